Source: an optimization exercise on an open RTL-to-GDS flow (aim: small area, a short achievable clock period and few clock cycles per item). Production flows keep margins and buffers that such runs may drop. At most, simulation tests tie the RTL to the original design; equivalence was not proved. Order is by start time. A run may have started before the one above it ended, and the first run may already hold edits. Not every run is shown, and edits may drop behaviour that the tests do not exercise. The RTL of runs 2 to 6, 14, 15, 19, 23, 24, 32 to 36 and 47 to 49 was laid out without a check of its function. Power figures rest on the tool's default switching activity, not on a simulated workload.

$ cat design/flow/design.v
module non_restoring_div #(parameter N = 16) (
    input  logic clk, rst_n, start,
    input  logic [N-1:0] dividend, divisor,
    output logic [N-1:0] quotient, remainder,
    output logic ready
);
    logic [N-1:0] m, q;
    logic [N:0]   a; 
    logic [$clog2(N):0] count;
    typedef enum logic [1:0] {IDLE, CALC, FIX, DONE} state_t;
    state_t state;
    logic [N:0] next_a;
    logic [N-1:0] next_q;
    logic [N:0] add_sub_a;
    always @(*) begin
        next_a = {a[N-1:0], q[N-1]};
        next_q = {q[N-2:0], 1'b0};
        if (a[N]) add_sub_a = next_a + m;
        else      add_sub_a = next_a - m;
    end
    always_ff @(posedge clk or negedge rst_n) begin
        if (!rst_n) begin
            state <= IDLE; ready <= 0;
            quotient <= '0; remainder <= '0;
            a <= '0; m <= '0; q <= '0; count <= '0;
        end else begin
            case (state)
                IDLE: begin
                    ready <= 0;
                    if (start && divisor != 0) begin
                        m <= divisor; q <= dividend; 
                        a <= '0; count <= N; state <= CALC;
                    end
                end
                CALC: begin
                    if (count > 0) begin
                        a <= add_sub_a;
                        q <= {next_q[N-1:1], ~add_sub_a[N]};
                        count <= count - 1;
                    end else begin
                        state <= FIX;
                    end
                end
                FIX: begin
                    if (a[N]) a <= a + m;
                    state <= DONE;
                end
                DONE: begin
                    quotient <= q; remainder <= a[N-1:0];
                    ready <= 1; state <= IDLE;
                end
            endcase
        end
    end
endmodule
$ cat design/flow/run.sh
#!/bin/bash
# synth_recipe.tcl (not shown) runs the flow's synth.tcl, then flattens the netlist and writes it again
# the make line also repeats each setting of config.mk as NAME=value (left out here)
make -C /OpenROAD-flow-scripts/flow DESIGN_CONFIG=/design/flow/config.mk WORK_HOME=/design/flow/orfs CLKGATE_MAP_FILE= SYNTH_SCRIPT=/design/flow/synth_recipe.tcl finish
$ cat design/flow/config.mk
export PLATFORM = sky130hd
export DESIGN_NAME = non_restoring_div
export DESIGN_NICKNAME = non_restoring_div
export VERILOG_FILES = /design/flow/design.v
export SDC_FILE = /design/flow/constraint.sdc
export NUM_CORES = 4
export LEC_CHECK = 0
export CAP_MARGIN = 20
export CORE_MARGIN = 2
export CORE_UTILIZATION = 40
export SLEW_MARGIN = 20
$ cat design/flow/constraint.sdc
create_clock -name core_clock -period 5.0 [get_ports {clk}]
set_input_delay 1.0000 -clock core_clock [delete_from_list [all_inputs] [get_ports {clk}]]
set_output_delay 1.0000 -clock core_clock [all_outputs]
set_load 0.01 [all_outputs]
==> flow_summary_export.csv, run 1 <==
group,metric,value,unit
finish,sequential_cell_area_in_the_final_layout,2230,sq um
sta,tightestPinTransition,0.930,ns
synthesis,synth_top_area_share,40.2,%
critical_path,crit_chain,"nor2_1 > nor4b_1 > nand2_1 > nor2_1 > a21oi_1 > xor2_1 > ha_1 > a21o_1 > a21o_1 > a21oi_1 > a21boi_1 > o31a_1 > or4_1 > o311ai_1 > o311ai_1",
sta,min_period_over_period,78.4,%
global_route,grt_antenna_before_repair,0,
placement,gp_congestion,0.916,
clock_tree,tritoncts_num_sinks,89,
finish,final_nets,687,
synthesis,synth_cells,550,
status,status,"no timing/DRC/antenna violations",
critical_path,timing_worst_setup_path_type,"reg2reg",
route,post_drt_via_cell_ratio,5.54,
critical_path,path_delay_family,"simple AND/OR/NAND/NOR gates",
finish,areaGrowthSynthToFinish,21.2,%
floorplanning,start_util,41.3,%
finish,antennaDiodeCount,0,
global_route,grt_pass1_vias,4515,
finish,multi_input_comb_area,3180,sq um
sta,setup_viol,0,
synthesis,synth.lib_cells_used.distinct,56,
global_route,grt_start_max_net_pins,59,
critical_path,critical-path-slowest-cell,"nor4b_1",
critical_path,critical_path.max_fanout,7,
sta,layout_min_cycle_time,3.92,ns
route,drc_violation_count_after_routing,0,
critical_path,critical_path_buf_inv_count,0,
floorplanning,dieArea,14800,sq um
placement,hpwl,10200,um
route,postRouteAntennaNets,0,
synthesis,post_synthesis_instance_area,5540,sq um
critical_path,max_stage_delay,0.50,ns
sta,finalHoldViolCount,0,
clock_tree,cts_hold_repair.buffers,0,
route,postRouteWirelength,13800,um
critical_path,cp.required,5.21,ns
clock_tree,cts_tree,"yes",
synthesis,number_of_enable_flip_flop_cells_after_synthesis,0,
synthesis,postSynth.asyncResetShare,100,%
floorplanning,chip_height,122,um
sta,slew_headroom,38.0,%
sta,rsz_0062_raised_after_global_routing,"false",
finish,fill_cells,1235,
floorplanning,fp.coreArea,13400,sq um
synthesis,synth_nets,626,
synthesis,yosysTopAreaCell,"dfrtp_1",
synthesis,synth_flop_cell,"dfrtp_1",
clock_tree,ctsHtreeMaxLevel,3,
floorplanning,rows,42,
route,drt-pass1-iter-count,4,
synthesis,syn_area_per_cell,10.1,sq um
global_route,grt_remaining_overflow,0,
route,number_of_drc_violations_after_detailed_routing_iteration_0,239,
critical_path,worst_setup_path_start_kind,"flop",
global_route,gr-usage-all-layers,20.0,%
clock_tree,cts.repair_timing.setup_buffer_count,0,
clock_tree,clk_latency,0.35,ns
min_path,hold_class,"reg2reg",
clock_tree,worst_setup_hold_path_clk_slew,0.07,ns
clock_tree,cts_made_buffers,9,
run,max_cap_violations,0,
synthesis,synthesis.yosys.warnings,1,
floorplanning,die_x,122,um
sta,fmax,255,MHz
floorplanning,io_pins,68,
synthesis,synth-seq-area-share,40.2,%
global_route,grt_first_pass_wirelength,23000,um
synthesis,yosys-top-cells-area,"dfrtp_1 (40%), mux2_2 (10%), ha_1 (8.8%)",
clock_tree,cts.repair.resized,0,
route,detailroute.via_count,4387,
sta,totalNegativeSetupSlack,0,ns
clock_tree,cts.path.max_buffers,2,
finish,layout-drive-gt1-share,12.8,%
synthesis,postSynthRegisterBits,89,
critical_path,worst-endpoint-arrival,4.14,ns
critical_path,setup.worst_path.end_class,"flop",
route,routedWlPerCell,17.4,um
sta,skew_final,0.00530,ns
placement,buffer_ports.inserted,67,
sta,slew_viol_final,0,
clock_tree,cts.root.buffer_cell,"clkbuf_16",
==> logic make-up after synthesis <==
kind of cell / share of synthesized area (%)
fa+ha+maj: 9.53
compound gates: 17.4
buf+inv: 2.44
xor+xnor: 5.54
simple gates: 11.4
flops: 40.2
mux: 13.4
==> metal layers <==
layer	GRT usage (%)	share of wire, %	vias to the layer above
met3	4.63	6.0	19
li1	-	-	2143
met5	0	0	-
met1	26.2	45	2109
met2	32.2	47	116
met4	8.05	2.0	0
==> layout by cell type, fill, tap and decap left out, types with 3 or more instances in the layout <==
cell type        count
a22oi_1              6
mux2_2              51
nand4_1              3
dfrtp_1             89
a22o_1               3
and3_1               4
inv_1               15
a221o_1              5
o21ai_0             27
xnor2_1             18
o21ai_1             23
a21o_1               9
and2_1               3
clkdlybuf4s50_1     66
a211oi_1             7
or4_1                3
buf_4                5
or3_1                5
nor4_1               8
nor2_1              29
nand3_1              4
mux2i_1             17
nand2_1             51
nor3_1               8
xor2_1              17
ha_1                38
o21a_1               5
nor2b_1              4
a21oi_1             34
a31oi_1              5
clkbuf_16            9
o21bai_1             5
==> path summary, 6_finish.rpt <==
kind,from,to,slack (ns),cells past startpoint
worst max-delay path,m[3],a[16],1.08,15
worst min-delay path,q[11],q[11],0.50,2
worst max register to register,m[3],a[16],1.08,15
worst min register to register,q[11],q[11],0.50,2
max in group asynchronous,rst_n,q[0],3.37,2
min in group asynchronous,rst_n,remainder[4],0.71,1
==> layout make-up <==
type / count / share of cell area, %
Multi-Input combinational cell: 425 / 47.4
Timing Repair Buffer: 71 / 10.4
Clock inverter: 6 / 1.45
Inverter: 15 / 0.839
Sequential cell: 89 / 33.2
Clock buffer: 10 / 3.41
Tap cell: 176 / 3.28
==> state kept, by name, indices dropped and copies added (netlist names) <==
register / flops
remainder: 16
ready: 1
count: 5
a: 17
m: 16
quotient: 16
state: 2
q: 16
==> worst register-to-register path, stage by stage (launching register included) <==
cell and delay, ns:
dfrtp_1 0.44, nor2_1 0.15, nor4b_1 0.50, nand2_1 0.11, nor2_1 0.25, a21oi_1 0.13
xor2_1 0.17, ha_1 0.36, a21o_1 0.21, a21o_1 0.17, a21oi_1 0.17, a21boi_1 0.10
o31a_1 0.29, or4_1 0.47, o311ai_1 0.14, o311ai_1 0.14
==> cell usage after synthesis (all sizes together), types with 4 or more instances <==
| library cell | count |
|---|---|
| a211oi | 8 |
| a21o | 9 |
| a21oi | 34 |
| a221o | 5 |
| a22oi | 6 |
| a31oi | 5 |
| and3 | 4 |
| clkbuf | 18 |
| dfrtp | 89 |
| ha | 39 |
| inv | 15 |
| mux2 | 51 |
| mux2i | 17 |
| nand2 | 51 |
| nand3 | 4 |
| nor2 | 29 |
| nor2b | 4 |
| nor3 | 9 |
| nor4 | 9 |
| o21a | 5 |
| o21ai | 51 |
| o21bai | 5 |
| or3 | 5 |
| xnor2 | 18 |
| xor2 | 17 |
==> metrics by stage <==
step / worst slack, ns / cells / hold WS [ns] / utilization [%] / cell area [sq um]
floorplan: 1.59 / 550 / 0.466 / - / 5540
global placement: 1.25 / 776 / 0.488 / 47.6 / 6380
detailed placement: 1.16 / 776 / 0.491 / 47.6 / 6380
CTS: 1.14 / 792 / 0.507 / 50.1 / 6710
global route: 0.735 / 792 / 0.524 / 50.1 / 6710
finish: 1.08 / 792 / 0.503 / 50.1 / 6710
Testbench counts, summed over its fixed seeds: cycles 64,000, items 3,200.
Power of run 1 is not shown: the default activity estimate is doubtful for this run.
==> run 2, diff against run 1 <==
==> design/flow/design.v (replaced) <==
module non_restoring_div #(parameter N = 16) (
    input  logic clk, rst_n, start,
    input  logic [N-1:0] dividend, divisor,
    output logic [N-1:0] quotient, remainder,
    output logic ready
);
    localparam W = $clog2(N);
    function automatic logic [W:0] blen(input logic [N-1:0] x);
        blen = '0;
        for (int i = 0; i < N; i++)
            if (x[i]) blen = i + 1;
    endfunction
    logic [N-1:0] r, d, q;
    logic [W-1:0] cnt;
    logic         busy;
    logic [W:0]   la, ld;
    logic [W+1:0] s;
    logic         accept;
    logic [N-1:0] dsh;
    logic [N:0]   diff;
    assign la     = blen(dividend);
    assign ld     = blen(divisor);
    assign s      = {1'b0, la} - {1'b0, ld};
    assign accept = start && !busy && divisor != '0;
    assign dsh    = d << cnt;
    assign diff   = {1'b0, r} - {1'b0, dsh};
    always_ff @(posedge clk or negedge rst_n) begin
        if (!rst_n) begin
            busy  <= 1'b0;
            ready <= 1'b0;
        end else if (accept) begin
            busy  <= !s[W+1];
            ready <= s[W+1];
        end else begin
            busy  <= busy && cnt != '0;
            ready <= busy && cnt == '0;
        end
    end
    always_ff @(posedge clk) begin
        if (accept) begin
            r   <= dividend;
            d   <= divisor;
            q   <= '0;
            cnt <= s[W-1:0];
        end else if (busy) begin
            if (!diff[N]) r <= diff[N-1:0];
            q   <= {q[N-2:0], !diff[N]};
            cnt <= cnt - 1'b1;
        end
    end
    assign quotient  = q;
    assign remainder = r;
endmodule
==> run 2 against run 1 <==
Die area decreased by 31%. Non-clock buffer count unchanged. Via count down 26%. Clock skew about the same. Synthesized area shrank 32%. Wire length fell by 30%. Critical path type unchanged. Cell area shrank 31%. Sequential cell count fell by 35. Hold slack better by 0.0042 ns.
==> flow_summary_export.csv, run 2 <==
group,metric,value,unit
critical_path,worst-endpoint-arrival,3.85,ns
route,routedWlPerCell,16.3,um
floorplanning,start_util,41.0,%
clock_tree,cts_tree,"yes",
synthesis,syn_area_per_cell,9.01,sq um
synthesis,yosysTopAreaCell,"edfxtp_1",
critical_path,critical-path-slowest-cell,"edfxtp_1",
sta,slew_headroom,39.3,%
min_path,hold_class,"reg2reg",
global_route,gr-usage-all-layers,19.3,%
synthesis,postSynthRegisterBits,54,
clock_tree,cts_hold_repair.buffers,0,
sta,min_period_over_period,79.2,%
sta,fmax,252,MHz
synthesis,postSynth.asyncResetShare,3.70,%
floorplanning,die_x,101,um
critical_path,worst_setup_path_start_kind,"flop",
finish,fill_cells,913,
sta,slew_viol_final,0,
global_route,grtUsageMet2,31.7,%
global_route,busiest_layer,"met2",
critical_path,cp.required,4.89,ns
critical_path,critical_path.max_fanout,19,
route,drt-pass1-iter-count,4,
run,max_cap_violations,0,
placement,hpwl,7400,um
synthesis,synth_top_area_share,28.7,%
critical_path,path_delay_family,"compound AO/OA/AOI/OAI gates",
synthesis,synthesis.yosys.warnings,1,
clock_tree,cts.repair_timing.setup_buffer_count,0,
global_route,grt_pass1_vias,3215,
global_route,met1_usage,25.7,%
synthesis,number_of_enable_flip_flop_cells_after_synthesis,36,
finish,layout-drive-gt1-share,4.80,%
floorplanning,rows,35,
sta,totalNegativeSetupSlack,0,ns
critical_path,crit_chain,"mux2_2 > nor2_1 > nor2_1 > mux2i_1 > or2_2 > ha_1 > o211ai_1 > a21oi_1 > o311a_1 > o21bai_1 > a21o_1 > nand2_1",
synthesis,synthMostInstantiatedCell,"nor2_1",
sta,layout_min_cycle_time,3.96,ns
floorplanning,fp.coreArea,9200,sq um
synthesis,synth_flop_cell,"edfxtp_1",
route,post_drt_via_cell_ratio,5.51,
sta,setup_viol,0,
synthesis,synth-seq-area-share,38.5,%
synthesis,yosys-top-cells-count,"nor2_1 (49), nand2_1 (44), a21oi_1 (39)",
route,detailroute.via_count,3250,
route,number_of_drc_violations_after_detailed_routing_iteration_0,186,
clock_tree,tritoncts_num_sinks,54,
clock_tree,cts.repair.resized,0,
route,drc_violation_count_after_routing,0,
critical_path,critical_path.most_common_cell,"nor2_1",
floorplanning,dieArea,10200,sq um
synthesis,post_synthesis_instance_area,3770,sq um
critical_path,critical_path_buf_inv_count,0,
status,status,"no timing/DRC/antenna violations",
synthesis,synth.lib_cells_used.distinct,47,
synthesis,synth_cells,418,
clock_tree,ctsHtreeMaxLevel,2,
clock_tree,clk_latency,0.31,ns
critical_path,timing_worst_setup_path_type,"reg2reg",
sta,tightestPinTransition,0.911,ns
critical_path,setup.worst_path.end_class,"flop",
sta,skew_final,0.00576,ns
synthesis,yosys-top-cells-area,"edfxtp_1 (29%), dfxtp_1 (8.5%), mux2i_1 (8.2%)",
finish,largest_regs,"d (16), q (16), r (16)",
critical_path,max_stage_delay,0.89,ns
global_route,global_route.usage.met3,4.16,%
finish,most_frequent_cells_in_the_layout,"clkdlybuf4s50_1 (67), nor2_1 (49), nand2_1 (44), a21oi_1 (39), edfxtp_1 (36)",
clock_tree,cts.root.buffer_cell,"clkbuf_8",
floorplanning,io_pins,68,
route,postRouteWirelength,9630,um
global_route,grt_antenna_before_repair,0,
placement,gp_congestion,0.903,
sta,finalHoldViolCount,0,
sta,rsz_0062_raised_after_global_routing,"false",
global_route,grt_remaining_overflow,0,
finish,commonest_non_fill_non_tap_cell_in_the_layout,"clkdlybuf4s50_1",
synthesis,synth_nets,477,
finish,final_nets,537,
global_route,grt_first_pass_wirelength,15400,um
clock_tree,worst_setup_hold_path_clk_slew,0.10,ns
placement,buffer_ports.inserted,67,
clock_tree,cts_made_buffers,5,
finish,areaGrowthSynthToFinish,22.9,%
route,postRouteAntennaNets,0,
finish,antennaDiodeCount,0,
clock_tree,cts.path.max_buffers,2,
floorplanning,chip_height,101,um
global_route,grt_start_max_net_pins,38,
## run 2: changes by cell type in the layout (fill, tap and decap cells not counted), moves of 14 or more
cell      change
dfrtp_1      -87
mux2_2       -45
edfxtp_1     +36
o21ai_1      -23
nor2_1       +20
dfxtp_1      +16
ha_1         -16
mux2i_1      +14
## run 2: cell families after synthesis
group                    share of synthesized area [%]
AO/OA/AOI/OAI                                     17.3
XOR/XNOR                                          3.02
adder cells (fa/ha/maj)                           8.37
buffers and inverters                             4.05
AND/OR/NAND/NOR                                   16.8
multiplexers                                      11.8
flip-flops                                        38.5
## run 2: worst paths after layout
| path | startpoint | end | slack [ns] | depth (start not counted) |
|---|---|---|---|---|
| worst max-delay path | cnt[1] | r[3] | 1.04 | 12 |
| worst min-delay path | q[15] | q[15] | 0.51 | 2 |
| worst max register to register | cnt[1] | r[3] | 1.04 | 12 |
| worst min register to register | q[15] | q[15] | 0.51 | 2 |
| max in group asynchronous | rst_n | ready | 4.02 | 1 |
| min in group asynchronous | rst_n | busy | 0.85 | 1 |
## run 2: layout make-up
class | count | area, sq um | share of cell area [%]
multi-input cells | 326 | 2160 | 46.7
flip-flops and latches | 54 | 1450 | 31.4
repair buffers | 71 | 701 | 15.1
well taps | 111 | 139 | 3.00
clock buffers | 8 | 101 | 2.19
inverters | 20 | 75.1 | 1.62
## run 2: per-layer routing
| metal | wire (um) | part of all wire, % |
|---|---|---|
| met5 | 0 | 0 |
| met3 | 483 | 5.0 |
| met1 | 4480 | 47 |
| met4 | 173 | 1.8 |
| met2 | 4490 | 47 |
## run 2: stage by stage
step	std cells	setup WS, ns	area, sq um	utilization (%)	hold WS (ns)
after CTS	590	1.04	4630	50.3	0.519
after detailed placement	582	1.06	4530	49.2	0.488
final	590	1.04	4630	50.3	0.508
after floorplan	418	1.86	3770	-	0.531
after global placement	582	1.19	4530	49.2	0.483
after global routing	590	0.804	4630	50.3	0.551
## run 2: worst min-delay path: stages (launching register included)
cell     delay (ns)
dfxtp_1        0.34
mux2i_1        0.06
nor2_1         0.07
Power of run 2 is not shown: the default activity estimate is doubtful for this run.
==> run 3, diff against run 2 <==
--- a/design/flow/config.mk
+++ b/design/flow/config.mk
@@ -7,2 +7,3 @@
 export LEC_CHECK = 0
+export ABC_CLOCK_PERIOD_IN_PS = 2800
 export CAP_MARGIN = 20
@@ -10,2 +11,3 @@
 export CORE_UTILIZATION = 40
+export SETUP_SLACK_MARGIN = 2.2
 export SLEW_MARGIN = 20
==> run 3 against run 2 <==
Still clean on timing, DRC and antenna. Synthesized cell count did not move. Non-clock buffer count rose by 43. Synthesized area unchanged. Sequential cell count did not move. Setup slack improved by 0.98 ns. Sequential share of layout area fell by 5.0 points. First-iteration DRC count decreased by 16%. Critical endpoint is now r[4].
==> flow_summary_export.csv, run 3 <==
group,metric,value,unit
route,drc_violation_count_after_routing,0,
min_path,worst_hold_path.num_cells,2,
floorplanning,fp.coreArea,9200,sq um
synthesis,yosysTopAreaCell,"edfxtp_1",
route,detailroute.via_count,3526,
finish,stdcell_count,635,
min_path,worst_hold_path.endpoint,"q[15]",
sta,skew_final,0.00867,ns
sta,finalHoldViolCount,0,
sta,setup_viol,0,
finish,final_nets,582,
sta,min_period_over_period,59.6,%
global_route,grt_pass1_vias,3500,
global_route,grt_start_max_net_pins,33,
synthesis,number_of_enable_flip_flop_cells_after_synthesis,36,
synthesis,synth-seq-area-share,38.5,%
clock_tree,ctsHtreeMaxLevel,2,
min_path,hp-start,"q[15]",
floorplanning,start_util,41.0,%
clock_tree,cts_tree,"yes",
synthesis,postSynthRegisterBits,54,
sta,fmax,336,MHz
floorplanning,die_x,101,um
synthesis,yosys-top-cells-area,"edfxtp_1 (29%), dfxtp_1 (8.5%), mux2i_1 (8.2%)",
finish,commonest_non_fill_non_tap_cell_in_the_layout,"nor2_1",
finish,largest_regs,"d (16), q (16), r (16)",
global_route,grtUsageMet2,37.1,%
global_route,busiest_layer,"met2",
clock_tree,worst_setup_hold_path_clk_slew,0.11,ns
critical_path,worst_setup_path_start_kind,"flop",
synthesis,post_synthesis_instance_area,3770,sq um
sta,setup_slack_of_the_critical_path_after_layout,2.02,ns
sta,totalNegativeSetupSlack,0,ns
global_route,global_route.usage.met3,4.16,%
critical_path,flop_to_flop_setup_slack,2.02,ns
global_route,grt_remaining_overflow,0,
min_path,hold_class,"reg2reg",
synthesis,synth.lib_cells_used.distinct,47,
finish,layout-drive-gt1-share,29.4,%
synthesis,synthesis.yosys.warnings,1,
global_route,grt_first_pass_wirelength,17100,um
synthesis,postSynth.asyncResetShare,3.70,%
global_route,met1_usage,27.1,%
clock_tree,cts.path.max_buffers,2,
route,postRouteWirelength,10900,um
floorplanning,dieArea,10200,sq um
placement,gp_congestion,0.934,
clock_tree,cts_hold_repair.buffers,0,
clock_tree,cts.root.buffer_cell,"clkbuf_8",
critical_path,ff2ff_path_depth,13,
synthesis,synth_flop_cell,"edfxtp_1",
critical_path,setup.worst_path.end_class,"flop",
synthesis,synth_top_area_share,28.7,%
synthesis,synthMostInstantiatedCell,"nor2_1",
sta,layout_min_cycle_time,2.98,ns
placement,hpwl,7210,um
route,post_drt_via_cell_ratio,5.55,
clock_tree,tritoncts_num_sinks,54,
sta,rsz_0062_raised_after_global_routing,"true",
synthesis,synth_nets,477,
critical_path,critical_path.max_fanout,8,
finish,antennaDiodeCount,0,
finish,most_frequent_cells_in_the_layout,"nor2_1 (43), nand2_1 (40), clkdlybuf4s50_1 (40), buf_4 (39), edfxtp_1 (36)",
sta,slew_viol_final,0,
floorplanning,rows,35,
status,status,"no timing/DRC/antenna violations",
placement,buffer_ports.inserted,67,
clock_tree,cts_made_buffers,5,
floorplanning,io_pins,68,
route,drt-pass1-iter-count,4,
synthesis,yosys-top-cells-count,"nor2_1 (49), nand2_1 (44), a21oi_1 (39)",
clock_tree,clk_latency,0.32,ns
floorplanning,chip_height,101,um
route,routedWlPerCell,17.1,um
placement,dp_worst_setup_slack,1.30,ns
sta,tightestPinTransition,0.864,ns
critical_path,worst-endpoint-arrival,3.01,ns
critical_path,timing.rr.start,"cnt[1]",
placement,place.detailed.instances,579,
synthesis,syn_area_per_cell,9.01,sq um
critical_path,cp.required,5.03,ns
critical_path,timing_worst_setup_path_type,"reg2reg",
sta,slew_headroom,42.4,%
global_route,grt_antenna_before_repair,0,
finish,areaGrowthSynthToFinish,46.3,%
route,number_of_drc_violations_after_detailed_routing_iteration_0,156,
global_route,gr-usage-all-layers,21.2,%
critical_path,regToRegEndpoint,"r[4]",
synthesis,synth_cells,418,
run,max_cap_violations,0,
route,postRouteAntennaNets,0,
==> run 3: worst max path at each step <==
stage | startpoint | endpoint | slack [ns] | depth (start not counted)
after floorplan | divisor[0] | busy | 2.12 | 13
after global placement | cnt[0] | r[5] | 1.32 | 11
final | cnt[1] | r[4] | 2.02 | 13
after CTS | cnt[1] | r[14] | 1.94 | 13
after global routing | cnt[1] | r[4] | 1.88 | 15
after detailed placement | cnt[0] | r[5] | 1.30 | 11
==> run 3: cell families after synthesis <==
family          after synthesis  share of synthesized area (%)
compound gates              109                           17.3
fa+ha+maj                    24                           8.37
mux                          40                           11.8
flops                        54                           38.5
xor+xnor                     13                           3.02
buf+inv                      38                           4.05
simple gates                140                           16.8
==> run 3: through the flow <==
stage | hold slack, ns | cell area, sq um | util [%]
2_1_floorplan | 0.531 | 3830 | -
3_3_place_gp | 0.485 | 4560 | 49.6
3_5_place_dp | 0.493 | 4560 | 49.6
4_1_cts | 0.533 | 5290 | 57.5
5_1_grt | 0.560 | 5510 | 59.9
6_report | 0.520 | 5510 | 59.9
==> run 3: what timing repair did <==
item	in CTS	in global routing
hold endpoints to repair	0	0
pin swaps	52	32
gates resized for setup	145	49
setup buffers	40	6
endpoints found under the setup margin	36	32
cloned	2	0
==> run 3: cell type report <==
cell class | instances | area, sq um
sequential | 54 | 1450
clock buffer | 6 | 93.8
timing repair buffer | 114 | 1040
fill | 808 | 3690
multi-input combinational | 327 | 2660
timing repair inverter | 1 | 8.76
inverter | 20 | 104
clock inverter | 2 | 12.5
tap | 111 | 139
==> run 3: layer usage <==
metal	vias to the layer above	part of all wire, %
li1	1732	-
met1	1688	44
met2	94	50
met3	12	4.2
met4	0	1.6
met5	-	0
==> run 3: critical path, stage by stage (launching register included) <==
cell,delay (ns)
edfxtp_1,0.42
buf_6,0.16
buf_6,0.13
mux2i_4,0.19
nand2_1,0.08
o21ai_2,0.08
o21ai_0,0.23
o21ai_2,0.10
ha_1,0.36
and3_1,0.22
o311a_4,0.25
o21bai_4,0.08
a21o_4,0.25
nand2_4,0.15
Power of run 3 is not shown: the default activity estimate is doubtful for this run.
==> run 4, diff against run 3 <==
--- a/design/flow/design.v
+++ b/design/flow/design.v
@@ -18,3 +18,2 @@
     logic         accept;
-    logic [N-1:0] dsh;
     logic [N:0]   diff;
@@ -24,4 +23,3 @@
     assign accept = start && !busy && divisor != '0;
-    assign dsh    = d << cnt;
-    assign diff   = {1'b0, r} - {1'b0, dsh};
+    assign diff   = {1'b0, r} - {1'b0, d};
     always_ff @(posedge clk or negedge rst_n) begin
@@ -41,3 +39,3 @@
             r   <= dividend;
-            d   <= divisor;
+            d   <= divisor << s[W-1:0];
             q   <= '0;
@@ -46,2 +44,3 @@
             if (!diff[N]) r <= diff[N-1:0];
+            d   <= d >> 1;
             q   <= {q[N-2:0], !diff[N]};
==> run 4 against run 3 <==
Still clean. Sequential cell count unchanged. Clock skew up 0.0021 ns. Sequential share of layout area down 0.77 points. Utilization down 1.2 points. Setup slack worse by 0.85 ns. First-iteration DRC count down 7.7%. Register-to-register slack better by 0.22 ns. Largest cell class unchanged. Highest routed layer unchanged.
==> flow_summary_export.csv, run 4 <==
group,metric,value,unit
placement,hpwl,7720,um
floorplanning,start_util,40.7,%
pwr,pwr_dens,632,nW/um^2
clock_tree,cts_tree,"yes",
critical_path,path_delay_family,"compound AO/OA/AOI/OAI gates",
global_route,grt_first_pass_wirelength,16900,um
min_path,worst_hold_path.num_cells,2,
placement,buffer_ports.inserted,67,
finish,antennaDiodeCount,0,
pwr,irDropWorstVdd,0.000251,V
finish,areaGrowthSynthToFinish,43.9,%
finish,largest_regs,"d (16), q (16), r (16)",
route,detailroute.via_count,3781,
floorplanning,chip_height,103,um
synthesis,yosys-top-cells-count,"nand2_1 (71), o21ai_0 (38), edfxtp_1 (36)",
synthesis,synth_adder_area_share,7.99,%
synthesis,synth_cells,452,
pwr,leakage_power_total,2.33,nW
min_path,hold_class,"reg2reg",
critical_path,cp.required,5.08,ns
route,number_of_drc_violations_after_detailed_routing_iteration_0,144,
synthesis,yosysTopAreaCell,"edfxtp_1",
route,postRouteWirelength,11400,um
synthesis,postSynth.asyncResetShare,3.70,%
synthesis,synth_flop_cell,"edfxtp_1",
synthesis,synth_top_area_share,27.4,%
synthesis,muxShareOfSynthArea,8.88,%
global_route,grt_remaining_overflow,0,
synthesis,synthMostInstantiatedCell,"nand2_1",
global_route,grt_pass1_vias,3402,
synthesis,dominant_combinational_cell_family_by_area_after_synthesis,"compound AO/OA/AOI/OAI gates",
sta,totalNegativeSetupSlack,0,ns
synthesis,postSynthRegisterBits,54,
sta,tightestPinTransition,0.640,ns
placement,place.detailed.instances,637,
floorplanning,io_pins,68,
finish,multi_input_comb_area,2770,sq um
clock_tree,cts.path.max_buffers,2,
placement,gp_congestion,0.858,
route,postRouteAntennaNets,0,
floorplanning,die_x,103,um
finish,layout-drive-gt1-share,29.5,%
sta,fmax,261,MHz
route,post_drt_via_cell_ratio,5.49,
synthesis,synth_compound_area_share,20.4,%
run,max_cap_violations,0,
synthesis,yosys-top-cells-area,"edfxtp_1 (27%), dfxtp_1 (8.1%), ha_1 (7.0%)",
sta,skew_final,0.0108,ns
floorplanning,rows,36,
finish,fill_cells,854,
finish,sequential_cell_area_in_the_final_layout,1450,sq um
synthesis,synthesis.yosys.warnings,1,
route,drt-pass1-iter-count,5,
sta,rsz_0062_raised_after_global_routing,"true",
critical_path,ff2ff_path_depth,10,
critical_path,max_stage_delay,0.67,ns
clock_tree,clk_latency,0.32,ns
clock_tree,ctsHtreeMaxLevel,2,
critical_path,timing_worst_setup_path_type,"in2reg",
clock_tree,worst_setup_hold_path_clk_slew,0.11,ns
finish,final_nets,614,
clock_tree,cts_made_buffers,5,
global_route,gr-usage-all-layers,20.4,%
critical_path,critical-path-slowest-cell,"fa_2",
route,drc_violation_count_after_routing,0,
clock_tree,cts.root.buffer_cell,"clkbuf_8",
sta,slew_headroom,57.1,%
critical_path,flop_to_flop_setup_slack,2.24,ns
critical_path,critical_path_buf_inv_count,4,
sta,finalHoldViolCount,0,
status,status,"no timing/DRC/antenna violations",
finish,commonest_non_fill_non_tap_cell_in_the_layout,"nand2_1",
floorplanning,fp.coreArea,9680,sq um
sta,min_period_over_period,76.7,%
synthesis,synth_nets,511,
global_route,grt_start_max_net_pins,39,
finish,stdcell_count,689,
critical_path,critical_path.most_common_cell,"buf_6",
synthesis,post_synthesis_instance_area,3950,sq um
critical_path,critical_path.max_fanout,5,
sta,setup_viol,0,
critical_path,setup.worst_path.end_class,"flop",
synthesis,synthSimpleGateAreaFrac,18.0,%
synthesis,number_of_enable_flip_flop_cells_after_synthesis,36,
synthesis,synth.lib_cells_used.distinct,58,
synthesis,synth_xor_xnor_area_share,2.89,%
sta,slew_viol_final,0,
critical_path,worst-endpoint-arrival,3.91,ns
critical_path,crit_chain,"buf_8 > nor3_4 > nor3_2 > o31a_1 > o31ai_1 > nor2b_4 > inv_2 > fa_2 > buf_6 > buf_6 > mux2i_4 > nand2_2 > o21ai_4 > and4b_1 > a31oi_1 > a22oi_1",
clock_tree,tritoncts_num_sinks,54,
floorplanning,dieArea,10700,sq um
route,routedWlPerCell,16.6,um
synthesis,syn_area_per_cell,8.73,sq um
critical_path,worst_setup_path_start_kind,"input pin",
global_route,grt_antenna_before_repair,0,
clock_tree,cts_hold_repair.buffers,0,
synthesis,synth-seq-area-share,36.8,%
critical_path,path_depth,16,
sta,layout_min_cycle_time,3.83,ns
finish,most_frequent_cells_in_the_layout,"nand2_1 (67), clkdlybuf4s50_1 (37), edfxtp_1 (36), buf_4 (30), nor2_1 (28)",
-- run 4: final timing paths --
kind                        startpoint     to
hold reg to reg                   q[7]   q[7]
min in group asynchronous        rst_n   busy
setup / recovery           dividend[4]  d[11]
setup reg to reg                  r[0]   r[2]
hold / removal                    q[7]   q[7]
max in group asynchronous        rst_n   busy
-- run 4: cells by family after synthesis --
logic type / Yosys count
flip-flops: 54
adder cells (fa/ha/maj): 24
AO/OA/AOI/OAI: 126
AND/OR/NAND/NOR: 154
buffers and inverters: 49
multiplexers: 32
XOR/XNOR: 13
-- run 4: layout make-up --
class / instances / area share, %
clock inverter: 3 / 0.352
clock buffer: 5 / 1.21
sequential: 54 / 25.6
tap: 133 / 2.93
inverter: 29 / 2.00
timing repair buffer: 114 / 19.3
multi-input combinational: 351 / 48.7
-- run 4: repair_timing --
action                     CTS  global route
setup endpoints to repair   79            78
resized for setup          138            78
setup buffers               22            20
cloned                       1             1
pin swaps                   31            32
-- run 4: layer usage --
metal	share of wire [%]	track usage [%]
met5	0	0
met4	3.3	7.29
met3	4.6	2.62
met2	47	32.8
met1	45	28.2
-- run 4: power by group --
group          internal (W)  total, W  switching, W  leakage (nW)
combinational       0.00114   0.00235       0.00120          1.76
clock             0.0000994  0.000254      0.000155        0.0484
sequential         0.000819  0.000989      0.000171         0.521
-- run 4: stage by stage --
step / utilization [%] / total power (W) / setup WS, ns / instance area [sq um] / hold WS, ns
2_1_floorplan: - / 0.00242 / 1.28 / 4130 / 0.480
5_1_grt: 58.7 / 0.00388 / 1.07 / 5680 / 0.499
3_5_place_dp: 50.1 / 0.00297 / 0.316 / 4850 / 0.456
4_1_cts: 54.1 / 0.00340 / 1.30 / 5240 / 0.484
6_report: 58.7 / 0.00359 / 1.17 / 5680 / 0.478
3_3_place_gp: 50.1 / 0.00293 / 0.325 / 4850 / 0.450
-- run 4: tightest hold or removal path: cells and delay by family, from the launching register on --
family / cells / cell delay, ns
compound gates: 1 / 0.06
simple gates: 1 / 0.05
flops: 1 / 0.33
==> run 5, diff against run 4 <==
==> design/flow/design.v (replaced) <==
module non_restoring_div #(parameter N = 16) (
    input  logic clk, rst_n, start,
    input  logic [N-1:0] dividend, divisor,
    output logic [N-1:0] quotient, remainder,
    output logic ready
);
    localparam W = $clog2(N);
    function automatic logic [W:0] blen(input logic [N-1:0] x);
        blen = '0;
        for (int i = 0; i < N; i++)
            if (x[i]) blen = i + 1;
    endfunction
    logic [N-1:0] r, d;
    logic [N-2:0] q;
    logic [W-1:0] cnt;
    logic         busy, align;
    logic [W:0]   la, ld;
    logic [W+1:0] s;
    logic         last, accept;
    logic [N:0]   diff;
    assign la     = blen(dividend);
    assign ld     = blen(divisor);
    assign s      = {1'b0, la} - {1'b0, ld};
    assign last   = !align && cnt == '0;
    assign accept = start && (!busy || last) && divisor != '0;
    assign diff   = {1'b0, r} - {1'b0, d};
    always_ff @(posedge clk or negedge rst_n) begin
        if (!rst_n)
            busy <= 1'b0;
        else
            busy <= accept || (busy && !last);
    end
    always_ff @(posedge clk) begin
        if (accept) begin
            r     <= dividend;
            d     <= divisor;
            q     <= '0;
            cnt   <= s[W+1] ? '0 : s[W-1:0];
            align <= !s[W+1];
        end else if (align) begin
            d     <= d << cnt;
            align <= 1'b0;
        end else begin
            if (!diff[N]) r <= diff[N-1:0];
            d   <= d >> 1;
            q   <= {q[N-3:0], !diff[N]};
            cnt <= cnt - 1'b1;
        end
    end
    assign ready     = busy && last;
    assign quotient  = {q, !diff[N]};
    assign remainder = diff[N] ? r : diff[N-1:0];
endmodule
--- a/design/flow/config.mk
+++ b/design/flow/config.mk
@@ -7,3 +7,3 @@
 export LEC_CHECK = 0
-export ABC_CLOCK_PERIOD_IN_PS = 2800
+export ABC_CLOCK_PERIOD_IN_PS = 2000
 export CAP_MARGIN = 20
@@ -11,3 +11,3 @@
 export CORE_UTILIZATION = 40
-export SETUP_SLACK_MARGIN = 2.2
+export SETUP_SLACK_MARGIN = 3.0
 export SLEW_MARGIN = 20
==> run 5 against run 4 <==
Still clean. Critical path depth fell by 7. Maximum frequency rose by 3.2%. Die area rose by 14%. Synthesized cell count rose by 16%. Clock skew rose by 0.00053 ns. Critical path type is now reg2out. Highest routed layer unchanged.
==> flow_summary_export.csv, run 5 <==
group,metric,value,unit
status,status,"no timing/DRC/antenna violations",
global_route,grt_first_pass_wirelength,25700,um
floorplanning,die_x,110,um
synthesis,number_of_enable_flip_flop_cells_after_synthesis,22,
clock_tree,worst_setup_hold_path_clk_slew,0.07,ns
placement,gp_congestion,0.888,
clock_tree,ctsHtreeMaxLevel,2,
finish,fin_area,7040,sq um
sta,rsz_0062_raised_after_global_routing,"true",
finish,largest_regs,"d (16), r (16), q (15)",
route,met3WireLength,1210,um
placement,buffer_ports.inserted,67,
global_route,gr-usage-all-layers,27.8,%
sta,skew_final,0.0113,ns
critical_path,cp.required,4.00,ns
route,wirelength_met1,7190,um
run,max_cap_violations,0,
floorplanning,dieArea,12100,sq um
sta,setup_viol,0,
synthesis,synthesis.yosys.warnings,1,
finish,sequential_cell_area_in_the_final_layout,1300,sq um
clock_tree,cts_made_buffers,5,
route,number_of_drc_violations_after_detailed_routing_iteration_0,442,
floorplanning,start_util,41.2,%
finish,final_nets,729,
synthesis,postSynth.asyncResetShare,1.89,%
global_route,grt_start_max_net_pins,40,
route,routedWlPerCell,21.7,um
floorplanning,chip_height,110,um
finish,antennaDiodeCount,0,
global_route,grt_remaining_overflow,0,
placement,dp_worst_setup_slack,0.962,ns
finish,commonest_non_fill_non_tap_cell_in_the_layout,"buf_4",
finish,fill_cells,901,
route,detailroute.via_count,5009,
global_route,grt_pass1_vias,4709,
synthesis,synth_flop_cell,"dfxtp_1",
sta,fin_worst_hold_slack,0.517,ns
synthesis,synth_nets,585,
route,postRouteWirelength,17500,um
sta,tightestPinTransition,0.682,ns
synthesis,synth_top_area_share,14.7,%
placement,hpwl,9780,um
critical_path,critical-path-slowest-cell,"edfxtp_1",
critical_path,worst-endpoint-arrival,2.71,ns
sta,setup_slack_of_the_critical_path_after_layout,1.29,ns
synthesis,yosys-top-cells-area,"edfxtp_1 (15%), dfxtp_1 (13%), mux2i_1 (7.8%)",
synthesis,yosysTopAreaCell,"edfxtp_1",
global_route,grt_antenna_before_repair,0,
clock_tree,cts_tree,"yes",
floorplanning,io_pins,68,
critical_path,crit_chain,"ha_4 > o21a_1 > o31a_1 > o211ai_2 > o211a_4 > inv_12 > buf_12 > mux2_2 > buf_6",
critical_path,worst_setup_path_start_kind,"flop",
placement,dpl-instance-area,5390,sq um
sta,fmax,269,MHz
route,drt-pass1-iter-count,5,
route,wl_met2,8460,um
critical_path,timing_worst_setup_path_type,"reg2out",
clock_tree,clk_latency,0.30,ns
route,drc_violation_count_after_routing,0,
critical_path,critical_path.max_fanout,8,
route,post_drt_via_cell_ratio,6.18,
synthesis,synth_cells,525,
sta,layout_min_cycle_time,3.71,ns
sta,min_period_over_period,74.3,%
finish,most_frequent_cells_in_the_layout,"buf_4 (49), nand2_1 (47), nor2_1 (47), buf_6 (36)",
synthesis,syn_area_per_cell,8.58,sq um
clock_tree,cts.root.buffer_cell,"clkbuf_16",
synthesis,postSynthRegisterBits,53,
floorplanning,rows,38,
sta,totalNegativeSetupSlack,0,ns
sta,slew_viol_final,0,
sta,slew_headroom,54.6,%
synthesis,synth-seq-area-share,28.5,%
clock_tree,tritoncts_num_sinks,53,
synthesis,post_synthesis_instance_area,4510,sq um
floorplanning,fp.coreArea,10900,sq um
synthesis,synth.lib_cells_used.distinct,72,
route,postRouteAntennaNets,0,
critical_path,setup.worst_path.end_class,"primary output",
critical_path,path_delay_family,"compound AO/OA/AOI/OAI gates",
synthesis,yosys-top-cells-count,"nor2_1 (53), nand2_1 (52), o21ai_0 (43)",
finish,layout-drive-gt1-share,40.4,%
clock_tree,cts.path.max_buffers,2,
min_path,hold_class,"reg2reg",
critical_path,max_stage_delay,0.46,ns
critical_path,critical_path_buf_inv_count,3,
finish,areaGrowthSynthToFinish,56.2,%
route,top_layer,"met4",
finish,multi_input_comb_area,3730,sq um
synthesis,synthMostInstantiatedCell,"nor2_1",
sta,finalHoldViolCount,0,
clock_tree,cts_hold_repair.buffers,0,
-- run 5: cells by family after synthesis --
| logic type | share of synthesized area (%) |
|---|---|
| fa+ha+maj | 7.28 |
| mux | 17.1 |
| flops | 28.5 |
| buf+inv | 5.83 |
| simple gates | 17.5 |
| compound gates | 21.6 |
| xor+xnor | 2.14 |
-- run 5: worst paths after layout --
path	from	endpoint	slack (ns)	cells after the start
setup / recovery	r[4]	remainder[6]	1.29	9
hold / removal	q[14]	q[14]	0.52	2
setup reg to reg	r[3]	r[3]	2.21	9
hold reg to reg	q[14]	q[14]	0.52	2
max in group asynchronous	rst_n	busy	4.08	1
min in group asynchronous	rst_n	busy	0.83	1
-- run 5: area by class of cell --
type	instances	share of cell area, %
multi-input cells	418	53.0
clock inverters	2	0.196
flip-flops and latches	53	18.5
clock buffers	6	1.83
repair inverters	1	0.160
inverters	37	2.19
well taps	140	2.49
repair buffers	153	21.6
-- run 5: layer usage --
| metal | GRT usage, % | vias to the layer above |
|---|---|---|
| met5 | 0 | - |
| met4 | 9.02 | 0 |
| met3 | 3.76 | 50 |
| met2 | 45.9 | 272 |
| met1 | 37.6 | 2429 |
| li1 | - | 2258 |
-- run 5: worst register-to-register path: cells and delay by family (launching register included) --
kind / cells / cell delay, ns
compound gates: 4 / 1.03
fa+ha+maj: 1 / 0.29
buf+inv: 2 / 0.19
flops: 1 / 0.45
mux: 2 / 0.58
-- run 5: repair_timing --
item,4_1_cts,5_1_grt
cloned,11,1
hold endpoints to repair,0,0
pin swaps,50,39
endpoints found under the setup margin,108,92
resized for setup,283,85
buffers inserted,55,26
-- run 5: metrics by stage --
step / cells / util (%)
finish: 810 / 64.3
global placement: 709 / 49.3
floorplan: 525 / -
detailed placement: 709 / 49.3
global route: 810 / 64.3
CTS: 783 / 59.6
Power of run 5 is not shown: the default activity estimate is doubtful for this run.
==> run 6, diff against run 5 <==
--- a/design/flow/design.v
+++ b/design/flow/design.v
@@ -12,4 +12,3 @@
     endfunction
-    logic [N-1:0] r, d;
-    logic [N-2:0] q;
+    logic [N-1:0] r, d, q;
     logic [W-1:0] cnt;
@@ -18,3 +17,3 @@
     logic [W+1:0] s;
-    logic         last, accept;
+    logic         accept;
     logic [N:0]   diff;
@@ -23,10 +22,15 @@
     assign s      = {1'b0, la} - {1'b0, ld};
-    assign last   = !align && cnt == '0;
-    assign accept = start && (!busy || last) && divisor != '0;
+    assign accept = start && !busy && divisor != '0;
     assign diff   = {1'b0, r} - {1'b0, d};
     always_ff @(posedge clk or negedge rst_n) begin
-        if (!rst_n)
-            busy <= 1'b0;
-        else
-            busy <= accept || (busy && !last);
+        if (!rst_n) begin
+            busy  <= 1'b0;
+            ready <= 1'b0;
+        end else if (accept) begin
+            busy  <= !s[W+1];
+            ready <= s[W+1];
+        end else begin
+            busy  <= busy && (align || cnt != '0);
+            ready <= busy && !align && cnt == '0;
+        end
     end
@@ -37,4 +41,4 @@
             q     <= '0;
-            cnt   <= s[W+1] ? '0 : s[W-1:0];
-            align <= !s[W+1];
+            cnt   <= s[W-1:0];
+            align <= 1'b1;
         end else if (align) begin
@@ -45,3 +49,3 @@
             d   <= d >> 1;
-            q   <= {q[N-3:0], !diff[N]};
+            q   <= {q[N-2:0], !diff[N]};
             cnt <= cnt - 1'b1;
@@ -49,5 +53,4 @@
     end
-    assign ready     = busy && last;
-    assign quotient  = {q, !diff[N]};
-    assign remainder = diff[N] ? r : diff[N-1:0];
+    assign quotient  = q;
+    assign remainder = r;
 endmodule
==> run 6 against run 5 <==
Hold slack about the same. Cell count fell by 12%. Critical path type is now in2reg. Still clean on timing, DRC and antenna. Synthesized cell count decreased by 14%. Via count down 19%. Sequential cell count increased by 2. Utilization rose by 0.093 points. Critical endpoint is now busy.
==> flow_summary_export.csv, run 6 <==
group,metric,value,unit
critical_path,timing_worst_setup_path_type,"in2reg",
critical_path,path_delay_family,"compound AO/OA/AOI/OAI gates",
synthesis,number_of_enable_flip_flop_cells_after_synthesis,22,
critical_path,critical_path_buf_inv_count,1,
finish,layout-drive-gt1-share,42.1,%
finish,antennaDiodeCount,0,
critical_path,critical-path-slowest-cell,"o31a_1",
clock_tree,cts_hold_repair.buffers,0,
synthesis,synth_cells,451,
synthesis,syn_area_per_cell,8.82,sq um
clock_tree,worst_setup_hold_path_clk_slew,0.11,ns
run,max_cap_violations,0,
route,number_of_drc_violations_after_detailed_routing_iteration_0,215,
global_route,grt_first_pass_wirelength,20700,um
synthesis,synth_xor_xnor_area_share,2.86,%
placement,gp_congestion,0.863,
synthesis,synth_compound_area_share,20.4,%
global_route,gr-usage-all-layers,24.0,%
critical_path,crit_chain,"buf_8 > nor3_4 > nor3_2 > o31a_1 > o31ai_2 > nor2b_2 > ha_1 > a21o_1 > a21oi_2 > o21bai_1 > a21o_1 > a22o_1",
critical_path,critical_path.max_fanout,3,
route,postRouteAntennaNets,0,
global_route,grt_remaining_overflow,0,
synthesis,synth-seq-area-share,33.5,%
placement,hpwl,8740,um
clock_tree,clk_latency,0.32,ns
synthesis,synth.lib_cells_used.distinct,62,
clock_tree,cts.path.max_buffers,2,
finish,commonest_non_fill_non_tap_cell_in_the_layout,"buf_6",
critical_path,worst_setup_path_start_kind,"input pin",
synthesis,synth_flop_cell,"dfxtp_1",
finish,most_frequent_cells_in_the_layout,"buf_6 (40), nor2_1 (31), mux2i_1 (31), inv_1 (28), buf_4 (25)",
sta,finalHoldViolCount,0,
synthesis,synth_adder_area_share,7.93,%
sta,skew_final,0.0121,ns
floorplanning,dieArea,10800,sq um
floorplanning,start_util,40.9,%
finish,areaGrowthSynthToFinish,57.6,%
synthesis,synthesis.yosys.warnings,1,
synthesis,synthMostInstantiatedCell,"nor2_1",
synthesis,synth_nets,510,
synthesis,postSynth.asyncResetShare,3.64,%
sta,rsz_0062_raised_after_global_routing,"true",
route,routedWlPerCell,19.1,um
route,post_drt_via_cell_ratio,5.72,
synthesis,post_synthesis_instance_area,3980,sq um
finish,sequential_cell_area_in_the_final_layout,1350,sq um
synthesis,yosysTopAreaCell,"edfxtp_1",
route,drc_violation_count_after_routing,0,
floorplanning,chip_height,104,um
critical_path,max_stage_delay,0.26,ns
clock_tree,tritoncts_num_sinks,55,
sta,tightestPinTransition,0.851,ns
critical_path,worst-endpoint-arrival,2.98,ns
sta,fmax,362,MHz
route,drt-pass1-iter-count,5,
global_route,grt_antenna_before_repair,0,
global_route,grt_start_max_net_pins,27,
min_path,hold_class,"reg2reg",
sta,setup_viol,0,
clock_tree,cts_tree,"yes",
synthesis,dominant_combinational_cell_family_by_area_after_synthesis,"compound AO/OA/AOI/OAI gates",
synthesis,synth_top_area_share,16.6,%
finish,finalCoreUtilization,64.4,%
clock_tree,cts_made_buffers,5,
placement,buffer_ports.inserted,67,
sta,slew_viol_final,0,
sta,min_period_over_period,55.3,%
finish,largest_regs,"d (16), q (16), r (16)",
floorplanning,die_x,104,um
finish,multi_input_comb_area,2960,sq um
synthesis,muxShareOfSynthArea,13.2,%
critical_path,cp.required,5.21,ns
clock_tree,cts.root.buffer_cell,"clkbuf_8",
floorplanning,io_pins,68,
sta,layout_min_cycle_time,2.77,ns
status,status,"no timing/DRC/antenna violations",
floorplanning,rows,36,
synthesis,synthSimpleGateAreaFrac,16.1,%
finish,fill_cells,768,
finish,final_nets,635,
critical_path,setup.worst_path.end_class,"flop",
sta,totalNegativeSetupSlack,0,ns
critical_path,critical_path.most_common_cell,"a21o_1",
synthesis,postSynthRegisterBits,55,
route,detailroute.via_count,4062,
synthesis,yosys-top-cells-area,"edfxtp_1 (17%), dfxtp_1 (16%), mux2i_1 (7.8%)",
floorplanning,fp.coreArea,9730,sq um
route,postRouteWirelength,13500,um
synthesis,yosys-top-cells-count,"nor2_1 (45), o21ai_0 (42), a21oi_1 (37)",
sta,slew_headroom,43.3,%
clock_tree,ctsHtreeMaxLevel,2,
global_route,grt_pass1_vias,3900,
sta,fin_worst_hold_slack,0.517,ns
-- run 6: changes by cell type in the layout (fill, tap and decap cells not counted), sizes merged, moves of 5 or more --
cell    delta
a21oi      +7
mux2      -15
buf       -19
o211ai    -11
and3       -5
a221oi     +5
nor3       +6
nor2       -8
nand2     -24
-- run 6: layout make-up --
cell class                 instances  share of cell area [%]
clock inverter                     3                   0.739
timing repair inverter             5                    1.34
tap                              133                    2.65
multi-input combinational        341                    47.1
timing repair buffer             135                    23.2
clock buffer                       5                    1.10
sequential                        55                    21.5
inverter                          33                    2.36
-- run 6: final timing paths --
path | startpoint | to | slack [ns] | cells past startpoint
max | dividend[3] | busy | 2.23 | 12
max in group asynchronous | rst_n | ready | 4.05 | 1
max reg2reg | r[0] | r[0] | 2.32 | 11
min | q[15] | q[15] | 0.52 | 2
min in group asynchronous | rst_n | busy | 0.83 | 1
min reg2reg | q[15] | q[15] | 0.52 | 2
-- run 6: cell families after synthesis --
| kind of cell | after synthesis |
|---|---|
| flip-flops | 55 |
| AO/OA/AOI/OAI | 129 |
| multiplexers | 42 |
| adder cells (fa/ha/maj) | 24 |
| buffers and inverters | 55 |
| AND/OR/NAND/NOR | 133 |
| XOR/XNOR | 13 |
-- run 6: worst min-delay path, stage by stage (launching register included) --
cell and delay [ns]:
dfxtp_1 0.34, mux2i_1 0.07, nor2_1 0.09
-- run 6: layer usage --
| layer | track usage (%) | vias up | wire, um |
|---|---|---|---|
| met5 | 0 | - | 0 |
| met4 | 5.41 | 0 | 223 |
| met3 | 2.83 | 20 | 674 |
| met2 | 41.8 | 164 | 6840 |
| met1 | 32.1 | 1975 | 5790 |
| li1 | - | 1903 | - |
-- run 6: timing repair --
item,CTS,global route
pin swaps,38,44
buffers inserted,41,20
setup endpoints to repair,110,97
cloned,8,0
resized for setup,270,114
-- run 6: through the flow --
| step | instances | instance area, sq um | worst slack, ns |
|---|---|---|---|
| 5_1_grt | 710 | 6270 | 2.12 |
| 3_5_place_dp | 633 | 4860 | 1.14 |
| 4_1_cts | 690 | 5770 | 2.05 |
| 3_3_place_gp | 633 | 4860 | 1.21 |
| 6_report | 710 | 6270 | 2.23 |
| 2_1_floorplan | 451 | 4170 | 2.19 |
Power of run 6 is not shown: the default activity estimate is doubtful for this run.
==> run 7, diff against run 6 <==
--- a/design/flow/design.v
+++ b/design/flow/design.v
@@ -7,17 +7,22 @@
     localparam W = $clog2(N);
-    function automatic logic [W:0] blen(input logic [N-1:0] x);
-        blen = '0;
-        for (int i = 0; i < N; i++)
-            if (x[i]) blen = i + 1;
+    function automatic logic [W-1:0] lead(input logic [N-1:0] x);
+        logic [N-1:0] sm;
+        lead = '0;
+        sm[N-1] = x[N-1];
+        for (int i = N - 2; i >= 0; i--) sm[i] = sm[i+1] | x[i];
+        for (int k = 0; k < W; k++)
+            for (int i = 0; i < N; i++)
+                if (i[k] && x[i] && (i == N - 1 || !sm[i+1])) lead[k] = 1'b1;
     endfunction
     logic [N-1:0] r, d, q;
-    logic [W-1:0] cnt;
+    logic [W-1:0] cnt, pd;
     logic         busy, align;
-    logic [W:0]   la, ld;
-    logic [W+1:0] s;
-    logic         accept;
+    logic [N-1:0] sma;
+    logic         below, accept;
     logic [N:0]   diff;
-    assign la     = blen(dividend);
-    assign ld     = blen(divisor);
-    assign s      = {1'b0, la} - {1'b0, ld};
+    always_comb begin
+        sma[N-1] = dividend[N-1];
+        for (int i = N - 2; i >= 0; i--) sma[i] = sma[i+1] | dividend[i];
+    end
+    assign below  = |(divisor & ~sma);
     assign accept = start && !busy && divisor != '0;
@@ -29,4 +34,4 @@
         end else if (accept) begin
-            busy  <= !s[W+1];
-            ready <= s[W+1];
+            busy  <= !below;
+            ready <= below;
         end else begin
@@ -37,3 +42,3 @@
     always_ff @(posedge clk) begin
-        if (accept) begin
+        if (!busy) begin
             r     <= dividend;
@@ -41,6 +46,8 @@
             q     <= '0;
-            cnt   <= s[W-1:0];
+            cnt   <= lead(dividend);
+            pd    <= lead(divisor);
             align <= 1'b1;
         end else if (align) begin
-            d     <= d << cnt;
+            d     <= d << (cnt - pd);
+            cnt   <= cnt - pd;
             align <= 1'b0;
--- a/design/flow/config.mk
+++ b/design/flow/config.mk
@@ -7,3 +7,3 @@
 export LEC_CHECK = 0
-export ABC_CLOCK_PERIOD_IN_PS = 2000
+export ABC_CLOCK_PERIOD_IN_PS = 2500
 export CAP_MARGIN = 20
@@ -11,3 +11,3 @@
 export CORE_UTILIZATION = 40
-export SETUP_SLACK_MARGIN = 3.0
+export SETUP_SLACK_MARGIN = 2.5
 export SLEW_MARGIN = 20
==> run 7 against run 6 <==
Largest cell class unchanged. Maximum frequency is 8.4% higher. Non-clock buffer count down 43. Count of clock-buffer cells in the layout up 4. Hold slack got worse by 0.016 ns. First-iteration DRC count up 23%. Critical path depth decreased by 6. Synthesized cell count increased by 5.3%. Synthesized area rose by 3.9%. Die area is 3.7% higher. Cell count decreased by 1.8%. Global-route usage is 0.90 points lower. Register-to-register slack gained 0.17 ns.
==> flow_summary_export.csv, run 7 <==
group,metric,value,unit
status,status,"no timing/DRC/antenna violations",
synthesis,synthMostInstantiatedCell,"nor2_1",
synthesis,postSynth.asyncResetShare,3.39,%
route,postRouteWirelength,12800,um
sta,fin_worst_hold_slack,0.502,ns
floorplanning,rows,37,
global_route,grt_antenna_before_repair,0,
finish,final_nets,614,
synthesis,yosys-top-cells-count,"nor2_1 (42), inv_1 (39), mux2i_1 (37)",
finish,antennaDiodeCount,0,
finish,layout-drive-gt1-share,20.0,%
route,drt-pass1-iter-count,6,
critical_path,critical_path.max_fanout,5,
route,postRouteAntennaNets,0,
global_route,gr-usage-all-layers,23.2,%
sta,slew_viol_final,0,
global_route,grt_first_pass_wirelength,19900,um
sta,min_period_over_period,51.0,%
clock_tree,cts_made_buffers,9,
synthesis,synth-seq-area-share,34.2,%
synthesis,synth_cells,475,
sta,totalNegativeSetupSlack,0,ns
placement,buffer_ports.inserted,67,
clock_tree,cts.path.max_buffers,2,
placement,gp_congestion,0.879,
clock_tree,cts_tree,"yes",
synthesis,synth.lib_cells_used.distinct,64,
global_route,grt_start_max_net_pins,48,
synthesis,synth_flop_cell,"dfxtp_1",
sta,tightestPinTransition,1.04,ns
global_route,grt_pass1_vias,3779,
clock_tree,tritoncts_num_sinks,59,
critical_path,setup.worst_path.end_class,"flop",
min_path,hold_class,"reg2reg",
critical_path,worst-endpoint-arrival,2.82,ns
synthesis,synth_top_area_share,17.0,%
floorplanning,chip_height,106,um
sta,slew_headroom,30.6,%
clock_tree,cts.root.buffer_cell,"clkbuf_8",
finish,largest_regs,"d (16), q (16), r (16)",
synthesis,yosysTopAreaCell,"dfxtp_1",
critical_path,worst_setup_path_start_kind,"input pin",
sta,setup_viol,0,
sta,rsz_0062_raised_after_global_routing,"true",
clock_tree,cts_hold_repair.buffers,0,
route,drc_violation_count_after_routing,0,
synthesis,postSynthRegisterBits,59,
clock_tree,ctsHtreeMaxLevel,3,
critical_path,flop_to_flop_setup_slack,2.49,ns
global_route,grt_remaining_overflow,0,
floorplanning,dieArea,11200,sq um
synthesis,synth_nets,533,
floorplanning,io_pins,68,
synthesis,yosys-top-cells-area,"dfxtp_1 (17%), edfxtp_1 (16%), mux2i_1 (9.0%)",
clock_tree,clk_latency,0.35,ns
route,routedWlPerCell,18.4,um
synthesis,synthesis.yosys.warnings,9,
floorplanning,fp.coreArea,10200,sq um
sta,layout_min_cycle_time,2.55,ns
synthesis,number_of_enable_flip_flop_cells_after_synthesis,22,
route,detailroute.via_count,3975,
route,number_of_drc_violations_after_detailed_routing_iteration_0,264,
critical_path,timing_worst_setup_path_type,"in2reg",
finish,areaGrowthSynthToFinish,34.2,%
finish,most_frequent_cells_in_the_layout,"clkdlybuf4s50_1 (66), nor2_1 (40), inv_1 (36), nand2_1 (33), o21ai_0 (31)",
synthesis,syn_area_per_cell,8.70,sq um
critical_path,cp.required,5.27,ns
clock_tree,worst_setup_hold_path_clk_slew,0.08,ns
floorplanning,die_x,106,um
run,max_cap_violations,0,
finish,commonest_non_fill_non_tap_cell_in_the_layout,"clkdlybuf4s50_1",
synthesis,post_synthesis_instance_area,4130,sq um
sta,skew_final,0.0111,ns
floorplanning,start_util,40.6,%
sta,fmax,392,MHz
route,post_drt_via_cell_ratio,5.70,
placement,hpwl,9010,um
sta,finalHoldViolCount,0,
## run 7: cell types whose count changed in the layout (fill, tap and decap cells not counted), sizes merged, moves of 6 or more
| cell | delta |
|---|---|
| o21ai | -9 |
| mux2i | +6 |
| a221oi | -6 |
| buf | -76 |
| clkdlybuf4s50 | +64 |
| mux4 | -6 |
| mux2 | +9 |
| o211ai | +9 |
| dlygate4sd2 | -16 |
## run 7: stage by stage
| step | instance area (sq um) | util [%] | cells | worst slack, ns |
|---|---|---|---|---|
| finish | 5540 | 54.4 | 697 | 2.45 |
| global route | 5540 | 54.4 | 697 | 2.39 |
| CTS | 5360 | 52.6 | 689 | 2.50 |
| detailed placement | 4910 | 48.2 | 658 | 1.97 |
| global placement | 4910 | 48.2 | 658 | 2.05 |
| floorplan | 4150 | - | 475 | 2.53 |
## run 7: cell type report
type | count | area [sq um]
flip-flops and latches | 59 | 1430
multi-input cells | 354 | 2730
well taps | 136 | 170
inverters | 40 | 150
repair buffers | 92 | 872
clock inverters | 7 | 75.1
fillers | 945 | 4640
clock buffers | 9 | 124
## run 7: cell families (layout without fill, tap and decap cells)
family	count (synthesis)	after routing	synth area share [%]
AOI/OAI and AO/OA	132	133	20.7
xor gates and xnor gates	15	15	3.18
and+or+nand+nor	132	132	15.4
adders and majority gates	23	23	7.33
DFF	59	59	34.2
muxes	51	51	13.4
buffers and inverters	63	148	5.84
## run 7: metal layers
metal	vias up	share of wire (%)	track usage [%]
met1	1871	44	32.8
met5	-	0	0
met4	0	2.5	6.58
met3	29	6.7	3.53
met2	172	47	36.7
li1	1903	-	-
## run 7: timing repair
item,in CTS,in global routing
cloned,1,0
hold endpoints to repair,0,0
setup buffers,14,8
pin swaps,5,11
setup endpoints to repair,39,36
gates resized for setup,33,33
## run 7: path summary, 6_finish.rpt
kind | startpoint | end | depth (start not counted)
max | dividend[11] | cnt[1] | 6
min | q[15] | q[15] | 2
max reg2reg | cnt[0] | d[14] | 11
min reg2reg | q[15] | q[15] | 2
max in group asynchronous | rst_n | busy | 1
min in group asynchronous | rst_n | ready | 1
## run 7: critical path: stages
cell	delay [ns]
clkdlybuf4s50_1	0.53
or2_2	0.38
or3_1	0.41
o221ai_1	0.20
nor2_1	0.11
a21oi_1	0.19
Testbench counts for the RTL of run 7, summed over its fixed seeds: cycles 14,538, items 3,200.
Power of run 7 is not shown: the default activity estimate is doubtful for this run.
==> run 8, diff against run 7 <==
--- a/design/flow/config.mk
+++ b/design/flow/config.mk
@@ -7,3 +7,3 @@
 export LEC_CHECK = 0
-export ABC_CLOCK_PERIOD_IN_PS = 2500
+export ABC_CLOCK_PERIOD_IN_PS = 2000
 export CAP_MARGIN = 20
@@ -11,3 +11,3 @@
 export CORE_UTILIZATION = 40
-export SETUP_SLACK_MARGIN = 2.5
+export SETUP_SLACK_MARGIN = 3.0
 export SLEW_MARGIN = 20
==> run 8 against run 7 <==
First-iteration DRC count increased by 29%. Wire length increased by 12%. Global-route usage increased by 1.8 points. Maximum frequency increased by 0.72%. Sequential cell count unchanged. Cell area increased by 15%. Register-to-register slack got worse by 0.02 ns. Setup slack improved by 0.018 ns. Clock skew increased by 0.0026 ns. Utilization increased by 8.0 points.
==> flow_summary_export.csv, run 8 <==
group,metric,value,unit
floorplanning,chip_height,106,um
placement,dp_worst_setup_slack,2.00,ns
global_route,grt_remaining_overflow,0,
synthesis,synth_cells,475,
route,drc_violation_count_after_routing,0,
synthesis,postSynth.asyncResetShare,3.39,%
clock_tree,clk_latency,0.35,ns
finish,multi_input_comb_area,3120,sq um
critical_path,path_delay_family,"adder cells",
status,status,"no timing/DRC/antenna violations",
finish,most_frequent_cells_in_the_layout,"buf_4 (45), buf_6 (38), nor2_1 (36), nand2_1 (32), mux2i_1 (30)",
synthesis,synthesis.yosys.warnings,9,
critical_path,critical-path-slowest-cell,"fa_2",
run,max_cap_violations,0,
sta,finalHoldViolCount,0,
clock_tree,tritoncts_num_sinks,59,
route,wl_met2,7050,um
route,post_drt_via_cell_ratio,5.73,
clock_tree,cts_tree,"yes",
sta,slew_viol_final,0,
route,detailroute.via_count,4262,
finish,stdcell_count,744,
floorplanning,io_pins,68,
finish,final_nets,661,
finish,antennaDiodeCount,0,
floorplanning,dieArea,11200,sq um
floorplanning,die_x,106,um
clock_tree,cts.path.max_buffers,2,
synthesis,synth-seq-area-share,34.2,%
synthesis,synth.lib_cells_used.distinct,64,
critical_path,timing_worst_setup_path_type,"reg2reg",
sta,rsz_0062_raised_after_global_routing,"true",
synthesis,yosys-top-cells-area,"dfxtp_1 (17%), edfxtp_1 (16%), mux2i_1 (9.0%)",
finish,layout-drive-gt1-share,42.1,%
critical_path,max_stage_delay,0.56,ns
critical_path,crit_chain,"inv_2 > ha_4 > inv_2 > fa_2 > buf_12 > mux2i_2 > mux2i_1 > mux2i_1 > nor2_1 > a31oi_1 > o221ai_1",
synthesis,syn_area_per_cell,8.70,sq um
synthesis,postSynthRegisterBits,59,
synthesis,synth_flop_cell,"dfxtp_1",
clock_tree,cts_made_buffers,9,
finish,areaGrowthSynthToFinish,53.8,%
sta,setup_viol,0,
floorplanning,fp.coreArea,10200,sq um
critical_path,critical_path_buf_inv_count,3,
finish,sequential_cell_area_in_the_final_layout,1430,sq um
placement,place.detailed.instances,658,
route,wirelength_met1,6000,um
sta,slew_headroom,32.1,%
finish,commonest_non_fill_non_tap_cell_in_the_layout,"buf_4",
floorplanning,start_util,40.6,%
global_route,grt_antenna_before_repair,0,
sta,totalNegativeSetupSlack,0,ns
sta,fmax,395,MHz
synthesis,synthMostInstantiatedCell,"nor2_1",
global_route,grt_start_max_net_pins,47,
clock_tree,cts.root.buffer_cell,"clkbuf_8",
critical_path,critical_path.max_fanout,10,
global_route,gr-usage-all-layers,24.9,%
route,postRouteWirelength,14300,um
critical_path,setup.worst_path.end_class,"flop",
route,top_layer,"met4",
sta,skew_final,0.0137,ns
route,routedWlPerCell,19.2,um
floorplanning,rows,37,
sta,tightestPinTransition,1.02,ns
placement,buffer_ports.inserted,67,
synthesis,number_of_enable_flip_flop_cells_after_synthesis,22,
critical_path,worst_setup_path_start_kind,"flop",
critical_path,flop_to_flop_setup_slack,2.47,ns
synthesis,post_synthesis_instance_area,4130,sq um
synthesis,synth_nets,533,
placement,hpwl,9250,um
global_route,grt_pass1_vias,4047,
clock_tree,worst_setup_hold_path_clk_slew,0.08,ns
sta,layout_min_cycle_time,2.53,ns
placement,gp_congestion,0.898,
synthesis,synth_top_area_share,17.0,%
clock_tree,ctsHtreeMaxLevel,3,
global_route,grt_first_pass_wirelength,21600,um
route,met3WireLength,1010,um
sta,min_period_over_period,50.7,%
sta,setup_slack_of_the_critical_path_after_layout,2.47,ns
finish,fill_cells,865,
critical_path,cp.required,5.08,ns
min_path,hold_class,"reg2reg",
synthesis,yosysTopAreaCell,"dfxtp_1",
route,number_of_drc_violations_after_detailed_routing_iteration_0,341,
finish,largest_regs,"d (16), q (16), r (16)",
synthesis,yosys-top-cells-count,"nor2_1 (42), inv_1 (39), mux2i_1 (37)",
route,drt-pass1-iter-count,5,
clock_tree,cts_hold_repair.buffers,0,
route,postRouteAntennaNets,0,
critical_path,worst-endpoint-arrival,2.61,ns
run 8: cell counts after synthesis:
Identical to the previous run, type by type.
run 8: worst paths after layout:
kind,end,from,depth (start not counted)
min in group asynchronous,busy,rst_n,1
max in group asynchronous,ready,rst_n,1
setup reg to reg,d[14],cnt[0],11
hold / removal,q[2],q[1],2
hold reg to reg,q[2],q[1],2
setup / recovery,d[14],cnt[0],11
run 8: cells by family (layout without fill, tap and decap cells):
logic type / Yosys count / count (layout) / share of synthesized area (%)
AO/OA/AOI/OAI: 132 / 133 / 20.7
multiplexers: 51 / 51 / 13.4
flip-flops: 59 / 59 / 34.2
XOR/XNOR: 15 / 15 / 3.18
adder cells (fa/ha/maj): 23 / 23 / 7.33
AND/OR/NAND/NOR: 132 / 132 / 15.4
buffers and inverters: 63 / 195 / 5.84
run 8: area by class of cell:
type,instances,share of cell area [%]
Clock buffer,9,1.95
Sequential cell,59,22.6
Inverter,40,2.36
Timing Repair Buffer,139,20.2
Clock inverter,7,1.16
Multi-Input combinational cell,354,49.1
Tap cell,136,2.68
run 8: through the flow:
step                hold slack, ns  util, %  instance area, sq um
global route                 0.549     62.4                  6360
CTS                          0.513     58.2                  5930
detailed placement           0.507     49.4                  5030
global placement             0.482     49.4                  5030
floorplan                    0.483        -                  4270
finish                       0.512     62.4                  6360
run 8: per-layer routing:
layer | global-route usage, % | up-vias
li1 | - | 2000
met3 | 4.21 | 25
met2 | 42.3 | 178
met5 | 0 | -
met1 | 33.7 | 2059
met4 | 4.61 | 0
run 8: what timing repair did:
| item | CTS | global route |
|---|---|---|
| setup buffers | 42 | 25 |
| setup endpoints to repair | 88 | 86 |
| cloned | 3 | 0 |
| gates resized for setup | 245 | 102 |
| pin swaps | 36 | 39 |
run 8: worst min-delay path, cell delays in order, from the launching register on:
cell	delay, ns
dfxtp_1	0.34
mux2i_1	0.07
nor2_1	0.07
Power of run 8 is not shown: the default activity estimate is doubtful for this run.
==> run 9, diff against run 8 <==
==> design/flow/flow/run.sh (new file) <==
#!/bin/bash
set -euo pipefail
export BUFFER_PORTS_ARGS="-buffer_cell sky130_fd_sc_hd__buf_2"
bash standard.sh > flow.log 2>&1
==> design/flow/standard.sh (new file) <==
#!/bin/bash
# synth_recipe.tcl (not shown) runs the flow's synth.tcl, then flattens the netlist and writes it again
# the make line also repeats each setting of config.mk as NAME=value (left out here)
make -C /OpenROAD-flow-scripts/flow DESIGN_CONFIG=/design/flow/config.mk WORK_HOME=/design/flow/orfs CLKGATE_MAP_FILE= SYNTH_SCRIPT=/design/flow/synth_recipe.tcl "${@:-finish}"
--- a/design/flow/config.mk
+++ b/design/flow/config.mk
@@ -7,3 +7,3 @@
 export LEC_CHECK = 0
-export ABC_CLOCK_PERIOD_IN_PS = 2000
+export ABC_CLOCK_PERIOD_IN_PS = 2500
 export CAP_MARGIN = 20
@@ -11,3 +11,3 @@
 export CORE_UTILIZATION = 40
-export SETUP_SLACK_MARGIN = 3.0
+export SETUP_SLACK_MARGIN = 2.5
 export SLEW_MARGIN = 20
removed: design/flow/run.sh
==> run 9 against run 8 <==
Sequential cell count did not move. Die area did not move. Utilization fell by 12 points. Hold slack got worse by 0.076 ns. Wire length fell by 12%. Count of clock-buffer cells in the layout did not move. Still clean. Largest cell class unchanged.
==> flow_summary_export.csv, run 9 <==
group,metric,value,unit
synthesis,synth-seq-area-share,34.2,%
critical_path,path_delay_family,"adder cells",
global_route,global_route.usage.met3,2.84,%
route,postRouteWirelength,12600,um
critical_path,ff2ff_path_depth,11,
route,routedWlPerCell,18.2,um
synthesis,synthMostInstantiatedCell,"nor2_1",
sta,rsz_0062_raised_after_global_routing,"true",
critical_path,critical_path.most_common_cell,"mux2i_1",
finish,antennaDiodeCount,0,
synthesis,yosys-top-cells-count,"nor2_1 (42), inv_1 (39), mux2i_1 (37)",
global_route,grt_antenna_before_repair,0,
global_route,grt_remaining_overflow,0,
critical_path,worst_setup_path_start_kind,"flop",
global_route,grt_pass1_vias,3680,
placement,buffer_ports.inserted,67,
finish,commonest_non_fill_non_tap_cell_in_the_layout,"buf_2",
floorplanning,start_util,40.6,%
sta,finalHoldViolCount,0,
floorplanning,die_x,106,um
synthesis,synth_top_area_share,17.0,%
critical_path,setup.worst_path.end_class,"flop",
sta,skew_final,0.00864,ns
synthesis,yosysTopAreaCell,"dfxtp_1",
synthesis,post_synthesis_instance_area,4130,sq um
route,detailroute.via_count,3938,
clock_tree,ctsHtreeMaxLevel,3,
finish,areaGrowthSynthToFinish,24.0,%
floorplanning,io_pins,68,
global_route,grtUsageMet2,36.8,%
critical_path,timing_worst_setup_path_type,"reg2reg",
synthesis,synth_cells,475,
critical_path,path_depth,11,
route,post_drt_via_cell_ratio,5.70,
placement,gp_congestion,0.946,
route,drc_violation_count_after_routing,0,
placement,hpwl,9130,um
global_route,grt_start_max_net_pins,48,
finish,finalCoreUtilization,50.3,%
sta,fmax,399,MHz
status,status,"no timing/DRC/antenna violations",
finish,most_frequent_cells_in_the_layout,"buf_2 (67), nor2_1 (42), inv_1 (35), nand2_1 (34), mux2i_1 (33)",
critical_path,crit_chain,"inv_4 > ha_4 > inv_2 > fa_2 > buf_12 > mux2i_4 > mux2i_1 > mux2i_1 > nor2_1 > a31oi_1 > o221ai_1",
clock_tree,cts_hold_repair.buffers,0,
clock_tree,cts.path.max_buffers,2,
clock_tree,tritoncts_num_sinks,59,
finish,layout-drive-gt1-share,28.5,%
synthesis,number_of_enable_flip_flop_cells_after_synthesis,22,
floorplanning,dieArea,11200,sq um
sta,slew_headroom,60.1,%
clock_tree,clk_latency,0.34,ns
global_route,met1_usage,30.5,%
finish,final_nets,608,
min_path,hold_class,"in2async",
run,max_cap_violations,0,
global_route,grt_first_pass_wirelength,19500,um
critical_path,critical_path_buf_inv_count,3,
sta,tightestPinTransition,0.590,ns
critical_path,critical-path-slowest-cell,"fa_2",
synthesis,postSynthRegisterBits,59,
critical_path,cp.required,5.07,ns
sta,min_period_over_period,50.1,%
sta,layout_min_cycle_time,2.50,ns
synthesis,yosys-top-cells-area,"dfxtp_1 (17%), edfxtp_1 (16%), mux2i_1 (9.0%)",
global_route,busiest_layer,"met2",
route,drt-pass1-iter-count,5,
synthesis,synth.lib_cells_used.distinct,64,
global_route,gr-usage-all-layers,22.3,%
clock_tree,cts.root.buffer_cell,"clkbuf_8",
synthesis,synth_nets,533,
clock_tree,cts_tree,"yes",
clock_tree,cts_made_buffers,9,
synthesis,postSynth.asyncResetShare,3.39,%
sta,totalNegativeSetupSlack,0,ns
floorplanning,chip_height,106,um
sta,slew_viol_final,0,
synthesis,synth_flop_cell,"dfxtp_1",
synthesis,synthesis.yosys.warnings,9,
floorplanning,rows,37,
sta,setup_viol,0,
route,number_of_drc_violations_after_detailed_routing_iteration_0,311,
critical_path,worst-endpoint-arrival,2.58,ns
critical_path,critical_path.max_fanout,6,
synthesis,syn_area_per_cell,8.70,sq um
clock_tree,worst_setup_hold_path_clk_slew,0.08,ns
route,postRouteAntennaNets,0,
finish,largest_regs,"d (16), q (16), r (16)",
floorplanning,fp.coreArea,10200,sq um
critical_path,max_stage_delay,0.60,ns
-- run 9: cell counts after synthesis --
Identical to the previous run, type by type.
-- run 9: stage by stage --
stage	hold slack (ns)	instances	area (sq um)	worst slack, ns
finish	0.435	691	5120	2.50
CTS	0.430	683	4950	2.47
global placement	0.475	660	4590	2.09
detailed placement	0.507	660	4590	2.00
floorplan	0.480	475	4150	2.53
global route	0.430	691	5120	2.37
-- run 9: what timing repair did --
action / CTS / global route
pin swaps: 7 / 9
endpoints found under the setup margin: 35 / 32
cloned: 1 / 2
setup buffers: 6 / 6
gates resized for setup: 19 / 27
-- run 9: area by class of cell --
cell class                      count  area [sq um]
Sequential cell                    59          1420
Clock inverter                      7          75.1
Inverter                           40           156
Tap cell                          136           170
Fill cell                         971          5060
Timing Repair inverter              1          5.00
Multi-Input combinational cell    354          2670
Timing Repair Buffer               85           504
Clock buffer                        9           124
-- run 9: cell families after synthesis --
| group | Yosys count | synth area share (%) |
|---|---|---|
| AO/OA/AOI/OAI | 132 | 20.7 |
| AND/OR/NAND/NOR | 132 | 15.4 |
| buffers and inverters | 63 | 5.84 |
| flip-flops | 59 | 34.2 |
| multiplexers | 51 | 13.4 |
| adder cells (fa/ha/maj) | 23 | 7.33 |
| XOR/XNOR | 15 | 3.18 |
-- run 9: path summary, 6_finish.rpt --
| check | end | from | slack (ns) |
|---|---|---|---|
| setup / recovery | d[14] | cnt[0] | 2.50 |
| setup reg to reg | d[14] | cnt[0] | 2.50 |
| min in group core_clock | q[10] | q[10] | 0.52 |
| max in group asynchronous | ready | rst_n | 4.47 |
| hold reg to reg | q[10] | q[10] | 0.52 |
| hold / removal | busy | rst_n | 0.44 |
-- run 9: metal layers --
layer | share of wire [%] | vias to the layer above | wire length [um]
met4 | 2.2 | 0 | 280
met3 | 6.0 | 28 | 753
met1 | 44 | 1886 | 5500
met2 | 48 | 136 | 6030
li1 | - | 1888 | -
met5 | 0 | - | 0
Power of run 9 is not shown: the default activity estimate is doubtful for this run.
==> run 10, diff against run 9 <==
==> design/flow/design.v (replaced) <==
module non_restoring_div #(parameter N = 16) (
    input  logic clk, rst_n, start,
    input  logic [N-1:0] dividend, divisor,
    output logic [N-1:0] quotient, remainder,
    output logic ready
);
    localparam W = $clog2(N);
    function automatic logic [3:0] lead16(input logic [15:0] x);
        logic [3:0] v;
        logic [1:0] e [4];
        for (int k = 0; k < 4; k++) begin
            v[k] = |x[4*k +: 4];
            e[k] = x[4*k+3] ? 2'd3 : x[4*k+2] ? 2'd2 : x[4*k+1] ? 2'd1 : 2'd0;
        end
        lead16[3] = v[3] | v[2];
        lead16[2] = v[3] | (!v[2] & v[1]);
        lead16[1:0] = v[3] ? e[3] : v[2] ? e[2] : v[1] ? e[1] : e[0];
    endfunction
    logic [N-1:0] r, d, q;
    logic [W-1:0] cnt;
    logic         busy, align;
    logic [N-1:0] sma;
    logic         below, accept, last;
    logic [W-1:0] amt;
    logic [N-1:0] rot;
    logic [N:0]   diff;
    always_comb begin
        sma[N-1] = dividend[N-1];
        for (int i = N - 2; i >= 0; i--) sma[i] = sma[i+1] | dividend[i];
    end
    assign below  = |(divisor & ~sma);
    assign accept = start && !busy && divisor != '0;
    assign last   = !align && cnt == '1;
    assign amt    = align ? cnt : '1;
    logic [N-1:0] rot1, rot2, rot4;
    assign rot1 = amt[0] ? {d[N-2:0],    d[N-1]}      : d;
    assign rot2 = amt[1] ? {rot1[N-3:0], rot1[N-1-:2]} : rot1;
    assign rot4 = amt[2] ? {rot2[N-5:0], rot2[N-1-:4]} : rot2;
    assign rot  = amt[3] ? {rot4[N-9:0], rot4[N-1-:8]} : rot4;
    assign diff   = {1'b0, r} - {1'b0, d};
    always_ff @(posedge clk or negedge rst_n) begin
        if (!rst_n) begin
            busy  <= 1'b0;
            ready <= 1'b0;
        end else if (accept) begin
            busy  <= !below;
            ready <= below;
        end else begin
            busy  <= busy && !last;
            ready <= busy && last;
        end
    end
    always_ff @(posedge clk) begin
        align <= !busy;
        if (!busy) begin
            r   <= dividend;
            d   <= divisor;
            q   <= '0;
            cnt <= lead16(dividend) - lead16(divisor);
        end else begin
            if (!align && !diff[N]) r <= diff[N-1:0];
            d   <= rot;
            q   <= {q[N-2:0], !align && !diff[N]};
            cnt <= cnt - 1'b1;
        end
    end
    assign quotient  = q;
    assign remainder = r;
endmodule
--- a/design/flow/config.mk
+++ b/design/flow/config.mk
@@ -10,3 +10,3 @@
 export CORE_MARGIN = 2
-export CORE_UTILIZATION = 40
+export CORE_UTILIZATION = 65
 export SETUP_SLACK_MARGIN = 2.5
==> run 10 against run 9 <==
Critical path depth up 1. Register-to-register slack improved by 0.08 ns. Utilization increased by 26 points. Die area is 36% lower. Wire length down 2.0%. Maximum frequency is 0.83% lower. Setup slack got worse by 0.021 ns. Global-route usage grew 11 points. Sequential share of layout area decreased by 1.5 points. Synthesized area rose by 2.8%. Cell count decreased by 6.5%. Critical endpoint is now cnt[3].
==> flow_summary_export.csv, run 10 <==
group,metric,value,unit
floorplanning,start_util,66.9,%
global_route,grt_start_max_net_pins,77,
floorplanning,fp.coreArea,6350,sq um
synthesis,synthesis.yosys.warnings,3,
synthesis,synth.lib_cells_used.distinct,64,
synthesis,synth_xor_xnor_area_share,2.06,%
critical_path,flop_to_flop_setup_slack,2.58,ns
synthesis,yosysTopAreaCell,"dfxtp_1",
synthesis,postSynthRegisterBits,55,
global_route,global_route.usage.met3,4.09,%
placement,buffer_ports.inserted,67,
finish,commonest_non_fill_non_tap_cell_in_the_layout,"buf_2",
clock_tree,worst_setup_hold_path_clk_slew,0.12,ns
route,number_of_drc_violations_after_detailed_routing_iteration_0,427,
route,drc_violation_count_after_routing,0,
clock_tree,cts_made_buffers,5,
route,detailroute.via_count,4333,
synthesis,muxShareOfSynthArea,9.07,%
finish,most_frequent_cells_in_the_layout,"buf_2 (62), nor2_1 (54), a21oi_1 (51), dfxtp_1 (36), inv_1 (34)",
finish,layout-drive-gt1-share,23.0,%
route,routedWlPerCell,19.1,um
placement,gp_congestion,0.990,
floorplanning,rows,29,
synthesis,dominant_combinational_cell_family_by_area_after_synthesis,"simple AND/OR/NAND/NOR gates",
critical_path,worst_setup_path_start_kind,"input pin",
clock_tree,cts.path.max_buffers,2,
global_route,grt_pass1_vias,3890,
synthesis,synthSimpleGateAreaFrac,23.3,%
critical_path,worst-endpoint-arrival,2.72,ns
critical_path,timing_worst_setup_path_type,"in2reg",
global_route,grt_first_pass_wirelength,19500,um
route,postRouteWirelength,12300,um
finish,areaGrowthSynthToFinish,14.0,%
synthesis,number_of_enable_flip_flop_cells_after_synthesis,16,
synthesis,synthMostInstantiatedCell,"nor2_1",
clock_tree,cts_tree,"yes",
synthesis,synth_nets,572,
floorplanning,io_pins,68,
synthesis,postSynth.asyncResetShare,3.64,%
sta,skew_final,0.0103,ns
global_route,grt_remaining_overflow,0,
critical_path,cp.required,5.19,ns
global_route,met1_usage,49.3,%
global_route,grtUsageMet2,52.4,%
sta,fmax,396,MHz
global_route,gr-usage-all-layers,33.8,%
sta,slew_viol_final,0,
synthesis,post_synthesis_instance_area,4250,sq um
status,status,"no timing/DRC/antenna violations",
finish,fill_cells,489,
finish,antennaDiodeCount,0,
finish,fin_area,4840,sq um
clock_tree,cts_hold_repair.buffers,0,
global_route,grt_antenna_before_repair,0,
synthesis,yosys-top-cells-area,"dfxtp_1 (17%), edfxtp_1 (11%), a21oi_1 (6.4%)",
run,max_cap_violations,0,
synthesis,yosys-top-cells-count,"nor2_1 (55), a21oi_1 (54), dfxtp_1 (37)",
min_path,hold_class,"in2async",
sta,min_period_over_period,50.5,%
floorplanning,dieArea,7200,sq um
sta,tightestPinTransition,1.08,ns
critical_path,setup.worst_path.end_class,"flop",
route,postRouteAntennaNets,0,
finish,final_nets,626,
clock_tree,cts.root.buffer_cell,"clkbuf_8",
global_route,busiest_layer,"met2",
clock_tree,tritoncts_num_sinks,55,
synthesis,synth_flop_cell,"dfxtp_1",
sta,totalNegativeSetupSlack,0,ns
sta,slew_headroom,27.7,%
finish,largest_regs,"d (16), q (16), r (16)",
floorplanning,die_x,84.8,um
route,post_drt_via_cell_ratio,6.71,
synthesis,synth_cells,514,
sta,layout_min_cycle_time,2.53,ns
synthesis,syn_area_per_cell,8.26,sq um
placement,dpl-instance-area,4570,sq um
clock_tree,ctsHtreeMaxLevel,2,
sta,rsz_0062_raised_after_global_routing,"true",
route,drt-pass1-iter-count,6,
critical_path,regToRegEndpoint,"r[4]",
sta,setup_viol,0,
critical_path,ff2ff_path_depth,7,
synthesis,synth_compound_area_share,21.8,%
sta,finalHoldViolCount,0,
placement,hpwl,8960,um
synthesis,synth_top_area_share,17.4,%
synthesis,synth-seq-area-share,29.9,%
critical_path,critical_path.max_fanout,2,
clock_tree,clk_latency,0.33,ns
critical_path,timing.rr.start,"d[10]",
synthesis,synth_adder_area_share,7.13,%
floorplanning,chip_height,84.8,um
## run 10: changes by cell type after synthesis, moves of 6 or more
cell / delta
a21oi_1: +21
and2_1: +17
edfxtp_1: -6
mux2_1: +11
mux2i_1: -21
nand2b_1: +7
nand3_1: +8
nor2_1: +13
nor4_2: +8
o21ai_0: -19
o22ai_1: +15
or3_1: -6
## run 10: repair_timing
action / 4_1_cts / 5_1_grt
hold endpoints to repair: 0 / 0
pin swaps: 8 / 15
buffers inserted: 1 / 4
cloned: 1 / 0
endpoints found under the setup margin: 19 / 19
gates resized for setup: 11 / 26
## run 10: final cells by class
cell class                      count  area [sq um]  share of cell area [%]
Clock buffer                        5          68.8                    1.42
Inverter                           36           135                    2.79
Timing Repair Buffer               74           423                    8.73
Clock inverter                      3          31.3                   0.646
Tap cell                           77          96.3                    1.99
Sequential cell                    55          1270                    26.3
Multi-Input combinational cell    396          2810                    58.1
## run 10: through the flow
stage,hold slack (ns),worst slack (ns),instances,util [%]
after floorplan,0.504,2.37,514,-
after global placement,0.432,2.11,632,72.0
after detailed placement,0.441,2.02,632,72.0
after CTS,0.436,2.48,642,74.5
after global routing,0.428,2.41,646,76.3
final,0.427,2.47,646,76.3
## run 10: logic make-up (layout without fill, tap and decap cells)
family                   after synthesis  count (layout)
AO/OA/AOI/OAI                        142             142
XOR/XNOR                              10              10
adder cells (fa/ha/maj)               23              23
buffers and inverters                 64             118
flip-flops                            55              55
multiplexers                          36              36
AND/OR/NAND/NOR                      184             185
## run 10: worst max path at each step
stage / start / endpoint / slack [ns] / cells after the start
2_1_floorplan: divisor[5] / cnt[3] / 2.37 / 11
3_3_place_gp: divisor[5] / cnt[3] / 2.11 / 12
3_5_place_dp: divisor[5] / cnt[3] / 2.02 / 12
4_1_cts: divisor[5] / cnt[3] / 2.48 / 12
5_1_grt: divisor[4] / cnt[3] / 2.41 / 12
6_report: divisor[4] / cnt[3] / 2.47 / 12
## run 10: metal layers
metal  part of all wire (%)  wire (um)  vias to the layer above
met5                      0          0                        -
met4                    2.8        345                        0
met3                     11       1330                       48
met2                     44       5400                      290
met1                     43       5240                     1994
li1                       -          -                     2001
## run 10: critical path: stages
cell,delay (ns)
buf_8,0.10
nor2_4,0.11
o21ai_2,0.07
a211oi_2,0.24
nor3_2,0.06
o31ai_2,0.24
inv_1,0.07
ha_1,0.29
a21o_1,0.19
a21oi_2,0.13
xnor2_1,0.14
o21ai_1,0.07
Testbench counts for the RTL of run 10, summed over its fixed seeds: cycles 14,538, items 3,200.
Power of run 10 is not shown: the default activity estimate is doubtful for this run.
==> run 11, diff against run 10 <==
==> design/flow/flow/run.sh (replaced) <==
#!/bin/bash
set -euo pipefail
export BUFFER_PORTS_ARGS="-buffer_cell sky130_fd_sc_hd__buf_1"
bash standard.sh > flow.log 2>&1
==> run 11 against run 10 <==
Count of clock-buffer cells in the layout unchanged. Synthesized cell count unchanged. Cell area down 0.23%. Non-clock buffer count up 3. Utilization down 0.18 points. Synthesized area unchanged. Setup slack worse by 0.0048 ns. Clock skew up 0.0054 ns. Largest cell class unchanged. Wire length up 1.3%. Hold slack better by 0.0089 ns. Die area unchanged.
==> flow_summary_export.csv, run 11 <==
group,metric,value,unit
synthesis,synth_nets,572,
sta,rsz_0062_raised_after_global_routing,"true",
floorplanning,start_util,66.9,%
finish,sequential_cell_area_in_the_final_layout,1270,sq um
finish,fill_cells,503,
sta,min_period_over_period,50.6,%
placement,gp_congestion,0.946,
synthesis,synth.lib_cells_used.distinct,64,
synthesis,postSynth.asyncResetShare,3.64,%
finish,antennaDiodeCount,0,
route,number_of_drc_violations_after_detailed_routing_iteration_0,332,
sta,layout_min_cycle_time,2.53,ns
min_path,hold_class,"in2async",
synthesis,synthesis.yosys.warnings,3,
sta,totalNegativeSetupSlack,0,ns
route,postRouteAntennaNets,0,
critical_path,cp.required,5.18,ns
critical_path,setup.worst_path.end_class,"flop",
placement,hpwl,9080,um
global_route,grt_first_pass_wirelength,19800,um
synthesis,synth_cells,514,
synthesis,postSynthRegisterBits,55,
floorplanning,fp.coreArea,6350,sq um
clock_tree,cts.root.buffer_cell,"clkbuf_8",
synthesis,yosys-top-cells-area,"dfxtp_1 (17%), edfxtp_1 (11%), a21oi_1 (6.4%)",
finish,final_nets,629,
finish,largest_regs,"d (16), q (16), r (16)",
sta,setup_viol,0,
status,status,"no timing/DRC/antenna violations",
critical_path,regToRegEndpoint,"r[5]",
finish,layout-drive-gt1-share,15.9,%
synthesis,post_synthesis_instance_area,4250,sq um
sta,fmax,395,MHz
sta,finalHoldViolCount,0,
synthesis,number_of_enable_flip_flop_cells_after_synthesis,16,
floorplanning,die_x,84.8,um
route,drc_violation_count_after_routing,0,
synthesis,syn_area_per_cell,8.26,sq um
placement,buffer_ports.inserted,67,
synthesis,synth-seq-area-share,29.9,%
clock_tree,tritoncts_num_sinks,55,
route,postRouteWirelength,12500,um
clock_tree,ctsHtreeMaxLevel,2,
critical_path,critical_path.max_fanout,6,
clock_tree,cts.path.max_buffers,2,
route,detailroute.via_count,4328,
sta,skew_final,0.0157,ns
finish,areaGrowthSynthToFinish,13.8,%
finish,most_frequent_cells_in_the_layout,"nor2_1 (51), buf_1 (51), a21oi_1 (50), dfxtp_1 (35), inv_1 (34)",
global_route,grt_pass1_vias,4009,
route,post_drt_via_cell_ratio,6.67,
route,routedWlPerCell,19.2,um
sta,tightestPinTransition,0.834,ns
global_route,grt_start_max_net_pins,77,
global_route,grt_antenna_before_repair,0,
critical_path,flop_to_flop_setup_slack,2.59,ns
synthesis,synth_flop_cell,"dfxtp_1",
sta,slew_viol_final,0,
clock_tree,clk_latency,0.32,ns
global_route,grt_remaining_overflow,0,
global_route,gr-usage-all-layers,34.3,%
floorplanning,rows,29,
floorplanning,chip_height,84.8,um
critical_path,ff2ff_path_depth,8,
clock_tree,cts_tree,"yes",
critical_path,timing.rr.start,"r[0]",
critical_path,timing_worst_setup_path_type,"in2reg",
synthesis,yosys-top-cells-count,"nor2_1 (55), a21oi_1 (54), dfxtp_1 (37)",
synthesis,synth_top_area_share,17.4,%
clock_tree,cts_made_buffers,5,
clock_tree,worst_setup_hold_path_clk_slew,0.12,ns
synthesis,yosysTopAreaCell,"dfxtp_1",
route,drt-pass1-iter-count,5,
critical_path,worst_setup_path_start_kind,"input pin",
floorplanning,io_pins,68,
floorplanning,dieArea,7200,sq um
finish,multi_input_comb_area,2840,sq um
run,max_cap_violations,0,
synthesis,synthMostInstantiatedCell,"nor2_1",
sta,slew_headroom,44.3,%
critical_path,worst-endpoint-arrival,2.71,ns
==> run 11: cell counts after synthesis <==
No cell type changed its count.
==> run 11: stage by stage <==
| stage | cell area [sq um] | hold slack, ns | util, % | worst slack (ns) | std cells |
|---|---|---|---|---|---|
| global placement | 4500 | 0.436 | 70.8 | 2.04 | 633 |
| detailed placement | 4500 | 0.447 | 70.8 | 2.02 | 633 |
| finish | 4830 | 0.436 | 76.1 | 2.47 | 649 |
| global route | 4830 | 0.439 | 76.1 | 2.36 | 649 |
| CTS | 4760 | 0.438 | 74.9 | 2.50 | 647 |
| floorplan | 4270 | 0.504 | - | 2.37 | 514 |
==> run 11: repair_timing <==
action	4_1_cts	5_1_grt
setup buffers	5	2
resized for setup	34	26
hold buffers	0	0
gates cloned	1	0
setup endpoints to repair	19	32
pin swaps	17	9
==> run 11: logic make-up (layout without fill, tap and decap cells) <==
kind of cell	Yosys count	in the layout	share of synthesized area, %
AND/OR/NAND/NOR	184	185	23.3
XOR/XNOR	10	10	2.06
multiplexers	36	36	9.07
flip-flops	55	55	29.9
adder cells (fa/ha/maj)	23	23	7.13
buffers and inverters	64	121	6.66
AO/OA/AOI/OAI	142	142	21.8
==> run 11: routing by layer <==
| layer | up-vias | GRT usage (%) | wire length, um |
|---|---|---|---|
| met5 | - | 0 | 0 |
| met4 | 0 | 11.0 | 341 |
| met3 | 45 | 6.81 | 1260 |
| met2 | 273 | 52.0 | 5520 |
| met1 | 1999 | 49.5 | 5370 |
| li1 | 2011 | - | - |
==> run 11: worst max-delay path: stages <==
cell and delay (ns):
buf_1 0.19, nor3_2 0.24, a221oi_2 0.10, a221o_1 0.33
ha_2 0.20, fa_1 0.40, xor2_1 0.16, a21oi_1 0.08
==> run 11: final cells by class <==
cell class,count,share of cell area (%)
Clock buffer,5,1.42
Clock inverter,3,0.699
Inverter,36,2.80
Multi-Input combinational cell,396,58.7
Sequential cell,55,26.4
Tap cell,77,1.99
Timing Repair Buffer,77,8.00
==> run 11: how the worst max path moves through the flow <==
stage	endpoint	cells after the start	from
floorplan	cnt[3]	11	divisor[5]
global placement	cnt[3]	12	divisor[5]
finish	cnt[2]	8	divisor[9]
CTS	cnt[3]	12	divisor[5]
detailed placement	cnt[3]	9	dividend[14]
global route	cnt[2]	8	divisor[9]
Power of run 11 is not shown: the default activity estimate is doubtful for this run.
==> run 12, diff against run 11 <==
--- a/design/flow/design.v
+++ b/design/flow/design.v
@@ -18,2 +18,22 @@
     endfunction
+    function automatic logic [N:0] sub(input logic [N-1:0] x, y, input int M);
+        logic [N-1:0] g, p;
+        g = ~x & y;
+        p = ~(x ^ y);
+        for (int l = 0; (2 << l) <= M; l++)
+            for (int i = 0; i < M; i++)
+                if ((i + 1) % (2 << l) == 0) begin
+                    g[i] = g[i] | (p[i] & g[i - (1 << l)]);
+                    p[i] = p[i] & p[i - (1 << l)];
+                end
+        for (int l = $clog2(M) - 2; l >= 0; l--)
+            for (int i = 0; i < M; i++)
+                if ((i + 1) % (2 << l) == (1 << l) && i >= (2 << l)) begin
+                    g[i] = g[i] | (p[i] & g[i - (1 << l)]);
+                    p[i] = p[i] & p[i - (1 << l)];
+                end
+        sub = '0;
+        sub[M] = g[M-1];
+        sub[N-1:0] = x ^ y ^ {g[N-2:0], 1'b0};
+    endfunction
     logic [N-1:0] r, d, q;
@@ -21,3 +41,3 @@
     logic         busy, align;
-    logic [N-1:0] sma;
+    logic [N:0]   s;
     logic         below, accept, last;
@@ -26,7 +46,5 @@
     logic [N:0]   diff;
-    always_comb begin
-        sma[N-1] = dividend[N-1];
-        for (int i = N - 2; i >= 0; i--) sma[i] = sma[i+1] | dividend[i];
-    end
-    assign below  = |(divisor & ~sma);
+    assign s      = sub({{(N-W){1'b0}}, lead16(dividend)},
+                        {{(N-W){1'b0}}, lead16(divisor)}, W);
+    assign below  = s[W];
     assign accept = start && !busy && divisor != '0;
@@ -39,3 +57,3 @@
     assign rot  = amt[3] ? {rot4[N-9:0], rot4[N-1-:8]} : rot4;
-    assign diff   = {1'b0, r} - {1'b0, d};
+    assign diff   = sub(r, d, N);
     always_ff @(posedge clk or negedge rst_n) begin
@@ -58,3 +76,3 @@
             q   <= '0;
-            cnt <= lead16(dividend) - lead16(divisor);
+            cnt <= s[W-1:0];
         end else begin
==> design/flow/flow/run.sh (replaced) <==
#!/bin/bash
set -euo pipefail
export BUFFER_PORTS_ARGS="-buffer_cell sky130_fd_sc_hd__buf_2"
bash standard.sh > flow.log 2>&1
--- a/design/flow/config.mk
+++ b/design/flow/config.mk
@@ -10,4 +10,4 @@
 export CORE_MARGIN = 2
-export CORE_UTILIZATION = 65
-export SETUP_SLACK_MARGIN = 2.5
+export CORE_UTILIZATION = 40
+export SETUP_SLACK_MARGIN = 2.0
 export SLEW_MARGIN = 20
==> run 12 against run 11 <==
Maximum frequency is 14% lower. Via count is 19% lower. Count of clock-buffer cells in the layout is 1 higher. Synthesized cell count is 12% lower. First-iteration DRC count is 39% lower. Critical path depth is 3 higher. Cell count is 1.8% lower.
==> flow_summary_export.csv, run 12 <==
group,metric,value,unit
status,status,"no timing/DRC/antenna violations",
sta,min_period_over_period,58.8,%
sta,setup_viol,0,
min_path,hold_class,"in2async",
route,detailroute.via_count,3520,
floorplanning,rows,36,
synthesis,postSynthRegisterBits,55,
critical_path,cp.required,5.25,ns
sta,slew_headroom,33.5,%
synthesis,synth_adder_area_share,11.1,%
clock_tree,cts_hold_repair.buffers,0,
synthesis,synthesis.yosys.warnings,3,
run,max_cap_violations,0,
critical_path,critical-path-slowest-cell,"fa_2",
sta,tightestPinTransition,0.993,ns
route,number_of_drc_violations_after_detailed_routing_iteration_0,201,
critical_path,setup.worst_path.end_class,"flop",
sta,skew_final,0.0183,ns
critical_path,max_stage_delay,0.42,ns
floorplanning,start_util,41.2,%
critical_path,worst_setup_path_start_kind,"input pin",
critical_path,ff2ff_path_depth,10,
finish,layout-drive-gt1-share,26.2,%
placement,dp_worst_setup_slack,1.63,ns
synthesis,yosysTopAreaCell,"dfxtp_1",
critical_path,regToRegEndpoint,"r[9]",
synthesis,synth_cells,450,
global_route,grt_first_pass_wirelength,17000,um
synthesis,synth_top_area_share,18.3,%
synthesis,yosys-top-cells-area,"dfxtp_1 (18%), edfxtp_1 (12%), ha_1 (6.2%)",
route,postRouteAntennaNets,0,
sta,layout_min_cycle_time,2.94,ns
route,drc_violation_count_after_routing,0,
synthesis,number_of_enable_flip_flop_cells_after_synthesis,16,
synthesis,synth_xor_xnor_area_share,2.16,%
floorplanning,die_x,105,um
clock_tree,ctsHtreeMaxLevel,2,
synthesis,yosys-top-cells-count,"dfxtp_1 (37), nor2_1 (34), inv_1 (30), nand2_1 (30), o21ai_0 (30)",
finish,largest_regs,"d (16), q (16), r (16)",
global_route,gr-usage-all-layers,19.4,%
route,post_drt_via_cell_ratio,5.53,
clock_tree,cts_made_buffers,5,
floorplanning,chip_height,105,um
floorplanning,dieArea,10900,sq um
synthesis,dominant_combinational_cell_family_by_area_after_synthesis,"compound AO/OA/AOI/OAI gates",
route,drt-pass1-iter-count,5,
placement,gp_congestion,0.903,
synthesis,synth_flop_cell,"dfxtp_1",
global_route,grt_antenna_before_repair,0,
synthesis,post_synthesis_instance_area,4050,sq um
finish,areaGrowthSynthToFinish,14.3,%
sta,setup_slack_of_the_critical_path_after_layout,2.06,ns
finish,final_nets,568,
route,postRouteWirelength,10800,um
clock_tree,clk_latency,0.32,ns
sta,rsz_0062_raised_after_global_routing,"true",
critical_path,crit_chain,"buf_8 > nor4_4 > and3_4 > or3b_4 > o21ai_2 > ha_2 > inv_2 > fa_2 > inv_2 > fa_2 > a21oi_2",
synthesis,synth.lib_cells_used.distinct,46,
critical_path,timing.rr.start,"d[0]",
floorplanning,io_pins,68,
critical_path,critical_path.max_fanout,2,
synthesis,synthSimpleGateAreaFrac,18.0,%
sta,totalNegativeSetupSlack,0,ns
finish,commonest_non_fill_non_tap_cell_in_the_layout,"buf_2",
finish,antennaDiodeCount,0,
clock_tree,cts_tree,"yes",
clock_tree,tritoncts_num_sinks,55,
finish,most_frequent_cells_in_the_layout,"buf_2 (65), dfxtp_1 (37), nor2_1 (34), nand2_1 (30), o21ai_0 (29)",
global_route,grt_start_max_net_pins,52,
route,routedWlPerCell,16.9,um
finish,fill_cells,979,
critical_path,path_delay_family,"adder cells",
sta,slew_viol_final,0,
sta,finalHoldViolCount,0,
critical_path,timing_worst_setup_path_type,"in2reg",
clock_tree,worst_setup_hold_path_clk_slew,0.10,ns
placement,hpwl,8150,um
synthesis,synthMostInstantiatedCell,"dfxtp_1",
placement,buffer_ports.inserted,67,
global_route,grt_remaining_overflow,0,
clock_tree,cts.path.max_buffers,2,
synthesis,syn_area_per_cell,9.00,sq um
synthesis,synth-seq-area-share,31.4,%
clock_tree,cts.root.buffer_cell,"clkbuf_8",
synthesis,muxShareOfSynthArea,11.1,%
floorplanning,fp.coreArea,9820,sq um
critical_path,flop_to_flop_setup_slack,2.12,ns
synthesis,synth_nets,515,
global_route,grt_pass1_vias,3248,
synthesis,synth_compound_area_share,19.4,%
critical_path,worst-endpoint-arrival,3.18,ns
critical_path,critical_path_buf_inv_count,3,
synthesis,postSynth.asyncResetShare,3.64,%
sta,fmax,340,MHz
-- run 12: cell types whose count changed in the layout (fill, tap and decap cells not counted), moves of 10 or more --
cell / delta
nor2_1: -17
o2111ai_1: +13
nor2b_1: +14
a21oi_2: +10
buf_2: +61
a21oi_1: -29
nor3b_1: +14
a22oi_1: +15
buf_1: -51
mux2_1: -11
o21ai_0: +19
mux2_2: +13
o22ai_1: -20
-- run 12: area by class of cell --
type	count	area [sq um]	share of cell area, %
clock buffer	6	72.6	1.57
clock inverter	2	38.8	0.838
inverter	31	116	2.51
multi-input combinational	337	2570	55.4
sequential	55	1270	27.5
tap	133	166	3.59
timing repair buffer	73	397	8.57
-- run 12: worst register-to-register path, delay by kind of cell (launching register included) --
family | cells | cell delay (ns)
mux | 1 | 0.27
simple gates | 2 | 0.25
flops | 1 | 0.40
xor+xnor | 1 | 0.15
compound gates | 3 | 0.58
fa+ha+maj | 3 | 1.02
-- run 12: what timing repair did --
| action | CTS | global route |
|---|---|---|
| pin swaps | 2 | 5 |
| setup buffers | 1 | 2 |
| endpoints found under the setup margin | 18 | 7 |
| gates resized for setup | 2 | 15 |
-- run 12: cell families after synthesis --
logic type	Yosys count
compound gates	117
xor+xnor	10
fa+ha+maj	30
buf+inv	58
flops	55
mux	42
simple gates	138
-- run 12: metal layers --
layer  vias to the layer above  share of wire (%)  GRT usage [%]
met2                       105                 50           32.7
li1                       1708                  -              -
met1                      1703                 45           26.9
met5                         -                  0              0
met3                         4                4.6           2.06
met4                         0               0.37           4.00
-- run 12: how the worst max path moves through the flow --
stage,startpoint,to,cells past startpoint
after global placement,dividend[11],cnt[2],11
after CTS,d[0],r[11],10
after global routing,dividend[8],cnt[2],11
after floorplan,dividend[11],cnt[2],10
final,dividend[8],cnt[2],11
after detailed placement,divisor[14],cnt[3],12
-- run 12: metrics by stage --
step	instance area (sq um)	util, %	hold slack, ns	instances
after global placement	4440	45.2	0.434	626
after global routing	4630	47.1	0.440	637
after detailed placement	4440	45.2	0.442	626
final	4630	47.1	0.450	637
after CTS	4560	46.4	0.448	635
after floorplan	4070	-	0.504	450
Testbench counts for the RTL of run 12, summed over its fixed seeds: cycles 14,556, items 3,200.
Power of run 12 is not shown: the default activity estimate is doubtful for this run.
==> run 13, diff against run 12 <==
--- a/design/flow/config.mk
+++ b/design/flow/config.mk
@@ -11,3 +11,3 @@
 export CORE_UTILIZATION = 40
-export SETUP_SLACK_MARGIN = 2.0
+export SETUP_SLACK_MARGIN = 2.5
 export SLEW_MARGIN = 20
==> run 13 against run 12 <==
Clock skew down 0.011 ns. Synthesized area unchanged. Sequential cell count stayed put. Still clean on timing, DRC and antenna. Hold slack got worse by 0.0061 ns. Largest cell class unchanged. Cell area rose by 1.1%. Wire length rose by 1.0%. Global-route usage up 0.59 points. Critical path type unchanged. Die area did not move.
==> flow_summary_export.csv, run 13 <==
group,metric,value,unit
global_route,grt_first_pass_wirelength,17500,um
floorplanning,dieArea,10900,sq um
synthesis,syn_area_per_cell,9.00,sq um
synthesis,post_synthesis_instance_area,4050,sq um
sta,slew_viol_final,0,
synthesis,postSynth.asyncResetShare,3.64,%
sta,skew_final,0.00755,ns
sta,layout_min_cycle_time,2.95,ns
synthesis,synthesis.yosys.warnings,3,
floorplanning,rows,36,
sta,setup_viol,0,
run,max_cap_violations,0,
synthesis,yosys-top-cells-count,"dfxtp_1 (37), nor2_1 (34), inv_1 (30), nand2_1 (30), o21ai_0 (30)",
floorplanning,start_util,41.2,%
sta,fmax,339,MHz
global_route,grt_pass1_vias,3324,
finish,final_nets,572,
synthesis,yosys-top-cells-area,"dfxtp_1 (18%), edfxtp_1 (12%), ha_1 (6.2%)",
finish,antennaDiodeCount,0,
status,status,"no timing/DRC/antenna violations",
floorplanning,die_x,105,um
route,drc_violation_count_after_routing,0,
finish,commonest_non_fill_non_tap_cell_in_the_layout,"buf_2",
critical_path,timing_worst_setup_path_type,"in2reg",
sta,setup_slack_of_the_critical_path_after_layout,2.05,ns
clock_tree,cts_tree,"yes",
clock_tree,ctsHtreeMaxLevel,2,
clock_tree,cts_hold_repair.buffers,0,
synthesis,synth_top_area_share,18.3,%
route,routedWlPerCell,17.0,um
critical_path,max_stage_delay,0.43,ns
floorplanning,chip_height,105,um
finish,fill_cells,1001,
route,detailroute.via_count,3535,
critical_path,setup.worst_path.end_class,"flop",
clock_tree,cts.path.max_buffers,2,
sta,rsz_0062_raised_after_global_routing,"true",
critical_path,crit_chain,"buf_8 > nor4_4 > and3_1 > or3b_4 > o21ai_2 > ha_2 > inv_2 > fa_2 > inv_2 > fa_2 > a21oi_2",
clock_tree,cts_made_buffers,5,
finish,layout-drive-gt1-share,28.9,%
route,drt-pass1-iter-count,5,
floorplanning,io_pins,68,
synthesis,synth_cells,450,
synthesis,number_of_enable_flip_flop_cells_after_synthesis,16,
synthesis,synth.lib_cells_used.distinct,46,
global_route,grt_antenna_before_repair,0,
critical_path,cp.required,5.25,ns
synthesis,synth-seq-area-share,31.4,%
placement,dp_worst_setup_slack,1.68,ns
sta,min_period_over_period,59.0,%
synthesis,synth_flop_cell,"dfxtp_1",
sta,totalNegativeSetupSlack,0,ns
global_route,grt_start_max_net_pins,44,
finish,most_frequent_cells_in_the_layout,"buf_2 (65), dfxtp_1 (34), nor2_1 (33), nand2_1 (30)",
synthesis,yosysTopAreaCell,"dfxtp_1",
critical_path,critical-path-slowest-cell,"fa_2",
finish,largest_regs,"d (16), q (16), r (16)",
global_route,gr-usage-all-layers,20.0,%
sta,slew_headroom,31.4,%
synthesis,postSynthRegisterBits,55,
finish,areaGrowthSynthToFinish,15.5,%
sta,finalHoldViolCount,0,
floorplanning,fp.coreArea,9820,sq um
sta,tightestPinTransition,1.02,ns
clock_tree,cts.root.buffer_cell,"clkbuf_8",
clock_tree,tritoncts_num_sinks,55,
min_path,hold_class,"in2async",
placement,hpwl,8130,um
clock_tree,clk_latency,0.32,ns
clock_tree,worst_setup_hold_path_clk_slew,0.10,ns
placement,gp_congestion,0.882,
synthesis,synth_nets,515,
route,postRouteWirelength,10900,um
global_route,grt_remaining_overflow,0,
placement,buffer_ports.inserted,67,
synthesis,synthMostInstantiatedCell,"dfxtp_1",
critical_path,worst-endpoint-arrival,3.20,ns
route,post_drt_via_cell_ratio,5.51,
critical_path,critical_path.max_fanout,3,
route,postRouteAntennaNets,0,
route,number_of_drc_violations_after_detailed_routing_iteration_0,249,
critical_path,worst_setup_path_start_kind,"input pin",
-- run 13: cell counts after synthesis --
Identical to the previous run, type by type.
-- run 13: worst paths after layout --
kind / depth (start not counted) / slack (ns) / endpoint / from
max: 11 / 2.05 / cnt[2] / dividend[10]
min: 1 / 0.44 / busy / rst_n
max reg2reg: 6 / 2.24 / r[6] / d[10]
min reg2reg: 1 / 0.47 / q[7] / q[6]
max in group asynchronous: 1 / 4.45 / busy / rst_n
min in group core_clock: 1 / 0.47 / q[7] / q[6]
-- run 13: critical path: cells and delay by family --
kind                       cells  cell delay [ns]
buffers and inverters          3             0.20
and+or+nand+nor                3             0.85
AOI/OAI and AO/OA              2             0.19
adders and majority gates      3             0.94
-- run 13: metrics by stage --
| stage | utilization [%] | std cells | hold WS (ns) | instance area (sq um) |
|---|---|---|---|---|
| detailed placement | 45.4 | 626 | 0.444 | 4460 |
| floorplan | - | 450 | 0.504 | 4090 |
| finish | 47.6 | 641 | 0.443 | 4680 |
| global route | 47.6 | 641 | 0.432 | 4680 |
| global placement | 45.4 | 626 | 0.435 | 4460 |
| CTS | 47.3 | 641 | 0.440 | 4650 |
-- run 13: timing repair --
action / CTS / global route
gates resized for setup: 18 / 7
setup endpoints to repair: 31 / 30
pin swaps: 9 / 7
buffers inserted: 7 / 0
-- run 13: kinds of logic after synthesis --
| family | count (synthesis) | synth area share [%] |
|---|---|---|
| multiplexers | 42 | 11.1 |
| buffers and inverters | 58 | 6.83 |
| AND/OR/NAND/NOR | 138 | 18.0 |
| XOR/XNOR | 10 | 2.16 |
| flip-flops | 55 | 31.4 |
| adder cells (fa/ha/maj) | 30 | 11.1 |
| AO/OA/AOI/OAI | 117 | 19.4 |
-- run 13: per-layer routing --
layer	wire, um	vias up	global-route usage (%)
met5	0	-	0
met2	5120	109	33.2
li1	-	1718	-
met3	566	20	3.31
met1	4930	1688	26.8
met4	251	0	5.62
-- run 13: area by class of cell --
type	instances	area [sq um]	area share [%]
multi-input combinational	337	2600	55.7
sequential	55	1280	27.3
timing repair buffer	77	430	9.20
tap	133	166	3.56
inverter	31	116	2.49
clock buffer	7	76.3	1.63
clock inverter	1	8.76	0.187
Power of run 13 is not shown: the default activity estimate is doubtful for this run.
==> run 14, diff against run 13 <==
--- a/design/flow/design.v
+++ b/design/flow/design.v
@@ -39,5 +39,6 @@
     logic [N-1:0] r, d, q;
-    logic [W-1:0] cnt;
+    logic [W-1:0] cnt, pd;
     logic         busy, align;
     logic [N:0]   s;
+    logic [N-1:0] sma;
     logic         below, accept, last;
@@ -46,8 +47,11 @@
     logic [N:0]   diff;
-    assign s      = sub({{(N-W){1'b0}}, lead16(dividend)},
-                        {{(N-W){1'b0}}, lead16(divisor)}, W);
-    assign below  = s[W];
+    always_comb begin
+        sma[N-1] = dividend[N-1];
+        for (int i = N - 2; i >= 0; i--) sma[i] = sma[i+1] | dividend[i];
+    end
+    assign below  = |(divisor & ~sma);
     assign accept = start && !busy && divisor != '0;
-    assign last   = !align && cnt == '1;
-    assign amt    = align ? cnt : '1;
+    assign s      = sub({{(N-W){1'b0}}, cnt}, {{(N-W){1'b0}}, pd}, W);
+    assign last   = !align && cnt == '0;
+    assign amt    = align ? s[W-1:0] : '1;
     logic [N-1:0] rot1, rot2, rot4;
@@ -76,3 +80,4 @@
             q   <= '0;
-            cnt <= s[W-1:0];
+            cnt <= lead16(dividend);
+            pd  <= lead16(divisor);
         end else begin
@@ -81,3 +86,3 @@
             q   <= {q[N-2:0], !align && !diff[N]};
-            cnt <= cnt - 1'b1;
+            cnt <= align ? s[W-1:0] : cnt - 1'b1;
         end
==> run 14 against run 13 <==
Die area rose by 5.2%. Critical path depth shrank 1. Via count is 17% higher. Clock skew increased by 0.0027 ns. Maximum frequency is 6.8% higher. Synthesized area rose by 5.4%. Cell count grew 7.5%. Critical endpoint is now r[15].
==> flow_summary_export.csv, run 14 <==
group,metric,value,unit
synthesis,synthSimpleGateAreaFrac,13.7,%
synthesis,muxShareOfSynthArea,7.35,%
clock_tree,tritoncts_num_sinks,59,
finish,sequential_cell_area_in_the_final_layout,1410,sq um
sta,setup_viol,0,
floorplanning,die_x,107,um
critical_path,timing_worst_setup_path_type,"reg2reg",
sta,fmax,362,MHz
critical_path,cp.required,5.11,ns
finish,layout-drive-gt1-share,36.3,%
synthesis,syn_area_per_cell,9.26,sq um
route,postRouteAntennaNets,0,
sta,rsz_0062_raised_after_global_routing,"true",
synthesis,postSynthRegisterBits,59,
floorplanning,io_pins,68,
sta,tightestPinTransition,0.958,ns
floorplanning,chip_height,107,um
global_route,grtUsageMet2,43.4,%
synthesis,synth_top_area_share,17.3,%
global_route,grt_first_pass_wirelength,22800,um
placement,gp_congestion,0.941,
route,postRouteWirelength,14500,um
clock_tree,cts_hold_repair.buffers,0,
finish,most_frequent_cells_in_the_layout,"buf_2 (68), inv_1 (32), dfxtp_1 (29), a21oi_1 (26), nand2_1 (25)",
critical_path,setup.worst_path.end_class,"flop",
synthesis,synthesis.yosys.warnings,3,
route,detailroute.via_count,4136,
critical_path,worst-endpoint-arrival,2.88,ns
global_route,global_route.usage.met3,6.17,%
clock_tree,ctsHtreeMaxLevel,3,
clock_tree,cts_made_buffers,9,
critical_path,critical_path.most_common_cell,"a21o_1",
finish,areaGrowthSynthToFinish,29.5,%
synthesis,synth_flop_cell,"dfxtp_1",
synthesis,synth-seq-area-share,32.6,%
global_route,grt_start_max_net_pins,44,
clock_tree,cts.path.max_buffers,2,
sta,totalNegativeSetupSlack,0,ns
finish,final_nets,611,
synthesis,synth_nets,524,
critical_path,critical_path_buf_inv_count,1,
sta,slew_viol_final,0,
sta,fin_worst_hold_slack,0.401,ns
clock_tree,worst_setup_hold_path_clk_slew,0.07,ns
floorplanning,dieArea,11500,sq um
critical_path,critical-path-slowest-cell,"edfxtp_1",
sta,finalHoldViolCount,0,
synthesis,synth_adder_area_share,9.96,%
synthesis,yosys-top-cells-count,"inv_1 (38), dfxtp_1 (37), a21oi_1 (30)",
synthesis,number_of_enable_flip_flop_cells_after_synthesis,20,
finish,commonest_non_fill_non_tap_cell_in_the_layout,"buf_2",
route,drt-pass1-iter-count,4,
global_route,met1_usage,32.7,%
global_route,grt_pass1_vias,4167,
critical_path,critical_path.max_fanout,3,
synthesis,dominant_combinational_cell_family_by_area_after_synthesis,"compound AO/OA/AOI/OAI gates",
sta,skew_final,0.0102,ns
placement,buffer_ports.inserted,67,
global_route,grt_antenna_before_repair,0,
sta,slew_headroom,36.1,%
global_route,busiest_layer,"met2",
synthesis,synth_compound_area_share,27.2,%
synthesis,post_synthesis_instance_area,4270,sq um
floorplanning,rows,37,
clock_tree,cts.root.buffer_cell,"clkbuf_8",
synthesis,synthMostInstantiatedCell,"inv_1",
global_route,grt_remaining_overflow,0,
synthesis,postSynth.asyncResetShare,3.39,%
synthesis,synth_xor_xnor_area_share,2.23,%
floorplanning,start_util,41.4,%
run,max_cap_violations,0,
critical_path,max_stage_delay,0.40,ns
status,status,"no timing/DRC/antenna violations",
route,number_of_drc_violations_after_detailed_routing_iteration_0,252,
critical_path,path_delay_family,"compound AO/OA/AOI/OAI gates",
synthesis,synth_cells,461,
min_path,hold_class,"in2async",
clock_tree,cts_tree,"yes",
critical_path,worst_setup_path_start_kind,"flop",
sta,min_period_over_period,55.3,%
finish,fill_cells,969,
finish,multi_input_comb_area,2990,sq um
synthesis,yosys-top-cells-area,"dfxtp_1 (17%), edfxtp_1 (14%), ha_1 (5.3%)",
global_route,gr-usage-all-layers,26.3,%
route,post_drt_via_cell_ratio,6.00,
finish,largest_regs,"d (16), q (16), r (16)",
placement,hpwl,10000,um
floorplanning,fp.coreArea,10300,sq um
synthesis,synth.lib_cells_used.distinct,67,
synthesis,yosysTopAreaCell,"dfxtp_1",
route,routedWlPerCell,21.0,um
route,drc_violation_count_after_routing,0,
finish,antennaDiodeCount,0,
critical_path,crit_chain,"inv_2 > ha_4 > a21o_1 > a21o_1 > a221o_1 > a31o_4 > a31o_1 > fa_2 > xnor2_1 > mux2_4",
sta,layout_min_cycle_time,2.76,ns
clock_tree,clk_latency,0.37,ns
## run 14: layout make-up
type | count | area share, %
inverter | 38 | 2.58
clock inverter | 4 | 0.905
sequential | 59 | 25.4
clock buffer | 12 | 2.81
multi-input combinational | 343 | 54.0
timing repair buffer | 97 | 11.2
tap | 136 | 3.08
## run 14: metal layers
layer	share of wire, %	wire [um]
met1	43	6170
met2	48	6980
met3	6.2	894
met4	3.0	440
met5	0	0
## run 14: path summary, 6_finish.rpt
| path | slack [ns] | startpoint | to | cells after the start |
|---|---|---|---|---|
| min | 0.40 | rst_n | ready | 1 |
| max in group asynchronous | 4.49 | rst_n | busy | 1 |
| min in group core_clock | 0.46 | q[6] | q[7] | 1 |
| min reg2reg | 0.46 | q[6] | q[7] | 1 |
| max reg2reg | 2.24 | r[9] | r[15] | 10 |
| max | 2.24 | r[9] | r[15] | 10 |
## run 14: repair_timing
item                       in CTS  in global routing
gates cloned                    4                  1
setup buffers                  23                  3
gates resized for setup        63                 16
setup endpoints to repair      42                 29
pin swaps                      39                 16
## run 14: kinds of logic (layout without fill, tap and decap cells)
logic type / count (synthesis) / after routing
AO/OA/AOI/OAI: 161 / 161
XOR/XNOR: 10 / 10
adder cells (fa/ha/maj): 28 / 28
buffers and inverters: 63 / 151
flip-flops: 59 / 59
multiplexers: 29 / 30
AND/OR/NAND/NOR: 111 / 114
## run 14: per-stage QoR
stage               setup slack (ns)  area (sq um)  std cells  util (%)
floorplan                       2.21          4340        461         -
global placement                1.82          4700        642      45.6
detailed placement              1.70          4700        642      45.6
CTS                             2.22          5430        685      52.6
global route                    2.17          5530        689      53.6
finish                          2.24          5530        689      53.6
## run 14: worst reg2reg max path, cell delays in order (launching register included)
cell and delay (ns):
edfxtp_1 0.40, inv_2 0.09, ha_4 0.20, a21o_1 0.16
a21o_1 0.18, a221o_1 0.32, a31o_4 0.23, a31o_1 0.20
fa_2 0.34, xnor2_1 0.13, mux2_4 0.25
Power of run 14 is not shown: the default activity estimate is doubtful for this run.
==> run 15, diff against run 14 <==
--- a/design/flow/config.mk
+++ b/design/flow/config.mk
@@ -7,3 +7,3 @@
 export LEC_CHECK = 0
-export ABC_CLOCK_PERIOD_IN_PS = 2500
+export ABC_CLOCK_PERIOD_IN_PS = 2200
 export CAP_MARGIN = 20
@@ -11,3 +11,3 @@
 export CORE_UTILIZATION = 40
-export SETUP_SLACK_MARGIN = 2.5
+export SETUP_SLACK_MARGIN = 2.8
 export SLEW_MARGIN = 20
==> run 15 against run 14 <==
Critical path depth increased by 2. Register-to-register slack got worse by 0.02 ns. Cell area decreased by 0.18%. Via count decreased by 1.1%. Die area unchanged. Synthesized area unchanged. Setup slack got worse by 0.020 ns. Maximum frequency decreased by 0.74%. First-iteration DRC count decreased by 2.4%. Utilization decreased by 0.097 points. Highest routed layer unchanged. Still clean on timing, DRC and antenna. Critical endpoint unchanged.
==> flow_summary_export.csv, run 15 <==
group,metric,value,unit
status,status,"no timing/DRC/antenna violations",
synthesis,number_of_enable_flip_flop_cells_after_synthesis,20,
floorplanning,fp.coreArea,10300,sq um
synthesis,yosys-top-cells-count,"inv_1 (38), dfxtp_1 (37), a21oi_1 (30)",
route,postRouteAntennaNets,0,
route,detailroute.via_count,4089,
placement,dp_worst_setup_slack,2.00,ns
finish,final_nets,605,
critical_path,worst_setup_path_start_kind,"flop",
route,wl_met2,6370,um
synthesis,postSynth.asyncResetShare,3.39,%
synthesis,synth_top_area_share,17.3,%
sta,fmax,359,MHz
global_route,grt_antenna_before_repair,0,
synthesis,synth_cells,461,
route,drt-pass1-iter-count,4,
sta,finalHoldViolCount,0,
global_route,grt_pass1_vias,4032,
global_route,grt_first_pass_wirelength,21800,um
synthesis,synthMostInstantiatedCell,"inv_1",
route,top_layer,"met4",
floorplanning,dieArea,11500,sq um
min_path,hold_class,"in2async",
route,drc_violation_count_after_routing,0,
critical_path,worst-endpoint-arrival,2.89,ns
clock_tree,worst_setup_hold_path_clk_slew,0.08,ns
synthesis,synth_flop_cell,"dfxtp_1",
sta,rsz_0062_raised_after_global_routing,"true",
finish,layout-drive-gt1-share,37.1,%
clock_tree,clk_latency,0.35,ns
sta,tightestPinTransition,0.894,ns
synthesis,yosys-top-cells-area,"dfxtp_1 (17%), edfxtp_1 (14%), ha_1 (5.3%)",
critical_path,setup.worst_path.end_class,"flop",
placement,hpwl,9730,um
sta,skew_final,0.00939,ns
synthesis,syn_area_per_cell,9.26,sq um
synthesis,synthesis.yosys.warnings,3,
critical_path,ff2ff_path_depth,12,
route,post_drt_via_cell_ratio,5.99,
sta,slew_headroom,40.4,%
floorplanning,die_x,107,um
sta,totalNegativeSetupSlack,0,ns
sta,setup_slack_of_the_critical_path_after_layout,2.22,ns
route,postRouteWirelength,13700,um
sta,setup_viol,0,
synthesis,postSynthRegisterBits,59,
clock_tree,cts_hold_repair.buffers,0,
route,routedWlPerCell,20.0,um
critical_path,timing_worst_setup_path_type,"reg2reg",
clock_tree,cts.path.max_buffers,2,
global_route,gr-usage-all-layers,24.8,%
floorplanning,io_pins,68,
clock_tree,cts_made_buffers,9,
clock_tree,ctsHtreeMaxLevel,3,
critical_path,regToRegEndpoint,"r[15]",
synthesis,synth.lib_cells_used.distinct,67,
sta,layout_min_cycle_time,2.78,ns
finish,areaGrowthSynthToFinish,29.3,%
route,met3WireLength,868,um
sta,slew_viol_final,0,
clock_tree,tritoncts_num_sinks,59,
floorplanning,rows,37,
floorplanning,chip_height,107,um
global_route,grt_start_max_net_pins,53,
finish,largest_regs,"d (16), q (16), r (16)",
critical_path,flop_to_flop_setup_slack,2.22,ns
placement,dpl-instance-area,4850,sq um
clock_tree,cts.root.buffer_cell,"clkbuf_8",
run,max_cap_violations,0,
clock_tree,cts_tree,"yes",
finish,antennaDiodeCount,0,
route,number_of_drc_violations_after_detailed_routing_iteration_0,246,
placement,gp_congestion,0.890,
synthesis,synth-seq-area-share,32.6,%
placement,buffer_ports.inserted,67,
sta,min_period_over_period,55.7,%
finish,most_frequent_cells_in_the_layout,"buf_2 (67), inv_1 (32), dfxtp_1 (31), nand2_1 (25), a21oi_1 (25)",
critical_path,critical_path.max_fanout,2,
synthesis,yosysTopAreaCell,"dfxtp_1",
floorplanning,start_util,41.4,%
global_route,grt_remaining_overflow,0,
route,wirelength_met1,5990,um
synthesis,post_synthesis_instance_area,4270,sq um
finish,fin_area,5520,sq um
synthesis,synth_nets,524,
finish,commonest_non_fill_non_tap_cell_in_the_layout,"buf_2",
critical_path,cp.required,5.11,ns
critical_path,timing.rr.start,"r[0]",
[run 15: through the flow]
stage / utilization, % / instances / hold slack (ns)
floorplan: - / 461 / 0.504
global placement: 47.0 / 641 / 0.432
detailed placement: 47.0 / 641 / 0.443
CTS: 52.7 / 680 / 0.399
global route: 53.5 / 683 / 0.408
finish: 53.5 / 683 / 0.421
[run 15: how the worst max path moves through the flow]
stage                     startpoint    end  slack, ns  cells past startpoint
after global routing            r[0]  r[15]       2.11                     12
final                           r[0]  r[15]       2.22                     12
after CTS                       r[9]  r[15]       2.25                     10
after detailed placement      cnt[0]   d[2]       2.00                     11
after floorplan                 r[9]  r[15]       2.21                     10
after global placement          d[9]  r[15]       2.05                      9
[run 15: cells by family (layout without fill, tap and decap cells)]
kind of cell	Yosys count	in the layout	share of synthesized area (%)
fa+ha+maj	28	28	9.96
compound gates	161	161	27.2
simple gates	111	114	13.7
mux	29	29	7.35
buf+inv	63	146	6.91
xor+xnor	10	10	2.23
flops	59	59	32.6
[run 15: metal layers]
layer	vias up	global-route usage, %
met5	-	0
met4	0	11.4
met3	33	5.21
met2	186	38.3
met1	1978	33.3
li1	1892	-
[run 15: critical path, cell delays in order (launching register included)]
cell and delay (ns):
edfxtp_1 0.35, inv_1 0.05, ha_2 0.18, inv_2 0.05, fa_2 0.20, nor2b_2 0.05
o211ai_1 0.28, nand3_1 0.17, a31o_4 0.27, a31o_1 0.22, fa_2 0.33, xnor2_1 0.13
mux2_2 0.25
[run 15: area by class of cell]
cell class              count  area, sq um
clock buffers              11          174
clock inverters             5         40.0
fillers                   965         4800
inverters                  38          143
multi-input cells         342         3000
flip-flops and latches     59         1400
well taps                 136          170
repair buffers             92          588
[run 15: timing repair]
action / in CTS / in global routing
pin swaps: 25 / 10
setup endpoints to repair: 45 / 46
cloned: 3 / 0
gates resized for setup: 40 / 11
buffers inserted: 20 / 3
Power of run 15 is not shown: the default activity estimate is doubtful for this run.
==> run 16, diff against run 15 <==
--- a/design/flow/design.v
+++ b/design/flow/design.v
@@ -18,26 +18,5 @@
     endfunction
-    function automatic logic [N:0] sub(input logic [N-1:0] x, y, input int M);
-        logic [N-1:0] g, p;
-        g = ~x & y;
-        p = ~(x ^ y);
-        for (int l = 0; (2 << l) <= M; l++)
-            for (int i = 0; i < M; i++)
-                if ((i + 1) % (2 << l) == 0) begin
-                    g[i] = g[i] | (p[i] & g[i - (1 << l)]);
-                    p[i] = p[i] & p[i - (1 << l)];
-                end
-        for (int l = $clog2(M) - 2; l >= 0; l--)
-            for (int i = 0; i < M; i++)
-                if ((i + 1) % (2 << l) == (1 << l) && i >= (2 << l)) begin
-                    g[i] = g[i] | (p[i] & g[i - (1 << l)]);
-                    p[i] = p[i] & p[i - (1 << l)];
-                end
-        sub = '0;
-        sub[M] = g[M-1];
-        sub[N-1:0] = x ^ y ^ {g[N-2:0], 1'b0};
-    endfunction
     logic [N-1:0] r, d, q;
-    logic [W-1:0] cnt, pd;
+    logic [W-1:0] cnt;
     logic         busy, align;
-    logic [N:0]   s;
     logic [N-1:0] sma;
@@ -53,5 +32,4 @@
     assign accept = start && !busy && divisor != '0;
-    assign s      = sub({{(N-W){1'b0}}, cnt}, {{(N-W){1'b0}}, pd}, W);
-    assign last   = !align && cnt == '0;
-    assign amt    = align ? s[W-1:0] : '1;
+    assign last   = !align && cnt == '1;
+    assign amt    = align ? cnt : '1;
     logic [N-1:0] rot1, rot2, rot4;
@@ -61,3 +39,3 @@
     assign rot  = amt[3] ? {rot4[N-9:0], rot4[N-1-:8]} : rot4;
-    assign diff   = sub(r, d, N);
+    assign diff   = {1'b0, r} - {1'b0, d};
     always_ff @(posedge clk or negedge rst_n) begin
@@ -80,4 +58,3 @@
             q   <= '0;
-            cnt <= lead16(dividend);
-            pd  <= lead16(divisor);
+            cnt <= lead16(dividend) - lead16(divisor);
         end else begin
@@ -86,3 +63,3 @@
             q   <= {q[N-2:0], !align && !diff[N]};
-            cnt <= align ? s[W-1:0] : cnt - 1'b1;
+            cnt <= cnt - 1'b1;
         end
--- a/design/flow/config.mk
+++ b/design/flow/config.mk
@@ -7,3 +7,3 @@
 export LEC_CHECK = 0
-export ABC_CLOCK_PERIOD_IN_PS = 2200
+export ABC_CLOCK_PERIOD_IN_PS = 2500
 export CAP_MARGIN = 20
@@ -11,3 +11,3 @@
 export CORE_UTILIZATION = 40
-export SETUP_SLACK_MARGIN = 2.8
+export SETUP_SLACK_MARGIN = 2.5
 export SLEW_MARGIN = 20
==> run 16 against run 15 <==
Synthesized area down 0.56%. Highest routed layer unchanged. Wire length decreased by 3.8%. Cell count grew 3.5%. Setup slack better by 0.25 ns. Die area decreased by 0.54%. Clock skew grew 0.0034 ns. Critical path depth down 2. Still clean on timing, DRC and antenna. Hold slack gained 0.015 ns. Largest cell class unchanged. Utilization decreased by 6.1 points.
==> flow_summary_export.csv, run 16 <==
group,metric,value,unit
status,status,"no timing/DRC/antenna violations",
route,routedWlPerCell,18.6,um
synthesis,yosys-top-cells-count,"nor2_1 (55), a21oi_1 (54), dfxtp_1 (37)",
route,number_of_drc_violations_after_detailed_routing_iteration_0,294,
global_route,grt_remaining_overflow,0,
floorplanning,chip_height,107,um
placement,hpwl,10000,um
synthesis,yosysTopAreaCell,"dfxtp_1",
critical_path,timing.critical_path.from,"divisor[3]",
synthesis,postSynthRegisterBits,55,
finish,antennaDiodeCount,0,
synthesis,post_synthesis_instance_area,4250,sq um
synthesis,syn_area_per_cell,8.26,sq um
critical_path,flop_to_flop_setup_slack,2.57,ns
clock_tree,cts_tree,"yes",
placement,gp_congestion,0.900,
clock_tree,clk_latency,0.32,ns
min_path,hold_class,"in2async",
sta,finalHoldViolCount,0,
run,max_cap_violations,0,
synthesis,synth_flop_cell,"dfxtp_1",
synthesis,synth_nets,572,
route,postRouteWirelength,13100,um
placement,buffer_ports.inserted,67,
route,postRouteAntennaNets,0,
route,post_drt_via_cell_ratio,5.89,
critical_path,worst-endpoint-arrival,2.79,ns
sta,totalNegativeSetupSlack,0,ns
placement,place.detailed.instances,693,
synthesis,yosys-top-cells-area,"dfxtp_1 (17%), edfxtp_1 (11%), a21oi_1 (6.4%)",
critical_path,worst_setup_path_start_kind,"input pin",
synthesis,synthesis.yosys.warnings,3,
critical_path,critical_path.most_common_cell,"a21oi_1",
synthesis,synth-seq-area-share,29.9,%
clock_tree,cts.path.max_buffers,2,
clock_tree,worst_setup_hold_path_clk_slew,0.11,ns
critical_path,regToRegEndpoint,"r[14]",
finish,commonest_non_fill_non_tap_cell_in_the_layout,"buf_2",
floorplanning,fp.coreArea,10300,sq um
critical_path,timing.rr.start,"d[7]",
floorplanning,start_util,41.1,%
clock_tree,ctsHtreeMaxLevel,2,
sta,layout_min_cycle_time,2.53,ns
sta,min_period_over_period,50.6,%
sta,tightestPinTransition,1.09,ns
critical_path,ff2ff_path_depth,8,
synthesis,synth_top_area_share,17.4,%
finish,final_nets,628,
finish,fill_cells,1030,
sta,slew_viol_final,0,
global_route,gr-usage-all-layers,23.4,%
global_route,grt_pass1_vias,3896,
synthesis,synth_cells,514,
synthesis,postSynth.asyncResetShare,3.64,%
floorplanning,die_x,107,um
global_route,grt_start_max_net_pins,53,
finish,stdcell_count,707,
critical_path,timing_worst_setup_path_type,"in2reg",
critical_path,critical_path.max_fanout,4,
critical_path,cp.required,5.26,ns
synthesis,number_of_enable_flip_flop_cells_after_synthesis,16,
sta,fmax,395,MHz
finish,most_frequent_cells_in_the_layout,"buf_2 (65), nor2_1 (54), a21oi_1 (52), dfxtp_1 (37), inv_1 (36)",
sta,skew_final,0.0128,ns
clock_tree,tritoncts_num_sinks,55,
floorplanning,dieArea,11500,sq um
floorplanning,rows,37,
finish,largest_regs,"d (16), q (16), r (16)",
floorplanning,io_pins,68,
route,drc_violation_count_after_routing,0,
synthesis,synthMostInstantiatedCell,"nor2_1",
route,drt-pass1-iter-count,5,
critical_path,crit_chain,"buf_2 > inv_1 > a21oi_1 > o21bai_1 > a221oi_1 > a221o_1 > ha_2 > fa_1 > xor2_1 > a21oi_1",
clock_tree,cts_made_buffers,5,
clock_tree,cts.root.buffer_cell,"clkbuf_8",
finish,areaGrowthSynthToFinish,15.1,%
critical_path,crit_path_end,"cnt[2]",
route,detailroute.via_count,4161,
sta,rsz_0062_raised_after_global_routing,"true",
sta,setup_viol,0,
finish,layout-drive-gt1-share,21.9,%
synthesis,synth.lib_cells_used.distinct,64,
critical_path,setup.worst_path.end_class,"flop",
critical_path,critical-path-slowest-cell,"fa_1",
critical_path,max_stage_delay,0.38,ns
sta,slew_headroom,27.1,%
global_route,grt_first_pass_wirelength,21000,um
global_route,grt_antenna_before_repair,0,
==> run 16: stage by stage <==
stage | cell area, sq um | util, % | hold slack (ns) | setup slack (ns)
2_1_floorplan | 4270 | - | 0.504 | 2.37
3_3_place_gp | 4660 | 45.2 | 0.441 | 2.11
3_5_place_dp | 4660 | 45.2 | 0.449 | 2.02
4_1_cts | 4830 | 46.8 | 0.427 | 2.51
5_1_grt | 4890 | 47.4 | 0.423 | 2.32
6_report | 4890 | 47.4 | 0.437 | 2.47
==> run 16: worst max-delay path, delay by kind of cell <==
family | cells | cell delay [ns]
buf+inv | 2 | 0.25
fa+ha+maj | 2 | 0.56
xor+xnor | 1 | 0.16
compound gates | 5 | 0.82
==> run 16: how the worst min path moves through the flow <==
| stage | startpoint | to | slack [ns] | cells after the start |
|---|---|---|---|---|
| CTS | rst_n | busy | 0.43 | 1 |
| finish | rst_n | busy | 0.44 | 1 |
| floorplan | q[9] | q[10] | 0.50 | 1 |
| detailed placement | q[7] | q[8] | 0.45 | 1 |
| global placement | q[2] | q[3] | 0.44 | 1 |
| global route | rst_n | busy | 0.42 | 1 |
==> run 16: cell type report <==
type | instances | area, sq um | share of cell area (%)
clock buffer | 5 | 68.8 | 1.41
clock inverter | 3 | 23.8 | 0.486
inverter | 36 | 135 | 2.76
multi-input combinational | 395 | 2780 | 56.8
sequential | 55 | 1270 | 26.0
tap | 136 | 170 | 3.48
timing repair buffer | 77 | 440 | 9.01
==> run 16: timing repair <==
action,CTS,global route
resized for setup,8,7
pin swaps,3,9
setup endpoints to repair,18,19
hold buffers,0,0
setup buffers,3,3
hold endpoints to repair,0,0
==> run 16: cell families after synthesis <==
| kind of cell | after synthesis | synth area share, % |
|---|---|---|
| AO/OA/AOI/OAI | 142 | 21.8 |
| AND/OR/NAND/NOR | 184 | 23.3 |
| multiplexers | 36 | 9.07 |
| XOR/XNOR | 10 | 2.06 |
| flip-flops | 55 | 29.9 |
| adder cells (fa/ha/maj) | 23 | 7.13 |
| buffers and inverters | 64 | 6.66 |
==> run 16: layer usage <==
layer	wire length, um	vias up	global-route usage [%]	part of all wire, %
met5	0	-	0	0
met4	220	0	5.84	1.7
met3	800	16	3.47	6.1
met2	5910	171	37.1	45
met1	6210	1966	33.3	47
li1	-	2008	-	-
Testbench counts for the RTL of run 16, summed over its fixed seeds: cycles 14,538, items 3,200.
Power of run 16 is not shown: the default activity estimate is doubtful for this run.
==> run 17, diff against run 16 <==
==> design/flow/flow/run.sh (replaced) <==
#!/bin/bash
set -euo pipefail
export BUFFER_PORTS_ARGS="-buffer_cell sky130_fd_sc_hd__buf_2"
bash standard.sh ADDER_MAP_FILE= finish > flow.log 2>&1
==> run 17 against run 16 <==
Hold slack improved by 0.0015 ns. Highest routed layer unchanged. Register-to-register slack improved by 0.07 ns. Utilization is 2.1 points higher. Synthesized area fell by 8.7%. Critical endpoint is now cnt[3]. Non-clock buffer count is the same. Maximum frequency fell by 11%. Count of clock-buffer cells in the layout unchanged. Still clean. First-iteration DRC count fell by 19%.
==> flow_summary_export.csv, run 17 <==
group,metric,value,unit
sta,slew_viol_final,0,
clock_tree,worst_setup_hold_path_clk_slew,0.11,ns
synthesis,number_of_enable_flip_flop_cells_after_synthesis,16,
floorplanning,rows,35,
floorplanning,chip_height,102,um
synthesis,yosysTopAreaCell,"dfxtp_1",
route,post_drt_via_cell_ratio,5.30,
route,drt-pass1-iter-count,5,
sta,layout_min_cycle_time,2.83,ns
synthesis,synthMostInstantiatedCell,"nand2_1",
route,detailroute.via_count,3530,
global_route,gr-usage-all-layers,20.8,%
sta,rsz_0062_raised_after_global_routing,"true",
sta,finalHoldViolCount,0,
critical_path,worst-endpoint-arrival,3.09,ns
critical_path,critical_path.max_fanout,3,
status,status,"no timing/DRC/antenna violations",
global_route,grt_remaining_overflow,0,
synthesis,synth-seq-area-share,32.8,%
critical_path,cp.required,5.26,ns
synthesis,synth_flop_cell,"dfxtp_1",
floorplanning,fp.coreArea,9330,sq um
sta,skew_final,0.00537,ns
route,postRouteAntennaNets,0,
sta,min_period_over_period,56.6,%
global_route,grt_first_pass_wirelength,16700,um
synthesis,post_synthesis_instance_area,3880,sq um
clock_tree,cts.root.buffer_cell,"clkbuf_8",
critical_path,timing_worst_setup_path_type,"in2reg",
finish,final_nets,571,
clock_tree,cts_hold_repair.buffers,0,
clock_tree,clk_latency,0.32,ns
clock_tree,cts.path.max_buffers,2,
global_route,grt_pass1_vias,3275,
clock_tree,cts_made_buffers,5,
floorplanning,io_pins,68,
sta,slew_headroom,29.6,%
synthesis,synth_cells,471,
finish,most_frequent_cells_in_the_layout,"buf_2 (62), nand2_1 (49), mux2i_1 (47), nor2_1 (41), dfxtp_1 (37)",
synthesis,synth_top_area_share,19.1,%
finish,commonest_non_fill_non_tap_cell_in_the_layout,"buf_2",
synthesis,yosys-top-cells-count,"nand2_1 (49), mux2i_1 (47), nor2_1 (41)",
global_route,grt_start_max_net_pins,42,
sta,fmax,353,MHz
run,max_cap_violations,0,
global_route,grt_antenna_before_repair,0,
clock_tree,tritoncts_num_sinks,55,
route,routedWlPerCell,16.1,um
placement,hpwl,8240,um
route,drc_violation_count_after_routing,0,
synthesis,postSynth.asyncResetShare,3.64,%
route,postRouteWirelength,10700,um
finish,largest_regs,"d (16), q (16), r (16)",
sta,setup_viol,0,
finish,layout-drive-gt1-share,22.3,%
route,number_of_drc_violations_after_detailed_routing_iteration_0,239,
synthesis,yosys-top-cells-area,"dfxtp_1 (19%), edfxtp_1 (12%), mux2i_1 (12%)",
synthesis,postSynthRegisterBits,55,
sta,totalNegativeSetupSlack,0,ns
floorplanning,start_util,41.6,%
finish,areaGrowthSynthToFinish,18.9,%
min_path,hold_class,"in2async",
floorplanning,die_x,102,um
synthesis,synth_nets,506,
clock_tree,cts_tree,"yes",
critical_path,setup.worst_path.end_class,"flop",
placement,buffer_ports.inserted,67,
synthesis,syn_area_per_cell,8.24,sq um
synthesis,synthesis.yosys.warnings,3,
floorplanning,dieArea,10500,sq um
clock_tree,ctsHtreeMaxLevel,2,
synthesis,synth.lib_cells_used.distinct,48,
finish,antennaDiodeCount,0,
placement,gp_congestion,0.883,
critical_path,worst_setup_path_start_kind,"input pin",
sta,tightestPinTransition,1.05,ns
==> run 17: cell type report <==
type	count	area [sq um]
Fill cell	919	4710
Timing Repair Buffer	77	462
Tap cell	129	161
Inverter	33	124
Clock inverter	3	23.8
Clock buffer	5	68.8
Sequential cell	55	1270
Multi-Input combinational cell	364	2500
==> run 17: per-layer routing <==
metal,vias up,track usage [%],share of wire (%)
li1,1749,-,-
met1,1654,29.5,47
met2,108,32.4,45
met3,19,3.56,5.6
met4,0,6.15,1.9
met5,-,0,0
==> run 17: metrics by stage <==
stage	cell area, sq um	instances	hold WS [ns]	setup WS (ns)	utilization, %
after floorplan	3890	471	0.504	2.01	-
after global placement	4320	649	0.435	1.78	46.3
after detailed placement	4320	649	0.441	1.73	46.3
after CTS	4540	665	0.434	2.15	48.7
after global routing	4610	666	0.416	2.09	49.5
final	4610	666	0.438	2.17	49.5
==> run 17: worst paths after layout <==
| check | startpoint | end | slack [ns] | depth (start not counted) |
|---|---|---|---|---|
| max | dividend[12] | cnt[3] | 2.17 | 9 |
| min | rst_n | busy | 0.44 | 1 |
| max reg2reg | r[12] | r[4] | 2.64 | 8 |
| min reg2reg | q[2] | q[3] | 0.46 | 1 |
| max in group asynchronous | rst_n | busy | 4.46 | 1 |
| min in group core_clock | q[2] | q[3] | 0.46 | 1 |
==> run 17: timing repair <==
action                                 4_1_cts  5_1_grt
endpoints found under the hold margin        0        0
pin swaps                                    8        5
gates resized for setup                      9       16
buffers inserted                             8        1
setup endpoints to repair                   18       37
==> run 17: cell families (layout without fill, tap and decap cells) <==
| family | count (synthesis) | count (layout) | synth area share, % |
|---|---|---|---|
| muxes | 58 | 58 | 15.3 |
| DFF | 55 | 55 | 32.8 |
| buffers and inverters | 52 | 118 | 5.10 |
| adders and majority gates | 13 | 13 | 3.42 |
| xor gates and xnor gates | 37 | 37 | 8.35 |
| and+or+nand+nor | 174 | 174 | 22.0 |
| AOI/OAI and AO/OA | 82 | 82 | 13.0 |
==> run 17: worst max-delay path, stage by stage <==
cell      delay [ns]
buf_8           0.10
or4_4           0.55
nor3_4          0.20
o21a_4          0.18
o221ai_4        0.10
maj3_2          0.35
maj3_2          0.34
xnor2_2         0.13
mux2i_1         0.13
Power of run 17 is not shown: the default activity estimate is doubtful for this run.
==> run 18, diff against run 17 <==
--- a/design/flow/design.v
+++ b/design/flow/design.v
@@ -18,2 +18,22 @@
     endfunction
+    function automatic logic [N:0] sub(input logic [N-1:0] x, y, input int M);
+        logic [N-1:0] g, p;
+        g = ~x & y;
+        p = ~(x ^ y);
+        for (int l = 0; (2 << l) <= M; l++)
+            for (int i = 0; i < M; i++)
+                if ((i + 1) % (2 << l) == 0) begin
+                    g[i] = g[i] | (p[i] & g[i - (1 << l)]);
+                    p[i] = p[i] & p[i - (1 << l)];
+                end
+        for (int l = $clog2(M) - 2; l >= 0; l--)
+            for (int i = 0; i < M; i++)
+                if ((i + 1) % (2 << l) == (1 << l) && i >= (2 << l)) begin
+                    g[i] = g[i] | (p[i] & g[i - (1 << l)]);
+                    p[i] = p[i] & p[i - (1 << l)];
+                end
+        sub = '0;
+        sub[M] = g[M-1];
+        sub[N-1:0] = x ^ y ^ {g[N-2:0], 1'b0};
+    endfunction
     logic [N-1:0] r, d, q;
@@ -21,3 +41,3 @@
     logic         busy, align;
-    logic [N-1:0] sma;
+    logic [N:0]   s;
     logic         below, accept, last;
@@ -26,7 +46,5 @@
     logic [N:0]   diff;
-    always_comb begin
-        sma[N-1] = dividend[N-1];
-        for (int i = N - 2; i >= 0; i--) sma[i] = sma[i+1] | dividend[i];
-    end
-    assign below  = |(divisor & ~sma);
+    assign s      = sub({{(N-W){1'b0}}, lead16(dividend)},
+                        {{(N-W){1'b0}}, lead16(divisor)}, W);
+    assign below  = s[W];
     assign accept = start && !busy && divisor != '0;
@@ -39,3 +57,3 @@
     assign rot  = amt[3] ? {rot4[N-9:0], rot4[N-1-:8]} : rot4;
-    assign diff   = {1'b0, r} - {1'b0, d};
+    assign diff   = sub(r, d, N);
     always_ff @(posedge clk or negedge rst_n) begin
@@ -58,3 +76,3 @@
             q   <= '0;
-            cnt <= lead16(dividend) - lead16(divisor);
+            cnt <= s[W-1:0];
         end else begin
==> run 18 against run 17 <==
Register-to-register slack got worse by 0.11 ns. Still clean on timing, DRC and antenna. First-iteration DRC count decreased by 36%. Sequential cell count unchanged. Cell count decreased by 4.4%. Maximum frequency increased by 1.5%. Synthesized area decreased by 3.9%. Count of clock-buffer cells in the layout unchanged. Cell area decreased by 1.5%. Non-clock buffer count increased by 3. Sequential share of layout area increased by 0.45 points. Synthesized cell count decreased by 3.0%.
==> flow_summary_export.csv, run 18 <==
group,metric,value,unit
clock_tree,cts_made_buffers,5,
run,max_cap_violations,0,
sta,tightestPinTransition,1.01,ns
critical_path,setup.worst_path.end_class,"flop",
synthesis,synth-seq-area-share,34.1,%
route,detailroute.via_count,3436,
synthesis,synth_xor_xnor_area_share,6.34,%
synthesis,synthMostInstantiatedCell,"nand2_1",
route,drc_violation_count_after_routing,0,
route,drt-pass1-iter-count,4,
finish,areaGrowthSynthToFinish,21.9,%
synthesis,dominant_combinational_cell_family_by_area_after_synthesis,"simple AND/OR/NAND/NOR gates",
placement,gp_congestion,0.936,
clock_tree,tritoncts_num_sinks,55,
clock_tree,worst_setup_hold_path_clk_slew,0.11,ns
sta,rsz_0062_raised_after_global_routing,"true",
sta,slew_headroom,32.7,%
synthesis,yosysTopAreaCell,"dfxtp_1",
status,status,"no timing/DRC/antenna violations",
critical_path,regToRegEndpoint,"r[0]",
placement,buffer_ports.inserted,67,
clock_tree,cts_hold_repair.buffers,0,
clock_tree,cts.path.max_buffers,2,
floorplanning,die_x,101,um
floorplanning,io_pins,68,
route,postRouteAntennaNets,0,
synthesis,number_of_enable_flip_flop_cells_after_synthesis,16,
sta,min_period_over_period,55.7,%
synthesis,synth_cells,457,
floorplanning,fp.coreArea,9150,sq um
synthesis,muxShareOfSynthArea,12.4,%
sta,setup_viol,0,
clock_tree,cts.root.buffer_cell,"clkbuf_8",
synthesis,synth_compound_area_share,16.9,%
critical_path,timing.critical_path.from,"dividend[11]",
critical_path,flop_to_flop_setup_slack,2.53,ns
critical_path,cp.required,5.22,ns
synthesis,postSynth.asyncResetShare,3.64,%
synthesis,synth.lib_cells_used.distinct,57,
floorplanning,dieArea,10100,sq um
sta,layout_min_cycle_time,2.79,ns
sta,slew_viol_final,0,
finish,layout-drive-gt1-share,25.9,%
route,postRouteWirelength,10100,um
global_route,grt_pass1_vias,3261,
sta,fmax,359,MHz
critical_path,worst_setup_path_start_kind,"input pin",
global_route,gr-usage-all-layers,20.1,%
synthesis,synth_nets,492,
synthesis,synth_flop_cell,"dfxtp_1",
global_route,grt_first_pass_wirelength,16000,um
floorplanning,chip_height,101,um
placement,hpwl,7580,um
sta,skew_final,0.0129,ns
clock_tree,clk_latency,0.33,ns
synthesis,synth_top_area_share,19.9,%
critical_path,worst-endpoint-arrival,3.01,ns
critical_path,crit_path_end,"busy",
synthesis,yosys-top-cells-area,"dfxtp_1 (20%), edfxtp_1 (13%), mux2i_1 (12%)",
finish,antennaDiodeCount,0,
global_route,grt_start_max_net_pins,80,
critical_path,timing_worst_setup_path_type,"in2reg",
synthesis,synthesis.yosys.warnings,3,
sta,totalNegativeSetupSlack,0,ns
global_route,grt_antenna_before_repair,0,
route,routedWlPerCell,15.9,um
synthesis,postSynthRegisterBits,55,
route,post_drt_via_cell_ratio,5.39,
floorplanning,rows,35,
sta,finalHoldViolCount,0,
finish,largest_regs,"d (16), q (16), r (16)",
route,number_of_drc_violations_after_detailed_routing_iteration_0,154,
critical_path,critical_path.max_fanout,4,
synthesis,yosys-top-cells-count,"nand2_1 (48), mux2i_1 (44), dfxtp_1 (37)",
min_path,hold_class,"in2async",
synthesis,post_synthesis_instance_area,3730,sq um
synthesis,syn_area_per_cell,8.16,sq um
finish,commonest_non_fill_non_tap_cell_in_the_layout,"buf_2",
critical_path,timing.rr.start,"r[6]",
critical_path,ff2ff_path_depth,8,
global_route,grt_remaining_overflow,0,
synthesis,synth_adder_area_share,1.07,%
finish,final_nets,560,
synthesis,synthSimpleGateAreaFrac,23.3,%
clock_tree,ctsHtreeMaxLevel,2,
floorplanning,start_util,40.7,%
clock_tree,cts_tree,"yes",
finish,most_frequent_cells_in_the_layout,"buf_2 (65), nand2_1 (47), mux2i_1 (44), inv_1 (36), dfxtp_1 (36)",
==> run 18: area by class of cell <==
type                            count  area [sq um]
Inverter                           36           135
Fill cell                         871          4610
Timing Repair Buffer               80           449
Tap cell                          111           139
Sequential cell                    55          1270
Clock buffer                        5          68.8
Multi-Input combinational cell    347          2450
Clock inverter                      3          26.3
==> run 18: repair_timing <==
item / CTS / global route
buffers inserted: 5 / 7
pin swaps: 4 / 5
gates resized for setup: 33 / 18
cloned: 1 / 0
endpoints found under the setup margin: 26 / 42
endpoints found under the hold margin: 0 / 0
==> run 18: cells by family after synthesis <==
| group | count (synthesis) |
|---|---|
| mux | 46 |
| xor+xnor | 27 |
| buf+inv | 56 |
| fa+ha+maj | 4 |
| compound gates | 97 |
| flops | 55 |
| simple gates | 172 |
==> run 18: metrics by stage <==
stage	utilization, %	setup WS [ns]	hold WS, ns	std cells	cell area [sq um]
6_report	49.7	2.21	0.436	637	4540
5_1_grt	49.7	2.18	0.410	637	4540
4_1_cts	48.3	2.21	0.427	630	4420
3_5_place_dp	45.2	1.66	0.442	616	4130
3_3_place_gp	45.2	1.76	0.445	616	4130
2_1_floorplan	-	2.09	0.453	457	3730
==> run 18: how the worst min path moves through the flow <==
stage,start,end
final,rst_n,busy
after global routing,rst_n,busy
after CTS,rst_n,busy
after detailed placement,q[8],q[9]
after global placement,q[13],q[14]
after floorplan,cnt[0],cnt[0]
==> run 18: metal layers <==
metal / vias up / wire [um] / track usage [%]
met4: 0 / 271 / 7.27
met1: 1611 / 4820 / 26.9
met3: 17 / 410 / 3.54
met2: 82 / 4610 / 32.7
met5: - / 0 / 0
li1: 1726 / - / -
==> run 18: worst max-delay path, stage by stage <==
cell and delay, ns:
buf_2 0.12, nor4_2 0.34, nand2_1 0.16, a211o_1 0.35, a211oi_4 0.34, a21oi_2 0.11
maj3_2 0.32, a32o_1 0.25
Testbench counts for the RTL of run 18, summed over its fixed seeds: cycles 14,556, items 3,200.
Power of run 18 is not shown: the default activity estimate is doubtful for this run.
==> run 19, diff against run 18 <==
--- a/design/flow/design.v
+++ b/design/flow/design.v
@@ -39,5 +39,6 @@
     logic [N-1:0] r, d, q;
-    logic [W-1:0] cnt;
+    logic [W-1:0] cnt, pd;
     logic         busy, align;
     logic [N:0]   s;
+    logic [N-1:0] sma;
     logic         below, accept, last;
@@ -46,8 +47,11 @@
     logic [N:0]   diff;
-    assign s      = sub({{(N-W){1'b0}}, lead16(dividend)},
-                        {{(N-W){1'b0}}, lead16(divisor)}, W);
-    assign below  = s[W];
+    always_comb begin
+        sma[N-1] = dividend[N-1];
+        for (int i = N - 2; i >= 0; i--) sma[i] = sma[i+1] | dividend[i];
+    end
+    assign below  = |(divisor & ~sma);
     assign accept = start && !busy && divisor != '0;
-    assign last   = !align && cnt == '1;
-    assign amt    = align ? cnt : '1;
+    assign s      = sub({{(N-W){1'b0}}, cnt}, {{(N-W){1'b0}}, pd}, W);
+    assign last   = !align && cnt == '0;
+    assign amt    = align ? s[W-1:0] : '1;
     logic [N-1:0] rot1, rot2, rot4;
@@ -76,3 +80,4 @@
             q   <= '0;
-            cnt <= s[W-1:0];
+            cnt <= lead16(dividend);
+            pd  <= lead16(divisor);
         end else begin
@@ -81,3 +86,3 @@
             q   <= {q[N-2:0], !align && !diff[N]};
-            cnt <= cnt - 1'b1;
+            cnt <= align ? s[W-1:0] : cnt - 1'b1;
         end
==> run 19 against run 18 <==
Hold slack got worse by 0.019 ns. First-iteration DRC count rose by 120%. Maximum frequency grew 12%. Sequential share of layout area is 1.4 points lower. Sequential cell count up 4. Utilization increased by 4.0 points. Synthesized area rose by 9.1%. Die area increased by 8.7%. Critical path type is now reg2reg. Largest cell class unchanged. Highest routed layer unchanged.
==> flow_summary_export.csv, run 19 <==
group,metric,value,unit
route,number_of_drc_violations_after_detailed_routing_iteration_0,338,
clock_tree,tritoncts_num_sinks,59,
critical_path,flop_to_flop_setup_slack,2.51,ns
finish,fill_cells,917,
critical_path,cp.required,5.25,ns
global_route,grt_first_pass_wirelength,18400,um
global_route,grt_start_max_net_pins,67,
synthesis,post_synthesis_instance_area,4070,sq um
route,postRouteWirelength,11700,um
critical_path,setup.worst_path.end_class,"flop",
finish,areaGrowthSynthToFinish,29.5,%
placement,buffer_ports.inserted,67,
min_path,hold_class,"in2async",
route,drt-pass1-iter-count,4,
sta,setup_viol,0,
floorplanning,start_util,41.4,%
synthesis,synth.lib_cells_used.distinct,58,
sta,skew_final,0.0109,ns
clock_tree,cts_made_buffers,9,
route,routedWlPerCell,18.4,um
sta,layout_min_cycle_time,2.49,ns
floorplanning,chip_height,105,um
placement,hpwl,8330,um
global_route,gr-usage-all-layers,21.6,%
finish,antennaDiodeCount,0,
critical_path,timing_worst_setup_path_type,"reg2reg",
sta,tightestPinTransition,0.743,ns
synthesis,synthMostInstantiatedCell,"dfxtp_1",
global_route,grt_antenna_before_repair,0,
synthesis,syn_area_per_cell,9.80,sq um
clock_tree,cts.path.max_buffers,2,
sta,totalNegativeSetupSlack,0,ns
synthesis,postSynth.asyncResetShare,3.39,%
route,drc_violation_count_after_routing,0,
placement,gp_congestion,0.878,
critical_path,worst-endpoint-arrival,2.74,ns
route,post_drt_via_cell_ratio,5.61,
floorplanning,fp.coreArea,9820,sq um
floorplanning,rows,36,
synthesis,synth_flop_cell,"dfxtp_1",
synthesis,synth_top_area_share,18.2,%
clock_tree,clk_latency,0.36,ns
global_route,grt_pass1_vias,3428,
synthesis,synth-seq-area-share,34.2,%
finish,final_nets,535,
synthesis,yosysTopAreaCell,"dfxtp_1",
synthesis,synth_cells,415,
sta,fmax,401,MHz
status,status,"no timing/DRC/antenna violations",
synthesis,synthesis.yosys.warnings,3,
synthesis,number_of_enable_flip_flop_cells_after_synthesis,20,
finish,multi_input_comb_area,2870,sq um
finish,sequential_cell_area_in_the_final_layout,1400,sq um
critical_path,critical_path.max_fanout,8,
run,max_cap_violations,0,
sta,min_period_over_period,49.8,%
synthesis,yosys-top-cells-count,"dfxtp_1 (37), mux2i_1 (34), a21oi_1 (27)",
floorplanning,io_pins,68,
finish,layout-drive-gt1-share,36.6,%
route,postRouteAntennaNets,0,
clock_tree,cts.root.buffer_cell,"clkbuf_8",
finish,largest_regs,"d (16), q (16), r (16)",
synthesis,yosys-top-cells-area,"dfxtp_1 (18%), edfxtp_1 (15%), mux2i_1 (8.4%)",
floorplanning,die_x,105,um
sta,slew_headroom,50.5,%
sta,slew_viol_final,0,
finish,commonest_non_fill_non_tap_cell_in_the_layout,"buf_2",
critical_path,worst_setup_path_start_kind,"flop",
finish,most_frequent_cells_in_the_layout,"buf_2 (67), dfxtp_1 (30), nor2_1 (26), a21oi_1 (26), xnor2_1 (23)",
clock_tree,cts_tree,"yes",
synthesis,postSynthRegisterBits,59,
sta,rsz_0062_raised_after_global_routing,"true",
sta,finalHoldViolCount,0,
clock_tree,cts_hold_repair.buffers,0,
clock_tree,worst_setup_hold_path_clk_slew,0.07,ns
route,detailroute.via_count,3576,
global_route,grt_remaining_overflow,0,
floorplanning,dieArea,11000,sq um
synthesis,synth_nets,450,
clock_tree,ctsHtreeMaxLevel,3,
-- run 19: path summary, 6_finish.rpt --
path | start | endpoint | depth (start not counted)
setup / recovery | pd[1] | d[0] | 8
hold / removal | rst_n | busy | 1
setup reg to reg | pd[1] | d[0] | 8
hold reg to reg | q[0] | q[1] | 1
max in group asynchronous | rst_n | busy | 1
min in group core_clock | q[0] | q[1] | 1
-- run 19: stage by stage --
| stage | cells | util [%] | cell area (sq um) | hold WS [ns] | worst slack [ns] |
|---|---|---|---|---|---|
| final | 638 | 53.6 | 5270 | 0.416 | 2.51 |
| after global routing | 638 | 53.6 | 5270 | 0.406 | 2.42 |
| after CTS | 628 | 51.0 | 5010 | 0.405 | 2.50 |
| after detailed placement | 599 | 45.9 | 4510 | 0.442 | 2.05 |
| after global placement | 599 | 45.9 | 4510 | 0.434 | 2.08 |
| after floorplan | 415 | - | 4080 | 0.504 | 2.59 |
-- run 19: what timing repair did --
item / in CTS / in global routing
gates cloned: 2 / 1
buffers inserted: 11 / 9
endpoints found under the hold margin: 0 / 0
pin swaps: 5 / 8
endpoints found under the setup margin: 35 / 35
gates resized for setup: 34 / 34
-- run 19: final cells by class --
class | instances | share of cell area [%]
multi-input cells | 323 | 54.5
flip-flops and latches | 59 | 26.7
repair buffers | 89 | 10.6
well taps | 133 | 3.16
clock buffers | 10 | 2.83
inverters | 18 | 1.35
clock inverters | 6 | 0.903
-- run 19: kinds of logic after synthesis --
| logic type | after synthesis | share of synthesized area, % |
|---|---|---|
| AOI/OAI and AO/OA | 82 | 12.9 |
| xor gates and xnor gates | 33 | 7.29 |
| adders and majority gates | 5 | 1.26 |
| buffers and inverters | 35 | 3.66 |
| DFF | 59 | 34.2 |
| muxes | 70 | 23.1 |
| and+or+nand+nor | 131 | 17.5 |
-- run 19: layer usage --
metal | share of wire (%) | track usage, % | up-vias
li1 | - | - | 1698
met1 | 44 | 29.1 | 1749
met2 | 47 | 34.0 | 107
met3 | 6.5 | 3.43 | 22
met4 | 2.9 | 10.2 | 0
met5 | 0 | 0 | -
-- run 19: critical path, stage by stage (launching register included) --
cell      delay (ns)
edfxtp_1        0.46
xnor2_2         0.18
xnor2_2         0.17
buf_6           0.19
nand2_8         0.13
mux2i_2         0.29
mux2i_1         0.17
mux4_1          0.51
mux2_2          0.27
Power of run 19 is not shown: the default activity estimate is doubtful for this run.
==> run 20, diff against run 19 <==
--- a/design/flow/design.v
+++ b/design/flow/design.v
@@ -18,26 +18,5 @@
     endfunction
-    function automatic logic [N:0] sub(input logic [N-1:0] x, y, input int M);
-        logic [N-1:0] g, p;
-        g = ~x & y;
-        p = ~(x ^ y);
-        for (int l = 0; (2 << l) <= M; l++)
-            for (int i = 0; i < M; i++)
-                if ((i + 1) % (2 << l) == 0) begin
-                    g[i] = g[i] | (p[i] & g[i - (1 << l)]);
-                    p[i] = p[i] & p[i - (1 << l)];
-                end
-        for (int l = $clog2(M) - 2; l >= 0; l--)
-            for (int i = 0; i < M; i++)
-                if ((i + 1) % (2 << l) == (1 << l) && i >= (2 << l)) begin
-                    g[i] = g[i] | (p[i] & g[i - (1 << l)]);
-                    p[i] = p[i] & p[i - (1 << l)];
-                end
-        sub = '0;
-        sub[M] = g[M-1];
-        sub[N-1:0] = x ^ y ^ {g[N-2:0], 1'b0};
-    endfunction
     logic [N-1:0] r, d, q;
-    logic [W-1:0] cnt, pd;
+    logic [W-1:0] cnt;
     logic         busy, align;
-    logic [N:0]   s;
     logic [N-1:0] sma;
@@ -53,5 +32,4 @@
     assign accept = start && !busy && divisor != '0;
-    assign s      = sub({{(N-W){1'b0}}, cnt}, {{(N-W){1'b0}}, pd}, W);
-    assign last   = !align && cnt == '0;
-    assign amt    = align ? s[W-1:0] : '1;
+    assign last   = !align && cnt == '1;
+    assign amt    = align ? cnt : '1;
     logic [N-1:0] rot1, rot2, rot4;
@@ -61,3 +39,3 @@
     assign rot  = amt[3] ? {rot4[N-9:0], rot4[N-1-:8]} : rot4;
-    assign diff   = sub(r, d, N);
+    assign diff   = {1'b0, r} - {1'b0, d};
     always_ff @(posedge clk or negedge rst_n) begin
@@ -80,4 +58,3 @@
             q   <= '0;
-            cnt <= lead16(dividend);
-            pd  <= lead16(divisor);
+            cnt <= lead16(dividend) - lead16(divisor);
         end else begin
@@ -86,3 +63,3 @@
             q   <= {q[N-2:0], !align && !diff[N]};
-            cnt <= align ? s[W-1:0] : cnt - 1'b1;
+            cnt <= cnt - 1'b1;
         end
--- a/design/flow/config.mk
+++ b/design/flow/config.mk
@@ -7,3 +7,3 @@
 export LEC_CHECK = 0
-export ABC_CLOCK_PERIOD_IN_PS = 2500
+export ABC_AREA = 1
 export CAP_MARGIN = 20
@@ -11,3 +11,3 @@
 export CORE_UTILIZATION = 40
-export SETUP_SLACK_MARGIN = 2.5
+export SETUP_SLACK_MARGIN = 2.6
 export SLEW_MARGIN = 20
==> run 20 against run 19 <==
Global-route usage grew 2.4 points. Maximum frequency grew 11%. Utilization shrank 7.6 points. Via count grew 26%.
==> flow_summary_export.csv, run 20 <==
group,metric,value,unit
status,status,"no timing/DRC/antenna violations",
sta,fmax,447,MHz
finish,multi_input_comb_area,2330,sq um
finish,largest_regs,"d (16), q (16), r (16)",
synthesis,dominant_combinational_cell_family_by_area_after_synthesis,"simple AND/OR/NAND/NOR gates",
finish,final_nets,776,
synthesis,postSynthRegisterBits,55,
critical_path,cp.required,5.22,ns
clock_tree,cts.root.buffer_cell,"clkbuf_8",
clock_tree,worst_setup_hold_path_clk_slew,0.11,ns
sta,slew_viol_final,0,
critical_path,regToRegEndpoint,"d[8]",
route,routedWlPerCell,15.3,um
synthesis,synth_xor_xnor_area_share,1.27,%
synthesis,synth_top_area_share,17.9,%
synthesis,muxShareOfSynthArea,2.90,%
global_route,gr-usage-all-layers,24.0,%
synthesis,synth_cells,685,
floorplanning,rows,37,
finish,fill_cells,1125,
finish,antennaDiodeCount,0,
global_route,grt_first_pass_wirelength,21000,um
critical_path,timing.rr.start,"align",
synthesis,yosys-top-cells-count,"nand2_1 (194), inv_1 (122), nand3_1 (64), nor2_1 (64), dfxtp_1 (37)",
synthesis,postSynth.asyncResetShare,3.64,%
synthesis,synth_compound_area_share,17.2,%
placement,hpwl,11000,um
route,post_drt_via_cell_ratio,5.12,
sta,min_period_over_period,44.7,%
synthesis,post_synthesis_instance_area,4150,sq um
synthesis,synth.lib_cells_used.distinct,34,
global_route,grt_start_max_net_pins,55,
global_route,grt_pass1_vias,4183,
critical_path,flop_to_flop_setup_slack,2.79,ns
floorplanning,start_util,40.7,%
synthesis,yosys-top-cells-area,"dfxtp_1 (18%), nand2_1 (18%), edfxtp_1 (12%)",
finish,areaGrowthSynthToFinish,13.0,%
critical_path,worst_setup_path_start_kind,"input pin",
synthesis,yosysTopAreaCell,"dfxtp_1",
floorplanning,chip_height,106,um
synthesis,synth_adder_area_share,0,%
synthesis,synthesis.yosys.warnings,3,
sta,skew_final,0.0132,ns
finish,commonest_non_fill_non_tap_cell_in_the_layout,"nand2_1",
synthesis,number_of_enable_flip_flop_cells_after_synthesis,16,
synthesis,synthSimpleGateAreaFrac,34.4,%
min_path,hold_class,"in2async",
floorplanning,dieArea,11200,sq um
sta,totalNegativeSetupSlack,0,ns
placement,gp_congestion,0.891,
critical_path,critical_path.max_fanout,4,
route,postRouteWirelength,13400,um
sta,setup_viol,0,
clock_tree,tritoncts_num_sinks,55,
floorplanning,die_x,106,um
sta,finalHoldViolCount,0,
floorplanning,io_pins,68,
critical_path,timing_worst_setup_path_type,"in2reg",
synthesis,synth_nets,720,
route,drc_violation_count_after_routing,0,
sta,slew_headroom,53.0,%
finish,sequential_cell_area_in_the_final_layout,1270,sq um
sta,layout_min_cycle_time,2.24,ns
clock_tree,cts_tree,"yes",
clock_tree,ctsHtreeMaxLevel,2,
clock_tree,clk_latency,0.31,ns
critical_path,setup.worst_path.end_class,"flop",
route,number_of_drc_violations_after_detailed_routing_iteration_0,259,
synthesis,synth_flop_cell,"dfxtp_1",
critical_path,worst-endpoint-arrival,2.45,ns
run,max_cap_violations,0,
synthesis,syn_area_per_cell,6.06,sq um
synthesis,synthMostInstantiatedCell,"nand2_1",
global_route,grt_antenna_before_repair,0,
route,postRouteAntennaNets,0,
critical_path,ff2ff_path_depth,9,
synthesis,synth-seq-area-share,30.6,%
clock_tree,cts.repair_timing.setup_buffer_count,0,
sta,tightestPinTransition,0.704,ns
finish,layout-drive-gt1-share,12.5,%
clock_tree,cts.path.max_buffers,2,
sta,rsz_0062_raised_after_global_routing,"false",
route,drt-pass1-iter-count,5,
placement,buffer_ports.inserted,67,
floorplanning,fp.coreArea,10200,sq um
global_route,grt_remaining_overflow,0,
clock_tree,cts_made_buffers,5,
route,detailroute.via_count,4495,
finish,most_frequent_cells_in_the_layout,"nand2_1 (193), inv_1 (122), buf_2 (67), nand3_1 (64), nor2_1 (60)",
run 20: cell types whose count changed in the layout (fill, tap and decap cells not counted), sizes merged, moves of 20 or more:
| cell | change |
|---|---|
| xnor2 | -23 |
| nor2 | +38 |
| mux2i | -22 |
| nand3 | +57 |
| o211ai | +22 |
| mux2 | -20 |
| inv | +107 |
| o21ai | +41 |
| nand2 | +174 |
run 20: worst max-delay path by stage:
stage                       from      to  cells past startpoint
finish                divisor[8]  cnt[3]                     15
global route                r[1]    r[6]                     11
CTS                   divisor[8]  cnt[3]                     15
detailed placement    divisor[8]   ready                      8
global placement      divisor[8]    busy                      7
floorplan           dividend[11]  cnt[2]                     12
run 20: what timing repair did:
item	CTS	global route
endpoints found under the setup margin	18	32
hold buffers	0	0
endpoints found under the hold margin	0	0
gates resized for setup	2	5
run 20: routing by layer:
layer	track usage, %	routed length [um]	vias to the layer above
met3	1.98	669	14
met1	33.2	6350	2035
met4	5.73	169	0
met5	0	0	-
li1	-	-	2300
met2	40.6	6220	146
run 20: kinds of logic after synthesis:
family	Yosys count
DFF	55
buffers and inverters	145
and+or+nand+nor	345
AOI/OAI and AO/OA	122
muxes	12
xor gates and xnor gates	6
run 20: cell type report:
| class | count | area share, % |
|---|---|---|
| multi-input combinational | 485 | 49.7 |
| sequential | 55 | 27.1 |
| inverter | 124 | 9.93 |
| timing repair buffer | 70 | 7.63 |
| tap | 136 | 3.63 |
| clock buffer | 5 | 1.47 |
| clock inverter | 3 | 0.480 |
run 20: metrics by stage:
stage,util (%),hold WS (ns),std cells,setup slack [ns],cell area (sq um)
after floorplan,-,0.446,685,2.88,4150
after detailed placement,45.0,0.421,870,2.23,4580
after CTS,45.9,0.432,878,2.68,4670
after global routing,46.0,0.426,878,2.61,4690
after global placement,45.0,0.413,870,2.18,4580
final,46.0,0.436,878,2.76,4690
run 20: critical path: stages:
cell and delay (ns):
buf_2 0.11, inv_1 0.11, nand2_1 0.10, nor2_2 0.19, nand2_1 0.16, inv_1 0.08
nand2_1 0.06, nand2_1 0.07, inv_1 0.06, nand2_1 0.10, nand4_1 0.12, nand2_1 0.09
nand2_1 0.05, nand3_1 0.09, nand2_1 0.07
Testbench counts for the RTL of run 20, summed over its fixed seeds: cycles 14,538, items 3,200.
Power of run 20 is not shown: the default activity estimate is doubtful for this run.
==> run 21, diff against run 20 <==
--- a/design/flow/design.v
+++ b/design/flow/design.v
@@ -18,2 +18,22 @@
     endfunction
+    function automatic logic [N:0] sub(input logic [N-1:0] x, y, input int M);
+        logic [N-1:0] g, p;
+        g = ~x & y;
+        p = ~(x ^ y);
+        for (int l = 0; (2 << l) <= M; l++)
+            for (int i = 0; i < M; i++)
+                if ((i + 1) % (2 << l) == 0) begin
+                    g[i] = g[i] | (p[i] & g[i - (1 << l)]);
+                    p[i] = p[i] & p[i - (1 << l)];
+                end
+        for (int l = $clog2(M) - 2; l >= 0; l--)
+            for (int i = 0; i < M; i++)
+                if ((i + 1) % (2 << l) == (1 << l) && i >= (2 << l)) begin
+                    g[i] = g[i] | (p[i] & g[i - (1 << l)]);
+                    p[i] = p[i] & p[i - (1 << l)];
+                end
+        sub = '0;
+        sub[M] = g[M-1];
+        sub[N-1:0] = x ^ y ^ {g[N-2:0], 1'b0};
+    endfunction
     logic [N-1:0] r, d, q;
@@ -21,3 +41,3 @@
     logic         busy, align;
-    logic [N-1:0] sma;
+    logic [N:0]   s;
     logic         below, accept, last;
@@ -26,7 +46,5 @@
     logic [N:0]   diff;
-    always_comb begin
-        sma[N-1] = dividend[N-1];
-        for (int i = N - 2; i >= 0; i--) sma[i] = sma[i+1] | dividend[i];
-    end
-    assign below  = |(divisor & ~sma);
+    assign s      = sub({{(N-W){1'b0}}, lead16(dividend)},
+                        {{(N-W){1'b0}}, lead16(divisor)}, W);
+    assign below  = s[W];
     assign accept = start && !busy && divisor != '0;
@@ -39,3 +57,3 @@
     assign rot  = amt[3] ? {rot4[N-9:0], rot4[N-1-:8]} : rot4;
-    assign diff   = {1'b0, r} - {1'b0, d};
+    assign diff   = sub(r, d, N);
     always_ff @(posedge clk or negedge rst_n) begin
@@ -58,3 +76,3 @@
             q   <= '0;
-            cnt <= lead16(dividend) - lead16(divisor);
+            cnt <= s[W-1:0];
         end else begin
==> run 21 against run 20 <==
Critical path depth unchanged. Sequential cell count unchanged. Synthesized cell count decreased by 13%. Sequential share of layout area increased by 1.6 points. First-iteration DRC count decreased by 28%. Via count decreased by 18%. Maximum frequency decreased by 0.58%. Highest routed layer unchanged. Cell area decreased by 5.7%. Largest cell class unchanged. Non-clock buffer count increased by 3.
==> flow_summary_export.csv, run 21 <==
group,metric,value,unit
synthesis,postSynthRegisterBits,55,
placement,buffer_ports.inserted,67,
finish,largest_regs,"d (16), q (16), r (16)",
status,status,"no timing/DRC/antenna violations",
synthesis,synth_cells,598,
sta,slew_headroom,39.5,%
critical_path,crit_chain,"buf_2 > nor2_1 > nand3_1 > inv_1 > nand2_1 > nand3_1 > nand2_1 > nor2_1 > o21ai_2 > nand2_1 > nand2_1 > nand2_1 > nand2_1 > nand2_1 > nand2_1",
sta,fmax,444,MHz
finish,areaGrowthSynthToFinish,15.3,%
synthesis,yosysTopAreaCell,"dfxtp_1",
global_route,gr-usage-all-layers,18.5,%
global_route,grt_antenna_before_repair,0,
synthesis,syn_area_per_cell,6.41,sq um
route,number_of_drc_violations_after_detailed_routing_iteration_0,186,
route,postRouteAntennaNets,0,
critical_path,ff2ff_path_depth,14,
clock_tree,worst_setup_hold_path_clk_slew,0.11,ns
critical_path,path_delay_family,"simple AND/OR/NAND/NOR gates",
clock_tree,cts_made_buffers,5,
critical_path,critical_path_buf_inv_count,2,
finish,layout-drive-gt1-share,23.9,%
global_route,grt_first_pass_wirelength,15300,um
finish,antennaDiodeCount,0,
synthesis,yosys-top-cells-area,"dfxtp_1 (19%), nand2_1 (17%), edfxtp_1 (13%)",
finish,finalCoreUtilization,47.6,%
synthesis,synth.lib_cells_used.distinct,31,
sta,fin_worst_hold_slack,0.437,ns
critical_path,critical_path.most_common_cell,"nand2_1",
route,drc_violation_count_after_routing,0,
synthesis,number_of_enable_flip_flop_cells_after_synthesis,16,
placement,gp_congestion,0.878,
sta,slew_viol_final,0,
route,detailroute.via_count,3694,
floorplanning,chip_height,102,um
critical_path,cp.required,5.21,ns
sta,totalNegativeSetupSlack,0,ns
sta,rsz_0062_raised_after_global_routing,"false",
min_path,worst_hold_path.num_cells,2,
finish,most_frequent_cells_in_the_layout,"nand2_1 (173), inv_1 (82), nor2_1 (70), buf_2 (67), dfxtp_1 (37)",
global_route,grt_remaining_overflow,0,
floorplanning,start_util,41.3,%
global_route,met1_usage,26.7,%
global_route,grt_start_max_net_pins,43,
sta,layout_min_cycle_time,2.25,ns
critical_path,worst-endpoint-arrival,2.46,ns
clock_tree,tritoncts_num_sinks,55,
clock_tree,cts.path.max_buffers,2,
sta,tightestPinTransition,0.907,ns
synthesis,post_synthesis_instance_area,3830,sq um
run,max_cap_violations,0,
global_route,busiest_layer,"met2",
clock_tree,cts_tree,"yes",
route,routedWlPerCell,12.5,um
sta,finalHoldViolCount,0,
global_route,grtUsageMet2,30.4,%
route,drt-pass1-iter-count,4,
clock_tree,ctsHtreeMaxLevel,2,
synthesis,synth_top_area_share,19.3,%
floorplanning,io_pins,68,
critical_path,timing_worst_setup_path_type,"in2reg",
route,postRouteWirelength,9840,um
floorplanning,die_x,102,um
floorplanning,rows,35,
global_route,grt_pass1_vias,3302,
finish,commonest_non_fill_non_tap_cell_in_the_layout,"nand2_1",
critical_path,path_depth,15,
critical_path,worst_setup_path_start_kind,"input pin",
critical_path,setup.worst_path.end_class,"flop",
floorplanning,dieArea,10400,sq um
synthesis,synth-seq-area-share,33.2,%
critical_path,critical-path-slowest-cell,"nand3_1",
synthesis,synth_flop_cell,"dfxtp_1",
sta,skew_final,0.0100,ns
critical_path,critical_path.max_fanout,5,
synthesis,synth_nets,633,
global_route,global_route.usage.met3,2.33,%
sta,setup_viol,0,
placement,place.detailed.instances,774,
clock_tree,cts.root.buffer_cell,"clkbuf_8",
synthesis,postSynth.asyncResetShare,3.64,%
finish,stdcell_count,786,
finish,final_nets,691,
floorplanning,fp.coreArea,9280,sq um
clock_tree,clk_latency,0.31,ns
synthesis,yosys-top-cells-count,"nand2_1 (177), inv_1 (82), nor2_1 (72)",
synthesis,synthMostInstantiatedCell,"nand2_1",
min_path,hold_class,"reg2reg",
synthesis,synthesis.yosys.warnings,3,
sta,min_period_over_period,45.0,%
route,post_drt_via_cell_ratio,4.70,
critical_path,max_stage_delay,0.17,ns
placement,hpwl,7600,um
==> run 21: final cells by class <==
cell class	instances	area, sq um
clock buffer	6	82.6
sequential	55	1270
multi-input combinational	430	2170
tap	129	161
clock inverter	2	16.3
fill	1007	4860
inverter	91	342
timing repair buffer	73	380
==> run 21: worst register-to-register path, stage by stage, from the launching register on <==
cell and delay [ns]:
edfxtp_1 0.41, inv_1 0.09, nor2_1 0.08, o21ai_4 0.19
nand2_1 0.09, nand2_2 0.11, nand2_2 0.08, nand2_4 0.08
nand2_2 0.06, nand2_2 0.06, nand2_1 0.08, nand2_2 0.11
nand2_4 0.08, o21ai_4 0.27, nand2_4 0.16
==> run 21: repair_timing <==
item	4_1_cts	5_1_grt
cloned	0	1
hold buffers	0	0
setup endpoints to repair	16	19
pin swaps	0	4
gates resized for setup	1	16
buffers inserted	0	3
==> run 21: per-stage QoR <==
step           area [sq um]  setup slack (ns)
2_1_floorplan          3830              2.80
3_3_place_gp           4220              2.46
3_5_place_dp           4220              2.40
4_1_cts                4320              2.70
5_1_grt                4420              2.60
6_report               4420              2.75
==> run 21: path summary, 6_finish.rpt <==
| path | startpoint | endpoint | slack, ns |
|---|---|---|---|
| setup reg to reg | r[1] | r[6] | 2.79 |
| hold reg to reg | q[9] | q[10] | 0.44 |
| min in group asynchronous | rst_n | busy | 0.45 |
| hold / removal | q[9] | q[10] | 0.44 |
| max in group asynchronous | rst_n | busy | 4.45 |
| setup / recovery | divisor[11] | cnt[3] | 2.75 |
==> run 21: metal layers <==
| metal | vias up | share of wire (%) |
|---|---|---|
| met1 | 1646 | 50 |
| li1 | 1969 | - |
| met3 | 4 | 4.4 |
| met2 | 75 | 46 |
| met5 | - | 0 |
| met4 | 0 | 0.32 |
==> run 21: kinds of logic after synthesis <==
group | after synthesis | synth area share [%]
DFF | 55 | 33.2
xor gates and xnor gates | 19 | 4.34
buffers and inverters | 114 | 12.6
and+or+nand+nor | 304 | 32.5
AOI/OAI and AO/OA | 106 | 17.4
Testbench counts for the RTL of run 21, summed over its fixed seeds: cycles 14,556, items 3,200.
Power of run 21 is not shown: the default activity estimate is doubtful for this run.
==> run 22, diff against run 21 <==
--- a/design/flow/config.mk
+++ b/design/flow/config.mk
@@ -11,3 +11,3 @@
 export CORE_UTILIZATION = 40
-export SETUP_SLACK_MARGIN = 2.6
+export SETUP_SLACK_MARGIN = 2.8
 export SLEW_MARGIN = 20
==> run 22 against run 21 <==
First-iteration DRC count decreased by 5.9%. Largest cell class unchanged. Wire length increased by 2.7%. Sequential cell count is the same. Hold slack worse by 0.00058 ns. Cell area rose by 4.8%. Still clean. Sequential share of layout area decreased by 1.3 points. Synthesized cell count stayed put. Die area unchanged. Setup slack improved by 0.069 ns.
==> flow_summary_export.csv, run 22 <==
group,metric,value,unit
status,status,"no timing/DRC/antenna violations",
floorplanning,fp.coreArea,9280,sq um
placement,gp_congestion,0.878,
placement,hpwl,7600,um
finish,sequential_cell_area_in_the_final_layout,1270,sq um
synthesis,synth_nets,633,
synthesis,syn_area_per_cell,6.41,sq um
route,post_drt_via_cell_ratio,4.71,
synthesis,yosys-top-cells-count,"nand2_1 (177), inv_1 (82), nor2_1 (72)",
global_route,gr-usage-all-layers,18.6,%
global_route,grt_antenna_before_repair,0,
synthesis,postSynthRegisterBits,55,
floorplanning,die_x,102,um
critical_path,worst-endpoint-arrival,2.21,ns
sta,layout_min_cycle_time,2.18,ns
synthesis,synthesis.yosys.warnings,3,
sta,setup_viol,0,
critical_path,worst_setup_path_start_kind,"flop",
clock_tree,cts.path.max_buffers,2,
synthesis,synth.lib_cells_used.distinct,31,
synthesis,post_synthesis_instance_area,3830,sq um
finish,final_nets,700,
clock_tree,clk_latency,0.31,ns
clock_tree,cts_hold_repair.buffers,0,
finish,antennaDiodeCount,0,
critical_path,timing_worst_setup_path_type,"reg2reg",
sta,totalNegativeSetupSlack,0,ns
route,drc_violation_count_after_routing,0,
finish,commonest_non_fill_non_tap_cell_in_the_layout,"nand2_1",
synthesis,yosys-top-cells-area,"dfxtp_1 (19%), nand2_1 (17%), edfxtp_1 (13%)",
sta,slew_viol_final,0,
run,max_cap_violations,0,
finish,layout-drive-gt1-share,29.6,%
placement,buffer_ports.inserted,67,
clock_tree,worst_setup_hold_path_clk_slew,0.10,ns
sta,skew_final,0.00938,ns
synthesis,postSynth.asyncResetShare,3.64,%
global_route,grt_first_pass_wirelength,15400,um
sta,tightestPinTransition,0.894,ns
clock_tree,cts_made_buffers,5,
route,postRouteWirelength,10100,um
route,routedWlPerCell,12.7,um
floorplanning,dieArea,10400,sq um
route,postRouteAntennaNets,0,
synthesis,synth_flop_cell,"dfxtp_1",
floorplanning,io_pins,68,
sta,rsz_0062_raised_after_global_routing,"true",
floorplanning,chip_height,102,um
finish,largest_regs,"d (16), q (16), r (16)",
critical_path,critical_path.max_fanout,8,
synthesis,yosysTopAreaCell,"dfxtp_1",
synthesis,synth_cells,598,
global_route,grt_remaining_overflow,0,
clock_tree,ctsHtreeMaxLevel,2,
route,drt-pass1-iter-count,5,
floorplanning,rows,35,
sta,slew_headroom,40.4,%
global_route,grt_pass1_vias,3336,
critical_path,setup.worst_path.end_class,"flop",
min_path,hold_class,"reg2reg",
critical_path,cp.required,5.03,ns
global_route,grt_start_max_net_pins,43,
clock_tree,tritoncts_num_sinks,55,
route,detailroute.via_count,3746,
finish,areaGrowthSynthToFinish,20.8,%
synthesis,number_of_enable_flip_flop_cells_after_synthesis,16,
finish,fill_cells,992,
clock_tree,cts.root.buffer_cell,"clkbuf_8",
finish,most_frequent_cells_in_the_layout,"nand2_1 (162), inv_1 (80), buf_2 (67), nor2_1 (60), dfxtp_1 (36)",
finish,multi_input_comb_area,2310,sq um
synthesis,synth_top_area_share,19.3,%
synthesis,synthMostInstantiatedCell,"nand2_1",
synthesis,synth-seq-area-share,33.2,%
route,number_of_drc_violations_after_detailed_routing_iteration_0,175,
floorplanning,start_util,41.3,%
sta,min_period_over_period,43.6,%
sta,fmax,458,MHz
sta,finalHoldViolCount,0,
clock_tree,cts_tree,"yes",
[run 22: metrics by stage]
step                hold WS [ns]  instance area, sq um  cells  setup slack (ns)  util [%]
CTS                        0.438                  4350    783              2.82      46.8
global route               0.425                  4630    795              2.69      49.9
finish                     0.436                  4630    795              2.82      49.9
detailed placement         0.417                  4220    774              2.40      45.4
floorplan                  0.446                  3830    598              2.80         -
global placement           0.411                  4220    774              2.46      45.4
[run 22: path summary, 6_finish.rpt]
kind / start / endpoint / slack (ns) / cells past startpoint
setup / recovery: r[6] / r[6] / 2.82 / 12
hold / removal: q[12] / q[13] / 0.44 / 2
setup reg to reg: r[6] / r[6] / 2.82 / 12
hold reg to reg: q[12] / q[13] / 0.44 / 2
max in group asynchronous: rst_n / busy / 4.45 / 1
min in group asynchronous: rst_n / busy / 0.45 / 1
[run 22: area by class of cell]
class,count,area share (%)
Clock buffer,6,1.78
Clock inverter,2,0.351
Inverter,91,7.37
Multi-Input combinational cell,430,49.8
Sequential cell,55,27.5
Tap cell,129,3.48
Timing Repair Buffer,82,9.67
[run 22: layer usage]
metal / up-vias / track usage (%) / share of wire (%)
li1: 1989 / - / -
met1: 1663 / 26.7 / 48
met2: 89 / 30.8 / 47
met3: 5 / 2.33 / 4.8
met4: 0 / 2.46 / 0.39
met5: - / 0 / 0
[run 22: what timing repair did]
item,in CTS,in global routing
setup endpoints to repair,31,22
gates resized for setup,8,54
setup buffers,1,11
gates cloned,0,1
pin swaps,1,16
[run 22: cell families after synthesis]
family                    Yosys count  share of synthesized area (%)
xor gates and xnor gates           19                           4.34
DFF                                55                           33.2
buffers and inverters             114                           12.6
and+or+nand+nor                   304                           32.5
AOI/OAI and AO/OA                 106                           17.4
[run 22: critical path, stage by stage (launching register included)]
cell      delay, ns
edfxtp_1       0.48
xnor2_2        0.22
nand2_1        0.12
nor2_2         0.17
nand2_4        0.07
nand2_4        0.08
nand2_4        0.06
nand2_4        0.07
nand2_4        0.05
nand2_4        0.08
nand2_4        0.06
o21ai_4        0.28
nand2_4        0.17
Power of run 22 is not shown: the default activity estimate is doubtful for this run.
==> run 23, diff against run 22 <==
--- a/design/flow/design.v
+++ b/design/flow/design.v
@@ -39,5 +39,6 @@
     logic [N-1:0] r, d, q;
-    logic [W-1:0] cnt;
+    logic [W-1:0] cnt, pd;
     logic         busy, align;
     logic [N:0]   s;
+    logic [N-1:0] sma;
     logic         below, accept, last;
@@ -46,8 +47,7 @@
     logic [N:0]   diff;
-    assign s      = sub({{(N-W){1'b0}}, lead16(dividend)},
-                        {{(N-W){1'b0}}, lead16(divisor)}, W);
-    assign below  = s[W];
+    assign below  = lead16(dividend) < lead16(divisor);
     assign accept = start && !busy && divisor != '0;
-    assign last   = !align && cnt == '1;
-    assign amt    = align ? cnt : '1;
+    assign s      = sub({{(N-W){1'b0}}, cnt}, {{(N-W){1'b0}}, pd}, W);
+    assign last   = !align && cnt == '0;
+    assign amt    = align ? s[W-1:0] : '1;
     logic [N-1:0] rot1, rot2, rot4;
@@ -76,3 +76,4 @@
             q   <= '0;
-            cnt <= s[W-1:0];
+            cnt <= lead16(dividend);
+            pd  <= lead16(divisor);
         end else begin
@@ -81,3 +82,3 @@
             q   <= {q[N-2:0], !align && !diff[N]};
-            cnt <= cnt - 1'b1;
+            cnt <= align ? s[W-1:0] : cnt - 1'b1;
         end
--- a/design/flow/config.mk
+++ b/design/flow/config.mk
@@ -11,3 +11,3 @@
 export CORE_UTILIZATION = 40
-export SETUP_SLACK_MARGIN = 2.8
+export SETUP_SLACK_MARGIN = 2.7
 export SLEW_MARGIN = 20
==> run 23 against run 22 <==
Clock skew increased by 0.0010 ns. Utilization decreased by 1.1 points. Hold slack lost 0.011 ns. Cell count increased by 0.88%. Count of clock-buffer cells in the layout rose by 3. Synthesized cell count down 1.0%. Largest cell class unchanged.
==> flow_summary_export.csv, run 23 <==
group,metric,value,unit
critical_path,crit_path_end,"busy",
critical_path,timing_worst_setup_path_type,"in2reg",
critical_path,cp.required,5.24,ns
synthesis,number_of_enable_flip_flop_cells_after_synthesis,20,
floorplanning,die_x,103,um
global_route,grt_pass1_vias,3419,
global_route,grt_start_max_net_pins,61,
global_route,gr-usage-all-layers,20.1,%
synthesis,yosysTopAreaCell,"dfxtp_1",
route,post_drt_via_cell_ratio,4.83,
critical_path,worst_setup_path_start_kind,"input pin",
finish,antennaDiodeCount,0,
critical_path,timing.critical_path.from,"dividend[11]",
critical_path,path_delay_family,"simple AND/OR/NAND/NOR gates",
finish,layout-drive-gt1-share,22.6,%
finish,most_frequent_cells_in_the_layout,"nand2_1 (187), inv_1 (76), buf_2 (67), nor2_1 (57), dfxtp_1 (35)",
global_route,grtUsageMet2,34.8,%
clock_tree,cts_tree,"yes",
route,drt-pass1-iter-count,4,
floorplanning,rows,36,
synthesis,synthMostInstantiatedCell,"nand2_1",
critical_path,critical_path.most_common_cell,"nand2_1",
floorplanning,dieArea,10600,sq um
finish,fill_cells,1059,
sta,tightestPinTransition,0.537,ns
clock_tree,ctsHtreeMaxLevel,3,
synthesis,syn_area_per_cell,6.61,sq um
route,postRouteAntennaNets,0,
synthesis,synth_adder_area_share,0,%
critical_path,critical_path.max_fanout,3,
clock_tree,cts.root.buffer_cell,"clkbuf_8",
critical_path,regToRegEndpoint,"r[6]",
placement,dp_worst_setup_slack,2.33,ns
synthesis,postSynthRegisterBits,59,
global_route,grt_first_pass_wirelength,16200,um
clock_tree,worst_setup_hold_path_clk_slew,0.07,ns
critical_path,crit_chain,"buf_2 > nor2_1 > nand3_2 > inv_1 > a21oi_2 > or2_2 > nand2_1 > nor3_1 > nand3_1 > nand2_1 > nand2_1 > nand2_1",
finish,sequential_cell_area_in_the_final_layout,1400,sq um
sta,slew_viol_final,0,
synthesis,synthesis.yosys.warnings,5,
critical_path,flop_to_flop_setup_slack,2.81,ns
synthesis,yosys-top-cells-area,"dfxtp_1 (19%), nand2_1 (19%), edfxtp_1 (15%)",
finish,largest_regs,"d (16), q (16), r (16)",
global_route,grt_remaining_overflow,0,
synthesis,postSynth.asyncResetShare,3.39,%
synthesis,yosys-top-cells-count,"nand2_1 (195), inv_1 (78), nor2_1 (59)",
placement,gp_congestion,0.918,
sta,totalNegativeSetupSlack,0,ns
synthesis,synthSimpleGateAreaFrac,31.7,%
placement,buffer_ports.inserted,67,
route,routedWlPerCell,13.4,um
sta,rsz_0062_raised_after_global_routing,"false",
synthesis,synth.lib_cells_used.distinct,35,
sta,finalHoldViolCount,0,
synthesis,synth_xor_xnor_area_share,3.13,%
route,number_of_drc_violations_after_detailed_routing_iteration_0,170,
finish,multi_input_comb_area,2160,sq um
min_path,hold_class,"in2async",
synthesis,synth_flop_cell,"dfxtp_1",
clock_tree,tritoncts_num_sinks,59,
status,status,"no timing/DRC/antenna violations",
critical_path,ff2ff_path_depth,12,
route,postRouteWirelength,10700,um
global_route,met1_usage,25.5,%
clock_tree,cts_made_buffers,9,
critical_path,worst-endpoint-arrival,2.47,ns
critical_path,timing.rr.start,"r[4]",
route,detailroute.via_count,3873,
placement,hpwl,7810,um
synthesis,muxShareOfSynthArea,4.09,%
floorplanning,fp.coreArea,9640,sq um
sta,layout_min_cycle_time,2.23,ns
finish,commonest_non_fill_non_tap_cell_in_the_layout,"nand2_1",
synthesis,synth_cells,592,
clock_tree,clk_latency,0.35,ns
critical_path,critical_path_buf_inv_count,2,
global_route,grt_antenna_before_repair,0,
sta,fmax,448,MHz
sta,fin_worst_hold_slack,0.425,ns
global_route,global_route.usage.met3,3.25,%
finish,areaGrowthSynthToFinish,20.3,%
synthesis,synth-seq-area-share,35.6,%
sta,setup_slack_of_the_critical_path_after_layout,2.77,ns
sta,skew_final,0.0104,ns
critical_path,critical-path-slowest-cell,"or2_2",
clock_tree,cts.path.max_buffers,2,
synthesis,synth_top_area_share,18.9,%
finish,final_nets,699,
sta,slew_headroom,64.2,%
clock_tree,cts_hold_repair.buffers,0,
floorplanning,io_pins,68,
floorplanning,chip_height,103,um
run,max_cap_violations,0,
critical_path,path_depth,12,
floorplanning,start_util,40.6,%
global_route,busiest_layer,"met2",
sta,setup_viol,0,
synthesis,post_synthesis_instance_area,3910,sq um
synthesis,synth_nets,627,
synthesis,synth_compound_area_share,13.6,%
route,drc_violation_count_after_routing,0,
sta,min_period_over_period,44.6,%
critical_path,max_stage_delay,0.32,ns
critical_path,setup.worst_path.end_class,"flop",
synthesis,dominant_combinational_cell_family_by_area_after_synthesis,"simple AND/OR/NAND/NOR gates",
run 23: cell types whose count changed in the layout (fill, tap and decap cells not counted), sizes merged, moves of 6 or more:
cell	change
nor2	-19
mux2i	+16
o21ai	-16
nand3	+9
a21oi	-7
nand2	+6
run 23: how the worst min path moves through the flow:
stage,startpoint,to,cells past startpoint
CTS,rst_n,busy,1
detailed placement,q[14],q[15],2
finish,rst_n,busy,1
global route,rst_n,busy,1
global placement,q[13],q[14],2
floorplan,q[0],q[1],2
run 23: timing repair:
item,4_1_cts,5_1_grt
setup endpoints to repair,34,35
pin swaps,0,6
endpoints found under the hold margin,0,0
cloned,1,1
buffers inserted,0,11
gates resized for setup,4,25
run 23: per-layer routing:
layer / vias up / wire [um] / share of wire [%]
met2: 83 / 5270 / 49
li1: 2015 / - / -
met4: 0 / 122 / 1.1
met1: 1765 / 4920 / 46
met3: 10 / 436 / 4.1
met5: - / 0 / 0
run 23: stage by stage:
stage	instance area (sq um)	util (%)	std cells
floorplan	3910	-	592
global placement	4290	44.5	773
detailed placement	4290	44.5	773
CTS	4520	46.9	790
global route	4710	48.8	802
finish	4710	48.8	802
run 23: logic make-up after synthesis:
logic type,after synthesis
buffers and inverters,108
AOI/OAI and AO/OA,90
xor gates and xnor gates,14
and+or+nand+nor,305
DFF,59
muxes,16
run 23: cell type report:
class                   instances  area share [%]
clock buffers                   9            2.63
clock inverters                 7            1.75
inverters                      87            7.07
multi-input cells             427            45.8
flip-flops and latches         59            29.7
well taps                     133            3.54
repair buffers                 80            9.47
Power of run 23 is not shown: the default activity estimate is doubtful for this run.
==> run 24, diff against run 23 <==
--- a/design/flow/design.v
+++ b/design/flow/design.v
@@ -39,6 +39,5 @@
     logic [N-1:0] r, d, q;
-    logic [W-1:0] cnt, pd;
+    logic [W-1:0] cnt;
     logic         busy, align;
     logic [N:0]   s;
-    logic [N-1:0] sma;
     logic         below, accept, last;
@@ -47,7 +46,7 @@
     logic [N:0]   diff;
-    assign below  = lead16(dividend) < lead16(divisor);
+    assign s      = {{(N-W){1'b0}}, 1'b0, lead16(dividend)} - {{(N-W){1'b0}}, 1'b0, lead16(divisor)};
+    assign below  = s[W];
     assign accept = start && !busy && divisor != '0;
-    assign s      = sub({{(N-W){1'b0}}, cnt}, {{(N-W){1'b0}}, pd}, W);
-    assign last   = !align && cnt == '0;
-    assign amt    = align ? s[W-1:0] : '1;
+    assign last   = !align && cnt == '1;
+    assign amt    = align ? cnt : '1;
     logic [N-1:0] rot1, rot2, rot4;
@@ -57,3 +56,3 @@
     assign rot  = amt[3] ? {rot4[N-9:0], rot4[N-1-:8]} : rot4;
-    assign diff   = sub(r, d, N);
+    assign diff   = {1'b0, r} - {1'b0, d};
     always_ff @(posedge clk or negedge rst_n) begin
@@ -76,4 +75,3 @@
             q   <= '0;
-            cnt <= lead16(dividend);
-            pd  <= lead16(divisor);
+            cnt <= s[W-1:0];
         end else begin
@@ -82,3 +80,3 @@
             q   <= {q[N-2:0], !align && !diff[N]};
-            cnt <= align ? s[W-1:0] : cnt - 1'b1;
+            cnt <= cnt - 1'b1;
         end
--- a/design/flow/config.mk
+++ b/design/flow/config.mk
@@ -11,3 +11,3 @@
 export CORE_UTILIZATION = 40
-export SETUP_SLACK_MARGIN = 2.7
+export SETUP_SLACK_MARGIN = 2.8
 export SLEW_MARGIN = 20
==> run 24 against run 23 <==
Critical path type unchanged. Highest routed layer unchanged. Synthesized cell count grew 14%. Setup slack gained 0.15 ns. Wire length grew 12%. Synthesized area grew 4.6%. Critical path depth grew 1. Cell count grew 8.0%. Register-to-register slack gained 0.15 ns. Global-route usage grew 1.2 points. Cell area grew 1.1%. Sequential cell count shrank 4. Clock skew grew 0.0025 ns. Hold slack gained 0.0029 ns.
==> flow_summary_export.csv, run 24 <==
group,metric,value,unit
status,status,"no timing/DRC/antenna violations",
clock_tree,ctsHtreeMaxLevel,2,
critical_path,crit_chain,"buf_2 > inv_1 > nand2_1 > nor2_4 > nor2_1 > nor2_2 > nand2_1 > nand2_2 > nand4_1 > nand2_1 > nand2_1 > nand3_1 > nand2_1",
synthesis,post_synthesis_instance_area,4090,sq um
synthesis,synth_nets,708,
sta,setup_viol,0,
critical_path,worst-endpoint-arrival,2.31,ns
critical_path,critical_path.max_fanout,4,
synthesis,number_of_enable_flip_flop_cells_after_synthesis,16,
sta,min_period_over_period,41.7,%
critical_path,setup.worst_path.end_class,"flop",
synthesis,synth.lib_cells_used.distinct,35,
clock_tree,cts.path.max_buffers,2,
global_route,grt_first_pass_wirelength,18800,um
global_route,grt_pass1_vias,3927,
critical_path,worst_setup_path_start_kind,"input pin",
placement,buffer_ports.inserted,67,
critical_path,max_stage_delay,0.16,ns
floorplanning,dieArea,11100,sq um
route,postRouteAntennaNets,0,
placement,dp_worst_setup_slack,2.36,ns
floorplanning,io_pins,68,
clock_tree,clk_latency,0.33,ns
global_route,grt_start_max_net_pins,67,
critical_path,ff2ff_path_depth,11,
finish,areaGrowthSynthToFinish,16.3,%
floorplanning,start_util,41.5,%
floorplanning,fp.coreArea,9860,sq um
min_path,hold_class,"in2async",
sta,slew_headroom,45.5,%
route,routedWlPerCell,13.9,um
finish,layout-drive-gt1-share,20.6,%
synthesis,synthesis.yosys.warnings,3,
route,met3WireLength,755,um
critical_path,path_delay_family,"simple AND/OR/NAND/NOR gates",
synthesis,postSynth.asyncResetShare,3.64,%
finish,most_frequent_cells_in_the_layout,"nand2_1 (202), inv_1 (92), nand3_1 (75), buf_2 (67), nor2_1 (56)",
clock_tree,cts_tree,"yes",
route,drc_violation_count_after_routing,0,
run,max_cap_violations,0,
route,detailroute.via_count,4392,
clock_tree,worst_setup_hold_path_clk_slew,0.12,ns
floorplanning,rows,36,
placement,hpwl,9520,um
sta,fmax,480,MHz
critical_path,timing_worst_setup_path_type,"in2reg",
sta,totalNegativeSetupSlack,0,ns
synthesis,yosys-top-cells-area,"nand2_1 (19%), dfxtp_1 (18%), edfxtp_1 (12%)",
synthesis,synthMostInstantiatedCell,"nand2_1",
route,wl_met2,5640,um
floorplanning,die_x,105,um
global_route,grt_remaining_overflow,0,
clock_tree,tritoncts_num_sinks,55,
synthesis,yosys-top-cells-count,"nand2_1 (208), inv_1 (93), nand3_1 (75)",
critical_path,path_depth,13,
sta,layout_min_cycle_time,2.09,ns
synthesis,yosysTopAreaCell,"nand2_1",
synthesis,synth_top_area_share,19.1,%
finish,largest_regs,"d (16), q (16), r (16)",
route,drt-pass1-iter-count,5,
global_route,grt_antenna_before_repair,0,
sta,slew_viol_final,0,
route,top_layer,"met4",
critical_path,critical_path_buf_inv_count,2,
sta,setup_slack_of_the_critical_path_after_layout,2.91,ns
finish,commonest_non_fill_non_tap_cell_in_the_layout,"nand2_1",
synthesis,syn_area_per_cell,6.08,sq um
sta,skew_final,0.0129,ns
global_route,gr-usage-all-layers,21.2,%
floorplanning,chip_height,105,um
finish,final_nets,767,
placement,gp_congestion,0.887,
critical_path,critical-path-slowest-cell,"nor2_4",
clock_tree,cts_hold_repair.buffers,0,
route,post_drt_via_cell_ratio,5.07,
synthesis,synth_cells,673,
critical_path,critical_path.most_common_cell,"nand2_1",
clock_tree,cts.root.buffer_cell,"clkbuf_8",
sta,rsz_0062_raised_after_global_routing,"false",
sta,tightestPinTransition,0.812,ns
sta,finalHoldViolCount,0,
route,postRouteWirelength,12000,um
synthesis,synth_flop_cell,"dfxtp_1",
route,wirelength_met1,5490,um
synthesis,postSynthRegisterBits,55,
route,number_of_drc_violations_after_detailed_routing_iteration_0,281,
critical_path,cp.required,5.22,ns
clock_tree,cts_made_buffers,5,
finish,antennaDiodeCount,0,
synthesis,synth-seq-area-share,31.1,%
-- run 24: cell count changes after synthesis, moves of 6 or more --
cell / before / now
a21oi_2: 1 / 8
inv_1: 78 / 93
mux2i_1: 16 / 0
nand2_1: 195 / 208
nand3_1: 31 / 75
nor2_1: 59 / 68
o21ai_1: 17 / 23
o21ai_2: 11 / 18
-- run 24: worst paths after layout --
kind	from	to	slack (ns)
max in group asynchronous	rst_n	busy	4.47
max reg2reg	r[0]	r[0]	2.96
min	rst_n	ready	0.43
min in group core_clock	q[7]	q[8]	0.44
min reg2reg	q[7]	q[8]	0.44
max	divisor[5]	cnt[3]	2.91
-- run 24: kinds of logic (layout without fill, tap and decap cells) --
| group | Yosys count | after routing | share of synthesized area (%) |
|---|---|---|---|
| xor+xnor | 10 | 10 | 2.14 |
| simple gates | 369 | 370 | 37.3 |
| buf+inv | 123 | 182 | 12.1 |
| flops | 55 | 55 | 31.1 |
| compound gates | 116 | 116 | 17.3 |
-- run 24: what timing repair did --
action                                 CTS  global route
endpoints found under the hold margin    0             0
gates resized for setup                  4            33
setup endpoints to repair               20            34
setup buffers                            0             2
pin swaps                                0             4
gates cloned                             0             1
-- run 24: through the flow --
step	hold WS, ns	cells	instance area (sq um)	utilization [%]
5_1_grt	0.420	866	4760	48.2
6_report	0.428	866	4760	48.2
3_5_place_dp	0.420	855	4500	45.6
4_1_cts	0.421	863	4620	46.8
2_1_floorplan	0.446	673	4090	-
3_3_place_gp	0.412	855	4500	45.6
-- run 24: metal layers --
| layer | track usage, % | vias to the layer above |
|---|---|---|
| li1 | - | 2264 |
| met1 | 28.4 | 1961 |
| met2 | 36.2 | 157 |
| met3 | 3.06 | 10 |
| met4 | 4.67 | 0 |
| met5 | 0 | - |
-- run 24: final cells by class --
cell class | count | area [sq um]
tap | 133 | 166
fill | 1040 | 5110
sequential | 55 | 1270
multi-input combinational | 496 | 2460
clock buffer | 5 | 68.8
clock inverter | 3 | 33.8
timing repair buffer | 72 | 373
inverter | 102 | 383
Power of run 24 is not shown: the default activity estimate is doubtful for this run.
==> run 25, diff against run 24 <==
--- a/design/flow/design.v
+++ b/design/flow/design.v
@@ -46,3 +46,4 @@
     logic [N:0]   diff;
-    assign s      = {{(N-W){1'b0}}, 1'b0, lead16(dividend)} - {{(N-W){1'b0}}, 1'b0, lead16(divisor)};
+    assign s      = sub({{(N-W){1'b0}}, lead16(dividend)},
+                        {{(N-W){1'b0}}, lead16(divisor)}, W);
     assign below  = s[W];
@@ -56,3 +57,3 @@
     assign rot  = amt[3] ? {rot4[N-9:0], rot4[N-1-:8]} : rot4;
-    assign diff   = {1'b0, r} - {1'b0, d};
+    assign diff   = sub(r, d, N);
     always_ff @(posedge clk or negedge rst_n) begin
==> design/flow/flow/run.sh (replaced) <==
#!/bin/bash
set -euo pipefail
export BUFFER_PORTS_ARGS="-buffer_cell sky130_fd_sc_hd__buf_1"
bash standard.sh ADDER_MAP_FILE= finish > flow.log 2>&1
--- a/design/flow/config.mk
+++ b/design/flow/config.mk
@@ -11,3 +11,3 @@
 export CORE_UTILIZATION = 40
-export SETUP_SLACK_MARGIN = 2.8
+export SETUP_SLACK_MARGIN = 2.6
 export SLEW_MARGIN = 20
==> run 25 against run 24 <==
Utilization is 1.8 points lower. Maximum frequency is 6.9% lower. Synthesized area is 6.3% lower. Clock skew is 0.0049 ns higher. Cell count is 8.9% lower. First-iteration DRC count is 38% lower. Register-to-register slack worse by 0.20 ns. Critical path depth is 1 higher. Largest cell class unchanged. Highest routed layer unchanged.
==> flow_summary_export.csv, run 25 <==
group,metric,value,unit
status,status,"no timing/DRC/antenna violations",
route,routedWlPerCell,12.3,um
route,postRouteAntennaNets,0,
clock_tree,ctsHtreeMaxLevel,2,
finish,most_frequent_cells_in_the_layout,"nand2_1 (176), inv_1 (82), nor2_1 (70), buf_1 (67), dfxtp_1 (37)",
clock_tree,worst_setup_hold_path_clk_slew,0.11,ns
finish,final_nets,694,
critical_path,timing.rr.start,"r[0]",
finish,fill_cells,1021,
placement,dp_worst_setup_slack,2.37,ns
sta,slew_viol_final,0,
critical_path,crit_chain,"inv_1 > nand2_1 > o21ai_2 > nand2_1 > nand2_2 > nand2_1 > nand2_2 > nand2_2 > nand2_2 > nand2_1 > nand2_2 > nand2_4 > o21ai_4 > nand2_4",
sta,tightestPinTransition,0.891,ns
placement,hpwl,7550,um
global_route,grt_antenna_before_repair,0,
sta,totalNegativeSetupSlack,0,ns
critical_path,timing.critical_path.from,"r[0]",
route,number_of_drc_violations_after_detailed_routing_iteration_0,173,
synthesis,synth_flop_cell,"dfxtp_1",
critical_path,critical_path.most_common_cell,"nand2_2",
placement,dpl-instance-area,4130,sq um
global_route,gr-usage-all-layers,18.5,%
critical_path,worst_setup_path_start_kind,"flop",
sta,setup_slack_of_the_critical_path_after_layout,2.76,ns
clock_tree,cts_made_buffers,5,
critical_path,setup.worst_path.end_class,"flop",
finish,fin_area,4310,sq um
critical_path,max_stage_delay,0.44,ns
critical_path,critical-path-slowest-cell,"edfxtp_1",
sta,rsz_0062_raised_after_global_routing,"false",
critical_path,cp.required,5.04,ns
synthesis,synthesis.yosys.warnings,3,
clock_tree,cts_tree,"yes",
critical_path,path_depth,14,
critical_path,critical_path.max_fanout,8,
clock_tree,cts_hold_repair.buffers,0,
global_route,grt_pass1_vias,3181,
synthesis,yosys-top-cells-area,"dfxtp_1 (19%), nand2_1 (17%), edfxtp_1 (13%)",
critical_path,path_delay_family,"simple AND/OR/NAND/NOR gates",
run,max_cap_violations,0,
clock_tree,clk_latency,0.32,ns
route,post_drt_via_cell_ratio,4.67,
min_path,hold_class,"reg2reg",
placement,gp_congestion,0.906,
synthesis,synthMostInstantiatedCell,"nand2_1",
global_route,grt_start_max_net_pins,43,
synthesis,syn_area_per_cell,6.41,sq um
clock_tree,tritoncts_num_sinks,55,
min_path,worst_hold_path.endpoint,"q[15]",
critical_path,regToRegEndpoint,"r[15]",
clock_tree,cts.path.max_buffers,2,
synthesis,post_synthesis_instance_area,3830,sq um
critical_path,timing_worst_setup_path_type,"reg2reg",
sta,finalHoldViolCount,0,
min_path,worst_hold_path.num_cells,2,
critical_path,flop_to_flop_setup_slack,2.76,ns
floorplanning,rows,35,
sta,fmax,446,MHz
synthesis,number_of_enable_flip_flop_cells_after_synthesis,16,
synthesis,yosysTopAreaCell,"dfxtp_1",
floorplanning,dieArea,10400,sq um
route,drc_violation_count_after_routing,0,
global_route,grt_remaining_overflow,0,
min_path,hp-start,"q[14]",
finish,layout-drive-gt1-share,13.0,%
floorplanning,io_pins,68,
sta,skew_final,0.0178,ns
sta,min_period_over_period,44.8,%
sta,layout_min_cycle_time,2.24,ns
floorplanning,start_util,41.3,%
finish,antennaDiodeCount,0,
critical_path,ff2ff_path_depth,14,
synthesis,yosys-top-cells-count,"nand2_1 (177), inv_1 (82), nor2_1 (72)",
floorplanning,chip_height,102,um
clock_tree,cts.root.buffer_cell,"clkbuf_8",
finish,commonest_non_fill_non_tap_cell_in_the_layout,"nand2_1",
synthesis,synth_nets,633,
finish,areaGrowthSynthToFinish,12.4,%
floorplanning,die_x,102,um
global_route,grt_first_pass_wirelength,15200,um
route,detailroute.via_count,3686,
route,drt-pass1-iter-count,4,
synthesis,postSynthRegisterBits,55,
finish,largest_regs,"d (16), q (16), r (16)",
synthesis,synth_top_area_share,19.3,%
synthesis,synth-seq-area-share,33.2,%
synthesis,synth_cells,598,
synthesis,synth.lib_cells_used.distinct,31,
sta,slew_headroom,40.5,%
route,postRouteWirelength,9720,um
synthesis,postSynth.asyncResetShare,3.64,%
sta,setup_viol,0,
critical_path,critical_path_buf_inv_count,1,
placement,buffer_ports.inserted,67,
floorplanning,fp.coreArea,9280,sq um
critical_path,worst-endpoint-arrival,2.28,ns
run 25: changes by cell type after synthesis, moves of 7 or more:
cell     delta
a21oi_1     -9
nand2_2    +13
inv_1      -11
nand2_1    -31
xor2_1      +7
nand3_1    -50
run 25: metal layers:
layer  track usage (%)  part of all wire [%]  up-vias
met2              29.6                    45       92
met4              2.77                  0.46        0
met3              2.33                   4.7        4
li1                  -                     -     1979
met1              27.4                    50     1611
met5                 0                     0        -
run 25: worst max-delay path by stage:
stage,slack [ns],end
3_3_place_gp,2.46,cnt[3]
3_5_place_dp,2.37,cnt[3]
6_report,2.76,r[15]
5_1_grt,2.59,ready
2_1_floorplan,2.80,ready
4_1_cts,2.63,r[4]
run 25: repair_timing:
item	4_1_cts	5_1_grt
buffers inserted	0	6
gates cloned	0	1
gates resized for setup	1	7
pin swaps	0	3
endpoints found under the setup margin	16	19
run 25: cells by family (layout without fill, tap and decap cells):
group                     count (synthesis)  after routing  synth area share [%]
and+or+nand+nor                         304            305                  32.5
AOI/OAI and AO/OA                       106            106                  17.4
DFF                                      55             55                  33.2
xor gates and xnor gates                 19             19                  4.34
buffers and inverters                   114            175                  12.6
run 25: tightest hold or removal path, stage by stage (launching register included):
cell,delay [ns]
dfxtp_1,0.32
nand2_1,0.06
inv_1,0.03
run 25: through the flow:
| step | cells | hold slack [ns] | util [%] |
|---|---|---|---|
| final | 789 | 0.437 | 46.4 |
| after floorplan | 598 | 0.446 | - |
| after global placement | 774 | 0.415 | 44.5 |
| after detailed placement | 774 | 0.422 | 44.5 |
| after global routing | 789 | 0.440 | 46.4 |
| after CTS | 782 | 0.441 | 45.5 |
run 25: area by class of cell:
| cell class | instances | area (sq um) | share of cell area, % |
|---|---|---|---|
| well taps | 129 | 161 | 3.75 |
| repair buffers | 76 | 319 | 7.41 |
| multi-input cells | 430 | 2120 | 49.3 |
| clock inverters | 2 | 16.3 | 0.378 |
| clock buffers | 6 | 72.6 | 1.68 |
| flip-flops and latches | 55 | 1270 | 29.5 |
| inverters | 91 | 342 | 7.93 |
Testbench counts for the RTL of run 25, summed over its fixed seeds: cycles 14,556, items 3,200.
Power of run 25 is not shown: the default activity estimate is doubtful for this run.
==> run 26, diff against run 25 <==
--- a/design/flow/config.mk
+++ b/design/flow/config.mk
@@ -11,3 +11,3 @@
 export CORE_UTILIZATION = 40
-export SETUP_SLACK_MARGIN = 2.6
+export SETUP_SLACK_MARGIN = 2.7
 export SLEW_MARGIN = 20
==> run 26 against run 25 <==
Still clean on timing, DRC and antenna. Utilization is 1.3 points higher. Clock skew about the same. Cell area up 2.7%. Register-to-register slack better by 0.05 ns. Hold slack barely moved. Cell count rose by 0.76%. Synthesized cell count did not move. Sequential share of layout area shrank 0.78 points. Sequential cell count unchanged. Highest routed layer unchanged.
==> flow_summary_export.csv, run 26 <==
group,metric,value,unit
critical_path,regToRegEndpoint,"r[15]",
global_route,grt_pass1_vias,3179,
floorplanning,chip_height,102,um
sta,skew_final,0.0182,ns
critical_path,worst_setup_path_start_kind,"flop",
clock_tree,cts.path.max_buffers,2,
route,postRouteAntennaNets,0,
sta,tightestPinTransition,0.879,ns
finish,final_nets,700,
sta,layout_min_cycle_time,2.19,ns
floorplanning,dieArea,10400,sq um
synthesis,post_synthesis_instance_area,3830,sq um
finish,most_frequent_cells_in_the_layout,"nand2_1 (169), inv_1 (81), buf_1 (67), nor2_1 (66), dfxtp_1 (37)",
min_path,worst_hold_path.endpoint,"q[15]",
synthesis,yosys-top-cells-area,"dfxtp_1 (19%), nand2_1 (17%), edfxtp_1 (13%)",
synthesis,number_of_enable_flip_flop_cells_after_synthesis,16,
synthesis,yosysTopAreaCell,"dfxtp_1",
route,post_drt_via_cell_ratio,4.63,
clock_tree,cts.root.buffer_cell,"clkbuf_8",
clock_tree,cts_hold_repair.buffers,0,
finish,largest_regs,"d (16), q (16), r (16)",
clock_tree,clk_latency,0.32,ns
clock_tree,worst_setup_hold_path_clk_slew,0.11,ns
critical_path,crit_chain,"inv_2 > nor2_2 > o21ai_2 > nand2_1 > nand2_2 > nand2_2 > nand2_4 > nand2_2 > nand2_2 > nand2_2 > nand2_2 > nand2_4 > o21ai_4 > nand2_4",
route,detailroute.via_count,3682,
route,number_of_drc_violations_after_detailed_routing_iteration_0,189,
global_route,grt_antenna_before_repair,0,
status,status,"no timing/DRC/antenna violations",
route,postRouteWirelength,9860,um
clock_tree,ctsHtreeMaxLevel,2,
global_route,grt_remaining_overflow,0,
sta,min_period_over_period,43.7,%
critical_path,critical_path.most_common_cell,"nand2_2",
global_route,gr-usage-all-layers,18.6,%
sta,fin_worst_hold_slack,0.437,ns
synthesis,synth_nets,633,
synthesis,synth-seq-area-share,33.2,%
placement,gp_congestion,0.906,
finish,areaGrowthSynthToFinish,15.4,%
critical_path,max_stage_delay,0.45,ns
critical_path,flop_to_flop_setup_slack,2.81,ns
sta,rsz_0062_raised_after_global_routing,"false",
route,drt-pass1-iter-count,4,
sta,slew_headroom,41.3,%
floorplanning,io_pins,68,
run,max_cap_violations,0,
global_route,grt_first_pass_wirelength,15200,um
critical_path,timing_worst_setup_path_type,"reg2reg",
finish,antennaDiodeCount,0,
route,drc_violation_count_after_routing,0,
sta,totalNegativeSetupSlack,0,ns
critical_path,worst-endpoint-arrival,2.22,ns
synthesis,synth.lib_cells_used.distinct,31,
critical_path,setup.worst_path.end_class,"flop",
clock_tree,cts_made_buffers,5,
critical_path,ff2ff_path_depth,14,
route,routedWlPerCell,12.4,um
sta,fmax,457,MHz
min_path,hp-start,"q[14]",
floorplanning,start_util,41.3,%
sta,slew_viol_final,0,
floorplanning,die_x,102,um
synthesis,synthesis.yosys.warnings,3,
clock_tree,tritoncts_num_sinks,55,
placement,hpwl,7550,um
min_path,worst_hold_path.num_cells,2,
floorplanning,rows,35,
min_path,hold_class,"reg2reg",
placement,buffer_ports.inserted,67,
synthesis,synthMostInstantiatedCell,"nand2_1",
synthesis,synth_cells,598,
finish,commonest_non_fill_non_tap_cell_in_the_layout,"nand2_1",
synthesis,synth_top_area_share,19.3,%
floorplanning,fp.coreArea,9280,sq um
sta,finalHoldViolCount,0,
synthesis,synth_flop_cell,"dfxtp_1",
synthesis,postSynth.asyncResetShare,3.64,%
synthesis,postSynthRegisterBits,55,
critical_path,critical-path-slowest-cell,"edfxtp_1",
clock_tree,cts_tree,"yes",
critical_path,timing.rr.start,"r[1]",
synthesis,syn_area_per_cell,6.41,sq um
finish,layout-drive-gt1-share,16.5,%
synthesis,yosys-top-cells-count,"nand2_1 (177), inv_1 (82), nor2_1 (72)",
critical_path,critical_path.max_fanout,8,
global_route,grt_start_max_net_pins,43,
critical_path,cp.required,5.04,ns
sta,setup_viol,0,
==> run 26: kinds of logic (layout without fill, tap and decap cells) <==
group                     after synthesis  after routing  synth area share, %
buffers and inverters                 114            181                 12.6
DFF                                    55             55                 33.2
AOI/OAI and AO/OA                     106            106                 17.4
xor gates and xnor gates               19             19                 4.34
and+or+nand+nor                       304            305                 32.5
==> run 26: what timing repair did <==
action	4_1_cts	5_1_grt
resized for setup	4	26
cloned	0	1
pin swaps	0	8
setup endpoints to repair	20	19
buffers inserted	0	12
==> run 26: worst max-delay path: cells and delay by family, from the launching register on <==
family	cells	cell delay [ns]
AND/OR/NAND/NOR	11	0.92
flip-flops	1	0.45
AO/OA/AOI/OAI	2	0.44
buffers and inverters	1	0.09
==> run 26: worst max-delay path by stage <==
stage,from,cells past startpoint,slack [ns],endpoint
after floorplan,divisor[11],14,2.80,ready
after global placement,dividend[15],14,2.46,cnt[3]
after detailed placement,dividend[15],14,2.37,cnt[3]
after CTS,dividend[15],14,2.72,cnt[3]
after global routing,dividend[11],14,2.67,cnt[3]
final,r[1],14,2.81,r[15]
==> run 26: area by class of cell <==
type | instances | area, sq um
multi-input combinational | 430 | 2200
tap | 129 | 161
clock inverter | 2 | 16.3
inverter | 91 | 342
timing repair buffer | 82 | 364
fill | 1016 | 4860
sequential | 55 | 1270
clock buffer | 6 | 72.6
==> run 26: layer usage <==
| layer | part of all wire, % | global-route usage, % | vias up |
|---|---|---|---|
| li1 | - | - | 1989 |
| met1 | 50 | 27.4 | 1600 |
| met2 | 44 | 29.7 | 89 |
| met3 | 5.1 | 2.33 | 4 |
| met4 | 0.49 | 2.77 | 0 |
| met5 | 0 | 0 | - |
==> run 26: through the flow <==
stage          util, %  setup WS, ns  area, sq um  instances
2_1_floorplan        -          2.80         3830        598
3_3_place_gp      44.5          2.46         4130        774
3_5_place_dp      44.5          2.37         4130        774
4_1_cts           45.6          2.72         4230        782
5_1_grt           47.7          2.67         4430        795
6_report          47.7          2.81         4430        795
Power of run 26 is not shown: the default activity estimate is doubtful for this run.
==> run 27, diff against run 26 <==
--- a/design/flow/config.mk
+++ b/design/flow/config.mk
@@ -11,3 +11,4 @@
 export CORE_UTILIZATION = 40
-export SETUP_SLACK_MARGIN = 2.7
+export PLACE_DENSITY = 0.75
+export SETUP_SLACK_MARGIN = 2.4
 export SLEW_MARGIN = 20
==> run 27 against run 26 <==
Cell area fell by 4.5%. Synthesized area did not move. Critical path depth down 2. Maximum frequency fell by 7.1%. Synthesized cell count stayed put. Sequential cell count stayed put. Via count is 2.1% higher. Global-route usage increased by 0.46 points. Count of clock-buffer cells in the layout down 1. Die area unchanged. Setup slack worse by 0.17 ns. Cell count fell by 1.6%. Highest routed layer unchanged.
==> flow_summary_export.csv, run 27 <==
group,metric,value,unit
global_route,grt_pass1_vias,3443,
global_route,grt_first_pass_wirelength,15700,um
global_route,grt_antenna_before_repair,0,
sta,setup_viol,0,
route,routedWlPerCell,12.3,um
sta,min_period_over_period,47.1,%
sta,totalNegativeSetupSlack,0,ns
synthesis,synthMostInstantiatedCell,"nand2_1",
finish,largest_regs,"d (16), q (16), r (16)",
floorplanning,rows,35,
critical_path,crit_chain,"xnor2_1 > nand2_1 > nor2_1 > nand2_1 > nand2_2 > nand2_2 > nand2_2 > nand2_1 > nand2_2 > nand2_2 > o21ai_2 > nand2_2",
synthesis,postSynthRegisterBits,55,
route,postRouteWirelength,9630,um
finish,commonest_non_fill_non_tap_cell_in_the_layout,"nand2_1",
synthesis,postSynth.asyncResetShare,3.64,%
critical_path,max_stage_delay,0.46,ns
critical_path,worst-endpoint-arrival,2.34,ns
clock_tree,cts_made_buffers,5,
route,detailroute.via_count,3760,
synthesis,synth.lib_cells_used.distinct,31,
critical_path,timing.critical_path.from,"r[5]",
sta,slew_headroom,42.6,%
sta,finalHoldViolCount,0,
finish,most_frequent_cells_in_the_layout,"nand2_1 (176), inv_1 (82), nor2_1 (71), buf_1 (67), dfxtp_1 (37)",
finish,antennaDiodeCount,0,
sta,skew_final,0.00891,ns
critical_path,critical_path.most_common_cell,"nand2_2",
clock_tree,cts_hold_repair.buffers,0,
clock_tree,tritoncts_num_sinks,55,
critical_path,timing_worst_setup_path_type,"reg2reg",
clock_tree,cts_tree,"yes",
route,postRouteAntennaNets,0,
finish,areaGrowthSynthToFinish,10.2,%
global_route,grt_start_max_net_pins,53,
run,max_cap_violations,0,
sta,slew_viol_final,0,
placement,hpwl,7620,um
finish,layout-drive-gt1-share,11.9,%
global_route,gr-usage-all-layers,19.0,%
critical_path,ff2ff_path_depth,12,
synthesis,post_synthesis_instance_area,3830,sq um
critical_path,critical-path-slowest-cell,"edfxtp_1",
critical_path,critical_path_buf_inv_count,0,
clock_tree,clk_latency,0.32,ns
synthesis,synth_cells,598,
route,number_of_drc_violations_after_detailed_routing_iteration_0,214,
route,drc_violation_count_after_routing,0,
critical_path,crit_path_end,"r[1]",
synthesis,synth-seq-area-share,33.2,%
clock_tree,worst_setup_hold_path_clk_slew,0.11,ns
critical_path,cp.required,4.99,ns
synthesis,syn_area_per_cell,6.41,sq um
placement,gp_congestion,0.850,
finish,final_nets,687,
critical_path,regToRegEndpoint,"r[1]",
floorplanning,fp.coreArea,9280,sq um
synthesis,synth_flop_cell,"dfxtp_1",
floorplanning,chip_height,102,um
critical_path,path_delay_family,"simple AND/OR/NAND/NOR gates",
floorplanning,die_x,102,um
clock_tree,cts.repair.resized,0,
floorplanning,io_pins,68,
synthesis,number_of_enable_flip_flop_cells_after_synthesis,16,
critical_path,worst_setup_path_start_kind,"flop",
clock_tree,cts.repair_timing.setup_buffer_count,0,
floorplanning,start_util,41.3,%
critical_path,setup.worst_path.end_class,"flop",
sta,rsz_0062_raised_after_global_routing,"false",
min_path,hold_class,"reg2reg",
placement,buffer_ports.inserted,67,
status,status,"no timing/DRC/antenna violations",
synthesis,yosys-top-cells-count,"nand2_1 (177), inv_1 (82), nor2_1 (72)",
sta,tightestPinTransition,0.860,ns
sta,fmax,425,MHz
floorplanning,dieArea,10400,sq um
critical_path,critical_path.max_fanout,16,
sta,layout_min_cycle_time,2.35,ns
clock_tree,ctsHtreeMaxLevel,2,
synthesis,synthesis.yosys.warnings,3,
clock_tree,cts.path.max_buffers,2,
synthesis,yosysTopAreaCell,"dfxtp_1",
synthesis,yosys-top-cells-area,"dfxtp_1 (19%), nand2_1 (17%), edfxtp_1 (13%)",
critical_path,path_depth,12,
synthesis,synth_nets,633,
critical_path,timing.rr.start,"r[5]",
clock_tree,cts.root.buffer_cell,"clkbuf_8",
synthesis,synth_top_area_share,19.3,%
route,drt-pass1-iter-count,5,
route,post_drt_via_cell_ratio,4.81,
global_route,grt_remaining_overflow,0,
critical_path,flop_to_flop_setup_slack,2.65,ns
==> run 27: how the worst min path moves through the flow <==
stage,from,end,slack (ns),depth (start not counted)
2_1_floorplan,cnt[0],cnt[0],0.45,1
3_3_place_gp,q[12],q[13],0.42,2
3_5_place_dp,q[9],q[10],0.43,2
4_1_cts,q[0],q[1],0.43,2
5_1_grt,rst_n,busy,0.45,1
6_report,q[0],q[1],0.44,2
==> run 27: kinds of logic after synthesis <==
group	count (synthesis)	synth area share, %
simple gates	304	32.5
buf+inv	114	12.6
compound gates	106	17.4
flops	55	33.2
xor+xnor	19	4.34
==> run 27: area by class of cell <==
cell class,count,area [sq um]
tap,129,161
clock buffer,5,68.8
timing repair buffer,70,274
clock inverter,3,22.5
fill,1031,5060
multi-input combinational,429,2080
sequential,55,1270
inverter,91,342
==> run 27: per-layer routing <==
layer  up-vias  global-route usage, %  share of wire, %
met2       114                   31.6                45
met4         0                   4.10               1.6
met5         -                      0                 0
met3        13                   2.94               5.7
li1       1960                      -                 -
met1      1673                   26.3                48
==> run 27: per-stage QoR <==
step	area, sq um	setup slack, ns	hold slack, ns	util, %	cells
detailed placement	4130	2.40	0.426	44.5	774
global route	4230	2.42	0.446	45.5	782
global placement	4130	2.47	0.415	44.5	774
CTS	4220	2.41	0.430	45.5	782
floorplan	3830	2.80	0.446	-	598
finish	4230	2.65	0.436	45.5	782
==> run 27: tightest hold or removal path, delay by kind of cell, from the launching register on <==
kind          cells  cell delay [ns]
simple gates      1             0.06
buf+inv           1             0.03
flops             1             0.33
Power of run 27 is not shown: the default activity estimate is doubtful for this run.
==> run 28, diff against run 27 <==
--- a/design/flow/config.mk
+++ b/design/flow/config.mk
@@ -12,3 +12,3 @@
 export PLACE_DENSITY = 0.75
-export SETUP_SLACK_MARGIN = 2.4
+export SETUP_SLACK_MARGIN = 2.2
 export SLEW_MARGIN = 20
==> run 28 against run 27 <==
Global-route usage unchanged. Still clean. Maximum frequency unchanged. Clock skew unchanged. Largest cell class unchanged. Cell count unchanged. Synthesized area unchanged. Hold slack unchanged. Non-clock buffer count unchanged. Sequential cell count unchanged.
==> flow_summary_export.csv, run 28 <==
group,metric,value,unit
status,status,"no timing/DRC/antenna violations",
finish,fill_cells,1031,
clock_tree,ctsHtreeMaxLevel,2,
route,drt-pass1-iter-count,5,
synthesis,yosysTopAreaCell,"dfxtp_1",
floorplanning,chip_height,102,um
route,number_of_drc_violations_after_detailed_routing_iteration_0,214,
synthesis,synth_adder_area_share,0,%
clock_tree,cts_made_buffers,5,
critical_path,timing.rr.start,"r[5]",
floorplanning,dieArea,10400,sq um
global_route,gr-usage-all-layers,19.0,%
clock_tree,cts_hold_repair.buffers,0,
synthesis,synth.lib_cells_used.distinct,31,
clock_tree,cts_tree,"yes",
synthesis,synth_top_area_share,19.3,%
clock_tree,tritoncts_num_sinks,55,
synthesis,synth_compound_area_share,17.4,%
global_route,grt_remaining_overflow,0,
sta,slew_viol_final,0,
floorplanning,fp.coreArea,9280,sq um
sta,skew_final,0.00891,ns
synthesis,synth-seq-area-share,33.2,%
synthesis,synth_flop_cell,"dfxtp_1",
sta,layout_min_cycle_time,2.35,ns
clock_tree,cts.path.max_buffers,2,
critical_path,timing_worst_setup_path_type,"reg2reg",
global_route,grt_pass1_vias,3443,
synthesis,synth_nets,633,
sta,fmax,425,MHz
critical_path,critical_path.max_fanout,16,
placement,buffer_ports.inserted,67,
run,max_cap_violations,0,
min_path,hold_class,"reg2reg",
critical_path,crit_chain,"xnor2_1 > nand2_1 > nor2_1 > nand2_1 > nand2_2 > nand2_2 > nand2_2 > nand2_1 > nand2_2 > nand2_2 > o21ai_2 > nand2_2",
sta,slew_headroom,42.6,%
synthesis,postSynthRegisterBits,55,
global_route,grt_start_max_net_pins,53,
clock_tree,worst_setup_hold_path_clk_slew,0.11,ns
critical_path,path_delay_family,"simple AND/OR/NAND/NOR gates",
floorplanning,die_x,102,um
critical_path,worst-endpoint-arrival,2.34,ns
synthesis,synthSimpleGateAreaFrac,32.5,%
synthesis,postSynth.asyncResetShare,3.64,%
route,routedWlPerCell,12.3,um
clock_tree,cts.repair_timing.setup_buffer_count,0,
placement,hpwl,7620,um
route,post_drt_via_cell_ratio,4.81,
critical_path,worst_setup_path_start_kind,"flop",
critical_path,critical_path_buf_inv_count,0,
synthesis,muxShareOfSynthArea,0,%
synthesis,synthesis.yosys.warnings,3,
sta,rsz_0062_raised_after_global_routing,"false",
critical_path,timing.critical_path.from,"r[5]",
route,detailroute.via_count,3760,
finish,commonest_non_fill_non_tap_cell_in_the_layout,"nand2_1",
floorplanning,io_pins,68,
clock_tree,clk_latency,0.32,ns
sta,totalNegativeSetupSlack,0,ns
synthesis,number_of_enable_flip_flop_cells_after_synthesis,16,
synthesis,synth_xor_xnor_area_share,4.34,%
finish,areaGrowthSynthToFinish,10.2,%
critical_path,cp.required,4.99,ns
floorplanning,start_util,41.3,%
synthesis,syn_area_per_cell,6.41,sq um
global_route,grt_first_pass_wirelength,15700,um
floorplanning,rows,35,
finish,final_nets,687,
route,postRouteAntennaNets,0,
synthesis,synth_cells,598,
critical_path,setup.worst_path.end_class,"flop",
critical_path,critical-path-slowest-cell,"edfxtp_1",
sta,setup_viol,0,
sta,tightestPinTransition,0.860,ns
critical_path,critical_path.most_common_cell,"nand2_2",
critical_path,max_stage_delay,0.46,ns
clock_tree,cts.root.buffer_cell,"clkbuf_8",
route,postRouteWirelength,9630,um
synthesis,yosys-top-cells-count,"nand2_1 (177), inv_1 (82), nor2_1 (72)",
min_path,hp-start,"q[0]",
global_route,grt_antenna_before_repair,0,
finish,largest_regs,"d (16), q (16), r (16)",
route,drc_violation_count_after_routing,0,
finish,layout-drive-gt1-share,11.9,%
placement,gp_congestion,0.850,
sta,finalHoldViolCount,0,
synthesis,post_synthesis_instance_area,3830,sq um
synthesis,synthMostInstantiatedCell,"nand2_1",
clock_tree,cts.repair.resized,0,
synthesis,yosys-top-cells-area,"dfxtp_1 (19%), nand2_1 (17%), edfxtp_1 (13%)",
finish,most_frequent_cells_in_the_layout,"nand2_1 (176), inv_1 (82), nor2_1 (71), buf_1 (67), dfxtp_1 (37)",
synthesis,dominant_combinational_cell_family_by_area_after_synthesis,"simple AND/OR/NAND/NOR gates",
finish,antennaDiodeCount,0,
sta,min_period_over_period,47.1,%
==> run 28: cell counts after synthesis <==
No cell type changed its count.
==> run 28: cells by family after synthesis <==
family	Yosys count
DFF	55
buffers and inverters	114
and+or+nand+nor	304
AOI/OAI and AO/OA	106
xor gates and xnor gates	19
==> run 28: stage by stage <==
| stage | hold slack [ns] | instance area [sq um] | std cells | utilization, % | worst slack, ns |
|---|---|---|---|---|---|
| final | 0.436 | 4230 | 782 | 45.5 | 2.65 |
| after CTS | 0.430 | 4220 | 782 | 45.5 | 2.41 |
| after floorplan | 0.446 | 3830 | 598 | - | 2.80 |
| after global placement | 0.415 | 4130 | 774 | 44.5 | 2.47 |
| after global routing | 0.446 | 4230 | 782 | 45.5 | 2.42 |
| after detailed placement | 0.426 | 4130 | 774 | 44.5 | 2.40 |
==> run 28: worst paths after layout <==
path                       slack, ns  depth (start not counted)    to
setup reg to reg                2.65                         12  r[1]
hold / removal                  0.44                          2  q[1]
max in group asynchronous       4.36                          1  busy
min in group asynchronous       0.47                          1  busy
hold reg to reg                 0.44                          2  q[1]
setup / recovery                2.65                         12  r[1]
==> run 28: layout make-up <==
| cell class | count | area, sq um | share of cell area [%] |
|---|---|---|---|
| clock inverters | 3 | 22.5 | 0.533 |
| repair buffers | 70 | 274 | 6.49 |
| well taps | 129 | 161 | 3.82 |
| multi-input cells | 429 | 2080 | 49.3 |
| inverters | 91 | 342 | 8.08 |
| flip-flops and latches | 55 | 1270 | 30.1 |
| clock buffers | 5 | 68.8 | 1.63 |
==> run 28: routing by layer <==
layer  global-route usage (%)  up-vias  part of all wire [%]
met5                        0        -                     0
met4                     4.10        0                   1.6
met3                     2.94       13                   5.7
met2                     31.6      114                    45
met1                     26.3     1673                    48
li1                         -     1960                     -
==> run 28: tightest hold or removal path: cells and delay by family, from the launching register on <==
family                 cells  cell delay (ns)
and+or+nand+nor            1             0.06
buffers and inverters      1             0.03
DFF                        1             0.33
Power of run 28 is not shown: the default activity estimate is doubtful for this run.
==> run 29, diff against run 28 <==
--- a/design/flow/config.mk
+++ b/design/flow/config.mk
@@ -10,5 +10,5 @@
 export CORE_MARGIN = 2
-export CORE_UTILIZATION = 40
+export CORE_UTILIZATION = 55
 export PLACE_DENSITY = 0.75
-export SETUP_SLACK_MARGIN = 2.2
+export SETUP_SLACK_MARGIN = 2.65
 export SLEW_MARGIN = 20
==> run 29 against run 28 <==
Setup slack better by 0.12 ns. Non-clock buffer count rose by 6. Via count is 0.29% lower. Hold slack better by 0.0020 ns. Utilization increased by 18 points. Critical endpoint is now cnt[3]. Largest cell class unchanged. Highest routed layer unchanged.
==> flow_summary_export.csv, run 29 <==
group,metric,value,unit
global_route,gr-usage-all-layers,24.1,%
sta,slew_viol_final,0,
synthesis,synth_top_area_share,19.3,%
placement,hpwl,7090,um
global_route,grt_first_pass_wirelength,14400,um
status,status,"no timing/DRC/antenna violations",
run,max_cap_violations,0,
synthesis,yosysTopAreaCell,"dfxtp_1",
finish,fill_cells,625,
route,detailroute.via_count,3749,
min_path,hold_class,"reg2reg",
finish,commonest_non_fill_non_tap_cell_in_the_layout,"nand2_1",
route,postRouteAntennaNets,0,
global_route,grt_remaining_overflow,0,
clock_tree,cts_hold_repair.buffers,0,
placement,gp_congestion,0.919,
route,drt-pass1-iter-count,5,
clock_tree,cts.path.max_buffers,2,
critical_path,cp.required,5.26,ns
finish,sequential_cell_area_in_the_final_layout,1270,sq um
clock_tree,ctsHtreeMaxLevel,2,
sta,totalNegativeSetupSlack,0,ns
route,postRouteWirelength,9150,um
finish,final_nets,694,
synthesis,yosys-top-cells-count,"nand2_1 (177), inv_1 (82), nor2_1 (72)",
synthesis,synth_flop_cell,"dfxtp_1",
sta,finalHoldViolCount,0,
synthesis,synth-seq-area-share,33.2,%
floorplanning,start_util,56.7,%
synthesis,synth_nets,633,
synthesis,post_synthesis_instance_area,3830,sq um
finish,areaGrowthSynthToFinish,12.1,%
sta,layout_min_cycle_time,2.23,ns
floorplanning,io_pins,68,
finish,multi_input_comb_area,2150,sq um
synthesis,postSynthRegisterBits,55,
sta,fmax,448,MHz
clock_tree,tritoncts_num_sinks,55,
placement,dp_worst_setup_slack,2.44,ns
sta,setup_slack_of_the_critical_path_after_layout,2.77,ns
floorplanning,rows,30,
finish,largest_regs,"d (16), q (16), r (16)",
synthesis,synth.lib_cells_used.distinct,31,
synthesis,postSynth.asyncResetShare,3.64,%
route,number_of_drc_violations_after_detailed_routing_iteration_0,314,
floorplanning,dieArea,7650,sq um
finish,most_frequent_cells_in_the_layout,"nand2_1 (174), inv_1 (81), nor2_1 (68), buf_1 (67), dfxtp_1 (37)",
placement,buffer_ports.inserted,67,
finish,layout-drive-gt1-share,14.4,%
finish,antennaDiodeCount,0,
critical_path,worst_setup_path_start_kind,"input pin",
sta,skew_final,0.0121,ns
floorplanning,fp.coreArea,6760,sq um
floorplanning,die_x,87.5,um
route,routedWlPerCell,12.4,um
synthesis,synthesis.yosys.warnings,3,
route,post_drt_via_cell_ratio,5.07,
global_route,grt_antenna_before_repair,0,
critical_path,timing_worst_setup_path_type,"in2reg",
synthesis,number_of_enable_flip_flop_cells_after_synthesis,16,
critical_path,worst-endpoint-arrival,2.49,ns
clock_tree,cts_made_buffers,5,
floorplanning,chip_height,87.5,um
critical_path,setup.worst_path.end_class,"flop",
clock_tree,cts.root.buffer_cell,"clkbuf_8",
clock_tree,clk_latency,0.32,ns
synthesis,syn_area_per_cell,6.41,sq um
sta,slew_headroom,43.5,%
clock_tree,worst_setup_hold_path_clk_slew,0.10,ns
global_route,grt_pass1_vias,3097,
synthesis,synthMostInstantiatedCell,"nand2_1",
sta,rsz_0062_raised_after_global_routing,"false",
global_route,grt_start_max_net_pins,34,
route,drc_violation_count_after_routing,0,
sta,tightestPinTransition,0.847,ns
synthesis,yosys-top-cells-area,"dfxtp_1 (19%), nand2_1 (17%), edfxtp_1 (13%)",
sta,min_period_over_period,44.6,%
synthesis,synth_cells,598,
sta,setup_viol,0,
critical_path,critical_path.max_fanout,4,
clock_tree,cts_tree,"yes",
## run 29: cell counts after synthesis
No cell type changed its count.
## run 29: layout make-up
cell class,instances,share of cell area (%)
repair buffers,76,7.89
clock buffers,5,1.60
clock inverters,3,0.524
flip-flops and latches,55,29.6
multi-input cells,430,50.1
inverters,91,7.95
well taps,80,2.33
## run 29: cells by family (layout without fill, tap and decap cells)
| kind of cell | Yosys count | after routing | share of synthesized area, % |
|---|---|---|---|
| AO/OA/AOI/OAI | 106 | 106 | 17.4 |
| AND/OR/NAND/NOR | 304 | 305 | 32.5 |
| flip-flops | 55 | 55 | 33.2 |
| XOR/XNOR | 19 | 19 | 4.34 |
| buffers and inverters | 114 | 175 | 12.6 |
## run 29: metrics by stage
stage                     hold slack, ns  instances  util (%)  cell area [sq um]
after global placement             0.414        724      60.1               4060
after floorplan                    0.446        598         -               3830
after detailed placement           0.422        725      60.5               4090
final                              0.437        740      63.6               4300
after global routing               0.450        740      63.6               4300
after CTS                          0.440        733      61.9               4180
## run 29: worst max-delay path, stage by stage
cell	delay, ns
buf_1	0.11
nor2_1	0.16
nand2_1	0.18
nor2_4	0.18
nand2_1	0.07
nand2_1	0.10
nand2_2	0.07
o21ai_1	0.16
nand2_1	0.11
nand2_1	0.07
nand2_1	0.08
nand2_1	0.07
nand2_1	0.04
nand2_1	0.08
## run 29: timing repair
| item | CTS | global route |
|---|---|---|
| cloned | 0 | 1 |
| resized for setup | 1 | 16 |
| pin swaps | 0 | 4 |
| buffers inserted | 0 | 6 |
| setup endpoints to repair | 16 | 19 |
## run 29: routing by layer
| layer | vias to the layer above | track usage (%) | share of wire [%] | wire length (um) |
|---|---|---|---|---|
| li1 | 1982 | - | - | - |
| met2 | 108 | 40.5 | 48 | 4370 |
| met5 | - | 0 | 0 | 0 |
| met3 | 7 | 2.84 | 5.8 | 527 |
| met4 | 0 | 5.03 | 0.85 | 78 |
| met1 | 1652 | 33.3 | 46 | 4180 |
## run 29: final timing paths
kind                              startpoint      to  slack [ns]  cells after the start
worst max-delay path            dividend[11]  cnt[3]        2.77                     14
worst min-delay path                    q[9]   q[10]        0.44                      2
worst max register to register         r[10]    r[3]        2.84                     10
worst min register to register          q[9]   q[10]        0.44                      2
max in group asynchronous              rst_n    busy        4.38                      1
min in group asynchronous              rst_n   ready        0.47                      1
Power of run 29 is not shown: the default activity estimate is doubtful for this run.
==> run 30, diff against run 29 <==
--- a/design/flow/config.mk
+++ b/design/flow/config.mk
@@ -10,5 +10,5 @@
 export CORE_MARGIN = 2
-export CORE_UTILIZATION = 55
-export PLACE_DENSITY = 0.75
-export SETUP_SLACK_MARGIN = 2.65
+export CORE_UTILIZATION = 40
+export PLACE_DENSITY = 0.85
+export SETUP_SLACK_MARGIN = 2.6
 export SLEW_MARGIN = 20
==> run 30 against run 29 <==
Register-to-register slack lost 0.06 ns. Clock skew grew 0.0043 ns. Hold slack gained 0.0056 ns. Via count grew 0.27%. Still clean. Critical path depth is the same. Die area grew 36%. Wire length grew 3.2%. Maximum frequency grew 0.40%. Cell area shrank 0.96%. Sequential cell count is the same. Synthesized cell count is the same.
==> flow_summary_export.csv, run 30 <==
group,metric,value,unit
route,number_of_drc_violations_after_detailed_routing_iteration_0,223,
finish,antennaDiodeCount,0,
synthesis,yosys-top-cells-count,"nand2_1 (177), inv_1 (82), nor2_1 (72)",
critical_path,timing_worst_setup_path_type,"reg2reg",
synthesis,postSynth.asyncResetShare,3.64,%
synthesis,synth_cells,598,
route,postRouteAntennaNets,0,
sta,slew_viol_final,0,
synthesis,synth.lib_cells_used.distinct,31,
synthesis,yosysTopAreaCell,"dfxtp_1",
clock_tree,worst_setup_hold_path_clk_slew,0.11,ns
clock_tree,cts.root.buffer_cell,"clkbuf_8",
route,post_drt_via_cell_ratio,4.81,
finish,finalCoreUtilization,45.9,%
sta,fmax,450,MHz
floorplanning,io_pins,68,
synthesis,synthMostInstantiatedCell,"nand2_1",
synthesis,synthesis.yosys.warnings,3,
finish,areaGrowthSynthToFinish,11.1,%
synthesis,synth_top_area_share,19.3,%
route,postRouteWirelength,9440,um
finish,layout-drive-gt1-share,12.6,%
synthesis,postSynthRegisterBits,55,
critical_path,critical-path-slowest-cell,"edfxtp_1",
placement,buffer_ports.inserted,67,
route,drc_violation_count_after_routing,0,
min_path,hold_class,"reg2reg",
finish,final_nets,687,
route,routedWlPerCell,12.1,um
floorplanning,chip_height,102,um
clock_tree,cts_made_buffers,5,
sta,skew_final,0.0163,ns
critical_path,crit_chain,"inv_1 > nand2_1 > o21ai_2 > nand2_1 > nand2_2 > nand2_1 > nand2_2 > nand2_2 > nand2_2 > nand2_1 > nand2_2 > nand2_2 > o21ai_2 > nand2_4",
run,max_cap_violations,0,
finish,commonest_non_fill_non_tap_cell_in_the_layout,"nand2_1",
critical_path,worst-endpoint-arrival,2.25,ns
global_route,grt_start_max_net_pins,40,
route,wl_met2,4690,um
floorplanning,dieArea,10400,sq um
critical_path,worst_setup_path_start_kind,"flop",
sta,setup_viol,0,
status,status,"no timing/DRC/antenna violations",
global_route,gr-usage-all-layers,18.4,%
clock_tree,cts_tree,"yes",
synthesis,synth_flop_cell,"dfxtp_1",
route,drt-pass1-iter-count,5,
synthesis,synth_nets,633,
global_route,grt_remaining_overflow,0,
sta,min_period_over_period,44.4,%
clock_tree,clk_latency,0.33,ns
synthesis,syn_area_per_cell,6.41,sq um
finish,largest_regs,"d (16), q (16), r (16)",
synthesis,number_of_enable_flip_flop_cells_after_synthesis,16,
critical_path,max_stage_delay,0.42,ns
placement,hpwl,7360,um
floorplanning,start_util,41.3,%
floorplanning,fp.coreArea,9280,sq um
clock_tree,cts.path.max_buffers,2,
clock_tree,ctsHtreeMaxLevel,2,
sta,layout_min_cycle_time,2.22,ns
synthesis,synth-seq-area-share,33.2,%
global_route,grt_first_pass_wirelength,15200,um
sta,finalHoldViolCount,0,
synthesis,yosys-top-cells-area,"dfxtp_1 (19%), nand2_1 (17%), edfxtp_1 (13%)",
sta,rsz_0062_raised_after_global_routing,"true",
critical_path,critical_path.most_common_cell,"nand2_2",
sta,slew_headroom,38.3,%
critical_path,critical_path.max_fanout,16,
placement,gp_congestion,0.949,
clock_tree,tritoncts_num_sinks,55,
sta,tightestPinTransition,0.924,ns
critical_path,setup.worst_path.end_class,"flop",
floorplanning,rows,35,
finish,most_frequent_cells_in_the_layout,"nand2_1 (175), inv_1 (82), nor2_1 (70), buf_1 (67), dfxtp_1 (37)",
route,met3WireLength,518,um
route,detailroute.via_count,3759,
synthesis,post_synthesis_instance_area,3830,sq um
sta,totalNegativeSetupSlack,0,ns
clock_tree,cts.repair_timing.setup_buffer_count,0,
global_route,grt_antenna_before_repair,0,
global_route,grt_pass1_vias,3365,
critical_path,cp.required,5.03,ns
floorplanning,die_x,102,um
route,wirelength_met1,4140,um
route,top_layer,"met4",
run 30: path summary, 6_finish.rpt:
| path | slack [ns] | from | depth (start not counted) | end |
|---|---|---|---|---|
| worst max-delay path | 2.78 | r[0] | 14 | r[1] |
| worst min-delay path | 0.44 | q[8] | 2 | q[9] |
| worst max register to register | 2.78 | r[0] | 14 | r[1] |
| worst min register to register | 0.44 | q[8] | 2 | q[9] |
| max in group asynchronous | 4.38 | rst_n | 1 | busy |
| min in group asynchronous | 0.45 | rst_n | 1 | ready |
run 30: kinds of logic after synthesis:
kind of cell           share of synthesized area [%]
AO/OA/AOI/OAI                                   17.4
XOR/XNOR                                        4.34
buffers and inverters                           12.6
flip-flops                                      33.2
AND/OR/NAND/NOR                                 32.5
run 30: critical path: cells and delay by family (launching register included):
kind / cells / cell delay (ns)
AO/OA/AOI/OAI: 2 / 0.41
AND/OR/NAND/NOR: 11 / 1.02
flip-flops: 1 / 0.42
buffers and inverters: 1 / 0.07
run 30: layout make-up:
cell class | instances | area, sq um
fill | 979 | 5030
multi-input combinational | 429 | 2110
sequential | 55 | 1270
inverter | 91 | 342
timing repair buffer | 70 | 274
tap | 129 | 161
clock buffer | 5 | 68.8
clock inverter | 3 | 31.3
run 30: per-stage QoR:
stage | hold slack, ns | cells | setup WS [ns] | cell area, sq um
after floorplan | 0.446 | 598 | 2.80 | 3830
after global placement | 0.416 | 774 | 2.45 | 4130
after detailed placement | 0.426 | 774 | 2.42 | 4130
after CTS | 0.444 | 782 | 2.68 | 4230
after global routing | 0.448 | 782 | 2.58 | 4260
final | 0.443 | 782 | 2.78 | 4260
run 30: repair_timing:
action | 4_1_cts | 5_1_grt
endpoints found under the setup margin | 16 | 19
pin swaps | 0 | 1
hold buffers | 0 | 0
resized for setup | 1 | 7
run 30: metal layers:
layer / vias to the layer above / global-route usage (%)
li1: 1961 / -
met1: 1671 / 22.8
met2: 116 / 33.2
met3: 11 / 3.21
met4: 0 / 4.10
met5: - / 0
Power of run 30 is not shown: the default activity estimate is doubtful for this run.
==> run 31, diff against run 30 <==
--- a/design/flow/config.mk
+++ b/design/flow/config.mk
@@ -11,3 +11,3 @@
 export CORE_UTILIZATION = 40
-export PLACE_DENSITY = 0.85
+export PLACE_DENSITY = 0.75
 export SETUP_SLACK_MARGIN = 2.6
==> run 31 against run 30 <==
Largest cell class unchanged. Cell count rose by 0.13%. Synthesized cell count stayed put. Non-clock buffer count stayed put. Sequential share of layout area fell by 0.18 points. Still clean on timing, DRC and antenna. Critical path type is now in2reg. Global-route usage increased by 0.70 points.
==> flow_summary_export.csv, run 31 <==
group,metric,value,unit
placement,buffer_ports.inserted,67,
route,number_of_drc_violations_after_detailed_routing_iteration_0,185,
synthesis,synthMostInstantiatedCell,"nand2_1",
synthesis,synthesis.yosys.warnings,3,
synthesis,number_of_enable_flip_flop_cells_after_synthesis,16,
clock_tree,cts_tree,"yes",
global_route,grt_antenna_before_repair,0,
floorplanning,rows,35,
route,detailroute.via_count,3734,
synthesis,yosysTopAreaCell,"dfxtp_1",
min_path,hold_class,"reg2reg",
global_route,met1_usage,26.3,%
critical_path,timing.rr.start,"r[6]",
placement,hpwl,7620,um
floorplanning,chip_height,102,um
route,routedWlPerCell,12.4,um
clock_tree,cts.repair_timing.setup_buffer_count,0,
critical_path,timing_worst_setup_path_type,"in2reg",
sta,fmax,452,MHz
sta,tightestPinTransition,0.863,ns
min_path,hp-start,"q[0]",
critical_path,cp.required,5.26,ns
synthesis,synth_flop_cell,"dfxtp_1",
route,drc_violation_count_after_routing,0,
clock_tree,cts.path.max_buffers,2,
critical_path,timing.critical_path.from,"dividend[7]",
sta,slew_viol_final,0,
finish,most_frequent_cells_in_the_layout,"nand2_1 (175), inv_1 (82), nor2_1 (68), buf_1 (67), dfxtp_1 (37)",
sta,setup_viol,0,
synthesis,synthSimpleGateAreaFrac,32.5,%
floorplanning,die_x,102,um
floorplanning,fp.coreArea,9280,sq um
sta,skew_final,0.0133,ns
critical_path,setup.worst_path.end_class,"flop",
finish,final_nets,688,
global_route,grtUsageMet2,31.7,%
synthesis,yosys-top-cells-count,"nand2_1 (177), inv_1 (82), nor2_1 (72)",
global_route,global_route.usage.met3,2.94,%
global_route,grt_first_pass_wirelength,15700,um
run,max_cap_violations,0,
global_route,grt_start_max_net_pins,53,
finish,commonest_non_fill_non_tap_cell_in_the_layout,"nand2_1",
floorplanning,io_pins,68,
sta,rsz_0062_raised_after_global_routing,"false",
synthesis,synth_adder_area_share,0,%
synthesis,synth_top_area_share,19.3,%
clock_tree,cts_made_buffers,5,
placement,gp_congestion,0.850,
synthesis,postSynth.asyncResetShare,3.64,%
critical_path,worst-endpoint-arrival,2.48,ns
clock_tree,clk_latency,0.32,ns
global_route,gr-usage-all-layers,19.1,%
critical_path,critical_path.max_fanout,3,
clock_tree,ctsHtreeMaxLevel,2,
global_route,grt_pass1_vias,3447,
synthesis,yosys-top-cells-area,"dfxtp_1 (19%), nand2_1 (17%), edfxtp_1 (13%)",
finish,fill_cells,1025,
synthesis,syn_area_per_cell,6.41,sq um
critical_path,critical_path.most_common_cell,"nand2_1",
sta,slew_headroom,42.4,%
synthesis,synth_nets,633,
synthesis,synth_xor_xnor_area_share,4.34,%
critical_path,crit_chain,"buf_1 > inv_1 > nand2_1 > o21bai_1 > a21oi_1 > nor2_1 > o21ai_2 > nand2_1 > nand2_1 > nand2_1 > nand2_1 > nand2_1 > nand2_1",
critical_path,critical-path-slowest-cell,"a21oi_1",
sta,layout_min_cycle_time,2.21,ns
synthesis,dominant_combinational_cell_family_by_area_after_synthesis,"simple AND/OR/NAND/NOR gates",
global_route,grt_remaining_overflow,0,
route,drt-pass1-iter-count,4,
clock_tree,cts.root.buffer_cell,"clkbuf_8",
synthesis,post_synthesis_instance_area,3830,sq um
synthesis,synth.lib_cells_used.distinct,31,
synthesis,synth_compound_area_share,17.4,%
finish,antennaDiodeCount,0,
synthesis,muxShareOfSynthArea,0,%
global_route,busiest_layer,"met2",
clock_tree,worst_setup_hold_path_clk_slew,0.12,ns
route,postRouteWirelength,9720,um
clock_tree,tritoncts_num_sinks,55,
finish,layout-drive-gt1-share,13.3,%
synthesis,synth_cells,598,
route,postRouteAntennaNets,0,
finish,largest_regs,"d (16), q (16), r (16)",
synthesis,postSynthRegisterBits,55,
sta,min_period_over_period,44.3,%
floorplanning,start_util,41.3,%
critical_path,worst_setup_path_start_kind,"input pin",
sta,totalNegativeSetupSlack,0,ns
sta,finalHoldViolCount,0,
finish,areaGrowthSynthToFinish,11.7,%
critical_path,max_stage_delay,0.30,ns
route,post_drt_via_cell_ratio,4.77,
status,status,"no timing/DRC/antenna violations",
synthesis,synth-seq-area-share,33.2,%
floorplanning,dieArea,10400,sq um
run 31: changes by cell type in the layout (fill, tap and decap cells not counted), sizes merged:
cell / change
clkinv: -1
nand2: +1
clkinvlp: +1
run 31: through the flow:
step                hold WS (ns)  area (sq um)  std cells  setup WS [ns]  utilization (%)
finish                     0.429          4280        783           2.79             46.1
CTS                        0.430          4230        782           2.66             45.5
floorplan                  0.446          3830        598           2.80                -
global route               0.446          4280        783           2.59             46.1
global placement           0.415          4130        774           2.47             44.5
detailed placement         0.426          4130        774           2.40             44.5
run 31: timing repair:
action                                 CTS  global route
hold buffers                             0             0
setup endpoints to repair               16            19
resized for setup                        1            13
gates cloned                             0             1
endpoints found under the hold margin    0             0
run 31: area by class of cell:
type	count	area (sq um)	share of cell area [%]
Clock buffer	5	68.8	1.61
Multi-Input combinational cell	430	2140	50.0
Tap cell	129	161	3.77
Sequential cell	55	1270	29.7
Timing Repair Buffer	70	274	6.40
Clock inverter	3	22.5	0.526
Inverter	91	342	7.97
run 31: critical path: cells and delay by family:
kind	cells	cell delay, ns
simple gates	8	0.63
buf+inv	2	0.19
compound gates	3	0.65
run 31: cells by family (layout without fill, tap and decap cells):
| group | after synthesis | after routing |
|---|---|---|
| AND/OR/NAND/NOR | 304 | 305 |
| buffers and inverters | 114 | 169 |
| AO/OA/AOI/OAI | 106 | 106 |
| flip-flops | 55 | 55 |
| XOR/XNOR | 19 | 19 |
run 31: final timing paths:
path | slack (ns) | to | cells past startpoint
hold reg to reg | 0.43 | q[1] | 2
hold / removal | 0.43 | q[1] | 2
max in group asynchronous | 4.36 | ready | 1
min in group asynchronous | 0.46 | busy | 1
setup / recovery | 2.79 | cnt[3] | 13
setup reg to reg | 2.81 | r[1] | 12
run 31: metal layers:
layer / share of wire, % / wire length [um] / vias up
li1: - / - / 1963
met1: 48 / 4710 / 1680
met2: 46 / 4460 / 84
met3: 4.6 / 444 / 7
met4: 1.1 / 104 / 0
met5: 0 / 0 / -
Power of run 31 is not shown: the default activity estimate is doubtful for this run.
==> run 32, diff against run 31 <==
--- a/design/flow/design.v
+++ b/design/flow/design.v
@@ -50,3 +50,5 @@
     assign accept = start && !busy && divisor != '0;
-    assign last   = !align && cnt == '1;
+    logic step;
+    assign step   = !align || cnt == '0;
+    assign last   = align ? cnt == '0 : cnt == '1;
     assign amt    = align ? cnt : '1;
@@ -78,5 +80,5 @@
         end else begin
-            if (!align && !diff[N]) r <= diff[N-1:0];
+            if (step && !diff[N]) r <= diff[N-1:0];
             d   <= rot;
-            q   <= {q[N-2:0], !align && !diff[N]};
+            q   <= {q[N-2:0], step && !diff[N]};
             cnt <= cnt - 1'b1;
==> run 32 against run 31 <==
Critical path type is now reg2reg. Count of clock-buffer cells in the layout unchanged. Via count grew 2.6%. Sequential share of layout area fell by 0.21 points. Die area up 1.0%. Non-clock buffer count stayed put. Critical endpoint is now r[3]. Still clean on timing, DRC and antenna. Largest cell class unchanged. Critical path depth up 3. Cell count increased by 0.51%.
==> flow_summary_export.csv, run 32 <==
group,metric,value,unit
status,status,"no timing/DRC/antenna violations",
synthesis,synth.lib_cells_used.distinct,32,
synthesis,syn_area_per_cell,6.43,sq um
synthesis,postSynthRegisterBits,55,
clock_tree,cts.path.max_buffers,2,
critical_path,worst_setup_path_start_kind,"flop",
route,number_of_drc_violations_after_detailed_routing_iteration_0,268,
sta,slew_viol_final,0,
floorplanning,chip_height,102,um
sta,layout_min_cycle_time,2.25,ns
synthesis,synth_top_area_share,19.1,%
critical_path,path_delay_family,"simple AND/OR/NAND/NOR gates",
critical_path,timing_worst_setup_path_type,"reg2reg",
floorplanning,io_pins,68,
clock_tree,ctsHtreeMaxLevel,2,
critical_path,regToRegEndpoint,"r[3]",
synthesis,post_synthesis_instance_area,3870,sq um
clock_tree,cts.repair_timing.setup_buffer_count,0,
synthesis,synth-seq-area-share,32.8,%
min_path,hold_class,"in2async",
global_route,gr-usage-all-layers,19.2,%
synthesis,synthesis.yosys.warnings,3,
clock_tree,clk_latency,0.33,ns
floorplanning,dieArea,10500,sq um
synthesis,synth_flop_cell,"dfxtp_1",
sta,min_period_over_period,44.9,%
synthesis,muxShareOfSynthArea,0,%
floorplanning,rows,35,
sta,fin_worst_hold_slack,0.435,ns
route,routedWlPerCell,12.5,um
critical_path,timing.critical_path.from,"r[0]",
sta,setup_viol,0,
synthesis,synth_compound_area_share,17.9,%
clock_tree,cts_tree,"yes",
synthesis,synthMostInstantiatedCell,"nand2_1",
clock_tree,tritoncts_num_sinks,55,
critical_path,critical_path_buf_inv_count,1,
finish,largest_regs,"d (16), q (16), r (16)",
critical_path,timing.rr.start,"r[0]",
route,drc_violation_count_after_routing,0,
route,drt-pass1-iter-count,5,
sta,finalHoldViolCount,0,
sta,skew_final,0.0154,ns
placement,buffer_ports.inserted,67,
sta,totalNegativeSetupSlack,0,ns
clock_tree,cts_made_buffers,5,
route,detailroute.via_count,3831,
global_route,grt_pass1_vias,3613,
global_route,grt_remaining_overflow,0,
critical_path,max_stage_delay,0.45,ns
clock_tree,cts_hold_repair.buffers,0,
route,post_drt_via_cell_ratio,4.87,
route,postRouteAntennaNets,0,
sta,rsz_0062_raised_after_global_routing,"true",
synthesis,synth_nets,638,
synthesis,synthSimpleGateAreaFrac,32.8,%
sta,fmax,445,MHz
clock_tree,worst_setup_hold_path_clk_slew,0.11,ns
finish,layout-drive-gt1-share,14.4,%
synthesis,yosys-top-cells-count,"nand2_1 (176), inv_1 (78), nor2_1 (75)",
synthesis,synth_cells,603,
synthesis,yosys-top-cells-area,"dfxtp_1 (19%), nand2_1 (17%), edfxtp_1 (12%)",
route,postRouteWirelength,9820,um
floorplanning,start_util,41.5,%
global_route,grt_first_pass_wirelength,15900,um
synthesis,synth_xor_xnor_area_share,4.07,%
finish,commonest_non_fill_non_tap_cell_in_the_layout,"nand2_1",
clock_tree,cts.root.buffer_cell,"clkbuf_8",
critical_path,cp.required,5.04,ns
critical_path,critical_path.most_common_cell,"nand2_2",
finish,most_frequent_cells_in_the_layout,"nand2_1 (175), inv_1 (78), nor2_1 (73), buf_1 (67), dfxtp_1 (37)",
global_route,grt_start_max_net_pins,53,
sta,slew_headroom,37.8,%
synthesis,dominant_combinational_cell_family_by_area_after_synthesis,"simple AND/OR/NAND/NOR gates",
global_route,grt_antenna_before_repair,0,
sta,tightestPinTransition,0.932,ns
finish,antennaDiodeCount,0,
synthesis,number_of_enable_flip_flop_cells_after_synthesis,16,
finish,areaGrowthSynthToFinish,11.3,%
finish,final_nets,692,
floorplanning,fp.coreArea,9330,sq um
floorplanning,die_x,102,um
placement,gp_congestion,0.925,
synthesis,yosysTopAreaCell,"dfxtp_1",
critical_path,flop_to_flop_setup_slack,2.75,ns
critical_path,ff2ff_path_depth,16,
critical_path,worst-endpoint-arrival,2.29,ns
critical_path,critical-path-slowest-cell,"edfxtp_1",
synthesis,synth_adder_area_share,0,%
run,max_cap_violations,0,
placement,hpwl,7740,um
synthesis,postSynth.asyncResetShare,3.64,%
critical_path,critical_path.max_fanout,16,
critical_path,setup.worst_path.end_class,"flop",
critical_path,crit_chain,"inv_1 > nand2_2 > o21ai_2 > nand2_1 > nand2_2 > nand2_1 > nand2_2 > nand2_2 > nand2_2 > nand2_1 > nand2_2 > nand2_2 > nand2_1 > nand2_1 > nand2_1 > nand2_4",
run 32: cell types whose count changed in the layout (fill, tap and decap cells not counted), moves of 2 or more:
cell	before	now
inv_1	82	78
o21ai_1	28	23
nor2_2	9	6
inv_2	9	15
or2_1	1	3
nor2_1	68	73
o21ai_2	18	23
run 32: logic make-up after synthesis:
| logic type | count (synthesis) |
|---|---|
| flip-flops | 55 |
| buffers and inverters | 116 |
| XOR/XNOR | 18 |
| AO/OA/AOI/OAI | 106 |
| AND/OR/NAND/NOR | 308 |
run 32: worst max-delay path by stage:
| stage | endpoint | slack [ns] | cells after the start |
|---|---|---|---|
| final | r[3] | 2.75 | 16 |
| after global routing | r[6] | 2.59 | 16 |
| after CTS | r[3] | 2.64 | 16 |
| after detailed placement | r[3] | 2.40 | 16 |
| after global placement | cnt[3] | 2.45 | 14 |
| after floorplan | ready | 2.81 | 14 |
run 32: per-stage QoR:
step                      cell area (sq um)  setup slack, ns  utilization, %  std cells
final                                  4310             2.75            46.3        787
after floorplan                        3870             2.81               -        603
after global routing                   4310             2.59            46.3        787
after detailed placement               4180             2.40            44.8        779
after CTS                              4280             2.64            45.9        787
after global placement                 4180             2.45            44.8        779
run 32: area by class of cell:
| type | instances | area (sq um) |
|---|---|---|
| Inverter | 93 | 349 |
| Tap cell | 129 | 161 |
| Clock buffer | 5 | 68.8 |
| Sequential cell | 55 | 1270 |
| Multi-Input combinational cell | 432 | 2150 |
| Clock inverter | 3 | 33.8 |
| Timing Repair Buffer | 70 | 274 |
| Fill cell | 973 | 5010 |
run 32: routing by layer:
| layer | vias to the layer above | track usage [%] | part of all wire, % |
|---|---|---|---|
| met4 | 0 | 6.05 | 2.0 |
| li1 | 1973 | - | - |
| met3 | 20 | 2.87 | 4.2 |
| met1 | 1730 | 25.1 | 46 |
| met2 | 108 | 32.6 | 48 |
| met5 | - | 0 | 0 |
run 32: what timing repair did:
action                     4_1_cts  5_1_grt
cloned                           0        0
setup endpoints to repair       16       19
gates resized for setup          1        6
Power of run 32 is not shown: the default activity estimate is doubtful for this run.
==> run 33, diff against run 32 <==
--- a/design/flow/config.mk
+++ b/design/flow/config.mk
@@ -12,3 +12,3 @@
 export PLACE_DENSITY = 0.75
-export SETUP_SLACK_MARGIN = 2.6
+export SETUP_SLACK_MARGIN = 2.7
 export SLEW_MARGIN = 20
==> run 33 against run 32 <==
Sequential cell count stayed put. Setup slack better by 0.032 ns. Synthesized area did not move. First-iteration DRC count up 9.3%. Maximum frequency is 1.4% higher. Clock skew about the same. Sequential share of layout area decreased by 0.60 points. Wire length rose by 3.9%. Largest cell class unchanged. Register-to-register slack improved by 0.03 ns. Critical path depth is the same.
==> flow_summary_export.csv, run 33 <==
group,metric,value,unit
clock_tree,cts.path.max_buffers,2,
floorplanning,chip_height,102,um
synthesis,synth_flop_cell,"dfxtp_1",
finish,largest_regs,"d (16), q (16), r (16)",
sta,skew_final,0.0152,ns
synthesis,synth_top_area_share,19.1,%
route,drc_violation_count_after_routing,0,
global_route,grt_first_pass_wirelength,16000,um
critical_path,cp.required,5.06,ns
synthesis,yosys-top-cells-area,"dfxtp_1 (19%), nand2_1 (17%), edfxtp_1 (12%)",
floorplanning,dieArea,10500,sq um
sta,setup_viol,0,
run,max_cap_violations,0,
global_route,grt_antenna_before_repair,0,
synthesis,syn_area_per_cell,6.43,sq um
finish,fin_area,4400,sq um
synthesis,synth_cells,603,
sta,layout_min_cycle_time,2.21,ns
route,routedWlPerCell,12.9,um
critical_path,setup.worst_path.end_class,"flop",
critical_path,crit_chain,"inv_1 > nand2_2 > o21ai_4 > nand2_1 > nand2_2 > nand2_1 > nand2_2 > nand2_2 > nand2_2 > nand2_1 > nand2_2 > nand2_2 > nand2_1 > nand2_1 > nand2_4 > nand2_4",
sta,rsz_0062_raised_after_global_routing,"true",
synthesis,postSynthRegisterBits,55,
synthesis,yosys-top-cells-count,"nand2_1 (176), inv_1 (78), nor2_1 (75)",
critical_path,critical_path_buf_inv_count,1,
critical_path,critical_path.max_fanout,8,
placement,hpwl,7740,um
finish,areaGrowthSynthToFinish,13.6,%
finish,commonest_non_fill_non_tap_cell_in_the_layout,"nand2_1",
route,post_drt_via_cell_ratio,4.86,
critical_path,critical_path.most_common_cell,"nand2_2",
finish,layout-drive-gt1-share,16.8,%
min_path,hold_class,"reg2reg",
synthesis,synth.lib_cells_used.distinct,32,
status,status,"no timing/DRC/antenna violations",
finish,final_nets,695,
sta,finalHoldViolCount,0,
sta,tightestPinTransition,0.965,ns
synthesis,yosysTopAreaCell,"dfxtp_1",
critical_path,worst-endpoint-arrival,2.27,ns
finish,most_frequent_cells_in_the_layout,"nand2_1 (171), inv_1 (78), nor2_1 (68), buf_1 (67), dfxtp_1 (37)",
sta,fmax,452,MHz
clock_tree,cts_tree,"yes",
synthesis,synthesis.yosys.warnings,3,
critical_path,worst_setup_path_start_kind,"flop",
critical_path,max_stage_delay,0.44,ns
synthesis,post_synthesis_instance_area,3870,sq um
floorplanning,rows,35,
floorplanning,io_pins,68,
placement,dpl-instance-area,4180,sq um
synthesis,synth_nets,638,
critical_path,path_delay_family,"simple AND/OR/NAND/NOR gates",
global_route,grt_pass1_vias,3621,
clock_tree,cts_hold_repair.buffers,0,
synthesis,postSynth.asyncResetShare,3.64,%
clock_tree,ctsHtreeMaxLevel,2,
floorplanning,start_util,41.5,%
route,number_of_drc_violations_after_detailed_routing_iteration_0,293,
sta,slew_headroom,35.6,%
placement,gp_congestion,0.925,
synthesis,number_of_enable_flip_flop_cells_after_synthesis,16,
sta,totalNegativeSetupSlack,0,ns
critical_path,timing_worst_setup_path_type,"reg2reg",
clock_tree,cts.root.buffer_cell,"clkbuf_8",
critical_path,critical-path-slowest-cell,"edfxtp_1",
route,postRouteAntennaNets,0,
clock_tree,worst_setup_hold_path_clk_slew,0.12,ns
global_route,grt_start_max_net_pins,53,
global_route,gr-usage-all-layers,19.2,%
clock_tree,cts_made_buffers,5,
placement,buffer_ports.inserted,67,
sta,slew_viol_final,0,
floorplanning,die_x,102,um
floorplanning,fp.coreArea,9330,sq um
route,drt-pass1-iter-count,4,
synthesis,synth-seq-area-share,32.8,%
route,detailroute.via_count,3839,
synthesis,synthMostInstantiatedCell,"nand2_1",
clock_tree,tritoncts_num_sinks,55,
route,postRouteWirelength,10200,um
sta,min_period_over_period,44.3,%
finish,fill_cells,966,
global_route,grt_remaining_overflow,0,
clock_tree,clk_latency,0.33,ns
finish,antennaDiodeCount,0,
==> run 33: path summary, 6_finish.rpt <==
path / cells after the start / start / slack, ns / endpoint
worst max register to register: 16 / r[0] / 2.79 / r[14]
max in group asynchronous: 1 / rst_n / 4.42 / busy
min in group asynchronous: 1 / rst_n / 0.45 / ready
worst min-delay path: 2 / q[2] / 0.44 / q[3]
worst max-delay path: 16 / r[0] / 2.79 / r[14]
worst min register to register: 2 / q[2] / 0.44 / q[3]
==> run 33: routing by layer <==
layer	share of wire (%)	wire (um)	global-route usage (%)
met2	48	4850	32.8
met3	4.4	452	2.87
met4	1.8	185	6.05
met1	46	4710	24.9
met5	0	0	0
==> run 33: metrics by stage <==
step / worst slack, ns / hold WS (ns) / utilization [%] / std cells
global route: 2.67 / 0.434 / 47.2 / 790
detailed placement: 2.40 / 0.428 / 44.8 / 779
global placement: 2.45 / 0.414 / 44.8 / 779
floorplan: 2.81 / 0.446 / - / 603
CTS: 2.73 / 0.440 / 46.0 / 787
finish: 2.79 / 0.436 / 47.2 / 790
==> run 33: final cells by class <==
cell class                      count  area [sq um]  area share (%)
Multi-Input combinational cell    433          2230            50.6
Sequential cell                    55          1270            28.9
Inverter                           93           349            7.93
Timing Repair Buffer               72           289            6.56
Tap cell                          129           161            3.67
Clock buffer                        5          68.8            1.56
Clock inverter                      3          33.8           0.767
==> run 33: logic make-up (layout without fill, tap and decap cells) <==
| group | count (synthesis) | count (layout) | share of synthesized area, % |
|---|---|---|---|
| AOI/OAI and AO/OA | 106 | 106 | 17.9 |
| buffers and inverters | 116 | 173 | 12.5 |
| DFF | 55 | 55 | 32.8 |
| and+or+nand+nor | 308 | 309 | 32.8 |
| xor gates and xnor gates | 18 | 18 | 4.07 |
==> run 33: worst register-to-register path, cell delays in order (launching register included) <==
cell and delay (ns):
edfxtp_1 0.44, inv_1 0.09, nand2_2 0.08, o21ai_4 0.18, nand2_1 0.08, nand2_2 0.10, nand2_1 0.07, nand2_2 0.10
nand2_2 0.07, nand2_2 0.06, nand2_1 0.08, nand2_2 0.08, nand2_2 0.06, nand2_1 0.10, nand2_1 0.09, nand2_4 0.11
nand2_4 0.13
==> run 33: timing repair <==
action                                  in CTS  in global routing
cloned                                       0                  1
setup buffers                                0                  2
hold endpoints to repair                     0                  0
resized for setup                            2                 24
pin swaps                                    0                  2
endpoints found under the setup margin      16                 19
Power of run 33 is not shown: the default activity estimate is doubtful for this run.
==> run 34, diff against run 33 <==
--- a/design/flow/config.mk
+++ b/design/flow/config.mk
@@ -11,4 +11,4 @@
 export CORE_UTILIZATION = 40
-export PLACE_DENSITY = 0.75
-export SETUP_SLACK_MARGIN = 2.7
+export PLACE_DENSITY = 0.85
+export SETUP_SLACK_MARGIN = 2.6
 export SLEW_MARGIN = 20
==> run 34 against run 33 <==
Synthesized cell count unchanged. Setup slack improved by 0.013 ns. Critical path type is now in2reg. Register-to-register slack about the same. Utilization decreased by 0.86 points. Synthesized area unchanged. Sequential share of layout area increased by 0.54 points. Via count decreased by 0.13%. Still clean on timing, DRC and antenna. Count of clock-buffer cells in the layout unchanged. Critical path depth decreased by 1. Wire length decreased by 6.7%. Clock skew decreased by 0.0066 ns.
==> flow_summary_export.csv, run 34 <==
group,metric,value,unit
floorplanning,chip_height,102,um
clock_tree,cts.path.max_buffers,2,
route,postRouteWirelength,9510,um
clock_tree,tritoncts_num_sinks,55,
floorplanning,dieArea,10500,sq um
floorplanning,io_pins,68,
route,drt-pass1-iter-count,5,
critical_path,ff2ff_path_depth,16,
synthesis,synthesis.yosys.warnings,3,
global_route,grt_pass1_vias,3543,
status,status,"no timing/DRC/antenna violations",
synthesis,yosys-top-cells-area,"dfxtp_1 (19%), nand2_1 (17%), edfxtp_1 (12%)",
synthesis,synthMostInstantiatedCell,"nand2_1",
finish,most_frequent_cells_in_the_layout,"nand2_1 (173), inv_1 (78), nor2_1 (72), buf_1 (67), dfxtp_1 (37)",
sta,slew_headroom,37.5,%
min_path,hold_class,"in2async",
critical_path,cp.required,5.28,ns
global_route,grt_antenna_before_repair,0,
clock_tree,ctsHtreeMaxLevel,2,
finish,areaGrowthSynthToFinish,11.6,%
critical_path,critical_path.max_fanout,3,
route,routedWlPerCell,12.1,um
synthesis,synth_flop_cell,"dfxtp_1",
synthesis,yosysTopAreaCell,"dfxtp_1",
clock_tree,worst_setup_hold_path_clk_slew,0.11,ns
placement,gp_congestion,0.913,
placement,place.detailed.instances,779,
synthesis,postSynth.asyncResetShare,3.64,%
sta,layout_min_cycle_time,2.20,ns
synthesis,synth.lib_cells_used.distinct,32,
route,number_of_drc_violations_after_detailed_routing_iteration_0,213,
finish,layout-drive-gt1-share,14.8,%
synthesis,post_synthesis_instance_area,3870,sq um
global_route,grt_first_pass_wirelength,15700,um
critical_path,setup.worst_path.end_class,"flop",
synthesis,synth_top_area_share,19.1,%
finish,stdcell_count,789,
route,drc_violation_count_after_routing,0,
sta,slew_viol_final,0,
sta,fin_worst_hold_slack,0.439,ns
sta,setup_viol,0,
placement,dpl-instance-area,4180,sq um
clock_tree,cts.root.buffer_cell,"clkbuf_8",
clock_tree,cts_made_buffers,5,
critical_path,timing.rr.start,"r[0]",
route,detailroute.via_count,3834,
sta,rsz_0062_raised_after_global_routing,"false",
route,postRouteAntennaNets,0,
clock_tree,clk_latency,0.33,ns
sta,skew_final,0.00860,ns
critical_path,flop_to_flop_setup_slack,2.80,ns
floorplanning,rows,35,
placement,hpwl,7360,um
finish,fin_area,4320,sq um
global_route,gr-usage-all-layers,18.8,%
floorplanning,die_x,102,um
finish,commonest_non_fill_non_tap_cell_in_the_layout,"nand2_1",
critical_path,regToRegEndpoint,"r[1]",
run,max_cap_violations,0,
finish,antennaDiodeCount,0,
sta,totalNegativeSetupSlack,0,ns
synthesis,postSynthRegisterBits,55,
synthesis,synth-seq-area-share,32.8,%
sta,tightestPinTransition,0.937,ns
synthesis,synth_cells,603,
critical_path,worst-endpoint-arrival,2.48,ns
critical_path,worst_setup_path_start_kind,"input pin",
placement,buffer_ports.inserted,67,
finish,largest_regs,"d (16), q (16), r (16)",
global_route,grt_start_max_net_pins,34,
finish,final_nets,694,
sta,min_period_over_period,44.0,%
floorplanning,fp.coreArea,9330,sq um
synthesis,number_of_enable_flip_flop_cells_after_synthesis,16,
sta,finalHoldViolCount,0,
global_route,grt_remaining_overflow,0,
synthesis,yosys-top-cells-count,"nand2_1 (176), inv_1 (78), nor2_1 (75)",
route,post_drt_via_cell_ratio,4.86,
critical_path,timing.critical_path.from,"dividend[2]",
synthesis,syn_area_per_cell,6.43,sq um
sta,fmax,454,MHz
floorplanning,start_util,41.5,%
synthesis,synth_nets,638,
clock_tree,cts_tree,"yes",
critical_path,crit_path_end,"cnt[3]",
critical_path,timing_worst_setup_path_type,"in2reg",
[run 34: cell count changes in the layout (fill, tap and decap cells not counted), moves of 2 or more]
cell	change
nor2_1	+4
nor2_2	-3
nand2_1	+2
o21ai_0	+2
xnor2_1	+2
xnor2_2	-2
[run 34: layout make-up]
cell class / instances / area [sq um]
Fill cell: 955 / 5000
Multi-Input combinational cell: 433 / 2160
Sequential cell: 55 / 1270
Inverter: 93 / 349
Timing Repair Buffer: 71 / 282
Tap cell: 129 / 161
Clock buffer: 5 / 68.8
Clock inverter: 3 / 33.8
[run 34: worst min-delay path by stage]
stage	depth (start not counted)	endpoint	startpoint	slack, ns
final	1	ready	rst_n	0.44
after global routing	1	ready	rst_n	0.44
after CTS	1	ready	rst_n	0.44
after detailed placement	2	q[2]	q[1]	0.43
after global placement	2	q[13]	q[12]	0.42
after floorplan	1	cnt[0]	cnt[0]	0.45
[run 34: cell families after synthesis]
kind of cell,synth area share (%)
flip-flops,32.8
AO/OA/AOI/OAI,17.9
AND/OR/NAND/NOR,32.8
buffers and inverters,12.5
XOR/XNOR,4.07
[run 34: what timing repair did]
action | in CTS | in global routing
cloned | 0 | 1
gates resized for setup | 1 | 7
setup endpoints to repair | 16 | 19
hold buffers | 0 | 0
setup buffers | 0 | 1
pin swaps | 0 | 2
[run 34: metal layers]
layer	up-vias	wire [um]	track usage, %
met3	14	606	3.83
met2	113	4510	32.7
li1	1980	-	-
met1	1727	4250	23.7
met4	0	140	4.72
met5	-	0	0
[run 34: per-stage QoR]
stage	util, %	worst slack (ns)
after floorplan	-	2.81
after global placement	44.8	2.39
after detailed placement	44.8	2.38
after CTS	45.9	2.69
after global routing	46.3	2.60
final	46.3	2.80
[run 34: critical path: stages]
cell and delay (ns):
buf_1 0.10, inv_1 0.07, a21oi_1 0.21, nand2_1 0.08, o21ai_0 0.12, nand2_1 0.09
nand2_1 0.13, nand2_2 0.09, o21ai_2 0.16, nand2_1 0.10, nand2_1 0.07, nand2_1 0.08
nand2_1 0.06, nand2_1 0.04, nand2_1 0.08
Power of run 34 is not shown: the default activity estimate is doubtful for this run.
==> run 35, diff against run 34 <==
--- a/design/flow/design.v
+++ b/design/flow/design.v
@@ -39,5 +39,6 @@
     logic [N-1:0] r, d, q;
-    logic [W-1:0] cnt;
+    logic [W-1:0] cnt, pd;
     logic         busy, align;
     logic [N:0]   s;
+    logic [N-1:0] sma;
     logic         below, accept, last;
@@ -46,10 +47,14 @@
     logic [N:0]   diff;
-    assign s      = sub({{(N-W){1'b0}}, lead16(dividend)},
-                        {{(N-W){1'b0}}, lead16(divisor)}, W);
-    assign below  = s[W];
+    always_comb begin
+        sma[N-1] = dividend[N-1];
+        for (int i = N - 2; i >= 0; i--) sma[i] = sma[i+1] | dividend[i];
+    end
+    assign below  = |(divisor & ~sma);
     assign accept = start && !busy && divisor != '0;
-    logic step;
-    assign step   = !align || cnt == '0;
-    assign last   = align ? cnt == '0 : cnt == '1;
-    assign amt    = align ? cnt : '1;
+    assign s      = sub({{(N-W){1'b0}}, cnt}, {{(N-W){1'b0}}, pd}, W);
+    logic step, s0;
+    assign s0     = cnt == pd;
+    assign step   = !align || s0;
+    assign last   = align ? s0 : cnt == '0;
+    assign amt    = align ? s[W-1:0] : '1;
     logic [N-1:0] rot1, rot2, rot4;
@@ -78,3 +83,4 @@
             q   <= '0;
-            cnt <= s[W-1:0];
+            cnt <= lead16(dividend);
+            pd  <= lead16(divisor);
         end else begin
@@ -83,3 +89,3 @@
             q   <= {q[N-2:0], step && !diff[N]};
-            cnt <= cnt - 1'b1;
+            cnt <= align ? s[W-1:0] : cnt - 1'b1;
         end
--- a/design/flow/config.mk
+++ b/design/flow/config.mk
@@ -11,4 +11,4 @@
 export CORE_UTILIZATION = 40
-export PLACE_DENSITY = 0.85
-export SETUP_SLACK_MARGIN = 2.6
+export PLACE_DENSITY = 0.75
+export SETUP_SLACK_MARGIN = 2.8
 export SLEW_MARGIN = 20
==> run 35 against run 34 <==
Critical path depth decreased by 3. First-iteration DRC count rose by 92%. Synthesized cell count stayed put. Utilization rose by 3.3 points. Register-to-register slack better by 0.096 ns. Sequential cell count grew 4. Critical path type is now reg2reg.
==> flow_summary_export.csv, run 35 <==
group,metric,value,unit
synthesis,synth_cells,603,
sta,tightestPinTransition,0.846,ns
global_route,gr-usage-all-layers,21.5,%
placement,dp_worst_setup_slack,2.39,ns
clock_tree,cts.root.buffer_cell,"clkbuf_8",
synthesis,postSynthRegisterBits,59,
synthesis,post_synthesis_instance_area,4020,sq um
clock_tree,tritoncts_num_sinks,59,
critical_path,setup.worst_path.end_class,"flop",
finish,areaGrowthSynthToFinish,20.8,%
finish,commonest_non_fill_non_tap_cell_in_the_layout,"nand2_1",
critical_path,critical_path_buf_inv_count,1,
clock_tree,cts.path.max_buffers,2,
critical_path,worst-endpoint-arrival,2.15,ns
sta,setup_slack_of_the_critical_path_after_layout,2.90,ns
synthesis,yosys-top-cells-area,"dfxtp_1 (18%), nand2_1 (16%), edfxtp_1 (15%)",
floorplanning,chip_height,104,um
synthesis,synth_top_area_share,18.4,%
route,number_of_drc_violations_after_detailed_routing_iteration_0,410,
synthesis,synth_flop_cell,"dfxtp_1",
critical_path,timing.critical_path.from,"r[10]",
critical_path,crit_chain,"or2_4 > nand2_1 > inv_1 > nand3_1 > nor2_1 > nor2_1 > nand2_2 > nand2_2 > nand2_2 > nand2_4 > o21ai_4 > nand2_4",
sta,setup_viol,0,
synthesis,postSynth.asyncResetShare,3.39,%
sta,rsz_0062_raised_after_global_routing,"false",
synthesis,synth_nets,638,
clock_tree,clk_latency,0.36,ns
synthesis,synthesis.yosys.warnings,3,
global_route,grt_first_pass_wirelength,18700,um
finish,fill_cells,964,
critical_path,cp.required,5.05,ns
sta,finalHoldViolCount,0,
route,drc_violation_count_after_routing,0,
synthesis,yosys-top-cells-count,"nand2_1 (175), inv_1 (86), nor2_1 (48)",
route,detailroute.via_count,4183,
floorplanning,start_util,41.1,%
clock_tree,cts_made_buffers,9,
finish,layout-drive-gt1-share,17.2,%
route,drt-pass1-iter-count,5,
synthesis,synth-seq-area-share,34.7,%
floorplanning,io_pins,68,
finish,final_nets,717,
global_route,grt_start_max_net_pins,74,
floorplanning,rows,36,
finish,most_frequent_cells_in_the_layout,"nand2_1 (159), inv_1 (85), buf_1 (67), nor2_1 (44), o21ai_1 (39)",
clock_tree,ctsHtreeMaxLevel,3,
global_route,grt_antenna_before_repair,0,
finish,antennaDiodeCount,0,
run,max_cap_violations,0,
min_path,hold_class,"in2async",
finish,finalCoreUtilization,49.6,%
critical_path,worst_setup_path_start_kind,"flop",
floorplanning,fp.coreArea,9770,sq um
placement,hpwl,8270,um
critical_path,timing_worst_setup_path_type,"reg2reg",
sta,fmax,475,MHz
global_route,grt_remaining_overflow,0,
sta,min_period_over_period,42.1,%
status,status,"no timing/DRC/antenna violations",
critical_path,timing.rr.start,"r[10]",
critical_path,critical_path.most_common_cell,"nand2_2",
sta,slew_headroom,43.5,%
sta,totalNegativeSetupSlack,0,ns
sta,slew_viol_final,0,
sta,skew_final,0.00895,ns
route,postRouteWirelength,11900,um
route,routedWlPerCell,14.5,um
route,postRouteAntennaNets,0,
critical_path,path_delay_family,"simple AND/OR/NAND/NOR gates",
synthesis,number_of_enable_flip_flop_cells_after_synthesis,20,
synthesis,synth.lib_cells_used.distinct,39,
sta,layout_min_cycle_time,2.10,ns
synthesis,synthMostInstantiatedCell,"nand2_1",
critical_path,critical-path-slowest-cell,"edfxtp_1",
floorplanning,die_x,104,um
clock_tree,worst_setup_hold_path_clk_slew,0.07,ns
critical_path,critical_path.max_fanout,8,
synthesis,syn_area_per_cell,6.66,sq um
route,post_drt_via_cell_ratio,5.10,
critical_path,max_stage_delay,0.42,ns
global_route,grt_pass1_vias,4003,
placement,gp_congestion,0.904,
floorplanning,dieArea,10900,sq um
placement,buffer_ports.inserted,67,
clock_tree,cts_tree,"yes",
synthesis,yosysTopAreaCell,"dfxtp_1",
finish,largest_regs,"d (16), q (16), r (16)",
==> run 35: cell type report <==
class | count | area (sq um) | area share, %
flip-flops and latches | 59 | 1400 | 28.9
clock inverters | 2 | 38.8 | 0.799
inverters | 92 | 358 | 7.37
well taps | 133 | 166 | 3.43
repair buffers | 85 | 399 | 8.23
clock buffers | 14 | 194 | 4.00
multi-input cells | 435 | 2290 | 47.3
==> run 35: cells by family after synthesis <==
logic type	count (synthesis)	share of synthesized area, %
AOI/OAI and AO/OA	126	19.0
xor gates and xnor gates	8	1.74
buffers and inverters	111	11.7
DFF	59	34.7
and+or+nand+nor	299	32.9
==> run 35: path summary, 6_finish.rpt <==
kind | to | slack (ns) | depth (start not counted)
max in group asynchronous | busy | 4.41 | 1
max | r[15] | 2.90 | 12
min in group core_clock | q[9] | 0.43 | 2
min | ready | 0.43 | 1
max reg2reg | r[15] | 2.90 | 12
min reg2reg | q[9] | 0.43 | 2
==> run 35: per-layer routing <==
metal / routed length, um / vias up / part of all wire [%] / GRT usage (%)
li1: - / 2100 / - / -
met1: 5090 / 1913 / 43 / 26.4
met2: 5710 / 134 / 48 / 36.5
met3: 601 / 36 / 5.1 / 3.51
met4: 466 / 0 / 3.9 / 10.7
met5: 0 / - / 0 / 0
==> run 35: what timing repair did <==
action / CTS / global route
gates cloned: 1 / 1
gates resized for setup: 12 / 35
pin swaps: 3 / 9
hold buffers: 0 / 0
buffers inserted: 4 / 13
setup endpoints to repair: 17 / 36
==> run 35: worst reg2reg max path, delay by kind of cell (launching register included) <==
| family | cells | cell delay (ns) |
|---|---|---|
| AND/OR/NAND/NOR | 10 | 1.23 |
| AO/OA/AOI/OAI | 1 | 0.08 |
| flip-flops | 1 | 0.42 |
| buffers and inverters | 1 | 0.07 |
==> run 35: per-stage QoR <==
stage          hold WS (ns)  cell area (sq um)  cells
5_1_grt               0.430               4850    820
4_1_cts               0.421               4630    806
6_report              0.431               4850    820
3_3_place_gp          0.414               4320    785
2_1_floorplan         0.461               4020    603
3_5_place_dp          0.422               4320    785
Power of run 35 is not shown: the default activity estimate is doubtful for this run.
==> run 36, diff against run 35 <==
--- a/design/flow/config.mk
+++ b/design/flow/config.mk
@@ -11,4 +11,4 @@
 export CORE_UTILIZATION = 40
-export PLACE_DENSITY = 0.75
-export SETUP_SLACK_MARGIN = 2.8
+export PLACE_DENSITY = 0.85
+export SETUP_SLACK_MARGIN = 2.7
 export SLEW_MARGIN = 20
==> run 36 against run 35 <==
Still clean. Clock skew rose by 0.0012 ns. Non-clock buffer count fell by 12. Cell count down 1.5%. Cell area is 3.4% lower. Via count about the same. Setup slack got worse by 0.11 ns. Die area is the same. Wire length down 8.2%. Global-route usage fell by 2.3 points. Critical path depth fell by 3. Synthesized cell count unchanged. Synthesized area did not move. Critical endpoint is now busy.
==> flow_summary_export.csv, run 36 <==
group,metric,value,unit
synthesis,synth_top_area_share,18.4,%
floorplanning,fp.coreArea,9770,sq um
critical_path,critical-path-slowest-cell,"a2111oi_4",
synthesis,synth_cells,603,
finish,most_frequent_cells_in_the_layout,"nand2_1 (170), inv_1 (84), buf_1 (67), nor2_1 (44), o21ai_1 (39)",
synthesis,syn_area_per_cell,6.66,sq um
critical_path,ff2ff_path_depth,11,
run,max_cap_violations,0,
min_path,hold_class,"in2async",
synthesis,synth.lib_cells_used.distinct,39,
clock_tree,cts.path.max_buffers,2,
finish,commonest_non_fill_non_tap_cell_in_the_layout,"nand2_1",
synthesis,synthesis.yosys.warnings,3,
finish,fin_area,4690,sq um
sta,slew_viol_final,0,
clock_tree,cts_made_buffers,9,
synthesis,post_synthesis_instance_area,4020,sq um
floorplanning,die_x,104,um
critical_path,critical_path_buf_inv_count,1,
status,status,"no timing/DRC/antenna violations",
clock_tree,cts.root.buffer_cell,"clkbuf_8",
finish,final_nets,705,
placement,dpl-instance-area,4320,sq um
critical_path,regToRegEndpoint,"r[3]",
clock_tree,cts_hold_repair.buffers,0,
synthesis,synth-seq-area-share,34.7,%
clock_tree,cts_tree,"yes",
route,drt-pass1-iter-count,5,
route,routedWlPerCell,13.5,um
clock_tree,clk_latency,0.34,ns
critical_path,cp.required,5.18,ns
global_route,grt_first_pass_wirelength,16800,um
finish,largest_regs,"d (16), q (16), r (16)",
route,postRouteWirelength,10900,um
critical_path,setup.worst_path.end_class,"flop",
synthesis,synth_nets,638,
route,post_drt_via_cell_ratio,5.18,
sta,min_period_over_period,44.2,%
clock_tree,ctsHtreeMaxLevel,3,
critical_path,worst-endpoint-arrival,2.39,ns
synthesis,synthMostInstantiatedCell,"nand2_1",
critical_path,max_stage_delay,0.29,ns
route,drc_violation_count_after_routing,0,
synthesis,yosys-top-cells-area,"dfxtp_1 (18%), nand2_1 (16%), edfxtp_1 (15%)",
sta,fmax,452,MHz
floorplanning,dieArea,10900,sq um
finish,fill_cells,961,
placement,buffer_ports.inserted,67,
critical_path,flop_to_flop_setup_slack,2.82,ns
finish,layout-drive-gt1-share,13.2,%
global_route,grt_antenna_before_repair,0,
route,number_of_drc_violations_after_detailed_routing_iteration_0,325,
sta,skew_final,0.0102,ns
synthesis,synth_flop_cell,"dfxtp_1",
critical_path,timing_worst_setup_path_type,"in2reg",
critical_path,path_delay_family,"simple AND/OR/NAND/NOR gates",
global_route,gr-usage-all-layers,19.2,%
synthesis,postSynthRegisterBits,59,
placement,gp_congestion,0.937,
synthesis,yosys-top-cells-count,"nand2_1 (175), inv_1 (86), nor2_1 (48)",
sta,slew_headroom,44.3,%
route,detailroute.via_count,4185,
global_route,grt_start_max_net_pins,52,
critical_path,crit_chain,"buf_1 > nor2_1 > nand2_1 > nor2_2 > nand2_1 > a2111oi_4 > a21oi_1 > nand3_1 > o21ai_0",
clock_tree,tritoncts_num_sinks,59,
floorplanning,rows,36,
clock_tree,worst_setup_hold_path_clk_slew,0.07,ns
synthesis,number_of_enable_flip_flop_cells_after_synthesis,20,
synthesis,postSynth.asyncResetShare,3.39,%
sta,layout_min_cycle_time,2.21,ns
sta,tightestPinTransition,0.835,ns
sta,rsz_0062_raised_after_global_routing,"true",
critical_path,path_depth,9,
floorplanning,io_pins,68,
global_route,grt_remaining_overflow,0,
critical_path,critical_path.most_common_cell,"nand2_1",
critical_path,timing.rr.start,"r[8]",
sta,setup_viol,0,
sta,totalNegativeSetupSlack,0,ns
finish,areaGrowthSynthToFinish,16.7,%
critical_path,critical_path.max_fanout,4,
finish,finalCoreUtilization,47.9,%
critical_path,worst_setup_path_start_kind,"input pin",
route,postRouteAntennaNets,0,
synthesis,yosysTopAreaCell,"dfxtp_1",
floorplanning,start_util,41.1,%
finish,antennaDiodeCount,0,
global_route,grt_pass1_vias,3670,
floorplanning,chip_height,104,um
sta,finalHoldViolCount,0,
placement,hpwl,7790,um
[run 36: worst max-delay path by stage]
stage | from | endpoint | slack (ns)
4_1_cts | dividend[14] | busy | 2.71
6_report | dividend[14] | busy | 2.79
3_3_place_gp | dividend[10] | busy | 1.98
3_5_place_dp | dividend[10] | busy | 2.00
5_1_grt | r[1] | r[3] | 2.67
2_1_floorplan | r[0] | r[0] | 2.76
[run 36: per-stage QoR]
stage	hold slack [ns]	setup WS, ns	std cells
floorplan	0.461	2.76	603
global placement	0.415	1.98	785
detailed placement	0.428	2.00	785
CTS	0.420	2.71	801
global route	0.426	2.67	808
finish	0.427	2.79	808
[run 36: what timing repair did]
| action | 4_1_cts | 5_1_grt |
|---|---|---|
| pin swaps | 0 | 5 |
| setup endpoints to repair | 18 | 25 |
| resized for setup | 7 | 19 |
| setup buffers | 0 | 5 |
| cloned | 0 | 2 |
[run 36: kinds of logic (layout without fill, tap and decap cells)]
group	Yosys count	in the layout	share of synthesized area, %
flops	59	59	34.7
xor+xnor	8	8	1.74
simple gates	299	301	32.9
buf+inv	111	181	11.7
compound gates	126	126	19.0
[run 36: layout make-up]
type                    instances  area (sq um)  area share, %
multi-input cells             435          2250           48.1
flip-flops and latches         59          1390           29.7
inverters                      92           353           7.53
repair buffers                 73           297           6.33
clock buffers                  13           180           3.85
well taps                     133           166           3.55
clock inverters                 3          43.8          0.935
[run 36: per-layer routing]
metal / share of wire [%] / wire length (um) / global-route usage [%]
met1: 42 / 4590 / 24.8
met2: 46 / 5040 / 30.3
met3: 7.5 / 818 / 4.01
met4: 4.1 / 451 / 9.75
met5: 0 / 0 / 0
Power of run 36 is not shown: the default activity estimate is doubtful for this run.
==> run 37, diff against run 36 <==
--- a/design/flow/design.v
+++ b/design/flow/design.v
@@ -39,6 +39,5 @@
     logic [N-1:0] r, d, q;
-    logic [W-1:0] cnt, pd;
+    logic [W-1:0] cnt;
     logic         busy, align;
     logic [N:0]   s;
-    logic [N-1:0] sma;
     logic         below, accept, last;
@@ -47,19 +46,15 @@
     logic [N:0]   diff;
-    always_comb begin
-        sma[N-1] = dividend[N-1];
-        for (int i = N - 2; i >= 0; i--) sma[i] = sma[i+1] | dividend[i];
-    end
-    assign below  = |(divisor & ~sma);
+    assign s      = sub({{(N-W){1'b0}}, lead16(dividend)},
+                        {{(N-W){1'b0}}, lead16(divisor)}, W);
+    assign below  = s[W];
     assign accept = start && !busy && divisor != '0;
-    assign s      = sub({{(N-W){1'b0}}, cnt}, {{(N-W){1'b0}}, pd}, W);
-    logic step, s0;
-    assign s0     = cnt == pd;
-    assign step   = !align || s0;
-    assign last   = align ? s0 : cnt == '0;
-    assign amt    = align ? s[W-1:0] : '1;
+    logic step;
+    assign step   = !align || cnt == '0;
+    assign last   = align ? cnt == '0 : cnt == '1;
+    assign amt    = cnt;
     logic [N-1:0] rot1, rot2, rot4;
-    assign rot1 = amt[0] ? {d[N-2:0],    d[N-1]}      : d;
-    assign rot2 = amt[1] ? {rot1[N-3:0], rot1[N-1-:2]} : rot1;
-    assign rot4 = amt[2] ? {rot2[N-5:0], rot2[N-1-:4]} : rot2;
-    assign rot  = amt[3] ? {rot4[N-9:0], rot4[N-1-:8]} : rot4;
+    assign rot1 = amt[0] ? {d[N-2:0],    1'b0}  : d;
+    assign rot2 = amt[1] ? {rot1[N-3:0], 2'b0}  : rot1;
+    assign rot4 = amt[2] ? {rot2[N-5:0], 4'b0}  : rot2;
+    assign rot  = amt[3] ? {rot4[N-9:0], 8'b0}  : rot4;
     assign diff   = sub(r, d, N);
@@ -83,9 +78,8 @@
             q   <= '0;
-            cnt <= lead16(dividend);
-            pd  <= lead16(divisor);
+            cnt <= s[W-1:0];
         end else begin
             if (step && !diff[N]) r <= diff[N-1:0];
-            d   <= rot;
+            d   <= align ? rot : d >> 1;
             q   <= {q[N-2:0], step && !diff[N]};
-            cnt <= align ? s[W-1:0] : cnt - 1'b1;
+            cnt <= cnt - 1'b1;
         end
--- a/design/flow/config.mk
+++ b/design/flow/config.mk
@@ -12,3 +12,3 @@
 export PLACE_DENSITY = 0.85
-export SETUP_SLACK_MARGIN = 2.7
+export SETUP_SLACK_MARGIN = 2.6
 export SLEW_MARGIN = 20
==> run 37 against run 36 <==
Critical path depth is 6 higher. First-iteration DRC count decreased by 7.7%. Cell count decreased by 8.9%. Cell area shrank 12%. Global-route usage increased by 1.3 points. Hold slack better by 0.0041 ns. Clock skew increased by 0.0051 ns. Non-clock buffer count is the same. Critical path type unchanged. Largest cell class unchanged.
==> flow_summary_export.csv, run 37 <==
group,metric,value,unit
status,status,"no timing/DRC/antenna violations",
synthesis,yosys-top-cells-area,"dfxtp_1 (19%), nand2_1 (16%), edfxtp_1 (15%)",
floorplanning,rows,34,
finish,areaGrowthSynthToFinish,13.4,%
route,postRouteAntennaNets,0,
critical_path,timing_worst_setup_path_type,"in2reg",
floorplanning,dieArea,9890,sq um
placement,buffer_ports.inserted,67,
critical_path,worst_setup_path_start_kind,"input pin",
synthesis,synth_adder_area_share,0,%
synthesis,postSynthRegisterBits,55,
sta,slew_headroom,56.1,%
finish,layout-drive-gt1-share,8.76,%
pwr,total_switching_power,0.00156,W
pwr,total_internal_power,0.00144,W
clock_tree,tritoncts_num_sinks,55,
clock_tree,worst_setup_hold_path_clk_slew,0.11,ns
global_route,gr-usage-all-layers,20.5,%
sta,fmax,444,MHz
critical_path,cp.required,5.22,ns
critical_path,critical_path.max_fanout,5,
floorplanning,chip_height,99.5,um
pwr,overall_power,0.00299,W
synthesis,synthSimpleGateAreaFrac,32.7,%
synthesis,synthesis.yosys.warnings,3,
critical_path,worst-endpoint-arrival,2.48,ns
route,routedWlPerCell,13.5,um
sta,skew_final,0.0153,ns
clock_tree,cts.path.max_buffers,2,
pwr,pwr-share-seq,30.8,%
synthesis,synth_flop_cell,"dfxtp_1",
synthesis,syn_area_per_cell,6.42,sq um
floorplanning,fp.coreArea,8760,sq um
floorplanning,die_x,99.5,um
finish,final_nets,662,
min_path,hold_class,"reg2reg",
synthesis,synth_top_area_share,19.2,%
synthesis,synth-seq-area-share,35.4,%
clock_tree,cts_made_buffers,5,
global_route,grt_first_pass_wirelength,16500,um
floorplanning,io_pins,68,
finish,sequential_cell_area_in_the_final_layout,1290,sq um
placement,gp_congestion,0.947,
pwr,share_clk_of_total_power,9.4,%
pwr,leakage_power_total,1.99,nW
sta,rsz_0062_raised_after_global_routing,"false",
pwr,pwr_dens,724,nW/um^2
placement,place.detailed.instances,725,
sta,tightestPinTransition,0.658,ns
synthesis,synth_cells,568,
route,drt-pass1-iter-count,5,
route,postRouteWirelength,9910,um
synthesis,synth.lib_cells_used.distinct,38,
finish,commonest_non_fill_non_tap_cell_in_the_layout,"nand2_1",
synthesis,muxShareOfSynthArea,0.549,%
finish,multi_input_comb_area,2000,sq um
synthesis,synth_compound_area_share,17.5,%
global_route,grt_antenna_before_repair,0,
clock_tree,clk_latency,0.33,ns
sta,finalHoldViolCount,0,
global_route,grt_start_max_net_pins,40,
finish,largest_regs,"d (16), q (16), r (16)",
sta,slew_viol_final,0,
synthesis,synthMostInstantiatedCell,"nand2_1",
route,number_of_drc_violations_after_detailed_routing_iteration_0,300,
synthesis,number_of_enable_flip_flop_cells_after_synthesis,18,
sta,layout_min_cycle_time,2.25,ns
pwr,comb_power_share,59.8,%
sta,setup_viol,0,
floorplanning,start_util,41.6,%
global_route,grt_remaining_overflow,0,
clock_tree,cts_tree,"yes",
sta,min_period_over_period,45.1,%
synthesis,yosysTopAreaCell,"dfxtp_1",
synthesis,synth_xor_xnor_area_share,3.12,%
pwr,power_switching_share,52.0,%
placement,hpwl,7350,um
pwr,irDropWorstVdd,0.000230,V
route,post_drt_via_cell_ratio,5.18,
run,max_cap_violations,0,
synthesis,post_synthesis_instance_area,3640,sq um
finish,antennaDiodeCount,0,
synthesis,synth_nets,603,
critical_path,setup.worst_path.end_class,"flop",
synthesis,dominant_combinational_cell_family_by_area_after_synthesis,"simple AND/OR/NAND/NOR gates",
sta,totalNegativeSetupSlack,0,ns
global_route,grt_pass1_vias,3616,
synthesis,postSynth.asyncResetShare,3.64,%
finish,stdcell_count,736,
route,detailroute.via_count,3810,
clock_tree,ctsHtreeMaxLevel,2,
synthesis,yosys-top-cells-count,"nand2_1 (155), inv_1 (76), nor2_1 (73)",
route,drc_violation_count_after_routing,0,
finish,fill_cells,895,
sta,fin_worst_hold_slack,0.431,ns
finish,most_frequent_cells_in_the_layout,"nand2_1 (154), inv_1 (76), nor2_1 (70), buf_1 (67), o21ai_0 (51)",
clock_tree,cts.root.buffer_cell,"clkbuf_8",
clock_tree,cts_hold_repair.buffers,0,
==> run 37: stage by stage <==
stage,setup slack (ns),instance area [sq um],util [%]
finish,2.75,4130,47.1
floorplan,2.82,3640,-
global route,2.60,4130,47.1
detailed placement,2.38,3970,45.3
CTS,2.66,4080,46.5
global placement,2.42,3970,45.3
==> run 37: timing repair <==
| action | 4_1_cts | 5_1_grt |
|---|---|---|
| hold endpoints to repair | 0 | 0 |
| setup buffers | 0 | 3 |
| endpoints found under the setup margin | 16 | 24 |
| gates resized for setup | 1 | 8 |
==> run 37: metal layers <==
layer,global-route usage [%],part of all wire (%),vias to the layer above
met5,0,0,-
met3,3.58,6.3,24
met4,8.32,3.3,0
met1,26.2,44,1714
li1,-,-,1933
met2,34.3,47,139
==> run 37: power groups by stage <==
stage,Combinational (W),Clock [W],Sequential (W)
2_1_floorplan,0.00138,0,0.000866
3_3_place_gp,0.00172,0,0.000925
3_5_place_dp,0.00173,0,0.000927
4_1_cts,0.00175,0.000288,0.000915
5_1_grt,0.00204,0.000306,0.000952
6_report,0.00179,0.000281,0.000922
==> run 37: final timing paths <==
check | slack [ns] | cells past startpoint | from | endpoint
max | 2.75 | 15 | divisor[11] | ready
min | 0.43 | 2 | q[8] | q[9]
max reg2reg | 2.82 | 16 | r[0] | r[1]
min reg2reg | 0.43 | 2 | q[8] | q[9]
max in group asynchronous | 4.40 | 1 | rst_n | busy
min in group asynchronous | 0.46 | 1 | rst_n | ready
==> run 37: worst max-delay path, stage by stage <==
cell and delay (ns):
buf_1 0.11, nor2_1 0.17, nand3_1 0.24, nor2_4 0.20, nand2_1 0.07, nand2_1 0.06, inv_1 0.05, nand2_1 0.11
o21ai_2 0.08, nand2_2 0.07, nand2_1 0.05, nand2_1 0.10, nand2_1 0.06, nand2_1 0.07, nand2_1 0.04
==> run 37: cell families (layout without fill, tap and decap cells) <==
logic type,count (synthesis),after routing
XOR/XNOR,13,13
flip-flops,55,55
multiplexers,2,2
AO/OA/AOI/OAI,111,111
AND/OR/NAND/NOR,285,285
buffers and inverters,102,162
==> run 37: cell type report <==
class / count / area share, %
Clock buffer: 5 / 1.67
Clock inverter: 3 / 0.818
Inverter: 81 / 7.45
Multi-Input combinational cell: 411 / 48.4
Sequential cell: 55 / 31.3
Tap cell: 108 / 3.27
Timing Repair Buffer: 73 / 7.18
Testbench counts for the RTL of run 37, summed over its fixed seeds: cycles 14,351, items 3,200.
==> run 38, diff against run 37 <==
--- a/design/flow/config.mk
+++ b/design/flow/config.mk
@@ -11,4 +11,4 @@
 export CORE_UTILIZATION = 40
-export PLACE_DENSITY = 0.85
-export SETUP_SLACK_MARGIN = 2.6
+export PLACE_DENSITY = 0.8
+export SETUP_SLACK_MARGIN = 2.65
 export SLEW_MARGIN = 20
==> run 38 against run 37 <==
Sequential share of layout area down 0.27 points. Still clean. Register-to-register slack hardly changed. Die area is the same.
==> flow_summary_export.csv, run 38 <==
group,metric,value,unit
synthesis,synth_cells,568,
global_route,grt_start_max_net_pins,57,
clock_tree,cts_made_buffers,5,
critical_path,path_delay_family,"simple AND/OR/NAND/NOR gates",
finish,fin_area,4170,sq um
critical_path,crit_chain,"buf_1 > nor2_2 > nand3_4 > nand2_1 > nand3_1 > nand2_1 > nor2_1 > o21ai_2 > nand2_2 > nand2_1 > nand2_1 > nand3_1 > nand2_1",
synthesis,synth_nets,603,
floorplanning,io_pins,68,
critical_path,worst-endpoint-arrival,2.45,ns
min_path,hold_class,"reg2reg",
critical_path,critical_path_buf_inv_count,1,
clock_tree,worst_setup_hold_path_clk_slew,0.11,ns
sta,skew_final,0.0164,ns
synthesis,yosys-top-cells-count,"nand2_1 (155), inv_1 (76), nor2_1 (73)",
critical_path,critical-path-slowest-cell,"nor2_2",
sta,totalNegativeSetupSlack,0,ns
route,drt-pass1-iter-count,7,
route,postRouteAntennaNets,0,
critical_path,worst_setup_path_start_kind,"input pin",
critical_path,timing_worst_setup_path_type,"in2reg",
finish,commonest_non_fill_non_tap_cell_in_the_layout,"nand2_1",
sta,finalHoldViolCount,0,
clock_tree,clk_latency,0.32,ns
floorplanning,dieArea,9890,sq um
synthesis,synth-seq-area-share,35.4,%
critical_path,critical_path.max_fanout,5,
route,number_of_drc_violations_after_detailed_routing_iteration_0,274,
route,routedWlPerCell,14.2,um
finish,largest_regs,"d (16), q (16), r (16)",
status,status,"no timing/DRC/antenna violations",
synthesis,synthesis.yosys.warnings,3,
floorplanning,die_x,99.5,um
floorplanning,chip_height,99.5,um
global_route,grt_first_pass_wirelength,17000,um
synthesis,postSynth.asyncResetShare,3.64,%
sta,slew_headroom,51.9,%
finish,stdcell_count,737,
placement,hpwl,7920,um
synthesis,number_of_enable_flip_flop_cells_after_synthesis,18,
synthesis,yosysTopAreaCell,"dfxtp_1",
floorplanning,rows,34,
finish,antennaDiodeCount,0,
finish,most_frequent_cells_in_the_layout,"nand2_1 (152), inv_1 (76), buf_1 (67), nor2_1 (66), o21ai_0 (50)",
clock_tree,cts_tree,"yes",
sta,setup_viol,0,
clock_tree,cts.path.max_buffers,2,
synthesis,syn_area_per_cell,6.42,sq um
sta,rsz_0062_raised_after_global_routing,"false",
critical_path,critical_path.most_common_cell,"nand2_1",
route,detailroute.via_count,3816,
placement,gp_congestion,0.935,
clock_tree,cts.root.buffer_cell,"clkbuf_8",
placement,buffer_ports.inserted,67,
critical_path,setup.worst_path.end_class,"flop",
global_route,grt_antenna_before_repair,0,
floorplanning,fp.coreArea,8760,sq um
synthesis,post_synthesis_instance_area,3640,sq um
placement,place.detailed.instances,725,
sta,min_period_over_period,44.8,%
route,postRouteWirelength,10500,um
finish,final_nets,663,
clock_tree,tritoncts_num_sinks,55,
finish,areaGrowthSynthToFinish,14.3,%
placement,dpl-instance-area,3970,sq um
sta,slew_viol_final,0,
route,post_drt_via_cell_ratio,5.18,
finish,layout-drive-gt1-share,10.2,%
clock_tree,cts_hold_repair.buffers,0,
synthesis,synth.lib_cells_used.distinct,38,
sta,fmax,446,MHz
synthesis,synth_flop_cell,"dfxtp_1",
clock_tree,ctsHtreeMaxLevel,2,
synthesis,synth_top_area_share,19.2,%
route,drc_violation_count_after_routing,0,
run,max_cap_violations,0,
global_route,grt_remaining_overflow,0,
finish,fill_cells,936,
synthesis,synthMostInstantiatedCell,"nand2_1",
synthesis,yosys-top-cells-area,"dfxtp_1 (19%), nand2_1 (16%), edfxtp_1 (15%)",
global_route,gr-usage-all-layers,20.9,%
global_route,grt_pass1_vias,3592,
synthesis,postSynthRegisterBits,55,
sta,layout_min_cycle_time,2.24,ns
critical_path,max_stage_delay,0.19,ns
critical_path,cp.required,5.21,ns
sta,tightestPinTransition,0.712,ns
floorplanning,start_util,41.6,%
## run 38: routing by layer
layer	global-route usage (%)	part of all wire, %	up-vias
met5	0	0	-
met4	3.58	1.5	0
met3	2.95	5.5	12
met2	36.2	48	119
met1	28.2	45	1756
li1	-	-	1929
## run 38: layout make-up
class	count	area (sq um)	share of cell area (%)
sequential	55	1290	31.0
inverter	81	308	7.39
tap	108	135	3.24
clock inverter	3	28.8	0.690
clock buffer	5	68.8	1.65
multi-input combinational	411	2030	48.8
timing repair buffer	74	304	7.30
## run 38: kinds of logic after synthesis
family / share of synthesized area [%]
muxes: 0.549
and+or+nand+nor: 32.7
xor gates and xnor gates: 3.12
buffers and inverters: 10.6
DFF: 35.4
AOI/OAI and AO/OA: 17.5
## run 38: metrics by stage
| stage | utilization [%] | setup slack [ns] | hold slack (ns) |
|---|---|---|---|
| global route | 47.6 | 2.65 | 0.441 |
| global placement | 45.3 | 2.41 | 0.424 |
| floorplan | - | 2.82 | 0.461 |
| finish | 47.6 | 2.76 | 0.438 |
| detailed placement | 45.3 | 2.35 | 0.428 |
| CTS | 46.5 | 2.69 | 0.444 |
## run 38: tightest hold or removal path, cell delays in order (launching register included)
cell and delay [ns]:
dfxtp_1 0.33, nand2_1 0.06, inv_1 0.03
## run 38: path summary, 6_finish.rpt
path,from,endpoint,slack (ns),cells after the start
worst max-delay path,divisor[11],busy,2.76,13
worst min-delay path,q[9],q[10],0.44,2
worst max register to register,r[0],r[0],2.83,16
worst min register to register,q[9],q[10],0.44,2
max in group asynchronous,rst_n,busy,4.42,1
min in group asynchronous,rst_n,ready,0.45,1
## run 38: repair_timing
item | in CTS | in global routing
resized for setup | 2 | 18
endpoints found under the setup margin | 16 | 28
buffers inserted | 0 | 4
pin swaps | 0 | 1
Power of run 38 is not shown: the default activity estimate is doubtful for this run.
==> run 39, diff against run 38 <==
==> design/flow/flow/run.sh (replaced) <==
#!/bin/bash
set -euo pipefail
W=$PWD
S=$FLOW_HOME/scripts
mkdir -p "$W/mysyn"
sed "s#set abc_script \$::env(SCRIPTS_DIR)/abc_area.script#set abc_script $W/flow/abc.script#" \
  "$S/synth_preamble.tcl" > "$W/mysyn/synth_preamble.tcl"
sed "s#source \$::env(SCRIPTS_DIR)/synth_preamble.tcl#source $W/mysyn/synth_preamble.tcl#" \
  "$S/synth.tcl" > "$W/mysyn/synth.tcl"
sed "s#source \$::env(SCRIPTS_DIR)/synth.tcl#source $W/mysyn/synth.tcl#" \
  "$W/synth_recipe.tcl" > "$W/mysyn/synth_recipe.tcl"
grep -q "$W/flow/abc.script" "$W/mysyn/synth_preamble.tcl"
grep -q "$W/mysyn/synth_preamble.tcl" "$W/mysyn/synth.tcl"
grep -q "$W/mysyn/synth.tcl" "$W/mysyn/synth_recipe.tcl"
export BUFFER_PORTS_ARGS="-buffer_cell sky130_fd_sc_hd__buf_1"
bash standard.sh ADDER_MAP_FILE= SYNTH_SCRIPT="$W/mysyn/synth_recipe.tcl" finish > flow.log 2>&1
==> design/flow/flow/abc.script (new file) <==
strash
dch
map -B 0.9
topo
stime -c
--- a/design/flow/config.mk
+++ b/design/flow/config.mk
@@ -11,4 +11,4 @@
 export CORE_UTILIZATION = 40
-export PLACE_DENSITY = 0.8
-export SETUP_SLACK_MARGIN = 2.65
+export PLACE_DENSITY = 0.85
+export SETUP_SLACK_MARGIN = 2.6
 export SLEW_MARGIN = 20
==> run 39 against run 38 <==
Still clean on timing, DRC and antenna. Global-route usage rose by 0.50 points. Synthesized cell count fell by 3.7%. Via count rose by 0.71%. First-iteration DRC count fell by 6.2%. Hold slack improved by 0.0086 ns. Clock skew fell by 0.0032 ns. Wire length fell by 4.9%. Utilization rose by 1.8 points. Cell area fell by 1.6%. Sequential cell count did not move.
==> flow_summary_export.csv, run 39 <==
group,metric,value,unit
finish,commonest_non_fill_non_tap_cell_in_the_layout,"nand2_1",
floorplanning,rows,33,
finish,most_frequent_cells_in_the_layout,"nand2_1 (164), clkinv_1 (79), nor2_1 (70), buf_1 (67), o21ai_0 (52)",
critical_path,timing_worst_setup_path_type,"reg2reg",
route,postRouteWirelength,9980,um
placement,place.detailed.instances,721,
critical_path,cp.required,5.03,ns
global_route,busiest_layer,"met2",
critical_path,critical_path.most_common_cell,"nand2_1",
route,post_drt_via_cell_ratio,5.25,
route,detailroute.via_count,3843,
critical_path,path_delay_family,"simple AND/OR/NAND/NOR gates",
floorplanning,die_x,97.2,um
floorplanning,chip_height,97.2,um
placement,buffer_ports.inserted,67,
sta,setup_viol,0,
critical_path,critical_path_buf_inv_count,1,
floorplanning,dieArea,9440,sq um
synthesis,synthesis.yosys.warnings,3,
sta,slew_headroom,51.6,%
floorplanning,fp.coreArea,8300,sq um
critical_path,setup.worst_path.end_class,"flop",
critical_path,critical_path.max_fanout,8,
synthesis,postSynth.asyncResetShare,3.64,%
route,routedWlPerCell,13.6,um
synthesis,postSynthRegisterBits,55,
global_route,grt_first_pass_wirelength,16800,um
floorplanning,io_pins,68,
synthesis,syn_area_per_cell,6.35,sq um
finish,stdcell_count,732,
synthesis,yosysTopAreaCell,"dfxtp_1",
global_route,grt_start_max_net_pins,57,
clock_tree,cts.root.buffer_cell,"clkbuf_8",
synthesis,synth_cells,547,
clock_tree,cts_made_buffers,5,
route,drt-pass1-iter-count,5,
status,status,"no timing/DRC/antenna violations",
critical_path,worst-endpoint-arrival,2.29,ns
global_route,grtUsageMet2,35.9,%
clock_tree,cts.path.max_buffers,2,
finish,final_nets,661,
finish,layout-drive-gt1-share,6.86,%
sta,slew_viol_final,0,
critical_path,worst_setup_path_start_kind,"flop",
finish,largest_regs,"d (16), q (16), r (16)",
global_route,met1_usage,28.4,%
sta,layout_min_cycle_time,2.27,ns
clock_tree,clk_latency,0.31,ns
sta,rsz_0062_raised_after_global_routing,"true",
route,drc_violation_count_after_routing,0,
critical_path,critical-path-slowest-cell,"dfxtp_1",
route,number_of_drc_violations_after_detailed_routing_iteration_0,257,
global_route,global_route.usage.met3,2.73,%
placement,hpwl,7460,um
global_route,grt_remaining_overflow,0,
placement,gp_congestion,0.998,
finish,antennaDiodeCount,0,
synthesis,yosys-top-cells-area,"dfxtp_1 (20%), nand2_1 (18%), edfxtp_1 (16%)",
placement,dpl-instance-area,3870,sq um
critical_path,max_stage_delay,0.37,ns
finish,fin_area,4100,sq um
sta,tightestPinTransition,0.718,ns
critical_path,crit_chain,"clkinv_1 > or2_2 > and2_2 > nand3_1 > nor2_1 > nand2_1 > nand2_1 > nand2_1 > nand2_1 > nand2_1 > nand2_1 > nand2_1 > nand2_4 > nand2_4",
synthesis,post_synthesis_instance_area,3470,sq um
synthesis,synth.lib_cells_used.distinct,23,
synthesis,number_of_enable_flip_flop_cells_after_synthesis,18,
sta,skew_final,0.0132,ns
clock_tree,ctsHtreeMaxLevel,2,
min_path,hold_class,"in2async",
sta,min_period_over_period,45.3,%
sta,finalHoldViolCount,0,
synthesis,synth_nets,582,
finish,areaGrowthSynthToFinish,18.0,%
synthesis,synth_top_area_share,20.2,%
synthesis,synth_flop_cell,"dfxtp_1",
global_route,grt_antenna_before_repair,0,
synthesis,synth-seq-area-share,37.2,%
synthesis,synthMostInstantiatedCell,"nand2_1",
route,postRouteAntennaNets,0,
synthesis,yosys-top-cells-count,"nand2_1 (171), clkinv_1 (81), nor2_1 (78)",
global_route,grt_pass1_vias,3574,
run,max_cap_violations,0,
global_route,gr-usage-all-layers,21.4,%
sta,fmax,441,MHz
floorplanning,start_util,41.9,%
clock_tree,cts_tree,"yes",
clock_tree,tritoncts_num_sinks,55,
sta,totalNegativeSetupSlack,0,ns
clock_tree,worst_setup_hold_path_clk_slew,0.10,ns
## run 39: final timing paths
| kind | cells past startpoint | to | from | slack [ns] |
|---|---|---|---|---|
| worst min-delay path | 1 | ready | rst_n | 0.45 |
| worst min register to register | 2 | q[1] | q[0] | 0.45 |
| min in group core_clock | 2 | q[1] | q[0] | 0.45 |
| worst max register to register | 14 | r[15] | d[8] | 2.73 |
| worst max-delay path | 14 | r[15] | d[8] | 2.73 |
| max in group asynchronous | 1 | busy | rst_n | 4.43 |
## run 39: routing by layer
| metal | part of all wire [%] | vias up |
|---|---|---|
| met5 | 0 | - |
| met4 | 2.5 | 0 |
| met3 | 5.2 | 21 |
| met2 | 49 | 130 |
| met1 | 43 | 1758 |
| li1 | - | 1934 |
## run 39: through the flow
step                      worst slack, ns  hold WS [ns]  utilization, %
after floorplan                      2.61         0.470               -
after global placement               2.25         0.416            46.7
after detailed placement             2.01         0.424            46.7
after CTS                            2.62         0.444            48.4
after global routing                 2.59         0.429            49.4
final                                2.73         0.447            49.4
## run 39: worst register-to-register path: cells and delay by family, from the launching register on
kind / cells / cell delay [ns]
DFF: 1 / 0.37
and+or+nand+nor: 13 / 1.49
buffers and inverters: 1 / 0.12
## run 39: layout make-up
cell class | count | area (sq um)
Clock buffer | 5 | 68.8
Clock inverter | 3 | 42.5
Fill cell | 829 | 4200
Inverter | 81 | 313
Multi-Input combinational cell | 412 | 1970
Sequential cell | 55 | 1290
Tap cell | 105 | 131
Timing Repair Buffer | 71 | 282
## run 39: cells by family (layout without fill, tap and decap cells)
logic type	Yosys count	count (layout)	share of synthesized area, %
AOI/OAI and AO/OA	111	111	17.8
xor gates and xnor gates	13	13	3.28
buffers and inverters	81	160	8.75
muxes	2	2	0.576
DFF	55	55	37.2
and+or+nand+nor	285	286	32.4
## run 39: what timing repair did
item                                    CTS  global route
buffers inserted                          1             1
cloned                                    1             0
resized for setup                         6            28
pin swaps                                 0             3
endpoints found under the setup margin   17            25
hold buffers                              0             0
Power of run 39 is not shown: the default activity estimate is doubtful for this run.
==> run 40, diff against run 39 <==
==> design/flow/flow/abc.script (replaced) <==
strash
dch -f
map -B 0.9
topo
stime -c
buffer -c
upsize -c
dnsize -c
==> run 40 against run 39 <==
Still clean on timing, DRC and antenna. Global-route usage decreased by 1.7 points. Die area up 7.2%. Hold slack worse by 0.010 ns. Wire length is 3.8% lower. Count of clock-buffer cells in the layout is the same. Sequential share of layout area decreased by 0.65 points. Maximum frequency decreased by 1.1%. Sequential cell count unchanged. Cell area is 1.9% higher. Non-clock buffer count down 1. Largest cell class unchanged. Highest routed layer unchanged.
==> flow_summary_export.csv, run 40 <==
group,metric,value,unit
status,status,"no timing/DRC/antenna violations",
clock_tree,cts_made_buffers,5,
critical_path,flop_to_flop_setup_slack,2.83,ns
sta,skew_final,0.0127,ns
finish,commonest_non_fill_non_tap_cell_in_the_layout,"nand2_1",
critical_path,timing.critical_path.from,"dividend[11]",
finish,stdcell_count,734,
route,postRouteWirelength,9600,um
route,routedWlPerCell,13.1,um
clock_tree,clk_latency,0.32,ns
sta,fin_worst_hold_slack,0.437,ns
synthesis,synth_nets,601,
sta,tightestPinTransition,0.634,ns
run,max_cap_violations,0,
global_route,gr-usage-all-layers,19.7,%
finish,most_frequent_cells_in_the_layout,"nand2_1 (144), inv_1 (82), buf_1 (67), o21ai_0 (51), nor2_1 (47)",
critical_path,critical_path.most_common_cell,"nand2_1",
floorplanning,dieArea,10100,sq um
sta,setup_viol,0,
placement,dpl-instance-area,4050,sq um
critical_path,worst-endpoint-arrival,2.51,ns
route,drt-pass1-iter-count,6,
critical_path,ff2ff_path_depth,7,
synthesis,synth_flop_cell,"dfxtp_1",
sta,slew_viol_final,0,
floorplanning,die_x,101,um
finish,largest_regs,"d (16), q (16), r (16)",
floorplanning,rows,35,
finish,antennaDiodeCount,0,
critical_path,path_depth,17,
sta,min_period_over_period,45.9,%
route,drc_violation_count_after_routing,0,
sta,totalNegativeSetupSlack,0,ns
global_route,grt_antenna_before_repair,0,
finish,final_nets,657,
placement,buffer_ports.inserted,67,
global_route,busiest_layer,"met2",
clock_tree,ctsHtreeMaxLevel,2,
synthesis,number_of_enable_flip_flop_cells_after_synthesis,18,
critical_path,path_delay_family,"simple AND/OR/NAND/NOR gates",
sta,slew_headroom,57.7,%
route,post_drt_via_cell_ratio,5.11,
critical_path,crit_chain,"buf_1 > nor2_2 > nand3_2 > nor2_4 > nand2_1 > nand2_1 > inv_1 > nand3_1 > nand2_1 > nand2_1 > nand2_1 > nand2_1 > nand2_1 > nand2_2 > nand2_1 > nand2_1 > nand2_1",
sta,layout_min_cycle_time,2.29,ns
synthesis,yosys-top-cells-count,"nand2_1 (145), inv_1 (82), o21ai_0 (52)",
synthesis,postSynth.asyncResetShare,3.64,%
critical_path,worst_setup_path_start_kind,"input pin",
synthesis,yosys-top-cells-area,"dfxtp_1 (19%), nand2_1 (15%), edfxtp_1 (14%)",
route,detailroute.via_count,3753,
critical_path,cp.required,5.22,ns
critical_path,critical-path-slowest-cell,"nor2_2",
global_route,grt_remaining_overflow,0,
floorplanning,chip_height,101,um
global_route,global_route.usage.met3,4.16,%
global_route,grt_start_max_net_pins,50,
synthesis,synthesis.yosys.warnings,3,
critical_path,timing.rr.start,"cnt[1]",
global_route,grt_pass1_vias,3499,
critical_path,setup.worst_path.end_class,"flop",
clock_tree,cts.path.max_buffers,2,
critical_path,critical_path.max_fanout,3,
synthesis,synth-seq-area-share,34.6,%
placement,hpwl,7240,um
route,postRouteAntennaNets,0,
critical_path,max_stage_delay,0.18,ns
floorplanning,fp.coreArea,9150,sq um
synthesis,post_synthesis_instance_area,3730,sq um
clock_tree,cts_tree,"yes",
critical_path,regToRegEndpoint,"d[14]",
synthesis,synth_cells,566,
placement,gp_congestion,0.975,
synthesis,synth_top_area_share,18.8,%
sta,rsz_0062_raised_after_global_routing,"false",
clock_tree,worst_setup_hold_path_clk_slew,0.11,ns
critical_path,timing_worst_setup_path_type,"in2reg",
finish,areaGrowthSynthToFinish,11.9,%
sta,fmax,436,MHz
finish,layout-drive-gt1-share,9.47,%
floorplanning,start_util,40.8,%
clock_tree,cts.root.buffer_cell,"clkbuf_8",
synthesis,yosysTopAreaCell,"dfxtp_1",
placement,place.detailed.instances,725,
sta,finalHoldViolCount,0,
finish,fin_area,4180,sq um
synthesis,postSynthRegisterBits,55,
global_route,grtUsageMet2,32.5,%
synthesis,syn_area_per_cell,6.60,sq um
min_path,hold_class,"in2async",
global_route,grt_first_pass_wirelength,16100,um
floorplanning,io_pins,68,
clock_tree,tritoncts_num_sinks,55,
critical_path,critical_path_buf_inv_count,2,
synthesis,synthMostInstantiatedCell,"nand2_1",
route,number_of_drc_violations_after_detailed_routing_iteration_0,332,
synthesis,synth.lib_cells_used.distinct,43,
global_route,met1_usage,26.5,%
## run 40: cell types whose count changed in the layout (fill, tap and decap cells not counted), sizes merged, moves of 4 or more
cell    before  now
clkinv      80    3
o311ai       4    0
o21ai       56   62
nor2        78   57
nand2      172  163
a21oi       26   31
inv          1   91
## run 40: how the worst max path moves through the flow
stage                     endpoint
after floorplan              ready
after global placement        busy
after detailed placement     ready
after CTS                    ready
after global routing         ready
final                       cnt[3]
## run 40: logic make-up (layout without fill, tap and decap cells)
| family | count (synthesis) | after routing | synth area share (%) |
|---|---|---|---|
| buffers and inverters | 112 | 169 | 11.7 |
| AOI/OAI and AO/OA | 125 | 125 | 19.2 |
| and+or+nand+nor | 258 | 258 | 30.8 |
| muxes | 2 | 2 | 0.536 |
| DFF | 55 | 55 | 34.6 |
| xor gates and xnor gates | 14 | 14 | 3.28 |
## run 40: cell type report
cell class	instances	area, sq um
timing repair buffer	70	274
clock inverter	3	26.3
inverter	91	342
multi-input combinational	399	2040
clock buffer	5	68.8
tap	111	139
fill	926	4970
sequential	55	1290
## run 40: metal layers
metal,routed length [um],share of wire (%),vias to the layer above
met5,0,0,-
li1,-,-,1928
met1,4350,45,1652
met4,142,1.5,0
met3,849,8.8,18
met2,4250,44,155
## run 40: per-stage QoR
step | util (%) | setup slack [ns]
6_report | 45.6 | 2.71
5_1_grt | 45.6 | 2.53
3_3_place_gp | 44.2 | 2.39
4_1_cts | 45.3 | 2.70
2_1_floorplan | - | 2.81
3_5_place_dp | 44.2 | 2.35
## run 40: repair_timing
| item | in CTS | in global routing |
|---|---|---|
| gates resized for setup | 2 | 7 |
| setup endpoints to repair | 17 | 23 |
| pin swaps | 0 | 2 |
| setup buffers | 0 | 1 |
| hold buffers | 0 | 0 |
## run 40: worst register-to-register path: stages (launching register included)
cell	delay [ns]
dfxtp_1	0.74
inv_1	0.37
o21ai_0	0.30
nand2_1	0.10
nand3_1	0.10
o21ai_0	0.08
nand2_1	0.08
o221ai_1	0.12
Power of run 40 is not shown: the default activity estimate is doubtful for this run.
==> run 41, diff against run 40 <==
==> design/flow/flow/run.sh (replaced) <==
#!/bin/bash
set -euo pipefail
export BUFFER_PORTS_ARGS="-buffer_cell sky130_fd_sc_hd__buf_1"
bash standard.sh ADDER_MAP_FILE= finish > flow.log 2>&1
--- a/design/flow/config.mk
+++ b/design/flow/config.mk
@@ -10,4 +10,4 @@
 export CORE_MARGIN = 2
-export CORE_UTILIZATION = 40
-export PLACE_DENSITY = 0.85
+export CORE_UTILIZATION = 60
+export PLACE_DENSITY = 0.9
 export SETUP_SLACK_MARGIN = 2.6
removed: design/flow/flow/abc.script
==> run 41 against run 40 <==
Critical path depth fell by 3. Clock skew decreased by 0.0021 ns. Wire length up 2.7%. Critical endpoint is now ready. First-iteration DRC count is 19% higher. Still clean. Sequential share of layout area up 0.78 points.
==> flow_summary_export.csv, run 41 <==
group,metric,value,unit
route,routedWlPerCell,14.1,um
clock_tree,cts.path.max_buffers,2,
clock_tree,cts_made_buffers,5,
finish,largest_regs,"d (16), q (16), r (16)",
floorplanning,fp.coreArea,5890,sq um
placement,hpwl,7290,um
finish,final_nets,659,
status,status,"no timing/DRC/antenna violations",
clock_tree,clk_latency,0.32,ns
sta,tightestPinTransition,0.731,ns
min_path,hp-start,"q[12]",
synthesis,number_of_enable_flip_flop_cells_after_synthesis,18,
synthesis,syn_area_per_cell,6.42,sq um
critical_path,worst-endpoint-arrival,2.52,ns
sta,fmax,442,MHz
route,detailroute.via_count,3859,
clock_tree,cts_tree,"yes",
route,post_drt_via_cell_ratio,5.51,
synthesis,synth_nets,603,
synthesis,yosysTopAreaCell,"dfxtp_1",
route,number_of_drc_violations_after_detailed_routing_iteration_0,394,
finish,fill_cells,535,
sta,slew_headroom,50.6,%
global_route,grt_pass1_vias,3433,
synthesis,postSynthRegisterBits,55,
synthesis,synthMostInstantiatedCell,"nand2_1",
sta,fin_worst_hold_slack,0.433,ns
synthesis,synth.lib_cells_used.distinct,38,
route,postRouteAntennaNets,0,
run,max_cap_violations,0,
synthesis,postSynth.asyncResetShare,3.64,%
floorplanning,die_x,81.9,um
critical_path,setup.worst_path.end_class,"flop",
critical_path,cp.required,5.26,ns
global_route,grt_first_pass_wirelength,15400,um
critical_path,worst_setup_path_start_kind,"input pin",
clock_tree,cts_hold_repair.buffers,0,
synthesis,synth_flop_cell,"dfxtp_1",
floorplanning,chip_height,81.9,um
floorplanning,io_pins,68,
global_route,grt_start_max_net_pins,56,
sta,rsz_0062_raised_after_global_routing,"true",
floorplanning,rows,28,
route,drc_violation_count_after_routing,0,
clock_tree,ctsHtreeMaxLevel,2,
clock_tree,tritoncts_num_sinks,55,
clock_tree,cts.repair.resized,1,
finish,most_frequent_cells_in_the_layout,"nand2_1 (154), inv_1 (76), nor2_1 (69), buf_1 (67), o21ai_0 (50)",
sta,layout_min_cycle_time,2.26,ns
critical_path,ff2ff_path_depth,6,
synthesis,synth_top_area_share,19.2,%
sta,totalNegativeSetupSlack,0,ns
clock_tree,worst_setup_hold_path_clk_slew,0.11,ns
finish,commonest_non_fill_non_tap_cell_in_the_layout,"nand2_1",
sta,min_period_over_period,45.2,%
route,postRouteWirelength,9850,um
synthesis,synth-seq-area-share,35.4,%
finish,antennaDiodeCount,0,
min_path,hold_class,"reg2reg",
finish,layout-drive-gt1-share,8.64,%
critical_path,flop_to_flop_setup_slack,2.76,ns
sta,finalHoldViolCount,0,
critical_path,critical_path.max_fanout,5,
global_route,grt_antenna_before_repair,0,
min_path,worst_hold_path.num_cells,2,
synthesis,yosys-top-cells-area,"dfxtp_1 (19%), nand2_1 (16%), edfxtp_1 (15%)",
placement,buffer_ports.inserted,67,
synthesis,synthesis.yosys.warnings,3,
critical_path,timing_worst_setup_path_type,"in2reg",
min_path,worst_hold_path.endpoint,"q[13]",
synthesis,post_synthesis_instance_area,3640,sq um
clock_tree,cts.root.buffer_cell,"clkbuf_8",
critical_path,timing.rr.start,"cnt[1]",
sta,setup_viol,0,
sta,skew_final,0.0106,ns
finish,areaGrowthSynthToFinish,11.7,%
route,drt-pass1-iter-count,5,
floorplanning,start_util,61.9,%
synthesis,yosys-top-cells-count,"nand2_1 (155), inv_1 (76), nor2_1 (73)",
finish,fin_area,4070,sq um
floorplanning,dieArea,6710,sq um
placement,dpl-instance-area,3930,sq um
sta,slew_viol_final,0,
critical_path,regToRegEndpoint,"d[15]",
synthesis,synth_cells,568,
global_route,gr-usage-all-layers,30.0,%
clock_tree,cts.repair_timing.setup_buffer_count,0,
global_route,grt_remaining_overflow,0,
placement,gp_congestion,0.993,
==> run 41: cell count changes after synthesis, moves of 3 or more <==
cell / delta
a21oi_1: -3
clkbuf_1: +5
inv_1: -6
inv_2: -3
nand2_1: +10
nand2_2: +4
nand2_4: -6
nand3_1: -3
nor2_1: +24
o21ai_1: -6
o311ai_0: +4
==> run 41: cell families (layout without fill, tap and decap cells) <==
| family | Yosys count | count (layout) | synth area share, % |
|---|---|---|---|
| AO/OA/AOI/OAI | 111 | 111 | 17.5 |
| multiplexers | 2 | 2 | 0.549 |
| AND/OR/NAND/NOR | 285 | 285 | 32.7 |
| XOR/XNOR | 13 | 13 | 3.12 |
| buffers and inverters | 102 | 159 | 10.6 |
| flip-flops | 55 | 55 | 35.4 |
==> run 41: how the worst max path moves through the flow <==
| stage | from | to | slack [ns] | depth (start not counted) |
|---|---|---|---|---|
| 2_1_floorplan | divisor[10] | ready | 2.82 | 14 |
| 3_3_place_gp | divisor[5] | ready | 2.47 | 17 |
| 3_5_place_dp | divisor[11] | ready | 2.33 | 15 |
| 4_1_cts | divisor[11] | ready | 2.67 | 15 |
| 5_1_grt | cnt[1] | d[15] | 2.54 | 6 |
| 6_report | divisor[11] | ready | 2.74 | 14 |
==> run 41: layer usage <==
| layer | track usage, % | up-vias | share of wire [%] |
|---|---|---|---|
| met1 | 39.3 | 1762 | 44 |
| met2 | 51.0 | 160 | 47 |
| met3 | 4.40 | 13 | 7.4 |
| met5 | 0 | - | 0 |
| met4 | 8.83 | 0 | 1.7 |
| li1 | - | 1924 | - |
==> run 41: cell type report <==
class	instances	area, sq um	area share [%]
sequential	55	1290	31.7
clock buffer	6	93.8	2.30
tap	75	93.8	2.30
clock inverter	2	17.5	0.430
multi-input combinational	411	1990	49.0
inverter	81	308	7.56
timing repair buffer	70	274	6.73
==> run 41: worst max-delay path: stages <==
cell	delay [ns]
buf_1	0.13
nor2_2	0.17
nand3_2	0.18
nand2_1	0.15
nand3_1	0.08
nand2_1	0.12
nor2_1	0.07
o21ai_2	0.17
nand2_2	0.08
nand2_1	0.07
nand2_1	0.09
nand2_1	0.08
nand2_1	0.06
nand2_1	0.07
==> run 41: metrics by stage <==
stage	worst slack (ns)	std cells	util, %
CTS	2.67	700	68.7
global placement	2.47	692	66.8
detailed placement	2.33	692	66.8
finish	2.74	700	69.2
global route	2.54	700	69.2
floorplan	2.82	568	-
Power of run 41 is not shown: the default activity estimate is doubtful for this run.
==> run 42, diff against run 41 <==
--- a/design/flow/config.mk
+++ b/design/flow/config.mk
@@ -10,5 +10,5 @@
 export CORE_MARGIN = 2
-export CORE_UTILIZATION = 60
-export PLACE_DENSITY = 0.9
-export SETUP_SLACK_MARGIN = 2.6
+export CORE_UTILIZATION = 50
+export PLACE_DENSITY = 0.85
+export SETUP_SLACK_MARGIN = 2.7
 export SLEW_MARGIN = 20
==> run 42 against run 41 <==
Count of clock-buffer cells in the layout decreased by 1. Sequential cell count unchanged. Die area increased by 19%. Cell area increased by 2.3%. Global-route usage decreased by 4.4 points. Cell count increased by 4.1%. Via count increased by 0.36%. Clock skew decreased by 0.00068 ns. Critical path depth increased by 2. Sequential share of layout area decreased by 0.68 points. Maximum frequency increased by 3.6%. Utilization decreased by 11 points.
==> flow_summary_export.csv, run 42 <==
group,metric,value,unit
status,status,"no timing/DRC/antenna violations",
critical_path,worst-endpoint-arrival,2.23,ns
global_route,global_route.usage.met3,3.79,%
placement,hpwl,7400,um
synthesis,synth_cells,568,
synthesis,synthMostInstantiatedCell,"nand2_1",
clock_tree,worst_setup_hold_path_clk_slew,0.11,ns
route,drc_violation_count_after_routing,0,
sta,layout_min_cycle_time,2.18,ns
finish,largest_regs,"d (16), q (16), r (16)",
global_route,met1_usage,34.8,%
sta,setup_viol,0,
sta,rsz_0062_raised_after_global_routing,"true",
synthesis,postSynthRegisterBits,55,
synthesis,yosysTopAreaCell,"dfxtp_1",
critical_path,setup.worst_path.end_class,"flop",
synthesis,synth-seq-area-share,35.4,%
sta,totalNegativeSetupSlack,0,ns
run,max_cap_violations,0,
critical_path,cp.required,5.05,ns
synthesis,synth_flop_cell,"dfxtp_1",
floorplanning,dieArea,7990,sq um
sta,fmax,458,MHz
synthesis,postSynth.asyncResetShare,3.64,%
route,drt-pass1-iter-count,5,
clock_tree,clk_latency,0.32,ns
sta,skew_final,0.00989,ns
synthesis,yosys-top-cells-area,"dfxtp_1 (19%), nand2_1 (16%), edfxtp_1 (15%)",
route,routedWlPerCell,13.7,um
synthesis,synth_top_area_share,19.2,%
sta,finalHoldViolCount,0,
global_route,gr-usage-all-layers,25.5,%
global_route,grt_remaining_overflow,0,
synthesis,syn_area_per_cell,6.42,sq um
finish,commonest_non_fill_non_tap_cell_in_the_layout,"nand2_1",
critical_path,flop_to_flop_setup_slack,2.82,ns
finish,final_nets,664,
synthesis,synth.lib_cells_used.distinct,38,
global_route,grt_pass1_vias,3493,
critical_path,critical_path.max_fanout,8,
clock_tree,cts.root.buffer_cell,"clkbuf_8",
clock_tree,cts_tree,"yes",
floorplanning,rows,31,
finish,antennaDiodeCount,0,
synthesis,number_of_enable_flip_flop_cells_after_synthesis,18,
clock_tree,cts_made_buffers,5,
critical_path,timing_worst_setup_path_type,"reg2reg",
floorplanning,io_pins,68,
route,post_drt_via_cell_ratio,5.31,
clock_tree,ctsHtreeMaxLevel,2,
global_route,grt_antenna_before_repair,0,
sta,tightestPinTransition,0.563,ns
floorplanning,start_util,51.1,%
sta,slew_viol_final,0,
synthesis,post_synthesis_instance_area,3640,sq um
route,detailroute.via_count,3873,
route,number_of_drc_violations_after_detailed_routing_iteration_0,416,
critical_path,worst_setup_path_start_kind,"flop",
finish,most_frequent_cells_in_the_layout,"nand2_1 (151), inv_1 (76), buf_1 (67), nor2_1 (66), o21ai_0 (50)",
floorplanning,chip_height,89.4,um
global_route,grtUsageMet2,42.2,%
synthesis,synthesis.yosys.warnings,3,
clock_tree,tritoncts_num_sinks,55,
placement,buffer_ports.inserted,67,
synthesis,yosys-top-cells-count,"nand2_1 (155), inv_1 (76), nor2_1 (73)",
clock_tree,cts.path.max_buffers,2,
global_route,grt_first_pass_wirelength,16000,um
floorplanning,die_x,89.4,um
placement,gp_congestion,0.964,
global_route,busiest_layer,"met2",
clock_tree,cts_hold_repair.buffers,0,
global_route,grt_start_max_net_pins,40,
sta,min_period_over_period,43.7,%
floorplanning,fp.coreArea,7140,sq um
min_path,hold_class,"in2async",
finish,layout-drive-gt1-share,10.3,%
finish,areaGrowthSynthToFinish,14.2,%
synthesis,synth_nets,603,
route,postRouteAntennaNets,0,
route,postRouteWirelength,9980,um
sta,slew_headroom,62.0,%
run 42: changes by cell type in the layout (fill, tap and decap cells not counted), sizes merged:
cell	change
buf	+4
inv	+2
nand2	+1
clkbuf	-1
clkinv	-1
run 42: what timing repair did:
item                       CTS  global route
pin swaps                    0             1
setup endpoints to repair   16            27
buffers inserted             0             4
cloned                       0             1
resized for setup            2            18
run 42: final timing paths:
check,from,endpoint,depth (start not counted)
setup / recovery,r[0],r[15],16
hold / removal,rst_n,ready,1
setup reg to reg,r[0],r[15],16
hold reg to reg,q[1],q[2],2
max in group asynchronous,rst_n,busy,1
min in group core_clock,q[1],q[2],2
run 42: per-layer routing:
metal | share of wire, % | vias to the layer above
met3 | 6.9 | 11
met5 | 0 | -
met4 | 1.2 | 0
met1 | 43 | 1759
met2 | 49 | 173
li1 | - | 1930
run 42: cell families after synthesis:
logic type,count (synthesis),synth area share (%)
simple gates,285,32.7
xor+xnor,13,3.12
flops,55,35.4
mux,2,0.549
buf+inv,102,10.6
compound gates,111,17.5
run 42: critical path: stages (launching register included):
cell and delay (ns):
edfxtp_1 0.43, inv_1 0.08, nand2_2 0.09, o21ai_4 0.20
nand2_2 0.09, nand2_4 0.09, nand2_2 0.05, nand2_2 0.10
nand2_2 0.07, nand2_2 0.07, nand2_2 0.06, nand2_2 0.06
nand2_2 0.06, nand2_2 0.07, nand2_1 0.06, nand2_2 0.17
nand2_4 0.14
run 42: area by class of cell:
type                    count  area [sq um]
inverters                  81           308
repair buffers             74           304
flip-flops and latches     55          1290
multi-input cells         412          2040
clock buffers               5          68.8
fillers                   712          2970
well taps                  99           124
clock inverters             3          28.8
run 42: metrics by stage:
step	area [sq um]	setup slack (ns)	utilization, %	hold slack, ns	instances
after CTS	4060	2.76	56.9	0.436	724
final	4160	2.82	58.3	0.441	729
after floorplan	3640	2.82	-	0.461	568
after global placement	3960	2.44	55.5	0.423	716
after detailed placement	3960	2.37	55.5	0.428	716
after global routing	4160	2.70	58.3	0.432	729
Power of run 42 is not shown: the default activity estimate is doubtful for this run.
==> run 43, diff against run 42 <==
--- a/design/flow/config.mk
+++ b/design/flow/config.mk
@@ -12,3 +12,3 @@
 export PLACE_DENSITY = 0.85
-export SETUP_SLACK_MARGIN = 2.7
+export SETUP_SLACK_MARGIN = 2.6
 export SLEW_MARGIN = 20
==> run 43 against run 42 <==
Global-route usage unchanged. Register-to-register slack got worse by 0.02 ns. Utilization fell by 1.0 points.
==> flow_summary_export.csv, run 43 <==
group,metric,value,unit
floorplanning,start_util,51.1,%
sta,slew_headroom,60.1,%
sta,skew_final,0.00795,ns
clock_tree,cts.root.buffer_cell,"clkbuf_8",
finish,fin_area,4090,sq um
critical_path,timing.critical_path.from,"dividend[8]",
global_route,gr-usage-all-layers,25.5,%
sta,slew_viol_final,0,
clock_tree,tritoncts_num_sinks,55,
route,postRouteAntennaNets,0,
placement,gp_congestion,0.964,
route,detailroute.via_count,3830,
global_route,grt_remaining_overflow,0,
clock_tree,cts.path.max_buffers,2,
floorplanning,die_x,89.4,um
synthesis,synth_top_area_share,19.2,%
finish,layout-drive-gt1-share,8.48,%
finish,commonest_non_fill_non_tap_cell_in_the_layout,"nand2_1",
global_route,grt_pass1_vias,3493,
route,number_of_drc_violations_after_detailed_routing_iteration_0,395,
synthesis,synth_cells,568,
synthesis,postSynth.asyncResetShare,3.64,%
status,status,"no timing/DRC/antenna violations",
critical_path,cp.required,5.22,ns
synthesis,post_synthesis_instance_area,3640,sq um
critical_path,flop_to_flop_setup_slack,2.80,ns
sta,min_period_over_period,44.0,%
finish,areaGrowthSynthToFinish,12.3,%
floorplanning,chip_height,89.4,um
synthesis,synth_flop_cell,"dfxtp_1",
critical_path,regToRegEndpoint,"r[3]",
min_path,hold_class,"in2async",
finish,multi_input_comb_area,2000,sq um
synthesis,yosys-top-cells-area,"dfxtp_1 (19%), nand2_1 (16%), edfxtp_1 (15%)",
sta,finalHoldViolCount,0,
synthesis,syn_area_per_cell,6.42,sq um
floorplanning,rows,31,
synthesis,number_of_enable_flip_flop_cells_after_synthesis,18,
sta,totalNegativeSetupSlack,0,ns
critical_path,timing_worst_setup_path_type,"in2reg",
clock_tree,cts_tree,"yes",
finish,fill_cells,728,
critical_path,critical_path.max_fanout,3,
synthesis,synthMostInstantiatedCell,"nand2_1",
floorplanning,fp.coreArea,7140,sq um
sta,fmax,454,MHz
finish,largest_regs,"d (16), q (16), r (16)",
route,postRouteWirelength,9870,um
floorplanning,io_pins,68,
placement,dpl-instance-area,3960,sq um
route,drc_violation_count_after_routing,0,
finish,antennaDiodeCount,0,
global_route,grt_first_pass_wirelength,16000,um
synthesis,yosys-top-cells-count,"nand2_1 (155), inv_1 (76), nor2_1 (73)",
sta,tightestPinTransition,0.597,ns
sta,layout_min_cycle_time,2.20,ns
synthesis,synth_nets,603,
synthesis,synth.lib_cells_used.distinct,38,
finish,most_frequent_cells_in_the_layout,"nand2_1 (154), inv_1 (76), nor2_1 (69), buf_1 (67), o21ai_0 (51)",
clock_tree,clk_latency,0.32,ns
synthesis,synth-seq-area-share,35.4,%
critical_path,setup.worst_path.end_class,"flop",
finish,sequential_cell_area_in_the_final_layout,1290,sq um
placement,buffer_ports.inserted,67,
placement,hpwl,7400,um
sta,setup_viol,0,
route,routedWlPerCell,13.6,um
run,max_cap_violations,0,
critical_path,worst_setup_path_start_kind,"input pin",
clock_tree,worst_setup_hold_path_clk_slew,0.11,ns
floorplanning,dieArea,7990,sq um
synthesis,synthesis.yosys.warnings,3,
route,drt-pass1-iter-count,5,
sta,rsz_0062_raised_after_global_routing,"false",
critical_path,ff2ff_path_depth,16,
route,post_drt_via_cell_ratio,5.29,
clock_tree,cts_made_buffers,5,
finish,final_nets,659,
synthesis,yosysTopAreaCell,"dfxtp_1",
global_route,grt_antenna_before_repair,0,
synthesis,postSynthRegisterBits,55,
clock_tree,ctsHtreeMaxLevel,2,
critical_path,timing.rr.start,"r[0]",
critical_path,worst-endpoint-arrival,2.42,ns
global_route,grt_start_max_net_pins,40,
run 43: cell counts after synthesis:
Identical to the previous run, type by type.
run 43: routing by layer:
layer  routed length, um  GRT usage, %  vias up
met4                 170          7.33        0
met5                   0             0        -
li1                    -             -     1920
met2                4750          42.2      153
met1                4340          34.8     1743
met3                 610          3.79       14
run 43: how the worst max path moves through the flow:
| stage | endpoint | slack, ns | cells past startpoint |
|---|---|---|---|
| after global routing | busy | 2.63 | 13 |
| after CTS | r[3] | 2.63 | 10 |
| final | busy | 2.80 | 13 |
| after detailed placement | r[7] | 2.37 | 16 |
| after floorplan | ready | 2.82 | 14 |
| after global placement | ready | 2.44 | 15 |
run 43: layout make-up:
cell class | instances | share of cell area [%]
multi-input combinational | 411 | 48.8
sequential | 55 | 31.6
tap | 99 | 3.03
clock buffer | 5 | 1.68
inverter | 81 | 7.52
timing repair buffer | 70 | 6.70
clock inverter | 3 | 0.703
run 43: cells by family (layout without fill, tap and decap cells):
logic type | Yosys count | after routing | synth area share (%)
multiplexers | 2 | 2 | 0.549
AND/OR/NAND/NOR | 285 | 285 | 32.7
AO/OA/AOI/OAI | 111 | 111 | 17.5
flip-flops | 55 | 55 | 35.4
XOR/XNOR | 13 | 13 | 3.12
buffers and inverters | 102 | 159 | 10.6
run 43: repair_timing:
| action | 4_1_cts | 5_1_grt |
|---|---|---|
| pin swaps | 0 | 0 |
| hold buffers | 0 | 0 |
| endpoints found under the setup margin | 16 | 20 |
| gates resized for setup | 1 | 8 |
| setup buffers | 0 | 0 |
run 43: critical path, stage by stage:
cell and delay, ns:
buf_1 0.11, nor2_1 0.16, nand2_1 0.17, nor2_2 0.20
nand2_1 0.08, nand2_1 0.10, nand2_1 0.11, o21ai_2 0.16
nand2_2 0.08, nand2_1 0.06, nand2_1 0.08, nand3_1 0.07
nand2_1 0.05
run 43: metrics by stage:
step	setup WS [ns]	hold slack [ns]	util [%]	instances
floorplan	2.82	0.461	-	568
global route	2.63	0.432	57.3	724
global placement	2.44	0.423	55.5	716
finish	2.80	0.439	57.3	724
detailed placement	2.37	0.428	55.5	716
CTS	2.63	0.436	56.9	724
Power of run 43 is not shown: the default activity estimate is doubtful for this run.
==> run 44, diff against run 43 <==
--- a/design/flow/config.mk
+++ b/design/flow/config.mk
@@ -11,4 +11,5 @@
 export CORE_UTILIZATION = 50
+export GPL_TIMING_DRIVEN = 0
 export PLACE_DENSITY = 0.85
-export SETUP_SLACK_MARGIN = 2.6
+export SETUP_SLACK_MARGIN = 2.65
 export SLEW_MARGIN = 20
==> run 44 against run 43 <==
Critical path type unchanged. Non-clock buffer count rose by 18. Sequential share of layout area is 0.62 points lower. Count of clock-buffer cells in the layout unchanged. First-iteration DRC count grew 1.5%. Synthesized area stayed put. Sequential cell count is the same. Global-route usage rose by 2.0 points. Via count up 3.2%. Cell area is 2.0% higher. Die area stayed put. Largest cell class unchanged.
==> flow_summary_export.csv, run 44 <==
group,metric,value,unit
sta,setup_viol,0,
synthesis,synth_adder_area_share,0,%
sta,fmax,455,MHz
placement,buffer_ports.inserted,67,
route,post_drt_via_cell_ratio,5.33,
global_route,grt_antenna_before_repair,0,
critical_path,worst_setup_path_start_kind,"input pin",
finish,areaGrowthSynthToFinish,14.5,%
finish,most_frequent_cells_in_the_layout,"nand2_1 (150), inv_1 (75), buf_1 (68), nor2_1 (67), o21ai_0 (50)",
finish,final_nets,677,
synthesis,synthSimpleGateAreaFrac,32.7,%
synthesis,post_synthesis_instance_area,3640,sq um
status,status,"no timing/DRC/antenna violations",
critical_path,setup.worst_path.end_class,"flop",
synthesis,yosysTopAreaCell,"dfxtp_1",
clock_tree,clk_latency,0.33,ns
sta,min_period_over_period,43.9,%
route,postRouteAntennaNets,0,
synthesis,synthesis.yosys.warnings,3,
sta,rsz_0062_raised_after_global_routing,"true",
finish,sequential_cell_area_in_the_final_layout,1290,sq um
clock_tree,cts_hold_repair.buffers,0,
synthesis,synth_nets,603,
floorplanning,fp.coreArea,7140,sq um
sta,tightestPinTransition,0.660,ns
finish,fill_cells,735,
synthesis,synth_xor_xnor_area_share,3.12,%
route,drc_violation_count_after_routing,0,
placement,dp_worst_setup_slack,2.34,ns
critical_path,critical_path.max_fanout,6,
critical_path,cp.required,5.22,ns
clock_tree,cts_tree,"yes",
finish,largest_regs,"d (16), q (16), r (16)",
sta,setup_slack_of_the_critical_path_after_layout,2.80,ns
synthesis,synth-seq-area-share,35.4,%
sta,totalNegativeSetupSlack,0,ns
sta,slew_headroom,56.0,%
synthesis,synthMostInstantiatedCell,"nand2_1",
route,routedWlPerCell,14.7,um
sta,finalHoldViolCount,0,
clock_tree,worst_setup_hold_path_clk_slew,0.11,ns
route,drt-pass1-iter-count,5,
synthesis,synth_flop_cell,"dfxtp_1",
synthesis,synth_cells,568,
critical_path,timing.critical_path.from,"dividend[14]",
clock_tree,cts_made_buffers,5,
synthesis,syn_area_per_cell,6.42,sq um
route,postRouteWirelength,10900,um
floorplanning,chip_height,89.4,um
global_route,grt_start_max_net_pins,20,
sta,layout_min_cycle_time,2.20,ns
finish,antennaDiodeCount,0,
run,max_cap_violations,0,
clock_tree,cts.path.max_buffers,2,
route,detailroute.via_count,3953,
clock_tree,tritoncts_num_sinks,55,
critical_path,timing_worst_setup_path_type,"in2reg",
clock_tree,ctsHtreeMaxLevel,2,
finish,commonest_non_fill_non_tap_cell_in_the_layout,"nand2_1",
critical_path,worst-endpoint-arrival,2.42,ns
global_route,grt_remaining_overflow,0,
critical_path,timing.rr.start,"r[0]",
floorplanning,rows,31,
floorplanning,die_x,89.4,um
synthesis,synth.lib_cells_used.distinct,38,
sta,slew_viol_final,0,
global_route,grt_pass1_vias,3547,
finish,layout-drive-gt1-share,9.49,%
floorplanning,io_pins,68,
global_route,grt_first_pass_wirelength,16800,um
synthesis,postSynth.asyncResetShare,3.64,%
placement,gp_congestion,0.970,
synthesis,yosys-top-cells-area,"dfxtp_1 (19%), nand2_1 (16%), edfxtp_1 (15%)",
synthesis,muxShareOfSynthArea,0.549,%
floorplanning,start_util,51.1,%
global_route,gr-usage-all-layers,27.5,%
synthesis,dominant_combinational_cell_family_by_area_after_synthesis,"simple AND/OR/NAND/NOR gates",
finish,multi_input_comb_area,2020,sq um
placement,hpwl,8300,um
synthesis,yosys-top-cells-count,"nand2_1 (155), inv_1 (76), nor2_1 (73)",
synthesis,synth_top_area_share,19.2,%
sta,skew_final,0.0162,ns
synthesis,synth_compound_area_share,17.5,%
min_path,hold_class,"in2async",
synthesis,number_of_enable_flip_flop_cells_after_synthesis,18,
floorplanning,dieArea,7990,sq um
route,number_of_drc_violations_after_detailed_routing_iteration_0,401,
synthesis,postSynthRegisterBits,55,
clock_tree,cts.root.buffer_cell,"clkbuf_8",
clock_tree,cts.repair_timing.setup_buffer_count,0,
==> run 44: cell counts after synthesis <==
No cell type changed its count.
==> run 44: cell families after synthesis <==
kind of cell | after synthesis
buffers and inverters | 102
flip-flops | 55
AND/OR/NAND/NOR | 285
multiplexers | 2
AO/OA/AOI/OAI | 111
XOR/XNOR | 13
==> run 44: cell type report <==
| class | count | share of cell area, % |
|---|---|---|
| Tap cell | 99 | 2.97 |
| Clock inverter | 3 | 0.629 |
| Multi-Input combinational cell | 411 | 48.5 |
| Buffer | 21 | 2.01 |
| Clock buffer | 5 | 1.65 |
| Timing Repair Buffer | 67 | 6.03 |
| Inverter | 81 | 7.28 |
| Sequential cell | 55 | 30.9 |
==> run 44: layer usage <==
metal / wire, um / track usage [%] / vias up
met5: 0 / 0 / -
met4: 203 / 7.33 / 0
met3: 685 / 3.51 / 17
met2: 5200 / 46.3 / 177
met1: 4810 / 37.4 / 1801
li1: - / - / 1958
==> run 44: timing repair <==
item	CTS	global route
endpoints found under the setup margin	16	19
pin swaps	0	1
resized for setup	2	16
==> run 44: worst paths after layout <==
kind | to | slack, ns | depth (start not counted)
worst min-delay path | busy | 0.44 | 1
max in group asynchronous | ready | 4.43 | 1
min in group core_clock | q[13] | 0.44 | 2
worst min register to register | q[13] | 0.44 | 2
worst max register to register | r[5] | 2.82 | 16
worst max-delay path | ready | 2.80 | 13
==> run 44: stage by stage <==
step | hold WS [ns] | instances | util [%] | cell area [sq um]
global placement | 0.421 | 734 | 56.3 | 4020
floorplan | 0.461 | 568 | - | 3640
CTS | 0.439 | 742 | 57.8 | 4120
global route | 0.441 | 742 | 58.5 | 4170
detailed placement | 0.425 | 734 | 56.3 | 4020
finish | 0.438 | 742 | 58.5 | 4170
==> run 44: worst max-delay path, cell delays in order <==
cell	delay (ns)
buf_1	0.10
nor2_1	0.16
nand2_2	0.12
a22oi_1	0.34
nand2_2	0.10
nand2_2	0.12
o21ai_2	0.08
nand2_2	0.07
nand2_1	0.05
nand2_1	0.10
nand2_1	0.06
nand2_1	0.06
nand2_1	0.05
Power of run 44 is not shown: the default activity estimate is doubtful for this run.
==> run 45, diff against run 44 <==
--- a/design/flow/config.mk
+++ b/design/flow/config.mk
@@ -11,5 +11,4 @@
 export CORE_UTILIZATION = 50
-export GPL_TIMING_DRIVEN = 0
 export PLACE_DENSITY = 0.85
-export SETUP_SLACK_MARGIN = 2.65
-export SLEW_MARGIN = 20
+export SETUP_SLACK_MARGIN = 2.6
+export SLEW_MARGIN = 85
==> run 45 against run 44 <==
Still clean on timing, DRC and antenna. Hold slack got worse by 0.013 ns. Setup slack got worse by 0.13 ns. Critical path depth decreased by 3. First-iteration DRC count increased by 3.0%.
==> flow_summary_export.csv, run 45 <==
group,metric,value,unit
synthesis,yosysTopAreaCell,"dfxtp_1",
clock_tree,tritoncts_num_sinks,55,
route,postRouteAntennaNets,0,
sta,skew_final,0.0151,ns
sta,slew_viol_final,0,
floorplanning,start_util,51.1,%
sta,totalNegativeSetupSlack,0,ns
sta,slew_headroom,84.5,%
floorplanning,chip_height,89.4,um
critical_path,setup.worst_path.end_class,"flop",
critical_path,timing.rr.start,"cnt[0]",
route,routedWlPerCell,14.9,um
finish,commonest_non_fill_non_tap_cell_in_the_layout,"nand2_1",
finish,final_nets,678,
sta,setup_viol,0,
sta,layout_min_cycle_time,2.33,ns
global_route,grt_start_max_net_pins,34,
critical_path,worst_setup_path_start_kind,"flop",
global_route,grt_antenna_before_repair,0,
critical_path,worst-endpoint-arrival,2.54,ns
route,drc_violation_count_after_routing,0,
run,max_cap_violations,0,
synthesis,postSynthRegisterBits,55,
clock_tree,ctsHtreeMaxLevel,2,
finish,antennaDiodeCount,0,
clock_tree,clk_latency,0.33,ns
clock_tree,worst_setup_hold_path_clk_slew,0.12,ns
synthesis,synth-seq-area-share,35.4,%
global_route,grt_pass1_vias,3703,
finish,layout-drive-gt1-share,20.2,%
route,postRouteWirelength,11100,um
route,post_drt_via_cell_ratio,5.48,
synthesis,post_synthesis_instance_area,3640,sq um
min_path,hold_class,"in2async",
critical_path,flop_to_flop_setup_slack,2.67,ns
sta,rsz_0062_raised_after_global_routing,"false",
synthesis,synth_flop_cell,"dfxtp_1",
synthesis,synth_top_area_share,19.2,%
placement,hpwl,7920,um
synthesis,yosys-top-cells-area,"dfxtp_1 (19%), nand2_1 (16%), edfxtp_1 (15%)",
global_route,grt_first_pass_wirelength,16900,um
synthesis,synth_nets,603,
route,drt-pass1-iter-count,6,
synthesis,synthesis.yosys.warnings,3,
floorplanning,fp.coreArea,7140,sq um
synthesis,synthMostInstantiatedCell,"nand2_1",
clock_tree,cts_tree,"yes",
critical_path,ff2ff_path_depth,10,
critical_path,cp.required,5.21,ns
floorplanning,die_x,89.4,um
finish,areaGrowthSynthToFinish,27.8,%
placement,buffer_ports.inserted,67,
synthesis,postSynth.asyncResetShare,3.64,%
critical_path,critical_path.max_fanout,16,
synthesis,synth_cells,568,
sta,min_period_over_period,46.6,%
sta,tightestPinTransition,0.231,ns
synthesis,synth.lib_cells_used.distinct,38,
clock_tree,cts.path.max_buffers,2,
global_route,grt_remaining_overflow,0,
clock_tree,cts.root.buffer_cell,"clkbuf_8",
floorplanning,rows,31,
synthesis,syn_area_per_cell,6.42,sq um
finish,largest_regs,"d (16), q (16), r (16)",
sta,finalHoldViolCount,0,
floorplanning,dieArea,7990,sq um
status,status,"no timing/DRC/antenna violations",
route,detailroute.via_count,4072,
synthesis,number_of_enable_flip_flop_cells_after_synthesis,18,
synthesis,yosys-top-cells-count,"nand2_1 (155), inv_1 (76), nor2_1 (73)",
global_route,gr-usage-all-layers,27.3,%
clock_tree,cts_hold_repair.buffers,0,
floorplanning,io_pins,68,
sta,fmax,429,MHz
route,number_of_drc_violations_after_detailed_routing_iteration_0,413,
placement,gp_congestion,0.964,
clock_tree,cts_made_buffers,5,
critical_path,regToRegEndpoint,"d[15]",
finish,most_frequent_cells_in_the_layout,"nand2_1 (151), inv_1 (70), buf_1 (66), nor2_1 (59), dfxtp_1 (26)",
critical_path,timing_worst_setup_path_type,"reg2reg",
-- run 45: stage by stage --
| step | std cells | instance area [sq um] | hold WS (ns) | util (%) | setup slack (ns) |
|---|---|---|---|---|---|
| finish | 743 | 4660 | 0.425 | 65.3 | 2.67 |
| global route | 743 | 4660 | 0.415 | 65.3 | 2.60 |
| CTS | 734 | 4400 | 0.423 | 61.7 | 2.47 |
| detailed placement | 725 | 4240 | 0.428 | 59.4 | 2.07 |
| global placement | 716 | 3960 | 0.423 | 55.5 | 2.44 |
| floorplan | 568 | 3640 | 0.461 | - | 2.82 |
-- run 45: layer usage --
metal / track usage (%) / part of all wire, % / vias up
met3: 5.17 / 7.7 / 51
met1: 35.2 / 41 / 1839
met4: 11.1 / 4.0 / 0
li1: - / - / 1959
met2: 44.8 / 47 / 223
met5: 0 / 0 / -
-- run 45: final cells by class --
class / instances / area, sq um
inverters: 81 / 314
multi-input cells: 411 / 2260
clock inverters: 3 / 33.8
fillers: 633 / 2480
repair buffers: 89 / 536
well taps: 99 / 124
clock buffers: 5 / 68.8
flip-flops and latches: 55 / 1320
-- run 45: cell families after synthesis --
kind of cell           count (synthesis)  share of synthesized area (%)
AND/OR/NAND/NOR                      285                           32.7
AO/OA/AOI/OAI                        111                           17.5
buffers and inverters                102                           10.6
flip-flops                            55                           35.4
XOR/XNOR                              13                           3.12
multiplexers                           2                          0.549
-- run 45: worst max path at each step --
stage                     slack [ns]     to  cells after the start          from
after floorplan                 2.82  ready                     14   divisor[10]
after global placement          2.44  ready                     15   divisor[11]
after detailed placement        2.07  ready                     14  dividend[14]
after CTS                       2.47   d[8]                     11        cnt[0]
after global routing            2.60   busy                     14  dividend[14]
final                           2.67  d[15]                     10        cnt[0]
-- run 45: critical path: stages (launching register included) --
cell and delay (ns):
dfxtp_4 0.40, bufbuf_16 0.30, o21ai_4 0.19, nand2_1 0.07
nand2_1 0.12, nand2_1 0.08, o21ai_2 0.10, nand3_2 0.12
o311ai_4 0.10, clkdlybuf4s15_1 0.23, clkdlybuf4s50_1 0.50
-- run 45: repair_timing --
| action | CTS | global route |
|---|---|---|
| resized for setup | 11 | 20 |
| pin swaps | 0 | 5 |
| setup buffers | 0 | 4 |
| setup endpoints to repair | 7 | 14 |
| gates cloned | 1 | 1 |
Power of run 45 is not shown: the default activity estimate is doubtful for this run.
==> run 46, diff against run 45 <==
--- a/design/flow/config.mk
+++ b/design/flow/config.mk
@@ -13,2 +13,2 @@
 export SETUP_SLACK_MARGIN = 2.6
-export SLEW_MARGIN = 85
+export SLEW_MARGIN = 70
==> run 46 against run 45 <==
Utilization shrank 8.0 points. Maximum frequency up 4.2%. Still clean. Die area did not move. Register-to-register slack better by 0.09 ns. Critical endpoint is now r[3]. First-iteration DRC count decreased by 20%. Count of clock-buffer cells in the layout unchanged. Largest cell class unchanged. Cell count down 2.6%. Hold slack better by 0.011 ns. Sequential share of layout area rose by 3.4 points. Cell area fell by 12%. Highest routed layer unchanged.
==> flow_summary_export.csv, run 46 <==
group,metric,value,unit
route,drc_violation_count_after_routing,0,
floorplanning,io_pins,68,
route,number_of_drc_violations_after_detailed_routing_iteration_0,329,
critical_path,ff2ff_path_depth,16,
sta,min_period_over_period,44.7,%
synthesis,yosys-top-cells-area,"dfxtp_1 (19%), nand2_1 (16%), edfxtp_1 (15%)",
critical_path,path_depth,16,
synthesis,synth_nets,603,
min_path,hold_class,"in2async",
route,detailroute.via_count,3816,
clock_tree,cts.repair.resized,0,
synthesis,synthSimpleGateAreaFrac,32.7,%
synthesis,post_synthesis_instance_area,3640,sq um
critical_path,max_stage_delay,0.44,ns
floorplanning,fp.coreArea,7140,sq um
floorplanning,start_util,51.1,%
placement,buffer_ports.inserted,67,
synthesis,syn_area_per_cell,6.42,sq um
finish,layout-drive-gt1-share,9.12,%
synthesis,synth_flop_cell,"dfxtp_1",
clock_tree,cts.path.max_buffers,2,
synthesis,synth.lib_cells_used.distinct,38,
clock_tree,cts.repair_timing.setup_buffer_count,0,
floorplanning,chip_height,89.4,um
clock_tree,cts.root.buffer_cell,"clkbuf_8",
critical_path,flop_to_flop_setup_slack,2.76,ns
floorplanning,rows,31,
route,wirelength_met1,4310,um
synthesis,synthesis.yosys.warnings,3,
clock_tree,clk_latency,0.33,ns
route,post_drt_via_cell_ratio,5.27,
critical_path,regToRegEndpoint,"r[3]",
critical_path,timing.critical_path.from,"r[0]",
finish,most_frequent_cells_in_the_layout,"nand2_1 (154), inv_1 (74), nor2_1 (70), buf_1 (67), o21ai_0 (50)",
run,max_cap_violations,0,
placement,dpl-instance-area,3970,sq um
global_route,grt_first_pass_wirelength,15600,um
global_route,gr-usage-all-layers,25.1,%
clock_tree,cts_tree,"yes",
critical_path,path_delay_family,"simple AND/OR/NAND/NOR gates",
floorplanning,dieArea,7990,sq um
clock_tree,ctsHtreeMaxLevel,2,
critical_path,critical_path.most_common_cell,"nand2_2",
synthesis,muxShareOfSynthArea,0.549,%
global_route,grt_start_max_net_pins,40,
route,postRouteWirelength,9900,um
global_route,grt_antenna_before_repair,0,
sta,layout_min_cycle_time,2.24,ns
route,wl_met2,4730,um
synthesis,yosys-top-cells-count,"nand2_1 (155), inv_1 (76), nor2_1 (73)",
synthesis,synth_adder_area_share,0,%
global_route,grt_remaining_overflow,0,
critical_path,critical_path_buf_inv_count,1,
finish,final_nets,659,
finish,fin_area,4090,sq um
sta,rsz_0062_raised_after_global_routing,"false",
placement,gp_congestion,0.964,
clock_tree,tritoncts_num_sinks,55,
synthesis,synth_top_area_share,19.2,%
synthesis,postSynthRegisterBits,55,
sta,setup_viol,0,
critical_path,cp.required,5.06,ns
clock_tree,worst_setup_hold_path_clk_slew,0.11,ns
critical_path,worst-endpoint-arrival,2.29,ns
clock_tree,cts_hold_repair.buffers,0,
synthesis,synth_xor_xnor_area_share,3.12,%
critical_path,crit_chain,"inv_1 > nand2_2 > o21ai_4 > nand2_2 > nand2_4 > nand2_2 > nand2_2 > nand2_2 > nand2_2 > nand2_2 > nand2_2 > nand2_2 > nand2_2 > nand2_1 > nand2_1 > nand2_8",
synthesis,synth_cells,568,
finish,commonest_non_fill_non_tap_cell_in_the_layout,"nand2_1",
critical_path,timing.rr.start,"r[0]",
route,drt-pass1-iter-count,6,
sta,slew_headroom,70.7,%
sta,slew_viol_final,0,
sta,fmax,447,MHz
sta,skew_final,0.0172,ns
clock_tree,cts_made_buffers,5,
critical_path,critical_path.max_fanout,16,
critical_path,setup.worst_path.end_class,"flop",
critical_path,worst_setup_path_start_kind,"flop",
route,routedWlPerCell,13.7,um
synthesis,synthMostInstantiatedCell,"nand2_1",
placement,dp_worst_setup_slack,2.43,ns
critical_path,timing_worst_setup_path_type,"reg2reg",
critical_path,critical-path-slowest-cell,"edfxtp_1",
finish,areaGrowthSynthToFinish,12.2,%
synthesis,dominant_combinational_cell_family_by_area_after_synthesis,"simple AND/OR/NAND/NOR gates",
sta,tightestPinTransition,0.432,ns
synthesis,yosysTopAreaCell,"dfxtp_1",
route,top_layer,"met4",
synthesis,postSynth.asyncResetShare,3.64,%
route,met3WireLength,636,um
sta,finalHoldViolCount,0,
global_route,grt_pass1_vias,3471,
critical_path,crit_path_end,"r[3]",
sta,setup_slack_of_the_critical_path_after_layout,2.76,ns
synthesis,number_of_enable_flip_flop_cells_after_synthesis,18,
status,status,"no timing/DRC/antenna violations",
finish,antennaDiodeCount,0,
placement,hpwl,7410,um
finish,largest_regs,"d (16), q (16), r (16)",
synthesis,synth_compound_area_share,17.5,%
synthesis,synth-seq-area-share,35.4,%
route,postRouteAntennaNets,0,
floorplanning,die_x,89.4,um
sta,fin_worst_hold_slack,0.437,ns
sta,totalNegativeSetupSlack,0,ns
-- run 46: cell counts after synthesis --
Identical to the previous run, type by type.
-- run 46: logic make-up (layout without fill, tap and decap cells) --
| family | Yosys count | in the layout |
|---|---|---|
| multiplexers | 2 | 2 |
| AO/OA/AOI/OAI | 111 | 111 |
| buffers and inverters | 102 | 159 |
| AND/OR/NAND/NOR | 285 | 285 |
| XOR/XNOR | 13 | 13 |
| flip-flops | 55 | 55 |
-- run 46: area by class of cell --
| type | count | area, sq um |
|---|---|---|
| clock buffers | 5 | 68.8 |
| clock inverters | 3 | 28.8 |
| fillers | 722 | 3050 |
| inverters | 81 | 304 |
| multi-input cells | 411 | 1990 |
| flip-flops and latches | 55 | 1300 |
| well taps | 99 | 124 |
| repair buffers | 70 | 278 |
-- run 46: how the worst min path moves through the flow --
| stage | end |
|---|---|
| 2_1_floorplan | q[10] |
| 6_report | ready |
| 3_5_place_dp | q[8] |
| 3_3_place_gp | q[9] |
| 4_1_cts | ready |
| 5_1_grt | ready |
-- run 46: per-layer routing --
layer,GRT usage (%),vias up
li1,-,1922
met1,32.3,1731
met2,42.2,143
met3,4.43,20
met4,8.82,0
met5,0,-
-- run 46: through the flow --
step | util (%) | cells
after global placement | 55.5 | 716
final | 57.3 | 724
after global routing | 57.3 | 724
after CTS | 57.0 | 724
after floorplan | - | 568
after detailed placement | 55.7 | 716
Power of run 46 is not shown: the default activity estimate is doubtful for this run.
==> run 47, diff against run 46 <==
--- a/design/flow/design.v
+++ b/design/flow/design.v
@@ -60,2 +60,15 @@
     assign diff   = sub(r, d, N);
+    function automatic logic ge16(input logic [15:0] x, y);
+        logic [15:0] gt, eq;
+        gt = x & ~y;
+        eq = ~(x ^ y);
+        for (int l = 0; l < 4; l++)
+            for (int i = 0; i < 16 >> (l + 1); i++) begin
+                gt[i] = gt[2*i+1] | (eq[2*i+1] & gt[2*i]);
+                eq[i] = eq[2*i+1] & eq[2*i];
+            end
+        ge16 = gt[0] | eq[0];
+    endfunction
+    logic ge;
+    assign ge     = ge16(r, d);
     always_ff @(posedge clk or negedge rst_n) begin
@@ -80,5 +93,5 @@
         end else begin
-            if (step && !diff[N]) r <= diff[N-1:0];
+            if (step && ge) r <= diff[N-1:0];
             d   <= align ? rot : d >> 1;
-            q   <= {q[N-2:0], step && !diff[N]};
+            q   <= {q[N-2:0], step && ge};
             cnt <= cnt - 1'b1;
--- a/design/flow/config.mk
+++ b/design/flow/config.mk
@@ -13,2 +13,2 @@
 export SETUP_SLACK_MARGIN = 2.6
-export SLEW_MARGIN = 70
+export SLEW_MARGIN = 20
==> run 47 against run 46 <==
Still clean. Hold slack better by 0.0062 ns. First-iteration DRC count shrank 10%. Clock skew decreased by 0.0092 ns. Global-route usage increased by 1.0 points. Critical path depth fell by 1. Critical path type is now in2reg. Highest routed layer unchanged.
==> flow_summary_export.csv, run 47 <==
group,metric,value,unit
status,status,"no timing/DRC/antenna violations",
sta,fin_worst_hold_slack,0.443,ns
route,drc_violation_count_after_routing,0,
synthesis,synth_cells,568,
critical_path,timing.critical_path.from,"divisor[7]",
critical_path,worst-endpoint-arrival,2.47,ns
critical_path,timing_worst_setup_path_type,"in2reg",
critical_path,ff2ff_path_depth,11,
global_route,grt_start_max_net_pins,35,
placement,buffer_ports.inserted,67,
finish,largest_regs,"d (16), q (16), r (16)",
critical_path,path_delay_family,"simple AND/OR/NAND/NOR gates",
synthesis,synth.lib_cells_used.distinct,42,
clock_tree,worst_setup_hold_path_clk_slew,0.10,ns
critical_path,path_depth,15,
sta,fmax,442,MHz
global_route,grt_antenna_before_repair,0,
sta,skew_final,0.00800,ns
finish,fin_area,4120,sq um
synthesis,yosysTopAreaCell,"dfxtp_1",
synthesis,postSynthRegisterBits,55,
clock_tree,clk_latency,0.31,ns
synthesis,synthMostInstantiatedCell,"nand2_1",
clock_tree,cts_tree,"yes",
global_route,grt_first_pass_wirelength,17300,um
route,post_drt_via_cell_ratio,5.39,
min_path,hold_class,"reg2reg",
sta,layout_min_cycle_time,2.26,ns
sta,slew_headroom,62.3,%
floorplanning,io_pins,68,
critical_path,crit_path_end,"cnt[3]",
finish,layout-drive-gt1-share,8.15,%
synthesis,post_synthesis_instance_area,3670,sq um
placement,hpwl,8030,um
floorplanning,fp.coreArea,7180,sq um
placement,dpl-instance-area,3980,sq um
floorplanning,chip_height,89.7,um
sta,finalHoldViolCount,0,
synthesis,synth-seq-area-share,35.2,%
placement,gp_congestion,0.931,
sta,slew_viol_final,0,
route,routedWlPerCell,14.3,um
synthesis,postSynth.asyncResetShare,3.64,%
critical_path,regToRegEndpoint,"r[0]",
critical_path,max_stage_delay,0.27,ns
finish,commonest_non_fill_non_tap_cell_in_the_layout,"nand2_1",
clock_tree,cts_made_buffers,5,
sta,rsz_0062_raised_after_global_routing,"true",
route,drt-pass1-iter-count,7,
route,postRouteWirelength,10400,um
sta,min_period_over_period,45.2,%
synthesis,synth_flop_cell,"dfxtp_1",
synthesis,synth_nets,603,
critical_path,timing.rr.start,"r[7]",
global_route,grt_pass1_vias,3801,
clock_tree,ctsHtreeMaxLevel,2,
clock_tree,cts.repair_timing.setup_buffer_count,0,
synthesis,synth_top_area_share,19.1,%
sta,totalNegativeSetupSlack,0,ns
synthesis,number_of_enable_flip_flop_cells_after_synthesis,18,
clock_tree,cts.path.max_buffers,2,
finish,most_frequent_cells_in_the_layout,"nand2_1 (158), inv_1 (83), buf_1 (67), nor2_1 (62), o21ai_0 (43)",
finish,areaGrowthSynthToFinish,12.1,%
floorplanning,start_util,51.2,%
critical_path,flop_to_flop_setup_slack,2.80,ns
global_route,grt_remaining_overflow,0,
sta,tightestPinTransition,0.565,ns
clock_tree,tritoncts_num_sinks,55,
finish,stdcell_count,725,
floorplanning,die_x,89.7,um
critical_path,critical_path_buf_inv_count,2,
critical_path,setup.worst_path.end_class,"flop",
global_route,gr-usage-all-layers,26.1,%
pwr,pwr_dens,717,nW/um^2
route,number_of_drc_violations_after_detailed_routing_iteration_0,295,
critical_path,critical_path.most_common_cell,"nand2_1",
critical_path,worst_setup_path_start_kind,"input pin",
route,postRouteAntennaNets,0,
synthesis,yosys-top-cells-area,"dfxtp_1 (19%), nand2_1 (16%), edfxtp_1 (15%)",
sta,setup_viol,0,
floorplanning,rows,31,
route,detailroute.via_count,3906,
critical_path,critical-path-slowest-cell,"a21oi_1",
finish,final_nets,660,
placement,place.detailed.instances,717,
floorplanning,dieArea,8050,sq um
finish,fill_cells,701,
critical_path,cp.required,5.21,ns
run,max_cap_violations,0,
clock_tree,cts.root.buffer_cell,"clkbuf_8",
synthesis,synthesis.yosys.warnings,3,
pwr,irDropWorstVdd,0.000383,V
finish,antennaDiodeCount,0,
critical_path,critical_path.max_fanout,3,
placement,dp_worst_setup_slack,2.34,ns
pwr,leakage_power_total,2.00,nW
critical_path,crit_chain,"buf_1 > inv_1 > nand2_1 > a21oi_1 > nand2_1 > nand3_1 > nand2_1 > nor2_1 > o21ai_2 > nand2_1 > nand2_1 > nand2_2 > nand2_1 > nand2_1 > nand2_1",
synthesis,syn_area_per_cell,6.47,sq um
synthesis,yosys-top-cells-count,"nand2_1 (161), inv_1 (83), nor2_1 (65)",
sta,setup_slack_of_the_critical_path_after_layout,2.74,ns
-- run 47: worst min-delay path by stage --
stage,start,endpoint,depth (start not counted)
floorplan,q[9],q[10],2
global placement,q[12],q[13],2
detailed placement,q[12],q[13],2
CTS,q[12],q[13],2
global route,rst_n,ready,1
finish,q[13],q[14],2
-- run 47: cell families (layout without fill, tap and decap cells) --
group                     after synthesis  count (layout)  synth area share, %
and+or+nand+nor                       280             280                 31.9
AOI/OAI and AO/OA                     112             112                 18.4
buffers and inverters                 108             166                 11.3
DFF                                    55              55                 35.2
xor gates and xnor gates               10              10                 2.39
muxes                                   3               3                0.818
-- run 47: routing by layer --
layer / global-route usage (%) / share of wire, % / vias to the layer above
met3: 3.94 / 6.1 / 24
met2: 46.5 / 49 / 164
li1: - / - / 1938
met1: 31.6 / 41 / 1780
met4: 10.5 / 2.9 / 0
met5: 0 / 0 / -
-- run 47: timing repair --
action | CTS | global route
pin swaps | 0 | 0
endpoints found under the hold margin | 0 | 0
hold buffers | 0 | 0
resized for setup | 2 | 13
endpoints found under the setup margin | 19 | 22
-- run 47: worst reg2reg max path, stage by stage, from the launching register on --
cell      delay [ns]
edfxtp_1        0.45
inv_1           0.08
nand2_1         0.07
nand2_2         0.11
o21ai_0         0.10
a21oi_2         0.23
nand3_1         0.20
nand2_1         0.12
nand4_1         0.08
o211ai_1        0.09
nand2_1         0.13
nand2_4         0.24
-- run 47: through the flow --
step                      power, W  utilization [%]
after global placement     0.00258             55.4
after global routing       0.00323             57.3
final                      0.00295             57.3
after CTS                  0.00291             56.8
after detailed placement   0.00264             55.4
after floorplan            0.00223                -
-- run 47: where the power goes --
| part | internal [W] | total (W) | switching (W) |
|---|---|---|---|
| Sequential | 0.000706 | 0.000942 | 0.000236 |
| Combinational | 0.000583 | 0.00175 | 0.00116 |
| Clock | 0.000101 | 0.000261 | 0.000160 |
| Total | 0.00139 | 0.00295 | 0.00156 |
-- run 47: area by class of cell --
class | instances | area [sq um] | area share [%]
multi-input cells | 405 | 2010 | 48.7
flip-flops and latches | 55 | 1290 | 31.4
inverters | 90 | 339 | 8.24
repair buffers | 68 | 259 | 6.29
well taps | 99 | 124 | 3.01
clock buffers | 5 | 68.8 | 1.67
clock inverters | 3 | 25.0 | 0.608
==> run 48, diff against run 47 <==
--- a/design/flow/config.mk
+++ b/design/flow/config.mk
@@ -12,3 +12,3 @@
 export PLACE_DENSITY = 0.85
-export SETUP_SLACK_MARGIN = 2.6
+export SETUP_SLACK_MARGIN = 2.7
 export SLEW_MARGIN = 20
==> run 48 against run 47 <==
Sequential share of layout area fell by 0.26 points. Wire length rose by 1.1%. Non-clock buffer count rose by 3. Maximum frequency rose by 2.1%. Synthesized area did not move. Utilization rose by 0.47 points. Clock skew rose by 0.00094 ns. Critical endpoint is now r[0].
==> flow_summary_export.csv, run 48 <==
group,metric,value,unit
status,status,"no timing/DRC/antenna violations",
critical_path,critical_path.most_common_cell,"nand2_1",
synthesis,synthMostInstantiatedCell,"nand2_1",
clock_tree,clk_latency,0.31,ns
synthesis,synth.lib_cells_used.distinct,42,
route,post_drt_via_cell_ratio,5.43,
synthesis,synth_flop_cell,"dfxtp_1",
synthesis,synth_cells,568,
placement,hpwl,8030,um
critical_path,worst_setup_path_start_kind,"flop",
clock_tree,cts_hold_repair.buffers,0,
min_path,hold_class,"reg2reg",
synthesis,postSynthRegisterBits,55,
sta,slew_headroom,63.0,%
finish,largest_regs,"d (16), q (16), r (16)",
critical_path,worst-endpoint-arrival,2.21,ns
floorplanning,rows,31,
synthesis,synth_nets,603,
synthesis,synth_top_area_share,19.1,%
floorplanning,dieArea,8050,sq um
placement,gp_congestion,0.931,
finish,most_frequent_cells_in_the_layout,"nand2_1 (156), inv_1 (83), buf_1 (67), nor2_1 (61), o21ai_0 (43)",
synthesis,synthesis.yosys.warnings,3,
synthesis,yosys-top-cells-area,"dfxtp_1 (19%), nand2_1 (16%), edfxtp_1 (15%)",
sta,slew_viol_final,0,
global_route,grt_start_max_net_pins,35,
route,postRouteAntennaNets,0,
floorplanning,io_pins,68,
synthesis,yosysTopAreaCell,"dfxtp_1",
run,max_cap_violations,0,
route,postRouteWirelength,10500,um
finish,stdcell_count,728,
finish,areaGrowthSynthToFinish,13.0,%
pwr,pwr_dens,712,nW/um^2
sta,setup_slack_of_the_critical_path_after_layout,2.79,ns
floorplanning,chip_height,89.7,um
sta,fmax,452,MHz
sta,tightestPinTransition,0.554,ns
route,detailroute.via_count,3953,
synthesis,synth-seq-area-share,35.2,%
finish,fill_cells,695,
synthesis,post_synthesis_instance_area,3670,sq um
critical_path,max_stage_delay,0.46,ns
sta,totalNegativeSetupSlack,0,ns
critical_path,timing_worst_setup_path_type,"reg2reg",
pwr,leakage_power_total,2.02,nW
critical_path,crit_chain,"inv_1 > nand2_1 > nand2_2 > o21ai_0 > a21oi_2 > nand3_1 > nand2_1 > nand4_1 > o211ai_1 > nand2_1 > nand2_4",
global_route,gr-usage-all-layers,26.1,%
pwr,overall_power,0.00295,W
synthesis,syn_area_per_cell,6.47,sq um
route,drc_violation_count_after_routing,0,
global_route,grt_antenna_before_repair,0,
synthesis,number_of_enable_flip_flop_cells_after_synthesis,18,
placement,buffer_ports.inserted,67,
clock_tree,cts.path.max_buffers,2,
global_route,grt_pass1_vias,3800,
sta,min_period_over_period,44.3,%
sta,skew_final,0.00894,ns
placement,place.detailed.instances,717,
global_route,grt_remaining_overflow,0,
clock_tree,cts_made_buffers,5,
finish,final_nets,663,
critical_path,critical_path.max_fanout,16,
route,number_of_drc_violations_after_detailed_routing_iteration_0,307,
critical_path,setup.worst_path.end_class,"flop",
synthesis,postSynth.asyncResetShare,3.64,%
finish,finalCoreUtilization,57.8,%
clock_tree,tritoncts_num_sinks,55,
global_route,grt_first_pass_wirelength,17400,um
placement,dp_worst_setup_slack,2.34,ns
clock_tree,worst_setup_hold_path_clk_slew,0.11,ns
pwr,irDropWorstVdd,0.000384,V
sta,setup_viol,0,
sta,finalHoldViolCount,0,
clock_tree,ctsHtreeMaxLevel,2,
finish,layout-drive-gt1-share,9.22,%
sta,rsz_0062_raised_after_global_routing,"true",
floorplanning,fp.coreArea,7180,sq um
floorplanning,die_x,89.7,um
finish,commonest_non_fill_non_tap_cell_in_the_layout,"nand2_1",
clock_tree,cts.root.buffer_cell,"clkbuf_8",
route,drt-pass1-iter-count,5,
floorplanning,start_util,51.2,%
finish,antennaDiodeCount,0,
synthesis,yosys-top-cells-count,"nand2_1 (161), inv_1 (83), nor2_1 (65)",
clock_tree,cts_tree,"yes",
critical_path,cp.required,5.00,ns
sta,layout_min_cycle_time,2.21,ns
critical_path,critical-path-slowest-cell,"edfxtp_1",
route,routedWlPerCell,14.4,um
-- run 48: cell counts after synthesis --
No cell type changed its count.
-- run 48: cell type report --
cell class	count	area, sq um	share of cell area (%)
Timing Repair Buffer	71	282	6.79
Multi-Input combinational cell	405	2020	48.6
Inverter	90	339	8.17
Clock inverter	3	25.0	0.603
Tap cell	99	124	2.99
Sequential cell	55	1290	31.2
Clock buffer	5	68.8	1.66
-- run 48: final timing paths --
path / slack, ns / to / from / cells after the start
min in group asynchronous: 0.46 / ready / rst_n / 1
max in group asynchronous: 4.39 / busy / rst_n / 1
max reg2reg: 2.79 / r[0] / r[7] / 11
min: 0.44 / q[14] / q[13] / 2
min reg2reg: 0.44 / q[14] / q[13] / 2
max: 2.79 / r[0] / r[7] / 11
-- run 48: worst max-delay path: cells and delay by family (launching register included) --
kind,cells,cell delay (ns)
buffers and inverters,1,0.08
DFF,1,0.46
and+or+nand+nor,7,0.95
AOI/OAI and AO/OA,3,0.42
-- run 48: cell families after synthesis --
family	count (synthesis)	share of synthesized area, %
AND/OR/NAND/NOR	280	31.9
AO/OA/AOI/OAI	112	18.4
buffers and inverters	108	11.3
flip-flops	55	35.2
XOR/XNOR	10	2.39
multiplexers	3	0.818
-- run 48: power breakdown --
part           switching [W]  leakage (nW)  internal (W)
clock               0.000157        0.0443      0.000101
combinational        0.00117          1.48      0.000585
sequential          0.000236         0.497      0.000706
total                0.00156          2.02       0.00139
-- run 48: per-stage QoR --
step	area (sq um)	hold WS, ns
floorplan	3670	0.459
global placement	3980	0.426
detailed placement	3980	0.429
CTS	4080	0.450
global route	4150	0.451
finish	4150	0.443
-- run 48: what timing repair did --
| action | in CTS | in global routing |
|---|---|---|
| pin swaps | 0 | 5 |
| gates cloned | 0 | 0 |
| gates resized for setup | 5 | 14 |
| setup buffers | 0 | 3 |
| endpoints found under the hold margin | 0 | 0 |
| endpoints found under the setup margin | 25 | 28 |
-- run 48: routing by layer --
layer	part of all wire, %	vias up	GRT usage [%]
li1	-	1945	-
met1	41	1798	31.7
met2	49	184	46.7
met3	6.2	26	3.77
met4	2.9	0	10.3
met5	0	-	0
==> run 49, diff against run 48 <==
--- a/design/flow/design.v
+++ b/design/flow/design.v
@@ -49,2 +49,4 @@
     assign below  = s[W];
+    logic one;
+    assign one    = divisor == 1;
     assign accept = start && !busy && divisor != '0;
@@ -60,15 +62,2 @@
     assign diff   = sub(r, d, N);
-    function automatic logic ge16(input logic [15:0] x, y);
-        logic [15:0] gt, eq;
-        gt = x & ~y;
-        eq = ~(x ^ y);
-        for (int l = 0; l < 4; l++)
-            for (int i = 0; i < 16 >> (l + 1); i++) begin
-                gt[i] = gt[2*i+1] | (eq[2*i+1] & gt[2*i]);
-                eq[i] = eq[2*i+1] & eq[2*i];
-            end
-        ge16 = gt[0] | eq[0];
-    endfunction
-    logic ge;
-    assign ge     = ge16(r, d);
     always_ff @(posedge clk or negedge rst_n) begin
@@ -78,4 +67,4 @@
         end else if (accept) begin
-            busy  <= !below;
-            ready <= below;
+            busy  <= !below && !one;
+            ready <= below || one;
         end else begin
@@ -88,10 +77,10 @@
         if (!busy) begin
-            r   <= dividend;
+            r   <= one ? '0 : dividend;
             d   <= divisor;
-            q   <= '0;
+            q   <= one ? dividend : '0;
             cnt <= s[W-1:0];
         end else begin
-            if (step && ge) r <= diff[N-1:0];
+            if (step && !diff[N]) r <= diff[N-1:0];
             d   <= align ? rot : d >> 1;
-            q   <= {q[N-2:0], step && ge};
+            q   <= {q[N-2:0], step && !diff[N]};
             cnt <= cnt - 1'b1;
--- a/design/flow/config.mk
+++ b/design/flow/config.mk
@@ -12,3 +12,3 @@
 export PLACE_DENSITY = 0.85
-export SETUP_SLACK_MARGIN = 2.7
+export SETUP_SLACK_MARGIN = 2.6
 export SLEW_MARGIN = 20
==> run 49 against run 48 <==
Still clean. Synthesized area up 4.4%. Count of clock-buffer cells in the layout stayed put. Setup slack lost 0.12 ns. Global-route usage is 1.3 points higher. Die area rose by 4.2%. Highest routed layer unchanged.
==> flow_summary_export.csv, run 49 <==
group,metric,value,unit
synthesis,number_of_enable_flip_flop_cells_after_synthesis,18,
synthesis,synth.lib_cells_used.distinct,46,
finish,areaGrowthSynthToFinish,11.5,%
floorplanning,rows,31,
critical_path,cp.required,5.09,ns
critical_path,worst-endpoint-arrival,2.43,ns
floorplanning,die_x,91.6,um
floorplanning,chip_height,91.6,um
finish,most_frequent_cells_in_the_layout,"nand2_1 (161), buf_1 (67), inv_1 (62), nor2_1 (61), o21ai_0 (50)",
finish,antennaDiodeCount,0,
sta,slew_viol_final,0,
global_route,grt_first_pass_wirelength,18700,um
placement,dp_worst_setup_slack,1.80,ns
synthesis,synth-seq-area-share,33.7,%
sta,slew_headroom,54.8,%
critical_path,worst_setup_path_start_kind,"input pin",
sta,fmax,429,MHz
global_route,global_route.usage.met3,2.90,%
placement,dpl-instance-area,4130,sq um
route,drc_violation_count_after_routing,0,
critical_path,critical_path_buf_inv_count,5,
route,post_drt_via_cell_ratio,5.59,
route,detailroute.via_count,4173,
clock_tree,clk_latency,0.32,ns
status,status,"no timing/DRC/antenna violations",
critical_path,timing.critical_path.from,"divisor[13]",
synthesis,yosys-top-cells-area,"dfxtp_1 (18%), nand2_1 (16%), edfxtp_1 (14%)",
synthesis,yosysTopAreaCell,"dfxtp_1",
synthesis,postSynthRegisterBits,55,
synthesis,yosys-top-cells-count,"nand2_1 (162), nor2_1 (63), inv_1 (62)",
sta,totalNegativeSetupSlack,0,ns
clock_tree,ctsHtreeMaxLevel,2,
synthesis,synth_top_area_share,18.3,%
route,number_of_drc_violations_after_detailed_routing_iteration_0,310,
route,postRouteWirelength,11300,um
run,max_cap_violations,0,
global_route,grt_start_max_net_pins,45,
global_route,grtUsageMet2,46.7,%
global_route,gr-usage-all-layers,27.4,%
clock_tree,cts_hold_repair.buffers,0,
finish,largest_regs,"d (16), q (16), r (16)",
floorplanning,fp.coreArea,7330,sq um
clock_tree,worst_setup_hold_path_clk_slew,0.12,ns
synthesis,synthesis.yosys.warnings,3,
floorplanning,io_pins,68,
critical_path,max_stage_delay,0.28,ns
sta,finalHoldViolCount,0,
global_route,busiest_layer,"met2",
global_route,grt_antenna_before_repair,0,
min_path,hold_class,"in2async",
critical_path,critical_path.most_common_cell,"inv_2",
sta,setup_viol,0,
critical_path,critical-path-slowest-cell,"nor4_4",
critical_path,timing_worst_setup_path_type,"in2reg",
sta,min_period_over_period,46.7,%
synthesis,synthMostInstantiatedCell,"nand2_1",
finish,finalCoreUtilization,58.3,%
critical_path,path_delay_family,"simple AND/OR/NAND/NOR gates",
critical_path,timing.rr.start,"r[6]",
floorplanning,start_util,52.3,%
synthesis,syn_area_per_cell,6.50,sq um
global_route,grt_remaining_overflow,0,
synthesis,synth_nets,625,
clock_tree,cts.root.buffer_cell,"clkbuf_8",
placement,buffer_ports.inserted,67,
route,drt-pass1-iter-count,6,
synthesis,synth_cells,590,
sta,layout_min_cycle_time,2.33,ns
clock_tree,tritoncts_num_sinks,55,
global_route,grt_pass1_vias,4057,
floorplanning,dieArea,8380,sq um
sta,skew_final,0.0113,ns
placement,hpwl,8770,um
critical_path,critical_path.max_fanout,15,
clock_tree,cts_made_buffers,5,
finish,fin_area,4270,sq um
synthesis,post_synthesis_instance_area,3830,sq um
global_route,met1_usage,36.2,%
clock_tree,cts_tree,"yes",
critical_path,crit_chain,"buf_1 > inv_2 > nand2_1 > nor3_4 > inv_2 > nor2_4 > inv_2 > nor4_4 > inv_2 > a22o_1",
finish,layout-drive-gt1-share,8.50,%
sta,setup_slack_of_the_critical_path_after_layout,2.67,ns
route,postRouteAntennaNets,0,
critical_path,setup.worst_path.end_class,"flop",
finish,commonest_non_fill_non_tap_cell_in_the_layout,"nand2_1",
route,routedWlPerCell,15.1,um
placement,gp_congestion,0.982,
sta,rsz_0062_raised_after_global_routing,"true",
synthesis,synth_flop_cell,"dfxtp_1",
synthesis,postSynth.asyncResetShare,3.64,%
finish,final_nets,681,
clock_tree,cts.path.max_buffers,2,
sta,tightestPinTransition,0.679,ns
[run 49: layer usage]
| layer | wire length [um] | up-vias |
|---|---|---|
| met1 | 4910 | 1914 |
| met5 | 0 | - |
| li1 | - | 2045 |
| met4 | 296 | 0 |
| met3 | 823 | 27 |
| met2 | 5270 | 187 |
[run 49: final cells by class]
class / count / area [sq um]
Clock buffer: 5 / 68.8
Clock inverter: 3 / 28.8
Fill cell: 672 / 3060
Inverter: 76 / 289
Multi-Input combinational cell: 437 / 2180
Sequential cell: 55 / 1290
Tap cell: 99 / 124
Timing Repair Buffer: 71 / 283
[run 49: what timing repair did]
item	CTS	global route
gates cloned	0	1
gates resized for setup	2	8
buffers inserted	1	0
pin swaps	1	1
endpoints found under the setup margin	45	37
[run 49: final timing paths]
check | end | slack (ns) | depth (start not counted)
max reg2reg | r[11] | 2.81 | 12
max in group asynchronous | busy | 4.42 | 1
min | ready | 0.45 | 1
min in group core_clock | q[7] | 0.46 | 2
min reg2reg | q[7] | 0.46 | 2
max | r[3] | 2.67 | 10
[run 49: logic make-up after synthesis]
group / after synthesis / synth area share (%)
AOI/OAI and AO/OA: 135 / 20.0
buffers and inverters: 98 / 9.89
xor gates and xnor gates: 9 / 2.06
DFF: 55 / 33.7
and+or+nand+nor: 288 / 33.0
muxes: 5 / 1.31
[run 49: per-stage QoR]
step / hold WS, ns / cells
2_1_floorplan: 0.471 / 590
3_3_place_gp: 0.448 / 736
3_5_place_dp: 0.448 / 736
5_1_grt: 0.458 / 746
4_1_cts: 0.448 / 745
6_report: 0.450 / 746
[run 49: worst register-to-register path, delay by kind of cell, from the launching register on]
family,cells,cell delay (ns)
xor+xnor,1,0.30
flops,1,0.45
simple gates,11,1.15
Power of run 49 is not shown: the default activity estimate is doubtful for this run.
==> run 50, diff against run 49 <==
--- a/design/flow/design.v
+++ b/design/flow/design.v
@@ -49,4 +49,2 @@
     assign below  = s[W];
-    logic one;
-    assign one    = divisor == 1;
     assign accept = start && !busy && divisor != '0;
@@ -67,4 +65,4 @@
         end else if (accept) begin
-            busy  <= !below && !one;
-            ready <= below || one;
+            busy  <= !below;
+            ready <= below;
         end else begin
@@ -77,5 +75,5 @@
         if (!busy) begin
-            r   <= one ? '0 : dividend;
+            r   <= dividend;
             d   <= divisor;
-            q   <= one ? dividend : '0;
+            q   <= '0;
             cnt <= s[W-1:0];
--- a/design/flow/config.mk
+++ b/design/flow/config.mk
@@ -10,3 +10,3 @@
 export CORE_MARGIN = 2
-export CORE_UTILIZATION = 50
+export CORE_UTILIZATION = 45
 export PLACE_DENSITY = 0.85
==> run 50 against run 49 <==
First-iteration DRC count rose by 23%. Cell area fell by 4.0%. Setup slack got worse by 0.014 ns. Via count fell by 6.8%. Synthesized cell count fell by 3.7%. Count of clock-buffer cells in the layout did not move. Clock skew barely moved. Utilization fell by 5.5 points. Wire length fell by 8.6%. Synthesized area fell by 4.9%. Critical path type is now reg2reg. Highest routed layer unchanged.
==> flow_summary_export.csv, run 50 <==
group,metric,value,unit
floorplanning,fp.coreArea,7770,sq um
floorplanning,chip_height,94.0,um
min_path,hold_class,"in2async",
floorplanning,die_x,94.0,um
critical_path,setup.worst_path.end_class,"flop",
finish,antennaDiodeCount,0,
floorplanning,io_pins,68,
critical_path,ff2ff_path_depth,5,
route,drc_violation_count_after_routing,0,
finish,commonest_non_fill_non_tap_cell_in_the_layout,"nand2_1",
synthesis,syn_area_per_cell,6.42,sq um
clock_tree,ctsHtreeMaxLevel,2,
finish,largest_regs,"d (16), q (16), r (16)",
global_route,grt_first_pass_wirelength,16500,um
route,number_of_drc_violations_after_detailed_routing_iteration_0,382,
synthesis,number_of_enable_flip_flop_cells_after_synthesis,18,
synthesis,synthMostInstantiatedCell,"nand2_1",
synthesis,yosys-top-cells-count,"nand2_1 (155), inv_1 (76), nor2_1 (73)",
sta,tightestPinTransition,0.609,ns
clock_tree,cts_tree,"yes",
critical_path,worst-endpoint-arrival,2.40,ns
critical_path,timing_worst_setup_path_type,"reg2reg",
synthesis,post_synthesis_instance_area,3640,sq um
sta,fin_worst_hold_slack,0.440,ns
critical_path,critical-path-slowest-cell,"dfxtp_1",
finish,most_frequent_cells_in_the_layout,"nand2_1 (154), inv_1 (76), nor2_1 (72), buf_1 (67), o21ai_0 (51)",
floorplanning,dieArea,8840,sq um
critical_path,worst_setup_path_start_kind,"flop",
clock_tree,worst_setup_hold_path_clk_slew,0.11,ns
synthesis,synth-seq-area-share,35.4,%
synthesis,synthesis.yosys.warnings,3,
route,post_drt_via_cell_ratio,5.32,
route,postRouteAntennaNets,0,
critical_path,flop_to_flop_setup_slack,2.65,ns
sta,fmax,426,MHz
sta,slew_headroom,58.9,%
sta,slew_viol_final,0,
global_route,gr-usage-all-layers,23.5,%
placement,buffer_ports.inserted,67,
sta,finalHoldViolCount,0,
placement,dpl-instance-area,3960,sq um
critical_path,max_stage_delay,0.68,ns
route,routedWlPerCell,14.1,um
floorplanning,start_util,46.9,%
sta,totalNegativeSetupSlack,0,ns
floorplanning,rows,32,
sta,layout_min_cycle_time,2.35,ns
clock_tree,cts_hold_repair.buffers,0,
synthesis,synth.lib_cells_used.distinct,38,
run,max_cap_violations,0,
critical_path,cp.required,5.05,ns
synthesis,postSynth.asyncResetShare,3.64,%
critical_path,critical_path.max_fanout,13,
synthesis,synth_nets,603,
clock_tree,cts.root.buffer_cell,"clkbuf_8",
sta,min_period_over_period,46.9,%
global_route,grt_remaining_overflow,0,
synthesis,synth_cells,568,
synthesis,postSynthRegisterBits,55,
sta,rsz_0062_raised_after_global_routing,"false",
placement,gp_congestion,0.913,
route,detailroute.via_count,3891,
route,drt-pass1-iter-count,6,
sta,setup_viol,0,
status,status,"no timing/DRC/antenna violations",
finish,final_nets,663,
route,postRouteWirelength,10300,um
global_route,grt_start_max_net_pins,39,
clock_tree,cts_made_buffers,5,
global_route,grt_pass1_vias,3613,
clock_tree,clk_latency,0.32,ns
global_route,grt_antenna_before_repair,0,
finish,fin_area,4100,sq um
synthesis,yosys-top-cells-area,"dfxtp_1 (19%), nand2_1 (16%), edfxtp_1 (15%)",
finish,areaGrowthSynthToFinish,12.5,%
sta,skew_final,0.0118,ns
finish,layout-drive-gt1-share,8.43,%
clock_tree,tritoncts_num_sinks,55,
critical_path,timing.rr.start,"cnt[1]",
critical_path,regToRegEndpoint,"d[15]",
critical_path,crit_chain,"clkinvlp_4 > buf_4 > o21ai_0 > o21ai_0 > o311ai_0",
clock_tree,cts.path.max_buffers,2,
critical_path,critical_path.most_common_cell,"o21ai_0",
synthesis,synth_flop_cell,"dfxtp_1",
synthesis,synth_top_area_share,19.2,%
placement,hpwl,7790,um
synthesis,yosysTopAreaCell,"dfxtp_1",
run 50: changes by cell type in the layout (fill, tap and decap cells not counted), sizes merged, moves of 4 or more:
cell    previous run  this run
o311ai             0         4
o22ai              7         3
nor2              66        78
nand3             34        24
xor2               2         8
o21ai             77        56
a31oi              2         8
inv               78        83
run 50: through the flow:
step                setup WS, ns  instances  utilization [%]
finish                      2.65        731             52.8
global route                2.58        731             52.8
CTS                         2.62        727             52.2
detailed placement          2.36        719             51.0
global placement            2.42        719             51.0
floorplan                   2.82        568                -
run 50: worst max path at each step:
stage           startpoint     to  slack, ns  depth (start not counted)
3_5_place_dp          r[0]   r[7]       2.36                         16
2_1_floorplan  divisor[10]  ready       2.82                         14
4_1_cts             cnt[0]   r[1]       2.62                         10
6_report            cnt[1]  d[15]       2.65                          5
3_3_place_gp   divisor[10]  ready       2.42                         15
5_1_grt             cnt[0]   r[2]       2.58                         10
run 50: final cells by class:
class,count,area [sq um]
repair buffers,74,304
fillers,829,3670
multi-input cells,411,1980
clock buffers,5,68.8
clock inverters,3,23.8
well taps,102,128
inverters,81,308
flip-flops and latches,55,1290
run 50: cell families after synthesis:
kind of cell	count (synthesis)	synth area share, %
AO/OA/AOI/OAI	111	17.5
multiplexers	2	0.549
XOR/XNOR	13	3.12
AND/OR/NAND/NOR	285	32.7
buffers and inverters	102	10.6
flip-flops	55	35.4
run 50: critical path: cells and delay by family, from the launching register on:
family | cells | cell delay, ns
AO/OA/AOI/OAI | 3 | 0.79
buffers and inverters | 2 | 0.61
flip-flops | 1 | 0.68
run 50: timing repair:
action	in CTS	in global routing
hold endpoints to repair	0	0
setup endpoints to repair	16	17
resized for setup	1	3
buffers inserted	0	4
run 50: metal layers:
metal	wire, um	vias to the layer above	global-route usage, %
met1	4450	1767	30.1
met3	761	25	3.61
met2	4880	171	41.1
met5	0	-	0
li1	-	1928	-
met4	225	0	6.64
Testbench counts for the RTL of run 50, summed over its fixed seeds: cycles 14,351, items 3,200.
Power of run 50 is not shown: the default activity estimate is doubtful for this run.
==> run 51, diff against run 50 <==
--- a/design/flow/config.mk
+++ b/design/flow/config.mk
@@ -10,5 +10,5 @@
 export CORE_MARGIN = 2
-export CORE_UTILIZATION = 45
+export CORE_UTILIZATION = 50
 export PLACE_DENSITY = 0.85
-export SETUP_SLACK_MARGIN = 2.6
+export SETUP_SLACK_MARGIN = 2.55
 export SLEW_MARGIN = 20
==> run 51 against run 50 <==
First-iteration DRC count grew 5.5%. Critical path depth up 1. Hold slack about the same. Utilization up 4.4 points. Register-to-register slack better by 0.097 ns. Sequential cell count is the same. Synthesized area unchanged. Cell count fell by 0.96%. Setup slack better by 0.097 ns. Cell area decreased by 0.52%. Die area down 9.6%. Critical path type unchanged. Largest cell class unchanged.
==> flow_summary_export.csv, run 51 <==
group,metric,value,unit
status,status,"no timing/DRC/antenna violations",
sta,slew_viol_final,0,
global_route,grt_pass1_vias,3493,
critical_path,critical_path.max_fanout,18,
sta,finalHoldViolCount,0,
route,detailroute.via_count,3844,
floorplanning,io_pins,68,
global_route,grt_first_pass_wirelength,16000,um
route,postRouteWirelength,9830,um
critical_path,timing.critical_path.from,"cnt[1]",
synthesis,post_synthesis_instance_area,3640,sq um
critical_path,flop_to_flop_setup_slack,2.75,ns
route,post_drt_via_cell_ratio,5.31,
synthesis,muxShareOfSynthArea,0.549,%
finish,commonest_non_fill_non_tap_cell_in_the_layout,"nand2_1",
synthesis,synth_top_area_share,19.2,%
route,drt-pass1-iter-count,5,
clock_tree,cts.repair_timing.setup_buffer_count,0,
critical_path,setup.worst_path.end_class,"flop",
synthesis,dominant_combinational_cell_family_by_area_after_synthesis,"simple AND/OR/NAND/NOR gates",
synthesis,syn_area_per_cell,6.42,sq um
synthesis,synth_flop_cell,"dfxtp_1",
run,max_cap_violations,0,
sta,layout_min_cycle_time,2.25,ns
critical_path,worst_setup_path_start_kind,"flop",
floorplanning,die_x,89.4,um
sta,rsz_0062_raised_after_global_routing,"true",
clock_tree,cts_tree,"yes",
min_path,hold_class,"in2async",
clock_tree,cts.root.buffer_cell,"clkbuf_8",
critical_path,timing.rr.start,"cnt[1]",
placement,gp_congestion,0.964,
sta,setup_viol,0,
global_route,gr-usage-all-layers,25.5,%
floorplanning,chip_height,89.4,um
synthesis,synth_xor_xnor_area_share,3.12,%
finish,areaGrowthSynthToFinish,11.9,%
route,drc_violation_count_after_routing,0,
critical_path,worst-endpoint-arrival,2.34,ns
synthesis,postSynthRegisterBits,55,
critical_path,ff2ff_path_depth,6,
finish,antennaDiodeCount,0,
synthesis,postSynth.asyncResetShare,3.64,%
synthesis,synthMostInstantiatedCell,"nand2_1",
clock_tree,ctsHtreeMaxLevel,2,
global_route,grt_antenna_before_repair,0,
critical_path,timing_worst_setup_path_type,"reg2reg",
finish,sequential_cell_area_in_the_final_layout,1290,sq um
floorplanning,start_util,51.1,%
sta,skew_final,0.00823,ns
critical_path,crit_path_end,"d[15]",
clock_tree,clk_latency,0.32,ns
synthesis,yosysTopAreaCell,"dfxtp_1",
sta,totalNegativeSetupSlack,0,ns
synthesis,yosys-top-cells-area,"dfxtp_1 (19%), nand2_1 (16%), edfxtp_1 (15%)",
sta,min_period_over_period,45.0,%
sta,tightestPinTransition,0.627,ns
finish,final_nets,659,
synthesis,synth_nets,603,
placement,buffer_ports.inserted,67,
floorplanning,rows,31,
finish,fill_cells,732,
placement,hpwl,7400,um
global_route,grt_start_max_net_pins,40,
route,number_of_drc_violations_after_detailed_routing_iteration_0,403,
sta,slew_headroom,58.1,%
finish,layout-drive-gt1-share,7.84,%
clock_tree,worst_setup_hold_path_clk_slew,0.12,ns
synthesis,yosys-top-cells-count,"nand2_1 (155), inv_1 (76), nor2_1 (73)",
finish,multi_input_comb_area,1990,sq um
sta,fmax,445,MHz
critical_path,cp.required,5.09,ns
synthesis,synthesis.yosys.warnings,3,
route,routedWlPerCell,13.6,um
route,postRouteAntennaNets,0,
synthesis,synth_compound_area_share,17.5,%
finish,most_frequent_cells_in_the_layout,"nand2_1 (154), inv_1 (76), nor2_1 (71), buf_1 (67), o21ai_0 (51)",
synthesis,synth.lib_cells_used.distinct,38,
synthesis,synthSimpleGateAreaFrac,32.7,%
synthesis,synth_adder_area_share,0,%
floorplanning,fp.coreArea,7140,sq um
synthesis,synth-seq-area-share,35.4,%
floorplanning,dieArea,7990,sq um
synthesis,number_of_enable_flip_flop_cells_after_synthesis,18,
clock_tree,cts_made_buffers,5,
global_route,grt_remaining_overflow,0,
critical_path,regToRegEndpoint,"d[15]",
synthesis,synth_cells,568,
clock_tree,cts.path.max_buffers,2,
finish,largest_regs,"d (16), q (16), r (16)",
clock_tree,tritoncts_num_sinks,55,
## run 51: cell count changes in the layout (fill, tap and decap cells not counted), sizes merged
cell,change
buf,-4
clkinvlp,-1
clkinv,+1
## run 51: cell type report
type	instances	share of cell area [%]
clock inverters	3	0.706
well taps	99	3.04
clock buffers	5	1.69
repair buffers	70	6.72
flip-flops and latches	55	31.7
inverters	81	7.46
multi-input cells	411	48.7
## run 51: routing by layer
layer	share of wire (%)	track usage [%]	routed length, um
met5	0	0	0
met4	1.5	7.33	148
met3	6.7	3.79	656
met2	48	42.2	4750
met1	43	34.8	4270
## run 51: how the worst min path moves through the flow
stage | startpoint | to | slack, ns | depth (start not counted)
2_1_floorplan | q[9] | q[10] | 0.46 | 2
3_3_place_gp | q[8] | q[9] | 0.42 | 2
3_5_place_dp | q[7] | q[8] | 0.43 | 2
4_1_cts | rst_n | ready | 0.44 | 1
5_1_grt | rst_n | busy | 0.43 | 1
6_report | rst_n | ready | 0.44 | 1
## run 51: critical path, cell delays in order, from the launching register on
cell and delay [ns]:
dfxtp_1 0.60, clkinv_1 0.53, nand2_1 0.18, o21ai_0 0.12, nand2_1 0.08, o21ai_0 0.11, o311ai_0 0.41
## run 51: stage by stage
step           instances  area [sq um]  worst slack (ns)  util, %  hold WS (ns)
2_1_floorplan        568          3640              2.82        -         0.461
5_1_grt              724          4080              2.54     57.1         0.432
3_3_place_gp         716          3960              2.44     55.5         0.423
6_report             724          4080              2.75     57.1         0.439
4_1_cts              724          4060              2.63     56.9         0.436
3_5_place_dp         716          3960              2.37     55.5         0.428
## run 51: repair_timing
item | CTS | global route
setup endpoints to repair | 16 | 19
hold buffers | 0 | 0
gates resized for setup | 1 | 4
## run 51: cell families after synthesis
kind of cell | count (synthesis)
simple gates | 285
compound gates | 111
buf+inv | 102
flops | 55
xor+xnor | 13
mux | 2
Power of run 51 is not shown: the default activity estimate is doubtful for this run.

[what the ideal ports hide]
No port has a modelled driver above. Below, the same layouts with a new extraction and two added sets of constraints. Step 1: set_driving_cell puts a clkbuf_16 on clk and a buf_2 on each other input, an assumption about the parent block. Step 2 adds t to the input delays and takes it off the output delays; t is the mean of the earliest and latest rising clock arrival at the registers after step 1. Input paths then give back, and output paths get back, about the clock's delay inside the block. Slacks: no drivers / after step 1 / after step 2; pairs: no drivers / after step 1.
run | t, ns | setup slack, ns | hold WS [ns] | worst setup path at the end | latest minus earliest clock arrival (ns)
run 1 | 0.387 | 1.079 / 1.079 / 1.079 | 0.503 / 0.503 / 0.503 | register to register | 0.006 / 0.006
run 2 | 0.338 | 1.038 / 1.038 / 1.038 | 0.508 / 0.508 / 0.508 | register to register | 0.006 / 0.006
run 3 | 0.344 | 2.020 / 2.020 / 1.809 | 0.520 / 0.520 / 0.520 | input to register | 0.009 / 0.009
run 4 | 0.347 | 1.166 / 1.156 / 0.809 | 0.478 / 0.478 / 0.478 | input to register | 0.010 / 0.011
run 5 | 0.334 | 1.287 / 1.251 / 1.402 | 0.517 / 0.517 / 0.517 | input to register | 0.011 / 0.012
run 6 | 0.347 | 2.234 / 2.216 / 1.869 | 0.517 / 0.517 / 0.517 | input to register | 0.012 / 0.012
run 7 | 0.379 | 2.449 / 2.462 / 2.083 | 0.502 / 0.502 / 0.502 | input to register | 0.011 / 0.011
run 8 | 0.379 | 2.467 / 2.467 / 2.467 | 0.512 / 0.512 / 0.512 | register to register | 0.014 / 0.014
run 9 | 0.371 | 2.496 / 2.496 / 2.348 | 0.435 / 0.425 / 0.520 | input to register | 0.008 / 0.009
run 10 | 0.356 | 2.475 / 2.470 / 2.114 | 0.427 / 0.414 / 0.465 | input to register | 0.010 / 0.010
run 11 | 0.343 | 2.470 / 2.473 / 2.130 | 0.436 / 0.428 / 0.471 | input to register | 0.016 / 0.016
run 12 | 0.338 | 2.061 / 2.051 / 1.713 | 0.450 / 0.443 / 0.465 | input to register | 0.019 / 0.018
run 13 | 0.345 | 2.048 / 2.040 / 1.695 | 0.443 / 0.432 / 0.467 | input to register | 0.007 / 0.008
run 14 | 0.396 | 2.236 / 2.236 / 2.236 | 0.401 / 0.387 / 0.463 | register to register | 0.010 / 0.010
run 15 | 0.385 | 2.216 / 2.216 / 2.216 | 0.421 / 0.413 / 0.456 | register to register | 0.010 / 0.009
run 16 | 0.350 | 2.468 / 2.482 / 2.132 | 0.437 / 0.439 / 0.463 | input to register | 0.013 / 0.013
run 17 | 0.351 | 2.170 / 2.165 / 1.813 | 0.438 / 0.427 / 0.461 | input to register | 0.006 / 0.005
run 18 | 0.355 | 2.213 / 2.210 / 1.855 | 0.436 / 0.424 / 0.469 | input to register | 0.012 / 0.012
run 19 | 0.384 | 2.509 / 2.509 / 2.296 | 0.416 / 0.408 / 0.457 | input to register | 0.011 / 0.010
run 20 | 0.340 | 2.763 / 2.774 / 2.434 | 0.436 / 0.429 / 0.436 | input to register | 0.013 / 0.014
run 21 | 0.335 | 2.750 / 2.759 / 2.424 | 0.437 / 0.437 / 0.437 | input to register | 0.010 / 0.010
run 22 | 0.336 | 2.818 / 2.818 / 2.574 | 0.436 / 0.436 / 0.436 | input to register | 0.009 / 0.009
run 23 | 0.379 | 2.769 / 2.785 / 2.406 | 0.425 / 0.417 / 0.434 | input to register | 0.011 / 0.011
run 24 | 0.353 | 2.915 / 2.928 / 2.574 | 0.428 / 0.420 / 0.437 | input to register | 0.013 / 0.013
run 25 | 0.340 | 2.759 / 2.759 / 2.458 | 0.437 / 0.437 / 0.437 | input to register | 0.018 / 0.018
run 26 | 0.339 | 2.813 / 2.813 / 2.497 | 0.437 / 0.437 / 0.437 | input to register | 0.018 / 0.018
run 27 | 0.348 | 2.645 / 2.645 / 2.353 | 0.436 / 0.436 / 0.436 | input to register | 0.008 / 0.009
run 28 | 0.348 | 2.645 / 2.645 / 2.353 | 0.436 / 0.436 / 0.436 | input to register | 0.008 / 0.009
run 29 | 0.345 | 2.770 / 2.779 / 2.434 | 0.437 / 0.437 / 0.437 | input to register | 0.012 / 0.013
run 30 | 0.348 | 2.778 / 2.778 / 2.442 | 0.443 / 0.443 / 0.443 | input to register | 0.017 / 0.016
run 31 | 0.348 | 2.787 / 2.795 / 2.447 | 0.429 / 0.429 / 0.429 | input to register | 0.013 / 0.014
run 32 | 0.354 | 2.755 / 2.755 / 2.443 | 0.435 / 0.435 / 0.435 | input to register | 0.016 / 0.016
run 33 | 0.351 | 2.786 / 2.786 / 2.476 | 0.436 / 0.436 / 0.436 | input to register | 0.016 / 0.015
run 34 | 0.353 | 2.799 / 2.804 / 2.451 | 0.439 / 0.431 / 0.444 | input to register | 0.009 / 0.008
run 35 | 0.385 | 2.895 / 2.895 / 2.538 | 0.431 / 0.427 / 0.431 | input to register | 0.009 / 0.009
run 36 | 0.369 | 2.788 / 2.797 / 2.428 | 0.427 / 0.419 / 0.429 | input to register | 0.011 / 0.011
run 37 | 0.350 | 2.746 / 2.751 / 2.402 | 0.431 / 0.431 / 0.431 | input to register | 0.015 / 0.015
run 38 | 0.340 | 2.758 / 2.764 / 2.425 | 0.438 / 0.438 / 0.438 | input to register | 0.016 / 0.017
run 39 | 0.339 | 2.733 / 2.733 / 2.475 | 0.447 / 0.442 / 0.447 | input to register | 0.013 / 0.013
run 40 | 0.346 | 2.707 / 2.710 / 2.364 | 0.437 / 0.437 / 0.437 | input to register | 0.013 / 0.014
run 41 | 0.345 | 2.738 / 2.748 / 2.403 | 0.433 / 0.433 / 0.433 | input to register | 0.011 / 0.011
run 42 | 0.351 | 2.816 / 2.816 / 2.489 | 0.441 / 0.441 / 0.443 | input to register | 0.010 / 0.010
run 43 | 0.351 | 2.798 / 2.802 / 2.458 | 0.439 / 0.440 / 0.444 | input to register | 0.008 / 0.008
run 44 | 0.353 | 2.802 / 2.811 / 2.458 | 0.438 / 0.438 / 0.438 | input to register | 0.016 / 0.016
run 45 | 0.354 | 2.669 / 2.669 / 2.387 | 0.425 / 0.431 / 0.431 | input to register | 0.015 / 0.015
run 46 | 0.354 | 2.763 / 2.763 / 2.427 | 0.437 / 0.435 / 0.437 | input to register | 0.017 / 0.017
run 47 | 0.340 | 2.740 / 2.744 / 2.404 | 0.443 / 0.443 / 0.443 | input to register | 0.008 / 0.008
run 48 | 0.337 | 2.787 / 2.787 / 2.467 | 0.443 / 0.443 / 0.443 | input to register | 0.009 / 0.009
run 49 | 0.344 | 2.667 / 2.676 / 2.332 | 0.450 / 0.447 / 0.464 | input to register | 0.012 / 0.012
run 50 | 0.345 | 2.653 / 2.653 / 2.361 | 0.440 / 0.443 / 0.446 | input to register | 0.011 / 0.012
run 51 | 0.350 | 2.751 / 2.751 / 2.448 | 0.439 / 0.439 / 0.444 | input to register | 0.008 / 0.008
After both steps every run listed still meets setup and hold. For run 7, which loses most, drivers alone change the setup slack by +0.013 ns; drivers and shift together by -0.366 ns.
